What follows belongs to an exercise in optimizing a design on an open flow for small area and a short achievable clock period; a production flow would make more cautious choices.
At most, simulation tests tie the RTL to the original design; equivalence was not proved.
Runs are listed by start time; runs that overlapped did not see each other's results, and the first one shown may already differ from the original design.
The series may have gaps, and a smaller design here may also do less where the tests do not look.
For runs 9 to 11, 13 to 16 and 19, only the layout was checked, not whether the RTL still works.

===== flow/run.sh =====
#!/bin/bash
# synth_recipe.tcl (not shown) runs the flow's synth.tcl, then flattens the netlist and writes it again
# the make line also repeats each setting of config.mk as NAME=value (left out here)
make -C /OpenROAD-flow-scripts/flow DESIGN_CONFIG=/design/flow/config.mk WORK_HOME=/design/flow/orfs CLKGATE_MAP_FILE= SYNTH_SCRIPT=/design/flow/synth_recipe.tcl finish

===== flow/config.mk =====
export PLATFORM = sky130hd
export DESIGN_NAME = FP_ALU_SYN
export DESIGN_NICKNAME = FP_ALU_SYN
export VERILOG_FILES = /design/flow/design.v
export SDC_FILE = /design/flow/constraint.sdc
export NUM_CORES = 4
export LEC_CHECK = 0
export CAP_MARGIN = 20
export CORE_MARGIN = 2
export CORE_UTILIZATION = 40
export SLEW_MARGIN = 20

===== flow/constraint.sdc =====
create_clock -name core_clock -period 16.0 [get_ports {clk}]
set_input_delay 3.2000 -clock core_clock [delete_from_list [all_inputs] [get_ports {clk}]]
set_output_delay 3.2000 -clock core_clock [all_outputs]
set_load 0.01 [all_outputs]

===== flow/design.v =====
module BigALU(
    output reg [24 : 0] out,  
    input [24 - 1 : 0] op1,
    input [24 - 1 : 0] op2,
    input operator       
);
reg [24 - 1 : 0] neg_op2;
always @(op1, op2, operator) begin
    if(!operator) begin
        out = op1 + op2;
        neg_op2 = 0;
    end
    else begin
        neg_op2 = ~op2 + 1'b1;
        out = op1 + neg_op2;
    end
end
endmodule
module NormalizedDecoder (
    output reg [25 - 3 : 0] result, 
    output reg [4 : 0] shift_times,
    input [25 - 1 : 0] in      
);
    reg [25 - 1 : 0] shifted_value;
    always @(in) begin
        casex (in)
            25'b1_1xxx_xxxx_xxxx_xxxx_xxxx_xxxx: begin 
                shift_times = 5'd0;
                shifted_value = in;
            end
            25'b1_01xx_xxxx_xxxx_xxxx_xxxx_xxxx: begin 
                shift_times = 5'd1;
                shifted_value = in << 1;
            end
            25'b1_001x_xxxx_xxxx_xxxx_xxxx_xxxx: begin 
                shift_times = 5'd2;
                shifted_value = in << 2;
            end
            25'b1_0001_xxxx_xxxx_xxxx_xxxx_xxxx: begin 
                shift_times = 5'd3; 
                shifted_value = in << 3;
            end
            25'b1_0000_1xxx_xxxx_xxxx_xxxx_xxxx: begin 
                shift_times = 5'd4;
                shifted_value = in << 4;
            end
            25'b1_0000_01xx_xxxx_xxxx_xxxx_xxxx: begin 
                shift_times = 5'd5;
                shifted_value = in << 5;
            end
            25'b1_0000_001x_xxxx_xxxx_xxxx_xxxx: begin 
                shift_times = 5'd6; 
                shifted_value = in << 6;
            end
            25'b1_0000_0001_xxxx_xxxx_xxxx_xxxx: begin 
                shift_times = 5'd7; 
                shifted_value = in << 7;
            end
            25'b1_0000_0000_1xxx_xxxx_xxxx_xxxx: begin 
                shift_times = 5'd8; 
                shifted_value = in << 8;
            end
            25'b1_0000_0000_01xx_xxxx_xxxx_xxxx: begin 
                shift_times = 5'd9; 
                shifted_value = in << 9;
            end
            25'b1_0000_0000_001x_xxxx_xxxx_xxxx: begin 
                shift_times = 5'd10; 
                shifted_value = in << 10;
            end
            25'b1_0000_0000_0001_0xxx_xxxx_xxxx: begin 
                shift_times = 5'd11; 
                shifted_value = in << 11;
            end
            25'b1_0000_0000_0000_10xx_xxxx_xxxx: begin 
                shift_times = 5'd12; 
                shifted_value = in << 12;
            end
            25'b1_0000_0000_0000_01xx_xxxx_xxxx: begin 
                shift_times = 5'd13; 
                shifted_value = in << 13;
            end
            25'b1_0000_0000_0000_001x_xxxx_xxxx: begin 
                shift_times = 5'd14; 
                shifted_value = in << 14;
            end
            25'b1_0000_0000_0000_0001_xxxx_xxxx: begin 
                shift_times = 5'd15; 
                shifted_value = in << 15;
            end
            25'b1_0000_0000_0000_0000_1xxx_xxxx: begin 
                shift_times = 5'd16; 
                shifted_value = in << 16;
            end
            25'b1_0000_0000_0000_0000_01xx_xxxx: begin 
                shift_times = 5'd17; 
                shifted_value = in << 17;
            end
            25'b1_0000_0000_0000_0000_001x_xxxx: begin 
                shift_times = 5'd18; 
                shifted_value = in << 18;
            end
            25'b1_0000_0000_0000_0000_0001_xxxx: begin 
                shift_times = 5'd19; 
                shifted_value = in << 19;
            end
            25'b1_0000_0000_0000_0000_0000_1xxx: begin 
                shift_times = 5'd20; 
                shifted_value = in << 20;
            end
            25'b1_0000_0000_0000_0000_0000_01xx: begin 
                shift_times = 5'd21; 
                shifted_value = in << 21;
            end
            25'b1_0000_0000_0000_0000_0000_001x: begin 
                shift_times = 5'd22; 
                shifted_value = in << 22;
            end
            25'b1_0000_0000_0000_0000_0000_0001: begin 
                shift_times = 5'd23; 
                shifted_value = in << 23;
            end
            25'b1_0000_0000_0000_0000_0000_0000: begin 
                shift_times = 5'd24; 
                shifted_value = in | 25'h1800000;
            end
            default: begin
                shifted_value = ~in + 1'b1;
                shift_times = 5'd0;
            end
        endcase
        result = shifted_value[25 - 3 : 0];
    end
endmodule
module AddOp (
    output reg [32 - 1 : 0] out,
    output reg under_overflow,
    input [32 - 1 : 0] para1,
    input [32 - 1 : 0] para2
);
localparam E_WIDTH = 8;          
localparam F_WIDTH = 23;         
reg [32 - 1 : 0] op1;   
reg [32 - 1 : 0] op2;
reg [F_WIDTH : 0] S_op1;  
reg [F_WIDTH : 0] S_op2; 
reg [E_WIDTH - 1 : 0] E_op1;  
reg [E_WIDTH - 1 : 0] E_op2;  
reg operator;        
reg [F_WIDTH : 0] S_shifted_op2; 
wire [F_WIDTH + 1 : 0] ALU_result;  
reg [F_WIDTH + 1 : 0] ALU_pos_result;  
wire [F_WIDTH - 1 : 0] normalized_result;  
wire [4 : 0] shift_times;
reg add_with_zero;
reg is_result_zero;
reg S_out; 
reg [E_WIDTH - 1 : 0] E_out; 
reg [F_WIDTH - 1 : 0] F_out;
always @(para1 or para2) begin
    operator = para1[32 - 1] ^ para2[32 - 1];
    {op1, op2} = (para1[32 - 2 : 0] >= para2[32 - 2 : 0])
                ? {para1, para2}
                : {para2, para1};  
    is_result_zero = (para1[32 - 2 : 0] == para2[32 - 2 : 0]) 
                    && (para1[32 - 1] != para2[32 - 1]);
    add_with_zero = ~|para1[32 - 2 : 0] | ~|para2[32 - 2 : 0];
end
always @(op1, op2) begin
    S_op1 = {1'b1, op1[F_WIDTH - 1 : 0]};
    S_op2 = {1'b1, op2[F_WIDTH - 1 : 0]};
    E_op1 = op1[32 - 2 : F_WIDTH];
    E_op2 = op2[32 - 2 : F_WIDTH];
end
always @(E_op1, E_op2, S_op2) begin
    if(E_op1 - E_op2 != 1'b0) S_shifted_op2 =  (S_op2 >> (E_op1 - E_op2)) + (((E_op1 - E_op2) <= 8'd24) ? S_op2[(E_op1 - E_op2) - 1] : 1'b0);
    else S_shifted_op2 = S_op2;
end 
BigALU ALU(.out(ALU_result), .op1(S_op1), .op2(S_shifted_op2), .operator(operator));
always @(ALU_result) begin
    if(ALU_result[F_WIDTH + 1] == 1'b0) begin
         ALU_pos_result = ~ALU_result + 1'b1;
    end
    else begin
        ALU_pos_result = ALU_result;
    end
end
NormalizedDecoder normalized_decoder(.result(normalized_result), .shift_times(shift_times), .in(ALU_pos_result));
always @(*) begin
    S_out = op1[32 - 1];
    if (is_result_zero) begin
        under_overflow = 0;
        {S_out, E_out, F_out} = 32'd0;
    end
    else if (add_with_zero) begin
        under_overflow = 0;
        S_out = op1[32 - 1] | op2[32 - 1];
        E_out = E_op1 | E_op2;
        F_out = op1[F_WIDTH - 1 : 0] | op2[F_WIDTH - 1 : 0];
    end
    else if (operator == 1'b0 && ALU_result[F_WIDTH + 1]) begin
        E_out = E_op1 + 1'b1;
        under_overflow = (E_out == 8'd255);
        F_out = (under_overflow) ? 23'd0 : ALU_result[F_WIDTH : 1] + ALU_result[0];
    end
    else if (operator == 1'b0) begin
        E_out = E_op1;
        under_overflow = 0;
        F_out = ALU_result[F_WIDTH - 1 : 0];
    end
    else begin
        E_out = (E_op1 > shift_times) ? E_op1 - shift_times : 8'hff;
        under_overflow = ~(E_op1 > shift_times);
        F_out = (under_overflow) ? 23'd0 : normalized_result;
    end
end
always @(S_out, E_out, F_out) begin
    out = {S_out, E_out, F_out};
end
endmodule   
module SubOp (
    output [32 - 1 : 0] out,
    output under_overflow,
    input [32 - 1 : 0] para1,
    input [32 - 1 : 0] para2
);
wire [32 - 1 : 0] inverse_para2;
assign inverse_para2 = {!para2[32 - 1], para2[32 - 2 : 0]};
AddOp add (.out(out), .under_overflow(under_overflow), .para1(para1), .para2(inverse_para2));
endmodule
module MultiOp(
    output reg [32 - 1 : 0] out,
    output reg under_overflow,
    input [32 - 1 : 0] para1,
    input [32 - 1 : 0] para2
);
localparam E_WIDTH = 8;          
localparam F_WIDTH = 23;         
localparam E_BIAS = 127;         
localparam MULTI_WIDTH = (F_WIDTH + 1) * 2;  
reg [F_WIDTH : 0] S_para1;  
reg [F_WIDTH : 0] S_para2; 
reg [E_WIDTH - 1 : 0] E_para1;  
reg [E_WIDTH - 1 : 0] E_para2;  
reg [MULTI_WIDTH - 1 : 0] multi_res;  
reg [F_WIDTH + 1 : 0] handled_multi_res;  
reg is_normalized;
reg [E_WIDTH : 0] add_res;  
reg multi_with_zero;
reg [F_WIDTH - 1 : 0] F_out;  
reg [E_WIDTH - 1 : 0] E_out;  
reg S_out;                    
reg overflow;
reg underflow;
always @(para1 or para2) begin
    S_para1 = {1'b1, para1[F_WIDTH - 1 : 0]};
    S_para2 = {1'b1, para2[F_WIDTH - 1 : 0]};
    E_para1 = para1[32 - 2 : F_WIDTH];
    E_para2 = para2[32 - 2 : F_WIDTH];
    multi_with_zero = ~|para1 | ~|para2;
end
always @(S_para1 or S_para2) begin
    multi_res = S_para1 * S_para2;
    handled_multi_res = multi_res[MULTI_WIDTH - 1 : F_WIDTH] + multi_res[F_WIDTH - 1];
    if (handled_multi_res[F_WIDTH + 1] == 1'b1) begin
        is_normalized = 1'b1;
        F_out = handled_multi_res[F_WIDTH : 1];   
    end 
    else begin
        is_normalized = 1'b0;
        F_out = handled_multi_res[F_WIDTH - 1 : 0];
    end
end
always @(E_para1, E_para2, is_normalized) begin
    add_res = E_para1 + E_para2 + is_normalized;
    overflow = 1'b0;
    underflow = 1'b0;
    E_out = 8'd0;
    if (add_res >= 9'd255 + E_BIAS) begin
        overflow = 1'b1;
    end
    else if (add_res >= E_BIAS) begin
        E_out = add_res - E_BIAS;
    end
    else begin
        underflow = 1'b1;
    end
end
always @(para1, para2) begin
    S_out = para1[32 - 1] ^ para2[32 - 1];
end
always @(underflow, overflow, S_out, E_out, F_out, multi_with_zero) begin
    under_overflow = (multi_with_zero) ? 1'b0 :  (underflow | overflow) ;
    if (multi_with_zero == 1'b1) begin
        out = 32'd0;
    end
    else if (underflow == 1'b1) begin
        out = 32'hff800000;
    end
    else if (overflow == 1'b1) begin
        out = 32'h7f800000;
    end
    else begin
        out = {S_out, E_out, F_out};
    end
end
endmodule
module FP_ALU_SYN (
    output reg [32 - 1 : 0] out,
    output reg under_overflow,
    output reg zero,
    input [32 - 1 : 0] para1,
    input [32 - 1 : 0] para2,
    input [1:0] ALU_op, 
    input clk
);
reg [32 - 1 : 0] out_ff;
reg under_overflow_ff, zero_ff;
reg [32 - 1 : 0] para1_ff;
reg [32 - 1 : 0] para2_ff;
reg [1:0] ALU_op_ff;
wire [32 - 1 : 0] add_result, multi_result, sub_result;
wire add_under_overflow, multi_under_overflow, sub_under_overflow;
always @(posedge clk) begin
    para1_ff <= para1;
    para2_ff <= para2;
    ALU_op_ff <= ALU_op;
end
AddOp add (.out(add_result), .under_overflow(add_under_overflow), .para1(para1_ff), .para2(para2_ff));
MultiOp multi (.out(multi_result), .under_overflow(multi_under_overflow), .para1(para1_ff), .para2(para2_ff));
SubOp sub (.out(sub_result), .under_overflow(sub_under_overflow), .para1(para1_ff), .para2(para2_ff));
always @(*) begin
    case (ALU_op_ff)
        2'b00: begin
            out_ff = add_result;
            under_overflow_ff = add_under_overflow;
        end
        2'b01: begin
            out_ff = sub_result;
            under_overflow_ff = sub_under_overflow;
        end
        2'b10: begin
            out_ff = multi_result;
            under_overflow_ff = multi_under_overflow;
        end
        default: begin
            out_ff = 32'd0;
            under_overflow_ff = 1'b0;
        end
    endcase
    zero_ff = ~|out_ff;
end
always @(posedge clk) begin
    out <= out_ff;
    zero <= zero_ff;
    under_overflow <= under_overflow_ff;
end
endmodule

==> results.json, run 1 <==
{
  "wl_per_cell_um": 31.3,
  "synthCells": 5786,
  "tightest_slew_ns": 1.35,
  "antenna_found_initial": 29,
  "hold_depth": 4,
  "yosys.area.top_type_share_pct": 22.6,
  "hpwl_mm": 188,
  "synth_warnings": 5,
  "cts_hold_buf": 0,
  "crit_buf_inv": 8,
  "required_ns": 16.30,
  "slowest_stage": "or4b_2",
  "cp_max_fo": 13,
  "final_util_pct": 46.5,
  "status": "no timing/DRC/antenna violations",
  "cts_buffers": 9,
  "hold_viol": 0,
  "rows": 120,
  "cts_sinks": 100,
  "ff2ff_path_depth": 70,
  "cts_buffer_depth": 2,
  "fin_worst_skew_ns": 0.0192,
  "clockRootBuffer": "clkbuf_16",
  "grt_pass1_vias": 46692,
  "setup_viol": 0,
  "numPortBuffers": 100,
  "grt-ovfl-total": 0,
  "drc_errors": 0,
  "fin_crit_sh_pct": 95.8,
  "start_util_pct": 40.4,
  "drive_gt1_share_pct": 13.5,
  "seq_area_frac_synth_pct": 4.63,
  "area_growth_pct": 15.2,
  "instances_no_fill": 7481,
  "ys_types": 113,
  "grt_pass1_wl_mm": 336,
  "gr-usage-met2_pct": 60.5,
  "ant_nets": 0,
  "syn-cell-area_um2": 43200,
  "critical-path-top-delay-family": "simple AND/OR/NAND/NOR gates",
  "die_area_um2": 111000,
  "r2r-end": "zero$_DFF_P_",
  "dr.pass1.iters": 8,
  "synth_area_leaders": "fa_1, ha_1, inv_1",
  "dpl.cell_count": 7420,
  "clkSlewWorstSetupHoldPaths_ns": 0.09,
  "timing.hold.ws_ns": 0.942,
  "use_met1_pct": 57.1,
  "min_path_type": "flip-flop to flip-flop",
  "ys_seq_elements": 100,
  "hold_end": "out[27]$_DFF_P_",
  "dieHeight_um": 333,
  "cp_slowest_stage_delay_ns": 0.65,
  "holdCritStartpoint": "para1_ff[27]$_DFF_P_",
  "grtUsageTotal_pct": 41.3,
  "clock_latency_ns": 0.41,
  "syn_avg_cell_area_um2": 7.47,
  "start_kind": "flip-flop",
  "nNetsFinal": 6953,
  "grt_max_degree": 63,
  "synth_area_leader_cell": "fa_1",
  "cts-htree-levels": 3,
  "path_class": "flip-flop to flip-flop",
  "cap_violations": 0,
  "synth_edf_count": 0,
  "async_flop_share_pct": 0,
  "vias": 48576,
  "min_period_ns": 15.33,
  "endpoint_kind": "flip-flop",
  "cts_tree": "yes",
  "wirelength_mm": 234,
  "busiest_layer": "met2",
  "post_drt_via_cell_ratio": 6.49,
  "r2r_slack_ns": 0.67,
  "r2r_start": "para2_ff[14]$_DFF_P_",
  "relSlewSlack_pct": 9.01,
  "drt_first_iter_violations": 5999,
  "finalWeightedCongestion": 1.06,
  "fillCellCount": 10978,
  "io_pins": 101,
  "use_met3_pct": 10.9,
  "arrival_ns": 15.63,
  "die_x_um": 333,
  "synthFlopType": "dfxtp_1",
  "drv_slew": 0,
  "fmaxAchievable_ghz": 0.0652,
  "core-area_um2": 107000
}
cell usage in the layout, fill, tap and decap left out, types with 27 or more instances in the layout:
cell,count
nand4_1,74
nor2b_1,28
and2_1,27
or2_2,31
a221oi_1,63
a211oi_1,49
o31ai_1,37
nand2_1,661
nor3_1,136
o221ai_1,43
buf_4,517
a211o_1,28
clkdlybuf4s50_1,100
or3_1,44
fa_1,487
o22ai_1,67
xnor2_1,223
nor4_1,69
o211ai_1,74
mux2i_1,93
a31oi_1,40
nor2_1,529
nand2b_1,47
a21oi_1,228
o21ai_0,247
nand3_1,152
a22oi_1,37
inv_1,670
xor2_1,85
ha_1,333
and3_1,51
dfxtp_1,100
a21o_1,50
area by class of cell:
| class | instances | area [um2] | share of cell area [%] |
|---|---|---|---|
| diodes | 16 | 40.0 | 0.0804 |
| clock buffers | 9 | 225 | 0.452 |
| clock inverters | 7 | 91.3 | 0.183 |
| inverters | 682 | 2560 | 5.15 |
| multi-input cells | 4638 | 38100 | 76.6 |
| flip-flops and latches | 100 | 2000 | 4.02 |
| well taps | 1403 | 1760 | 3.53 |
| repair buffers | 626 | 5000 | 10.0 |
state kept, by name (all words and copies together) (netlist names):
| register | cells |
|---|---|
| para1_ff | 32 |
| out | 32 |
| para2_ff | 32 |
| under_overflow | 1 |
| ALU_op_ff | 2 |
| zero | 1 |
cell families after synthesis:
logic type	count (synthesis)	synth area share, %
xor gates and xnor gates	324	6.59
adders and majority gates	829	32.5
buffers and inverters	1049	9.29
DFF	100	4.63
AOI/OAI and AO/OA	1333	21.6
muxes	126	3.19
and+or+nand+nor	2025	22.2
cells in the mapped netlist, types with 48 or more instances:
library cell / instances
a221oi_1: 67
mux2i_1: 96
ha_1: 342
nand4_1: 74
nor3_1: 151
xnor2_1: 237
and3_1: 54
nand2_1: 665
nand3_1: 158
a211oi_1: 55
clkbuf_1: 281
fa_1: 487
a21o_1: 52
dfxtp_1: 100
nor4_1: 78
nor2_1: 538
xor2_1: 86
inv_1: 671
o22ai_1: 67
buf_1: 50
a21oi_1: 243
nand2b_1: 48
o211ai_1: 74
o21ai_0: 260
layer usage:
layer / wire length [um] / vias up
met5: 186 / -
met4: 12300 / 24
met3: 27700 / 660
met2: 96300 / 3052
met1: 97500 / 24095
li1: - / 20745
worst reg2reg max path, delay by kind of cell (launching register included):
kind,cells,cell delay (ns)
AND/OR/NAND/NOR,31,6.55
AO/OA/AOI/OAI,18,3.33
adder cells (fa/ha/maj),7,2.19
buffers and inverters,8,1.25
multiplexers,3,0.94
XOR/XNOR,3,0.63
flip-flops,1,0.34
per-stage QoR:
stage	instance area, um2	worst slack, ns	TNS (ns)
after floorplan	43500	0.0349	0
after global placement	48500	-0.136	-0.136
after detailed placement	48600	-0.330	-0.330
after CTS	48900	0.0418	0
after global routing	49800	-0.0282	-0.0282
final	49800	0.671	0
what timing repair did:
action,CTS,global route
setup endpoints to repair,1,28
setup buffers,0,26
gates resized for setup,4,134
gates cloned,0,2
pin swaps,0,26
worst max path at each step:
stage | startpoint | cells after the start | endpoint | slack, ns
6_report | para2_ff[14]$_DFF_P_ | 70 | zero$_DFF_P_ | 0.67
5_1_grt | para1_ff[14]$_DFF_P_ | 72 | zero$_DFF_P_ | -0.03
4_1_cts | para2_ff[13]$_DFF_P_ | 70 | zero$_DFF_P_ | 0.04
3_5_place_dp | para2_ff[13]$_DFF_P_ | 73 | zero$_DFF_P_ | -0.33
3_3_place_gp | para2_ff[13]$_DFF_P_ | 67 | zero$_DFF_P_ | -0.14
2_1_floorplan | para1_ff[13]$_DFF_P_ | 84 | zero$_DFF_P_ | 0.03
Power of run 1 is left out: the tool's default activity adds up to more than one toggle a clock period on the data nets, which glitch-free logic cannot reach.
==> run 2: changes to the inputs <==
==> flow/design.v (replaced) <==
module NormalizedDecoder (
    output [22:0] result,
    output [4:0]  shift_times,
    input  [23:0] in
);
wire        z16 = ~|in[23:8];
wire [23:0] s16 = z16 ? {in[7:0], 16'd0} : in;
wire        z8  = ~|s16[23:16];
wire [23:0] s8  = z8 ? {s16[15:0], 8'd0} : s16;
wire        z4  = ~|s8[23:20];
wire [23:0] s4  = z4 ? {s8[19:0], 4'd0} : s8;
wire        z2  = ~|s4[23:22];
wire [23:0] s2  = z2 ? {s4[21:0], 2'd0} : s4;
wire        z1  = ~s2[23];
wire [23:0] s1  = z1 ? {s2[22:0], 1'b0} : s2;
wire in_zero = z16 & ~|in[7:0];
wire defect  = (in[23:11] == 13'b0000000000011) |
               (in[23:10] == 14'b00000000000011);
wire [22:0] neg = -in[22:0];
assign result      = defect ? neg : s1[22:0];
assign shift_times = defect ? 5'd0 : in_zero ? 5'd24 : {z16, z8, z4, z2, z1};
endmodule
module AddOp (
    output reg [31:0] out,
    output reg under_overflow,
    input  [31:0] op1,
    input  [31:0] op2
);
wire        sub = op1[31] ^ op2[31];
wire [7:0]  E1  = op1[30:23];
wire [7:0]  E2  = op2[30:23];
wire [23:0] S1  = {1'b1, op1[22:0]};
wire [23:0] S2  = {1'b1, op2[22:0]};
wire is_result_zero = sub && (op1[30:0] == op2[30:0]);
wire add_with_zero  = ~|op2[30:0];
wire [7:0]  d   = E1 - E2;
wire        big = d > 8'd24;                     
wire [24:0] aligned = {S2, 1'b0} >> d[4:0];
wire [23:0] U = big ? 24'd0 : aligned[24:1];
wire        r = ~big & aligned[0];
wire        sub_big = sub & big;
wire [23:0] xa = S1 ^ {24{sub_big}};
wire [23:0] ya = U  ^ {24{sub & ~big}};
wire [24:0] sum = {1'b0, xa} + {1'b0, ya} + (r ^ sub);
wire [22:0] norm_frac;
wire [4:0]  shift;
NormalizedDecoder nd (.result(norm_frac), .shift_times(shift), .in(sum[23:0]));
wire [8:0] e_sub = {1'b0, E1} - {4'd0, shift};
wire       sub_uf = e_sub[8] | (e_sub[7:0] == 8'd0);    
wire       add_of = (E1 == 8'd254);
always @(*) begin
    out = {op1[31], 31'd0};
    under_overflow = 1'b0;
    if (is_result_zero) begin
        out = 32'd0;
    end
    else if (add_with_zero) begin
        out = op1 | op2;
    end
    else if (!sub && sum[24]) begin
        under_overflow = add_of;
        out[30:23] = E1 + 8'd1;
        out[22:0]  = add_of ? 23'd0 : sum[23:1] + sum[0];
    end
    else if (!sub) begin
        out[30:0] = {E1, sum[22:0]};
    end
    else begin
        under_overflow = sub_uf;
        out[30:0] = sub_uf ? {8'hff, 23'd0} : {e_sub[7:0], norm_frac};
    end
end
endmodule
module MultiOp (
    output reg [31:0] out,
    output reg under_overflow,
    input  [31:0] para1,
    input  [31:0] para2
);
wire [23:0] Sa = {1'b1, para1[22:0]};
wire [23:0] Sb = {1'b1, para2[22:0]};
wire [47:0] prod = Sa * Sb + 48'h400000;
wire [24:0] h    = prod[47:23];
wire        norm = h[24];
wire [22:0] frac = norm ? h[23:1] : h[22:0];
wire [8:0] es = para1[30:23] + para2[30:23];
wire [8:0] e0 = es - 9'd127;
wire [8:0] e1 = es - 9'd126;
wire of0 = es >= 9'd382;
wire of1 = es >= 9'd381;
wire uf0 = es < 9'd127;
wire uf1 = es < 9'd126;
wire       of = norm ? of1 : of0;
wire       uf = norm ? uf1 : uf0;
wire [7:0] e  = norm ? e1[7:0] : e0[7:0];
wire mzero = ~|para1 | ~|para2;
always @(*) begin
    under_overflow = ~mzero & (uf | of);
    if (mzero)   out = 32'd0;
    else if (uf) out = 32'hff800000;
    else if (of) out = 32'h7f800000;
    else         out = {para1[31] ^ para2[31], e, frac};
end
endmodule
module FP_ALU_SYN (
    output reg [31:0] out,
    output reg under_overflow,
    output zero,
    input  [31:0] para1,
    input  [31:0] para2,
    input  [1:0]  ALU_op,
    input  clk
);
wire [31:0] p2_eff = {para2[31] ^ (ALU_op == 2'b01), para2[30:0]};
wire        keep   = para1[30:0] >= para2[30:0];
reg [31:0] op1_ff, op2_ff;
reg [1:0]  ALU_op_ff;
always @(posedge clk) begin
    op1_ff    <= keep ? para1  : p2_eff;
    op2_ff    <= keep ? p2_eff : para1;
    ALU_op_ff <= ALU_op;
end
wire [31:0] add_result, multi_result;
wire        add_under_overflow, multi_under_overflow;
AddOp   add   (.out(add_result),   .under_overflow(add_under_overflow),
               .op1(op1_ff), .op2(op2_ff));
MultiOp multi (.out(multi_result), .under_overflow(multi_under_overflow),
               .para1(op1_ff), .para2(op2_ff));
reg [31:0] out_d;
reg        uo_d;
always @(*) begin
    case (ALU_op_ff)
        2'b00, 2'b01: begin out_d = add_result;   uo_d = add_under_overflow;   end
        2'b10:        begin out_d = multi_result; uo_d = multi_under_overflow; end
        default:      begin out_d = 32'd0;        uo_d = 1'b0;                 end
    endcase
end
always @(posedge clk) begin
    out            <= out_d;
    under_overflow <= uo_d;
end
assign zero = ~|out;
endmodule
==> run 2 against run 1 <==
Against the previous run:
- die area is 30% lower
- worst hold slack worse by 0.17 ns
- register-to-register slack gained 3.4 ns
- wire length decreased by 52%
- clock-buffer cell count grew 1
- cell count is 38% lower
- global-route usage down 12 points
- via count shrank 46%
==> results.json, run 2 <==
{
  "seq_area_frac_synth_pct": 6.58,
  "relSlewSlack_pct": 17.5,
  "cp_slowest_stage_delay_ns": 0.91,
  "layout_common_cells": "inv_1, fa_1, nand2_1",
  "drive_gt1_share_pct": 6.63,
  "drt_first_iter_violations": 2306,
  "area_growth_pct": 8.30,
  "die_area_um2": 77600,
  "endpoint_kind": "flip-flop",
  "async_flop_share_pct": 0,
  "synthCells": 3679,
  "clockRootBuffer": "clkbuf_16",
  "fin_crit_sh_pct": 74.7,
  "start_kind": "flip-flop",
  "ys_seq_elements": 99,
  "min_period_ns": 11.94,
  "hold_viol": 0,
  "fillCellCount": 7562,
  "rsz0062_at_grt": "no",
  "synthTopCellsByCount": "inv_1, fa_1, nand2_1",
  "start_util_pct": 40.4,
  "hpwl_mm": 90.0,
  "grtUsageTotal_pct": 29.8,
  "numPortBuffers": 100,
  "setup_viol": 0,
  "post_drt_via_cell_ratio": 5.66,
  "cp_max_fo": 26,
  "tightest_slew_ns": 1.21,
  "status": "no timing/DRC/antenna violations",
  "grt_pass1_vias": 26901,
  "synth_most_common_cell": "inv_1",
  "drv_slew": 0,
  "cts-htree-levels": 3,
  "cap_violations": 0,
  "dr.pass1.iters": 6,
  "top_regs": "op1_ff: 32 flops, op2_ff: 32 flops, out: 32 flops",
  "dieHeight_um": 278,
  "grt_pass1_wl_mm": 173,
  "io_pins": 101,
  "drc_errors": 0,
  "clock_latency_ns": 0.42,
  "synth_area_leaders": "fa_1, ha_1, inv_1",
  "die_x_um": 278,
  "grt_max_degree": 62,
  "arrival_ns": 12.21,
  "rows": 100,
  "cts_buffers": 9,
  "synth_warnings": 3,
  "finalWeightedCongestion": 1.02,
  "ys_types": 88,
  "yosys.area.top_type_share_pct": 32.4,
  "cts_buffer_depth": 2,
  "core-area_um2": 74600,
  "fin_worst_skew_ns": 0.0168,
  "antenna_found_initial": 3,
  "final_common_cell": "inv_1",
  "post_cts_resized": 0,
  "cp_common_cell": "a21oi_1",
  "post_cts_buffers": 0,
  "cts_hold_buf": 0,
  "min_path_type": "flip-flop to flip-flop",
  "synth_edf_count": 0,
  "syn-cell-area_um2": 30100,
  "grt-ovfl-total": 0,
  "clkSlewWorstSetupHoldPaths_ns": 0.08,
  "nNetsFinal": 4557,
  "path_class": "flip-flop to flip-flop",
  "fin_tns_setup_ns": 0,
  "vias": 26349,
  "fmaxAchievable_ghz": 0.0837,
  "slowest_stage": "or4_1",
  "wirelength_mm": 113,
  "final_util_pct": 43.8,
  "synth_area_leader_cell": "fa_1",
  "ant_nets": 0,
  "cts_sinks": 99,
  "cts_tree": "yes",
  "synthFlopType": "dfxtp_1",
  "wl_per_cell_um": 24.4,
  "required_ns": 16.27,
  "syn_avg_cell_area_um2": 8.19
}
==> run 2: cell types whose count changed after synthesis, moves of 61 or more <==
cell and change:
nand2_1 -197, nand3_1 -109, clkbuf_1 -107, nor2_1 -179, nor3_1 -100, xnor2_1 -129, a21oi_1 -98, o21ai_0 -162
mux2i_1 -61
==> run 2: critical path: cells and delay by family, from the launching register on <==
| family | cells | cell delay (ns) |
|---|---|---|
| flops | 1 | 0.64 |
| buf+inv | 3 | 0.81 |
| fa+ha+maj | 4 | 1.38 |
| compound gates | 16 | 4.08 |
| simple gates | 13 | 3.98 |
| xor+xnor | 4 | 0.85 |
==> run 2: metal layers <==
metal	share of wire, %	global-route usage, %
met2	44	46.7
met5	0.011	0
met3	8.0	4.66
met1	42	39.6
met4	6.1	15.7
==> run 2: final cells by class <==
cell class / count / area, um2 / share of cell area [%]
clock buffer: 10 / 229 / 0.702
tap: 969 / 1210 / 3.71
multi-input combinational: 2698 / 24900 / 76.2
clock inverter: 5 / 86.3 / 0.265
timing repair buffer: 199 / 1740 / 5.34
sequential: 99 / 1980 / 6.07
inverter: 671 / 2520 / 7.72
antenna: 1 / 2.50 / 0.00767
==> run 2: cells by family after synthesis <==
logic type	share of synthesized area, %
AND/OR/NAND/NOR	15.5
buffers and inverters	11.1
adder cells (fa/ha/maj)	45.8
AO/OA/AOI/OAI	11.4
XOR/XNOR	4.50
multiplexers	5.10
flip-flops	6.58
==> run 2: path summary, 6_finish.rpt <==
kind / endpoint / startpoint / cells after the start / slack (ns)
max: out[4]$_DFF_P_ / op1_ff[24]$_DFF_P_ / 40 / 4.06
min: out[31]$_DFF_P_ / op1_ff[31]$_DFF_P_ / 2 / 0.77
max reg2reg: out[4]$_DFF_P_ / op1_ff[24]$_DFF_P_ / 40 / 4.06
min reg2reg: out[31]$_DFF_P_ / op1_ff[31]$_DFF_P_ / 2 / 0.77
==> run 2: metrics by stage <==
stage | setup WS [ns] | area [um2] | hold WS [ns] | instances
2_1_floorplan | 6.36 | 30100 | 0.547 | 3679
3_3_place_gp | 4.52 | 32300 | 0.694 | 4636
3_5_place_dp | 4.32 | 32300 | 0.722 | 4636
4_1_cts | 4.31 | 32600 | 0.751 | 4651
5_1_grt | 3.26 | 32600 | 0.792 | 4651
6_report | 4.06 | 32600 | 0.772 | 4652
Power of run 2 is left out for the same reason.
==> run 3: changes to the inputs <==
--- a/flow/design.v
+++ b/flow/design.v
@@ -1,3 +1,11 @@
+module BigALU (
+    output [24:0] out,
+    input  [23:0] op1,
+    input  [23:0] op2,
+    input         cin
+);
+assign out = {1'b0, op1} + {1'b0, op2} + {24'd0, cin};
+endmodule
 module NormalizedDecoder (
     output [22:0] result,
     output [4:0]  shift_times,
@@ -24,24 +32,24 @@
     output reg [31:0] out,
     output reg under_overflow,
     input  [31:0] op1,
-    input  [31:0] op2
+    input  [31:0] op2,
+    input  [4:0]  d,
+    input         big
 );
 wire        sub = op1[31] ^ op2[31];
 wire [7:0]  E1  = op1[30:23];
-wire [7:0]  E2  = op2[30:23];
 wire [23:0] S1  = {1'b1, op1[22:0]};
 wire [23:0] S2  = {1'b1, op2[22:0]};
 wire is_result_zero = sub && (op1[30:0] == op2[30:0]);
 wire add_with_zero  = ~|op2[30:0];
-wire [7:0]  d   = E1 - E2;
-wire        big = d > 8'd24;                     
-wire [24:0] aligned = {S2, 1'b0} >> d[4:0];
+wire [24:0] aligned = {S2, 1'b0} >> d;
 wire [23:0] U = big ? 24'd0 : aligned[24:1];
 wire        r = ~big & aligned[0];
 wire        sub_big = sub & big;
 wire [23:0] xa = S1 ^ {24{sub_big}};
 wire [23:0] ya = U  ^ {24{sub & ~big}};
-wire [24:0] sum = {1'b0, xa} + {1'b0, ya} + (r ^ sub);
+wire [24:0] sum;
+BigALU alu (.out(sum), .op1(xa), .op2(ya), .cin(r ^ sub));
 wire [22:0] norm_frac;
 wire [4:0]  shift;
 NormalizedDecoder nd (.result(norm_frac), .shift_times(shift), .in(sum[23:0]));
@@ -77,9 +85,8 @@
     input  [31:0] para1,
     input  [31:0] para2
 );
-wire [23:0] Sa = {1'b1, para1[22:0]};
-wire [23:0] Sb = {1'b1, para2[22:0]};
-wire [47:0] prod = Sa * Sb + 48'h400000;
+wire [47:0] prod;
+MulCore core (.p(prod), .fa(para1[22:0]), .fb(para2[22:0]));
 wire [24:0] h    = prod[47:23];
 wire        norm = h[24];
 wire [22:0] frac = norm ? h[23:1] : h[22:0];
@@ -102,6 +109,1222 @@
     else         out = {para1[31] ^ para2[31], e, frac};
 end
 endmodule
+module MulCore (
+    output [47:0] p,
+    input  [22:0] fa,
+    input  [22:0] fb
+);
+wire [23:0] a = {1'b1, fa};
+wire [23:0] b = {1'b1, fb};
+wire one0, two0;
+MulBoothEnc e0 (.one(one0), .two(two0), .b2(b[1]), .b1(b[0]), .b0(1'b0));
+wire neg0 = b[1];
+wire one1, two1;
+MulBoothEnc e1 (.one(one1), .two(two1), .b2(b[3]), .b1(b[2]), .b0(b[1]));
+wire neg1 = b[3];
+wire one2, two2;
+MulBoothEnc e2 (.one(one2), .two(two2), .b2(b[5]), .b1(b[4]), .b0(b[3]));
+wire neg2 = b[5];
+wire one3, two3;
+MulBoothEnc e3 (.one(one3), .two(two3), .b2(b[7]), .b1(b[6]), .b0(b[5]));
+wire neg3 = b[7];
+wire one4, two4;
+MulBoothEnc e4 (.one(one4), .two(two4), .b2(b[9]), .b1(b[8]), .b0(b[7]));
+wire neg4 = b[9];
+wire one5, two5;
+MulBoothEnc e5 (.one(one5), .two(two5), .b2(b[11]), .b1(b[10]), .b0(b[9]));
+wire neg5 = b[11];
+wire one6, two6;
+MulBoothEnc e6 (.one(one6), .two(two6), .b2(b[13]), .b1(b[12]), .b0(b[11]));
+wire neg6 = b[13];
+wire one7, two7;
+MulBoothEnc e7 (.one(one7), .two(two7), .b2(b[15]), .b1(b[14]), .b0(b[13]));
+wire neg7 = b[15];
+wire one8, two8;
+MulBoothEnc e8 (.one(one8), .two(two8), .b2(b[17]), .b1(b[16]), .b0(b[15]));
+wire neg8 = b[17];
+wire one9, two9;
+MulBoothEnc e9 (.one(one9), .two(two9), .b2(b[19]), .b1(b[18]), .b0(b[17]));
+wire neg9 = b[19];
+wire one10, two10;
+MulBoothEnc e10 (.one(one10), .two(two10), .b2(b[21]), .b1(b[20]), .b0(b[19]));
+wire neg10 = b[21];
+wire one11 = b[22] ^ b[21];
+wire two11 = (b[23] & ~b[22] & ~b[21]) | (~b[23] & b[22] & b[21]);
+wire neg11 = b[23];
+wire pp0_0 = ((a[0] & one0) | (1'b0 & two0)) ^ neg0;
+wire pp0_1;
+MulBoothPP q0_1 (.p(pp0_1), .a1(a[1]), .a0(a[0]), .one(one0), .two(two0), .neg(neg0));
+wire pp0_2;
+MulBoothPP q0_2 (.p(pp0_2), .a1(a[2]), .a0(a[1]), .one(one0), .two(two0), .neg(neg0));
+wire pp0_3;
+MulBoothPP q0_3 (.p(pp0_3), .a1(a[3]), .a0(a[2]), .one(one0), .two(two0), .neg(neg0));
+wire pp0_4;
+MulBoothPP q0_4 (.p(pp0_4), .a1(a[4]), .a0(a[3]), .one(one0), .two(two0), .neg(neg0));
+wire pp0_5;
+MulBoothPP q0_5 (.p(pp0_5), .a1(a[5]), .a0(a[4]), .one(one0), .two(two0), .neg(neg0));
+wire pp0_6;
+MulBoothPP q0_6 (.p(pp0_6), .a1(a[6]), .a0(a[5]), .one(one0), .two(two0), .neg(neg0));
+wire pp0_7;
+MulBoothPP q0_7 (.p(pp0_7), .a1(a[7]), .a0(a[6]), .one(one0), .two(two0), .neg(neg0));
+wire pp0_8;
+MulBoothPP q0_8 (.p(pp0_8), .a1(a[8]), .a0(a[7]), .one(one0), .two(two0), .neg(neg0));
+wire pp0_9;
+MulBoothPP q0_9 (.p(pp0_9), .a1(a[9]), .a0(a[8]), .one(one0), .two(two0), .neg(neg0));
+wire pp0_10;
+MulBoothPP q0_10 (.p(pp0_10), .a1(a[10]), .a0(a[9]), .one(one0), .two(two0), .neg(neg0));
+wire pp0_11;
+MulBoothPP q0_11 (.p(pp0_11), .a1(a[11]), .a0(a[10]), .one(one0), .two(two0), .neg(neg0));
+wire pp0_12;
+MulBoothPP q0_12 (.p(pp0_12), .a1(a[12]), .a0(a[11]), .one(one0), .two(two0), .neg(neg0));
+wire pp0_13;
+MulBoothPP q0_13 (.p(pp0_13), .a1(a[13]), .a0(a[12]), .one(one0), .two(two0), .neg(neg0));
+wire pp0_14;
+MulBoothPP q0_14 (.p(pp0_14), .a1(a[14]), .a0(a[13]), .one(one0), .two(two0), .neg(neg0));
+wire pp0_15;
+MulBoothPP q0_15 (.p(pp0_15), .a1(a[15]), .a0(a[14]), .one(one0), .two(two0), .neg(neg0));
+wire pp0_16;
+MulBoothPP q0_16 (.p(pp0_16), .a1(a[16]), .a0(a[15]), .one(one0), .two(two0), .neg(neg0));
+wire pp0_17;
+MulBoothPP q0_17 (.p(pp0_17), .a1(a[17]), .a0(a[16]), .one(one0), .two(two0), .neg(neg0));
+wire pp0_18;
+MulBoothPP q0_18 (.p(pp0_18), .a1(a[18]), .a0(a[17]), .one(one0), .two(two0), .neg(neg0));
+wire pp0_19;
+MulBoothPP q0_19 (.p(pp0_19), .a1(a[19]), .a0(a[18]), .one(one0), .two(two0), .neg(neg0));
+wire pp0_20;
+MulBoothPP q0_20 (.p(pp0_20), .a1(a[20]), .a0(a[19]), .one(one0), .two(two0), .neg(neg0));
+wire pp0_21;
+MulBoothPP q0_21 (.p(pp0_21), .a1(a[21]), .a0(a[20]), .one(one0), .two(two0), .neg(neg0));
+wire pp0_22;
+MulBoothPP q0_22 (.p(pp0_22), .a1(a[22]), .a0(a[21]), .one(one0), .two(two0), .neg(neg0));
+wire pp0_23 = ((a[23] & one0) | (a[22] & two0)) ^ neg0;
+wire pp0_24 = ((1'b0 & one0) | (a[23] & two0)) ^ neg0;
+wire pp1_0 = ((a[0] & one1) | (1'b0 & two1)) ^ neg1;
+wire pp1_1;
+MulBoothPP q1_1 (.p(pp1_1), .a1(a[1]), .a0(a[0]), .one(one1), .two(two1), .neg(neg1));
+wire pp1_2;
+MulBoothPP q1_2 (.p(pp1_2), .a1(a[2]), .a0(a[1]), .one(one1), .two(two1), .neg(neg1));
+wire pp1_3;
+MulBoothPP q1_3 (.p(pp1_3), .a1(a[3]), .a0(a[2]), .one(one1), .two(two1), .neg(neg1));
+wire pp1_4;
+MulBoothPP q1_4 (.p(pp1_4), .a1(a[4]), .a0(a[3]), .one(one1), .two(two1), .neg(neg1));
+wire pp1_5;
+MulBoothPP q1_5 (.p(pp1_5), .a1(a[5]), .a0(a[4]), .one(one1), .two(two1), .neg(neg1));
+wire pp1_6;
+MulBoothPP q1_6 (.p(pp1_6), .a1(a[6]), .a0(a[5]), .one(one1), .two(two1), .neg(neg1));
+wire pp1_7;
+MulBoothPP q1_7 (.p(pp1_7), .a1(a[7]), .a0(a[6]), .one(one1), .two(two1), .neg(neg1));
+wire pp1_8;
+MulBoothPP q1_8 (.p(pp1_8), .a1(a[8]), .a0(a[7]), .one(one1), .two(two1), .neg(neg1));
+wire pp1_9;
+MulBoothPP q1_9 (.p(pp1_9), .a1(a[9]), .a0(a[8]), .one(one1), .two(two1), .neg(neg1));
+wire pp1_10;
+MulBoothPP q1_10 (.p(pp1_10), .a1(a[10]), .a0(a[9]), .one(one1), .two(two1), .neg(neg1));
+wire pp1_11;
+MulBoothPP q1_11 (.p(pp1_11), .a1(a[11]), .a0(a[10]), .one(one1), .two(two1), .neg(neg1));
+wire pp1_12;
+MulBoothPP q1_12 (.p(pp1_12), .a1(a[12]), .a0(a[11]), .one(one1), .two(two1), .neg(neg1));
+wire pp1_13;
+MulBoothPP q1_13 (.p(pp1_13), .a1(a[13]), .a0(a[12]), .one(one1), .two(two1), .neg(neg1));
+wire pp1_14;
+MulBoothPP q1_14 (.p(pp1_14), .a1(a[14]), .a0(a[13]), .one(one1), .two(two1), .neg(neg1));
+wire pp1_15;
+MulBoothPP q1_15 (.p(pp1_15), .a1(a[15]), .a0(a[14]), .one(one1), .two(two1), .neg(neg1));
+wire pp1_16;
+MulBoothPP q1_16 (.p(pp1_16), .a1(a[16]), .a0(a[15]), .one(one1), .two(two1), .neg(neg1));
+wire pp1_17;
+MulBoothPP q1_17 (.p(pp1_17), .a1(a[17]), .a0(a[16]), .one(one1), .two(two1), .neg(neg1));
+wire pp1_18;
+MulBoothPP q1_18 (.p(pp1_18), .a1(a[18]), .a0(a[17]), .one(one1), .two(two1), .neg(neg1));
+wire pp1_19;
+MulBoothPP q1_19 (.p(pp1_19), .a1(a[19]), .a0(a[18]), .one(one1), .two(two1), .neg(neg1));
+wire pp1_20;
+MulBoothPP q1_20 (.p(pp1_20), .a1(a[20]), .a0(a[19]), .one(one1), .two(two1), .neg(neg1));
+wire pp1_21;
+MulBoothPP q1_21 (.p(pp1_21), .a1(a[21]), .a0(a[20]), .one(one1), .two(two1), .neg(neg1));
+wire pp1_22;
+MulBoothPP q1_22 (.p(pp1_22), .a1(a[22]), .a0(a[21]), .one(one1), .two(two1), .neg(neg1));
+wire pp1_23 = ((a[23] & one1) | (a[22] & two1)) ^ neg1;
+wire pp1_24 = ((1'b0 & one1) | (a[23] & two1)) ^ neg1;
+wire pp2_0 = ((a[0] & one2) | (1'b0 & two2)) ^ neg2;
+wire pp2_1;
+MulBoothPP q2_1 (.p(pp2_1), .a1(a[1]), .a0(a[0]), .one(one2), .two(two2), .neg(neg2));
+wire pp2_2;
+MulBoothPP q2_2 (.p(pp2_2), .a1(a[2]), .a0(a[1]), .one(one2), .two(two2), .neg(neg2));
+wire pp2_3;
+MulBoothPP q2_3 (.p(pp2_3), .a1(a[3]), .a0(a[2]), .one(one2), .two(two2), .neg(neg2));
+wire pp2_4;
+MulBoothPP q2_4 (.p(pp2_4), .a1(a[4]), .a0(a[3]), .one(one2), .two(two2), .neg(neg2));
+wire pp2_5;
+MulBoothPP q2_5 (.p(pp2_5), .a1(a[5]), .a0(a[4]), .one(one2), .two(two2), .neg(neg2));
+wire pp2_6;
+MulBoothPP q2_6 (.p(pp2_6), .a1(a[6]), .a0(a[5]), .one(one2), .two(two2), .neg(neg2));
+wire pp2_7;
+MulBoothPP q2_7 (.p(pp2_7), .a1(a[7]), .a0(a[6]), .one(one2), .two(two2), .neg(neg2));
+wire pp2_8;
+MulBoothPP q2_8 (.p(pp2_8), .a1(a[8]), .a0(a[7]), .one(one2), .two(two2), .neg(neg2));
+wire pp2_9;
+MulBoothPP q2_9 (.p(pp2_9), .a1(a[9]), .a0(a[8]), .one(one2), .two(two2), .neg(neg2));
+wire pp2_10;
+MulBoothPP q2_10 (.p(pp2_10), .a1(a[10]), .a0(a[9]), .one(one2), .two(two2), .neg(neg2));
+wire pp2_11;
+MulBoothPP q2_11 (.p(pp2_11), .a1(a[11]), .a0(a[10]), .one(one2), .two(two2), .neg(neg2));
+wire pp2_12;
+MulBoothPP q2_12 (.p(pp2_12), .a1(a[12]), .a0(a[11]), .one(one2), .two(two2), .neg(neg2));
+wire pp2_13;
+MulBoothPP q2_13 (.p(pp2_13), .a1(a[13]), .a0(a[12]), .one(one2), .two(two2), .neg(neg2));
+wire pp2_14;
+MulBoothPP q2_14 (.p(pp2_14), .a1(a[14]), .a0(a[13]), .one(one2), .two(two2), .neg(neg2));
+wire pp2_15;
+MulBoothPP q2_15 (.p(pp2_15), .a1(a[15]), .a0(a[14]), .one(one2), .two(two2), .neg(neg2));
+wire pp2_16;
+MulBoothPP q2_16 (.p(pp2_16), .a1(a[16]), .a0(a[15]), .one(one2), .two(two2), .neg(neg2));
+wire pp2_17;
+MulBoothPP q2_17 (.p(pp2_17), .a1(a[17]), .a0(a[16]), .one(one2), .two(two2), .neg(neg2));
+wire pp2_18;
+MulBoothPP q2_18 (.p(pp2_18), .a1(a[18]), .a0(a[17]), .one(one2), .two(two2), .neg(neg2));
+wire pp2_19;
+MulBoothPP q2_19 (.p(pp2_19), .a1(a[19]), .a0(a[18]), .one(one2), .two(two2), .neg(neg2));
+wire pp2_20;
+MulBoothPP q2_20 (.p(pp2_20), .a1(a[20]), .a0(a[19]), .one(one2), .two(two2), .neg(neg2));
+wire pp2_21;
+MulBoothPP q2_21 (.p(pp2_21), .a1(a[21]), .a0(a[20]), .one(one2), .two(two2), .neg(neg2));
+wire pp2_22;
+MulBoothPP q2_22 (.p(pp2_22), .a1(a[22]), .a0(a[21]), .one(one2), .two(two2), .neg(neg2));
+wire pp2_23 = ((a[23] & one2) | (a[22] & two2)) ^ neg2;
+wire pp2_24 = ((1'b0 & one2) | (a[23] & two2)) ^ neg2;
+wire pp3_0 = ((a[0] & one3) | (1'b0 & two3)) ^ neg3;
+wire pp3_1;
+MulBoothPP q3_1 (.p(pp3_1), .a1(a[1]), .a0(a[0]), .one(one3), .two(two3), .neg(neg3));
+wire pp3_2;
+MulBoothPP q3_2 (.p(pp3_2), .a1(a[2]), .a0(a[1]), .one(one3), .two(two3), .neg(neg3));
+wire pp3_3;
+MulBoothPP q3_3 (.p(pp3_3), .a1(a[3]), .a0(a[2]), .one(one3), .two(two3), .neg(neg3));
+wire pp3_4;
+MulBoothPP q3_4 (.p(pp3_4), .a1(a[4]), .a0(a[3]), .one(one3), .two(two3), .neg(neg3));
+wire pp3_5;
+MulBoothPP q3_5 (.p(pp3_5), .a1(a[5]), .a0(a[4]), .one(one3), .two(two3), .neg(neg3));
+wire pp3_6;
+MulBoothPP q3_6 (.p(pp3_6), .a1(a[6]), .a0(a[5]), .one(one3), .two(two3), .neg(neg3));
+wire pp3_7;
+MulBoothPP q3_7 (.p(pp3_7), .a1(a[7]), .a0(a[6]), .one(one3), .two(two3), .neg(neg3));
+wire pp3_8;
+MulBoothPP q3_8 (.p(pp3_8), .a1(a[8]), .a0(a[7]), .one(one3), .two(two3), .neg(neg3));
+wire pp3_9;
+MulBoothPP q3_9 (.p(pp3_9), .a1(a[9]), .a0(a[8]), .one(one3), .two(two3), .neg(neg3));
+wire pp3_10;
+MulBoothPP q3_10 (.p(pp3_10), .a1(a[10]), .a0(a[9]), .one(one3), .two(two3), .neg(neg3));
+wire pp3_11;
+MulBoothPP q3_11 (.p(pp3_11), .a1(a[11]), .a0(a[10]), .one(one3), .two(two3), .neg(neg3));
+wire pp3_12;
+MulBoothPP q3_12 (.p(pp3_12), .a1(a[12]), .a0(a[11]), .one(one3), .two(two3), .neg(neg3));
+wire pp3_13;
+MulBoothPP q3_13 (.p(pp3_13), .a1(a[13]), .a0(a[12]), .one(one3), .two(two3), .neg(neg3));
+wire pp3_14;
+MulBoothPP q3_14 (.p(pp3_14), .a1(a[14]), .a0(a[13]), .one(one3), .two(two3), .neg(neg3));
+wire pp3_15;
+MulBoothPP q3_15 (.p(pp3_15), .a1(a[15]), .a0(a[14]), .one(one3), .two(two3), .neg(neg3));
+wire pp3_16;
+MulBoothPP q3_16 (.p(pp3_16), .a1(a[16]), .a0(a[15]), .one(one3), .two(two3), .neg(neg3));
+wire pp3_17;
+MulBoothPP q3_17 (.p(pp3_17), .a1(a[17]), .a0(a[16]), .one(one3), .two(two3), .neg(neg3));
+wire pp3_18;
+MulBoothPP q3_18 (.p(pp3_18), .a1(a[18]), .a0(a[17]), .one(one3), .two(two3), .neg(neg3));
+wire pp3_19;
+MulBoothPP q3_19 (.p(pp3_19), .a1(a[19]), .a0(a[18]), .one(one3), .two(two3), .neg(neg3));
+wire pp3_20;
+MulBoothPP q3_20 (.p(pp3_20), .a1(a[20]), .a0(a[19]), .one(one3), .two(two3), .neg(neg3));
+wire pp3_21;
+MulBoothPP q3_21 (.p(pp3_21), .a1(a[21]), .a0(a[20]), .one(one3), .two(two3), .neg(neg3));
+wire pp3_22;
+MulBoothPP q3_22 (.p(pp3_22), .a1(a[22]), .a0(a[21]), .one(one3), .two(two3), .neg(neg3));
+wire pp3_23 = ((a[23] & one3) | (a[22] & two3)) ^ neg3;
+wire pp3_24 = ((1'b0 & one3) | (a[23] & two3)) ^ neg3;
+wire pp4_0 = ((a[0] & one4) | (1'b0 & two4)) ^ neg4;
+wire pp4_1;
+MulBoothPP q4_1 (.p(pp4_1), .a1(a[1]), .a0(a[0]), .one(one4), .two(two4), .neg(neg4));
+wire pp4_2;
+MulBoothPP q4_2 (.p(pp4_2), .a1(a[2]), .a0(a[1]), .one(one4), .two(two4), .neg(neg4));
+wire pp4_3;
+MulBoothPP q4_3 (.p(pp4_3), .a1(a[3]), .a0(a[2]), .one(one4), .two(two4), .neg(neg4));
+wire pp4_4;
+MulBoothPP q4_4 (.p(pp4_4), .a1(a[4]), .a0(a[3]), .one(one4), .two(two4), .neg(neg4));
+wire pp4_5;
+MulBoothPP q4_5 (.p(pp4_5), .a1(a[5]), .a0(a[4]), .one(one4), .two(two4), .neg(neg4));
+wire pp4_6;
+MulBoothPP q4_6 (.p(pp4_6), .a1(a[6]), .a0(a[5]), .one(one4), .two(two4), .neg(neg4));
+wire pp4_7;
+MulBoothPP q4_7 (.p(pp4_7), .a1(a[7]), .a0(a[6]), .one(one4), .two(two4), .neg(neg4));
+wire pp4_8;
+MulBoothPP q4_8 (.p(pp4_8), .a1(a[8]), .a0(a[7]), .one(one4), .two(two4), .neg(neg4));
+wire pp4_9;
+MulBoothPP q4_9 (.p(pp4_9), .a1(a[9]), .a0(a[8]), .one(one4), .two(two4), .neg(neg4));
+wire pp4_10;
+MulBoothPP q4_10 (.p(pp4_10), .a1(a[10]), .a0(a[9]), .one(one4), .two(two4), .neg(neg4));
+wire pp4_11;
+MulBoothPP q4_11 (.p(pp4_11), .a1(a[11]), .a0(a[10]), .one(one4), .two(two4), .neg(neg4));
+wire pp4_12;
+MulBoothPP q4_12 (.p(pp4_12), .a1(a[12]), .a0(a[11]), .one(one4), .two(two4), .neg(neg4));
+wire pp4_13;
+MulBoothPP q4_13 (.p(pp4_13), .a1(a[13]), .a0(a[12]), .one(one4), .two(two4), .neg(neg4));
+wire pp4_14;
+MulBoothPP q4_14 (.p(pp4_14), .a1(a[14]), .a0(a[13]), .one(one4), .two(two4), .neg(neg4));
+wire pp4_15;
+MulBoothPP q4_15 (.p(pp4_15), .a1(a[15]), .a0(a[14]), .one(one4), .two(two4), .neg(neg4));
+wire pp4_16;
+MulBoothPP q4_16 (.p(pp4_16), .a1(a[16]), .a0(a[15]), .one(one4), .two(two4), .neg(neg4));
+wire pp4_17;
+MulBoothPP q4_17 (.p(pp4_17), .a1(a[17]), .a0(a[16]), .one(one4), .two(two4), .neg(neg4));
+wire pp4_18;
+MulBoothPP q4_18 (.p(pp4_18), .a1(a[18]), .a0(a[17]), .one(one4), .two(two4), .neg(neg4));
+wire pp4_19;
+MulBoothPP q4_19 (.p(pp4_19), .a1(a[19]), .a0(a[18]), .one(one4), .two(two4), .neg(neg4));
+wire pp4_20;
+MulBoothPP q4_20 (.p(pp4_20), .a1(a[20]), .a0(a[19]), .one(one4), .two(two4), .neg(neg4));
+wire pp4_21;
+MulBoothPP q4_21 (.p(pp4_21), .a1(a[21]), .a0(a[20]), .one(one4), .two(two4), .neg(neg4));
+wire pp4_22;
+MulBoothPP q4_22 (.p(pp4_22), .a1(a[22]), .a0(a[21]), .one(one4), .two(two4), .neg(neg4));
+wire pp4_23 = ((a[23] & one4) | (a[22] & two4)) ^ neg4;
+wire pp4_24 = ((1'b0 & one4) | (a[23] & two4)) ^ neg4;
+wire pp5_0 = ((a[0] & one5) | (1'b0 & two5)) ^ neg5;
+wire pp5_1;
+MulBoothPP q5_1 (.p(pp5_1), .a1(a[1]), .a0(a[0]), .one(one5), .two(two5), .neg(neg5));
+wire pp5_2;
+MulBoothPP q5_2 (.p(pp5_2), .a1(a[2]), .a0(a[1]), .one(one5), .two(two5), .neg(neg5));
+wire pp5_3;
+MulBoothPP q5_3 (.p(pp5_3), .a1(a[3]), .a0(a[2]), .one(one5), .two(two5), .neg(neg5));
+wire pp5_4;
+MulBoothPP q5_4 (.p(pp5_4), .a1(a[4]), .a0(a[3]), .one(one5), .two(two5), .neg(neg5));
+wire pp5_5;
+MulBoothPP q5_5 (.p(pp5_5), .a1(a[5]), .a0(a[4]), .one(one5), .two(two5), .neg(neg5));
+wire pp5_6;
+MulBoothPP q5_6 (.p(pp5_6), .a1(a[6]), .a0(a[5]), .one(one5), .two(two5), .neg(neg5));
+wire pp5_7;
+MulBoothPP q5_7 (.p(pp5_7), .a1(a[7]), .a0(a[6]), .one(one5), .two(two5), .neg(neg5));
+wire pp5_8;
+MulBoothPP q5_8 (.p(pp5_8), .a1(a[8]), .a0(a[7]), .one(one5), .two(two5), .neg(neg5));
+wire pp5_9;
+MulBoothPP q5_9 (.p(pp5_9), .a1(a[9]), .a0(a[8]), .one(one5), .two(two5), .neg(neg5));
+wire pp5_10;
+MulBoothPP q5_10 (.p(pp5_10), .a1(a[10]), .a0(a[9]), .one(one5), .two(two5), .neg(neg5));
+wire pp5_11;
+MulBoothPP q5_11 (.p(pp5_11), .a1(a[11]), .a0(a[10]), .one(one5), .two(two5), .neg(neg5));
+wire pp5_12;
+MulBoothPP q5_12 (.p(pp5_12), .a1(a[12]), .a0(a[11]), .one(one5), .two(two5), .neg(neg5));
+wire pp5_13;
+MulBoothPP q5_13 (.p(pp5_13), .a1(a[13]), .a0(a[12]), .one(one5), .two(two5), .neg(neg5));
+wire pp5_14;
+MulBoothPP q5_14 (.p(pp5_14), .a1(a[14]), .a0(a[13]), .one(one5), .two(two5), .neg(neg5));
+wire pp5_15;
+MulBoothPP q5_15 (.p(pp5_15), .a1(a[15]), .a0(a[14]), .one(one5), .two(two5), .neg(neg5));
+wire pp5_16;
+MulBoothPP q5_16 (.p(pp5_16), .a1(a[16]), .a0(a[15]), .one(one5), .two(two5), .neg(neg5));
+wire pp5_17;
+MulBoothPP q5_17 (.p(pp5_17), .a1(a[17]), .a0(a[16]), .one(one5), .two(two5), .neg(neg5));
+wire pp5_18;
+MulBoothPP q5_18 (.p(pp5_18), .a1(a[18]), .a0(a[17]), .one(one5), .two(two5), .neg(neg5));
+wire pp5_19;
+MulBoothPP q5_19 (.p(pp5_19), .a1(a[19]), .a0(a[18]), .one(one5), .two(two5), .neg(neg5));
+wire pp5_20;
+MulBoothPP q5_20 (.p(pp5_20), .a1(a[20]), .a0(a[19]), .one(one5), .two(two5), .neg(neg5));
+wire pp5_21;
+MulBoothPP q5_21 (.p(pp5_21), .a1(a[21]), .a0(a[20]), .one(one5), .two(two5), .neg(neg5));
+wire pp5_22;
+MulBoothPP q5_22 (.p(pp5_22), .a1(a[22]), .a0(a[21]), .one(one5), .two(two5), .neg(neg5));
+wire pp5_23 = ((a[23] & one5) | (a[22] & two5)) ^ neg5;
+wire pp5_24 = ((1'b0 & one5) | (a[23] & two5)) ^ neg5;
+wire pp6_0 = ((a[0] & one6) | (1'b0 & two6)) ^ neg6;
+wire pp6_1;
+MulBoothPP q6_1 (.p(pp6_1), .a1(a[1]), .a0(a[0]), .one(one6), .two(two6), .neg(neg6));
+wire pp6_2;
+MulBoothPP q6_2 (.p(pp6_2), .a1(a[2]), .a0(a[1]), .one(one6), .two(two6), .neg(neg6));
+wire pp6_3;
+MulBoothPP q6_3 (.p(pp6_3), .a1(a[3]), .a0(a[2]), .one(one6), .two(two6), .neg(neg6));
+wire pp6_4;
+MulBoothPP q6_4 (.p(pp6_4), .a1(a[4]), .a0(a[3]), .one(one6), .two(two6), .neg(neg6));
+wire pp6_5;
+MulBoothPP q6_5 (.p(pp6_5), .a1(a[5]), .a0(a[4]), .one(one6), .two(two6), .neg(neg6));
+wire pp6_6;
+MulBoothPP q6_6 (.p(pp6_6), .a1(a[6]), .a0(a[5]), .one(one6), .two(two6), .neg(neg6));
+wire pp6_7;
+MulBoothPP q6_7 (.p(pp6_7), .a1(a[7]), .a0(a[6]), .one(one6), .two(two6), .neg(neg6));
+wire pp6_8;
+MulBoothPP q6_8 (.p(pp6_8), .a1(a[8]), .a0(a[7]), .one(one6), .two(two6), .neg(neg6));
+wire pp6_9;
+MulBoothPP q6_9 (.p(pp6_9), .a1(a[9]), .a0(a[8]), .one(one6), .two(two6), .neg(neg6));
+wire pp6_10;
+MulBoothPP q6_10 (.p(pp6_10), .a1(a[10]), .a0(a[9]), .one(one6), .two(two6), .neg(neg6));
+wire pp6_11;
+MulBoothPP q6_11 (.p(pp6_11), .a1(a[11]), .a0(a[10]), .one(one6), .two(two6), .neg(neg6));
+wire pp6_12;
+MulBoothPP q6_12 (.p(pp6_12), .a1(a[12]), .a0(a[11]), .one(one6), .two(two6), .neg(neg6));
+wire pp6_13;
+MulBoothPP q6_13 (.p(pp6_13), .a1(a[13]), .a0(a[12]), .one(one6), .two(two6), .neg(neg6));
+wire pp6_14;
+MulBoothPP q6_14 (.p(pp6_14), .a1(a[14]), .a0(a[13]), .one(one6), .two(two6), .neg(neg6));
+wire pp6_15;
+MulBoothPP q6_15 (.p(pp6_15), .a1(a[15]), .a0(a[14]), .one(one6), .two(two6), .neg(neg6));
+wire pp6_16;
+MulBoothPP q6_16 (.p(pp6_16), .a1(a[16]), .a0(a[15]), .one(one6), .two(two6), .neg(neg6));
+wire pp6_17;
+MulBoothPP q6_17 (.p(pp6_17), .a1(a[17]), .a0(a[16]), .one(one6), .two(two6), .neg(neg6));
+wire pp6_18;
+MulBoothPP q6_18 (.p(pp6_18), .a1(a[18]), .a0(a[17]), .one(one6), .two(two6), .neg(neg6));
+wire pp6_19;
+MulBoothPP q6_19 (.p(pp6_19), .a1(a[19]), .a0(a[18]), .one(one6), .two(two6), .neg(neg6));
+wire pp6_20;
+MulBoothPP q6_20 (.p(pp6_20), .a1(a[20]), .a0(a[19]), .one(one6), .two(two6), .neg(neg6));
+wire pp6_21;
+MulBoothPP q6_21 (.p(pp6_21), .a1(a[21]), .a0(a[20]), .one(one6), .two(two6), .neg(neg6));
+wire pp6_22;
+MulBoothPP q6_22 (.p(pp6_22), .a1(a[22]), .a0(a[21]), .one(one6), .two(two6), .neg(neg6));
+wire pp6_23 = ((a[23] & one6) | (a[22] & two6)) ^ neg6;
+wire pp6_24 = ((1'b0 & one6) | (a[23] & two6)) ^ neg6;
+wire pp7_0 = ((a[0] & one7) | (1'b0 & two7)) ^ neg7;
+wire pp7_1;
+MulBoothPP q7_1 (.p(pp7_1), .a1(a[1]), .a0(a[0]), .one(one7), .two(two7), .neg(neg7));
+wire pp7_2;
+MulBoothPP q7_2 (.p(pp7_2), .a1(a[2]), .a0(a[1]), .one(one7), .two(two7), .neg(neg7));
+wire pp7_3;
+MulBoothPP q7_3 (.p(pp7_3), .a1(a[3]), .a0(a[2]), .one(one7), .two(two7), .neg(neg7));
+wire pp7_4;
+MulBoothPP q7_4 (.p(pp7_4), .a1(a[4]), .a0(a[3]), .one(one7), .two(two7), .neg(neg7));
+wire pp7_5;
+MulBoothPP q7_5 (.p(pp7_5), .a1(a[5]), .a0(a[4]), .one(one7), .two(two7), .neg(neg7));
+wire pp7_6;
+MulBoothPP q7_6 (.p(pp7_6), .a1(a[6]), .a0(a[5]), .one(one7), .two(two7), .neg(neg7));
+wire pp7_7;
+MulBoothPP q7_7 (.p(pp7_7), .a1(a[7]), .a0(a[6]), .one(one7), .two(two7), .neg(neg7));
+wire pp7_8;
+MulBoothPP q7_8 (.p(pp7_8), .a1(a[8]), .a0(a[7]), .one(one7), .two(two7), .neg(neg7));
+wire pp7_9;
+MulBoothPP q7_9 (.p(pp7_9), .a1(a[9]), .a0(a[8]), .one(one7), .two(two7), .neg(neg7));
+wire pp7_10;
+MulBoothPP q7_10 (.p(pp7_10), .a1(a[10]), .a0(a[9]), .one(one7), .two(two7), .neg(neg7));
+wire pp7_11;
+MulBoothPP q7_11 (.p(pp7_11), .a1(a[11]), .a0(a[10]), .one(one7), .two(two7), .neg(neg7));
+wire pp7_12;
+MulBoothPP q7_12 (.p(pp7_12), .a1(a[12]), .a0(a[11]), .one(one7), .two(two7), .neg(neg7));
+wire pp7_13;
+MulBoothPP q7_13 (.p(pp7_13), .a1(a[13]), .a0(a[12]), .one(one7), .two(two7), .neg(neg7));
+wire pp7_14;
+MulBoothPP q7_14 (.p(pp7_14), .a1(a[14]), .a0(a[13]), .one(one7), .two(two7), .neg(neg7));
+wire pp7_15;
+MulBoothPP q7_15 (.p(pp7_15), .a1(a[15]), .a0(a[14]), .one(one7), .two(two7), .neg(neg7));
+wire pp7_16;
+MulBoothPP q7_16 (.p(pp7_16), .a1(a[16]), .a0(a[15]), .one(one7), .two(two7), .neg(neg7));
+wire pp7_17;
+MulBoothPP q7_17 (.p(pp7_17), .a1(a[17]), .a0(a[16]), .one(one7), .two(two7), .neg(neg7));
+wire pp7_18;
+MulBoothPP q7_18 (.p(pp7_18), .a1(a[18]), .a0(a[17]), .one(one7), .two(two7), .neg(neg7));
+wire pp7_19;
+MulBoothPP q7_19 (.p(pp7_19), .a1(a[19]), .a0(a[18]), .one(one7), .two(two7), .neg(neg7));
+wire pp7_20;
+MulBoothPP q7_20 (.p(pp7_20), .a1(a[20]), .a0(a[19]), .one(one7), .two(two7), .neg(neg7));
+wire pp7_21;
+MulBoothPP q7_21 (.p(pp7_21), .a1(a[21]), .a0(a[20]), .one(one7), .two(two7), .neg(neg7));
+wire pp7_22;
+MulBoothPP q7_22 (.p(pp7_22), .a1(a[22]), .a0(a[21]), .one(one7), .two(two7), .neg(neg7));
+wire pp7_23 = ((a[23] & one7) | (a[22] & two7)) ^ neg7;
+wire pp7_24 = ((1'b0 & one7) | (a[23] & two7)) ^ neg7;
+wire pp8_0 = ((a[0] & one8) | (1'b0 & two8)) ^ neg8;
+wire pp8_1;
+MulBoothPP q8_1 (.p(pp8_1), .a1(a[1]), .a0(a[0]), .one(one8), .two(two8), .neg(neg8));
+wire pp8_2;
+MulBoothPP q8_2 (.p(pp8_2), .a1(a[2]), .a0(a[1]), .one(one8), .two(two8), .neg(neg8));
+wire pp8_3;
+MulBoothPP q8_3 (.p(pp8_3), .a1(a[3]), .a0(a[2]), .one(one8), .two(two8), .neg(neg8));
+wire pp8_4;
+MulBoothPP q8_4 (.p(pp8_4), .a1(a[4]), .a0(a[3]), .one(one8), .two(two8), .neg(neg8));
+wire pp8_5;
+MulBoothPP q8_5 (.p(pp8_5), .a1(a[5]), .a0(a[4]), .one(one8), .two(two8), .neg(neg8));
+wire pp8_6;
+MulBoothPP q8_6 (.p(pp8_6), .a1(a[6]), .a0(a[5]), .one(one8), .two(two8), .neg(neg8));
+wire pp8_7;
+MulBoothPP q8_7 (.p(pp8_7), .a1(a[7]), .a0(a[6]), .one(one8), .two(two8), .neg(neg8));
+wire pp8_8;
+MulBoothPP q8_8 (.p(pp8_8), .a1(a[8]), .a0(a[7]), .one(one8), .two(two8), .neg(neg8));
+wire pp8_9;
+MulBoothPP q8_9 (.p(pp8_9), .a1(a[9]), .a0(a[8]), .one(one8), .two(two8), .neg(neg8));
+wire pp8_10;
+MulBoothPP q8_10 (.p(pp8_10), .a1(a[10]), .a0(a[9]), .one(one8), .two(two8), .neg(neg8));
+wire pp8_11;
+MulBoothPP q8_11 (.p(pp8_11), .a1(a[11]), .a0(a[10]), .one(one8), .two(two8), .neg(neg8));
+wire pp8_12;
+MulBoothPP q8_12 (.p(pp8_12), .a1(a[12]), .a0(a[11]), .one(one8), .two(two8), .neg(neg8));
+wire pp8_13;
+MulBoothPP q8_13 (.p(pp8_13), .a1(a[13]), .a0(a[12]), .one(one8), .two(two8), .neg(neg8));
+wire pp8_14;
+MulBoothPP q8_14 (.p(pp8_14), .a1(a[14]), .a0(a[13]), .one(one8), .two(two8), .neg(neg8));
+wire pp8_15;
+MulBoothPP q8_15 (.p(pp8_15), .a1(a[15]), .a0(a[14]), .one(one8), .two(two8), .neg(neg8));
+wire pp8_16;
+MulBoothPP q8_16 (.p(pp8_16), .a1(a[16]), .a0(a[15]), .one(one8), .two(two8), .neg(neg8));
+wire pp8_17;
+MulBoothPP q8_17 (.p(pp8_17), .a1(a[17]), .a0(a[16]), .one(one8), .two(two8), .neg(neg8));
+wire pp8_18;
+MulBoothPP q8_18 (.p(pp8_18), .a1(a[18]), .a0(a[17]), .one(one8), .two(two8), .neg(neg8));
+wire pp8_19;
+MulBoothPP q8_19 (.p(pp8_19), .a1(a[19]), .a0(a[18]), .one(one8), .two(two8), .neg(neg8));
+wire pp8_20;
+MulBoothPP q8_20 (.p(pp8_20), .a1(a[20]), .a0(a[19]), .one(one8), .two(two8), .neg(neg8));
+wire pp8_21;
+MulBoothPP q8_21 (.p(pp8_21), .a1(a[21]), .a0(a[20]), .one(one8), .two(two8), .neg(neg8));
+wire pp8_22;
+MulBoothPP q8_22 (.p(pp8_22), .a1(a[22]), .a0(a[21]), .one(one8), .two(two8), .neg(neg8));
+wire pp8_23 = ((a[23] & one8) | (a[22] & two8)) ^ neg8;
+wire pp8_24 = ((1'b0 & one8) | (a[23] & two8)) ^ neg8;
+wire pp9_0 = ((a[0] & one9) | (1'b0 & two9)) ^ neg9;
+wire pp9_1;
+MulBoothPP q9_1 (.p(pp9_1), .a1(a[1]), .a0(a[0]), .one(one9), .two(two9), .neg(neg9));
+wire pp9_2;
+MulBoothPP q9_2 (.p(pp9_2), .a1(a[2]), .a0(a[1]), .one(one9), .two(two9), .neg(neg9));
+wire pp9_3;
+MulBoothPP q9_3 (.p(pp9_3), .a1(a[3]), .a0(a[2]), .one(one9), .two(two9), .neg(neg9));
+wire pp9_4;
+MulBoothPP q9_4 (.p(pp9_4), .a1(a[4]), .a0(a[3]), .one(one9), .two(two9), .neg(neg9));
+wire pp9_5;
+MulBoothPP q9_5 (.p(pp9_5), .a1(a[5]), .a0(a[4]), .one(one9), .two(two9), .neg(neg9));
+wire pp9_6;
+MulBoothPP q9_6 (.p(pp9_6), .a1(a[6]), .a0(a[5]), .one(one9), .two(two9), .neg(neg9));
+wire pp9_7;
+MulBoothPP q9_7 (.p(pp9_7), .a1(a[7]), .a0(a[6]), .one(one9), .two(two9), .neg(neg9));
+wire pp9_8;
+MulBoothPP q9_8 (.p(pp9_8), .a1(a[8]), .a0(a[7]), .one(one9), .two(two9), .neg(neg9));
+wire pp9_9;
+MulBoothPP q9_9 (.p(pp9_9), .a1(a[9]), .a0(a[8]), .one(one9), .two(two9), .neg(neg9));
+wire pp9_10;
+MulBoothPP q9_10 (.p(pp9_10), .a1(a[10]), .a0(a[9]), .one(one9), .two(two9), .neg(neg9));
+wire pp9_11;
+MulBoothPP q9_11 (.p(pp9_11), .a1(a[11]), .a0(a[10]), .one(one9), .two(two9), .neg(neg9));
+wire pp9_12;
+MulBoothPP q9_12 (.p(pp9_12), .a1(a[12]), .a0(a[11]), .one(one9), .two(two9), .neg(neg9));
+wire pp9_13;
+MulBoothPP q9_13 (.p(pp9_13), .a1(a[13]), .a0(a[12]), .one(one9), .two(two9), .neg(neg9));
+wire pp9_14;
+MulBoothPP q9_14 (.p(pp9_14), .a1(a[14]), .a0(a[13]), .one(one9), .two(two9), .neg(neg9));
+wire pp9_15;
+MulBoothPP q9_15 (.p(pp9_15), .a1(a[15]), .a0(a[14]), .one(one9), .two(two9), .neg(neg9));
+wire pp9_16;
+MulBoothPP q9_16 (.p(pp9_16), .a1(a[16]), .a0(a[15]), .one(one9), .two(two9), .neg(neg9));
+wire pp9_17;
+MulBoothPP q9_17 (.p(pp9_17), .a1(a[17]), .a0(a[16]), .one(one9), .two(two9), .neg(neg9));
+wire pp9_18;
+MulBoothPP q9_18 (.p(pp9_18), .a1(a[18]), .a0(a[17]), .one(one9), .two(two9), .neg(neg9));
+wire pp9_19;
+MulBoothPP q9_19 (.p(pp9_19), .a1(a[19]), .a0(a[18]), .one(one9), .two(two9), .neg(neg9));
+wire pp9_20;
+MulBoothPP q9_20 (.p(pp9_20), .a1(a[20]), .a0(a[19]), .one(one9), .two(two9), .neg(neg9));
+wire pp9_21;
+MulBoothPP q9_21 (.p(pp9_21), .a1(a[21]), .a0(a[20]), .one(one9), .two(two9), .neg(neg9));
+wire pp9_22;
+MulBoothPP q9_22 (.p(pp9_22), .a1(a[22]), .a0(a[21]), .one(one9), .two(two9), .neg(neg9));
+wire pp9_23 = ((a[23] & one9) | (a[22] & two9)) ^ neg9;
+wire pp9_24 = ((1'b0 & one9) | (a[23] & two9)) ^ neg9;
+wire pp10_0 = ((a[0] & one10) | (1'b0 & two10)) ^ neg10;
+wire pp10_1;
+MulBoothPP q10_1 (.p(pp10_1), .a1(a[1]), .a0(a[0]), .one(one10), .two(two10), .neg(neg10));
+wire pp10_2;
+MulBoothPP q10_2 (.p(pp10_2), .a1(a[2]), .a0(a[1]), .one(one10), .two(two10), .neg(neg10));
+wire pp10_3;
+MulBoothPP q10_3 (.p(pp10_3), .a1(a[3]), .a0(a[2]), .one(one10), .two(two10), .neg(neg10));
+wire pp10_4;
+MulBoothPP q10_4 (.p(pp10_4), .a1(a[4]), .a0(a[3]), .one(one10), .two(two10), .neg(neg10));
+wire pp10_5;
+MulBoothPP q10_5 (.p(pp10_5), .a1(a[5]), .a0(a[4]), .one(one10), .two(two10), .neg(neg10));
+wire pp10_6;
+MulBoothPP q10_6 (.p(pp10_6), .a1(a[6]), .a0(a[5]), .one(one10), .two(two10), .neg(neg10));
+wire pp10_7;
+MulBoothPP q10_7 (.p(pp10_7), .a1(a[7]), .a0(a[6]), .one(one10), .two(two10), .neg(neg10));
+wire pp10_8;
+MulBoothPP q10_8 (.p(pp10_8), .a1(a[8]), .a0(a[7]), .one(one10), .two(two10), .neg(neg10));
+wire pp10_9;
+MulBoothPP q10_9 (.p(pp10_9), .a1(a[9]), .a0(a[8]), .one(one10), .two(two10), .neg(neg10));
+wire pp10_10;
+MulBoothPP q10_10 (.p(pp10_10), .a1(a[10]), .a0(a[9]), .one(one10), .two(two10), .neg(neg10));
+wire pp10_11;
+MulBoothPP q10_11 (.p(pp10_11), .a1(a[11]), .a0(a[10]), .one(one10), .two(two10), .neg(neg10));
+wire pp10_12;
+MulBoothPP q10_12 (.p(pp10_12), .a1(a[12]), .a0(a[11]), .one(one10), .two(two10), .neg(neg10));
+wire pp10_13;
+MulBoothPP q10_13 (.p(pp10_13), .a1(a[13]), .a0(a[12]), .one(one10), .two(two10), .neg(neg10));
+wire pp10_14;
+MulBoothPP q10_14 (.p(pp10_14), .a1(a[14]), .a0(a[13]), .one(one10), .two(two10), .neg(neg10));
+wire pp10_15;
+MulBoothPP q10_15 (.p(pp10_15), .a1(a[15]), .a0(a[14]), .one(one10), .two(two10), .neg(neg10));
+wire pp10_16;
+MulBoothPP q10_16 (.p(pp10_16), .a1(a[16]), .a0(a[15]), .one(one10), .two(two10), .neg(neg10));
+wire pp10_17;
+MulBoothPP q10_17 (.p(pp10_17), .a1(a[17]), .a0(a[16]), .one(one10), .two(two10), .neg(neg10));
+wire pp10_18;
+MulBoothPP q10_18 (.p(pp10_18), .a1(a[18]), .a0(a[17]), .one(one10), .two(two10), .neg(neg10));
+wire pp10_19;
+MulBoothPP q10_19 (.p(pp10_19), .a1(a[19]), .a0(a[18]), .one(one10), .two(two10), .neg(neg10));
+wire pp10_20;
+MulBoothPP q10_20 (.p(pp10_20), .a1(a[20]), .a0(a[19]), .one(one10), .two(two10), .neg(neg10));
+wire pp10_21;
+MulBoothPP q10_21 (.p(pp10_21), .a1(a[21]), .a0(a[20]), .one(one10), .two(two10), .neg(neg10));
+wire pp10_22;
+MulBoothPP q10_22 (.p(pp10_22), .a1(a[22]), .a0(a[21]), .one(one10), .two(two10), .neg(neg10));
+wire pp10_23 = ((a[23] & one10) | (a[22] & two10)) ^ neg10;
+wire pp10_24 = ((1'b0 & one10) | (a[23] & two10)) ^ neg10;
+wire pp11_0 = ((a[0] & one11) | (1'b0 & two11)) ^ neg11;
+wire pp11_1;
+MulBoothPP q11_1 (.p(pp11_1), .a1(a[1]), .a0(a[0]), .one(one11), .two(two11), .neg(neg11));
+wire pp11_2;
+MulBoothPP q11_2 (.p(pp11_2), .a1(a[2]), .a0(a[1]), .one(one11), .two(two11), .neg(neg11));
+wire pp11_3;
+MulBoothPP q11_3 (.p(pp11_3), .a1(a[3]), .a0(a[2]), .one(one11), .two(two11), .neg(neg11));
+wire pp11_4;
+MulBoothPP q11_4 (.p(pp11_4), .a1(a[4]), .a0(a[3]), .one(one11), .two(two11), .neg(neg11));
+wire pp11_5;
+MulBoothPP q11_5 (.p(pp11_5), .a1(a[5]), .a0(a[4]), .one(one11), .two(two11), .neg(neg11));
+wire pp11_6;
+MulBoothPP q11_6 (.p(pp11_6), .a1(a[6]), .a0(a[5]), .one(one11), .two(two11), .neg(neg11));
+wire pp11_7;
+MulBoothPP q11_7 (.p(pp11_7), .a1(a[7]), .a0(a[6]), .one(one11), .two(two11), .neg(neg11));
+wire pp11_8;
+MulBoothPP q11_8 (.p(pp11_8), .a1(a[8]), .a0(a[7]), .one(one11), .two(two11), .neg(neg11));
+wire pp11_9;
+MulBoothPP q11_9 (.p(pp11_9), .a1(a[9]), .a0(a[8]), .one(one11), .two(two11), .neg(neg11));
+wire pp11_10;
+MulBoothPP q11_10 (.p(pp11_10), .a1(a[10]), .a0(a[9]), .one(one11), .two(two11), .neg(neg11));
+wire pp11_11;
+MulBoothPP q11_11 (.p(pp11_11), .a1(a[11]), .a0(a[10]), .one(one11), .two(two11), .neg(neg11));
+wire pp11_12;
+MulBoothPP q11_12 (.p(pp11_12), .a1(a[12]), .a0(a[11]), .one(one11), .two(two11), .neg(neg11));
+wire pp11_13;
+MulBoothPP q11_13 (.p(pp11_13), .a1(a[13]), .a0(a[12]), .one(one11), .two(two11), .neg(neg11));
+wire pp11_14;
+MulBoothPP q11_14 (.p(pp11_14), .a1(a[14]), .a0(a[13]), .one(one11), .two(two11), .neg(neg11));
+wire pp11_15;
+MulBoothPP q11_15 (.p(pp11_15), .a1(a[15]), .a0(a[14]), .one(one11), .two(two11), .neg(neg11));
+wire pp11_16;
+MulBoothPP q11_16 (.p(pp11_16), .a1(a[16]), .a0(a[15]), .one(one11), .two(two11), .neg(neg11));
+wire pp11_17;
+MulBoothPP q11_17 (.p(pp11_17), .a1(a[17]), .a0(a[16]), .one(one11), .two(two11), .neg(neg11));
+wire pp11_18;
+MulBoothPP q11_18 (.p(pp11_18), .a1(a[18]), .a0(a[17]), .one(one11), .two(two11), .neg(neg11));
+wire pp11_19;
+MulBoothPP q11_19 (.p(pp11_19), .a1(a[19]), .a0(a[18]), .one(one11), .two(two11), .neg(neg11));
+wire pp11_20;
+MulBoothPP q11_20 (.p(pp11_20), .a1(a[20]), .a0(a[19]), .one(one11), .two(two11), .neg(neg11));
+wire pp11_21;
+MulBoothPP q11_21 (.p(pp11_21), .a1(a[21]), .a0(a[20]), .one(one11), .two(two11), .neg(neg11));
+wire pp11_22;
+MulBoothPP q11_22 (.p(pp11_22), .a1(a[22]), .a0(a[21]), .one(one11), .two(two11), .neg(neg11));
+wire pp11_23 = ((a[23] & one11) | (a[22] & two11)) ^ neg11;
+wire pp11_24 = ((1'b0 & one11) | (a[23] & two11)) ^ neg11;
+wire s1, c2;
+MulHA hs1 (.s(s1), .co(c2), .a(neg8), .b(pp0_16));
+wire s3, c4;
+MulHA hs3 (.s(s3), .co(c4), .a(pp0_17), .b(pp1_15));
+wire s5, c6;
+MulFA fs5 (.s(s5), .co(c6), .a(neg9), .b(pp0_18), .c(pp1_16));
+wire s7, c8;
+MulHA hs7 (.s(s7), .co(c8), .a(pp2_14), .b(pp3_12));
+wire s9, c10;
+MulFA fs9 (.s(s9), .co(c10), .a(pp0_19), .b(pp1_17), .c(pp2_15));
+wire s11, c12;
+MulHA hs11 (.s(s11), .co(c12), .a(pp3_13), .b(pp4_11));
+wire s13, c14;
+MulFA fs13 (.s(s13), .co(c14), .a(neg10), .b(pp0_20), .c(pp1_18));
+wire s15, c16;
+MulFA fs15 (.s(s15), .co(c16), .a(pp2_16), .b(pp3_14), .c(pp4_12));
+wire s17, c18;
+MulHA hs17 (.s(s17), .co(c18), .a(pp5_10), .b(pp6_8));
+wire s19, c20;
+MulFA fs19 (.s(s19), .co(c20), .a(pp0_21), .b(pp1_19), .c(pp2_17));
+wire s21, c22;
+MulFA fs21 (.s(s21), .co(c22), .a(pp3_15), .b(pp4_13), .c(pp5_11));
+wire s23, c24;
+MulHA hs23 (.s(s23), .co(c24), .a(pp6_9), .b(pp7_7));
+wire s25, c26;
+MulFA fs25 (.s(s25), .co(c26), .a(pp0_22), .b(pp1_20), .c(pp2_18));
+wire s27, c28;
+MulFA fs27 (.s(s27), .co(c28), .a(pp3_16), .b(pp4_14), .c(pp5_12));
+wire s29, c30;
+MulFA fs29 (.s(s29), .co(c30), .a(pp6_10), .b(pp7_8), .c(pp8_6));
+wire s31 = ~(pp0_23 ^ pp1_21);
+wire c32 = pp0_23 | pp1_21;
+wire s33, c34;
+MulFA fs33 (.s(s33), .co(c34), .a(pp2_19), .b(pp3_17), .c(pp4_15));
+wire s35, c36;
+MulFA fs35 (.s(s35), .co(c36), .a(pp5_13), .b(pp6_11), .c(pp7_9));
+wire s37, c38;
+MulHA hs37 (.s(s37), .co(c38), .a(pp8_7), .b(pp9_5));
+wire s39, c40;
+MulFA fs39 (.s(s39), .co(c40), .a(a[0]), .b(pp0_24), .c(pp1_22));
+wire s41, c42;
+MulFA fs41 (.s(s41), .co(c42), .a(pp2_20), .b(pp3_18), .c(pp4_16));
+wire s43, c44;
+MulFA fs43 (.s(s43), .co(c44), .a(pp5_14), .b(pp6_12), .c(pp7_10));
+wire s45, c46;
+MulFA fs45 (.s(s45), .co(c46), .a(pp8_8), .b(pp9_6), .c(pp10_4));
+wire s47, c48;
+MulFA fs47 (.s(s47), .co(c48), .a(a[1]), .b(neg0), .c(pp1_23));
+wire s49, c50;
+MulFA fs49 (.s(s49), .co(c50), .a(pp2_21), .b(pp3_19), .c(pp4_17));
+wire s51, c52;
+MulFA fs51 (.s(s51), .co(c52), .a(pp5_15), .b(pp6_13), .c(pp7_11));
+wire s53, c54;
+MulFA fs53 (.s(s53), .co(c54), .a(pp8_9), .b(pp9_7), .c(pp10_5));
+wire s55, c56;
+MulFA fs55 (.s(s55), .co(c56), .a(a[2]), .b(neg0), .c(pp1_24));
+wire s57, c58;
+MulFA fs57 (.s(s57), .co(c58), .a(pp2_22), .b(pp3_20), .c(pp4_18));
+wire s59, c60;
+MulFA fs59 (.s(s59), .co(c60), .a(pp5_16), .b(pp6_14), .c(pp7_12));
+wire s61, c62;
+MulFA fs61 (.s(s61), .co(c62), .a(pp8_10), .b(pp9_8), .c(pp10_6));
+wire s63, c64;
+MulFA fs63 (.s(s63), .co(c64), .a(a[3]), .b(~neg0), .c(~neg1));
+wire s65, c66;
+MulFA fs65 (.s(s65), .co(c66), .a(pp2_23), .b(pp3_21), .c(pp4_19));
+wire s67, c68;
+MulFA fs67 (.s(s67), .co(c68), .a(pp5_17), .b(pp6_15), .c(pp7_13));
+wire s69, c70;
+MulFA fs69 (.s(s69), .co(c70), .a(pp8_11), .b(pp9_9), .c(pp10_7));
+wire s71 = ~(a[4] ^ pp2_24);
+wire c72 = a[4] | pp2_24;
+wire s73, c74;
+MulFA fs73 (.s(s73), .co(c74), .a(pp3_22), .b(pp4_20), .c(pp5_18));
+wire s75, c76;
+MulFA fs75 (.s(s75), .co(c76), .a(pp6_16), .b(pp7_14), .c(pp8_12));
+wire s77, c78;
+MulHA hs77 (.s(s77), .co(c78), .a(pp9_10), .b(pp10_8));
+wire s79, c80;
+MulFA fs79 (.s(s79), .co(c80), .a(a[5]), .b(~neg2), .c(pp3_23));
+wire s81, c82;
+MulFA fs81 (.s(s81), .co(c82), .a(pp4_21), .b(pp5_19), .c(pp6_17));
+wire s83, c84;
+MulFA fs83 (.s(s83), .co(c84), .a(pp7_15), .b(pp8_13), .c(pp9_11));
+wire s85 = ~(a[6] ^ pp3_24);
+wire c86 = a[6] | pp3_24;
+wire s87, c88;
+MulFA fs87 (.s(s87), .co(c88), .a(pp4_22), .b(pp5_20), .c(pp6_18));
+wire s89, c90;
+MulHA hs89 (.s(s89), .co(c90), .a(pp7_16), .b(pp8_14));
+wire s91, c92;
+MulFA fs91 (.s(s91), .co(c92), .a(a[7]), .b(~neg3), .c(pp4_23));
+wire s93, c94;
+MulFA fs93 (.s(s93), .co(c94), .a(pp5_21), .b(pp6_19), .c(pp7_17));
+wire s95 = ~(a[8] ^ pp4_24);
+wire c96 = a[8] | pp4_24;
+wire s97, c98;
+MulHA hs97 (.s(s97), .co(c98), .a(pp5_22), .b(pp6_20));
+wire s99, c100;
+MulFA fs99 (.s(s99), .co(c100), .a(a[9]), .b(~neg4), .c(pp5_23));
+wire s101 = ~a[10];
+wire c102 = a[10];
+wire s103, c104;
+MulHA hs103 (.s(s103), .co(c104), .a(neg5), .b(pp0_10));
+wire s105, c106;
+MulHA hs105 (.s(s105), .co(c106), .a(pp0_11), .b(pp1_9));
+wire s107, c108;
+MulFA fs107 (.s(s107), .co(c108), .a(neg6), .b(pp0_12), .c(pp1_10));
+wire s109, c110;
+MulHA hs109 (.s(s109), .co(c110), .a(pp2_8), .b(pp3_6));
+wire s111, c112;
+MulFA fs111 (.s(s111), .co(c112), .a(pp0_13), .b(pp1_11), .c(pp2_9));
+wire s113, c114;
+MulHA hs113 (.s(s113), .co(c114), .a(pp3_7), .b(pp4_5));
+wire s115, c116;
+MulFA fs115 (.s(s115), .co(c116), .a(neg7), .b(pp0_14), .c(pp1_12));
+wire s117, c118;
+MulFA fs117 (.s(s117), .co(c118), .a(pp2_10), .b(pp3_8), .c(pp4_6));
+wire s119, c120;
+MulHA hs119 (.s(s119), .co(c120), .a(pp5_4), .b(pp6_2));
+wire s121, c122;
+MulFA fs121 (.s(s121), .co(c122), .a(pp0_15), .b(pp1_13), .c(pp2_11));
+wire s123, c124;
+MulFA fs123 (.s(s123), .co(c124), .a(pp3_9), .b(pp4_7), .c(pp5_5));
+wire s125, c126;
+MulHA hs125 (.s(s125), .co(c126), .a(pp6_3), .b(pp7_1));
+wire s127, c128;
+MulFA fs127 (.s(s127), .co(c128), .a(pp1_14), .b(pp2_12), .c(pp3_10));
+wire s129, c130;
+MulFA fs129 (.s(s129), .co(c130), .a(pp4_8), .b(pp5_6), .c(pp6_4));
+wire s131, c132;
+MulFA fs131 (.s(s131), .co(c132), .a(pp7_2), .b(pp8_0), .c(s1));
+wire s133, c134;
+MulFA fs133 (.s(s133), .co(c134), .a(pp2_13), .b(pp3_11), .c(pp4_9));
+wire s135, c136;
+MulFA fs135 (.s(s135), .co(c136), .a(pp5_7), .b(pp6_5), .c(pp7_3));
+wire s137, c138;
+MulFA fs137 (.s(s137), .co(c138), .a(pp8_1), .b(c2), .c(s3));
+wire s139, c140;
+MulFA fs139 (.s(s139), .co(c140), .a(pp4_10), .b(pp5_8), .c(pp6_6));
+wire s141, c142;
+MulFA fs141 (.s(s141), .co(c142), .a(pp7_4), .b(pp8_2), .c(pp9_0));
+wire s143, c144;
+MulFA fs143 (.s(s143), .co(c144), .a(c4), .b(s7), .c(s5));
+wire s145, c146;
+MulFA fs145 (.s(s145), .co(c146), .a(pp5_9), .b(pp6_7), .c(pp7_5));
+wire s147, c148;
+MulFA fs147 (.s(s147), .co(c148), .a(pp8_3), .b(pp9_1), .c(c8));
+wire s149, c150;
+MulFA fs149 (.s(s149), .co(c150), .a(s11), .b(c6), .c(s9));
+wire s151, c152;
+MulFA fs151 (.s(s151), .co(c152), .a(pp7_6), .b(pp8_4), .c(pp9_2));
+wire s153, c154;
+MulFA fs153 (.s(s153), .co(c154), .a(pp10_0), .b(c12), .c(s17));
+wire s155, c156;
+MulFA fs155 (.s(s155), .co(c156), .a(c10), .b(s13), .c(s15));
+wire s157, c158;
+MulFA fs157 (.s(s157), .co(c158), .a(pp8_5), .b(pp9_3), .c(pp10_1));
+wire s159, c160;
+MulFA fs159 (.s(s159), .co(c160), .a(c18), .b(s23), .c(c14));
+wire s161, c162;
+MulFA fs161 (.s(s161), .co(c162), .a(c16), .b(s19), .c(s21));
+wire s163, c164;
+MulFA fs163 (.s(s163), .co(c164), .a(pp9_4), .b(pp10_2), .c(pp11_0));
+wire s165, c166;
+MulFA fs165 (.s(s165), .co(c166), .a(c24), .b(c20), .c(c22));
+wire s167, c168;
+MulFA fs167 (.s(s167), .co(c168), .a(s25), .b(s27), .c(s29));
+wire s169, c170;
+MulFA fs169 (.s(s169), .co(c170), .a(pp10_3), .b(pp11_1), .c(s37));
+wire s171, c172;
+MulFA fs171 (.s(s171), .co(c172), .a(c26), .b(c28), .c(c30));
+wire s173, c174;
+MulFA fs173 (.s(s173), .co(c174), .a(s31), .b(s33), .c(s35));
+wire s175, c176;
+MulFA fs175 (.s(s175), .co(c176), .a(pp11_2), .b(c38), .c(c32));
+wire s177, c178;
+MulFA fs177 (.s(s177), .co(c178), .a(c34), .b(c36), .c(s39));
+wire s179, c180;
+MulFA fs179 (.s(s179), .co(c180), .a(s41), .b(s43), .c(s45));
+wire s181, c182;
+MulFA fs181 (.s(s181), .co(c182), .a(pp11_3), .b(c40), .c(c42));
+wire s183, c184;
+MulFA fs183 (.s(s183), .co(c184), .a(c44), .b(c46), .c(s47));
+wire s185, c186;
+MulFA fs185 (.s(s185), .co(c186), .a(s49), .b(s51), .c(s53));
+wire s187, c188;
+MulFA fs187 (.s(s187), .co(c188), .a(pp11_4), .b(c48), .c(c50));
+wire s189, c190;
+MulFA fs189 (.s(s189), .co(c190), .a(c52), .b(c54), .c(s55));
+wire s191, c192;
+MulFA fs191 (.s(s191), .co(c192), .a(s57), .b(s59), .c(s61));
+wire s193, c194;
+MulFA fs193 (.s(s193), .co(c194), .a(pp11_5), .b(s63), .c(c56));
+wire s195, c196;
+MulFA fs195 (.s(s195), .co(c196), .a(c58), .b(c60), .c(c62));
+wire s197, c198;
+MulFA fs197 (.s(s197), .co(c198), .a(s65), .b(s67), .c(s69));
+wire s199, c200;
+MulFA fs199 (.s(s199), .co(c200), .a(pp11_6), .b(c64), .c(s77));
+wire s201, c202;
+MulFA fs201 (.s(s201), .co(c202), .a(c66), .b(c68), .c(c70));
+wire s203, c204;
+MulFA fs203 (.s(s203), .co(c204), .a(s71), .b(s73), .c(s75));
+wire s205, c206;
+MulFA fs205 (.s(s205), .co(c206), .a(pp10_9), .b(pp11_7), .c(c78));
+wire s207, c208;
+MulFA fs207 (.s(s207), .co(c208), .a(c72), .b(c74), .c(c76));
+wire s209, c210;
+MulFA fs209 (.s(s209), .co(c210), .a(s79), .b(s81), .c(s83));
+wire s211, c212;
+MulFA fs211 (.s(s211), .co(c212), .a(pp9_12), .b(pp10_10), .c(pp11_8));
+wire s213, c214;
+MulFA fs213 (.s(s213), .co(c214), .a(s89), .b(c80), .c(c82));
+wire s215, c216;
+MulFA fs215 (.s(s215), .co(c216), .a(c84), .b(s85), .c(s87));
+wire s217, c218;
+MulFA fs217 (.s(s217), .co(c218), .a(pp8_15), .b(pp9_13), .c(pp10_11));
+wire s219, c220;
+MulFA fs219 (.s(s219), .co(c220), .a(pp11_9), .b(c90), .c(c86));
+wire s221, c222;
+MulFA fs221 (.s(s221), .co(c222), .a(c88), .b(s91), .c(s93));
+wire s223, c224;
+MulFA fs223 (.s(s223), .co(c224), .a(pp7_18), .b(pp8_16), .c(pp9_14));
+wire s225, c226;
+MulFA fs225 (.s(s225), .co(c226), .a(pp10_12), .b(pp11_10), .c(s97));
+wire s227, c228;
+MulFA fs227 (.s(s227), .co(c228), .a(c92), .b(c94), .c(s95));
+wire s229, c230;
+MulFA fs229 (.s(s229), .co(c230), .a(pp6_21), .b(pp7_19), .c(pp8_17));
+wire s231, c232;
+MulFA fs231 (.s(s231), .co(c232), .a(pp9_15), .b(pp10_13), .c(pp11_11));
+wire s233, c234;
+MulFA fs233 (.s(s233), .co(c234), .a(c98), .b(c96), .c(s99));
+wire s235, c236;
+MulFA fs235 (.s(s235), .co(c236), .a(s101), .b(pp5_24), .c(pp6_22));
+wire s237, c238;
+MulFA fs237 (.s(s237), .co(c238), .a(pp7_20), .b(pp8_18), .c(pp9_16));
+wire s239, c240;
+MulFA fs239 (.s(s239), .co(c240), .a(pp10_14), .b(pp11_12), .c(c100));
+wire s241, c242;
+MulFA fs241 (.s(s241), .co(c242), .a(a[11]), .b(~neg5), .c(c102));
+wire s243, c244;
+MulFA fs243 (.s(s243), .co(c244), .a(pp6_23), .b(pp7_21), .c(pp8_19));
+wire s245, c246;
+MulFA fs245 (.s(s245), .co(c246), .a(pp9_17), .b(pp10_15), .c(pp11_13));
+wire s247 = ~(a[12] ^ pp6_24);
+wire c248 = a[12] | pp6_24;
+wire s249, c250;
+MulFA fs249 (.s(s249), .co(c250), .a(pp7_22), .b(pp8_20), .c(pp9_18));
+wire s251, c252;
+MulHA hs251 (.s(s251), .co(c252), .a(pp10_16), .b(pp11_14));
+wire s253, c254;
+MulFA fs253 (.s(s253), .co(c254), .a(a[13]), .b(~neg6), .c(pp7_23));
+wire s255, c256;
+MulFA fs255 (.s(s255), .co(c256), .a(pp8_21), .b(pp9_19), .c(pp10_17));
+wire s257 = ~(a[14] ^ pp7_24);
+wire c258 = a[14] | pp7_24;
+wire s259, c260;
+MulHA hs259 (.s(s259), .co(c260), .a(pp8_22), .b(pp9_20));
+wire s261, c262;
+MulFA fs261 (.s(s261), .co(c262), .a(a[15]), .b(~neg7), .c(pp8_23));
+wire s263 = ~a[16];
+wire c264 = a[16];
+wire s265, c266;
+MulHA hs265 (.s(s265), .co(c266), .a(neg3), .b(pp0_6));
+wire s267, c268;
+MulHA hs267 (.s(s267), .co(c268), .a(pp0_7), .b(pp1_5));
+wire s269, c270;
+MulFA fs269 (.s(s269), .co(c270), .a(neg4), .b(pp0_8), .c(pp1_6));
+wire s271, c272;
+MulHA hs271 (.s(s271), .co(c272), .a(pp2_4), .b(pp3_2));
+wire s273, c274;
+MulFA fs273 (.s(s273), .co(c274), .a(pp0_9), .b(pp1_7), .c(pp2_5));
+wire s275, c276;
+MulHA hs275 (.s(s275), .co(c276), .a(pp3_3), .b(pp4_1));
+wire s277, c278;
+MulFA fs277 (.s(s277), .co(c278), .a(pp1_8), .b(pp2_6), .c(pp3_4));
+wire s279, c280;
+MulFA fs279 (.s(s279), .co(c280), .a(pp4_2), .b(pp5_0), .c(s103));
+wire s281, c282;
+MulFA fs281 (.s(s281), .co(c282), .a(pp2_7), .b(pp3_5), .c(pp4_3));
+wire s283, c284;
+MulFA fs283 (.s(s283), .co(c284), .a(pp5_1), .b(c104), .c(s105));
+wire s285, c286;
+MulFA fs285 (.s(s285), .co(c286), .a(pp4_4), .b(pp5_2), .c(pp6_0));
+wire s287, c288;
+MulFA fs287 (.s(s287), .co(c288), .a(c106), .b(s109), .c(s107));
+wire s289, c290;
+MulFA fs289 (.s(s289), .co(c290), .a(pp5_3), .b(pp6_1), .c(c110));
+wire s291, c292;
+MulFA fs291 (.s(s291), .co(c292), .a(s113), .b(c108), .c(s111));
+wire s293, c294;
+MulFA fs293 (.s(s293), .co(c294), .a(pp7_0), .b(c114), .c(s119));
+wire s295, c296;
+MulFA fs295 (.s(s295), .co(c296), .a(c112), .b(s115), .c(s117));
+wire s297, c298;
+MulFA fs297 (.s(s297), .co(c298), .a(c120), .b(s125), .c(c116));
+wire s299, c300;
+MulFA fs299 (.s(s299), .co(c300), .a(c118), .b(s121), .c(s123));
+wire s301, c302;
+MulFA fs301 (.s(s301), .co(c302), .a(c126), .b(c122), .c(c124));
+wire s303, c304;
+MulFA fs303 (.s(s303), .co(c304), .a(s127), .b(s129), .c(s131));
+wire s305, c306;
+MulFA fs305 (.s(s305), .co(c306), .a(c128), .b(c130), .c(s133));
+wire s307, c308;
+MulFA fs307 (.s(s307), .co(c308), .a(s135), .b(c132), .c(s137));
+wire s309, c310;
+MulFA fs309 (.s(s309), .co(c310), .a(c134), .b(c136), .c(s139));
+wire s311, c312;
+MulFA fs311 (.s(s311), .co(c312), .a(s141), .b(c138), .c(s143));
+wire s313, c314;
+MulFA fs313 (.s(s313), .co(c314), .a(c140), .b(c142), .c(s145));
+wire s315, c316;
+MulFA fs315 (.s(s315), .co(c316), .a(s147), .b(c144), .c(s149));
+wire s317, c318;
+MulFA fs317 (.s(s317), .co(c318), .a(c146), .b(s151), .c(c148));
+wire s319, c320;
+MulFA fs319 (.s(s319), .co(c320), .a(s153), .b(c150), .c(s155));
+wire s321, c322;
+MulFA fs321 (.s(s321), .co(c322), .a(c152), .b(s157), .c(c154));
+wire s323, c324;
+MulFA fs323 (.s(s323), .co(c324), .a(c156), .b(s159), .c(s161));
+wire s325, c326;
+MulFA fs325 (.s(s325), .co(c326), .a(c158), .b(s163), .c(c160));
+wire s327, c328;
+MulFA fs327 (.s(s327), .co(c328), .a(c162), .b(s165), .c(s167));
+wire s329, c330;
+MulFA fs329 (.s(s329), .co(c330), .a(c164), .b(s169), .c(c166));
+wire s331, c332;
+MulFA fs331 (.s(s331), .co(c332), .a(c168), .b(s171), .c(s173));
+wire s333, c334;
+MulFA fs333 (.s(s333), .co(c334), .a(c170), .b(c172), .c(c174));
+wire s335, c336;
+MulFA fs335 (.s(s335), .co(c336), .a(s175), .b(s177), .c(s179));
+wire s337, c338;
+MulFA fs337 (.s(s337), .co(c338), .a(c176), .b(c178), .c(c180));
+wire s339, c340;
+MulFA fs339 (.s(s339), .co(c340), .a(s181), .b(s183), .c(s185));
+wire s341, c342;
+MulFA fs341 (.s(s341), .co(c342), .a(c182), .b(c184), .c(c186));
+wire s343, c344;
+MulFA fs343 (.s(s343), .co(c344), .a(s187), .b(s189), .c(s191));
+wire s345, c346;
+MulFA fs345 (.s(s345), .co(c346), .a(c188), .b(c190), .c(c192));
+wire s347, c348;
+MulFA fs347 (.s(s347), .co(c348), .a(s193), .b(s195), .c(s197));
+wire s349, c350;
+MulFA fs349 (.s(s349), .co(c350), .a(s199), .b(c194), .c(c196));
+wire s351, c352;
+MulFA fs351 (.s(s351), .co(c352), .a(c198), .b(s201), .c(s203));
+wire s353, c354;
+MulFA fs353 (.s(s353), .co(c354), .a(s205), .b(c200), .c(c202));
+wire s355, c356;
+MulFA fs355 (.s(s355), .co(c356), .a(c204), .b(s207), .c(s209));
+wire s357, c358;
+MulFA fs357 (.s(s357), .co(c358), .a(s211), .b(c206), .c(c208));
+wire s359, c360;
+MulFA fs359 (.s(s359), .co(c360), .a(c210), .b(s213), .c(s215));
+wire s361, c362;
+MulFA fs361 (.s(s361), .co(c362), .a(c212), .b(s217), .c(c214));
+wire s363, c364;
+MulFA fs363 (.s(s363), .co(c364), .a(c216), .b(s219), .c(s221));
+wire s365, c366;
+MulFA fs365 (.s(s365), .co(c366), .a(c218), .b(s223), .c(s225));
+wire s367, c368;
+MulFA fs367 (.s(s367), .co(c368), .a(c220), .b(c222), .c(s227));
+wire s369, c370;
+MulFA fs369 (.s(s369), .co(c370), .a(c224), .b(s229), .c(s231));
+wire s371, c372;
+MulFA fs371 (.s(s371), .co(c372), .a(c226), .b(c228), .c(s233));
+wire s373, c374;
+MulFA fs373 (.s(s373), .co(c374), .a(c230), .b(c232), .c(s235));
+wire s375, c376;
+MulFA fs375 (.s(s375), .co(c376), .a(s237), .b(c234), .c(s239));
+wire s377, c378;
+MulFA fs377 (.s(s377), .co(c378), .a(s241), .b(c236), .c(c238));
+wire s379, c380;
+MulFA fs379 (.s(s379), .co(c380), .a(s243), .b(s245), .c(c240));
+wire s381, c382;
+MulFA fs381 (.s(s381), .co(c382), .a(c242), .b(s251), .c(c244));
+wire s383, c384;
+MulFA fs383 (.s(s383), .co(c384), .a(c246), .b(s247), .c(s249));
+wire s385, c386;
+MulFA fs385 (.s(s385), .co(c386), .a(pp11_15), .b(c252), .c(c248));
+wire s387, c388;
+MulFA fs387 (.s(s387), .co(c388), .a(c250), .b(s253), .c(s255));
+wire s389, c390;
+MulFA fs389 (.s(s389), .co(c390), .a(pp10_18), .b(pp11_16), .c(s259));
+wire s391, c392;
+MulFA fs391 (.s(s391), .co(c392), .a(c254), .b(c256), .c(s257));
+wire s393, c394;
+MulFA fs393 (.s(s393), .co(c394), .a(pp9_21), .b(pp10_19), .c(pp11_17));
+wire s395, c396;
+MulFA fs395 (.s(s395), .co(c396), .a(c260), .b(c258), .c(s261));
+wire s397, c398;
+MulFA fs397 (.s(s397), .co(c398), .a(s263), .b(pp8_24), .c(pp9_22));
+wire s399, c400;
+MulFA fs399 (.s(s399), .co(c400), .a(pp10_20), .b(pp11_18), .c(c262));
+wire s401, c402;
+MulFA fs401 (.s(s401), .co(c402), .a(a[17]), .b(~neg8), .c(c264));
+wire s403, c404;
+MulFA fs403 (.s(s403), .co(c404), .a(pp9_23), .b(pp10_21), .c(pp11_19));
+wire s405 = ~(a[18] ^ pp9_24);
+wire c406 = a[18] | pp9_24;
+wire s407, c408;
+MulHA hs407 (.s(s407), .co(c408), .a(pp10_22), .b(pp11_20));
+wire s409, c410;
+MulFA fs409 (.s(s409), .co(c410), .a(a[19]), .b(~neg9), .c(pp10_23));
+wire s411 = ~a[20];
+wire c412 = a[20];
+wire s413, c414;
+MulHA hs413 (.s(s413), .co(c414), .a(neg2), .b(pp0_4));
+wire s415, c416;
+MulHA hs415 (.s(s415), .co(c416), .a(pp0_5), .b(pp1_3));
+wire s417, c418;
+MulFA fs417 (.s(s417), .co(c418), .a(pp1_4), .b(pp2_2), .c(pp3_0));
+wire s419, c420;
+MulFA fs419 (.s(s419), .co(c420), .a(pp2_3), .b(pp3_1), .c(c266));
+wire s421, c422;
+MulFA fs421 (.s(s421), .co(c422), .a(pp4_0), .b(c268), .c(s271));
+wire s423, c424;
+MulFA fs423 (.s(s423), .co(c424), .a(c272), .b(s275), .c(c270));
+wire s425, c426;
+MulFA fs425 (.s(s425), .co(c426), .a(c276), .b(c274), .c(s277));
+wire s427, c428;
+MulFA fs427 (.s(s427), .co(c428), .a(c278), .b(s281), .c(c280));
+wire s429, c430;
+MulFA fs429 (.s(s429), .co(c430), .a(c282), .b(s285), .c(c284));
+wire s431, c432;
+MulFA fs431 (.s(s431), .co(c432), .a(c286), .b(s289), .c(c288));
+wire s433, c434;
+MulFA fs433 (.s(s433), .co(c434), .a(c290), .b(s293), .c(c292));
+wire s435, c436;
+MulFA fs435 (.s(s435), .co(c436), .a(c294), .b(c296), .c(s297));
+wire s437, c438;
+MulFA fs437 (.s(s437), .co(c438), .a(c298), .b(c300), .c(s301));
+wire s439, c440;
+MulFA fs439 (.s(s439), .co(c440), .a(c302), .b(s305), .c(c304));
+wire s441, c442;
+MulFA fs441 (.s(s441), .co(c442), .a(c306), .b(s309), .c(c308));
+wire s443, c444;
+MulFA fs443 (.s(s443), .co(c444), .a(c310), .b(s313), .c(c312));
+wire s445, c446;
+MulFA fs445 (.s(s445), .co(c446), .a(c314), .b(s317), .c(c316));
+wire s447, c448;
+MulFA fs447 (.s(s447), .co(c448), .a(c318), .b(s321), .c(c320));
+wire s449, c450;
+MulFA fs449 (.s(s449), .co(c450), .a(c322), .b(s325), .c(c324));
+wire s451, c452;
+MulFA fs451 (.s(s451), .co(c452), .a(c326), .b(s329), .c(c328));
+wire s453, c454;
+MulFA fs453 (.s(s453), .co(c454), .a(c330), .b(c332), .c(s333));
+wire s455, c456;
+MulFA fs455 (.s(s455), .co(c456), .a(c334), .b(c336), .c(s337));
+wire s457, c458;
+MulFA fs457 (.s(s457), .co(c458), .a(c338), .b(c340), .c(s341));
+wire s459, c460;
+MulFA fs459 (.s(s459), .co(c460), .a(c342), .b(c344), .c(s345));
+wire s461, c462;
+MulFA fs461 (.s(s461), .co(c462), .a(c346), .b(s349), .c(c348));
+wire s463, c464;
+MulFA fs463 (.s(s463), .co(c464), .a(c350), .b(s353), .c(c352));
+wire s465, c466;
+MulFA fs465 (.s(s465), .co(c466), .a(c354), .b(s357), .c(c356));
+wire s467, c468;
+MulFA fs467 (.s(s467), .co(c468), .a(c358), .b(s361), .c(c360));
+wire s469, c470;
+MulFA fs469 (.s(s469), .co(c470), .a(s365), .b(c362), .c(c364));
+wire s471, c472;
+MulFA fs471 (.s(s471), .co(c472), .a(s369), .b(c366), .c(c368));
+wire s473, c474;
+MulFA fs473 (.s(s473), .co(c474), .a(c370), .b(s373), .c(c372));
+wire s475, c476;
+MulFA fs475 (.s(s475), .co(c476), .a(c374), .b(s377), .c(c376));
+wire s477, c478;
+MulFA fs477 (.s(s477), .co(c478), .a(c378), .b(s381), .c(s383));
+wire s479, c480;
+MulFA fs479 (.s(s479), .co(c480), .a(c382), .b(c384), .c(s385));
+wire s481, c482;
+MulFA fs481 (.s(s481), .co(c482), .a(s389), .b(c386), .c(c388));
+wire s483, c484;
+MulFA fs483 (.s(s483), .co(c484), .a(s393), .b(c390), .c(c392));
+wire s485, c486;
+MulFA fs485 (.s(s485), .co(c486), .a(c394), .b(s397), .c(c396));
+wire s487, c488;
+MulFA fs487 (.s(s487), .co(c488), .a(s401), .b(c398), .c(s403));
+wire s489, c490;
+MulFA fs489 (.s(s489), .co(c490), .a(c402), .b(s407), .c(c404));
+wire s491, c492;
+MulFA fs491 (.s(s491), .co(c492), .a(pp11_21), .b(c408), .c(c406));
+wire s493, c494;
+MulFA fs493 (.s(s493), .co(c494), .a(s411), .b(pp10_24), .c(pp11_22));
+wire s495, c496;
+MulFA fs495 (.s(s495), .co(c496), .a(a[21]), .b(~neg10), .c(c412));
+wire s497 = ~a[22];
+wire c498 = a[22];
+wire s499, c500;
+MulHA hs499 (.s(s499), .co(c500), .a(neg1), .b(pp0_2));
+wire s501, c502;
+MulHA hs501 (.s(s501), .co(c502), .a(pp0_3), .b(pp1_1));
+wire s503, c504;
+MulFA fs503 (.s(s503), .co(c504), .a(pp1_2), .b(pp2_0), .c(s413));
+wire s505, c506;
+MulFA fs505 (.s(s505), .co(c506), .a(pp2_1), .b(c414), .c(s415));
+wire s507, c508;
+MulFA fs507 (.s(s507), .co(c508), .a(c416), .b(s265), .c(s417));
+wire s509, c510;
+MulFA fs509 (.s(s509), .co(c510), .a(s267), .b(c418), .c(s419));
+wire s511, c512;
+MulFA fs511 (.s(s511), .co(c512), .a(s269), .b(c420), .c(s421));
+wire s513, c514;
+MulFA fs513 (.s(s513), .co(c514), .a(s273), .b(c422), .c(s423));
+wire s515, c516;
+MulFA fs515 (.s(s515), .co(c516), .a(s279), .b(c424), .c(s425));
+wire s517, c518;
+MulFA fs517 (.s(s517), .co(c518), .a(s283), .b(c426), .c(s427));
+wire s519, c520;
+MulFA fs519 (.s(s519), .co(c520), .a(s287), .b(c428), .c(s429));
+wire s521, c522;
+MulFA fs521 (.s(s521), .co(c522), .a(s291), .b(c430), .c(s431));
+wire s523, c524;
+MulFA fs523 (.s(s523), .co(c524), .a(s295), .b(c432), .c(s433));
+wire s525, c526;
+MulFA fs525 (.s(s525), .co(c526), .a(s299), .b(c434), .c(s435));
+wire s527, c528;
+MulFA fs527 (.s(s527), .co(c528), .a(s303), .b(c436), .c(s437));
+wire s529, c530;
+MulFA fs529 (.s(s529), .co(c530), .a(s307), .b(c438), .c(s439));
+wire s531, c532;
+MulFA fs531 (.s(s531), .co(c532), .a(s311), .b(c440), .c(s441));
+wire s533, c534;
+MulFA fs533 (.s(s533), .co(c534), .a(s315), .b(c442), .c(s443));
+wire s535, c536;
+MulFA fs535 (.s(s535), .co(c536), .a(s319), .b(c444), .c(s445));
+wire s537, c538;
+MulFA fs537 (.s(s537), .co(c538), .a(s323), .b(c446), .c(s447));
+wire s539, c540;
+MulFA fs539 (.s(s539), .co(c540), .a(s327), .b(c448), .c(s449));
+wire s541, c542;
+MulFA fs541 (.s(s541), .co(c542), .a(s331), .b(c450), .c(s451));
+wire s543, c544;
+MulFA fs543 (.s(s543), .co(c544), .a(s335), .b(c452), .c(s453));
+wire s545, c546;
+MulFA fs545 (.s(s545), .co(c546), .a(s339), .b(c454), .c(s455));
+wire s547, c548;
+MulFA fs547 (.s(s547), .co(c548), .a(s343), .b(c456), .c(s457));
+wire s549, c550;
+MulFA fs549 (.s(s549), .co(c550), .a(s347), .b(c458), .c(s459));
+wire s551, c552;
+MulFA fs551 (.s(s551), .co(c552), .a(s351), .b(c460), .c(s461));
+wire s553, c554;
+MulFA fs553 (.s(s553), .co(c554), .a(s355), .b(c462), .c(s463));
+wire s555, c556;
+MulFA fs555 (.s(s555), .co(c556), .a(s359), .b(c464), .c(s465));
+wire s557, c558;
+MulFA fs557 (.s(s557), .co(c558), .a(s363), .b(c466), .c(s467));
+wire s559, c560;
+MulFA fs559 (.s(s559), .co(c560), .a(s367), .b(c468), .c(s469));
+wire s561, c562;
+MulFA fs561 (.s(s561), .co(c562), .a(s371), .b(c470), .c(s471));
+wire s563, c564;
+MulFA fs563 (.s(s563), .co(c564), .a(s375), .b(c472), .c(s473));
+wire s565, c566;
+MulFA fs565 (.s(s565), .co(c566), .a(s379), .b(c474), .c(s475));
+wire s567, c568;
+MulFA fs567 (.s(s567), .co(c568), .a(c380), .b(s477), .c(c476));
+wire s569, c570;
+MulFA fs569 (.s(s569), .co(c570), .a(s387), .b(c478), .c(s479));
+wire s571, c572;
+MulFA fs571 (.s(s571), .co(c572), .a(s391), .b(c480), .c(s481));
+wire s573, c574;
+MulFA fs573 (.s(s573), .co(c574), .a(s395), .b(c482), .c(s483));
+wire s575, c576;
+MulFA fs575 (.s(s575), .co(c576), .a(s399), .b(c484), .c(s485));
+wire s577, c578;
+MulFA fs577 (.s(s577), .co(c578), .a(c400), .b(s487), .c(c486));
+wire s579, c580;
+MulFA fs579 (.s(s579), .co(c580), .a(s405), .b(c488), .c(s489));
+wire s581, c582;
+MulFA fs581 (.s(s581), .co(c582), .a(s409), .b(c490), .c(s491));
+wire s583, c584;
+MulFA fs583 (.s(s583), .co(c584), .a(c410), .b(s493), .c(c492));
+wire s585, c586;
+MulFA fs585 (.s(s585), .co(c586), .a(pp11_23), .b(s495), .c(c494));
+wire s587, c588;
+MulFA fs587 (.s(s587), .co(c588), .a(s497), .b(pp11_24), .c(c496));
+wire s589 = ~c498;
+wire c590 = c498;
+wire [47:0] ra = {c588, c586, c584, c582, c580, c578, c576, c574, c572, c570, c568, c566, c564, c562, c560, c558, c556, c554, c552, c550, c548, c546, c544, c542, c540, c538, c536, c534, c532, c530, c528, c526, c524, c522, c520, c518, c516, c514, c512, c510, c508, c506, c504, c502, c500, s499, pp0_1, neg0};
+wire [47:0] rb = {s589, s587, s585, s583, s581, s579, s577, s575, s573, s571, s569, s567, s565, s563, s561, s559, s557, s555, s553, s551, s549, s547, s545, s543, s541, s539, s537, s535, s533, s531, s529, s527, s525, s523, s521, s519, s517, s515, s513, s511, s509, s507, s505, s503, s501, pp1_0, 1'b0, pp0_0};
+assign p = ra + rb;
+endmodule
+module MulFA (output s, output co, input a, input b, input c);
+assign s  = a ^ b ^ c;
+assign co = (a & b) | (c & (a ^ b));
+endmodule
+module MulBoothEnc (output one, output two, input b2, input b1, input b0);
+assign one = b1 ^ b0;
+assign two = (b2 & ~b1 & ~b0) | (~b2 & b1 & b0);
+endmodule
+module MulBoothPP (output p, input a1, input a0, input one, input two, input neg);
+assign p = ((a1 & one) | (a0 & two)) ^ neg;
+endmodule
+module MulHA (output s, output co, input a, input b);
+assign s  = a ^ b;
+assign co = a & b;
+endmodule
 module FP_ALU_SYN (
     output reg [31:0] out,
     output reg under_overflow,
@@ -113,17 +1336,24 @@
 );
 wire [31:0] p2_eff = {para2[31] ^ (ALU_op == 2'b01), para2[30:0]};
 wire        keep   = para1[30:0] >= para2[30:0];
+wire [7:0]  d12    = para1[30:23] - para2[30:23];
+wire [7:0]  d21    = para2[30:23] - para1[30:23];
+wire [7:0]  d      = keep ? d12 : d21;
 reg [31:0] op1_ff, op2_ff;
 reg [1:0]  ALU_op_ff;
+reg [4:0]  d_ff;
+reg        big_ff;
 always @(posedge clk) begin
     op1_ff    <= keep ? para1  : p2_eff;
     op2_ff    <= keep ? p2_eff : para1;
     ALU_op_ff <= ALU_op;
+    d_ff      <= d[4:0];
+    big_ff    <= d > 8'd24;
 end
 wire [31:0] add_result, multi_result;
 wire        add_under_overflow, multi_under_overflow;
 AddOp   add   (.out(add_result),   .under_overflow(add_under_overflow),
-               .op1(op1_ff), .op2(op2_ff));
+               .op1(op1_ff), .op2(op2_ff), .d(d_ff), .big(big_ff));
 MultiOp multi (.out(multi_result), .under_overflow(multi_under_overflow),
                .para1(op1_ff), .para2(op2_ff));
 reg [31:0] out_d;
--- a/flow/config.mk
+++ b/flow/config.mk
@@ -9,3 +9,4 @@
 export CORE_MARGIN = 2
 export CORE_UTILIZATION = 40
 export SLEW_MARGIN = 20
+export SYNTH_HIERARCHICAL = 1
==> run 3 against run 2 <==
Against the previous run:
- critical path type unchanged
- cell count fell by 12%
- setup slack improved by 1.4 ns
- area after synthesis fell by 7.9%
- clock skew fell by 0.00090 ns
- sequential cell count rose by 6
- clock-buffer cell count fell by 1
- wire length fell by 10%
==> results.json, run 3 <==
{
  "status": "no timing/DRC/antenna violations",
  "clock_latency_ns": 0.38,
  "start_util_pct": 40.4,
  "dr.pass1.iters": 6,
  "area_growth_pct": 9.94,
  "startpoint": "d_ff[2]$_DFF_P_",
  "post_cts_buffers": 0,
  "hold_viol": 0,
  "tightest_slew_ns": 1.22,
  "dpl.cell_count": 4095,
  "cp_slowest_stage_delay_ns": 0.73,
  "cts-htree-levels": 3,
  "top_regs": "op1_ff: 32 flops, op2_ff: 32 flops, out: 32 flops",
  "drv_slew": 0,
  "ant_nets": 0,
  "rows": 96,
  "nNetsFinal": 3705,
  "cts_buffer_depth": 2,
  "grt_pass1_vias": 24737,
  "setup_viol": 0,
  "grt-ovfl-total": 0,
  "endpoint_kind": "flip-flop",
  "post_drt_via_cell_ratio": 6.15,
  "final_common_cell": "xnor2_1",
  "min_period_ns": 10.55,
  "layout_common_cells": "xnor2_1, a22oi_2, fa_1",
  "relSlewSlack_pct": 18.6,
  "endpoint": "out[19]$_DFF_P_",
  "rsz0062_at_grt": "no",
  "cp_max_fo": 20,
  "fmaxAchievable_ghz": 0.0948,
  "drive_gt1_share_pct": 17.3,
  "vias": 25278,
  "fin_worst_skew_ns": 0.0159,
  "synthCells": 3085,
  "path_class": "flip-flop to flip-flop",
  "synth_warnings": 9,
  "fin_tns_setup_ns": 0,
  "min_path_type": "flip-flop to flip-flop",
  "finalWeightedCongestion": 0.958,
  "cts_tree": "yes",
  "r2r_start": "d_ff[2]$_DFF_P_",
  "start_kind": "flip-flop",
  "post_cts_resized": 0,
  "syn_avg_cell_area_um2": 9.00,
  "r2r-end": "out[19]$_DFF_P_",
  "grt_max_degree": 62,
  "ff2ff_path_depth": 31,
  "drc_errors": 0,
  "clkSlewWorstSetupHoldPaths_ns": 0.08,
  "io_pins": 101,
  "grtUsageTotal_pct": 28.4,
  "die_x_um": 267,
  "instances_no_fill": 4112,
  "cts_buffers": 9,
  "die_area_um2": 71500,
  "wirelength_mm": 102,
  "hpwl_mm": 73.1,
  "clockRootBuffer": "clkbuf_16",
  "dieHeight_um": 267,
  "arrival_ns": 10.79,
  "cts_sinks": 105,
  "drt_first_iter_violations": 2715,
  "r2r_slack_ns": 5.45,
  "diodes": 0,
  "antenna_found_initial": 0,
  "core-area_um2": 68700,
  "required_ns": 16.24,
  "grt_pass1_wl_mm": 155,
  "place_ws_ns": 5.61,
  "wl_per_cell_um": 24.8,
  "cap_violations": 0,
  "numPortBuffers": 100,
  "slowest_stage": "or4_1",
  "fin_ws_ns": 5.45,
  "cts_hold_buf": 0,
  "syn-cell-area_um2": 27800,
  "fin_crit_sh_pct": 65.9
}
-- run 3: worst min-delay path by stage --
stage / start / to / slack [ns] / depth (start not counted)
final: ALU_op_ff[0]$_DFF_P_ / out[10]$_DFF_P_ / 0.57 / 2
after global routing: ALU_op_ff[0]$_DFF_P_ / out[10]$_DFF_P_ / 0.61 / 2
after CTS: ALU_op_ff[0]$_DFF_P_ / out[10]$_DFF_P_ / 0.57 / 2
after detailed placement: ALU_op_ff[0]$_DFF_P_ / out[10]$_DFF_P_ / 0.56 / 2
after global placement: ALU_op_ff[0]$_DFF_P_ / out[10]$_DFF_P_ / 0.55 / 2
after floorplan: ALU_op_ff[0]$_DFF_P_ / out[10]$_DFF_P_ / 0.50 / 2
-- run 3: metal layers --
metal / up-vias / GRT usage [%] / share of wire [%]
li1: 11354 / - / -
met1: 12421 / 40.1 / 43
met2: 1303 / 44.4 / 44
met3: 200 / 4.31 / 8.6
met4: 0 / 9.27 / 3.6
met5: - / 0 / 0
-- run 3: area by class of cell --
cell class,count,area [um2]
clock buffer,9,225
clock inverter,7,82.6
fill,6928,38200
inverter,233,875
multi-input combinational,2633,24300
sequential,105,2140
tap,931,1160
timing repair buffer,194,1710
-- run 3: stage by stage --
step	area, um2	utilization (%)	hold slack [ns]
global route	30500	44.4	0.612
detailed placement	30200	44.0	0.560
global placement	30200	44.0	0.549
floorplan	27800	-	0.498
finish	30500	44.4	0.566
CTS	30500	44.4	0.567
-- run 3: critical path: cells and delay by family (launching register included) --
family / cells / cell delay [ns]
buffers and inverters: 3 / 0.83
muxes: 2 / 0.90
DFF: 1 / 0.46
and+or+nand+nor: 5 / 2.60
xor gates and xnor gates: 3 / 0.54
AOI/OAI and AO/OA: 14 / 3.57
adders and majority gates: 4 / 1.48
Power of run 3 is left out for the same reason.
==> run 4: changes to the inputs <==
==> flow/flow/run.sh (new file) <==
#!/bin/bash
set -euo pipefail
bash standard.sh synth > synth.log 2>&1
bash standard.sh finish SETUP_SLACK_MARGIN=10.5 TNS_END_PERCENT=100 > layout.log 2>&1
==> flow/standard.sh (new file) <==
#!/bin/bash
# synth_recipe.tcl (not shown) runs the flow's synth.tcl, then flattens the netlist and writes it again
# the make line also repeats each setting of config.mk as NAME=value (left out here)
make -C /OpenROAD-flow-scripts/flow DESIGN_CONFIG=/design/flow/config.mk WORK_HOME=/design/flow/orfs CLKGATE_MAP_FILE= SYNTH_SCRIPT=/design/flow/synth_recipe.tcl "${@:-finish}"
removed: flow/run.sh
==> run 4 against run 3 <==
Against the previous run:
- still clean
- via count grew 6.3%
- final area grew 10%
- worst hold slack gained 0.089 ns
- critical path type unchanged
- critical endpoint is now out[28]$_DFF_P_
==> results.json, run 4 <==
{
  "finalWeightedCongestion": 0.960,
  "grt_pass1_vias": 26653,
  "post_drt_via_cell_ratio": 6.33,
  "final_common_cell": "xnor2_1",
  "holdCritStartpoint": "ALU_op_ff[0]$_DFF_P_",
  "instances_no_fill": 4247,
  "cp_max_fo": 7,
  "grt_pass1_wl_mm": 169,
  "top_regs": "op1_ff: 32 flops, op2_ff: 32 flops, out: 32 flops",
  "relSlewSlack_pct": 31.5,
  "syn-cell-area_um2": 27800,
  "drc_errors": 0,
  "arrival_ns": 8.66,
  "cts_tree": "yes",
  "drt_first_iter_violations": 2925,
  "min_path_type": "flip-flop to flip-flop",
  "diodes": 0,
  "drv_slew": 0,
  "numPortBuffers": 100,
  "die_area_um2": 71500,
  "grtUsageTotal_pct": 30.9,
  "design_area_um2": 33700,
  "rsz0062_at_grt": "yes",
  "fin_worst_skew_ns": 0.0120,
  "clock_latency_ns": 0.37,
  "core-area_um2": 68700,
  "die_x_um": 267,
  "fin_ws_ns": 7.62,
  "clockRootBuffer": "clkbuf_16",
  "setup_viol": 0,
  "fmaxAchievable_ghz": 0.119,
  "slowest_stage": "or4_4",
  "hpwl_mm": 72.4,
  "area_growth_pct": 21.3,
  "synthCells": 3085,
  "wirelength_mm": 112,
  "placed_area_um2": 30300,
  "clkSlewWorstSetupHoldPaths_ns": 0.08,
  "cap_violations": 0,
  "dr.pass1.iters": 6,
  "grt_max_degree": 55,
  "drive_gt1_share_pct": 25.6,
  "tightest_slew_ns": 1.02,
  "fillCellCount": 6476,
  "syn_avg_cell_area_um2": 9.00,
  "layout_common_cells": "xnor2_1, a22oi_2, fa_1",
  "dieHeight_um": 267,
  "place_ws_ns": 5.99,
  "rows": 96,
  "nNetsFinal": 3840,
  "cts-htree-levels": 3,
  "path_class": "flip-flop to flip-flop",
  "fin_crit_sh_pct": 52.3,
  "fin_tns_setup_ns": 0,
  "min_period_ns": 8.38,
  "cp_slowest_stage_delay_ns": 0.60,
  "required_ns": 16.28,
  "synth_warnings": 9,
  "status": "no timing/DRC/antenna violations",
  "endpoint_kind": "flip-flop",
  "ant_nets": 0,
  "cts_buffers": 9,
  "startpoint": "d_ff[1]$_DFF_P_",
  "start_kind": "flip-flop",
  "r2r_start": "d_ff[1]$_DFF_P_",
  "wl_per_cell_um": 26.4,
  "hold_viol": 0,
  "grt-ovfl-total": 0,
  "dpl.cell_count": 4085,
  "antenna_found_initial": 3,
  "vias": 26869,
  "cts_sinks": 105,
  "cts_buffer_depth": 2,
  "start_util_pct": 40.4,
  "io_pins": 101
}
run 4: changes by cell type in the layout (fill, tap and decap cells not counted), moves of 19 or more:
| cell | previous run | this run |
|---|---|---|
| buf_4 | 93 | 153 |
| buf_12 | 0 | 28 |
| clkdlybuf4s50_1 | 100 | 40 |
| dlygate4sd2_1 | 0 | 46 |
| ha_4 | 0 | 22 |
| ha_1 | 200 | 175 |
| inv_1 | 232 | 213 |
run 4: cell type report:
| type | count | area (um2) | share of cell area, % |
|---|---|---|---|
| clock buffer | 11 | 253 | 0.750 |
| clock inverter | 5 | 38.8 | 0.115 |
| inverter | 233 | 878 | 2.61 |
| multi-input combinational | 2636 | 25600 | 76.0 |
| sequential | 105 | 2200 | 6.54 |
| tap | 931 | 1160 | 3.46 |
| timing repair buffer | 325 | 3550 | 10.5 |
| timing repair inverter | 1 | 5.00 | 0.0149 |
run 4: critical path: cells and delay by family, from the launching register on:
family | cells | cell delay, ns
fa+ha+maj | 4 | 1.35
buf+inv | 6 | 0.69
simple gates | 4 | 1.57
flops | 1 | 0.37
xor+xnor | 3 | 0.46
compound gates | 15 | 2.87
mux | 3 | 1.00
run 4: what timing repair did:
item,in CTS,in global routing
pin swaps,92,47
gates cloned,19,0
gates resized for setup,314,60
setup buffers,114,13
hold buffers,0,0
endpoints found under the setup margin,102,58
run 4: path summary, 6_finish.rpt:
| check | end | slack [ns] | cells after the start |
|---|---|---|---|
| max | out[28]$_DFF_P_ | 7.62 | 35 |
| max reg2reg | out[28]$_DFF_P_ | 7.62 | 35 |
| min reg2reg | out[10]$_DFF_P_ | 0.66 | 2 |
| min | out[10]$_DFF_P_ | 0.66 | 2 |
run 4: per-stage QoR:
step / utilization (%) / hold WS, ns
after CTS: 48.5 / 0.626
final: 49.0 / 0.656
after global routing: 49.0 / 0.679
after global placement: 44.2 / 0.614
after detailed placement: 44.2 / 0.626
after floorplan: - / 0.498
run 4: routing by layer:
metal	part of all wire, %	up-vias	track usage [%]	wire length [um]
met4	5.2	6	12.8	5840
met3	9.9	361	5.88	11100
met5	0.032	-	0	36
met1	39	13233	41.0	44300
met2	45	1607	49.3	51000
li1	-	11662	-	-
Power of run 4 is left out for the same reason.
==> run 5: changes to the inputs <==
--- a/flow/design.v
+++ b/flow/design.v
@@ -11,22 +11,38 @@
     output [4:0]  shift_times,
     input  [23:0] in
 );
-wire        z16 = ~|in[23:8];
-wire [23:0] s16 = z16 ? {in[7:0], 16'd0} : in;
-wire        z8  = ~|s16[23:16];
-wire [23:0] s8  = z8 ? {s16[15:0], 8'd0} : s16;
-wire        z4  = ~|s8[23:20];
-wire [23:0] s4  = z4 ? {s8[19:0], 4'd0} : s8;
-wire        z2  = ~|s4[23:22];
-wire [23:0] s2  = z2 ? {s4[21:0], 2'd0} : s4;
-wire        z1  = ~s2[23];
-wire [23:0] s1  = z1 ? {s2[22:0], 1'b0} : s2;
-wire in_zero = z16 & ~|in[7:0];
-wire defect  = (in[23:11] == 13'b0000000000011) |
-               (in[23:10] == 14'b00000000000011);
-wire [22:0] neg = -in[22:0];
-assign result      = defect ? neg : s1[22:0];
-assign shift_times = defect ? 5'd0 : in_zero ? 5'd24 : {z16, z8, z4, z2, z1};
+wire [31:0] x = {in, 8'hff};
+wire [7:0]  v4;
+wire [15:0] c4;
+genvar k;
+generate for (k = 0; k < 8; k = k + 1) begin : nib
+    wire [3:0] n = x[4*k+3:4*k];
+    assign v4[k] = |n;
+    assign c4[2*k+1:2*k] = n[3] ? 2'd0 : n[2] ? 2'd1 : n[1] ? 2'd2 : 2'd3;
+end endgenerate
+wire [3:0]  v8;
+wire [11:0] c8;
+generate for (k = 0; k < 4; k = k + 1) begin : byt
+    assign v8[k] = v4[2*k+1] | v4[2*k];
+    assign c8[3*k+2:3*k] = v4[2*k+1] ? {1'b0, c4[4*k+3:4*k+2]} : {1'b1, c4[4*k+1:4*k]};
+end endgenerate
+wire [1:0] v16;
+wire [7:0] c16;
+generate for (k = 0; k < 2; k = k + 1) begin : hlf
+    assign v16[k] = v8[2*k+1] | v8[2*k];
+    assign c16[4*k+3:4*k] = v8[2*k+1] ? {1'b0, c8[6*k+5:6*k+3]} : {1'b1, c8[6*k+2:6*k]};
+end endgenerate
+wire [4:0] lz = v16[1] ? {1'b0, c16[7:4]} : {1'b1, c16[3:0]};
+wire [23:0] s16 = lz[4] ? {in[7:0], 16'd0} : in;
+wire [23:0] s8  = lz[3] ? {s16[15:0], 8'd0} : s16;
+wire [23:0] s4  = lz[2] ? {s8[19:0], 4'd0} : s8;
+wire [23:0] s2  = lz[1] ? {s4[21:0], 2'd0} : s4;
+wire [23:0] s1  = lz[0] ? {s2[22:0], 1'b0} : s2;
+wire defect = (in[23:11] == 13'b0000000000011) |
+              (in[23:10] == 14'b00000000000011);
+wire [12:0] neg = -in[12:0];
+assign result      = defect ? {10'h3ff, neg} : s1[22:0];
+assign shift_times = defect ? 5'd0 : lz;
 endmodule
 module AddOp (
     output reg [31:0] out,
@@ -34,7 +50,9 @@
     input  [31:0] op1,
     input  [31:0] op2,
     input  [4:0]  d,
-    input         big
+    input         big,
+    input         dz,
+    input         d1
 );
 wire        sub = op1[31] ^ op2[31];
 wire [7:0]  E1  = op1[30:23];
@@ -42,40 +60,66 @@
 wire [23:0] S2  = {1'b1, op2[22:0]};
 wire is_result_zero = sub && (op1[30:0] == op2[30:0]);
 wire add_with_zero  = ~|op2[30:0];
+wire near = sub & (dz | d1 | big);
 wire [24:0] aligned = {S2, 1'b0} >> d;
 wire [23:0] U = big ? 24'd0 : aligned[24:1];
 wire        r = ~big & aligned[0];
-wire        sub_big = sub & big;
-wire [23:0] xa = S1 ^ {24{sub_big}};
-wire [23:0] ya = U  ^ {24{sub & ~big}};
-wire [24:0] sum;
-BigALU alu (.out(sum), .op1(xa), .op2(ya), .cin(r ^ sub));
+wire [24:0] R;
+BigALU far_alu (.out(R), .op1(S1), .op2(U ^ {24{sub}}), .cin(r ^ sub));
+wire [22:0] R_inc = R[23:1] + R[0];
+wire        add_of = (E1 == 8'd254);
+wire [7:0]  E1p1 = E1 + 8'd1;
+wire [7:0]  E1m1 = E1 - 8'd1;
+reg [31:0] far_out;
+reg        far_uo;
+always @(*) begin
+    far_out = {op1[31], 31'd0};
+    far_uo  = 1'b0;
+    if (!sub) begin
+        if (R[24]) begin
+            far_uo = add_of;
+            far_out[30:0] = {E1p1, add_of ? 23'd0 : R_inc};
+        end
+        else
+            far_out[30:0] = {E1, R[22:0]};
+    end
+    else if (R[23]) begin
+        far_uo = (E1 == 8'd0);
+        far_out[30:0] = far_uo ? {8'hff, 23'd0} : {E1, R[22:0]};
+    end
+    else begin
+        far_uo = (E1[7:1] == 7'd0);
+        far_out[30:0] = far_uo ? {8'hff, 23'd0} : {E1m1, R[21:0], 1'b0};
+    end
+end
+wire [23:0] nA  = big ? 24'd0 : S1;
+wire [23:0] nB  = big ? S1 : (dz ? S2 : {1'b0, S2[23:1]});
+wire        nci = big | dz | ~S2[0];
+wire [24:0] Dsum;
+BigALU near_alu (.out(Dsum), .op1(nA), .op2(~nB), .cin(nci));
 wire [22:0] norm_frac;
 wire [4:0]  shift;
-NormalizedDecoder nd (.result(norm_frac), .shift_times(shift), .in(sum[23:0]));
+NormalizedDecoder nd (.result(norm_frac), .shift_times(shift), .in(Dsum[23:0]));
 wire [8:0] e_sub = {1'b0, E1} - {4'd0, shift};
-wire       sub_uf = e_sub[8] | (e_sub[7:0] == 8'd0);    
-wire       add_of = (E1 == 8'd254);
+wire       near_uo = e_sub[8] | (e_sub[7:0] == 8'd0);    
+wire [31:0] near_out = near_uo ? {op1[31], 8'hff, 23'd0}
+                               : {op1[31], e_sub[7:0], norm_frac};
 always @(*) begin
-    out = {op1[31], 31'd0};
-    under_overflow = 1'b0;
     if (is_result_zero) begin
         out = 32'd0;
+        under_overflow = 1'b0;
     end
     else if (add_with_zero) begin
         out = op1 | op2;
+        under_overflow = 1'b0;
     end
-    else if (!sub && sum[24]) begin
-        under_overflow = add_of;
-        out[30:23] = E1 + 8'd1;
-        out[22:0]  = add_of ? 23'd0 : sum[23:1] + sum[0];
-    end
-    else if (!sub) begin
-        out[30:0] = {E1, sum[22:0]};
+    else if (near) begin
+        out = near_out;
+        under_overflow = near_uo;
     end
     else begin
-        under_overflow = sub_uf;
-        out[30:0] = sub_uf ? {8'hff, 23'd0} : {e_sub[7:0], norm_frac};
+        out = far_out;
+        under_overflow = far_uo;
     end
 end
 endmodule
@@ -1342,18 +1386,21 @@
 reg [31:0] op1_ff, op2_ff;
 reg [1:0]  ALU_op_ff;
 reg [4:0]  d_ff;
-reg        big_ff;
+reg        big_ff, dz_ff, d1_ff;
 always @(posedge clk) begin
     op1_ff    <= keep ? para1  : p2_eff;
     op2_ff    <= keep ? p2_eff : para1;
     ALU_op_ff <= ALU_op;
     d_ff      <= d[4:0];
     big_ff    <= d > 8'd24;
+    dz_ff     <= d == 8'd0;
+    d1_ff     <= d == 8'd1;
 end
 wire [31:0] add_result, multi_result;
 wire        add_under_overflow, multi_under_overflow;
 AddOp   add   (.out(add_result),   .under_overflow(add_under_overflow),
-               .op1(op1_ff), .op2(op2_ff), .d(d_ff), .big(big_ff));
+               .op1(op1_ff), .op2(op2_ff), .d(d_ff), .big(big_ff),
+               .dz(dz_ff), .d1(d1_ff));
 MultiOp multi (.out(multi_result), .under_overflow(multi_under_overflow),
                .para1(op1_ff), .para2(op2_ff));
 reg [31:0] out_d;
==> flow/run.sh (new file) <==
#!/bin/bash
# synth_recipe.tcl (not shown) runs the flow's synth.tcl, then flattens the netlist and writes it again
# the make line also repeats each setting of config.mk as NAME=value (left out here)
make -C /OpenROAD-flow-scripts/flow DESIGN_CONFIG=/design/flow/config.mk WORK_HOME=/design/flow/orfs CLKGATE_MAP_FILE= SYNTH_SCRIPT=/design/flow/synth_recipe.tcl finish
removed: flow/flow/run.sh
removed: flow/standard.sh
==> run 5 against run 4 <==
Against the previous run:
- via count grew 1.8%
- die area grew 9.4%
- wire length shrank 5.5%
- clock skew grew 0.011 ns
- critical path depth shrank 6
- register-to-register slack lost 1.0 ns
- area after synthesis grew 9.6%
- setup slack lost 1.0 ns
- non-clock buffer count shrank 131
==> results.json, run 5 <==
{
  "min_period_ns": 9.39,
  "required_ns": 16.25,
  "min_path_type": "flip-flop to flip-flop",
  "critical-path-top-delay-family": "compound AO/OA/AOI/OAI gates",
  "cap_violations": 0,
  "cts_tree": "yes",
  "cp_slowest_stage_delay_ns": 0.74,
  "design_area_um2": 33000,
  "wl_per_cell_um": 23.7,
  "cts-htree-levels": 3,
  "hpwl_mm": 77.4,
  "cp_common_cell": "fa_1",
  "rows": 101,
  "instances_no_fill": 4477,
  "dieHeight_um": 280,
  "drive_gt1_share_pct": 16.8,
  "dr.pass1.iters": 6,
  "core-area_um2": 75600,
  "placed_area_um2": 32600,
  "die_x_um": 280,
  "ant_nets": 0,
  "fin_crit_sh_pct": 58.7,
  "area_growth_pct": 8.41,
  "clock_latency_ns": 0.40,
  "fin_worst_skew_ns": 0.0230,
  "synthCells": 3437,
  "die_area_um2": 78300,
  "slowest_stage": "o211ai_4",
  "vias": 27365,
  "synth_warnings": 9,
  "top_regs": "op1_ff: 32 flops, op2_ff: 32 flops, out: 32 flops",
  "post_cts_buffers": 0,
  "fin_tns_setup_ns": 0,
  "endpoint_kind": "flip-flop",
  "grt_pass1_wl_mm": 165,
  "relSlewSlack_pct": 23.2,
  "fmaxAchievable_ghz": 0.106,
  "grtUsageTotal_pct": 26.9,
  "grt_max_degree": 83,
  "syn-cell-area_um2": 30400,
  "final_common_cell": "xnor2_1",
  "finalWeightedCongestion": 0.940,
  "grt_pass1_vias": 27244,
  "drc_errors": 0,
  "post_cts_resized": 0,
  "cts_buffer_depth": 2,
  "rsz0062_at_grt": "no",
  "crit_buf_inv": 3,
  "numPortBuffers": 100,
  "cts_sinks": 107,
  "nNetsFinal": 4049,
  "syn_avg_cell_area_um2": 8.85,
  "diodes": 0,
  "hold_viol": 0,
  "start_util_pct": 40.2,
  "layout_common_cells": "xnor2_1, fa_1, a22oi_2",
  "status": "no timing/DRC/antenna violations",
  "io_pins": 101,
  "tightest_slew_ns": 1.14,
  "grt-ovfl-total": 0,
  "wirelength_mm": 106,
  "drv_slew": 0,
  "start_kind": "flip-flop",
  "cts_buffers": 9,
  "r2r_slack_ns": 6.61,
  "antenna_found_initial": 0,
  "clkSlewWorstSetupHoldPaths_ns": 0.10,
  "path_class": "flip-flop to flip-flop",
  "post_drt_via_cell_ratio": 6.11,
  "arrival_ns": 9.64,
  "timing.hold.ws_ns": 0.771,
  "setup_viol": 0,
  "clockRootBuffer": "clkbuf_16",
  "cp_max_fo": 41,
  "drt_first_iter_violations": 2504,
  "dpl.cell_count": 4461,
  "cts_hold_buf": 0
}
==> run 5: layout make-up <==
type	instances	area [um2]
sequential	107	2180
multi-input combinational	2952	26700
inverter	230	863
clock buffer	9	225
fill	7534	42600
clock inverter	7	116
tap	978	1220
timing repair buffer	194	1710
==> run 5: path summary, 6_finish.rpt <==
kind                      to  cells after the start                  from
max           out[9]$_DFF_P_                     29     op2_ff[9]$_DFF_P_
max reg2reg   out[9]$_DFF_P_                     29     op2_ff[9]$_DFF_P_
min          out[30]$_DFF_P_                      2  ALU_op_ff[1]$_DFF_P_
min reg2reg  out[30]$_DFF_P_                      2  ALU_op_ff[1]$_DFF_P_
==> run 5: routing by layer <==
layer  vias up  part of all wire, %  GRT usage, %
met4         0                  2.7          7.28
met5         -                    0             0
li1      12561                    -             -
met1     13391                   45          38.7
met3       177                  8.7          4.53
met2      1236                   44          41.5
==> run 5: stage by stage <==
step	utilization [%]	worst slack (ns)
floorplan	-	6.71
global placement	43.2	6.93
CTS	43.6	6.70
global route	43.6	6.16
finish	43.6	6.61
detailed placement	43.2	6.72
==> run 5: worst register-to-register path, delay by kind of cell, from the launching register on <==
family | cells | cell delay [ns]
AOI/OAI and AO/OA | 10 | 2.85
adders and majority gates | 6 | 2.71
and+or+nand+nor | 7 | 1.41
buffers and inverters | 3 | 1.34
xor gates and xnor gates | 2 | 0.33
DFF | 1 | 0.32
muxes | 1 | 0.27
Power of run 5 is left out for the same reason.
==> run 6: changes to the inputs <==
==> flow/flow/run.sh (new file) <==
#!/bin/bash
set -euo pipefail
bash standard.sh synth > synth.log 2>&1
bash standard.sh finish SETUP_SLACK_MARGIN=10.5 TNS_END_PERCENT=100 > layout.log 2>&1
==> flow/standard.sh (new file) <==
#!/bin/bash
# synth_recipe.tcl (not shown) runs the flow's synth.tcl, then flattens the netlist and writes it again
# the make line also repeats each setting of config.mk as NAME=value (left out here)
make -C /OpenROAD-flow-scripts/flow DESIGN_CONFIG=/design/flow/config.mk WORK_HOME=/design/flow/orfs CLKGATE_MAP_FILE= SYNTH_SCRIPT=/design/flow/synth_recipe.tcl "${@:-finish}"
removed: flow/run.sh
==> run 6 against run 5 <==
Against the previous run:
- still clean
- global-route usage increased by 2.6 points
- sequential cell count unchanged
- clock skew decreased by 0.011 ns
- final area increased by 12%
- area after synthesis unchanged
- critical path type unchanged
==> results.json, run 6 <==
{
  "crit_buf_inv": 5,
  "setup_viol": 0,
  "io_pins": 101,
  "critical-path-top-delay-family": "adder cells",
  "start_kind": "flip-flop",
  "relSlewSlack_pct": 17.0,
  "layout_common_cells": "xnor2_1, a22oi_2, fa_1",
  "grtUsageTotal_pct": 29.5,
  "clockRootBuffer": "clkbuf_16",
  "top_regs": "op1_ff: 32 flops, op2_ff: 32 flops, out: 32 flops",
  "post_drt_via_cell_ratio": 6.28,
  "dpl.cell_count": 4438,
  "synthCells": 3437,
  "cts_buffers": 9,
  "dr.pass1.iters": 7,
  "final_common_cell": "xnor2_1",
  "cts_buffer_depth": 2,
  "drc_errors": 0,
  "cts_sinks": 107,
  "place_ws_ns": 6.65,
  "hpwl_mm": 79.3,
  "rows": 101,
  "instances_no_fill": 4680,
  "area_growth_pct": 21.2,
  "cp_slowest_stage_delay_ns": 0.67,
  "start_util_pct": 40.2,
  "required_ns": 16.24,
  "fin_crit_sh_pct": 48.5,
  "fmaxAchievable_ghz": 0.129,
  "grt-ovfl-total": 0,
  "slowest_stage": "fa_1",
  "antenna_found_initial": 2,
  "cts_tree": "yes",
  "hold_viol": 0,
  "rsz0062_at_grt": "yes",
  "core-area_um2": 75600,
  "clkSlewWorstSetupHoldPaths_ns": 0.08,
  "die_x_um": 280,
  "vias": 29367,
  "tightest_slew_ns": 1.25,
  "cts-htree-levels": 3,
  "dieHeight_um": 280,
  "path_class": "flip-flop to flip-flop",
  "fin_worst_skew_ns": 0.0119,
  "drv_slew": 0,
  "min_path_type": "flip-flop to flip-flop",
  "synth_warnings": 9,
  "cp_max_fo": 6,
  "syn-cell-area_um2": 30400,
  "nNetsFinal": 4251,
  "drive_gt1_share_pct": 25.2,
  "fin_tns_setup_ns": 0,
  "grt_max_degree": 83,
  "clock_latency_ns": 0.39,
  "endpoint_kind": "flip-flop",
  "arrival_ns": 8.00,
  "die_area_um2": 78300,
  "cp_common_cell": "fa_1",
  "wirelength_mm": 119,
  "cap_violations": 0,
  "fin_ws_ns": 8.24,
  "grt_pass1_wl_mm": 178,
  "grt_pass1_vias": 28265,
  "status": "no timing/DRC/antenna violations",
  "wl_per_cell_um": 25.5,
  "min_period_ns": 7.76,
  "syn_avg_cell_area_um2": 8.85,
  "cts_hold_buf": 0,
  "numPortBuffers": 100,
  "finalWeightedCongestion": 0.969,
  "drt_first_iter_violations": 3598,
  "ant_nets": 0
}
==> run 6: cell count changes in the layout (fill, tap and decap cells not counted), moves of 18 or more <==
cell             change
ha_4                +21
buf_4               +94
ha_1                -22
xnor2_1             -20
clkdlybuf4s50_1     -18
buf_6               +30
buf_12              +36
dfxtp_4             +19
xnor2_2             +20
==> run 6: cell type report <==
class,count,area (um2)
diodes,1,2.50
clock inverters,7,68.8
clock buffers,9,225
inverters,230,866
multi-input cells,2965,28000
flip-flops and latches,107,2240
fillers,7039,38700
repair buffers,383,4180
well taps,978,1220
==> run 6: layer usage <==
| metal | global-route usage, % | vias to the layer above | wire length [um] |
|---|---|---|---|
| met3 | 5.33 | 373 | 11600 |
| met5 | 0 | - | 13 |
| met2 | 44.3 | 1694 | 50500 |
| met1 | 40.9 | 14284 | 50200 |
| li1 | - | 13014 | - |
| met4 | 14.2 | 2 | 6960 |
==> run 6: repair_timing <==
| action | in CTS | in global routing |
|---|---|---|
| resized for setup | 188 | 112 |
| buffers inserted | 156 | 43 |
| endpoints found under the setup margin | 104 | 63 |
| pin swaps | 83 | 64 |
| gates cloned | 23 | 3 |
==> run 6: path summary, 6_finish.rpt <==
| check | slack, ns | to | cells after the start | from |
|---|---|---|---|---|
| worst max register to register | 8.24 | out[18]$_DFF_P_ | 30 | op2_ff[4]$_DFF_P_ |
| worst min register to register | 0.79 | out[20]$_DFF_P_ | 1 | ALU_op_ff[1]$_DFF_P_ |
| worst max-delay path | 8.24 | out[18]$_DFF_P_ | 30 | op2_ff[4]$_DFF_P_ |
| worst min-delay path | 0.79 | out[20]$_DFF_P_ | 1 | ALU_op_ff[1]$_DFF_P_ |
==> run 6: worst register-to-register path, delay by kind of cell (launching register included) <==
family	cells	cell delay, ns
buffers and inverters	5	0.90
DFF	1	0.40
AOI/OAI and AO/OA	10	1.97
muxes	1	0.18
xor gates and xnor gates	2	0.44
and+or+nand+nor	7	1.26
adders and majority gates	5	2.46
==> run 6: per-stage QoR <==
stage / hold WS [ns] / cell area (um2) / util (%)
2_1_floorplan: 0.489 / 30900 / -
3_3_place_gp: 0.799 / 32800 / 43.4
3_5_place_dp: 0.808 / 32800 / 43.4
4_1_cts: 0.815 / 36000 / 47.6
5_1_grt: 0.821 / 36900 / 48.8
6_report: 0.787 / 36900 / 48.8
Power of run 6 is left out for the same reason.
==> run 7: changes to the inputs <==
--- a/flow/design.v
+++ b/flow/design.v
@@ -2,9 +2,138 @@
     output [24:0] out,
     input  [23:0] op1,
     input  [23:0] op2,
+    input  cin
+);
+wire [23:0] p0 = op1 ^ op2;
+wire [23:0] g0 = op1 & op2;
+wire c0;
+PfxG cg0 (.g(c0), .gh(g0[0]), .ph(p0[0]), .gl(cin));
+wire G1;
+PfxG c1 (.g(G1), .gh(g0[1]), .ph(p0[1]), .gl(c0));
+wire G2, P2;
+PfxGP c2 (.g(G2), .p(P2), .gh(g0[3]), .ph(p0[3]), .gl(g0[2]), .pl(p0[2]));
+wire G3, P3;
+PfxGP c3 (.g(G3), .p(P3), .gh(g0[5]), .ph(p0[5]), .gl(g0[4]), .pl(p0[4]));
+wire G4, P4;
+PfxGP c4 (.g(G4), .p(P4), .gh(g0[7]), .ph(p0[7]), .gl(g0[6]), .pl(p0[6]));
+wire G5, P5;
+PfxGP c5 (.g(G5), .p(P5), .gh(g0[9]), .ph(p0[9]), .gl(g0[8]), .pl(p0[8]));
+wire G6, P6;
+PfxGP c6 (.g(G6), .p(P6), .gh(g0[11]), .ph(p0[11]), .gl(g0[10]), .pl(p0[10]));
+wire G7, P7;
+PfxGP c7 (.g(G7), .p(P7), .gh(g0[13]), .ph(p0[13]), .gl(g0[12]), .pl(p0[12]));
+wire G8, P8;
+PfxGP c8 (.g(G8), .p(P8), .gh(g0[15]), .ph(p0[15]), .gl(g0[14]), .pl(p0[14]));
+wire G9, P9;
+PfxGP c9 (.g(G9), .p(P9), .gh(g0[17]), .ph(p0[17]), .gl(g0[16]), .pl(p0[16]));
+wire G10, P10;
+PfxGP c10 (.g(G10), .p(P10), .gh(g0[19]), .ph(p0[19]), .gl(g0[18]), .pl(p0[18]));
+wire G11, P11;
+PfxGP c11 (.g(G11), .p(P11), .gh(g0[21]), .ph(p0[21]), .gl(g0[20]), .pl(p0[20]));
+wire G12, P12;
+PfxGP c12 (.g(G12), .p(P12), .gh(g0[23]), .ph(p0[23]), .gl(g0[22]), .pl(p0[22]));
+wire G13;
+PfxG c13 (.g(G13), .gh(g0[2]), .ph(p0[2]), .gl(G1));
+wire G14;
+PfxG c14 (.g(G14), .gh(G2), .ph(P2), .gl(G1));
+wire G15, P15;
+PfxGP c15 (.g(G15), .p(P15), .gh(g0[6]), .ph(p0[6]), .gl(G3), .pl(P3));
+wire G16, P16;
+PfxGP c16 (.g(G16), .p(P16), .gh(G4), .ph(P4), .gl(G3), .pl(P3));
+wire G17, P17;
+PfxGP c17 (.g(G17), .p(P17), .gh(g0[10]), .ph(p0[10]), .gl(G5), .pl(P5));
+wire G18, P18;
+PfxGP c18 (.g(G18), .p(P18), .gh(G6), .ph(P6), .gl(G5), .pl(P5));
+wire G19, P19;
+PfxGP c19 (.g(G19), .p(P19), .gh(g0[14]), .ph(p0[14]), .gl(G7), .pl(P7));
+wire G20, P20;
+PfxGP c20 (.g(G20), .p(P20), .gh(G8), .ph(P8), .gl(G7), .pl(P7));
+wire G21, P21;
+PfxGP c21 (.g(G21), .p(P21), .gh(g0[18]), .ph(p0[18]), .gl(G9), .pl(P9));
+wire G22, P22;
+PfxGP c22 (.g(G22), .p(P22), .gh(G10), .ph(P10), .gl(G9), .pl(P9));
+wire G23, P23;
+PfxGP c23 (.g(G23), .p(P23), .gh(g0[22]), .ph(p0[22]), .gl(G11), .pl(P11));
+wire G24, P24;
+PfxGP c24 (.g(G24), .p(P24), .gh(G12), .ph(P12), .gl(G11), .pl(P11));
+wire G25;
+PfxG c25 (.g(G25), .gh(g0[4]), .ph(p0[4]), .gl(G14));
+wire G26;
+PfxG c26 (.g(G26), .gh(G3), .ph(P3), .gl(G14));
+wire G27;
+PfxG c27 (.g(G27), .gh(G15), .ph(P15), .gl(G14));
+wire G28;
+PfxG c28 (.g(G28), .gh(G16), .ph(P16), .gl(G14));
+wire G29, P29;
+PfxGP c29 (.g(G29), .p(P29), .gh(g0[12]), .ph(p0[12]), .gl(G18), .pl(P18));
+wire G30, P30;
+PfxGP c30 (.g(G30), .p(P30), .gh(G7), .ph(P7), .gl(G18), .pl(P18));
+wire G31, P31;
+PfxGP c31 (.g(G31), .p(P31), .gh(G19), .ph(P19), .gl(G18), .pl(P18));
+wire G32, P32;
+PfxGP c32 (.g(G32), .p(P32), .gh(G20), .ph(P20), .gl(G18), .pl(P18));
+wire G33, P33;
+PfxGP c33 (.g(G33), .p(P33), .gh(g0[20]), .ph(p0[20]), .gl(G22), .pl(P22));
+wire G34, P34;
+PfxGP c34 (.g(G34), .p(P34), .gh(G11), .ph(P11), .gl(G22), .pl(P22));
+wire G35, P35;
+PfxGP c35 (.g(G35), .p(P35), .gh(G23), .ph(P23), .gl(G22), .pl(P22));
+wire G36, P36;
+PfxGP c36 (.g(G36), .p(P36), .gh(G24), .ph(P24), .gl(G22), .pl(P22));
+wire G37;
+PfxG c37 (.g(G37), .gh(g0[8]), .ph(p0[8]), .gl(G28));
+wire G38;
+PfxG c38 (.g(G38), .gh(G5), .ph(P5), .gl(G28));
+wire G39;
+PfxG c39 (.g(G39), .gh(G17), .ph(P17), .gl(G28));
+wire G40;
+PfxG c40 (.g(G40), .gh(G18), .ph(P18), .gl(G28));
+wire G41;
+PfxG c41 (.g(G41), .gh(G29), .ph(P29), .gl(G28));
+wire G42;
+PfxG c42 (.g(G42), .gh(G30), .ph(P30), .gl(G28));
+wire G43;
+PfxG c43 (.g(G43), .gh(G31), .ph(P31), .gl(G28));
+wire G44;
+PfxG c44 (.g(G44), .gh(G32), .ph(P32), .gl(G28));
+wire G45;
+PfxG c45 (.g(G45), .gh(g0[16]), .ph(p0[16]), .gl(G44));
+wire G46;
+PfxG c46 (.g(G46), .gh(G9), .ph(P9), .gl(G44));
+wire G47;
+PfxG c47 (.g(G47), .gh(G21), .ph(P21), .gl(G44));
+wire G48;
+PfxG c48 (.g(G48), .gh(G22), .ph(P22), .gl(G44));
+wire G49;
+PfxG c49 (.g(G49), .gh(G33), .ph(P33), .gl(G44));
+wire G50;
+PfxG c50 (.g(G50), .gh(G34), .ph(P34), .gl(G44));
+wire G51;
+PfxG c51 (.g(G51), .gh(G35), .ph(P35), .gl(G44));
+wire G52;
+PfxG c52 (.g(G52), .gh(G36), .ph(P36), .gl(G44));
+assign out = {G52, p0[23] ^ G51, p0[22] ^ G50, p0[21] ^ G49, p0[20] ^ G48, p0[19] ^ G47, p0[18] ^ G46, p0[17] ^ G45, p0[16] ^ G44, p0[15] ^ G43, p0[14] ^ G42, p0[13] ^ G41, p0[12] ^ G40, p0[11] ^ G39, p0[10] ^ G38, p0[9] ^ G37, p0[8] ^ G28, p0[7] ^ G27, p0[6] ^ G26, p0[5] ^ G25, p0[4] ^ G14, p0[3] ^ G13, p0[2] ^ G1, p0[1] ^ c0, p0[0] ^ cin};
+endmodule
+module PfxGP (output g, output p, input gh, input ph, input gl, input pl);
+assign g = gh | (ph & gl);
+assign p = ph & pl;
+endmodule
+module PfxG (output g, input gh, input ph, input gl);
+assign g = gh | (ph & gl);
+endmodule
+module Inc23 (
+    output [22:0] out,
+    input  [22:0] in,
     input         cin
 );
-assign out = {1'b0, op1} + {1'b0, op2} + {24'd0, cin};
+wire [22:0] a0 = in;
+wire [22:0] a1 = {a0[22:1] & a0[21:0], a0[0]};
+wire [22:0] a2 = {a1[22:2] & a1[20:0], a1[1:0]};
+wire [22:0] a4 = {a2[22:4] & a2[18:0], a2[3:0]};
+wire [22:0] a8 = {a4[22:8] & a4[14:0], a4[7:0]};
+wire [22:0] a16 = {a8[22:16] & a8[6:0], a8[15:0]};
+wire [22:0] c = {a16[21:0], 1'b1} & {23{cin}};
+assign out = in ^ c;
 endmodule
 module NormalizedDecoder (
     output [22:0] result,
@@ -66,7 +195,8 @@
 wire        r = ~big & aligned[0];
 wire [24:0] R;
 BigALU far_alu (.out(R), .op1(S1), .op2(U ^ {24{sub}}), .cin(r ^ sub));
-wire [22:0] R_inc = R[23:1] + R[0];
+wire [22:0] R_inc;
+Inc23 rinc (.out(R_inc), .in(R[23:1]), .cin(R[0]));
 wire        add_of = (E1 == 8'd254);
 wire [7:0]  E1p1 = E1 + 8'd1;
 wire [7:0]  E1m1 = E1 - 8'd1;
@@ -129,11 +259,9 @@
     input  [31:0] para1,
     input  [31:0] para2
 );
-wire [47:0] prod;
-MulCore core (.p(prod), .fa(para1[22:0]), .fb(para2[22:0]));
-wire [24:0] h    = prod[47:23];
-wire        norm = h[24];
-wire [22:0] frac = norm ? h[23:1] : h[22:0];
+wire [24:0] h;
+MulCore core (.p(h), .fa(para1[22:0]), .fb(para2[22:0]));
+wire        norm = h[24];     
 wire [8:0] es = para1[30:23] + para2[30:23];
 wire [8:0] e0 = es - 9'd127;
 wire [8:0] e1 = es - 9'd126;
@@ -141,20 +269,22 @@
 wire of1 = es >= 9'd381;
 wire uf0 = es < 9'd127;
 wire uf1 = es < 9'd126;
-wire       of = norm ? of1 : of0;
-wire       uf = norm ? uf1 : uf0;
-wire [7:0] e  = norm ? e1[7:0] : e0[7:0];
 wire mzero = ~|para1 | ~|para2;
+wire sgn   = para1[31] ^ para2[31];
+wire [8:0] top0 = mzero ? 9'h000 : uf0 ? 9'h1ff : of0 ? 9'h0ff : {sgn, e0[7:0]};
+wire [8:0] top1 = mzero ? 9'h000 : uf1 ? 9'h1ff : of1 ? 9'h0ff : {sgn, e1[7:0]};
+wire keep0 = ~(mzero | uf0 | of0);
+wire keep1 = ~(mzero | uf1 | of1);
+wire uo0   = ~mzero & (uf0 | of0);
+wire uo1   = ~mzero & (uf1 | of1);
 always @(*) begin
-    under_overflow = ~mzero & (uf | of);
-    if (mzero)   out = 32'd0;
-    else if (uf) out = 32'hff800000;
-    else if (of) out = 32'h7f800000;
-    else         out = {para1[31] ^ para2[31], e, frac};
+    under_overflow = norm ? uo1 : uo0;
+    out[31:23]     = norm ? top1 : top0;
+    out[22:0]      = norm ? (h[23:1] & {23{keep1}}) : (h[22:0] & {23{keep0}});
 end
 endmodule
 module MulCore (
-    output [47:0] p,
+    output [24:0] p,
     input  [22:0] fa,
     input  [22:0] fb
 );
@@ -1352,7 +1482,9 @@
 wire c590 = c498;
 wire [47:0] ra = {c588, c586, c584, c582, c580, c578, c576, c574, c572, c570, c568, c566, c564, c562, c560, c558, c556, c554, c552, c550, c548, c546, c544, c542, c540, c538, c536, c534, c532, c530, c528, c526, c524, c522, c520, c518, c516, c514, c512, c510, c508, c506, c504, c502, c500, s499, pp0_1, neg0};
 wire [47:0] rb = {s589, s587, s585, s583, s581, s579, s577, s575, s573, s571, s569, s567, s565, s563, s561, s559, s557, s555, s553, s551, s549, s547, s545, s543, s541, s539, s537, s535, s533, s531, s529, s527, s525, s523, s521, s519, s517, s515, s513, s511, s509, s507, s505, s503, s501, pp1_0, 1'b0, pp0_0};
-assign p = ra + rb;
+wire [25:0] hi;
+MulCPA cpa (.out(hi), .op1(ra), .op2(rb), .cin(1'b0));
+assign p = hi[24:0];
 endmodule
 module MulFA (output s, output co, input a, input b, input c);
 assign s  = a ^ b ^ c;
@@ -1369,9 +1501,225 @@
 assign s  = a ^ b;
 assign co = a & b;
 endmodule
+module MulCPA (
+    output [25:0] out,
+    input  [47:0] op1,
+    input  [47:0] op2,
+    input  cin
+);
+wire [47:0] p0 = op1 ^ op2;
+wire [47:0] g0 = op1 & op2;
+wire c0;
+PfxG cg0 (.g(c0), .gh(g0[0]), .ph(p0[0]), .gl(cin));
+wire G1;
+PfxG c1 (.g(G1), .gh(g0[1]), .ph(p0[1]), .gl(c0));
+wire G2, P2;
+PfxGP c2 (.g(G2), .p(P2), .gh(g0[3]), .ph(p0[3]), .gl(g0[2]), .pl(p0[2]));
+wire G3, P3;
+PfxGP c3 (.g(G3), .p(P3), .gh(g0[5]), .ph(p0[5]), .gl(g0[4]), .pl(p0[4]));
+wire G4, P4;
+PfxGP c4 (.g(G4), .p(P4), .gh(g0[7]), .ph(p0[7]), .gl(g0[6]), .pl(p0[6]));
+wire G5, P5;
+PfxGP c5 (.g(G5), .p(P5), .gh(g0[9]), .ph(p0[9]), .gl(g0[8]), .pl(p0[8]));
+wire G6, P6;
+PfxGP c6 (.g(G6), .p(P6), .gh(g0[11]), .ph(p0[11]), .gl(g0[10]), .pl(p0[10]));
+wire G7, P7;
+PfxGP c7 (.g(G7), .p(P7), .gh(g0[13]), .ph(p0[13]), .gl(g0[12]), .pl(p0[12]));
+wire G8, P8;
+PfxGP c8 (.g(G8), .p(P8), .gh(g0[15]), .ph(p0[15]), .gl(g0[14]), .pl(p0[14]));
+wire G9, P9;
+PfxGP c9 (.g(G9), .p(P9), .gh(g0[17]), .ph(p0[17]), .gl(g0[16]), .pl(p0[16]));
+wire G10, P10;
+PfxGP c10 (.g(G10), .p(P10), .gh(g0[19]), .ph(p0[19]), .gl(g0[18]), .pl(p0[18]));
+wire G11, P11;
+PfxGP c11 (.g(G11), .p(P11), .gh(g0[21]), .ph(p0[21]), .gl(g0[20]), .pl(p0[20]));
+wire G12, P12;
+PfxGP c12 (.g(G12), .p(P12), .gh(g0[23]), .ph(p0[23]), .gl(g0[22]), .pl(p0[22]));
+wire G13, P13;
+PfxGP c13 (.g(G13), .p(P13), .gh(g0[25]), .ph(p0[25]), .gl(g0[24]), .pl(p0[24]));
+wire G14, P14;
+PfxGP c14 (.g(G14), .p(P14), .gh(g0[27]), .ph(p0[27]), .gl(g0[26]), .pl(p0[26]));
+wire G15, P15;
+PfxGP c15 (.g(G15), .p(P15), .gh(g0[29]), .ph(p0[29]), .gl(g0[28]), .pl(p0[28]));
+wire G16, P16;
+PfxGP c16 (.g(G16), .p(P16), .gh(g0[31]), .ph(p0[31]), .gl(g0[30]), .pl(p0[30]));
+wire G17, P17;
+PfxGP c17 (.g(G17), .p(P17), .gh(g0[33]), .ph(p0[33]), .gl(g0[32]), .pl(p0[32]));
+wire G18, P18;
+PfxGP c18 (.g(G18), .p(P18), .gh(g0[35]), .ph(p0[35]), .gl(g0[34]), .pl(p0[34]));
+wire G19, P19;
+PfxGP c19 (.g(G19), .p(P19), .gh(g0[37]), .ph(p0[37]), .gl(g0[36]), .pl(p0[36]));
+wire G20, P20;
+PfxGP c20 (.g(G20), .p(P20), .gh(g0[39]), .ph(p0[39]), .gl(g0[38]), .pl(p0[38]));
+wire G21, P21;
+PfxGP c21 (.g(G21), .p(P21), .gh(g0[41]), .ph(p0[41]), .gl(g0[40]), .pl(p0[40]));
+wire G22, P22;
+PfxGP c22 (.g(G22), .p(P22), .gh(g0[43]), .ph(p0[43]), .gl(g0[42]), .pl(p0[42]));
+wire G23, P23;
+PfxGP c23 (.g(G23), .p(P23), .gh(g0[45]), .ph(p0[45]), .gl(g0[44]), .pl(p0[44]));
+wire G24, P24;
+PfxGP c24 (.g(G24), .p(P24), .gh(g0[47]), .ph(p0[47]), .gl(g0[46]), .pl(p0[46]));
+wire G25;
+PfxG c25 (.g(G25), .gh(G2), .ph(P2), .gl(G1));
+wire G26, P26;
+PfxGP c26 (.g(G26), .p(P26), .gh(G4), .ph(P4), .gl(G3), .pl(P3));
+wire G27, P27;
+PfxGP c27 (.g(G27), .p(P27), .gh(G6), .ph(P6), .gl(G5), .pl(P5));
+wire G28, P28;
+PfxGP c28 (.g(G28), .p(P28), .gh(G8), .ph(P8), .gl(G7), .pl(P7));
+wire G29, P29;
+PfxGP c29 (.g(G29), .p(P29), .gh(G10), .ph(P10), .gl(G9), .pl(P9));
+wire G30, P30;
+PfxGP c30 (.g(G30), .p(P30), .gh(g0[22]), .ph(p0[22]), .gl(G11), .pl(P11));
+wire G31, P31;
+PfxGP c31 (.g(G31), .p(P31), .gh(G12), .ph(P12), .gl(G11), .pl(P11));
+wire G32, P32;
+PfxGP c32 (.g(G32), .p(P32), .gh(g0[26]), .ph(p0[26]), .gl(G13), .pl(P13));
+wire G33, P33;
+PfxGP c33 (.g(G33), .p(P33), .gh(G14), .ph(P14), .gl(G13), .pl(P13));
+wire G34, P34;
+PfxGP c34 (.g(G34), .p(P34), .gh(g0[30]), .ph(p0[30]), .gl(G15), .pl(P15));
+wire G35, P35;
+PfxGP c35 (.g(G35), .p(P35), .gh(G16), .ph(P16), .gl(G15), .pl(P15));
+wire G36, P36;
+PfxGP c36 (.g(G36), .p(P36), .gh(g0[34]), .ph(p0[34]), .gl(G17), .pl(P17));
+wire G37, P37;
+PfxGP c37 (.g(G37), .p(P37), .gh(G18), .ph(P18), .gl(G17), .pl(P17));
+wire G38, P38;
+PfxGP c38 (.g(G38), .p(P38), .gh(g0[38]), .ph(p0[38]), .gl(G19), .pl(P19));
+wire G39, P39;
+PfxGP c39 (.g(G39), .p(P39), .gh(G20), .ph(P20), .gl(G19), .pl(P19));
+wire G40, P40;
+PfxGP c40 (.g(G40), .p(P40), .gh(g0[42]), .ph(p0[42]), .gl(G21), .pl(P21));
+wire G41, P41;
+PfxGP c41 (.g(G41), .p(P41), .gh(G22), .ph(P22), .gl(G21), .pl(P21));
+wire G42, P42;
+PfxGP c42 (.g(G42), .p(P42), .gh(g0[46]), .ph(p0[46]), .gl(G23), .pl(P23));
+wire G43, P43;
+PfxGP c43 (.g(G43), .p(P43), .gh(G24), .ph(P24), .gl(G23), .pl(P23));
+wire G44;
+PfxG c44 (.g(G44), .gh(G26), .ph(P26), .gl(G25));
+wire G45, P45;
+PfxGP c45 (.g(G45), .p(P45), .gh(G28), .ph(P28), .gl(G27), .pl(P27));
+wire G46, P46;
+PfxGP c46 (.g(G46), .p(P46), .gh(G30), .ph(P30), .gl(G29), .pl(P29));
+wire G47, P47;
+PfxGP c47 (.g(G47), .p(P47), .gh(G31), .ph(P31), .gl(G29), .pl(P29));
+wire G48, P48;
+PfxGP c48 (.g(G48), .p(P48), .gh(g0[28]), .ph(p0[28]), .gl(G33), .pl(P33));
+wire G49, P49;
+PfxGP c49 (.g(G49), .p(P49), .gh(G15), .ph(P15), .gl(G33), .pl(P33));
+wire G50, P50;
+PfxGP c50 (.g(G50), .p(P50), .gh(G34), .ph(P34), .gl(G33), .pl(P33));
+wire G51, P51;
+PfxGP c51 (.g(G51), .p(P51), .gh(G35), .ph(P35), .gl(G33), .pl(P33));
+wire G52, P52;
+PfxGP c52 (.g(G52), .p(P52), .gh(g0[36]), .ph(p0[36]), .gl(G37), .pl(P37));
+wire G53, P53;
+PfxGP c53 (.g(G53), .p(P53), .gh(G19), .ph(P19), .gl(G37), .pl(P37));
+wire G54, P54;
+PfxGP c54 (.g(G54), .p(P54), .gh(G38), .ph(P38), .gl(G37), .pl(P37));
+wire G55, P55;
+PfxGP c55 (.g(G55), .p(P55), .gh(G39), .ph(P39), .gl(G37), .pl(P37));
+wire G56, P56;
+PfxGP c56 (.g(G56), .p(P56), .gh(g0[44]), .ph(p0[44]), .gl(G41), .pl(P41));
+wire G57, P57;
+PfxGP c57 (.g(G57), .p(P57), .gh(G23), .ph(P23), .gl(G41), .pl(P41));
+wire G58, P58;
+PfxGP c58 (.g(G58), .p(P58), .gh(G42), .ph(P42), .gl(G41), .pl(P41));
+wire G59, P59;
+PfxGP c59 (.g(G59), .p(P59), .gh(G43), .ph(P43), .gl(G41), .pl(P41));
+wire G60;
+PfxG c60 (.g(G60), .gh(G45), .ph(P45), .gl(G44));
+wire G61, P61;
+PfxGP c61 (.g(G61), .p(P61), .gh(g0[24]), .ph(p0[24]), .gl(G47), .pl(P47));
+wire G62, P62;
+PfxGP c62 (.g(G62), .p(P62), .gh(G13), .ph(P13), .gl(G47), .pl(P47));
+wire G63, P63;
+PfxGP c63 (.g(G63), .p(P63), .gh(G32), .ph(P32), .gl(G47), .pl(P47));
+wire G64, P64;
+PfxGP c64 (.g(G64), .p(P64), .gh(G33), .ph(P33), .gl(G47), .pl(P47));
+wire G65, P65;
+PfxGP c65 (.g(G65), .p(P65), .gh(G48), .ph(P48), .gl(G47), .pl(P47));
+wire G66, P66;
+PfxGP c66 (.g(G66), .p(P66), .gh(G49), .ph(P49), .gl(G47), .pl(P47));
+wire G67, P67;
+PfxGP c67 (.g(G67), .p(P67), .gh(G50), .ph(P50), .gl(G47), .pl(P47));
+wire G68, P68;
+PfxGP c68 (.g(G68), .p(P68), .gh(G51), .ph(P51), .gl(G47), .pl(P47));
+wire G69, P69;
+PfxGP c69 (.g(G69), .p(P69), .gh(g0[40]), .ph(p0[40]), .gl(G55), .pl(P55));
+wire G70, P70;
+PfxGP c70 (.g(G70), .p(P70), .gh(G21), .ph(P21), .gl(G55), .pl(P55));
+wire G71, P71;
+PfxGP c71 (.g(G71), .p(P71), .gh(G40), .ph(P40), .gl(G55), .pl(P55));
+wire G72, P72;
+PfxGP c72 (.g(G72), .p(P72), .gh(G41), .ph(P41), .gl(G55), .pl(P55));
+wire G73, P73;
+PfxGP c73 (.g(G73), .p(P73), .gh(G56), .ph(P56), .gl(G55), .pl(P55));
+wire G74, P74;
+PfxGP c74 (.g(G74), .p(P74), .gh(G57), .ph(P57), .gl(G55), .pl(P55));
+wire G75, P75;
+PfxGP c75 (.g(G75), .p(P75), .gh(G58), .ph(P58), .gl(G55), .pl(P55));
+wire G76, P76;
+PfxGP c76 (.g(G76), .p(P76), .gh(G59), .ph(P59), .gl(G55), .pl(P55));
+wire G77;
+PfxG c77 (.g(G77), .gh(G46), .ph(P46), .gl(G60));
+wire G78;
+PfxG c78 (.g(G78), .gh(G47), .ph(P47), .gl(G60));
+wire G79;
+PfxG c79 (.g(G79), .gh(G61), .ph(P61), .gl(G60));
+wire G80;
+PfxG c80 (.g(G80), .gh(G62), .ph(P62), .gl(G60));
+wire G81;
+PfxG c81 (.g(G81), .gh(G63), .ph(P63), .gl(G60));
+wire G82;
+PfxG c82 (.g(G82), .gh(G64), .ph(P64), .gl(G60));
+wire G83;
+PfxG c83 (.g(G83), .gh(G65), .ph(P65), .gl(G60));
+wire G84;
+PfxG c84 (.g(G84), .gh(G66), .ph(P66), .gl(G60));
+wire G85;
+PfxG c85 (.g(G85), .gh(G67), .ph(P67), .gl(G60));
+wire G86;
+PfxG c86 (.g(G86), .gh(G68), .ph(P68), .gl(G60));
+wire G87;
+PfxG c87 (.g(G87), .gh(g0[32]), .ph(p0[32]), .gl(G86));
+wire G88;
+PfxG c88 (.g(G88), .gh(G17), .ph(P17), .gl(G86));
+wire G89;
+PfxG c89 (.g(G89), .gh(G36), .ph(P36), .gl(G86));
+wire G90;
+PfxG c90 (.g(G90), .gh(G37), .ph(P37), .gl(G86));
+wire G91;
+PfxG c91 (.g(G91), .gh(G52), .ph(P52), .gl(G86));
+wire G92;
+PfxG c92 (.g(G92), .gh(G53), .ph(P53), .gl(G86));
+wire G93;
+PfxG c93 (.g(G93), .gh(G54), .ph(P54), .gl(G86));
+wire G94;
+PfxG c94 (.g(G94), .gh(G55), .ph(P55), .gl(G86));
+wire G95;
+PfxG c95 (.g(G95), .gh(G69), .ph(P69), .gl(G86));
+wire G96;
+PfxG c96 (.g(G96), .gh(G70), .ph(P70), .gl(G86));
+wire G97;
+PfxG c97 (.g(G97), .gh(G71), .ph(P71), .gl(G86));
+wire G98;
+PfxG c98 (.g(G98), .gh(G72), .ph(P72), .gl(G86));
+wire G99;
+PfxG c99 (.g(G99), .gh(G73), .ph(P73), .gl(G86));
+wire G100;
+PfxG c100 (.g(G100), .gh(G74), .ph(P74), .gl(G86));
+wire G101;
+PfxG c101 (.g(G101), .gh(G75), .ph(P75), .gl(G86));
+wire G102;
+PfxG c102 (.g(G102), .gh(G76), .ph(P76), .gl(G86));
+assign out = {G102, p0[47] ^ G101, p0[46] ^ G100, p0[45] ^ G99, p0[44] ^ G98, p0[43] ^ G97, p0[42] ^ G96, p0[41] ^ G95, p0[40] ^ G94, p0[39] ^ G93, p0[38] ^ G92, p0[37] ^ G91, p0[36] ^ G90, p0[35] ^ G89, p0[34] ^ G88, p0[33] ^ G87, p0[32] ^ G86, p0[31] ^ G85, p0[30] ^ G84, p0[29] ^ G83, p0[28] ^ G82, p0[27] ^ G81, p0[26] ^ G80, p0[25] ^ G79, p0[24] ^ G78, p0[23] ^ G77};
+endmodule
 module FP_ALU_SYN (
-    output reg [31:0] out,
-    output reg under_overflow,
+    output [31:0] out,
+    output under_overflow,
     output zero,
     input  [31:0] para1,
     input  [31:0] para2,
@@ -1403,18 +1751,18 @@
                .dz(dz_ff), .d1(d1_ff));
 MultiOp multi (.out(multi_result), .under_overflow(multi_under_overflow),
                .para1(op1_ff), .para2(op2_ff));
-reg [31:0] out_d;
-reg        uo_d;
-always @(*) begin
-    case (ALU_op_ff)
-        2'b00, 2'b01: begin out_d = add_result;   uo_d = add_under_overflow;   end
-        2'b10:        begin out_d = multi_result; uo_d = multi_under_overflow; end
-        default:      begin out_d = 32'd0;        uo_d = 1'b0;                 end
-    endcase
-end
+reg [31:0] add_r, mul_r;
+reg        add_uo_r, mul_uo_r;
+reg        sel_add, sel_mul;
 always @(posedge clk) begin
-    out            <= out_d;
-    under_overflow <= uo_d;
+    add_r    <= add_result;
+    add_uo_r <= add_under_overflow;
+    mul_r    <= multi_result;
+    mul_uo_r <= multi_under_overflow;
+    sel_add  <= ~ALU_op_ff[1];
+    sel_mul  <= ALU_op_ff == 2'b10;
 end
-assign zero = ~|out;
+assign out = ({32{sel_add}} & add_r) | ({32{sel_mul}} & mul_r);
+assign under_overflow = (sel_add & add_uo_r) | (sel_mul & mul_uo_r);
+assign zero = ~((sel_add & |add_r) | (sel_mul & |mul_r));
 endmodule
==> flow/run.sh (new file) <==
#!/bin/bash
# synth_recipe.tcl (not shown) runs the flow's synth.tcl, then flattens the netlist and writes it again
# the make line also repeats each setting of config.mk as NAME=value (left out here)
make -C /OpenROAD-flow-scripts/flow DESIGN_CONFIG=/design/flow/config.mk WORK_HOME=/design/flow/orfs CLKGATE_MAP_FILE= SYNTH_SCRIPT=/design/flow/synth_recipe.tcl finish
removed: flow/flow/run.sh
removed: flow/standard.sh
==> run 7 against run 6 <==
Against the previous run:
- setup slack got worse by 1.2 ns
- highest routed layer unchanged
- final area is 9.7% lower
- critical endpoint is now mul_r[7]$_DFF_P_
- area after synthesis is 0.77% lower
- wire length down 11%
- maximum frequency shrank 13%
- die area decreased by 0.76%
- critical path depth down 6
- global-route usage is 2.2 points lower
- via count shrank 8.6%
- utilization fell by 4.1 points
- synthesized cell count down 3.8%
- non-clock buffer count decreased by 198
==> results.json, run 7 <==
{
  "status": "no timing/DRC/antenna violations",
  "post_cts_buffers": 0,
  "fin_tns_setup_ns": 0,
  "start_util_pct": 40.5,
  "hpwl_mm": 75.4,
  "numPortBuffers": 100,
  "syn-cell-area_um2": 30200,
  "grt-ovfl-total": 0,
  "required_ns": 16.38,
  "grt_max_degree": 85,
  "hold_viol": 0,
  "fin_crit_sh_pct": 55.8,
  "layout_common_cells": "xnor2_1, a22oi_2, fa_1",
  "cts_sinks": 142,
  "cp_slowest_stage_delay_ns": 0.76,
  "cts_buffers": 17,
  "wirelength_mm": 106,
  "cp_max_fo": 40,
  "nNetsFinal": 3953,
  "die_x_um": 279,
  "grtUsageTotal_pct": 27.3,
  "post_cts_resized": 0,
  "drv_slew": 0,
  "cts_buffer_depth": 2,
  "endpoint_kind": "flip-flop",
  "synthCells": 3307,
  "drc_errors": 0,
  "cap_violations": 0,
  "cts_tree": "yes",
  "clkSlewWorstSetupHoldPaths_ns": 0.06,
  "clockRootBuffer": "clkbuf_16",
  "fin_worst_skew_ns": 0.0101,
  "dr.pass1.iters": 7,
  "drt_first_iter_violations": 2434,
  "arrival_ns": 9.31,
  "antenna_found_initial": 3,
  "tightest_slew_ns": 1.15,
  "fmaxAchievable_ghz": 0.112,
  "final_common_cell": "xnor2_1",
  "grt_pass1_wl_mm": 165,
  "dieHeight_um": 279,
  "min_path_type": "flip-flop to flip-flop",
  "grt_pass1_vias": 27401,
  "fin_ws_ns": 7.07,
  "die_area_um2": 77700,
  "critical_path.cell_chain": "buf_4 -> nand2_1 -> o22ai_2 -> buf_4 -> a22oi_2 -> xnor2_1 -> fa_1 -> fa_1 -> fa_1 -> fa_1 -> fa_1 -> ha_1 -> and2_1 -> and2_1 -> and2_1 -> and2_1 -> a21o_1 -> a21o_1 -> xor2_1 -> and2_1 -> and3_1 -> a221o_1 -> o21ai_0 -> a21oi_1",
  "wl_per_cell_um": 24.2,
  "io_pins": 101,
  "post_drt_via_cell_ratio": 6.13,
  "start_kind": "flip-flop",
  "syn_avg_cell_area_um2": 9.13,
  "rows": 100,
  "path_class": "flip-flop to flip-flop",
  "clock_latency_ns": 0.45,
  "place_ws_ns": 7.28,
  "synth_warnings": 9,
  "cts_hold_buf": 0,
  "ant_nets": 0,
  "area_growth_pct": 10.3,
  "slowest_stage": "xor2_1",
  "core-area_um2": 74600,
  "min_period_ns": 8.93,
  "cts-htree-levels": 4,
  "setup_viol": 0,
  "rsz0062_at_grt": "no",
  "drive_gt1_share_pct": 15.5,
  "finalWeightedCongestion": 0.938,
  "vias": 26853,
  "relSlewSlack_pct": 23.4
}
## run 7: metrics by stage
| step | hold WS [ns] | instances | utilization [%] | area [um2] |
|---|---|---|---|---|
| after CTS | 0.382 | 4381 | 44.6 | 33300 |
| after global routing | 0.392 | 4382 | 44.7 | 33300 |
| after global placement | 0.361 | 4349 | 43.9 | 32700 |
| after floorplan | 0.357 | 3332 | - | 30300 |
| final | 0.379 | 4382 | 44.7 | 33300 |
| after detailed placement | 0.368 | 4350 | 43.9 | 32700 |
## run 7: per-layer routing
metal	up-vias	global-route usage [%]	wire length, um
met3	272	3.82	7650
met5	-	0	16
met1	13228	35.6	44200
li1	12142	-	-
met2	1209	45.1	49300
met4	2	12.0	5030
## run 7: area by class of cell
cell class                      instances  area, um2
Antenna cell                            1       2.50
Timing Repair Buffer                  185       1660
Sequential cell                       142       2890
Clock inverter                         13       90.1
Clock buffer                           18        439
Fill cell                            7358      41300
Tap cell                              969       1210
Multi-Input combinational cell       2861      26300
Inverter                              193        724
## run 7: critical path: cells and delay by family (launching register included)
kind / cells / cell delay [ns]
compound gates: 7 / 2.46
xor+xnor: 2 / 0.94
fa+ha+maj: 6 / 2.68
buf+inv: 2 / 1.00
flops: 1 / 0.31
simple gates: 7 / 1.42
## run 7: path summary, 6_finish.rpt
| path | slack, ns | cells past startpoint | startpoint | to |
|---|---|---|---|---|
| min | 0.38 | 1 | ALU_op_ff[0]$_DFF_P_ | sel_mul$_DFF_P_ |
| max | 7.07 | 24 | op2_ff[11]$_DFF_P_ | mul_r[7]$_DFF_P_ |
| max reg2reg | 7.07 | 24 | op2_ff[11]$_DFF_P_ | mul_r[7]$_DFF_P_ |
| min reg2reg | 0.38 | 1 | ALU_op_ff[0]$_DFF_P_ | sel_mul$_DFF_P_ |
Power of run 7 is left out for the same reason.
==> run 8: changes to the inputs <==
==> flow/flow/run.sh (new file) <==
#!/bin/bash
set -euo pipefail
bash standard.sh synth > synth.log 2>&1
bash standard.sh finish SETUP_SLACK_MARGIN=10.5 TNS_END_PERCENT=100 > layout.log 2>&1
==> flow/standard.sh (new file) <==
#!/bin/bash
# synth_recipe.tcl (not shown) runs the flow's synth.tcl, then flattens the netlist and writes it again
# the make line also repeats each setting of config.mk as NAME=value (left out here)
make -C /OpenROAD-flow-scripts/flow DESIGN_CONFIG=/design/flow/config.mk WORK_HOME=/design/flow/orfs CLKGATE_MAP_FILE= SYNTH_SCRIPT=/design/flow/synth_recipe.tcl "${@:-finish}"
removed: flow/run.sh
==> run 8 against run 7 <==
Against the previous run:
- sequential share of layout area is 1.1 points lower
- sequential cell count stayed put
- highest routed layer unchanged
- synthesized cell count unchanged
- clock-buffer cell count unchanged
- area after synthesis unchanged
- non-clock buffer count rose by 260
- utilization is 7.4 points higher
- die area did not move
- critical path depth rose by 3
- final area up 17%
- setup slack better by 2.2 ns
- first-iteration DRC count up 25%
==> results.json, run 8 <==
{
  "hold_depth": 1,
  "fin_ws_ns": 9.29,
  "hpwl_mm": 77.7,
  "seqCellArea_um2": 2950,
  "relSlewSlack_pct": 27.1,
  "fin_crit_sh_pct": 42.0,
  "timing.hold.ws_ns": 0.377,
  "drive_gt1_share_pct": 30.3,
  "tightest_slew_ns": 1.09,
  "startpoint": "op2_ff[7]$_DFF_P_",
  "slowest_stage": "fa_2",
  "cap_violations": 0,
  "multiInputGateArea_um2": 28400,
  "ant_nets": 0,
  "final_common_cell": "xnor2_1",
  "holdCritStartpoint": "ALU_op_ff[0]$_DFF_P_",
  "fmaxAchievable_ghz": 0.149,
  "drv_slew": 0,
  "start_util_pct": 40.5,
  "final_util_pct": 52.0,
  "wirelength_mm": 126,
  "core-area_um2": 74600,
  "r2r_start": "op2_ff[7]$_DFF_P_",
  "min_period_ns": 6.71,
  "r2r-end": "mul_r[26]$_DFF_P_",
  "arrival_ns": 7.08,
  "fin_tns_setup_ns": 0,
  "cts_buffer_depth": 2,
  "grt_pass1_vias": 29681,
  "grtUsageTotal_pct": 32.0,
  "grt_max_degree": 73,
  "cts_buffers": 17,
  "hold_viol": 0,
  "dr.pass1.iters": 6,
  "synthCells": 3307,
  "r2r_slack_ns": 9.29,
  "cts_hold_buf": 0,
  "syn-cell-area_um2": 30200,
  "layout_common_cells": "xnor2_1, a22oi_2, fa_1",
  "grt_pass1_wl_mm": 189,
  "rsz0062_at_grt": "yes",
  "wl_per_cell_um": 27.0,
  "drt_first_iter_violations": 3033,
  "clockRootBuffer": "clkbuf_16",
  "antenna_found_initial": 4,
  "setup_viol": 0,
  "hold_end": "sel_mul$_DFF_P_",
  "finalWeightedCongestion": 0.939,
  "min_path_type": "flip-flop to flip-flop",
  "cts-htree-levels": 4,
  "fin_worst_skew_ns": 0.0121,
  "io_pins": 101,
  "syn_avg_cell_area_um2": 9.13,
  "clock_latency_ns": 0.47,
  "synth_warnings": 9,
  "die_area_um2": 77700,
  "cp_slowest_stage_delay_ns": 0.57,
  "cts_tree": "yes",
  "nNetsFinal": 4223,
  "place_ws_ns": 7.68,
  "drc_errors": 0,
  "endpoint_kind": "flip-flop",
  "required_ns": 16.37,
  "die_x_um": 279,
  "area_growth_pct": 28.6,
  "clkSlewWorstSetupHoldPaths_ns": 0.07,
  "fillCellCount": 6762,
  "ff2ff_path_depth": 27,
  "vias": 29228,
  "numPortBuffers": 100,
  "cts_sinks": 142,
  "path_class": "flip-flop to flip-flop",
  "grt-ovfl-total": 0,
  "rows": 100,
  "cp_max_fo": 6,
  "status": "no timing/DRC/antenna violations",
  "post_drt_via_cell_ratio": 6.28,
  "start_kind": "flip-flop",
  "dieHeight_um": 279
}
run 8: changes by cell type in the layout (fill, tap and decap cells not counted), sizes merged, moves of 7 or more:
cell / before / now
buf: 85 / 351
clkdlybuf4s50: 100 / 40
bufbuf: 0 / 17
dlygate4sd2: 0 / 17
clkbuf: 18 / 28
clkdlybuf4s15: 0 / 7
run 8: worst max-delay path by stage:
stage,cells after the start,to
6_report,27,mul_r[26]$_DFF_P_
5_1_grt,28,mul_r[26]$_DFF_P_
4_1_cts,26,mul_r[26]$_DFF_P_
3_5_place_dp,29,add_r[3]$_DFF_P_
3_3_place_gp,29,add_r[11]$_DFF_P_
2_1_floorplan,23,mul_r[2]$_DFF_P_
run 8: cell type report:
cell class | count | area share, %
Inverter | 193 | 1.90
Multi-Input combinational cell | 2871 | 73.1
Clock buffer | 18 | 1.11
Tap cell | 969 | 3.12
Clock inverter | 14 | 0.493
Timing Repair Buffer | 445 | 12.7
Antenna cell | 1 | 0.00645
Sequential cell | 142 | 7.60
run 8: metrics by stage:
stage / instance area (um2) / cells
finish: 38800 / 4653
global route: 38800 / 4653
CTS: 38100 / 4622
detailed placement: 33200 / 4351
global placement: 33200 / 4351
floorplan: 31000 / 3332
run 8: timing repair:
| action | in CTS | in global routing |
|---|---|---|
| setup buffers | 208 | 30 |
| resized for setup | 498 | 150 |
| endpoints found under the setup margin | 153 | 109 |
| cloned | 31 | 0 |
| pin swaps | 155 | 103 |
run 8: metal layers:
| metal | wire, um | global-route usage [%] | vias to the layer above |
|---|---|---|---|
| met5 | 57 | 0 | - |
| met4 | 7600 | 17.1 | 8 |
| met3 | 12700 | 7.46 | 432 |
| met2 | 56800 | 50.8 | 1698 |
| met1 | 48700 | 40.3 | 14370 |
| li1 | - | - | 12720 |
run 8: critical path: cells and delay by family (launching register included):
family	cells	cell delay, ns
fa+ha+maj	6	2.68
simple gates	7	1.03
flops	1	0.37
xor+xnor	2	0.36
buf+inv	6	0.84
compound gates	6	1.30
Power of run 8 is left out for the same reason.
==> run 9: changes to the inputs <==
--- a/flow/design.v
+++ b/flow/design.v
@@ -230,37 +230,29 @@
 wire [22:0] norm_frac;
 wire [4:0]  shift;
 NormalizedDecoder nd (.result(norm_frac), .shift_times(shift), .in(Dsum[23:0]));
-wire [8:0] e_sub = {1'b0, E1} - {4'd0, shift};
-wire       near_uo = e_sub[8] | (e_sub[7:0] == 8'd0);    
-wire [31:0] near_out = near_uo ? {op1[31], 8'hff, 23'd0}
-                               : {op1[31], e_sub[7:0], norm_frac};
+wire [7:0] e_sub   = E1 - {3'd0, shift};
+wire       near_uo = E1 <= {3'd0, shift};
+wire [31:0] near_out = {op1[31], e_sub | {8{near_uo}}, norm_frac & {23{~near_uo}}};
+wire sel_or   = ~is_result_zero & add_with_zero;
+wire sel_near = ~is_result_zero & ~add_with_zero & near;
+wire sel_far  = ~is_result_zero & ~add_with_zero & ~near;
 always @(*) begin
-    if (is_result_zero) begin
-        out = 32'd0;
-        under_overflow = 1'b0;
-    end
-    else if (add_with_zero) begin
-        out = op1 | op2;
-        under_overflow = 1'b0;
-    end
-    else if (near) begin
-        out = near_out;
-        under_overflow = near_uo;
-    end
-    else begin
-        out = far_out;
-        under_overflow = far_uo;
-    end
+    out = ({32{sel_or}}   & (op1 | op2))
+        | ({32{sel_near}} & near_out)
+        | ({32{sel_far}}  & far_out);
+    under_overflow = (sel_near & near_uo) | (sel_far & far_uo);
 end
 endmodule
 module MultiOp (
     output reg [31:0] out,
     output reg under_overflow,
     input  [31:0] para1,
-    input  [31:0] para2
+    input  [31:0] para2,
+    input  [11:0] one,      
+    input  [11:0] two
 );
 wire [24:0] h;
-MulCore core (.p(h), .fa(para1[22:0]), .fb(para2[22:0]));
+MulCore core (.p(h), .fa(para1[22:0]), .fb(para2[22:0]), .one(one), .two(two));
 wire        norm = h[24];     
 wire [8:0] es = para1[30:23] + para2[30:23];
 wire [8:0] e0 = es - 9'd127;
@@ -286,45 +278,47 @@
 module MulCore (
     output [24:0] p,
     input  [22:0] fa,
-    input  [22:0] fb
+    input  [22:0] fb,
+    input  [11:0] one,    
+    input  [11:0] two     
 );
 wire [23:0] a = {1'b1, fa};
 wire [23:0] b = {1'b1, fb};
-wire one0, two0;
-MulBoothEnc e0 (.one(one0), .two(two0), .b2(b[1]), .b1(b[0]), .b0(1'b0));
+wire one0 = one[0];
+wire two0 = two[0];
 wire neg0 = b[1];
-wire one1, two1;
-MulBoothEnc e1 (.one(one1), .two(two1), .b2(b[3]), .b1(b[2]), .b0(b[1]));
+wire one1 = one[1];
+wire two1 = two[1];
 wire neg1 = b[3];
-wire one2, two2;
-MulBoothEnc e2 (.one(one2), .two(two2), .b2(b[5]), .b1(b[4]), .b0(b[3]));
+wire one2 = one[2];
+wire two2 = two[2];
 wire neg2 = b[5];
-wire one3, two3;
-MulBoothEnc e3 (.one(one3), .two(two3), .b2(b[7]), .b1(b[6]), .b0(b[5]));
+wire one3 = one[3];
+wire two3 = two[3];
 wire neg3 = b[7];
-wire one4, two4;
-MulBoothEnc e4 (.one(one4), .two(two4), .b2(b[9]), .b1(b[8]), .b0(b[7]));
+wire one4 = one[4];
+wire two4 = two[4];
 wire neg4 = b[9];
-wire one5, two5;
-MulBoothEnc e5 (.one(one5), .two(two5), .b2(b[11]), .b1(b[10]), .b0(b[9]));
+wire one5 = one[5];
+wire two5 = two[5];
 wire neg5 = b[11];
-wire one6, two6;
-MulBoothEnc e6 (.one(one6), .two(two6), .b2(b[13]), .b1(b[12]), .b0(b[11]));
+wire one6 = one[6];
+wire two6 = two[6];
 wire neg6 = b[13];
-wire one7, two7;
-MulBoothEnc e7 (.one(one7), .two(two7), .b2(b[15]), .b1(b[14]), .b0(b[13]));
+wire one7 = one[7];
+wire two7 = two[7];
 wire neg7 = b[15];
-wire one8, two8;
-MulBoothEnc e8 (.one(one8), .two(two8), .b2(b[17]), .b1(b[16]), .b0(b[15]));
+wire one8 = one[8];
+wire two8 = two[8];
 wire neg8 = b[17];
-wire one9, two9;
-MulBoothEnc e9 (.one(one9), .two(two9), .b2(b[19]), .b1(b[18]), .b0(b[17]));
+wire one9 = one[9];
+wire two9 = two[9];
 wire neg9 = b[19];
-wire one10, two10;
-MulBoothEnc e10 (.one(one10), .two(two10), .b2(b[21]), .b1(b[20]), .b0(b[19]));
+wire one10 = one[10];
+wire two10 = two[10];
 wire neg10 = b[21];
-wire one11 = b[22] ^ b[21];
-wire two11 = (b[23] & ~b[22] & ~b[21]) | (~b[23] & b[22] & b[21]);
+wire one11 = one[11];
+wire two11 = two[11];
 wire neg11 = b[23];
 wire pp0_0 = ((a[0] & one0) | (1'b0 & two0)) ^ neg0;
 wire pp0_1;
@@ -1731,13 +1725,25 @@
 wire [7:0]  d12    = para1[30:23] - para2[30:23];
 wire [7:0]  d21    = para2[30:23] - para1[30:23];
 wire [7:0]  d      = keep ? d12 : d21;
+wire [31:0] n1 = keep ? para1  : p2_eff;
+wire [31:0] n2 = keep ? p2_eff : para1;
+wire [24:0] bx = {1'b1, n2[22:0], 1'b0};
+wire [11:0] one_n, two_n;
+genvar j;
+generate for (j = 0; j < 12; j = j + 1) begin : booth
+    assign one_n[j] = bx[2*j+1] ^ bx[2*j];
+    assign two_n[j] = (bx[2*j+2] & ~bx[2*j+1] & ~bx[2*j]) | (~bx[2*j+2] & bx[2*j+1] & bx[2*j]);
+end endgenerate
 reg [31:0] op1_ff, op2_ff;
+reg [11:0] one_ff, two_ff;
 reg [1:0]  ALU_op_ff;
 reg [4:0]  d_ff;
 reg        big_ff, dz_ff, d1_ff;
 always @(posedge clk) begin
-    op1_ff    <= keep ? para1  : p2_eff;
-    op2_ff    <= keep ? p2_eff : para1;
+    op1_ff    <= n1;
+    op2_ff    <= n2;
+    one_ff    <= one_n;
+    two_ff    <= two_n;
     ALU_op_ff <= ALU_op;
     d_ff      <= d[4:0];
     big_ff    <= d > 8'd24;
@@ -1750,7 +1756,7 @@
                .op1(op1_ff), .op2(op2_ff), .d(d_ff), .big(big_ff),
                .dz(dz_ff), .d1(d1_ff));
 MultiOp multi (.out(multi_result), .under_overflow(multi_under_overflow),
-               .para1(op1_ff), .para2(op2_ff));
+               .para1(op1_ff), .para2(op2_ff), .one(one_ff), .two(two_ff));
 reg [31:0] add_r, mul_r;
 reg        add_uo_r, mul_uo_r;
 reg        sel_add, sel_mul;
==> run 9 against run 8 <==
Against the previous run:
- final area up 3.1%
- critical path type unchanged
- global-route usage up 0.31 points
- clock-buffer cell count up 2
- cell count up 0.47%
- maximum frequency grew 7.0%
- via count is 1.9% higher
- first-iteration DRC count grew 28%
- utilization increased by 0.64 points
==> results.json, run 9 <==
{
  "cp_slowest_stage_delay_ns": 0.54,
  "clock_latency_ns": 0.46,
  "dr.pass1.iters": 13,
  "critical-path-top-delay-family": "adder cells",
  "critical_path.cell_chain": "buf_4 -> a22oi_2 -> xnor2_2 -> fa_1 -> fa_1 -> fa_2 -> fa_1 -> fa_1 -> ha_1 -> a21o_1 -> a21o_1 -> a21o_4 -> a21o_1 -> a21o_4 -> a21o_1 -> xor2_1 -> buf_6 -> and2_4 -> and3_4 -> a221oi_4 -> buf_4 -> nand2_2 -> a221oi_2",
  "drv_slew": 0,
  "tightest_slew_ns": 1.26,
  "fillCellCount": 6643,
  "io_pins": 101,
  "layout_common_cells": "xnor2_1, a22oi_2, buf_4",
  "wl_per_cell_um": 28.0,
  "nNetsFinal": 4177,
  "post_drt_via_cell_ratio": 6.37,
  "required_ns": 16.37,
  "drc_errors": 0,
  "status": "no timing/DRC/antenna violations",
  "cap_violations": 0,
  "fin_tns_setup_ns": 0,
  "synth_warnings": 9,
  "final_common_cell": "xnor2_1",
  "slowest_stage": "fa_1",
  "numPortBuffers": 100,
  "die_area_um2": 78900,
  "rsz0062_at_grt": "yes",
  "finalWeightedCongestion": 1.01,
  "path_class": "flip-flop to flip-flop",
  "synthCells": 3192,
  "hpwl_mm": 77.6,
  "min_path_type": "flip-flop to flip-flop",
  "drive_gt1_share_pct": 33.5,
  "cp_max_fo": 8,
  "cts-htree-levels": 4,
  "cts_sinks": 165,
  "wirelength_mm": 131,
  "timing.hold.ws_ns": 0.382,
  "clockRootBuffer": "clkbuf_16",
  "syn_avg_cell_area_um2": 9.61,
  "drt_first_iter_violations": 3871,
  "grt_pass1_wl_mm": 190,
  "grt_pass1_vias": 29283,
  "relSlewSlack_pct": 15.3,
  "syn-cell-area_um2": 30700,
  "ant_nets": 0,
  "multiInputGateArea_um2": 28100,
  "antenna_found_initial": 11,
  "die_x_um": 281,
  "start_util_pct": 40.4,
  "grt-ovfl-total": 0,
  "cts_tree": "yes",
  "cts_buffer_depth": 2,
  "seqCellArea_um2": 3510,
  "start_kind": "flip-flop",
  "vias": 29777,
  "setup_viol": 0,
  "grt_max_degree": 51,
  "core-area_um2": 75900,
  "top_regs": "add_r: 32 flops, mul_r: 32 flops, op1_ff: 32 flops",
  "area_growth_pct": 30.4,
  "final_util_pct": 52.7,
  "hold_viol": 0,
  "min_period_ns": 6.27,
  "crit_buf_inv": 3,
  "fin_crit_sh_pct": 39.2,
  "rows": 101,
  "cts_buffers": 17,
  "arrival_ns": 6.64,
  "fmaxAchievable_ghz": 0.159,
  "clkSlewWorstSetupHoldPaths_ns": 0.07,
  "grtUsageTotal_pct": 32.3,
  "fin_worst_skew_ns": 0.0146,
  "endpoint_kind": "flip-flop",
  "dieHeight_um": 281
}
run 9: routing by layer:
metal  share of wire (%)  vias to the layer above  global-route usage (%)
met3                  13                      596                    10.9
li1                    -                    12519                       -
met2                  43                     2034                    49.4
met4                 6.2                        4                    15.7
met1                  38                    14624                    40.6
met5               0.063                        -                   0.625
run 9: final timing paths:
check / start / cells after the start / slack, ns / to
setup / recovery: op1_ff[15]$_DFF_P_ / 23 / 9.73 / mul_r[27]$_DFF_P_
hold / removal: ALU_op_ff[1]$_DFF_P_ / 1 / 0.38 / sel_add$_DFF_P_
setup reg to reg: op1_ff[15]$_DFF_P_ / 23 / 9.73 / mul_r[27]$_DFF_P_
hold reg to reg: ALU_op_ff[1]$_DFF_P_ / 1 / 0.38 / sel_add$_DFF_P_
run 9: final cells by class:
class,count,share of cell area (%)
inverter,177,1.69
sequential,165,8.78
tap,1030,3.22
clock buffer,20,1.17
timing repair buffer,510,14.4
multi-input combinational,2754,70.3
antenna,7,0.0438
clock inverter,12,0.397
run 9: stage by stage:
step | setup WS [ns] | instances | instance area, um2
floorplan | 9.99 | 3214 | 31300
global placement | 8.61 | 4266 | 33200
detailed placement | 8.54 | 4268 | 33300
CTS | 9.86 | 4595 | 38600
global route | 9.58 | 4674 | 40000
finish | 9.73 | 4675 | 40000
run 9: worst reg2reg max path, delay by kind of cell, from the launching register on:
family                   cells  cell delay [ns]
AO/OA/AOI/OAI                9             1.88
XOR/XNOR                     2             0.32
adder cells (fa/ha/maj)      6             2.66
buffers and inverters        3             0.50
flip-flops                   1             0.40
AND/OR/NAND/NOR              3             0.44
run 9: repair_timing:
action                                  CTS  global route
gates cloned                             14             2
buffers inserted                        281            71
gates resized for setup                 260           227
endpoints found under the setup margin  160           135
pin swaps                                97            80
hold buffers                              0             0
Power of run 9 is left out for the same reason.
==> run 10: changes to the inputs <==
==> flow/flow/run.sh (replaced) <==
#!/bin/bash
set -euo pipefail
bash standard.sh synth > synth.log 2>&1
bash standard.sh finish SETUP_SLACK_MARGIN=9.5 TNS_END_PERCENT=100 > layout.log 2>&1
==> run 10 against run 9 <==
Against the previous run:
- first-iteration DRC count shrank 25%
- non-clock buffer count shrank 134
- synthesized cell count is the same
- maximum frequency shrank 1.3%
- setup slack lost 0.081 ns
- clock skew grew 0.0083 ns
- register-to-register slack lost 0.07 ns
- wire length shrank 9.4%
- sequential share of layout area grew 0.57 points
- die area is the same
- largest cell class unchanged
==> results.json, run 10 <==
{
  "status": "no timing/DRC/antenna violations",
  "fin_tns_setup_ns": 0,
  "slowest_stage": "mux2i_1",
  "fillCellCount": 7066,
  "startpoint": "para2[13]",
  "clock_latency_ns": 0.47,
  "setup_viol": 0,
  "numPortBuffers": 100,
  "arrival_ns": 6.73,
  "io_pins": 101,
  "instances_no_fill": 4533,
  "path_class": "input pin to flip-flop",
  "rows": 101,
  "grt_pass1_vias": 26927,
  "diodes": 0,
  "r2r_slack_ns": 9.66,
  "final_common_cell": "xnor2_1",
  "crit_buf_inv": 3,
  "cts_sinks": 165,
  "die_area_um2": 78900,
  "antenna_found_initial": 0,
  "wl_per_cell_um": 26.2,
  "cts-htree-levels": 4,
  "top_regs": "add_r: 32 flops, mul_r: 32 flops, op1_ff: 32 flops",
  "die_x_um": 281,
  "cts_buffers": 17,
  "vias": 28004,
  "drc_errors": 0,
  "fin_crit_sh_pct": 39.7,
  "ff2ff_path_depth": 23,
  "cts_hold_buf": 0,
  "cp.depth": 12,
  "cap_violations": 0,
  "grt-ovfl-total": 0,
  "fmaxAchievable_ghz": 0.157,
  "start_kind": "input pin",
  "r2r_start": "op1_ff[15]$_DFF_P_",
  "cts_tree": "yes",
  "hold_viol": 0,
  "dpl.cell_count": 4293,
  "fin_worst_skew_ns": 0.0229,
  "wirelength_mm": 119,
  "relSlewSlack_pct": 30.9,
  "ant_nets": 0,
  "cp_max_fo": 58,
  "syn_avg_cell_area_um2": 9.61,
  "synthCells": 3192,
  "drt_first_iter_violations": 2912,
  "synth_warnings": 9,
  "dr.pass1.iters": 8,
  "rsz0062_at_grt": "yes",
  "hpwl_mm": 73.9,
  "grt_max_degree": 77,
  "r2r-end": "mul_r[1]$_DFF_P_",
  "drive_gt1_share_pct": 24.7,
  "finalWeightedCongestion": 0.934,
  "min_path_type": "flip-flop to flip-flop",
  "critical-path-top-delay-family": "compound AO/OA/AOI/OAI gates",
  "min_period_ns": 6.35,
  "dieHeight_um": 281,
  "cp_slowest_stage_delay_ns": 0.63,
  "start_util_pct": 40.4,
  "drv_slew": 0,
  "post_drt_via_cell_ratio": 6.18,
  "endpoint": "two_ff[1]$_DFF_P_",
  "required_ns": 16.38,
  "critical_path.cell_chain": "clkdlybuf4s50_1 -> inv_1 -> ha_1 -> a21oi_1 -> nand2_1 -> a211oi_1 -> a31oi_1 -> nor2_4 -> buf_8 -> mux2i_1 -> nand2b_1 -> o22ai_1",
  "grt_pass1_wl_mm": 167,
  "clockRootBuffer": "clkbuf_16",
  "nNetsFinal": 4042,
  "area_growth_pct": 20.9,
  "layout_common_cells": "xnor2_1, a22oi_2, fa_1",
  "endpoint_kind": "flip-flop",
  "syn-cell-area_um2": 30700,
  "clkSlewWorstSetupHoldPaths_ns": 0.07,
  "core-area_um2": 75900,
  "grtUsageTotal_pct": 27.8,
  "cts_buffer_depth": 2,
  "tightest_slew_ns": 1.03
}
==> run 10: through the flow <==
step | instance area, um2 | hold slack [ns] | utilization [%] | worst slack, ns
6_report | 37100 | 0.383 | 48.8 | 9.65
5_1_grt | 37100 | 0.387 | 48.8 | 9.46
4_1_cts | 34600 | 0.382 | 45.5 | 9.49
3_5_place_dp | 33000 | 0.364 | 43.5 | 8.33
3_3_place_gp | 33000 | 0.362 | 43.5 | 8.36
2_1_floorplan | 30800 | 0.357 | - | 9.54
==> run 10: what timing repair did <==
| item | in CTS | in global routing |
|---|---|---|
| endpoints found under the setup margin | 129 | 64 |
| gates cloned | 2 | 26 |
| pin swaps | 4 | 30 |
| gates resized for setup | 118 | 144 |
| buffers inserted | 24 | 156 |
==> run 10: worst min path at each step <==
stage                                     from               to  depth (start not counted)
after floorplan           ALU_op_ff[1]$_DFF_P_  sel_add$_DFF_P_                          1
after global placement    ALU_op_ff[1]$_DFF_P_  sel_add$_DFF_P_                          1
after detailed placement  ALU_op_ff[1]$_DFF_P_  sel_add$_DFF_P_                          1
after CTS                 ALU_op_ff[1]$_DFF_P_  sel_add$_DFF_P_                          1
after global routing      ALU_op_ff[1]$_DFF_P_  sel_add$_DFF_P_                          1
final                     ALU_op_ff[1]$_DFF_P_  sel_add$_DFF_P_                          1
==> run 10: metal layers <==
metal  wire length, um  vias to the layer above  global-route usage, %
met4              6170                        0                   12.2
met2             51200                     1583                   43.1
li1                  -                    12250                      -
met5                 0                        -                      0
met1             48000                    13839                   37.4
met3             13100                      332                   5.33
==> run 10: worst reg2reg max path: stages (launching register included) <==
cell and delay, ns:
dfxtp_4 0.35, buf_12 0.16, buf_4 0.18, a22oi_2 0.15, xnor2_2 0.14, fa_1 0.45, fa_1 0.53, fa_2 0.41
fa_1 0.49, fa_1 0.61, ha_4 0.23, a21o_1 0.21, a21o_1 0.18, a21o_1 0.15, a21o_1 0.15, a21o_1 0.18
buf_12 0.16, a21o_1 0.25, xor2_4 0.17, and2_4 0.17, and3_4 0.19, a221o_4 0.44, o21ai_0 0.20, a21oi_1 0.09
==> run 10: cell type report <==
| class | count | area [um2] | share of cell area, % |
|---|---|---|---|
| sequential | 165 | 3470 | 9.35 |
| multi-input combinational | 2753 | 26700 | 72.0 |
| clock inverter | 15 | 156 | 0.422 |
| clock buffer | 17 | 425 | 1.15 |
| inverter | 177 | 669 | 1.80 |
| timing repair buffer | 376 | 4360 | 11.8 |
| tap | 1030 | 1290 | 3.47 |
Power of run 10 is left out for the same reason.
==> run 11: changes to the inputs <==
==> flow/flow/run.sh (replaced) <==
#!/bin/bash
set -euo pipefail
bash standard.sh synth > synth.log 2>&1
bash standard.sh finish SETUP_SLACK_MARGIN=9.0 TNS_END_PERCENT=100 > layout.log 2>&1
==> run 11 against run 10 <==
Against the previous run:
- sequential share of layout area rose by 0.53 points
- synthesized cell count did not move
- register-to-register slack got worse by 0.43 ns
- setup slack got worse by 0.48 ns
- cell count fell by 3.9%
- global-route usage fell by 0.33 points
- highest routed layer unchanged
- largest cell class unchanged
- non-clock buffer count fell by 176
- area after synthesis did not move
- first-iteration DRC count fell by 5.9%
- clock skew fell by 0.0094 ns
- wire length fell by 7.5%
==> results.json, run 11 <==
{
  "min_period_ns": 6.83,
  "cap_violations": 0,
  "dr.pass1.iters": 5,
  "grt-ovfl-total": 0,
  "fin_tns_setup_ns": 0,
  "io_pins": 101,
  "status": "no timing/DRC/antenna violations",
  "multiInputGateArea_um2": 26300,
  "grt_pass1_wl_mm": 165,
  "start_util_pct": 40.4,
  "endpoint_kind": "flip-flop",
  "fin_ws_ns": 9.17,
  "vias": 26713,
  "numPortBuffers": 100,
  "synthCells": 3192,
  "setup_viol": 0,
  "die_area_um2": 78900,
  "drive_gt1_share_pct": 17.8,
  "fillCellCount": 7380,
  "diodes": 0,
  "cts_tree": "yes",
  "clock_latency_ns": 0.47,
  "synth_warnings": 9,
  "rows": 101,
  "dieHeight_um": 281,
  "die_x_um": 281,
  "top_regs": "add_r: 32 flops, mul_r: 32 flops, op1_ff: 32 flops",
  "nNetsFinal": 3864,
  "antenna_found_initial": 0,
  "wl_per_cell_um": 25.2,
  "arrival_ns": 7.15,
  "ff2ff_path_depth": 21,
  "hpwl_mm": 75.4,
  "final_common_cell": "xnor2_1",
  "ant_nets": 0,
  "start_kind": "input pin",
  "relSlewSlack_pct": 33.2,
  "cts_buffers": 17,
  "clkSlewWorstSetupHoldPaths_ns": 0.07,
  "syn-cell-area_um2": 30700,
  "clockRootBuffer": "clkbuf_16",
  "drc_errors": 0,
  "post_drt_via_cell_ratio": 6.13,
  "seqCellArea_um2": 3370,
  "drv_slew": 0,
  "cts_sinks": 165,
  "fin_crit_sh_pct": 42.7,
  "grtUsageTotal_pct": 27.4,
  "cts-htree-levels": 4,
  "critical_path.cell_chain": "clkdlybuf4s50_1 -> inv_1 -> ha_1 -> a21o_1 -> a221o_1 -> a311oi_2 -> o21ai_2 -> nor2_4 -> buf_6 -> mux2i_1 -> o22ai_1",
  "drt_first_iter_violations": 2741,
  "cp_slowest_stage_delay_ns": 0.66,
  "core-area_um2": 75900,
  "wirelength_mm": 110,
  "place_ws_ns": 8.22,
  "grt_max_degree": 77,
  "grt_pass1_vias": 26681,
  "tightest_slew_ns": 1.00,
  "layout_common_cells": "xnor2_1, a22oi_2, fa_1",
  "syn_avg_cell_area_um2": 9.61,
  "hold_viol": 0,
  "rsz0062_at_grt": "yes",
  "area_growth_pct": 11.2,
  "min_path_type": "flip-flop to flip-flop",
  "finalWeightedCongestion": 0.954,
  "hold_depth": 1,
  "cp_max_fo": 61,
  "slowest_stage": "mux2i_1",
  "fin_worst_skew_ns": 0.0135,
  "path_class": "input pin to flip-flop",
  "cts_buffer_depth": 2,
  "required_ns": 16.32,
  "fmaxAchievable_ghz": 0.146
}
run 11: path summary, 6_finish.rpt:
check / from / to / slack (ns)
max: para1[26] / two_ff[1]$_DFF_P_ / 9.17
min reg2reg: ALU_op_ff[0]$_DFF_P_ / sel_mul$_DFF_P_ / 0.38
min: ALU_op_ff[0]$_DFF_P_ / sel_mul$_DFF_P_ / 0.38
max reg2reg: op2_ff[7]$_DFF_P_ / mul_r[15]$_DFF_P_ / 9.23
run 11: layer usage:
layer	up-vias	track usage (%)	wire, um
met2	1383	43.5	49100
met3	240	4.12	9920
met1	13207	37.6	46500
met5	-	0	0
li1	11883	-	-
met4	0	9.95	4050
run 11: cell type report:
cell class / instances / area share, %
Clock buffer: 19 / 1.30
Clock inverter: 13 / 0.400
Inverter: 177 / 1.96
Multi-Input combinational cell: 2751 / 77.0
Sequential cell: 165 / 9.88
Tap cell: 1030 / 3.78
Timing Repair Buffer: 200 / 5.66
run 11: critical path: cells and delay by family:
kind	cells	cell delay [ns]
fa+ha+maj	1	0.46
simple gates	1	0.53
compound gates	5	1.16
buf+inv	3	1.09
mux	1	0.66
run 11: repair_timing:
item | CTS | global route
buffers inserted | 2 | 17
resized for setup | 17 | 36
hold endpoints to repair | 0 | 0
setup endpoints to repair | 65 | 70
hold buffers | 0 | 0
pin swaps | 1 | 3
cloned | 0 | 1
run 11: per-stage QoR:
step	hold slack, ns	cell area, um2	util (%)	cells
5_1_grt	0.403	34100	44.9	4355
4_1_cts	0.386	33700	44.4	4337
2_1_floorplan	0.357	30800	-	3214
3_3_place_gp	0.363	33100	43.5	4303
6_report	0.384	34100	44.9	4355
3_5_place_dp	0.368	33100	43.5	4303
Power of run 11 is left out for the same reason.
==> run 12: changes to the inputs <==
--- a/flow/design.v
+++ b/flow/design.v
@@ -114,6 +114,42 @@
 PfxG c52 (.g(G52), .gh(G36), .ph(P36), .gl(G44));
 assign out = {G52, p0[23] ^ G51, p0[22] ^ G50, p0[21] ^ G49, p0[20] ^ G48, p0[19] ^ G47, p0[18] ^ G46, p0[17] ^ G45, p0[16] ^ G44, p0[15] ^ G43, p0[14] ^ G42, p0[13] ^ G41, p0[12] ^ G40, p0[11] ^ G39, p0[10] ^ G38, p0[9] ^ G37, p0[8] ^ G28, p0[7] ^ G27, p0[6] ^ G26, p0[5] ^ G25, p0[4] ^ G14, p0[3] ^ G13, p0[2] ^ G1, p0[1] ^ c0, p0[0] ^ cin};
 endmodule
+module ExpSub (
+    output [8:0] out,
+    input  [7:0] op1,
+    input  [7:0] op2,
+    input  cin
+);
+wire [7:0] p0 = op1 ^ op2;
+wire [7:0] g0 = op1 & op2;
+wire c0;
+PfxG cg0 (.g(c0), .gh(g0[0]), .ph(p0[0]), .gl(cin));
+wire G1;
+PfxG c1 (.g(G1), .gh(g0[1]), .ph(p0[1]), .gl(c0));
+wire G2, P2;
+PfxGP c2 (.g(G2), .p(P2), .gh(g0[3]), .ph(p0[3]), .gl(g0[2]), .pl(p0[2]));
+wire G3, P3;
+PfxGP c3 (.g(G3), .p(P3), .gh(g0[5]), .ph(p0[5]), .gl(g0[4]), .pl(p0[4]));
+wire G4, P4;
+PfxGP c4 (.g(G4), .p(P4), .gh(g0[7]), .ph(p0[7]), .gl(g0[6]), .pl(p0[6]));
+wire G5;
+PfxG c5 (.g(G5), .gh(g0[2]), .ph(p0[2]), .gl(G1));
+wire G6;
+PfxG c6 (.g(G6), .gh(G2), .ph(P2), .gl(G1));
+wire G7, P7;
+PfxGP c7 (.g(G7), .p(P7), .gh(g0[6]), .ph(p0[6]), .gl(G3), .pl(P3));
+wire G8, P8;
+PfxGP c8 (.g(G8), .p(P8), .gh(G4), .ph(P4), .gl(G3), .pl(P3));
+wire G9;
+PfxG c9 (.g(G9), .gh(g0[4]), .ph(p0[4]), .gl(G6));
+wire G10;
+PfxG c10 (.g(G10), .gh(G3), .ph(P3), .gl(G6));
+wire G11;
+PfxG c11 (.g(G11), .gh(G7), .ph(P7), .gl(G6));
+wire G12;
+PfxG c12 (.g(G12), .gh(G8), .ph(P8), .gl(G6));
+assign out = {G12, p0[7] ^ G11, p0[6] ^ G10, p0[5] ^ G9, p0[4] ^ G6, p0[3] ^ G5, p0[2] ^ G1, p0[1] ^ c0, p0[0] ^ cin};
+endmodule
 module PfxGP (output g, output p, input gh, input ph, input gl, input pl);
 assign g = gh | (ph & gl);
 assign p = ph & pl;
@@ -230,8 +266,15 @@
 wire [22:0] norm_frac;
 wire [4:0]  shift;
 NormalizedDecoder nd (.result(norm_frac), .shift_times(shift), .in(Dsum[23:0]));
-wire [7:0] e_sub   = E1 - {3'd0, shift};
-wire       near_uo = E1 <= {3'd0, shift};
+wire [8:0] e_sum;
+ExpSub esub (.out(e_sum), .op1(E1), .op2({3'b111, ~shift}), .cin(1'b1));
+wire [7:0] e_sub = e_sum[7:0];
+wire [24:0] e_le;
+genvar k;
+generate for (k = 0; k < 25; k = k + 1) begin : le
+    assign e_le[k] = E1 <= k;
+end endgenerate
+wire       near_uo = e_le[shift];
 wire [31:0] near_out = {op1[31], e_sub | {8{near_uo}}, norm_frac & {23{~near_uo}}};
 wire sel_or   = ~is_result_zero & add_with_zero;
 wire sel_near = ~is_result_zero & ~add_with_zero & near;
@@ -244,16 +287,17 @@
 end
 endmodule
 module MultiOp (
-    output reg [31:0] out,
-    output reg under_overflow,
+    output [24:0] h,
+    output [8:0]  top0,       
+    output [8:0]  top1,       
+    output        keep0,      
+    output        keep1,
+    output        uo0,        
+    output        uo1,
     input  [31:0] para1,
-    input  [31:0] para2,
-    input  [11:0] one,      
-    input  [11:0] two
+    input  [31:0] para2
 );
-wire [24:0] h;
-MulCore core (.p(h), .fa(para1[22:0]), .fb(para2[22:0]), .one(one), .two(two));
-wire        norm = h[24];     
+MulCore core (.p(h), .fa(para1[22:0]), .fb(para2[22:0]));
 wire [8:0] es = para1[30:23] + para2[30:23];
 wire [8:0] e0 = es - 9'd127;
 wire [8:0] e1 = es - 9'd126;
@@ -263,62 +307,71 @@
 wire uf1 = es < 9'd126;
 wire mzero = ~|para1 | ~|para2;
 wire sgn   = para1[31] ^ para2[31];
-wire [8:0] top0 = mzero ? 9'h000 : uf0 ? 9'h1ff : of0 ? 9'h0ff : {sgn, e0[7:0]};
-wire [8:0] top1 = mzero ? 9'h000 : uf1 ? 9'h1ff : of1 ? 9'h0ff : {sgn, e1[7:0]};
-wire keep0 = ~(mzero | uf0 | of0);
-wire keep1 = ~(mzero | uf1 | of1);
-wire uo0   = ~mzero & (uf0 | of0);
-wire uo1   = ~mzero & (uf1 | of1);
-always @(*) begin
-    under_overflow = norm ? uo1 : uo0;
-    out[31:23]     = norm ? top1 : top0;
-    out[22:0]      = norm ? (h[23:1] & {23{keep1}}) : (h[22:0] & {23{keep0}});
-end
+assign top0  = mzero ? 9'h000 : uf0 ? 9'h1ff : of0 ? 9'h0ff : {sgn, e0[7:0]};
+assign top1  = mzero ? 9'h000 : uf1 ? 9'h1ff : of1 ? 9'h0ff : {sgn, e1[7:0]};
+assign keep0 = ~(mzero | uf0 | of0);
+assign keep1 = ~(mzero | uf1 | of1);
+assign uo0   = ~mzero & (uf0 | of0);
+assign uo1   = ~mzero & (uf1 | of1);
+endmodule
+module MulOut (
+    output [31:0] out,
+    output        under_overflow,
+    input  [24:0] h,
+    input  [8:0]  top0,
+    input  [8:0]  top1,
+    input         keep0,
+    input         keep1,
+    input         uo0,
+    input         uo1
+);
+wire norm = h[24];
+assign under_overflow = norm ? uo1 : uo0;
+assign out[31:23]     = norm ? top1 : top0;
+assign out[22:0]      = norm ? (h[23:1] & {23{keep1}}) : (h[22:0] & {23{keep0}});
 endmodule
 module MulCore (
     output [24:0] p,
     input  [22:0] fa,
-    input  [22:0] fb,
-    input  [11:0] one,    
-    input  [11:0] two     
+    input  [22:0] fb
 );
 wire [23:0] a = {1'b1, fa};
 wire [23:0] b = {1'b1, fb};
-wire one0 = one[0];
-wire two0 = two[0];
+wire one0, two0;
+MulBoothEnc e0 (.one(one0), .two(two0), .b2(b[1]), .b1(b[0]), .b0(1'b0));
 wire neg0 = b[1];
-wire one1 = one[1];
-wire two1 = two[1];
+wire one1, two1;
+MulBoothEnc e1 (.one(one1), .two(two1), .b2(b[3]), .b1(b[2]), .b0(b[1]));
 wire neg1 = b[3];
-wire one2 = one[2];
-wire two2 = two[2];
+wire one2, two2;
+MulBoothEnc e2 (.one(one2), .two(two2), .b2(b[5]), .b1(b[4]), .b0(b[3]));
 wire neg2 = b[5];
-wire one3 = one[3];
-wire two3 = two[3];
+wire one3, two3;
+MulBoothEnc e3 (.one(one3), .two(two3), .b2(b[7]), .b1(b[6]), .b0(b[5]));
 wire neg3 = b[7];
-wire one4 = one[4];
-wire two4 = two[4];
+wire one4, two4;
+MulBoothEnc e4 (.one(one4), .two(two4), .b2(b[9]), .b1(b[8]), .b0(b[7]));
 wire neg4 = b[9];
-wire one5 = one[5];
-wire two5 = two[5];
+wire one5, two5;
+MulBoothEnc e5 (.one(one5), .two(two5), .b2(b[11]), .b1(b[10]), .b0(b[9]));
 wire neg5 = b[11];
-wire one6 = one[6];
-wire two6 = two[6];
+wire one6, two6;
+MulBoothEnc e6 (.one(one6), .two(two6), .b2(b[13]), .b1(b[12]), .b0(b[11]));
 wire neg6 = b[13];
-wire one7 = one[7];
-wire two7 = two[7];
+wire one7, two7;
+MulBoothEnc e7 (.one(one7), .two(two7), .b2(b[15]), .b1(b[14]), .b0(b[13]));
 wire neg7 = b[15];
-wire one8 = one[8];
-wire two8 = two[8];
+wire one8, two8;
+MulBoothEnc e8 (.one(one8), .two(two8), .b2(b[17]), .b1(b[16]), .b0(b[15]));
 wire neg8 = b[17];
-wire one9 = one[9];
-wire two9 = two[9];
+wire one9, two9;
+MulBoothEnc e9 (.one(one9), .two(two9), .b2(b[19]), .b1(b[18]), .b0(b[17]));
 wire neg9 = b[19];
-wire one10 = one[10];
-wire two10 = two[10];
+wire one10, two10;
+MulBoothEnc e10 (.one(one10), .two(two10), .b2(b[21]), .b1(b[20]), .b0(b[19]));
 wire neg10 = b[21];
-wire one11 = one[11];
-wire two11 = two[11];
+wire one11 = b[22] ^ b[21];
+wire two11 = (b[23] & ~b[22] & ~b[21]) | (~b[23] & b[22] & b[21]);
 wire neg11 = b[23];
 wire pp0_0 = ((a[0] & one0) | (1'b0 & two0)) ^ neg0;
 wire pp0_1;
@@ -1725,50 +1778,53 @@
 wire [7:0]  d12    = para1[30:23] - para2[30:23];
 wire [7:0]  d21    = para2[30:23] - para1[30:23];
 wire [7:0]  d      = keep ? d12 : d21;
-wire [31:0] n1 = keep ? para1  : p2_eff;
-wire [31:0] n2 = keep ? p2_eff : para1;
-wire [24:0] bx = {1'b1, n2[22:0], 1'b0};
-wire [11:0] one_n, two_n;
-genvar j;
-generate for (j = 0; j < 12; j = j + 1) begin : booth
-    assign one_n[j] = bx[2*j+1] ^ bx[2*j];
-    assign two_n[j] = (bx[2*j+2] & ~bx[2*j+1] & ~bx[2*j]) | (~bx[2*j+2] & bx[2*j+1] & bx[2*j]);
-end endgenerate
 reg [31:0] op1_ff, op2_ff;
-reg [11:0] one_ff, two_ff;
 reg [1:0]  ALU_op_ff;
 reg [4:0]  d_ff;
 reg        big_ff, dz_ff, d1_ff;
 always @(posedge clk) begin
-    op1_ff    <= n1;
-    op2_ff    <= n2;
-    one_ff    <= one_n;
-    two_ff    <= two_n;
+    op1_ff    <= keep ? para1  : p2_eff;
+    op2_ff    <= keep ? p2_eff : para1;
     ALU_op_ff <= ALU_op;
     d_ff      <= d[4:0];
     big_ff    <= d > 8'd24;
     dz_ff     <= d == 8'd0;
     d1_ff     <= d == 8'd1;
 end
-wire [31:0] add_result, multi_result;
-wire        add_under_overflow, multi_under_overflow;
-AddOp   add   (.out(add_result),   .under_overflow(add_under_overflow),
+wire [31:0] add_result;
+wire        add_under_overflow;
+wire [24:0] mh;
+wire [8:0]  mtop0, mtop1;
+wire        mkeep0, mkeep1, muo0, muo1;
+AddOp   add   (.out(add_result), .under_overflow(add_under_overflow),
                .op1(op1_ff), .op2(op2_ff), .d(d_ff), .big(big_ff),
                .dz(dz_ff), .d1(d1_ff));
-MultiOp multi (.out(multi_result), .under_overflow(multi_under_overflow),
-               .para1(op1_ff), .para2(op2_ff), .one(one_ff), .two(two_ff));
-reg [31:0] add_r, mul_r;
-reg        add_uo_r, mul_uo_r;
+MultiOp multi (.h(mh), .top0(mtop0), .top1(mtop1), .keep0(mkeep0), .keep1(mkeep1),
+               .uo0(muo0), .uo1(muo1), .para1(op1_ff), .para2(op2_ff));
+reg [31:0] add_r;
+reg        add_uo_r;
+reg [24:0] mh_r;
+reg [8:0]  mtop0_r, mtop1_r;
+reg        mkeep0_r, mkeep1_r, muo0_r, muo1_r;
 reg        sel_add, sel_mul;
 always @(posedge clk) begin
     add_r    <= add_result;
     add_uo_r <= add_under_overflow;
-    mul_r    <= multi_result;
-    mul_uo_r <= multi_under_overflow;
+    mh_r     <= mh;
+    mtop0_r  <= mtop0;
+    mtop1_r  <= mtop1;
+    mkeep0_r <= mkeep0;
+    mkeep1_r <= mkeep1;
+    muo0_r   <= muo0;
+    muo1_r   <= muo1;
     sel_add  <= ~ALU_op_ff[1];
     sel_mul  <= ALU_op_ff == 2'b10;
 end
-assign out = ({32{sel_add}} & add_r) | ({32{sel_mul}} & mul_r);
-assign under_overflow = (sel_add & add_uo_r) | (sel_mul & mul_uo_r);
-assign zero = ~((sel_add & |add_r) | (sel_mul & |mul_r));
+wire [31:0] mul_out;
+wire        mul_uo;
+MulOut mout (.out(mul_out), .under_overflow(mul_uo), .h(mh_r), .top0(mtop0_r), .top1(mtop1_r),
+             .keep0(mkeep0_r), .keep1(mkeep1_r), .uo0(muo0_r), .uo1(muo1_r));
+assign out = ({32{sel_add}} & add_r) | ({32{sel_mul}} & mul_out);
+assign under_overflow = (sel_add & add_uo_r) | (sel_mul & mul_uo);
+assign zero = ~|out;
 endmodule
==> flow/flow/run.sh (replaced) <==
#!/bin/bash
set -euo pipefail
bash standard.sh synth > synth.log 2>&1
bash standard.sh finish SETUP_SLACK_MARGIN=9.5 TNS_END_PERCENT=100 \
    "BUFFER_PORTS_ARGS=-buffer_cell sky130_fd_sc_hd__buf_4" > layout.log 2>&1
==> run 12 against run 11 <==
Against the previous run:
- utilization rose by 0.39 points
- worst hold slack worse by 0.0064 ns
- still clean on timing, DRC and antenna
- sequential share of layout area fell by 0.52 points
- clock-buffer cell count down 1
- register-to-register slack better by 0.42 ns
- synthesized cell count is 1.4% lower
- maximum frequency up 7.5%
- global-route usage decreased by 1.2 points
==> results.json, run 12 <==
{
  "path_class": "flip-flop to flip-flop",
  "status": "no timing/DRC/antenna violations",
  "wl_per_cell_um": 24.2,
  "ant_nets": 0,
  "finalWeightedCongestion": 0.961,
  "ff2ff_path_depth": 19,
  "layout_common_cells": "xnor2_1, a22oi_2, fa_1",
  "die_x_um": 279,
  "cts_sinks": 156,
  "rows": 100,
  "rsz0062_at_grt": "yes",
  "area_growth_pct": 11.5,
  "hold_viol": 0,
  "r2r-end": "mh_r[19]$_DFF_P_",
  "cts_buffers": 17,
  "grt_max_degree": 78,
  "cts_buffer_depth": 2,
  "grt_pass1_vias": 25364,
  "clkSlewWorstSetupHoldPaths_ns": 0.07,
  "diodes": 0,
  "grt_pass1_wl_mm": 158,
  "start_util_pct": 40.6,
  "instances_no_fill": 4273,
  "grt-ovfl-total": 0,
  "io_pins": 101,
  "vias": 25799,
  "fin_crit_sh_pct": 39.7,
  "antenna_found_initial": 0,
  "core-area_um2": 74700,
  "cts-htree-levels": 4,
  "dpl.cell_count": 4225,
  "synthCells": 3146,
  "r2r_slack_ns": 9.65,
  "r2r_start": "op2_ff[13]$_DFF_P_",
  "final_common_cell": "xnor2_1",
  "fin_tns_setup_ns": 0,
  "hpwl_mm": 73.5,
  "cp_max_fo": 33,
  "drv_slew": 0,
  "post_drt_via_cell_ratio": 6.04,
  "numPortBuffers": 100,
  "setup_viol": 0,
  "endpoint": "mh_r[19]$_DFF_P_",
  "required_ns": 16.32,
  "drive_gt1_share_pct": 22.4,
  "drc_errors": 0,
  "syn-cell-area_um2": 30300,
  "wirelength_mm": 104,
  "drt_first_iter_violations": 2356,
  "fillCellCount": 7131,
  "clock_latency_ns": 0.47,
  "start_kind": "flip-flop",
  "endpoint_kind": "flip-flop",
  "cap_violations": 0,
  "grtUsageTotal_pct": 26.2,
  "syn_avg_cell_area_um2": 9.64,
  "die_area_um2": 78100,
  "dieHeight_um": 279,
  "startpoint": "op2_ff[13]$_DFF_P_",
  "fmaxAchievable_ghz": 0.157,
  "cts_tree": "yes",
  "timing.hold.ws_ns": 0.378,
  "top_regs": "add_r: 32 flops, op1_ff: 32 flops, op2_ff: 32 flops",
  "dr.pass1.iters": 6,
  "arrival_ns": 6.68,
  "relSlewSlack_pct": 38.2,
  "clockRootBuffer": "clkbuf_16",
  "tightest_slew_ns": 0.923,
  "fin_worst_skew_ns": 0.0139,
  "min_path_type": "flip-flop to flip-flop",
  "nNetsFinal": 3848,
  "synth_warnings": 8,
  "min_period_ns": 6.35
}
run 12: timing repair:
| item | 4_1_cts | 5_1_grt |
|---|---|---|
| hold buffers | 0 | 0 |
| gates resized for setup | 49 | 33 |
| setup endpoints to repair | 48 | 47 |
| buffers inserted | 7 | 8 |
| cloned | 0 | 2 |
| pin swaps | 4 | 3 |
run 12: metal layers:
layer / global-route usage [%] / up-vias / wire (um)
li1: - / 11750 / -
met1: 37.9 / 12735 / 46700
met2: 39.7 / 1126 / 44900
met3: 4.75 / 188 / 8830
met4: 7.72 / 0 / 3140
met5: 0 / - / 0
run 12: worst min path at each step:
stage / cells after the start / start / endpoint
after global placement: 1 / ALU_op_ff[1]$_DFF_P_ / sel_add$_DFF_P_
after CTS: 1 / ALU_op_ff[0]$_DFF_P_ / sel_mul$_DFF_P_
final: 1 / ALU_op_ff[0]$_DFF_P_ / sel_mul$_DFF_P_
after detailed placement: 1 / ALU_op_ff[0]$_DFF_P_ / sel_mul$_DFF_P_
after global routing: 1 / ALU_op_ff[1]$_DFF_P_ / sel_add$_DFF_P_
after floorplan: 1 / ALU_op_ff[1]$_DFF_P_ / sel_add$_DFF_P_
run 12: final cells by class:
type	instances	area (um2)	area share, %
timing repair buffer	218	1840	5.43
multi-input combinational	2704	26300	77.7
inverter	195	743	2.20
tap	969	1210	3.58
sequential	156	3170	9.36
clock buffer	18	429	1.27
clock inverter	13	159	0.470
run 12: stage by stage:
step                utilization [%]  instance area [um2]  worst slack, ns
floorplan                         -                30500             9.54
global placement               43.8                32700             8.24
detailed placement             43.8                32700             8.15
CTS                            44.9                33600             9.50
global route                   45.3                33800             9.48
finish                         45.3                33800             9.65
run 12: worst max-delay path: stages (launching register included):
cell	delay [ns]
dfxtp_2	0.58
buf_12	0.30
nand2b_1	0.11
o22ai_2	0.16
buf_6	0.32
a22oi_2	0.09
xnor2_1	0.17
fa_1	0.58
fa_1	0.46
fa_1	0.42
fa_1	0.51
fa_1	0.42
ha_1	0.32
and2_1	0.18
and2_1	0.16
a21o_1	0.28
a21o_1	0.24
a21o_4	0.27
a21o_1	0.19
xor2_1	0.35
Power of run 12 is left out for the same reason.
==> run 13: changes to the inputs <==
--- a/flow/design.v
+++ b/flow/design.v
@@ -295,9 +295,12 @@
     output        uo0,        
     output        uo1,
     input  [31:0] para1,
-    input  [31:0] para2
+    input  [31:0] para2,
+    input  [11:0] one,        
+    input  [11:0] two,        
+    input  [11:0] neg
 );
-MulCore core (.p(h), .fa(para1[22:0]), .fb(para2[22:0]));
+MulCore core (.p(h), .fa(para1[22:0]), .fb(para2[22:0]), .one(one), .two(two), .neg(neg));
 wire [8:0] es = para1[30:23] + para2[30:23];
 wire [8:0] e0 = es - 9'd127;
 wire [8:0] e1 = es - 9'd126;
@@ -333,608 +336,347 @@
 module MulCore (
     output [24:0] p,
     input  [22:0] fa,
-    input  [22:0] fb
+    input  [22:0] fb,
+    input  [11:0] one,    
+    input  [11:0] two,    
+    input  [11:0] neg     
 );
 wire [23:0] a = {1'b1, fa};
 wire [23:0] b = {1'b1, fb};
-wire one0, two0;
-MulBoothEnc e0 (.one(one0), .two(two0), .b2(b[1]), .b1(b[0]), .b0(1'b0));
-wire neg0 = b[1];
-wire one1, two1;
-MulBoothEnc e1 (.one(one1), .two(two1), .b2(b[3]), .b1(b[2]), .b0(b[1]));
-wire neg1 = b[3];
-wire one2, two2;
-MulBoothEnc e2 (.one(one2), .two(two2), .b2(b[5]), .b1(b[4]), .b0(b[3]));
-wire neg2 = b[5];
-wire one3, two3;
-MulBoothEnc e3 (.one(one3), .two(two3), .b2(b[7]), .b1(b[6]), .b0(b[5]));
-wire neg3 = b[7];
-wire one4, two4;
-MulBoothEnc e4 (.one(one4), .two(two4), .b2(b[9]), .b1(b[8]), .b0(b[7]));
-wire neg4 = b[9];
-wire one5, two5;
-MulBoothEnc e5 (.one(one5), .two(two5), .b2(b[11]), .b1(b[10]), .b0(b[9]));
-wire neg5 = b[11];
-wire one6, two6;
-MulBoothEnc e6 (.one(one6), .two(two6), .b2(b[13]), .b1(b[12]), .b0(b[11]));
-wire neg6 = b[13];
-wire one7, two7;
-MulBoothEnc e7 (.one(one7), .two(two7), .b2(b[15]), .b1(b[14]), .b0(b[13]));
-wire neg7 = b[15];
-wire one8, two8;
-MulBoothEnc e8 (.one(one8), .two(two8), .b2(b[17]), .b1(b[16]), .b0(b[15]));
-wire neg8 = b[17];
-wire one9, two9;
-MulBoothEnc e9 (.one(one9), .two(two9), .b2(b[19]), .b1(b[18]), .b0(b[17]));
-wire neg9 = b[19];
-wire one10, two10;
-MulBoothEnc e10 (.one(one10), .two(two10), .b2(b[21]), .b1(b[20]), .b0(b[19]));
-wire neg10 = b[21];
-wire one11 = b[22] ^ b[21];
-wire two11 = (b[23] & ~b[22] & ~b[21]) | (~b[23] & b[22] & b[21]);
-wire neg11 = b[23];
+wire one0 = one[0];
+wire two0 = two[0];
+wire neg0 = neg[0];
+wire one1 = one[1];
+wire two1 = two[1];
+wire neg1 = neg[1];
+wire one2 = one[2];
+wire two2 = two[2];
+wire neg2 = neg[2];
+wire one3 = one[3];
+wire two3 = two[3];
+wire neg3 = neg[3];
+wire one4 = one[4];
+wire two4 = two[4];
+wire neg4 = neg[4];
+wire one5 = one[5];
+wire two5 = two[5];
+wire neg5 = neg[5];
+wire one6 = one[6];
+wire two6 = two[6];
+wire neg6 = neg[6];
+wire one7 = one[7];
+wire two7 = two[7];
+wire neg7 = neg[7];
+wire one8 = one[8];
+wire two8 = two[8];
+wire neg8 = neg[8];
+wire one9 = one[9];
+wire two9 = two[9];
+wire neg9 = neg[9];
+wire one10 = one[10];
+wire two10 = two[10];
+wire neg10 = neg[10];
+wire one11 = one[11];
+wire two11 = two[11];
+wire neg11 = neg[11];
 wire pp0_0 = ((a[0] & one0) | (1'b0 & two0)) ^ neg0;
-wire pp0_1;
-MulBoothPP q0_1 (.p(pp0_1), .a1(a[1]), .a0(a[0]), .one(one0), .two(two0), .neg(neg0));
-wire pp0_2;
-MulBoothPP q0_2 (.p(pp0_2), .a1(a[2]), .a0(a[1]), .one(one0), .two(two0), .neg(neg0));
-wire pp0_3;
-MulBoothPP q0_3 (.p(pp0_3), .a1(a[3]), .a0(a[2]), .one(one0), .two(two0), .neg(neg0));
-wire pp0_4;
-MulBoothPP q0_4 (.p(pp0_4), .a1(a[4]), .a0(a[3]), .one(one0), .two(two0), .neg(neg0));
-wire pp0_5;
-MulBoothPP q0_5 (.p(pp0_5), .a1(a[5]), .a0(a[4]), .one(one0), .two(two0), .neg(neg0));
-wire pp0_6;
-MulBoothPP q0_6 (.p(pp0_6), .a1(a[6]), .a0(a[5]), .one(one0), .two(two0), .neg(neg0));
-wire pp0_7;
-MulBoothPP q0_7 (.p(pp0_7), .a1(a[7]), .a0(a[6]), .one(one0), .two(two0), .neg(neg0));
-wire pp0_8;
-MulBoothPP q0_8 (.p(pp0_8), .a1(a[8]), .a0(a[7]), .one(one0), .two(two0), .neg(neg0));
-wire pp0_9;
-MulBoothPP q0_9 (.p(pp0_9), .a1(a[9]), .a0(a[8]), .one(one0), .two(two0), .neg(neg0));
-wire pp0_10;
-MulBoothPP q0_10 (.p(pp0_10), .a1(a[10]), .a0(a[9]), .one(one0), .two(two0), .neg(neg0));
-wire pp0_11;
-MulBoothPP q0_11 (.p(pp0_11), .a1(a[11]), .a0(a[10]), .one(one0), .two(two0), .neg(neg0));
-wire pp0_12;
-MulBoothPP q0_12 (.p(pp0_12), .a1(a[12]), .a0(a[11]), .one(one0), .two(two0), .neg(neg0));
-wire pp0_13;
-MulBoothPP q0_13 (.p(pp0_13), .a1(a[13]), .a0(a[12]), .one(one0), .two(two0), .neg(neg0));
-wire pp0_14;
-MulBoothPP q0_14 (.p(pp0_14), .a1(a[14]), .a0(a[13]), .one(one0), .two(two0), .neg(neg0));
-wire pp0_15;
-MulBoothPP q0_15 (.p(pp0_15), .a1(a[15]), .a0(a[14]), .one(one0), .two(two0), .neg(neg0));
-wire pp0_16;
-MulBoothPP q0_16 (.p(pp0_16), .a1(a[16]), .a0(a[15]), .one(one0), .two(two0), .neg(neg0));
-wire pp0_17;
-MulBoothPP q0_17 (.p(pp0_17), .a1(a[17]), .a0(a[16]), .one(one0), .two(two0), .neg(neg0));
-wire pp0_18;
-MulBoothPP q0_18 (.p(pp0_18), .a1(a[18]), .a0(a[17]), .one(one0), .two(two0), .neg(neg0));
-wire pp0_19;
-MulBoothPP q0_19 (.p(pp0_19), .a1(a[19]), .a0(a[18]), .one(one0), .two(two0), .neg(neg0));
-wire pp0_20;
-MulBoothPP q0_20 (.p(pp0_20), .a1(a[20]), .a0(a[19]), .one(one0), .two(two0), .neg(neg0));
-wire pp0_21;
-MulBoothPP q0_21 (.p(pp0_21), .a1(a[21]), .a0(a[20]), .one(one0), .two(two0), .neg(neg0));
-wire pp0_22;
-MulBoothPP q0_22 (.p(pp0_22), .a1(a[22]), .a0(a[21]), .one(one0), .two(two0), .neg(neg0));
+wire pp0_1, pp0_2;
+MulBoothPP2 q0_1 (.p({pp0_2, pp0_1}), .a2(a[2]), .a1(a[1]), .a0(a[0]), .one(one0), .two(two0), .neg(neg0));
+wire pp0_3, pp0_4;
+MulBoothPP2 q0_3 (.p({pp0_4, pp0_3}), .a2(a[4]), .a1(a[3]), .a0(a[2]), .one(one0), .two(two0), .neg(neg0));
+wire pp0_5, pp0_6;
+MulBoothPP2 q0_5 (.p({pp0_6, pp0_5}), .a2(a[6]), .a1(a[5]), .a0(a[4]), .one(one0), .two(two0), .neg(neg0));
+wire pp0_7, pp0_8;
+MulBoothPP2 q0_7 (.p({pp0_8, pp0_7}), .a2(a[8]), .a1(a[7]), .a0(a[6]), .one(one0), .two(two0), .neg(neg0));
+wire pp0_9, pp0_10;
+MulBoothPP2 q0_9 (.p({pp0_10, pp0_9}), .a2(a[10]), .a1(a[9]), .a0(a[8]), .one(one0), .two(two0), .neg(neg0));
+wire pp0_11, pp0_12;
+MulBoothPP2 q0_11 (.p({pp0_12, pp0_11}), .a2(a[12]), .a1(a[11]), .a0(a[10]), .one(one0), .two(two0), .neg(neg0));
+wire pp0_13, pp0_14;
+MulBoothPP2 q0_13 (.p({pp0_14, pp0_13}), .a2(a[14]), .a1(a[13]), .a0(a[12]), .one(one0), .two(two0), .neg(neg0));
+wire pp0_15, pp0_16;
+MulBoothPP2 q0_15 (.p({pp0_16, pp0_15}), .a2(a[16]), .a1(a[15]), .a0(a[14]), .one(one0), .two(two0), .neg(neg0));
+wire pp0_17, pp0_18;
+MulBoothPP2 q0_17 (.p({pp0_18, pp0_17}), .a2(a[18]), .a1(a[17]), .a0(a[16]), .one(one0), .two(two0), .neg(neg0));
+wire pp0_19, pp0_20;
+MulBoothPP2 q0_19 (.p({pp0_20, pp0_19}), .a2(a[20]), .a1(a[19]), .a0(a[18]), .one(one0), .two(two0), .neg(neg0));
+wire pp0_21, pp0_22;
+MulBoothPP2 q0_21 (.p({pp0_22, pp0_21}), .a2(a[22]), .a1(a[21]), .a0(a[20]), .one(one0), .two(two0), .neg(neg0));
 wire pp0_23 = ((a[23] & one0) | (a[22] & two0)) ^ neg0;
 wire pp0_24 = ((1'b0 & one0) | (a[23] & two0)) ^ neg0;
 wire pp1_0 = ((a[0] & one1) | (1'b0 & two1)) ^ neg1;
-wire pp1_1;
-MulBoothPP q1_1 (.p(pp1_1), .a1(a[1]), .a0(a[0]), .one(one1), .two(two1), .neg(neg1));
-wire pp1_2;
-MulBoothPP q1_2 (.p(pp1_2), .a1(a[2]), .a0(a[1]), .one(one1), .two(two1), .neg(neg1));
-wire pp1_3;
-MulBoothPP q1_3 (.p(pp1_3), .a1(a[3]), .a0(a[2]), .one(one1), .two(two1), .neg(neg1));
-wire pp1_4;
-MulBoothPP q1_4 (.p(pp1_4), .a1(a[4]), .a0(a[3]), .one(one1), .two(two1), .neg(neg1));
-wire pp1_5;
-MulBoothPP q1_5 (.p(pp1_5), .a1(a[5]), .a0(a[4]), .one(one1), .two(two1), .neg(neg1));
-wire pp1_6;
-MulBoothPP q1_6 (.p(pp1_6), .a1(a[6]), .a0(a[5]), .one(one1), .two(two1), .neg(neg1));
-wire pp1_7;
-MulBoothPP q1_7 (.p(pp1_7), .a1(a[7]), .a0(a[6]), .one(one1), .two(two1), .neg(neg1));
-wire pp1_8;
-MulBoothPP q1_8 (.p(pp1_8), .a1(a[8]), .a0(a[7]), .one(one1), .two(two1), .neg(neg1));
-wire pp1_9;
-MulBoothPP q1_9 (.p(pp1_9), .a1(a[9]), .a0(a[8]), .one(one1), .two(two1), .neg(neg1));
-wire pp1_10;
-MulBoothPP q1_10 (.p(pp1_10), .a1(a[10]), .a0(a[9]), .one(one1), .two(two1), .neg(neg1));
-wire pp1_11;
-MulBoothPP q1_11 (.p(pp1_11), .a1(a[11]), .a0(a[10]), .one(one1), .two(two1), .neg(neg1));
-wire pp1_12;
-MulBoothPP q1_12 (.p(pp1_12), .a1(a[12]), .a0(a[11]), .one(one1), .two(two1), .neg(neg1));
-wire pp1_13;
-MulBoothPP q1_13 (.p(pp1_13), .a1(a[13]), .a0(a[12]), .one(one1), .two(two1), .neg(neg1));
-wire pp1_14;
-MulBoothPP q1_14 (.p(pp1_14), .a1(a[14]), .a0(a[13]), .one(one1), .two(two1), .neg(neg1));
-wire pp1_15;
-MulBoothPP q1_15 (.p(pp1_15), .a1(a[15]), .a0(a[14]), .one(one1), .two(two1), .neg(neg1));
-wire pp1_16;
-MulBoothPP q1_16 (.p(pp1_16), .a1(a[16]), .a0(a[15]), .one(one1), .two(two1), .neg(neg1));
-wire pp1_17;
-MulBoothPP q1_17 (.p(pp1_17), .a1(a[17]), .a0(a[16]), .one(one1), .two(two1), .neg(neg1));
-wire pp1_18;
-MulBoothPP q1_18 (.p(pp1_18), .a1(a[18]), .a0(a[17]), .one(one1), .two(two1), .neg(neg1));
-wire pp1_19;
-MulBoothPP q1_19 (.p(pp1_19), .a1(a[19]), .a0(a[18]), .one(one1), .two(two1), .neg(neg1));
-wire pp1_20;
-MulBoothPP q1_20 (.p(pp1_20), .a1(a[20]), .a0(a[19]), .one(one1), .two(two1), .neg(neg1));
-wire pp1_21;
-MulBoothPP q1_21 (.p(pp1_21), .a1(a[21]), .a0(a[20]), .one(one1), .two(two1), .neg(neg1));
-wire pp1_22;
-MulBoothPP q1_22 (.p(pp1_22), .a1(a[22]), .a0(a[21]), .one(one1), .two(two1), .neg(neg1));
+wire pp1_1, pp1_2;
+MulBoothPP2 q1_1 (.p({pp1_2, pp1_1}), .a2(a[2]), .a1(a[1]), .a0(a[0]), .one(one1), .two(two1), .neg(neg1));
+wire pp1_3, pp1_4;
+MulBoothPP2 q1_3 (.p({pp1_4, pp1_3}), .a2(a[4]), .a1(a[3]), .a0(a[2]), .one(one1), .two(two1), .neg(neg1));
+wire pp1_5, pp1_6;
+MulBoothPP2 q1_5 (.p({pp1_6, pp1_5}), .a2(a[6]), .a1(a[5]), .a0(a[4]), .one(one1), .two(two1), .neg(neg1));
+wire pp1_7, pp1_8;
+MulBoothPP2 q1_7 (.p({pp1_8, pp1_7}), .a2(a[8]), .a1(a[7]), .a0(a[6]), .one(one1), .two(two1), .neg(neg1));
+wire pp1_9, pp1_10;
+MulBoothPP2 q1_9 (.p({pp1_10, pp1_9}), .a2(a[10]), .a1(a[9]), .a0(a[8]), .one(one1), .two(two1), .neg(neg1));
+wire pp1_11, pp1_12;
+MulBoothPP2 q1_11 (.p({pp1_12, pp1_11}), .a2(a[12]), .a1(a[11]), .a0(a[10]), .one(one1), .two(two1), .neg(neg1));
+wire pp1_13, pp1_14;
+MulBoothPP2 q1_13 (.p({pp1_14, pp1_13}), .a2(a[14]), .a1(a[13]), .a0(a[12]), .one(one1), .two(two1), .neg(neg1));
+wire pp1_15, pp1_16;
+MulBoothPP2 q1_15 (.p({pp1_16, pp1_15}), .a2(a[16]), .a1(a[15]), .a0(a[14]), .one(one1), .two(two1), .neg(neg1));
+wire pp1_17, pp1_18;
+MulBoothPP2 q1_17 (.p({pp1_18, pp1_17}), .a2(a[18]), .a1(a[17]), .a0(a[16]), .one(one1), .two(two1), .neg(neg1));
+wire pp1_19, pp1_20;
+MulBoothPP2 q1_19 (.p({pp1_20, pp1_19}), .a2(a[20]), .a1(a[19]), .a0(a[18]), .one(one1), .two(two1), .neg(neg1));
+wire pp1_21, pp1_22;
+MulBoothPP2 q1_21 (.p({pp1_22, pp1_21}), .a2(a[22]), .a1(a[21]), .a0(a[20]), .one(one1), .two(two1), .neg(neg1));
 wire pp1_23 = ((a[23] & one1) | (a[22] & two1)) ^ neg1;
 wire pp1_24 = ((1'b0 & one1) | (a[23] & two1)) ^ neg1;
 wire pp2_0 = ((a[0] & one2) | (1'b0 & two2)) ^ neg2;
-wire pp2_1;
-MulBoothPP q2_1 (.p(pp2_1), .a1(a[1]), .a0(a[0]), .one(one2), .two(two2), .neg(neg2));
-wire pp2_2;
-MulBoothPP q2_2 (.p(pp2_2), .a1(a[2]), .a0(a[1]), .one(one2), .two(two2), .neg(neg2));
-wire pp2_3;
-MulBoothPP q2_3 (.p(pp2_3), .a1(a[3]), .a0(a[2]), .one(one2), .two(two2), .neg(neg2));
-wire pp2_4;
-MulBoothPP q2_4 (.p(pp2_4), .a1(a[4]), .a0(a[3]), .one(one2), .two(two2), .neg(neg2));
-wire pp2_5;
-MulBoothPP q2_5 (.p(pp2_5), .a1(a[5]), .a0(a[4]), .one(one2), .two(two2), .neg(neg2));
-wire pp2_6;
-MulBoothPP q2_6 (.p(pp2_6), .a1(a[6]), .a0(a[5]), .one(one2), .two(two2), .neg(neg2));
-wire pp2_7;
-MulBoothPP q2_7 (.p(pp2_7), .a1(a[7]), .a0(a[6]), .one(one2), .two(two2), .neg(neg2));
-wire pp2_8;
-MulBoothPP q2_8 (.p(pp2_8), .a1(a[8]), .a0(a[7]), .one(one2), .two(two2), .neg(neg2));
-wire pp2_9;
-MulBoothPP q2_9 (.p(pp2_9), .a1(a[9]), .a0(a[8]), .one(one2), .two(two2), .neg(neg2));
-wire pp2_10;
-MulBoothPP q2_10 (.p(pp2_10), .a1(a[10]), .a0(a[9]), .one(one2), .two(two2), .neg(neg2));
-wire pp2_11;
-MulBoothPP q2_11 (.p(pp2_11), .a1(a[11]), .a0(a[10]), .one(one2), .two(two2), .neg(neg2));
-wire pp2_12;
-MulBoothPP q2_12 (.p(pp2_12), .a1(a[12]), .a0(a[11]), .one(one2), .two(two2), .neg(neg2));
-wire pp2_13;
-MulBoothPP q2_13 (.p(pp2_13), .a1(a[13]), .a0(a[12]), .one(one2), .two(two2), .neg(neg2));
-wire pp2_14;
-MulBoothPP q2_14 (.p(pp2_14), .a1(a[14]), .a0(a[13]), .one(one2), .two(two2), .neg(neg2));
-wire pp2_15;
-MulBoothPP q2_15 (.p(pp2_15), .a1(a[15]), .a0(a[14]), .one(one2), .two(two2), .neg(neg2));
-wire pp2_16;
-MulBoothPP q2_16 (.p(pp2_16), .a1(a[16]), .a0(a[15]), .one(one2), .two(two2), .neg(neg2));
-wire pp2_17;
-MulBoothPP q2_17 (.p(pp2_17), .a1(a[17]), .a0(a[16]), .one(one2), .two(two2), .neg(neg2));
-wire pp2_18;
-MulBoothPP q2_18 (.p(pp2_18), .a1(a[18]), .a0(a[17]), .one(one2), .two(two2), .neg(neg2));
-wire pp2_19;
-MulBoothPP q2_19 (.p(pp2_19), .a1(a[19]), .a0(a[18]), .one(one2), .two(two2), .neg(neg2));
-wire pp2_20;
-MulBoothPP q2_20 (.p(pp2_20), .a1(a[20]), .a0(a[19]), .one(one2), .two(two2), .neg(neg2));
-wire pp2_21;
-MulBoothPP q2_21 (.p(pp2_21), .a1(a[21]), .a0(a[20]), .one(one2), .two(two2), .neg(neg2));
-wire pp2_22;
-MulBoothPP q2_22 (.p(pp2_22), .a1(a[22]), .a0(a[21]), .one(one2), .two(two2), .neg(neg2));
+wire pp2_1, pp2_2;
+MulBoothPP2 q2_1 (.p({pp2_2, pp2_1}), .a2(a[2]), .a1(a[1]), .a0(a[0]), .one(one2), .two(two2), .neg(neg2));
+wire pp2_3, pp2_4;
+MulBoothPP2 q2_3 (.p({pp2_4, pp2_3}), .a2(a[4]), .a1(a[3]), .a0(a[2]), .one(one2), .two(two2), .neg(neg2));
+wire pp2_5, pp2_6;
+MulBoothPP2 q2_5 (.p({pp2_6, pp2_5}), .a2(a[6]), .a1(a[5]), .a0(a[4]), .one(one2), .two(two2), .neg(neg2));
+wire pp2_7, pp2_8;
+MulBoothPP2 q2_7 (.p({pp2_8, pp2_7}), .a2(a[8]), .a1(a[7]), .a0(a[6]), .one(one2), .two(two2), .neg(neg2));
+wire pp2_9, pp2_10;
+MulBoothPP2 q2_9 (.p({pp2_10, pp2_9}), .a2(a[10]), .a1(a[9]), .a0(a[8]), .one(one2), .two(two2), .neg(neg2));
+wire pp2_11, pp2_12;
+MulBoothPP2 q2_11 (.p({pp2_12, pp2_11}), .a2(a[12]), .a1(a[11]), .a0(a[10]), .one(one2), .two(two2), .neg(neg2));
+wire pp2_13, pp2_14;
+MulBoothPP2 q2_13 (.p({pp2_14, pp2_13}), .a2(a[14]), .a1(a[13]), .a0(a[12]), .one(one2), .two(two2), .neg(neg2));
+wire pp2_15, pp2_16;
+MulBoothPP2 q2_15 (.p({pp2_16, pp2_15}), .a2(a[16]), .a1(a[15]), .a0(a[14]), .one(one2), .two(two2), .neg(neg2));
+wire pp2_17, pp2_18;
+MulBoothPP2 q2_17 (.p({pp2_18, pp2_17}), .a2(a[18]), .a1(a[17]), .a0(a[16]), .one(one2), .two(two2), .neg(neg2));
+wire pp2_19, pp2_20;
+MulBoothPP2 q2_19 (.p({pp2_20, pp2_19}), .a2(a[20]), .a1(a[19]), .a0(a[18]), .one(one2), .two(two2), .neg(neg2));
+wire pp2_21, pp2_22;
+MulBoothPP2 q2_21 (.p({pp2_22, pp2_21}), .a2(a[22]), .a1(a[21]), .a0(a[20]), .one(one2), .two(two2), .neg(neg2));
 wire pp2_23 = ((a[23] & one2) | (a[22] & two2)) ^ neg2;
 wire pp2_24 = ((1'b0 & one2) | (a[23] & two2)) ^ neg2;
 wire pp3_0 = ((a[0] & one3) | (1'b0 & two3)) ^ neg3;
-wire pp3_1;
-MulBoothPP q3_1 (.p(pp3_1), .a1(a[1]), .a0(a[0]), .one(one3), .two(two3), .neg(neg3));
-wire pp3_2;
-MulBoothPP q3_2 (.p(pp3_2), .a1(a[2]), .a0(a[1]), .one(one3), .two(two3), .neg(neg3));
-wire pp3_3;
-MulBoothPP q3_3 (.p(pp3_3), .a1(a[3]), .a0(a[2]), .one(one3), .two(two3), .neg(neg3));
-wire pp3_4;
-MulBoothPP q3_4 (.p(pp3_4), .a1(a[4]), .a0(a[3]), .one(one3), .two(two3), .neg(neg3));
-wire pp3_5;
-MulBoothPP q3_5 (.p(pp3_5), .a1(a[5]), .a0(a[4]), .one(one3), .two(two3), .neg(neg3));
-wire pp3_6;
-MulBoothPP q3_6 (.p(pp3_6), .a1(a[6]), .a0(a[5]), .one(one3), .two(two3), .neg(neg3));
-wire pp3_7;
-MulBoothPP q3_7 (.p(pp3_7), .a1(a[7]), .a0(a[6]), .one(one3), .two(two3), .neg(neg3));
-wire pp3_8;
-MulBoothPP q3_8 (.p(pp3_8), .a1(a[8]), .a0(a[7]), .one(one3), .two(two3), .neg(neg3));
-wire pp3_9;
-MulBoothPP q3_9 (.p(pp3_9), .a1(a[9]), .a0(a[8]), .one(one3), .two(two3), .neg(neg3));
-wire pp3_10;
-MulBoothPP q3_10 (.p(pp3_10), .a1(a[10]), .a0(a[9]), .one(one3), .two(two3), .neg(neg3));
-wire pp3_11;
-MulBoothPP q3_11 (.p(pp3_11), .a1(a[11]), .a0(a[10]), .one(one3), .two(two3), .neg(neg3));
-wire pp3_12;
-MulBoothPP q3_12 (.p(pp3_12), .a1(a[12]), .a0(a[11]), .one(one3), .two(two3), .neg(neg3));
-wire pp3_13;
-MulBoothPP q3_13 (.p(pp3_13), .a1(a[13]), .a0(a[12]), .one(one3), .two(two3), .neg(neg3));
-wire pp3_14;
-MulBoothPP q3_14 (.p(pp3_14), .a1(a[14]), .a0(a[13]), .one(one3), .two(two3), .neg(neg3));
-wire pp3_15;
-MulBoothPP q3_15 (.p(pp3_15), .a1(a[15]), .a0(a[14]), .one(one3), .two(two3), .neg(neg3));
-wire pp3_16;
-MulBoothPP q3_16 (.p(pp3_16), .a1(a[16]), .a0(a[15]), .one(one3), .two(two3), .neg(neg3));
-wire pp3_17;
-MulBoothPP q3_17 (.p(pp3_17), .a1(a[17]), .a0(a[16]), .one(one3), .two(two3), .neg(neg3));
-wire pp3_18;
-MulBoothPP q3_18 (.p(pp3_18), .a1(a[18]), .a0(a[17]), .one(one3), .two(two3), .neg(neg3));
-wire pp3_19;
-MulBoothPP q3_19 (.p(pp3_19), .a1(a[19]), .a0(a[18]), .one(one3), .two(two3), .neg(neg3));
-wire pp3_20;
-MulBoothPP q3_20 (.p(pp3_20), .a1(a[20]), .a0(a[19]), .one(one3), .two(two3), .neg(neg3));
-wire pp3_21;
-MulBoothPP q3_21 (.p(pp3_21), .a1(a[21]), .a0(a[20]), .one(one3), .two(two3), .neg(neg3));
-wire pp3_22;
-MulBoothPP q3_22 (.p(pp3_22), .a1(a[22]), .a0(a[21]), .one(one3), .two(two3), .neg(neg3));
+wire pp3_1, pp3_2;
+MulBoothPP2 q3_1 (.p({pp3_2, pp3_1}), .a2(a[2]), .a1(a[1]), .a0(a[0]), .one(one3), .two(two3), .neg(neg3));
+wire pp3_3, pp3_4;
+MulBoothPP2 q3_3 (.p({pp3_4, pp3_3}), .a2(a[4]), .a1(a[3]), .a0(a[2]), .one(one3), .two(two3), .neg(neg3));
+wire pp3_5, pp3_6;
+MulBoothPP2 q3_5 (.p({pp3_6, pp3_5}), .a2(a[6]), .a1(a[5]), .a0(a[4]), .one(one3), .two(two3), .neg(neg3));
+wire pp3_7, pp3_8;
+MulBoothPP2 q3_7 (.p({pp3_8, pp3_7}), .a2(a[8]), .a1(a[7]), .a0(a[6]), .one(one3), .two(two3), .neg(neg3));
+wire pp3_9, pp3_10;
+MulBoothPP2 q3_9 (.p({pp3_10, pp3_9}), .a2(a[10]), .a1(a[9]), .a0(a[8]), .one(one3), .two(two3), .neg(neg3));
+wire pp3_11, pp3_12;
+MulBoothPP2 q3_11 (.p({pp3_12, pp3_11}), .a2(a[12]), .a1(a[11]), .a0(a[10]), .one(one3), .two(two3), .neg(neg3));
+wire pp3_13, pp3_14;
+MulBoothPP2 q3_13 (.p({pp3_14, pp3_13}), .a2(a[14]), .a1(a[13]), .a0(a[12]), .one(one3), .two(two3), .neg(neg3));
+wire pp3_15, pp3_16;
+MulBoothPP2 q3_15 (.p({pp3_16, pp3_15}), .a2(a[16]), .a1(a[15]), .a0(a[14]), .one(one3), .two(two3), .neg(neg3));
+wire pp3_17, pp3_18;
+MulBoothPP2 q3_17 (.p({pp3_18, pp3_17}), .a2(a[18]), .a1(a[17]), .a0(a[16]), .one(one3), .two(two3), .neg(neg3));
+wire pp3_19, pp3_20;
+MulBoothPP2 q3_19 (.p({pp3_20, pp3_19}), .a2(a[20]), .a1(a[19]), .a0(a[18]), .one(one3), .two(two3), .neg(neg3));
+wire pp3_21, pp3_22;
+MulBoothPP2 q3_21 (.p({pp3_22, pp3_21}), .a2(a[22]), .a1(a[21]), .a0(a[20]), .one(one3), .two(two3), .neg(neg3));
 wire pp3_23 = ((a[23] & one3) | (a[22] & two3)) ^ neg3;
 wire pp3_24 = ((1'b0 & one3) | (a[23] & two3)) ^ neg3;
 wire pp4_0 = ((a[0] & one4) | (1'b0 & two4)) ^ neg4;
-wire pp4_1;
-MulBoothPP q4_1 (.p(pp4_1), .a1(a[1]), .a0(a[0]), .one(one4), .two(two4), .neg(neg4));
-wire pp4_2;
-MulBoothPP q4_2 (.p(pp4_2), .a1(a[2]), .a0(a[1]), .one(one4), .two(two4), .neg(neg4));
-wire pp4_3;
-MulBoothPP q4_3 (.p(pp4_3), .a1(a[3]), .a0(a[2]), .one(one4), .two(two4), .neg(neg4));
-wire pp4_4;
-MulBoothPP q4_4 (.p(pp4_4), .a1(a[4]), .a0(a[3]), .one(one4), .two(two4), .neg(neg4));
-wire pp4_5;
-MulBoothPP q4_5 (.p(pp4_5), .a1(a[5]), .a0(a[4]), .one(one4), .two(two4), .neg(neg4));
-wire pp4_6;
-MulBoothPP q4_6 (.p(pp4_6), .a1(a[6]), .a0(a[5]), .one(one4), .two(two4), .neg(neg4));
-wire pp4_7;
-MulBoothPP q4_7 (.p(pp4_7), .a1(a[7]), .a0(a[6]), .one(one4), .two(two4), .neg(neg4));
-wire pp4_8;
-MulBoothPP q4_8 (.p(pp4_8), .a1(a[8]), .a0(a[7]), .one(one4), .two(two4), .neg(neg4));
-wire pp4_9;
-MulBoothPP q4_9 (.p(pp4_9), .a1(a[9]), .a0(a[8]), .one(one4), .two(two4), .neg(neg4));
-wire pp4_10;
-MulBoothPP q4_10 (.p(pp4_10), .a1(a[10]), .a0(a[9]), .one(one4), .two(two4), .neg(neg4));
-wire pp4_11;
-MulBoothPP q4_11 (.p(pp4_11), .a1(a[11]), .a0(a[10]), .one(one4), .two(two4), .neg(neg4));
-wire pp4_12;
-MulBoothPP q4_12 (.p(pp4_12), .a1(a[12]), .a0(a[11]), .one(one4), .two(two4), .neg(neg4));
-wire pp4_13;
-MulBoothPP q4_13 (.p(pp4_13), .a1(a[13]), .a0(a[12]), .one(one4), .two(two4), .neg(neg4));
-wire pp4_14;
-MulBoothPP q4_14 (.p(pp4_14), .a1(a[14]), .a0(a[13]), .one(one4), .two(two4), .neg(neg4));
-wire pp4_15;
-MulBoothPP q4_15 (.p(pp4_15), .a1(a[15]), .a0(a[14]), .one(one4), .two(two4), .neg(neg4));
-wire pp4_16;
-MulBoothPP q4_16 (.p(pp4_16), .a1(a[16]), .a0(a[15]), .one(one4), .two(two4), .neg(neg4));
-wire pp4_17;
-MulBoothPP q4_17 (.p(pp4_17), .a1(a[17]), .a0(a[16]), .one(one4), .two(two4), .neg(neg4));
-wire pp4_18;
-MulBoothPP q4_18 (.p(pp4_18), .a1(a[18]), .a0(a[17]), .one(one4), .two(two4), .neg(neg4));
-wire pp4_19;
-MulBoothPP q4_19 (.p(pp4_19), .a1(a[19]), .a0(a[18]), .one(one4), .two(two4), .neg(neg4));
-wire pp4_20;
-MulBoothPP q4_20 (.p(pp4_20), .a1(a[20]), .a0(a[19]), .one(one4), .two(two4), .neg(neg4));
-wire pp4_21;
-MulBoothPP q4_21 (.p(pp4_21), .a1(a[21]), .a0(a[20]), .one(one4), .two(two4), .neg(neg4));
-wire pp4_22;
-MulBoothPP q4_22 (.p(pp4_22), .a1(a[22]), .a0(a[21]), .one(one4), .two(two4), .neg(neg4));
+wire pp4_1, pp4_2;
+MulBoothPP2 q4_1 (.p({pp4_2, pp4_1}), .a2(a[2]), .a1(a[1]), .a0(a[0]), .one(one4), .two(two4), .neg(neg4));
+wire pp4_3, pp4_4;
+MulBoothPP2 q4_3 (.p({pp4_4, pp4_3}), .a2(a[4]), .a1(a[3]), .a0(a[2]), .one(one4), .two(two4), .neg(neg4));
+wire pp4_5, pp4_6;
+MulBoothPP2 q4_5 (.p({pp4_6, pp4_5}), .a2(a[6]), .a1(a[5]), .a0(a[4]), .one(one4), .two(two4), .neg(neg4));
+wire pp4_7, pp4_8;
+MulBoothPP2 q4_7 (.p({pp4_8, pp4_7}), .a2(a[8]), .a1(a[7]), .a0(a[6]), .one(one4), .two(two4), .neg(neg4));
+wire pp4_9, pp4_10;
+MulBoothPP2 q4_9 (.p({pp4_10, pp4_9}), .a2(a[10]), .a1(a[9]), .a0(a[8]), .one(one4), .two(two4), .neg(neg4));
+wire pp4_11, pp4_12;
+MulBoothPP2 q4_11 (.p({pp4_12, pp4_11}), .a2(a[12]), .a1(a[11]), .a0(a[10]), .one(one4), .two(two4), .neg(neg4));
+wire pp4_13, pp4_14;
+MulBoothPP2 q4_13 (.p({pp4_14, pp4_13}), .a2(a[14]), .a1(a[13]), .a0(a[12]), .one(one4), .two(two4), .neg(neg4));
+wire pp4_15, pp4_16;
+MulBoothPP2 q4_15 (.p({pp4_16, pp4_15}), .a2(a[16]), .a1(a[15]), .a0(a[14]), .one(one4), .two(two4), .neg(neg4));
+wire pp4_17, pp4_18;
+MulBoothPP2 q4_17 (.p({pp4_18, pp4_17}), .a2(a[18]), .a1(a[17]), .a0(a[16]), .one(one4), .two(two4), .neg(neg4));
+wire pp4_19, pp4_20;
+MulBoothPP2 q4_19 (.p({pp4_20, pp4_19}), .a2(a[20]), .a1(a[19]), .a0(a[18]), .one(one4), .two(two4), .neg(neg4));
+wire pp4_21, pp4_22;
+MulBoothPP2 q4_21 (.p({pp4_22, pp4_21}), .a2(a[22]), .a1(a[21]), .a0(a[20]), .one(one4), .two(two4), .neg(neg4));
 wire pp4_23 = ((a[23] & one4) | (a[22] & two4)) ^ neg4;
 wire pp4_24 = ((1'b0 & one4) | (a[23] & two4)) ^ neg4;
 wire pp5_0 = ((a[0] & one5) | (1'b0 & two5)) ^ neg5;
-wire pp5_1;
-MulBoothPP q5_1 (.p(pp5_1), .a1(a[1]), .a0(a[0]), .one(one5), .two(two5), .neg(neg5));
-wire pp5_2;
-MulBoothPP q5_2 (.p(pp5_2), .a1(a[2]), .a0(a[1]), .one(one5), .two(two5), .neg(neg5));
-wire pp5_3;
-MulBoothPP q5_3 (.p(pp5_3), .a1(a[3]), .a0(a[2]), .one(one5), .two(two5), .neg(neg5));
-wire pp5_4;
-MulBoothPP q5_4 (.p(pp5_4), .a1(a[4]), .a0(a[3]), .one(one5), .two(two5), .neg(neg5));
-wire pp5_5;
-MulBoothPP q5_5 (.p(pp5_5), .a1(a[5]), .a0(a[4]), .one(one5), .two(two5), .neg(neg5));
-wire pp5_6;
-MulBoothPP q5_6 (.p(pp5_6), .a1(a[6]), .a0(a[5]), .one(one5), .two(two5), .neg(neg5));
-wire pp5_7;
-MulBoothPP q5_7 (.p(pp5_7), .a1(a[7]), .a0(a[6]), .one(one5), .two(two5), .neg(neg5));
-wire pp5_8;
-MulBoothPP q5_8 (.p(pp5_8), .a1(a[8]), .a0(a[7]), .one(one5), .two(two5), .neg(neg5));
-wire pp5_9;
-MulBoothPP q5_9 (.p(pp5_9), .a1(a[9]), .a0(a[8]), .one(one5), .two(two5), .neg(neg5));
-wire pp5_10;
-MulBoothPP q5_10 (.p(pp5_10), .a1(a[10]), .a0(a[9]), .one(one5), .two(two5), .neg(neg5));
-wire pp5_11;
-MulBoothPP q5_11 (.p(pp5_11), .a1(a[11]), .a0(a[10]), .one(one5), .two(two5), .neg(neg5));
-wire pp5_12;
-MulBoothPP q5_12 (.p(pp5_12), .a1(a[12]), .a0(a[11]), .one(one5), .two(two5), .neg(neg5));
-wire pp5_13;
-MulBoothPP q5_13 (.p(pp5_13), .a1(a[13]), .a0(a[12]), .one(one5), .two(two5), .neg(neg5));
-wire pp5_14;
-MulBoothPP q5_14 (.p(pp5_14), .a1(a[14]), .a0(a[13]), .one(one5), .two(two5), .neg(neg5));
-wire pp5_15;
-MulBoothPP q5_15 (.p(pp5_15), .a1(a[15]), .a0(a[14]), .one(one5), .two(two5), .neg(neg5));
-wire pp5_16;
-MulBoothPP q5_16 (.p(pp5_16), .a1(a[16]), .a0(a[15]), .one(one5), .two(two5), .neg(neg5));
-wire pp5_17;
-MulBoothPP q5_17 (.p(pp5_17), .a1(a[17]), .a0(a[16]), .one(one5), .two(two5), .neg(neg5));
-wire pp5_18;
-MulBoothPP q5_18 (.p(pp5_18), .a1(a[18]), .a0(a[17]), .one(one5), .two(two5), .neg(neg5));
-wire pp5_19;
-MulBoothPP q5_19 (.p(pp5_19), .a1(a[19]), .a0(a[18]), .one(one5), .two(two5), .neg(neg5));
-wire pp5_20;
-MulBoothPP q5_20 (.p(pp5_20), .a1(a[20]), .a0(a[19]), .one(one5), .two(two5), .neg(neg5));
-wire pp5_21;
-MulBoothPP q5_21 (.p(pp5_21), .a1(a[21]), .a0(a[20]), .one(one5), .two(two5), .neg(neg5));
-wire pp5_22;
-MulBoothPP q5_22 (.p(pp5_22), .a1(a[22]), .a0(a[21]), .one(one5), .two(two5), .neg(neg5));
+wire pp5_1, pp5_2;
+MulBoothPP2 q5_1 (.p({pp5_2, pp5_1}), .a2(a[2]), .a1(a[1]), .a0(a[0]), .one(one5), .two(two5), .neg(neg5));
+wire pp5_3, pp5_4;
+MulBoothPP2 q5_3 (.p({pp5_4, pp5_3}), .a2(a[4]), .a1(a[3]), .a0(a[2]), .one(one5), .two(two5), .neg(neg5));
+wire pp5_5, pp5_6;
+MulBoothPP2 q5_5 (.p({pp5_6, pp5_5}), .a2(a[6]), .a1(a[5]), .a0(a[4]), .one(one5), .two(two5), .neg(neg5));
+wire pp5_7, pp5_8;
+MulBoothPP2 q5_7 (.p({pp5_8, pp5_7}), .a2(a[8]), .a1(a[7]), .a0(a[6]), .one(one5), .two(two5), .neg(neg5));
+wire pp5_9, pp5_10;
+MulBoothPP2 q5_9 (.p({pp5_10, pp5_9}), .a2(a[10]), .a1(a[9]), .a0(a[8]), .one(one5), .two(two5), .neg(neg5));
+wire pp5_11, pp5_12;
+MulBoothPP2 q5_11 (.p({pp5_12, pp5_11}), .a2(a[12]), .a1(a[11]), .a0(a[10]), .one(one5), .two(two5), .neg(neg5));
+wire pp5_13, pp5_14;
+MulBoothPP2 q5_13 (.p({pp5_14, pp5_13}), .a2(a[14]), .a1(a[13]), .a0(a[12]), .one(one5), .two(two5), .neg(neg5));
+wire pp5_15, pp5_16;
+MulBoothPP2 q5_15 (.p({pp5_16, pp5_15}), .a2(a[16]), .a1(a[15]), .a0(a[14]), .one(one5), .two(two5), .neg(neg5));
+wire pp5_17, pp5_18;
+MulBoothPP2 q5_17 (.p({pp5_18, pp5_17}), .a2(a[18]), .a1(a[17]), .a0(a[16]), .one(one5), .two(two5), .neg(neg5));
+wire pp5_19, pp5_20;
+MulBoothPP2 q5_19 (.p({pp5_20, pp5_19}), .a2(a[20]), .a1(a[19]), .a0(a[18]), .one(one5), .two(two5), .neg(neg5));
+wire pp5_21, pp5_22;
+MulBoothPP2 q5_21 (.p({pp5_22, pp5_21}), .a2(a[22]), .a1(a[21]), .a0(a[20]), .one(one5), .two(two5), .neg(neg5));
 wire pp5_23 = ((a[23] & one5) | (a[22] & two5)) ^ neg5;
 wire pp5_24 = ((1'b0 & one5) | (a[23] & two5)) ^ neg5;
 wire pp6_0 = ((a[0] & one6) | (1'b0 & two6)) ^ neg6;
-wire pp6_1;
-MulBoothPP q6_1 (.p(pp6_1), .a1(a[1]), .a0(a[0]), .one(one6), .two(two6), .neg(neg6));
-wire pp6_2;
-MulBoothPP q6_2 (.p(pp6_2), .a1(a[2]), .a0(a[1]), .one(one6), .two(two6), .neg(neg6));
-wire pp6_3;
-MulBoothPP q6_3 (.p(pp6_3), .a1(a[3]), .a0(a[2]), .one(one6), .two(two6), .neg(neg6));
-wire pp6_4;
-MulBoothPP q6_4 (.p(pp6_4), .a1(a[4]), .a0(a[3]), .one(one6), .two(two6), .neg(neg6));
-wire pp6_5;
-MulBoothPP q6_5 (.p(pp6_5), .a1(a[5]), .a0(a[4]), .one(one6), .two(two6), .neg(neg6));
-wire pp6_6;
-MulBoothPP q6_6 (.p(pp6_6), .a1(a[6]), .a0(a[5]), .one(one6), .two(two6), .neg(neg6));
-wire pp6_7;
-MulBoothPP q6_7 (.p(pp6_7), .a1(a[7]), .a0(a[6]), .one(one6), .two(two6), .neg(neg6));
-wire pp6_8;
-MulBoothPP q6_8 (.p(pp6_8), .a1(a[8]), .a0(a[7]), .one(one6), .two(two6), .neg(neg6));
-wire pp6_9;
-MulBoothPP q6_9 (.p(pp6_9), .a1(a[9]), .a0(a[8]), .one(one6), .two(two6), .neg(neg6));
-wire pp6_10;
-MulBoothPP q6_10 (.p(pp6_10), .a1(a[10]), .a0(a[9]), .one(one6), .two(two6), .neg(neg6));
-wire pp6_11;
-MulBoothPP q6_11 (.p(pp6_11), .a1(a[11]), .a0(a[10]), .one(one6), .two(two6), .neg(neg6));
-wire pp6_12;
-MulBoothPP q6_12 (.p(pp6_12), .a1(a[12]), .a0(a[11]), .one(one6), .two(two6), .neg(neg6));
-wire pp6_13;
-MulBoothPP q6_13 (.p(pp6_13), .a1(a[13]), .a0(a[12]), .one(one6), .two(two6), .neg(neg6));
-wire pp6_14;
-MulBoothPP q6_14 (.p(pp6_14), .a1(a[14]), .a0(a[13]), .one(one6), .two(two6), .neg(neg6));
-wire pp6_15;
-MulBoothPP q6_15 (.p(pp6_15), .a1(a[15]), .a0(a[14]), .one(one6), .two(two6), .neg(neg6));
-wire pp6_16;
-MulBoothPP q6_16 (.p(pp6_16), .a1(a[16]), .a0(a[15]), .one(one6), .two(two6), .neg(neg6));
-wire pp6_17;
-MulBoothPP q6_17 (.p(pp6_17), .a1(a[17]), .a0(a[16]), .one(one6), .two(two6), .neg(neg6));
-wire pp6_18;
-MulBoothPP q6_18 (.p(pp6_18), .a1(a[18]), .a0(a[17]), .one(one6), .two(two6), .neg(neg6));
-wire pp6_19;
-MulBoothPP q6_19 (.p(pp6_19), .a1(a[19]), .a0(a[18]), .one(one6), .two(two6), .neg(neg6));
-wire pp6_20;
-MulBoothPP q6_20 (.p(pp6_20), .a1(a[20]), .a0(a[19]), .one(one6), .two(two6), .neg(neg6));
-wire pp6_21;
-MulBoothPP q6_21 (.p(pp6_21), .a1(a[21]), .a0(a[20]), .one(one6), .two(two6), .neg(neg6));
-wire pp6_22;
-MulBoothPP q6_22 (.p(pp6_22), .a1(a[22]), .a0(a[21]), .one(one6), .two(two6), .neg(neg6));
+wire pp6_1, pp6_2;
+MulBoothPP2 q6_1 (.p({pp6_2, pp6_1}), .a2(a[2]), .a1(a[1]), .a0(a[0]), .one(one6), .two(two6), .neg(neg6));
+wire pp6_3, pp6_4;
+MulBoothPP2 q6_3 (.p({pp6_4, pp6_3}), .a2(a[4]), .a1(a[3]), .a0(a[2]), .one(one6), .two(two6), .neg(neg6));
+wire pp6_5, pp6_6;
+MulBoothPP2 q6_5 (.p({pp6_6, pp6_5}), .a2(a[6]), .a1(a[5]), .a0(a[4]), .one(one6), .two(two6), .neg(neg6));
+wire pp6_7, pp6_8;
+MulBoothPP2 q6_7 (.p({pp6_8, pp6_7}), .a2(a[8]), .a1(a[7]), .a0(a[6]), .one(one6), .two(two6), .neg(neg6));
+wire pp6_9, pp6_10;
+MulBoothPP2 q6_9 (.p({pp6_10, pp6_9}), .a2(a[10]), .a1(a[9]), .a0(a[8]), .one(one6), .two(two6), .neg(neg6));
+wire pp6_11, pp6_12;
+MulBoothPP2 q6_11 (.p({pp6_12, pp6_11}), .a2(a[12]), .a1(a[11]), .a0(a[10]), .one(one6), .two(two6), .neg(neg6));
+wire pp6_13, pp6_14;
+MulBoothPP2 q6_13 (.p({pp6_14, pp6_13}), .a2(a[14]), .a1(a[13]), .a0(a[12]), .one(one6), .two(two6), .neg(neg6));
+wire pp6_15, pp6_16;
+MulBoothPP2 q6_15 (.p({pp6_16, pp6_15}), .a2(a[16]), .a1(a[15]), .a0(a[14]), .one(one6), .two(two6), .neg(neg6));
+wire pp6_17, pp6_18;
+MulBoothPP2 q6_17 (.p({pp6_18, pp6_17}), .a2(a[18]), .a1(a[17]), .a0(a[16]), .one(one6), .two(two6), .neg(neg6));
+wire pp6_19, pp6_20;
+MulBoothPP2 q6_19 (.p({pp6_20, pp6_19}), .a2(a[20]), .a1(a[19]), .a0(a[18]), .one(one6), .two(two6), .neg(neg6));
+wire pp6_21, pp6_22;
+MulBoothPP2 q6_21 (.p({pp6_22, pp6_21}), .a2(a[22]), .a1(a[21]), .a0(a[20]), .one(one6), .two(two6), .neg(neg6));
 wire pp6_23 = ((a[23] & one6) | (a[22] & two6)) ^ neg6;
 wire pp6_24 = ((1'b0 & one6) | (a[23] & two6)) ^ neg6;
 wire pp7_0 = ((a[0] & one7) | (1'b0 & two7)) ^ neg7;
-wire pp7_1;
-MulBoothPP q7_1 (.p(pp7_1), .a1(a[1]), .a0(a[0]), .one(one7), .two(two7), .neg(neg7));
-wire pp7_2;
-MulBoothPP q7_2 (.p(pp7_2), .a1(a[2]), .a0(a[1]), .one(one7), .two(two7), .neg(neg7));
-wire pp7_3;
-MulBoothPP q7_3 (.p(pp7_3), .a1(a[3]), .a0(a[2]), .one(one7), .two(two7), .neg(neg7));
-wire pp7_4;
-MulBoothPP q7_4 (.p(pp7_4), .a1(a[4]), .a0(a[3]), .one(one7), .two(two7), .neg(neg7));
-wire pp7_5;
-MulBoothPP q7_5 (.p(pp7_5), .a1(a[5]), .a0(a[4]), .one(one7), .two(two7), .neg(neg7));
-wire pp7_6;
-MulBoothPP q7_6 (.p(pp7_6), .a1(a[6]), .a0(a[5]), .one(one7), .two(two7), .neg(neg7));
-wire pp7_7;
-MulBoothPP q7_7 (.p(pp7_7), .a1(a[7]), .a0(a[6]), .one(one7), .two(two7), .neg(neg7));
-wire pp7_8;
-MulBoothPP q7_8 (.p(pp7_8), .a1(a[8]), .a0(a[7]), .one(one7), .two(two7), .neg(neg7));
-wire pp7_9;
-MulBoothPP q7_9 (.p(pp7_9), .a1(a[9]), .a0(a[8]), .one(one7), .two(two7), .neg(neg7));
-wire pp7_10;
-MulBoothPP q7_10 (.p(pp7_10), .a1(a[10]), .a0(a[9]), .one(one7), .two(two7), .neg(neg7));
-wire pp7_11;
-MulBoothPP q7_11 (.p(pp7_11), .a1(a[11]), .a0(a[10]), .one(one7), .two(two7), .neg(neg7));
-wire pp7_12;
-MulBoothPP q7_12 (.p(pp7_12), .a1(a[12]), .a0(a[11]), .one(one7), .two(two7), .neg(neg7));
-wire pp7_13;
-MulBoothPP q7_13 (.p(pp7_13), .a1(a[13]), .a0(a[12]), .one(one7), .two(two7), .neg(neg7));
-wire pp7_14;
-MulBoothPP q7_14 (.p(pp7_14), .a1(a[14]), .a0(a[13]), .one(one7), .two(two7), .neg(neg7));
-wire pp7_15;
-MulBoothPP q7_15 (.p(pp7_15), .a1(a[15]), .a0(a[14]), .one(one7), .two(two7), .neg(neg7));
-wire pp7_16;
-MulBoothPP q7_16 (.p(pp7_16), .a1(a[16]), .a0(a[15]), .one(one7), .two(two7), .neg(neg7));
-wire pp7_17;
-MulBoothPP q7_17 (.p(pp7_17), .a1(a[17]), .a0(a[16]), .one(one7), .two(two7), .neg(neg7));
-wire pp7_18;
-MulBoothPP q7_18 (.p(pp7_18), .a1(a[18]), .a0(a[17]), .one(one7), .two(two7), .neg(neg7));
-wire pp7_19;
-MulBoothPP q7_19 (.p(pp7_19), .a1(a[19]), .a0(a[18]), .one(one7), .two(two7), .neg(neg7));
-wire pp7_20;
-MulBoothPP q7_20 (.p(pp7_20), .a1(a[20]), .a0(a[19]), .one(one7), .two(two7), .neg(neg7));
-wire pp7_21;
-MulBoothPP q7_21 (.p(pp7_21), .a1(a[21]), .a0(a[20]), .one(one7), .two(two7), .neg(neg7));
-wire pp7_22;
-MulBoothPP q7_22 (.p(pp7_22), .a1(a[22]), .a0(a[21]), .one(one7), .two(two7), .neg(neg7));
+wire pp7_1, pp7_2;
+MulBoothPP2 q7_1 (.p({pp7_2, pp7_1}), .a2(a[2]), .a1(a[1]), .a0(a[0]), .one(one7), .two(two7), .neg(neg7));
+wire pp7_3, pp7_4;
+MulBoothPP2 q7_3 (.p({pp7_4, pp7_3}), .a2(a[4]), .a1(a[3]), .a0(a[2]), .one(one7), .two(two7), .neg(neg7));
+wire pp7_5, pp7_6;
+MulBoothPP2 q7_5 (.p({pp7_6, pp7_5}), .a2(a[6]), .a1(a[5]), .a0(a[4]), .one(one7), .two(two7), .neg(neg7));
+wire pp7_7, pp7_8;
+MulBoothPP2 q7_7 (.p({pp7_8, pp7_7}), .a2(a[8]), .a1(a[7]), .a0(a[6]), .one(one7), .two(two7), .neg(neg7));
+wire pp7_9, pp7_10;
+MulBoothPP2 q7_9 (.p({pp7_10, pp7_9}), .a2(a[10]), .a1(a[9]), .a0(a[8]), .one(one7), .two(two7), .neg(neg7));
+wire pp7_11, pp7_12;
+MulBoothPP2 q7_11 (.p({pp7_12, pp7_11}), .a2(a[12]), .a1(a[11]), .a0(a[10]), .one(one7), .two(two7), .neg(neg7));
+wire pp7_13, pp7_14;
+MulBoothPP2 q7_13 (.p({pp7_14, pp7_13}), .a2(a[14]), .a1(a[13]), .a0(a[12]), .one(one7), .two(two7), .neg(neg7));
+wire pp7_15, pp7_16;
+MulBoothPP2 q7_15 (.p({pp7_16, pp7_15}), .a2(a[16]), .a1(a[15]), .a0(a[14]), .one(one7), .two(two7), .neg(neg7));
+wire pp7_17, pp7_18;
+MulBoothPP2 q7_17 (.p({pp7_18, pp7_17}), .a2(a[18]), .a1(a[17]), .a0(a[16]), .one(one7), .two(two7), .neg(neg7));
+wire pp7_19, pp7_20;
+MulBoothPP2 q7_19 (.p({pp7_20, pp7_19}), .a2(a[20]), .a1(a[19]), .a0(a[18]), .one(one7), .two(two7), .neg(neg7));
+wire pp7_21, pp7_22;
+MulBoothPP2 q7_21 (.p({pp7_22, pp7_21}), .a2(a[22]), .a1(a[21]), .a0(a[20]), .one(one7), .two(two7), .neg(neg7));
 wire pp7_23 = ((a[23] & one7) | (a[22] & two7)) ^ neg7;
 wire pp7_24 = ((1'b0 & one7) | (a[23] & two7)) ^ neg7;
 wire pp8_0 = ((a[0] & one8) | (1'b0 & two8)) ^ neg8;
-wire pp8_1;
-MulBoothPP q8_1 (.p(pp8_1), .a1(a[1]), .a0(a[0]), .one(one8), .two(two8), .neg(neg8));
-wire pp8_2;
-MulBoothPP q8_2 (.p(pp8_2), .a1(a[2]), .a0(a[1]), .one(one8), .two(two8), .neg(neg8));
-wire pp8_3;
-MulBoothPP q8_3 (.p(pp8_3), .a1(a[3]), .a0(a[2]), .one(one8), .two(two8), .neg(neg8));
-wire pp8_4;
-MulBoothPP q8_4 (.p(pp8_4), .a1(a[4]), .a0(a[3]), .one(one8), .two(two8), .neg(neg8));
-wire pp8_5;
-MulBoothPP q8_5 (.p(pp8_5), .a1(a[5]), .a0(a[4]), .one(one8), .two(two8), .neg(neg8));
-wire pp8_6;
-MulBoothPP q8_6 (.p(pp8_6), .a1(a[6]), .a0(a[5]), .one(one8), .two(two8), .neg(neg8));
-wire pp8_7;
-MulBoothPP q8_7 (.p(pp8_7), .a1(a[7]), .a0(a[6]), .one(one8), .two(two8), .neg(neg8));
-wire pp8_8;
-MulBoothPP q8_8 (.p(pp8_8), .a1(a[8]), .a0(a[7]), .one(one8), .two(two8), .neg(neg8));
-wire pp8_9;
-MulBoothPP q8_9 (.p(pp8_9), .a1(a[9]), .a0(a[8]), .one(one8), .two(two8), .neg(neg8));
-wire pp8_10;
-MulBoothPP q8_10 (.p(pp8_10), .a1(a[10]), .a0(a[9]), .one(one8), .two(two8), .neg(neg8));
-wire pp8_11;
-MulBoothPP q8_11 (.p(pp8_11), .a1(a[11]), .a0(a[10]), .one(one8), .two(two8), .neg(neg8));
-wire pp8_12;
-MulBoothPP q8_12 (.p(pp8_12), .a1(a[12]), .a0(a[11]), .one(one8), .two(two8), .neg(neg8));
-wire pp8_13;
-MulBoothPP q8_13 (.p(pp8_13), .a1(a[13]), .a0(a[12]), .one(one8), .two(two8), .neg(neg8));
-wire pp8_14;
-MulBoothPP q8_14 (.p(pp8_14), .a1(a[14]), .a0(a[13]), .one(one8), .two(two8), .neg(neg8));
-wire pp8_15;
-MulBoothPP q8_15 (.p(pp8_15), .a1(a[15]), .a0(a[14]), .one(one8), .two(two8), .neg(neg8));
-wire pp8_16;
-MulBoothPP q8_16 (.p(pp8_16), .a1(a[16]), .a0(a[15]), .one(one8), .two(two8), .neg(neg8));
-wire pp8_17;
-MulBoothPP q8_17 (.p(pp8_17), .a1(a[17]), .a0(a[16]), .one(one8), .two(two8), .neg(neg8));
-wire pp8_18;
-MulBoothPP q8_18 (.p(pp8_18), .a1(a[18]), .a0(a[17]), .one(one8), .two(two8), .neg(neg8));
-wire pp8_19;
-MulBoothPP q8_19 (.p(pp8_19), .a1(a[19]), .a0(a[18]), .one(one8), .two(two8), .neg(neg8));
-wire pp8_20;
-MulBoothPP q8_20 (.p(pp8_20), .a1(a[20]), .a0(a[19]), .one(one8), .two(two8), .neg(neg8));
-wire pp8_21;
-MulBoothPP q8_21 (.p(pp8_21), .a1(a[21]), .a0(a[20]), .one(one8), .two(two8), .neg(neg8));
-wire pp8_22;
-MulBoothPP q8_22 (.p(pp8_22), .a1(a[22]), .a0(a[21]), .one(one8), .two(two8), .neg(neg8));
+wire pp8_1, pp8_2;
+MulBoothPP2 q8_1 (.p({pp8_2, pp8_1}), .a2(a[2]), .a1(a[1]), .a0(a[0]), .one(one8), .two(two8), .neg(neg8));
+wire pp8_3, pp8_4;
+MulBoothPP2 q8_3 (.p({pp8_4, pp8_3}), .a2(a[4]), .a1(a[3]), .a0(a[2]), .one(one8), .two(two8), .neg(neg8));
+wire pp8_5, pp8_6;
+MulBoothPP2 q8_5 (.p({pp8_6, pp8_5}), .a2(a[6]), .a1(a[5]), .a0(a[4]), .one(one8), .two(two8), .neg(neg8));
+wire pp8_7, pp8_8;
+MulBoothPP2 q8_7 (.p({pp8_8, pp8_7}), .a2(a[8]), .a1(a[7]), .a0(a[6]), .one(one8), .two(two8), .neg(neg8));
+wire pp8_9, pp8_10;
+MulBoothPP2 q8_9 (.p({pp8_10, pp8_9}), .a2(a[10]), .a1(a[9]), .a0(a[8]), .one(one8), .two(two8), .neg(neg8));
+wire pp8_11, pp8_12;
+MulBoothPP2 q8_11 (.p({pp8_12, pp8_11}), .a2(a[12]), .a1(a[11]), .a0(a[10]), .one(one8), .two(two8), .neg(neg8));
+wire pp8_13, pp8_14;
+MulBoothPP2 q8_13 (.p({pp8_14, pp8_13}), .a2(a[14]), .a1(a[13]), .a0(a[12]), .one(one8), .two(two8), .neg(neg8));
+wire pp8_15, pp8_16;
+MulBoothPP2 q8_15 (.p({pp8_16, pp8_15}), .a2(a[16]), .a1(a[15]), .a0(a[14]), .one(one8), .two(two8), .neg(neg8));
+wire pp8_17, pp8_18;
+MulBoothPP2 q8_17 (.p({pp8_18, pp8_17}), .a2(a[18]), .a1(a[17]), .a0(a[16]), .one(one8), .two(two8), .neg(neg8));
+wire pp8_19, pp8_20;
+MulBoothPP2 q8_19 (.p({pp8_20, pp8_19}), .a2(a[20]), .a1(a[19]), .a0(a[18]), .one(one8), .two(two8), .neg(neg8));
+wire pp8_21, pp8_22;
+MulBoothPP2 q8_21 (.p({pp8_22, pp8_21}), .a2(a[22]), .a1(a[21]), .a0(a[20]), .one(one8), .two(two8), .neg(neg8));
 wire pp8_23 = ((a[23] & one8) | (a[22] & two8)) ^ neg8;
 wire pp8_24 = ((1'b0 & one8) | (a[23] & two8)) ^ neg8;
 wire pp9_0 = ((a[0] & one9) | (1'b0 & two9)) ^ neg9;
-wire pp9_1;
-MulBoothPP q9_1 (.p(pp9_1), .a1(a[1]), .a0(a[0]), .one(one9), .two(two9), .neg(neg9));
-wire pp9_2;
-MulBoothPP q9_2 (.p(pp9_2), .a1(a[2]), .a0(a[1]), .one(one9), .two(two9), .neg(neg9));
-wire pp9_3;
-MulBoothPP q9_3 (.p(pp9_3), .a1(a[3]), .a0(a[2]), .one(one9), .two(two9), .neg(neg9));
-wire pp9_4;
-MulBoothPP q9_4 (.p(pp9_4), .a1(a[4]), .a0(a[3]), .one(one9), .two(two9), .neg(neg9));
-wire pp9_5;
-MulBoothPP q9_5 (.p(pp9_5), .a1(a[5]), .a0(a[4]), .one(one9), .two(two9), .neg(neg9));
-wire pp9_6;
-MulBoothPP q9_6 (.p(pp9_6), .a1(a[6]), .a0(a[5]), .one(one9), .two(two9), .neg(neg9));
-wire pp9_7;
-MulBoothPP q9_7 (.p(pp9_7), .a1(a[7]), .a0(a[6]), .one(one9), .two(two9), .neg(neg9));
-wire pp9_8;
-MulBoothPP q9_8 (.p(pp9_8), .a1(a[8]), .a0(a[7]), .one(one9), .two(two9), .neg(neg9));
-wire pp9_9;
-MulBoothPP q9_9 (.p(pp9_9), .a1(a[9]), .a0(a[8]), .one(one9), .two(two9), .neg(neg9));
-wire pp9_10;
-MulBoothPP q9_10 (.p(pp9_10), .a1(a[10]), .a0(a[9]), .one(one9), .two(two9), .neg(neg9));
-wire pp9_11;
-MulBoothPP q9_11 (.p(pp9_11), .a1(a[11]), .a0(a[10]), .one(one9), .two(two9), .neg(neg9));
-wire pp9_12;
-MulBoothPP q9_12 (.p(pp9_12), .a1(a[12]), .a0(a[11]), .one(one9), .two(two9), .neg(neg9));
-wire pp9_13;
-MulBoothPP q9_13 (.p(pp9_13), .a1(a[13]), .a0(a[12]), .one(one9), .two(two9), .neg(neg9));
-wire pp9_14;
-MulBoothPP q9_14 (.p(pp9_14), .a1(a[14]), .a0(a[13]), .one(one9), .two(two9), .neg(neg9));
-wire pp9_15;
-MulBoothPP q9_15 (.p(pp9_15), .a1(a[15]), .a0(a[14]), .one(one9), .two(two9), .neg(neg9));
-wire pp9_16;
-MulBoothPP q9_16 (.p(pp9_16), .a1(a[16]), .a0(a[15]), .one(one9), .two(two9), .neg(neg9));
-wire pp9_17;
-MulBoothPP q9_17 (.p(pp9_17), .a1(a[17]), .a0(a[16]), .one(one9), .two(two9), .neg(neg9));
-wire pp9_18;
-MulBoothPP q9_18 (.p(pp9_18), .a1(a[18]), .a0(a[17]), .one(one9), .two(two9), .neg(neg9));
-wire pp9_19;
-MulBoothPP q9_19 (.p(pp9_19), .a1(a[19]), .a0(a[18]), .one(one9), .two(two9), .neg(neg9));
-wire pp9_20;
-MulBoothPP q9_20 (.p(pp9_20), .a1(a[20]), .a0(a[19]), .one(one9), .two(two9), .neg(neg9));
-wire pp9_21;
-MulBoothPP q9_21 (.p(pp9_21), .a1(a[21]), .a0(a[20]), .one(one9), .two(two9), .neg(neg9));
-wire pp9_22;
-MulBoothPP q9_22 (.p(pp9_22), .a1(a[22]), .a0(a[21]), .one(one9), .two(two9), .neg(neg9));
+wire pp9_1, pp9_2;
+MulBoothPP2 q9_1 (.p({pp9_2, pp9_1}), .a2(a[2]), .a1(a[1]), .a0(a[0]), .one(one9), .two(two9), .neg(neg9));
+wire pp9_3, pp9_4;
+MulBoothPP2 q9_3 (.p({pp9_4, pp9_3}), .a2(a[4]), .a1(a[3]), .a0(a[2]), .one(one9), .two(two9), .neg(neg9));
+wire pp9_5, pp9_6;
+MulBoothPP2 q9_5 (.p({pp9_6, pp9_5}), .a2(a[6]), .a1(a[5]), .a0(a[4]), .one(one9), .two(two9), .neg(neg9));
+wire pp9_7, pp9_8;
+MulBoothPP2 q9_7 (.p({pp9_8, pp9_7}), .a2(a[8]), .a1(a[7]), .a0(a[6]), .one(one9), .two(two9), .neg(neg9));
+wire pp9_9, pp9_10;
+MulBoothPP2 q9_9 (.p({pp9_10, pp9_9}), .a2(a[10]), .a1(a[9]), .a0(a[8]), .one(one9), .two(two9), .neg(neg9));
+wire pp9_11, pp9_12;
+MulBoothPP2 q9_11 (.p({pp9_12, pp9_11}), .a2(a[12]), .a1(a[11]), .a0(a[10]), .one(one9), .two(two9), .neg(neg9));
+wire pp9_13, pp9_14;
+MulBoothPP2 q9_13 (.p({pp9_14, pp9_13}), .a2(a[14]), .a1(a[13]), .a0(a[12]), .one(one9), .two(two9), .neg(neg9));
+wire pp9_15, pp9_16;
+MulBoothPP2 q9_15 (.p({pp9_16, pp9_15}), .a2(a[16]), .a1(a[15]), .a0(a[14]), .one(one9), .two(two9), .neg(neg9));
+wire pp9_17, pp9_18;
+MulBoothPP2 q9_17 (.p({pp9_18, pp9_17}), .a2(a[18]), .a1(a[17]), .a0(a[16]), .one(one9), .two(two9), .neg(neg9));
+wire pp9_19, pp9_20;
+MulBoothPP2 q9_19 (.p({pp9_20, pp9_19}), .a2(a[20]), .a1(a[19]), .a0(a[18]), .one(one9), .two(two9), .neg(neg9));
+wire pp9_21, pp9_22;
+MulBoothPP2 q9_21 (.p({pp9_22, pp9_21}), .a2(a[22]), .a1(a[21]), .a0(a[20]), .one(one9), .two(two9), .neg(neg9));
 wire pp9_23 = ((a[23] & one9) | (a[22] & two9)) ^ neg9;
 wire pp9_24 = ((1'b0 & one9) | (a[23] & two9)) ^ neg9;
 wire pp10_0 = ((a[0] & one10) | (1'b0 & two10)) ^ neg10;
-wire pp10_1;
-MulBoothPP q10_1 (.p(pp10_1), .a1(a[1]), .a0(a[0]), .one(one10), .two(two10), .neg(neg10));
-wire pp10_2;
-MulBoothPP q10_2 (.p(pp10_2), .a1(a[2]), .a0(a[1]), .one(one10), .two(two10), .neg(neg10));
-wire pp10_3;
-MulBoothPP q10_3 (.p(pp10_3), .a1(a[3]), .a0(a[2]), .one(one10), .two(two10), .neg(neg10));
-wire pp10_4;
-MulBoothPP q10_4 (.p(pp10_4), .a1(a[4]), .a0(a[3]), .one(one10), .two(two10), .neg(neg10));
-wire pp10_5;
-MulBoothPP q10_5 (.p(pp10_5), .a1(a[5]), .a0(a[4]), .one(one10), .two(two10), .neg(neg10));
-wire pp10_6;
-MulBoothPP q10_6 (.p(pp10_6), .a1(a[6]), .a0(a[5]), .one(one10), .two(two10), .neg(neg10));
-wire pp10_7;
-MulBoothPP q10_7 (.p(pp10_7), .a1(a[7]), .a0(a[6]), .one(one10), .two(two10), .neg(neg10));
-wire pp10_8;
-MulBoothPP q10_8 (.p(pp10_8), .a1(a[8]), .a0(a[7]), .one(one10), .two(two10), .neg(neg10));
-wire pp10_9;
-MulBoothPP q10_9 (.p(pp10_9), .a1(a[9]), .a0(a[8]), .one(one10), .two(two10), .neg(neg10));
-wire pp10_10;
-MulBoothPP q10_10 (.p(pp10_10), .a1(a[10]), .a0(a[9]), .one(one10), .two(two10), .neg(neg10));
-wire pp10_11;
-MulBoothPP q10_11 (.p(pp10_11), .a1(a[11]), .a0(a[10]), .one(one10), .two(two10), .neg(neg10));
-wire pp10_12;
-MulBoothPP q10_12 (.p(pp10_12), .a1(a[12]), .a0(a[11]), .one(one10), .two(two10), .neg(neg10));
-wire pp10_13;
-MulBoothPP q10_13 (.p(pp10_13), .a1(a[13]), .a0(a[12]), .one(one10), .two(two10), .neg(neg10));
-wire pp10_14;
-MulBoothPP q10_14 (.p(pp10_14), .a1(a[14]), .a0(a[13]), .one(one10), .two(two10), .neg(neg10));
-wire pp10_15;
-MulBoothPP q10_15 (.p(pp10_15), .a1(a[15]), .a0(a[14]), .one(one10), .two(two10), .neg(neg10));
-wire pp10_16;
-MulBoothPP q10_16 (.p(pp10_16), .a1(a[16]), .a0(a[15]), .one(one10), .two(two10), .neg(neg10));
-wire pp10_17;
-MulBoothPP q10_17 (.p(pp10_17), .a1(a[17]), .a0(a[16]), .one(one10), .two(two10), .neg(neg10));
-wire pp10_18;
-MulBoothPP q10_18 (.p(pp10_18), .a1(a[18]), .a0(a[17]), .one(one10), .two(two10), .neg(neg10));
-wire pp10_19;
-MulBoothPP q10_19 (.p(pp10_19), .a1(a[19]), .a0(a[18]), .one(one10), .two(two10), .neg(neg10));
-wire pp10_20;
-MulBoothPP q10_20 (.p(pp10_20), .a1(a[20]), .a0(a[19]), .one(one10), .two(two10), .neg(neg10));
-wire pp10_21;
-MulBoothPP q10_21 (.p(pp10_21), .a1(a[21]), .a0(a[20]), .one(one10), .two(two10), .neg(neg10));
-wire pp10_22;
-MulBoothPP q10_22 (.p(pp10_22), .a1(a[22]), .a0(a[21]), .one(one10), .two(two10), .neg(neg10));
+wire pp10_1, pp10_2;
+MulBoothPP2 q10_1 (.p({pp10_2, pp10_1}), .a2(a[2]), .a1(a[1]), .a0(a[0]), .one(one10), .two(two10), .neg(neg10));
+wire pp10_3, pp10_4;
+MulBoothPP2 q10_3 (.p({pp10_4, pp10_3}), .a2(a[4]), .a1(a[3]), .a0(a[2]), .one(one10), .two(two10), .neg(neg10));
+wire pp10_5, pp10_6;
+MulBoothPP2 q10_5 (.p({pp10_6, pp10_5}), .a2(a[6]), .a1(a[5]), .a0(a[4]), .one(one10), .two(two10), .neg(neg10));
+wire pp10_7, pp10_8;
+MulBoothPP2 q10_7 (.p({pp10_8, pp10_7}), .a2(a[8]), .a1(a[7]), .a0(a[6]), .one(one10), .two(two10), .neg(neg10));
+wire pp10_9, pp10_10;
+MulBoothPP2 q10_9 (.p({pp10_10, pp10_9}), .a2(a[10]), .a1(a[9]), .a0(a[8]), .one(one10), .two(two10), .neg(neg10));
+wire pp10_11, pp10_12;
+MulBoothPP2 q10_11 (.p({pp10_12, pp10_11}), .a2(a[12]), .a1(a[11]), .a0(a[10]), .one(one10), .two(two10), .neg(neg10));
+wire pp10_13, pp10_14;
+MulBoothPP2 q10_13 (.p({pp10_14, pp10_13}), .a2(a[14]), .a1(a[13]), .a0(a[12]), .one(one10), .two(two10), .neg(neg10));
+wire pp10_15, pp10_16;
+MulBoothPP2 q10_15 (.p({pp10_16, pp10_15}), .a2(a[16]), .a1(a[15]), .a0(a[14]), .one(one10), .two(two10), .neg(neg10));
+wire pp10_17, pp10_18;
+MulBoothPP2 q10_17 (.p({pp10_18, pp10_17}), .a2(a[18]), .a1(a[17]), .a0(a[16]), .one(one10), .two(two10), .neg(neg10));
+wire pp10_19, pp10_20;
+MulBoothPP2 q10_19 (.p({pp10_20, pp10_19}), .a2(a[20]), .a1(a[19]), .a0(a[18]), .one(one10), .two(two10), .neg(neg10));
+wire pp10_21, pp10_22;
+MulBoothPP2 q10_21 (.p({pp10_22, pp10_21}), .a2(a[22]), .a1(a[21]), .a0(a[20]), .one(one10), .two(two10), .neg(neg10));
 wire pp10_23 = ((a[23] & one10) | (a[22] & two10)) ^ neg10;
 wire pp10_24 = ((1'b0 & one10) | (a[23] & two10)) ^ neg10;
 wire pp11_0 = ((a[0] & one11) | (1'b0 & two11)) ^ neg11;
-wire pp11_1;
-MulBoothPP q11_1 (.p(pp11_1), .a1(a[1]), .a0(a[0]), .one(one11), .two(two11), .neg(neg11));
-wire pp11_2;
-MulBoothPP q11_2 (.p(pp11_2), .a1(a[2]), .a0(a[1]), .one(one11), .two(two11), .neg(neg11));
-wire pp11_3;
-MulBoothPP q11_3 (.p(pp11_3), .a1(a[3]), .a0(a[2]), .one(one11), .two(two11), .neg(neg11));
-wire pp11_4;
-MulBoothPP q11_4 (.p(pp11_4), .a1(a[4]), .a0(a[3]), .one(one11), .two(two11), .neg(neg11));
-wire pp11_5;
-MulBoothPP q11_5 (.p(pp11_5), .a1(a[5]), .a0(a[4]), .one(one11), .two(two11), .neg(neg11));
-wire pp11_6;
-MulBoothPP q11_6 (.p(pp11_6), .a1(a[6]), .a0(a[5]), .one(one11), .two(two11), .neg(neg11));
-wire pp11_7;
-MulBoothPP q11_7 (.p(pp11_7), .a1(a[7]), .a0(a[6]), .one(one11), .two(two11), .neg(neg11));
-wire pp11_8;
-MulBoothPP q11_8 (.p(pp11_8), .a1(a[8]), .a0(a[7]), .one(one11), .two(two11), .neg(neg11));
-wire pp11_9;
-MulBoothPP q11_9 (.p(pp11_9), .a1(a[9]), .a0(a[8]), .one(one11), .two(two11), .neg(neg11));
-wire pp11_10;
-MulBoothPP q11_10 (.p(pp11_10), .a1(a[10]), .a0(a[9]), .one(one11), .two(two11), .neg(neg11));
-wire pp11_11;
-MulBoothPP q11_11 (.p(pp11_11), .a1(a[11]), .a0(a[10]), .one(one11), .two(two11), .neg(neg11));
-wire pp11_12;
-MulBoothPP q11_12 (.p(pp11_12), .a1(a[12]), .a0(a[11]), .one(one11), .two(two11), .neg(neg11));
-wire pp11_13;
-MulBoothPP q11_13 (.p(pp11_13), .a1(a[13]), .a0(a[12]), .one(one11), .two(two11), .neg(neg11));
-wire pp11_14;
-MulBoothPP q11_14 (.p(pp11_14), .a1(a[14]), .a0(a[13]), .one(one11), .two(two11), .neg(neg11));
-wire pp11_15;
-MulBoothPP q11_15 (.p(pp11_15), .a1(a[15]), .a0(a[14]), .one(one11), .two(two11), .neg(neg11));
-wire pp11_16;
-MulBoothPP q11_16 (.p(pp11_16), .a1(a[16]), .a0(a[15]), .one(one11), .two(two11), .neg(neg11));
-wire pp11_17;
-MulBoothPP q11_17 (.p(pp11_17), .a1(a[17]), .a0(a[16]), .one(one11), .two(two11), .neg(neg11));
-wire pp11_18;
-MulBoothPP q11_18 (.p(pp11_18), .a1(a[18]), .a0(a[17]), .one(one11), .two(two11), .neg(neg11));
-wire pp11_19;
-MulBoothPP q11_19 (.p(pp11_19), .a1(a[19]), .a0(a[18]), .one(one11), .two(two11), .neg(neg11));
-wire pp11_20;
-MulBoothPP q11_20 (.p(pp11_20), .a1(a[20]), .a0(a[19]), .one(one11), .two(two11), .neg(neg11));
-wire pp11_21;
-MulBoothPP q11_21 (.p(pp11_21), .a1(a[21]), .a0(a[20]), .one(one11), .two(two11), .neg(neg11));
-wire pp11_22;
-MulBoothPP q11_22 (.p(pp11_22), .a1(a[22]), .a0(a[21]), .one(one11), .two(two11), .neg(neg11));
+wire pp11_1, pp11_2;
+MulBoothPP2 q11_1 (.p({pp11_2, pp11_1}), .a2(a[2]), .a1(a[1]), .a0(a[0]), .one(one11), .two(two11), .neg(neg11));
+wire pp11_3, pp11_4;
+MulBoothPP2 q11_3 (.p({pp11_4, pp11_3}), .a2(a[4]), .a1(a[3]), .a0(a[2]), .one(one11), .two(two11), .neg(neg11));
+wire pp11_5, pp11_6;
+MulBoothPP2 q11_5 (.p({pp11_6, pp11_5}), .a2(a[6]), .a1(a[5]), .a0(a[4]), .one(one11), .two(two11), .neg(neg11));
+wire pp11_7, pp11_8;
+MulBoothPP2 q11_7 (.p({pp11_8, pp11_7}), .a2(a[8]), .a1(a[7]), .a0(a[6]), .one(one11), .two(two11), .neg(neg11));
+wire pp11_9, pp11_10;
+MulBoothPP2 q11_9 (.p({pp11_10, pp11_9}), .a2(a[10]), .a1(a[9]), .a0(a[8]), .one(one11), .two(two11), .neg(neg11));
+wire pp11_11, pp11_12;
+MulBoothPP2 q11_11 (.p({pp11_12, pp11_11}), .a2(a[12]), .a1(a[11]), .a0(a[10]), .one(one11), .two(two11), .neg(neg11));
+wire pp11_13, pp11_14;
+MulBoothPP2 q11_13 (.p({pp11_14, pp11_13}), .a2(a[14]), .a1(a[13]), .a0(a[12]), .one(one11), .two(two11), .neg(neg11));
+wire pp11_15, pp11_16;
+MulBoothPP2 q11_15 (.p({pp11_16, pp11_15}), .a2(a[16]), .a1(a[15]), .a0(a[14]), .one(one11), .two(two11), .neg(neg11));
+wire pp11_17, pp11_18;
+MulBoothPP2 q11_17 (.p({pp11_18, pp11_17}), .a2(a[18]), .a1(a[17]), .a0(a[16]), .one(one11), .two(two11), .neg(neg11));
+wire pp11_19, pp11_20;
+MulBoothPP2 q11_19 (.p({pp11_20, pp11_19}), .a2(a[20]), .a1(a[19]), .a0(a[18]), .one(one11), .two(two11), .neg(neg11));
+wire pp11_21, pp11_22;
+MulBoothPP2 q11_21 (.p({pp11_22, pp11_21}), .a2(a[22]), .a1(a[21]), .a0(a[20]), .one(one11), .two(two11), .neg(neg11));
 wire pp11_23 = ((a[23] & one11) | (a[22] & two11)) ^ neg11;
 wire pp11_24 = ((1'b0 & one11) | (a[23] & two11)) ^ neg11;
 wire s1, c2;
@@ -1544,6 +1286,10 @@
 module MulBoothPP (output p, input a1, input a0, input one, input two, input neg);
 assign p = ((a1 & one) | (a0 & two)) ^ neg;
 endmodule
+module MulBoothPP2 (output [1:0] p, input a2, input a1, input a0, input one, input two, input neg);
+assign p[1] = ((a2 & one) | (a1 & two)) ^ neg;
+assign p[0] = ((a1 & one) | (a0 & two)) ^ neg;
+endmodule
 module MulHA (output s, output co, input a, input b);
 assign s  = a ^ b;
 assign co = a & b;
@@ -1778,13 +1524,27 @@
 wire [7:0]  d12    = para1[30:23] - para2[30:23];
 wire [7:0]  d21    = para2[30:23] - para1[30:23];
 wire [7:0]  d      = keep ? d12 : d21;
+wire [31:0] n2 = keep ? p2_eff : para1;
+wire [24:0] bx = {1'b1, n2[22:0], 1'b0};
+wire [11:0] one_n, two_n, neg_n;
+genvar j;
+generate for (j = 0; j < 12; j = j + 1) begin : booth
+    assign one_n[j] = bx[2*j+1] ^ bx[2*j];
+    assign two_n[j] = (bx[2*j+2] & ~bx[2*j+1] & ~bx[2*j]) | (~bx[2*j+2] & bx[2*j+1] & bx[2*j]);
+    assign neg_n[j] = bx[2*j+2];
+end endgenerate
 reg [31:0] op1_ff, op2_ff;
+reg [11:0] one_ff, two_ff;
+reg [10:0] neg_ff;
 reg [1:0]  ALU_op_ff;
 reg [4:0]  d_ff;
 reg        big_ff, dz_ff, d1_ff;
 always @(posedge clk) begin
     op1_ff    <= keep ? para1  : p2_eff;
-    op2_ff    <= keep ? p2_eff : para1;
+    op2_ff    <= n2;
+    one_ff    <= one_n;
+    two_ff    <= two_n;
+    neg_ff    <= neg_n[10:0];
     ALU_op_ff <= ALU_op;
     d_ff      <= d[4:0];
     big_ff    <= d > 8'd24;
@@ -1800,7 +1560,8 @@
                .op1(op1_ff), .op2(op2_ff), .d(d_ff), .big(big_ff),
                .dz(dz_ff), .d1(d1_ff));
 MultiOp multi (.h(mh), .top0(mtop0), .top1(mtop1), .keep0(mkeep0), .keep1(mkeep1),
-               .uo0(muo0), .uo1(muo1), .para1(op1_ff), .para2(op2_ff));
+               .uo0(muo0), .uo1(muo1), .para1(op1_ff), .para2(op2_ff),
+               .one(one_ff), .two(two_ff), .neg({1'b1, neg_ff}));
 reg [31:0] add_r;
 reg        add_uo_r;
 reg [24:0] mh_r;
==> flow/flow/run.sh (replaced) <==
#!/bin/bash
set -euo pipefail
bash standard.sh synth > synth.log 2>&1
bash standard.sh finish SETUP_SLACK_MARGIN=10.0 TNS_END_PERCENT=100 \
    "BUFFER_PORTS_ARGS=-buffer_cell sky130_fd_sc_hd__buf_4" > layout.log 2>&1
==> run 13 against run 12 <==
Against the previous run:
- global-route usage increased by 0.69 points
- die area decreased by 2.5%
- clock-buffer cell count increased by 2
- critical endpoint is now zero
- largest cell class unchanged
- highest routed layer unchanged
==> results.json, run 13 <==
{
  "status": "no timing/DRC/antenna violations",
  "setup_viol": 0,
  "post_drt_via_cell_ratio": 6.11,
  "synth_warnings": 8,
  "ant_nets": 0,
  "fin_ws_ns": 10.01,
  "clock_latency_ns": 0.49,
  "numPortBuffers": 100,
  "hpwl_mm": 70.2,
  "r2r_slack_ns": 10.22,
  "diodes": 0,
  "cap_violations": 0,
  "min_period_ns": 5.99,
  "cts_sinks": 179,
  "grtUsageTotal_pct": 26.9,
  "clkSlewWorstSetupHoldPaths_ns": 0.07,
  "start_kind": "flip-flop",
  "drive_gt1_share_pct": 14.8,
  "drv_slew": 0,
  "io_pins": 101,
  "grt-ovfl-total": 0,
  "rsz0062_at_grt": "yes",
  "r2r_start": "big_ff$_DFF_P_",
  "min_path_type": "flip-flop to flip-flop",
  "r2r-end": "add_r[29]$_DFF_P_",
  "cts-htree-levels": 4,
  "grt_pass1_wl_mm": 156,
  "fin_worst_skew_ns": 0.0139,
  "vias": 26314,
  "dr.pass1.iters": 18,
  "path_class": "flip-flop to primary output",
  "final_common_cell": "xnor2_1",
  "syn-cell-area_um2": 29500,
  "hold_viol": 0,
  "tightest_slew_ns": 1.10,
  "wirelength_mm": 103,
  "fmaxAchievable_ghz": 0.167,
  "place_ws_ns": 8.11,
  "required_ns": 12.80,
  "drc_errors": 0,
  "dieHeight_um": 276,
  "fin_tns_setup_ns": 0,
  "fillCellCount": 7049,
  "arrival_ns": 2.79,
  "cts_buffer_depth": 2,
  "finalWeightedCongestion": 0.978,
  "grt_pass1_vias": 25768,
  "antenna_found_initial": 0,
  "fin_crit_sh_pct": 37.4,
  "cp_max_fo": 7,
  "startpoint": "mh_r[24]$_DFF_P_",
  "start_util_pct": 40.4,
  "nNetsFinal": 3894,
  "core-area_um2": 73100,
  "cts_tree": "yes",
  "endpoint_kind": "primary output",
  "die_x_um": 276,
  "clockRootBuffer": "clkbuf_16",
  "layout_common_cells": "xnor2_1, a22oi_1, fa_1",
  "area_growth_pct": 12.7,
  "syn_avg_cell_area_um2": 9.32,
  "wl_per_cell_um": 23.9,
  "cts_buffers": 17,
  "endpoint": "zero",
  "top_regs": "add_r: 32 flops, op1_ff: 32 flops, mh_r: 25 flops",
  "drt_first_iter_violations": 2794,
  "rows": 99,
  "die_area_um2": 76100,
  "relSlewSlack_pct": 26.1,
  "synthCells": 3169,
  "ff2ff_path_depth": 28,
  "cts_hold_buf": 0,
  "grt_max_degree": 78
}
-- run 13: per-layer routing --
metal / vias up / GRT usage [%] / wire length [um]
met2: 1406 / 39.7 / 43500
li1: 11863 / - / -
met1: 12810 / 38.6 / 45300
met4: 0 / 8.97 / 3320
met3: 235 / 6.25 / 11000
met5: - / 0 / 0
-- run 13: stage by stage --
step                      utilization (%)  area [um2]  instances  hold slack (ns)
after global placement               43.3       31700       4219            0.365
final                                45.6       33300       4309            0.381
after global routing                 45.6       33300       4309            0.413
after floorplan                         -       29700       3199            0.357
after detailed placement             43.3       31700       4219            0.367
after CTS                            44.9       32800       4276            0.382
-- run 13: critical path, stage by stage, from the launching register on --
cell,delay (ns)
dfxtp_4,0.39
and2_4,0.23
a22o_1,0.23
a22o_4,0.25
nor4_4,0.45
nand4_1,0.40
nor2_1,0.21
buf_4,0.14
-- run 13: worst min path at each step --
| stage | depth (start not counted) | endpoint | startpoint | slack (ns) |
|---|---|---|---|---|
| CTS | 1 | sel_add$_DFF_P_ | ALU_op_ff[1]$_DFF_P_ | 0.38 |
| detailed placement | 1 | sel_add$_DFF_P_ | ALU_op_ff[1]$_DFF_P_ | 0.37 |
| floorplan | 1 | sel_add$_DFF_P_ | ALU_op_ff[1]$_DFF_P_ | 0.36 |
| global placement | 1 | sel_mul$_DFF_P_ | ALU_op_ff[0]$_DFF_P_ | 0.36 |
| finish | 1 | sel_add$_DFF_P_ | ALU_op_ff[1]$_DFF_P_ | 0.38 |
| global route | 1 | sel_mul$_DFF_P_ | ALU_op_ff[0]$_DFF_P_ | 0.41 |
-- run 13: what timing repair did --
item / 4_1_cts / 5_1_grt
resized for setup: 75 / 37
buffers inserted: 20 / 31
pin swaps: 15 / 12
setup endpoints to repair: 133 / 69
gates cloned: 6 / 2
-- run 13: final cells by class --
type | count | area, um2 | share of cell area, %
Clock buffer | 20 | 457 | 1.37
Clock inverter | 11 | 105 | 0.316
Inverter | 207 | 793 | 2.38
Multi-Input combinational cell | 2698 | 25200 | 75.6
Tap cell | 959 | 1200 | 3.60
Sequential cell | 179 | 3610 | 10.9
Timing Repair Buffer | 235 | 1940 | 5.84
Power of run 13 is left out for the same reason.
==> run 14: changes to the inputs <==
--- a/flow/design.v
+++ b/flow/design.v
@@ -115,40 +115,26 @@
 assign out = {G52, p0[23] ^ G51, p0[22] ^ G50, p0[21] ^ G49, p0[20] ^ G48, p0[19] ^ G47, p0[18] ^ G46, p0[17] ^ G45, p0[16] ^ G44, p0[15] ^ G43, p0[14] ^ G42, p0[13] ^ G41, p0[12] ^ G40, p0[11] ^ G39, p0[10] ^ G38, p0[9] ^ G37, p0[8] ^ G28, p0[7] ^ G27, p0[6] ^ G26, p0[5] ^ G25, p0[4] ^ G14, p0[3] ^ G13, p0[2] ^ G1, p0[1] ^ c0, p0[0] ^ cin};
 endmodule
 module ExpSub (
-    output [8:0] out,
-    input  [7:0] op1,
-    input  [7:0] op2,
+    output [5:0] out,
+    input  [4:0] op1,
+    input  [4:0] op2,
     input  cin
 );
-wire [7:0] p0 = op1 ^ op2;
-wire [7:0] g0 = op1 & op2;
+wire [4:0] p0 = op1 ^ op2;
+wire [4:0] g0 = op1 & op2;
 wire c0;
 PfxG cg0 (.g(c0), .gh(g0[0]), .ph(p0[0]), .gl(cin));
 wire G1;
 PfxG c1 (.g(G1), .gh(g0[1]), .ph(p0[1]), .gl(c0));
 wire G2, P2;
 PfxGP c2 (.g(G2), .p(P2), .gh(g0[3]), .ph(p0[3]), .gl(g0[2]), .pl(p0[2]));
-wire G3, P3;
-PfxGP c3 (.g(G3), .p(P3), .gh(g0[5]), .ph(p0[5]), .gl(g0[4]), .pl(p0[4]));
-wire G4, P4;
-PfxGP c4 (.g(G4), .p(P4), .gh(g0[7]), .ph(p0[7]), .gl(g0[6]), .pl(p0[6]));
+wire G3;
+PfxG c3 (.g(G3), .gh(g0[2]), .ph(p0[2]), .gl(G1));
+wire G4;
+PfxG c4 (.g(G4), .gh(G2), .ph(P2), .gl(G1));
 wire G5;
-PfxG c5 (.g(G5), .gh(g0[2]), .ph(p0[2]), .gl(G1));
-wire G6;
-PfxG c6 (.g(G6), .gh(G2), .ph(P2), .gl(G1));
-wire G7, P7;
-PfxGP c7 (.g(G7), .p(P7), .gh(g0[6]), .ph(p0[6]), .gl(G3), .pl(P3));
-wire G8, P8;
-PfxGP c8 (.g(G8), .p(P8), .gh(G4), .ph(P4), .gl(G3), .pl(P3));
-wire G9;
-PfxG c9 (.g(G9), .gh(g0[4]), .ph(p0[4]), .gl(G6));
-wire G10;
-PfxG c10 (.g(G10), .gh(G3), .ph(P3), .gl(G6));
-wire G11;
-PfxG c11 (.g(G11), .gh(G7), .ph(P7), .gl(G6));
-wire G12;
-PfxG c12 (.g(G12), .gh(G8), .ph(P8), .gl(G6));
-assign out = {G12, p0[7] ^ G11, p0[6] ^ G10, p0[5] ^ G9, p0[4] ^ G6, p0[3] ^ G5, p0[2] ^ G1, p0[1] ^ c0, p0[0] ^ cin};
+PfxG c5 (.g(G5), .gh(g0[4]), .ph(p0[4]), .gl(G4));
+assign out = {G5, p0[4] ^ G4, p0[3] ^ G3, p0[2] ^ G1, p0[1] ^ c0, p0[0] ^ cin};
 endmodule
 module PfxGP (output g, output p, input gh, input ph, input gl, input pl);
 assign g = gh | (ph & gl);
@@ -266,9 +252,10 @@
 wire [22:0] norm_frac;
 wire [4:0]  shift;
 NormalizedDecoder nd (.result(norm_frac), .shift_times(shift), .in(Dsum[23:0]));
-wire [8:0] e_sum;
-ExpSub esub (.out(e_sum), .op1(E1), .op2({3'b111, ~shift}), .cin(1'b1));
-wire [7:0] e_sub = e_sum[7:0];
+wire [5:0] e_lo;
+ExpSub esub (.out(e_lo), .op1(E1[4:0]), .op2(~shift), .cin(1'b1));
+wire [2:0] E1_hi_m1 = E1[7:5] - 3'd1;
+wire [7:0] e_sub = {e_lo[5] ? E1[7:5] : E1_hi_m1, e_lo[4:0]};
 wire [24:0] e_le;
 genvar k;
 generate for (k = 0; k < 25; k = k + 1) begin : le
@@ -1521,18 +1508,24 @@
 );
 wire [31:0] p2_eff = {para2[31] ^ (ALU_op == 2'b01), para2[30:0]};
 wire        keep   = para1[30:0] >= para2[30:0];
-wire [7:0]  d12    = para1[30:23] - para2[30:23];
+wire [8:0]  d12    = {1'b0, para1[30:23]} - {1'b0, para2[30:23]};
 wire [7:0]  d21    = para2[30:23] - para1[30:23];
-wire [7:0]  d      = keep ? d12 : d21;
+wire [7:0]  d      = d12[8] ? d21 : d12[7:0];
 wire [31:0] n2 = keep ? p2_eff : para1;
-wire [24:0] bx = {1'b1, n2[22:0], 1'b0};
-wire [11:0] one_n, two_n, neg_n;
+wire [24:0] bx1 = {1'b1, para1[22:0], 1'b0};
+wire [24:0] bx2 = {1'b1, para2[22:0], 1'b0};
+wire [11:0] one1, two1, one2, two2;
 genvar j;
 generate for (j = 0; j < 12; j = j + 1) begin : booth
-    assign one_n[j] = bx[2*j+1] ^ bx[2*j];
-    assign two_n[j] = (bx[2*j+2] & ~bx[2*j+1] & ~bx[2*j]) | (~bx[2*j+2] & bx[2*j+1] & bx[2*j]);
-    assign neg_n[j] = bx[2*j+2];
+    assign one1[j] = bx1[2*j+1] ^ bx1[2*j];
+    assign two1[j] = (bx1[2*j+2] & ~bx1[2*j+1] & ~bx1[2*j]) | (~bx1[2*j+2] & bx1[2*j+1] & bx1[2*j]);
+    assign one2[j] = bx2[2*j+1] ^ bx2[2*j];
+    assign two2[j] = (bx2[2*j+2] & ~bx2[2*j+1] & ~bx2[2*j]) | (~bx2[2*j+2] & bx2[2*j+1] & bx2[2*j]);
 end endgenerate
+wire [11:0] one_n = keep ? one2 : one1;
+wire [11:0] two_n = keep ? two2 : two1;
+wire [11:0] neg_n = {1'b1, n2[21], n2[19], n2[17], n2[15], n2[13], n2[11],
+                     n2[9], n2[7], n2[5], n2[3], n2[1]};
 reg [31:0] op1_ff, op2_ff;
 reg [11:0] one_ff, two_ff;
 reg [10:0] neg_ff;
==> run 14 against run 13 <==
Against the previous run:
- cell count grew 3.3%
- critical path depth is the same
- critical endpoint unchanged
- maximum frequency up 1.2%
- still clean on timing, DRC and antenna
- clock skew grew 0.014 ns
- worst hold slack worse by 0.011 ns
- synthesized cell count rose by 3.7%
- via count is 4.5% higher
- final area up 2.7%
- non-clock buffer count grew 23
- die area increased by 2.1%
- sequential share of layout area fell by 0.28 points
==> results.json, run 14 <==
{
  "status": "no timing/DRC/antenna violations",
  "finalWeightedCongestion": 0.929,
  "drc_errors": 0,
  "drive_gt1_share_pct": 13.1,
  "critical-path-top-delay-family": "simple AND/OR/NAND/NOR gates",
  "numPortBuffers": 100,
  "clockRootBuffer": "clkbuf_16",
  "wl_per_cell_um": 24.3,
  "relSlewSlack_pct": 28.5,
  "grt_max_degree": 80,
  "grt_pass1_vias": 26283,
  "dr.pass1.iters": 8,
  "core-area_um2": 74600,
  "rows": 100,
  "vias": 27486,
  "ant_nets": 0,
  "io_pins": 101,
  "syn_avg_cell_area_um2": 9.19,
  "fin_worst_skew_ns": 0.0274,
  "nNetsFinal": 4029,
  "cp_common_cell": "and4_1",
  "antenna_found_initial": 0,
  "top_regs": "add_r: 32 flops, op1_ff: 32 flops, mh_r: 25 flops",
  "hpwl_mm": 74.5,
  "final_common_cell": "xnor2_1",
  "grt-ovfl-total": 0,
  "cts_buffers": 17,
  "fin_tns_setup_ns": 0,
  "synthCells": 3286,
  "clkSlewWorstSetupHoldPaths_ns": 0.07,
  "endpoint_kind": "primary output",
  "min_path_type": "flip-flop to flip-flop",
  "clock_latency_ns": 0.52,
  "cp_max_fo": 11,
  "start_util_pct": 40.5,
  "setup_viol": 0,
  "layout_common_cells": "xnor2_1, a22oi_1, fa_1",
  "tightest_slew_ns": 1.07,
  "dieHeight_um": 279,
  "fmaxAchievable_ghz": 0.169,
  "hold_viol": 0,
  "critical_path.cell_chain": "and2_4 -> a22o_1 -> or4_1 -> a211oi_1 -> and4_1 -> and4_1 -> buf_4",
  "r2r-end": "add_r[29]$_DFF_P_",
  "r2r_slack_ns": 10.09,
  "die_area_um2": 77700,
  "fin_crit_sh_pct": 37.0,
  "slowest_stage": "or4_1",
  "cp_slowest_stage_delay_ns": 0.53,
  "cts_sinks": 179,
  "placed_area_um2": 32400,
  "cts_hold_buf": 0,
  "diodes": 0,
  "cap_violations": 0,
  "crit_buf_inv": 1,
  "ff2ff_path_depth": 22,
  "required_ns": 12.80,
  "drt_first_iter_violations": 2961,
  "min_period_ns": 5.92,
  "rsz0062_at_grt": "no",
  "wirelength_mm": 108,
  "die_x_um": 279,
  "drv_slew": 0,
  "hold_depth": 1,
  "grt_pass1_wl_mm": 162,
  "start_kind": "flip-flop",
  "cts-htree-levels": 4,
  "synth_warnings": 8,
  "grtUsageTotal_pct": 27.0,
  "cts_tree": "yes",
  "cts_buffer_depth": 2,
  "r2r_start": "dz_ff$_DFF_P_",
  "design_area_um2": 34200,
  "hold_end": "sel_mul$_DFF_P_",
  "holdCritStartpoint": "ALU_op_ff[0]$_DFF_P_",
  "path_class": "flip-flop to primary output",
  "post_drt_via_cell_ratio": 6.17,
  "syn-cell-area_um2": 30200,
  "area_growth_pct": 13.3,
  "arrival_ns": 2.72
}
## run 14: metrics by stage
step / hold WS [ns] / setup slack, ns / util [%] / instances
CTS: 0.377 / 10.01 / 44.9 / 4405
global route: 0.385 / 9.96 / 45.9 / 4453
detailed placement: 0.365 / 8.57 / 43.4 / 4351
global placement: 0.363 / 8.64 / 43.4 / 4351
floorplan: 0.357 / 10.03 / - / 3313
finish: 0.370 / 10.08 / 45.9 / 4453
## run 14: final cells by class
type / count / area (um2)
repair buffers: 258 / 2190
flip-flops and latches: 179 / 3620
clock buffers: 20 / 447
inverters: 188 / 719
multi-input cells: 2827 / 25900
fillers: 7255 / 40400
clock inverters: 12 / 164
well taps: 969 / 1210
## run 14: worst max-delay path by stage
stage,start,endpoint,cells past startpoint,slack [ns]
finish,mh_r[24]$_DFF_P_,zero,7,10.08
global route,dz_ff$_DFF_P_,add_r[29]$_DFF_P_,26,9.96
CTS,mh_r[24]$_DFF_P_,zero,7,10.01
detailed placement,neg_ff[0]$_DFF_P_,add_r[22]$_DFF_P_,22,8.57
global placement,neg_ff[0]$_DFF_P_,add_r[4]$_DFF_P_,25,8.64
floorplan,big_ff$_DFF_P_,add_r[28]$_DFF_P_,31,10.03
## run 14: worst register-to-register path, stage by stage (launching register included)
cell	delay (ns)
dfxtp_2	0.35
buf_12	0.13
mux2i_1	0.18
nor2_1	0.05
a21oi_1	0.13
ha_1	0.26
a21o_1	0.20
a21o_1	0.22
a21o_4	0.25
buf_4	0.14
a21o_1	0.16
xor2_1	0.14
buf_4	0.19
or4_4	0.56
nor4b_4	0.41
nor2_2	0.13
nor3_1	0.57
inv_2	0.09
buf_4	0.19
a311oi_1	0.37
a211oi_4	0.17
or4b_2	0.80
o2111ai_1	0.15
## run 14: what timing repair did
item	in CTS	in global routing
resized for setup	55	69
cloned	4	7
hold endpoints to repair	0	0
setup buffers	18	41
pin swaps	7	26
endpoints found under the setup margin	84	43
## run 14: routing by layer
metal	share of wire, %	track usage, %	vias up
met5	0	0	-
met4	3.7	10.4	0
met3	10	5.71	233
met2	43	40.9	1516
met1	43	37.6	13390
li1	-	-	12347
Power of run 14 is left out for the same reason.
==> run 15: changes to the inputs <==
==> flow/design.v: back to that of run 13 <==
==> flow/flow/run.sh (replaced) <==
#!/bin/bash
set -euo pipefail
bash standard.sh synth > synth.log 2>&1
bash standard.sh finish SETUP_SLACK_MARGIN=10.5 TNS_END_PERCENT=100 \
    "BUFFER_PORTS_ARGS=-buffer_cell sky130_fd_sc_hd__buf_4" > layout.log 2>&1
==> run 15 against run 14 <==
Against the previous run:
- still clean
- setup slack better by 0.085 ns
- worst hold slack better by 0.0070 ns
- cell count down 2.0%
- global-route usage down 0.20 points
- first-iteration DRC count up 1.9%
- clock skew down 0.0035 ns
- utilization up 2.0 points
- non-clock buffer count up 28
- via count down 3.2%
- clock-buffer cell count down 1
==> results.json, run 15 <==
{
  "seqCellArea_um2": 3650,
  "antenna_found_initial": 3,
  "hold_depth": 1,
  "top_regs": "add_r: 32 flops, op1_ff: 32 flops, mh_r: 25 flops",
  "drv_slew": 0,
  "synthCells": 3169,
  "clockRootBuffer": "clkbuf_16",
  "dieHeight_um": 276,
  "finalWeightedCongestion": 0.911,
  "synth_warnings": 8,
  "cts_buffers": 17,
  "fin_tns_setup_ns": 0,
  "cts-htree-levels": 4,
  "start_kind": "flip-flop",
  "wirelength_mm": 107,
  "ant_nets": 0,
  "setup_viol": 0,
  "drc_errors": 0,
  "area_growth_pct": 18.5,
  "cts_hold_buf": 0,
  "vias": 26596,
  "clkSlewWorstSetupHoldPaths_ns": 0.07,
  "fmaxAchievable_ghz": 0.171,
  "wl_per_cell_um": 24.5,
  "layout_common_cells": "xnor2_1, a22oi_1, fa_1",
  "grt_max_degree": 55,
  "grt_pass1_vias": 25364,
  "rows": 99,
  "syn_avg_cell_area_um2": 9.32,
  "post_drt_via_cell_ratio": 6.10,
  "dr.pass1.iters": 19,
  "io_pins": 101,
  "start_util_pct": 40.4,
  "final_common_cell": "xnor2_1",
  "clock_latency_ns": 0.48,
  "min_period_ns": 5.83,
  "timing.hold.ws_ns": 0.377,
  "nNetsFinal": 3945,
  "drive_gt1_share_pct": 18.1,
  "tightest_slew_ns": 0.898,
  "cts_sinks": 179,
  "fin_worst_skew_ns": 0.0239,
  "ff2ff_path_depth": 26,
  "required_ns": 12.80,
  "min_path_type": "flip-flop to flip-flop",
  "die_area_um2": 76100,
  "path_class": "flip-flop to primary output",
  "relSlewSlack_pct": 40.1,
  "grt_pass1_wl_mm": 156,
  "fin_crit_sh_pct": 36.5,
  "final_util_pct": 47.9,
  "multiInputGateArea_um2": 25700,
  "cts_buffer_depth": 2,
  "cts_tree": "yes",
  "grt-ovfl-total": 0,
  "design_area_um2": 35000,
  "grtUsageTotal_pct": 26.8,
  "fillCellCount": 6979,
  "core-area_um2": 73100,
  "cp_max_fo": 7,
  "cap_violations": 0,
  "placed_area_um2": 31900,
  "numPortBuffers": 100,
  "hpwl_mm": 71.1,
  "rsz0062_at_grt": "yes",
  "syn-cell-area_um2": 29500,
  "hold_viol": 0,
  "endpoint_kind": "primary output",
  "arrival_ns": 2.63,
  "drt_first_iter_violations": 3017,
  "die_x_um": 276,
  "status": "no timing/DRC/antenna violations"
}
==> run 15: changes by cell type in the layout (fill, tap and decap cells not counted), moves of 23 or more <==
cell      delta
a21oi_1     -56
mux2_2      +36
nor2b_1     -23
a221o_1     +46
a311oi_1    -24
mux2_1      -48
nor2_1      -42
mux2i_1     -39
a32oi_1     -23
buf_4       -26
buf_12      +25
==> run 15: what timing repair did <==
action,in CTS,in global routing
buffers inserted,50,26
setup endpoints to repair,99,78
resized for setup,118,194
pin swaps,37,40
hold endpoints to repair,0,0
gates cloned,8,16
==> run 15: path summary, 6_finish.rpt <==
| check | start | slack (ns) | end |
|---|---|---|---|
| setup / recovery | mh_r[24]$_DFF_P_ | 10.17 | zero |
| hold / removal | ALU_op_ff[0]$_DFF_P_ | 0.38 | sel_mul$_DFF_P_ |
| setup reg to reg | dz_ff$_DFF_P_ | 10.45 | add_r[8]$_DFF_P_ |
| hold reg to reg | ALU_op_ff[0]$_DFF_P_ | 0.38 | sel_mul$_DFF_P_ |
==> run 15: final cells by class <==
cell class              count  share of cell area, %
multi-input cells        2698                   73.3
clock inverters            13                  0.482
repair buffers            286                   8.82
inverters                 207                   2.26
clock buffers              19                   1.27
diodes                      1                0.00715
well taps                 959                   3.43
flip-flops and latches    179                   10.4
==> run 15: routing by layer <==
metal	global-route usage [%]	part of all wire, %
met2	40.4	44
met5	0	0
met4	7.88	3.1
met3	4.57	9.2
met1	39.2	44
==> run 15: through the flow <==
step	instances	setup WS, ns
global placement	4229	9.02
global route	4361	10.13
CTS	4319	10.15
finish	4362	10.17
detailed placement	4229	8.90
floorplan	3199	10.29
==> run 15: worst max-delay path, cell delays in order (launching register included) <==
cell and delay (ns):
dfxtp_4 0.41, and2_4 0.23, a22o_1 0.27, a22o_4 0.24, nor4_4 0.26, nand4_1 0.37, nor2_1 0.22, buf_4 0.14
Power of run 15 is left out for the same reason.
==> run 16: changes to the inputs <==
==> flow/design.v: back to that of run 14 <==
==> run 16 against run 15 <==
Against the previous run:
- wire length is 3.7% higher
- die area is 2.1% higher
- sequential share of layout area is 0.17 points lower
- global-route usage is 1.1 points higher
- utilization is 0.49 points lower
- final area is 0.99% higher
- clock-buffer cell count is 1 lower
- sequential cell count stayed put
- synthesized cell count is 3.7% higher
==> results.json, run 16 <==
{
  "cts-htree-levels": 4,
  "clock_latency_ns": 0.50,
  "grt_max_degree": 76,
  "core-area_um2": 74600,
  "wl_per_cell_um": 24.8,
  "numPortBuffers": 100,
  "wirelength_mm": 111,
  "top_regs": "add_r: 32 flops, op1_ff: 32 flops, mh_r: 25 flops",
  "die_x_um": 279,
  "relSlewSlack_pct": 30.9,
  "drive_gt1_share_pct": 15.4,
  "required_ns": 12.80,
  "tightest_slew_ns": 1.04,
  "final_common_cell": "xnor2_1",
  "grt_pass1_wl_mm": 168,
  "cp_max_fo": 7,
  "ant_nets": 0,
  "fmaxAchievable_ghz": 0.174,
  "finalWeightedCongestion": 0.960,
  "start_util_pct": 40.5,
  "r2r_slack_ns": 10.38,
  "setup_viol": 0,
  "rsz0062_at_grt": "yes",
  "drt_first_iter_violations": 3021,
  "cap_violations": 0,
  "status": "no timing/DRC/antenna violations",
  "start_kind": "flip-flop",
  "io_pins": 101,
  "area_growth_pct": 17.1,
  "cts_hold_buf": 0,
  "post_drt_via_cell_ratio": 6.16,
  "fin_tns_setup_ns": 0,
  "syn-cell-area_um2": 30200,
  "cts_tree": "yes",
  "drc_errors": 0,
  "layout_common_cells": "xnor2_1, a22oi_1, fa_1",
  "die_area_um2": 77700,
  "hpwl_mm": 75.8,
  "path_class": "flip-flop to primary output",
  "grt-ovfl-total": 0,
  "nNetsFinal": 4055,
  "fin_worst_skew_ns": 0.0174,
  "dr.pass1.iters": 6,
  "seqCellArea_um2": 3630,
  "fillCellCount": 7151,
  "clkSlewWorstSetupHoldPaths_ns": 0.07,
  "rows": 100,
  "multiInputGateArea_um2": 26300,
  "cts_buffer_depth": 2,
  "vias": 27595,
  "cts_buffers": 17,
  "endpoint_kind": "primary output",
  "dieHeight_um": 279,
  "antenna_found_initial": 0,
  "synth_warnings": 8,
  "synthCells": 3286,
  "min_period_ns": 5.73,
  "diodes": 0,
  "cts_sinks": 179,
  "arrival_ns": 2.53,
  "drv_slew": 0,
  "grtUsageTotal_pct": 27.9,
  "min_path_type": "flip-flop to flip-flop",
  "grt_pass1_vias": 27082,
  "syn_avg_cell_area_um2": 9.19,
  "fin_crit_sh_pct": 35.8,
  "clockRootBuffer": "clkbuf_16",
  "hold_viol": 0
}
## run 16: changes by cell type in the layout (fill, tap and decap cells not counted), moves of 24 or more
cell / previous run / this run
nor2_1: 112 / 152
mux2_1: 7 / 55
o21ai_0: 70 / 46
a21oi_1: 62 / 113
mux2i_1: 68 / 106
a221o_1: 59 / 13
mux2_2: 56 / 20
## run 16: per-layer routing
layer | routed length, um | track usage [%]
met4 | 4600 | 10.8
met1 | 45600 | 36.5
met5 | 0 | 0
met3 | 8680 | 4.78
met2 | 52200 | 45.8
## run 16: final timing paths
kind	cells past startpoint	endpoint	startpoint
worst max register to register	29	add_r[20]$_DFF_P_	dz_ff$_DFF_P_
worst max-delay path	7	zero	mh_r[24]$_DFF_P_
worst min-delay path	1	sel_add$_DFF_P_	ALU_op_ff[1]$_DFF_P_
worst min register to register	1	sel_add$_DFF_P_	ALU_op_ff[1]$_DFF_P_
## run 16: cell type report
| type | instances | area share, % |
|---|---|---|
| multi-input cells | 2823 | 74.4 |
| flip-flops and latches | 179 | 10.3 |
| repair buffers | 288 | 8.17 |
| well taps | 969 | 3.43 |
| inverters | 188 | 2.07 |
| clock buffers | 18 | 1.21 |
| clock inverters | 14 | 0.418 |
## run 16: critical path, stage by stage (launching register included)
cell      delay [ns]
dfxtp_4         0.38
and2_4          0.19
a22o_1          0.22
or4_4           0.53
a211oi_2        0.20
and4_1          0.22
and4_1          0.18
buf_4           0.12
## run 16: metrics by stage
stage	worst slack (ns)	area, um2	cells	hold WS [ns]	util, %
after floorplan	10.31	30600	3313	0.357	-
after global placement	8.67	32500	4344	0.364	43.6
after detailed placement	8.68	32500	4344	0.373	43.6
after CTS	10.24	34400	4451	0.389	46.2
after global routing	10.16	35400	4479	0.409	47.4
final	10.27	35400	4479	0.386	47.4
## run 16: timing repair
action / in CTS / in global routing
gates cloned: 6 / 3
setup buffers: 69 / 25
gates resized for setup: 129 / 153
endpoints found under the setup margin: 158 / 97
hold endpoints to repair: 0 / 0
pin swaps: 37 / 41
Power of run 16 is left out for the same reason.
==> run 17: changes to the inputs <==
--- a/flow/design.v
+++ b/flow/design.v
@@ -115,26 +115,40 @@
 assign out = {G52, p0[23] ^ G51, p0[22] ^ G50, p0[21] ^ G49, p0[20] ^ G48, p0[19] ^ G47, p0[18] ^ G46, p0[17] ^ G45, p0[16] ^ G44, p0[15] ^ G43, p0[14] ^ G42, p0[13] ^ G41, p0[12] ^ G40, p0[11] ^ G39, p0[10] ^ G38, p0[9] ^ G37, p0[8] ^ G28, p0[7] ^ G27, p0[6] ^ G26, p0[5] ^ G25, p0[4] ^ G14, p0[3] ^ G13, p0[2] ^ G1, p0[1] ^ c0, p0[0] ^ cin};
 endmodule
 module ExpSub (
-    output [5:0] out,
-    input  [4:0] op1,
-    input  [4:0] op2,
+    output [8:0] out,
+    input  [7:0] op1,
+    input  [7:0] op2,
     input  cin
 );
-wire [4:0] p0 = op1 ^ op2;
-wire [4:0] g0 = op1 & op2;
+wire [7:0] p0 = op1 ^ op2;
+wire [7:0] g0 = op1 & op2;
 wire c0;
 PfxG cg0 (.g(c0), .gh(g0[0]), .ph(p0[0]), .gl(cin));
 wire G1;
 PfxG c1 (.g(G1), .gh(g0[1]), .ph(p0[1]), .gl(c0));
 wire G2, P2;
 PfxGP c2 (.g(G2), .p(P2), .gh(g0[3]), .ph(p0[3]), .gl(g0[2]), .pl(p0[2]));
-wire G3;
-PfxG c3 (.g(G3), .gh(g0[2]), .ph(p0[2]), .gl(G1));
-wire G4;
-PfxG c4 (.g(G4), .gh(G2), .ph(P2), .gl(G1));
+wire G3, P3;
+PfxGP c3 (.g(G3), .p(P3), .gh(g0[5]), .ph(p0[5]), .gl(g0[4]), .pl(p0[4]));
+wire G4, P4;
+PfxGP c4 (.g(G4), .p(P4), .gh(g0[7]), .ph(p0[7]), .gl(g0[6]), .pl(p0[6]));
 wire G5;
-PfxG c5 (.g(G5), .gh(g0[4]), .ph(p0[4]), .gl(G4));
-assign out = {G5, p0[4] ^ G4, p0[3] ^ G3, p0[2] ^ G1, p0[1] ^ c0, p0[0] ^ cin};
+PfxG c5 (.g(G5), .gh(g0[2]), .ph(p0[2]), .gl(G1));
+wire G6;
+PfxG c6 (.g(G6), .gh(G2), .ph(P2), .gl(G1));
+wire G7, P7;
+PfxGP c7 (.g(G7), .p(P7), .gh(g0[6]), .ph(p0[6]), .gl(G3), .pl(P3));
+wire G8, P8;
+PfxGP c8 (.g(G8), .p(P8), .gh(G4), .ph(P4), .gl(G3), .pl(P3));
+wire G9;
+PfxG c9 (.g(G9), .gh(g0[4]), .ph(p0[4]), .gl(G6));
+wire G10;
+PfxG c10 (.g(G10), .gh(G3), .ph(P3), .gl(G6));
+wire G11;
+PfxG c11 (.g(G11), .gh(G7), .ph(P7), .gl(G6));
+wire G12;
+PfxG c12 (.g(G12), .gh(G8), .ph(P8), .gl(G6));
+assign out = {G12, p0[7] ^ G11, p0[6] ^ G10, p0[5] ^ G9, p0[4] ^ G6, p0[3] ^ G5, p0[2] ^ G1, p0[1] ^ c0, p0[0] ^ cin};
 endmodule
 module PfxGP (output g, output p, input gh, input ph, input gl, input pl);
 assign g = gh | (ph & gl);
@@ -252,10 +266,9 @@
 wire [22:0] norm_frac;
 wire [4:0]  shift;
 NormalizedDecoder nd (.result(norm_frac), .shift_times(shift), .in(Dsum[23:0]));
-wire [5:0] e_lo;
-ExpSub esub (.out(e_lo), .op1(E1[4:0]), .op2(~shift), .cin(1'b1));
-wire [2:0] E1_hi_m1 = E1[7:5] - 3'd1;
-wire [7:0] e_sub = {e_lo[5] ? E1[7:5] : E1_hi_m1, e_lo[4:0]};
+wire [8:0] e_sum;
+ExpSub esub (.out(e_sum), .op1(E1), .op2({3'b111, ~shift}), .cin(1'b1));
+wire [7:0] e_sub = e_sum[7:0];
 wire [24:0] e_le;
 genvar k;
 generate for (k = 0; k < 25; k = k + 1) begin : le
@@ -282,12 +295,9 @@
     output        uo0,        
     output        uo1,
     input  [31:0] para1,
-    input  [31:0] para2,
-    input  [11:0] one,        
-    input  [11:0] two,        
-    input  [11:0] neg
+    input  [31:0] para2
 );
-MulCore core (.p(h), .fa(para1[22:0]), .fb(para2[22:0]), .one(one), .two(two), .neg(neg));
+MulCore core (.p(h), .fa(para1[22:0]), .fb(para2[22:0]));
 wire [8:0] es = para1[30:23] + para2[30:23];
 wire [8:0] e0 = es - 9'd127;
 wire [8:0] e1 = es - 9'd126;
@@ -323,49 +333,46 @@
 module MulCore (
     output [24:0] p,
     input  [22:0] fa,
-    input  [22:0] fb,
-    input  [11:0] one,    
-    input  [11:0] two,    
-    input  [11:0] neg     
+    input  [22:0] fb
 );
 wire [23:0] a = {1'b1, fa};
 wire [23:0] b = {1'b1, fb};
-wire one0 = one[0];
-wire two0 = two[0];
-wire neg0 = neg[0];
-wire one1 = one[1];
-wire two1 = two[1];
-wire neg1 = neg[1];
-wire one2 = one[2];
-wire two2 = two[2];
-wire neg2 = neg[2];
-wire one3 = one[3];
-wire two3 = two[3];
-wire neg3 = neg[3];
-wire one4 = one[4];
-wire two4 = two[4];
-wire neg4 = neg[4];
-wire one5 = one[5];
-wire two5 = two[5];
-wire neg5 = neg[5];
-wire one6 = one[6];
-wire two6 = two[6];
-wire neg6 = neg[6];
-wire one7 = one[7];
-wire two7 = two[7];
-wire neg7 = neg[7];
-wire one8 = one[8];
-wire two8 = two[8];
-wire neg8 = neg[8];
-wire one9 = one[9];
-wire two9 = two[9];
-wire neg9 = neg[9];
-wire one10 = one[10];
-wire two10 = two[10];
-wire neg10 = neg[10];
-wire one11 = one[11];
-wire two11 = two[11];
-wire neg11 = neg[11];
+wire one0, two0;
+MulBoothEnc e0 (.one(one0), .two(two0), .b2(b[1]), .b1(b[0]), .b0(1'b0));
+wire neg0 = b[1];
+wire one1, two1;
+MulBoothEnc e1 (.one(one1), .two(two1), .b2(b[3]), .b1(b[2]), .b0(b[1]));
+wire neg1 = b[3];
+wire one2, two2;
+MulBoothEnc e2 (.one(one2), .two(two2), .b2(b[5]), .b1(b[4]), .b0(b[3]));
+wire neg2 = b[5];
+wire one3, two3;
+MulBoothEnc e3 (.one(one3), .two(two3), .b2(b[7]), .b1(b[6]), .b0(b[5]));
+wire neg3 = b[7];
+wire one4, two4;
+MulBoothEnc e4 (.one(one4), .two(two4), .b2(b[9]), .b1(b[8]), .b0(b[7]));
+wire neg4 = b[9];
+wire one5, two5;
+MulBoothEnc e5 (.one(one5), .two(two5), .b2(b[11]), .b1(b[10]), .b0(b[9]));
+wire neg5 = b[11];
+wire one6, two6;
+MulBoothEnc e6 (.one(one6), .two(two6), .b2(b[13]), .b1(b[12]), .b0(b[11]));
+wire neg6 = b[13];
+wire one7, two7;
+MulBoothEnc e7 (.one(one7), .two(two7), .b2(b[15]), .b1(b[14]), .b0(b[13]));
+wire neg7 = b[15];
+wire one8, two8;
+MulBoothEnc e8 (.one(one8), .two(two8), .b2(b[17]), .b1(b[16]), .b0(b[15]));
+wire neg8 = b[17];
+wire one9, two9;
+MulBoothEnc e9 (.one(one9), .two(two9), .b2(b[19]), .b1(b[18]), .b0(b[17]));
+wire neg9 = b[19];
+wire one10, two10;
+MulBoothEnc e10 (.one(one10), .two(two10), .b2(b[21]), .b1(b[20]), .b0(b[19]));
+wire neg10 = b[21];
+wire one11 = b[22] ^ b[21];
+wire two11 = (b[23] & ~b[22] & ~b[21]) | (~b[23] & b[22] & b[21]);
+wire neg11 = b[23];
 wire pp0_0 = ((a[0] & one0) | (1'b0 & two0)) ^ neg0;
 wire pp0_1, pp0_2;
 MulBoothPP2 q0_1 (.p({pp0_2, pp0_1}), .a2(a[2]), .a1(a[1]), .a0(a[0]), .one(one0), .two(two0), .neg(neg0));
@@ -1508,36 +1515,16 @@
 );
 wire [31:0] p2_eff = {para2[31] ^ (ALU_op == 2'b01), para2[30:0]};
 wire        keep   = para1[30:0] >= para2[30:0];
-wire [8:0]  d12    = {1'b0, para1[30:23]} - {1'b0, para2[30:23]};
+wire [7:0]  d12    = para1[30:23] - para2[30:23];
 wire [7:0]  d21    = para2[30:23] - para1[30:23];
-wire [7:0]  d      = d12[8] ? d21 : d12[7:0];
-wire [31:0] n2 = keep ? p2_eff : para1;
-wire [24:0] bx1 = {1'b1, para1[22:0], 1'b0};
-wire [24:0] bx2 = {1'b1, para2[22:0], 1'b0};
-wire [11:0] one1, two1, one2, two2;
-genvar j;
-generate for (j = 0; j < 12; j = j + 1) begin : booth
-    assign one1[j] = bx1[2*j+1] ^ bx1[2*j];
-    assign two1[j] = (bx1[2*j+2] & ~bx1[2*j+1] & ~bx1[2*j]) | (~bx1[2*j+2] & bx1[2*j+1] & bx1[2*j]);
-    assign one2[j] = bx2[2*j+1] ^ bx2[2*j];
-    assign two2[j] = (bx2[2*j+2] & ~bx2[2*j+1] & ~bx2[2*j]) | (~bx2[2*j+2] & bx2[2*j+1] & bx2[2*j]);
-end endgenerate
-wire [11:0] one_n = keep ? one2 : one1;
-wire [11:0] two_n = keep ? two2 : two1;
-wire [11:0] neg_n = {1'b1, n2[21], n2[19], n2[17], n2[15], n2[13], n2[11],
-                     n2[9], n2[7], n2[5], n2[3], n2[1]};
+wire [7:0]  d      = keep ? d12 : d21;
 reg [31:0] op1_ff, op2_ff;
-reg [11:0] one_ff, two_ff;
-reg [10:0] neg_ff;
 reg [1:0]  ALU_op_ff;
 reg [4:0]  d_ff;
 reg        big_ff, dz_ff, d1_ff;
 always @(posedge clk) begin
     op1_ff    <= keep ? para1  : p2_eff;
-    op2_ff    <= n2;
-    one_ff    <= one_n;
-    two_ff    <= two_n;
-    neg_ff    <= neg_n[10:0];
+    op2_ff    <= keep ? p2_eff : para1;
     ALU_op_ff <= ALU_op;
     d_ff      <= d[4:0];
     big_ff    <= d > 8'd24;
@@ -1553,8 +1540,7 @@
                .op1(op1_ff), .op2(op2_ff), .d(d_ff), .big(big_ff),
                .dz(dz_ff), .d1(d1_ff));
 MultiOp multi (.h(mh), .top0(mtop0), .top1(mtop1), .keep0(mkeep0), .keep1(mkeep1),
-               .uo0(muo0), .uo1(muo1), .para1(op1_ff), .para2(op2_ff),
-               .one(one_ff), .two(two_ff), .neg({1'b1, neg_ff}));
+               .uo0(muo0), .uo1(muo1), .para1(op1_ff), .para2(op2_ff));
 reg [31:0] add_r;
 reg        add_uo_r;
 reg [24:0] mh_r;
==> flow/flow/run.sh (replaced) <==
#!/bin/bash
set -euo pipefail
bash standard.sh synth > synth.log 2>&1
bash standard.sh finish SETUP_SLACK_MARGIN=10.0 TNS_END_PERCENT=100 \
    "BUFFER_PORTS_ARGS=-buffer_cell sky130_fd_sc_hd__buf_4" > layout.log 2>&1
==> run 17 against run 16 <==
Against the previous run:
- still clean on timing, DRC and antenna
- clock-buffer cell count rose by 1
- utilization is 0.21 points lower
- first-iteration DRC count up 0.73%
- highest routed layer unchanged
- synthesized cell count down 4.3%
- sequential share of layout area shrank 0.85 points
- clock skew grew 0.0042 ns
- global-route usage up 0.41 points
- non-clock buffer count up 1
- die area down 3.8%
==> results.json, run 17 <==
{
  "grt_pass1_vias": 25271,
  "dieHeight_um": 273,
  "nNetsFinal": 3921,
  "fin_tns_setup_ns": 0,
  "start_kind": "flip-flop",
  "finalWeightedCongestion": 0.938,
  "path_class": "flip-flop to flip-flop",
  "clockRootBuffer": "clkbuf_16",
  "syn_avg_cell_area_um2": 9.22,
  "min_path_type": "flip-flop to flip-flop",
  "cts-htree-levels": 4,
  "io_pins": 101,
  "numPortBuffers": 100,
  "endpoint_kind": "flip-flop",
  "cts_buffers": 17,
  "die_area_um2": 74700,
  "rsz0062_at_grt": "no",
  "cp_common_cell": "a21o_1",
  "arrival_ns": 6.18,
  "fin_crit_sh_pct": 36.5,
  "wirelength_mm": 108,
  "grt_pass1_wl_mm": 161,
  "grt-ovfl-total": 0,
  "drv_slew": 0,
  "die_x_um": 273,
  "drt_first_iter_violations": 3043,
  "hpwl_mm": 71.6,
  "cp_slowest_stage_delay_ns": 0.44,
  "cap_violations": 0,
  "clkSlewWorstSetupHoldPaths_ns": 0.07,
  "top_regs": "add_r: 32 flops, op1_ff: 32 flops, op2_ff: 32 flops",
  "drive_gt1_share_pct": 16.5,
  "slowest_stage": "dfxtp_4",
  "cts_tree": "yes",
  "grt_max_degree": 78,
  "antenna_found_initial": 0,
  "cts_sinks": 156,
  "drc_errors": 0,
  "cp_max_fo": 20,
  "layout_common_cells": "xnor2_1, a22oi_1, fa_1",
  "setup_viol": 0,
  "rows": 98,
  "post_drt_via_cell_ratio": 6.13,
  "wl_per_cell_um": 24.9,
  "syn-cell-area_um2": 29000,
  "final_common_cell": "xnor2_1",
  "required_ns": 16.34,
  "core-area_um2": 71600,
  "start_util_pct": 40.5,
  "fin_worst_skew_ns": 0.0216,
  "status": "no timing/DRC/antenna violations",
  "synthCells": 3146,
  "tightest_slew_ns": 1.04,
  "min_period_ns": 5.84,
  "cts_buffer_depth": 2,
  "synth_warnings": 8,
  "relSlewSlack_pct": 30.3,
  "fmaxAchievable_ghz": 0.171,
  "ant_nets": 0,
  "vias": 26537,
  "hold_viol": 0,
  "dr.pass1.iters": 7,
  "grtUsageTotal_pct": 28.3,
  "clock_latency_ns": 0.49,
  "area_growth_pct": 16.5
}
## run 17: layout make-up
cell class                      instances  area [um2]
Clock buffer                           19         443
Multi-Input combinational cell       2706       25300
Antenna cell                            1        2.50
Clock inverter                         13         128
Timing Repair Buffer                  289        2840
Fill cell                            6957       37800
Sequential cell                       156        3180
Inverter                              195         741
Tap cell                              950        1190
## run 17: worst paths after layout
check / from / to / slack, ns / cells after the start
worst min register to register: ALU_op_ff[0]$_DFF_P_ / sel_mul$_DFF_P_ / 0.38 / 1
worst max-delay path: big_ff$_DFF_P_ / add_r[29]$_DFF_P_ / 10.16 / 29
worst min-delay path: ALU_op_ff[0]$_DFF_P_ / sel_mul$_DFF_P_ / 0.38 / 1
worst max register to register: big_ff$_DFF_P_ / add_r[29]$_DFF_P_ / 10.16 / 29
## run 17: worst max-delay path: cells and delay by family (launching register included)
| family | cells | cell delay [ns] |
|---|---|---|
| DFF | 1 | 0.44 |
| AOI/OAI and AO/OA | 13 | 2.78 |
| buffers and inverters | 6 | 0.79 |
| adders and majority gates | 2 | 0.53 |
| and+or+nand+nor | 6 | 0.81 |
| xor gates and xnor gates | 2 | 0.33 |
## run 17: metrics by stage
step	cells	hold WS (ns)	util, %	instance area (um2)	setup slack [ns]
final	4329	0.376	47.2	33800	10.16
after global routing	4328	0.389	47.2	33800	9.99
after CTS	4267	0.379	45.8	32800	9.98
after detailed placement	4197	0.363	43.7	31300	8.58
after global placement	4197	0.368	43.7	31300	8.62
after floorplan	3176	0.357	-	29300	10.00
## run 17: metal layers
layer  up-vias  GRT usage (%)  share of wire (%)
met1     12922           40.9                 43
met3       231           4.54                 10
met4         0           12.4                4.4
met2      1467           41.3                 42
met5         -              0                  0
li1      11917              -                  -
## run 17: repair_timing
action / in CTS / in global routing
endpoints found under the setup margin: 57 / 52
hold buffers: 0 / 0
gates resized for setup: 82 / 69
pin swaps: 7 / 24
setup buffers: 34 / 53
cloned: 4 / 8
Power of run 17 is left out for the same reason.
==> run 18: changes to the inputs <==
--- a/flow/config.mk
+++ b/flow/config.mk
@@ -8,5 +8,6 @@
 export CAP_MARGIN = 20
 export CORE_MARGIN = 2
 export CORE_UTILIZATION = 40
+export CTS_BUF_LIST = sky130_fd_sc_hd__clkbuf_4 sky130_fd_sc_hd__clkbuf_8
 export SLEW_MARGIN = 20
 export SYNTH_HIERARCHICAL = 1
==> run 18 against run 17 <==
Against the previous run:
- area after synthesis unchanged
- worst hold slack improved by 0.0036 ns
- non-clock buffer count is 15 higher
- setup slack lost 0.031 ns
- register-to-register slack got worse by 0.03 ns
- highest routed layer unchanged
==> results.json, run 18 <==
{
  "wirelength_mm": 108,
  "endpoint_kind": "flip-flop",
  "path_class": "flip-flop to flip-flop",
  "cts_buffers": 17,
  "drive_gt1_share_pct": 16.9,
  "crit_buf_inv": 2,
  "top_regs": "add_r: 32 flops, op1_ff: 32 flops, op2_ff: 32 flops",
  "wl_per_cell_um": 24.9,
  "vias": 26590,
  "hold_viol": 0,
  "die_area_um2": 74700,
  "start_kind": "flip-flop",
  "grt_pass1_vias": 25312,
  "cp_max_fo": 14,
  "arrival_ns": 6.28,
  "io_pins": 101,
  "grt_pass1_wl_mm": 161,
  "dr.pass1.iters": 6,
  "rsz0062_at_grt": "no",
  "required_ns": 16.41,
  "finalWeightedCongestion": 0.938,
  "fin_tns_setup_ns": 0,
  "clockRootBuffer": "clkbuf_8",
  "area_growth_pct": 16.2,
  "start_util_pct": 40.5,
  "ant_nets": 0,
  "die_x_um": 273,
  "critical_path.cell_chain": "buf_12 -> mux2i_1 -> nor2_1 -> a21oi_1 -> ha_1 -> a21o_1 -> a21o_1 -> a21o_4 -> a21o_4 -> a21o_4 -> a21o_1 -> xor2_4 -> or4_4 -> nor2_4 -> and3_2 -> nor2_2 -> nor2b_1 -> a211oi_1 -> a211oi_1 -> o211ai_4 -> buf_4 -> o31ai_1 -> o211ai_1",
  "drt_first_iter_violations": 2942,
  "rows": 98,
  "fin_worst_skew_ns": 0.0272,
  "cp.depth": 23,
  "cap_violations": 0,
  "grtUsageTotal_pct": 28.4,
  "cts_buffer_depth": 2,
  "cp_slowest_stage_delay_ns": 0.61,
  "layout_common_cells": "xnor2_1, a22oi_1, fa_1",
  "min_period_ns": 5.87,
  "critical-path-top-delay-family": "compound AO/OA/AOI/OAI gates",
  "core-area_um2": 71600,
  "clkSlewWorstSetupHoldPaths_ns": 0.10,
  "cts_tree": "yes",
  "clock_latency_ns": 0.55,
  "relSlewSlack_pct": 26.6,
  "cts-htree-levels": 4,
  "dieHeight_um": 273,
  "status": "no timing/DRC/antenna violations",
  "grt-ovfl-total": 0,
  "slowest_stage": "or4_4",
  "min_path_type": "flip-flop to flip-flop",
  "cts_sinks": 156,
  "syn_avg_cell_area_um2": 9.22,
  "ff2ff_path_depth": 23,
  "post_drt_via_cell_ratio": 6.12,
  "grt_max_degree": 78,
  "tightest_slew_ns": 1.10,
  "final_common_cell": "xnor2_1",
  "hpwl_mm": 71.6,
  "antenna_found_initial": 1,
  "hold_depth": 1,
  "syn-cell-area_um2": 29000,
  "setup_viol": 0,
  "fin_crit_sh_pct": 36.7,
  "synth_warnings": 8,
  "drv_slew": 0,
  "nNetsFinal": 3936,
  "fmaxAchievable_ghz": 0.170,
  "numPortBuffers": 100,
  "synthCells": 3146,
  "drc_errors": 0
}
run 18: area by class of cell:
| type | instances | area, um2 |
|---|---|---|
| sequential | 156 | 3180 |
| timing repair buffer | 304 | 2950 |
| antenna | 1 | 2.50 |
| inverter | 195 | 741 |
| clock buffer | 19 | 255 |
| multi-input combinational | 2706 | 25300 |
| tap | 950 | 1190 |
| fill | 6977 | 37900 |
| clock inverter | 13 | 128 |
run 18: what timing repair did:
| action | CTS | global route |
|---|---|---|
| gates cloned | 4 | 10 |
| setup endpoints to repair | 57 | 50 |
| pin swaps | 7 | 23 |
| gates resized for setup | 81 | 64 |
| hold buffers | 0 | 0 |
| setup buffers | 35 | 65 |
run 18: stage by stage:
step	cells	utilization (%)	setup WS (ns)	instance area [um2]	hold WS [ns]
final	4344	47.1	10.13	33700	0.379
after detailed placement	4197	43.7	8.58	31300	0.363
after floorplan	3176	-	10.00	29300	0.357
after global placement	4197	43.7	8.62	31300	0.368
after CTS	4268	45.6	10.00	32600	0.382
after global routing	4344	47.1	9.95	33700	0.396
run 18: routing by layer:
metal / vias up / global-route usage, % / wire length, um
met5: - / 0 / 0
met1: 12990 / 40.9 / 47400
met4: 0 / 12.9 / 5110
li1: 11928 / - / -
met3: 219 / 4.63 / 10600
met2: 1453 / 41.2 / 45100
run 18: worst paths after layout:
| check | endpoint | slack, ns | start |
|---|---|---|---|
| worst min-delay path | sel_mul$_DFF_P_ | 0.38 | ALU_op_ff[0]$_DFF_P_ |
| worst min register to register | sel_mul$_DFF_P_ | 0.38 | ALU_op_ff[0]$_DFF_P_ |
| worst max-delay path | add_r[24]$_DFF_P_ | 10.13 | dz_ff$_DFF_P_ |
| worst max register to register | add_r[24]$_DFF_P_ | 10.13 | dz_ff$_DFF_P_ |
Power of run 18 is left out for the same reason.
==> run 19: changes to the inputs <==
--- a/flow/design.v
+++ b/flow/design.v
@@ -1515,9 +1515,9 @@
 );
 wire [31:0] p2_eff = {para2[31] ^ (ALU_op == 2'b01), para2[30:0]};
 wire        keep   = para1[30:0] >= para2[30:0];
-wire [7:0]  d12    = para1[30:23] - para2[30:23];
+wire [8:0]  d12    = {1'b0, para1[30:23]} - {1'b0, para2[30:23]};
 wire [7:0]  d21    = para2[30:23] - para1[30:23];
-wire [7:0]  d      = keep ? d12 : d21;
+wire [7:0]  d      = d12[8] ? d21 : d12[7:0];
 reg [31:0] op1_ff, op2_ff;
 reg [1:0]  ALU_op_ff;
 reg [4:0]  d_ff;
--- a/flow/config.mk
+++ b/flow/config.mk
@@ -8,6 +8,5 @@
 export CAP_MARGIN = 20
 export CORE_MARGIN = 2
 export CORE_UTILIZATION = 40
-export CTS_BUF_LIST = sky130_fd_sc_hd__clkbuf_4 sky130_fd_sc_hd__clkbuf_8
 export SLEW_MARGIN = 20
 export SYNTH_HIERARCHICAL = 1
==> run 19 against run 18 <==
Against the previous run:
- via count shrank 0.16%
- worst hold slack worse by 0.0031 ns
- critical path depth is 16 lower
- area after synthesis rose by 0.57%
- wire length up 1.7%
- critical endpoint is now zero
- setup slack worse by 0.050 ns
- first-iteration DRC count down 3.5%
- synthesized cell count decreased by 0.92%
- clock skew decreased by 0.0096 ns
- register-to-register slack is essentially flat
- maximum frequency shrank 0.84%
- global-route usage is 0.052 points higher
==> results.json, run 19 <==
{
  "status": "no timing/DRC/antenna violations",
  "ant_nets": 0,
  "die_x_um": 274,
  "grtUsageTotal_pct": 28.4,
  "setup_viol": 0,
  "clock_latency_ns": 0.48,
  "top_regs": "add_r: 32 flops, op1_ff: 32 flops, op2_ff: 32 flops",
  "grt_pass1_wl_mm": 162,
  "final_common_cell": "xnor2_1",
  "drt_first_iter_violations": 2840,
  "slowest_stage": "or4_1",
  "arrival_ns": 2.72,
  "clkSlewWorstSetupHoldPaths_ns": 0.07,
  "wirelength_mm": 110,
  "grt-ovfl-total": 0,
  "rows": 99,
  "path_class": "flip-flop to primary output",
  "post_drt_via_cell_ratio": 6.16,
  "antenna_found_initial": 2,
  "cts_sinks": 156,
  "cts_tree": "yes",
  "min_period_ns": 5.92,
  "grt_pass1_vias": 25732,
  "cap_violations": 0,
  "core-area_um2": 72600,
  "cts-htree-levels": 4,
  "nNetsFinal": 3892,
  "critical-path-top-delay-family": "simple AND/OR/NAND/NOR gates",
  "wl_per_cell_um": 25.5,
  "drv_slew": 0,
  "cp_common_cell": "and4_1",
  "syn_avg_cell_area_um2": 9.36,
  "drive_gt1_share_pct": 16.1,
  "fin_worst_skew_ns": 0.0176,
  "io_pins": 101,
  "synth_warnings": 8,
  "design_area_um2": 33900,
  "relSlewSlack_pct": 43.5,
  "area_growth_pct": 16.3,
  "hpwl_mm": 73.0,
  "start_kind": "flip-flop",
  "tightest_slew_ns": 0.845,
  "layout_common_cells": "xnor2_1, a22oi_1, fa_1",
  "cts_buffer_depth": 2,
  "placed_area_um2": 31500,
  "cp_max_fo": 12,
  "drc_errors": 0,
  "fmaxAchievable_ghz": 0.169,
  "seqCellArea_um2": 3200,
  "required_ns": 12.80,
  "fillCellCount": 7103,
  "cts_buffers": 17,
  "numPortBuffers": 100,
  "fin_tns_setup_ns": 0,
  "endpoint_kind": "primary output",
  "fin_crit_sh_pct": 37.0,
  "multiInputGateArea_um2": 25500,
  "vias": 26548,
  "syn-cell-area_um2": 29200,
  "hold_viol": 0,
  "rsz0062_at_grt": "no",
  "dieHeight_um": 274,
  "start_util_pct": 40.2,
  "grt_max_degree": 65,
  "crit_buf_inv": 1,
  "min_path_type": "flip-flop to flip-flop",
  "die_area_um2": 75100,
  "dr.pass1.iters": 7,
  "finalWeightedCongestion": 0.932,
  "clockRootBuffer": "clkbuf_16",
  "synthCells": 3117,
  "cp_slowest_stage_delay_ns": 0.57,
  "critical_path.cell_chain": "and2_4 -> a22o_1 -> or4_1 -> a211oi_2 -> and4_1 -> and4_1 -> buf_4"
}
-- run 19: metal layers --
layer	GRT usage [%]	up-vias	routed length (um)
met3	5.75	241	10300
li1	-	11821	-
met4	11.5	0	4660
met2	42.8	1341	47700
met1	39.6	13145	47400
met5	0.128	-	0
-- run 19: worst reg2reg max path, cell delays in order (launching register included) --
cell      delay [ns]
dfxtp_1         0.31
buf_4           0.21
nand2b_1        0.22
o22ai_4         0.22
buf_12          0.18
a22oi_1         0.11
xnor2_1         0.18
fa_1            0.57
fa_1            0.43
fa_1            0.41
fa_1            0.57
fa_1            0.44
ha_1            0.33
and2_1          0.18
a21o_1          0.24
a21o_1          0.21
a21o_4          0.22
a21o_4          0.26
a21o_1          0.20
xor2_1          0.27
-- run 19: cell type report --
type	instances	area share [%]
Antenna cell	4	0.0295
Inverter	194	2.19
Timing Repair Buffer	280	7.97
Clock inverter	14	0.483
Tap cell	959	3.54
Clock buffer	18	1.33
Sequential cell	156	9.42
Multi-Input combinational cell	2686	75.0
-- run 19: through the flow --
step | instances | utilization (%) | setup WS [ns] | hold slack, ns
floorplan | 3147 | - | 10.00 | 0.357
global placement | 4176 | 43.3 | 8.14 | 0.363
detailed placement | 4177 | 43.3 | 8.03 | 0.367
CTS | 4252 | 45.5 | 9.97 | 0.378
global route | 4308 | 46.7 | 10.0 | 0.385
finish | 4311 | 46.7 | 10.08 | 0.376
-- run 19: timing repair --
item	CTS	global route
hold buffers	0	0
endpoints found under the setup margin	58	49
gates cloned	3	10
buffers inserted	40	45
gates resized for setup	78	74
pin swaps	10	25
-- run 19: path summary, 6_finish.rpt --
path,from,end,slack [ns],cells past startpoint
setup / recovery,mh_r[24]$_DFF_P_,zero,10.08,7
hold / removal,ALU_op_ff[0]$_DFF_P_,sel_mul$_DFF_P_,0.38,1
setup reg to reg,op2_ff[16]$_DFF_P_,mh_r[21]$_DFF_P_,10.12,19
hold reg to reg,ALU_op_ff[0]$_DFF_P_,sel_mul$_DFF_P_,0.38,1
Power of run 19 is left out for the same reason.

[port drivers added, routing unchanged]
No port has a modelled driver above. Below, the same layouts with a new extraction and two added sets of constraints. Step 1 sets driving cells, clkbuf_16 on the clock port and buf_2 on the other inputs (assumed; they add their load-dependent delay and slew). Step 2 also shifts input and output timing later by t, the mid clock arrival at the registers, as if the neighbouring blocks saw the same clock. a / b / c = ideal ports / drivers / drivers and shift; a / b = the first two.
run	shift t [ns]	slack for setup (ns)	hold WS [ns]	pins driven straight from the clock port
run 1	0.454	0.671 / 0.671 / 0.671	0.942 / 0.942 / 0.942	1
run 2	0.464	4.056 / 4.056 / 4.056	0.772 / 0.772 / 0.772	1
run 3	0.418	5.449 / 5.449 / 5.449	0.566 / 0.566 / 0.566	1
run 4	0.403	7.624 / 7.624 / 7.624	0.656 / 0.656 / 0.656	1
run 5	0.422	6.609 / 6.609 / 6.609	0.771 / 0.771 / 0.771	1
run 6	0.425	8.241 / 8.241 / 8.241	0.787 / 0.787 / 0.787	1
run 7	0.497	7.068 / 7.068 / 7.068	0.379 / 0.379 / 0.379	1
run 8	0.512	9.286 / 9.286 / 9.286	0.377 / 0.377 / 0.377	1
run 9	0.508	9.727 / 9.727 / 9.727	0.382 / 0.382 / 0.382	1
run 10	0.514	9.646 / 9.657 / 9.161	0.383 / 0.383 / 0.383	1
run 11	0.516	9.169 / 9.201 / 8.686	0.384 / 0.384 / 0.384	1
run 12	0.520	9.646 / 9.646 / 9.570	0.378 / 0.378 / 0.378	1
run 13	0.538	10.013 / 9.957 / 9.681	0.381 / 0.381 / 0.381	1
run 14	0.564	10.082 / 10.023 / 9.624	0.370 / 0.370 / 0.370	1
run 15	0.521	10.167 / 10.114 / 10.072	0.377 / 0.377 / 0.377	1
run 16	0.557	10.268 / 10.206 / 10.139	0.386 / 0.386 / 0.386	1
run 17	0.542	10.161 / 10.153 / 9.716	0.376 / 0.376 / 0.376	1
run 18	0.600	10.130 / 10.082 / 9.677	0.379 / 0.379 / 0.379	1
run 19	0.520	10.081 / 10.028 / 9.830	0.376 / 0.376 / 0.376	1
After both steps every run listed still meets setup and hold. For run 10, which loses most, drivers alone change the setup slack by +0.011 ns; drivers and shift together by -0.485 ns.
